Context: an optimization exercise on an open-source flow, tuned for small area, a short achievable clock period and few clock cycles per item. The choices shown serve that exercise and are no tape-out recipe. RTL that was checked went through simulation tests only; none was proved equivalent to the original. The runs stand in the order in which they began. Some may have run side by side, so a run need not build on the results above it, and the first need not be the original design. Some runs may be left out. An edit can pass the tests and still lose a function that they never use. Function not checked in runs 2 to 7, 9 to 15, 17, 20, 26, 27, 32 and 33: the RTL went through the layout flow alone. In runs 26 and 28 to 34 the design's own scripts or RTL, not TritonCTS, make the clock network. The clock port is modelled as an ideal driver, which makes a skipped or thinned clock tree look cheaper than it is; a real chip needs a root buffer or a tree. Power figures rest on the tool's default switching activity, not on a simulated workload.

<file path="flow/config.mk">
export PLATFORM = sky130hd
export DESIGN_NAME = bnn_layer0
export DESIGN_NICKNAME = bnn_layer0
export VERILOG_FILES = /design/flow/design.v
export SDC_FILE = /design/flow/constraint.sdc
export NUM_CORES = 4
export LEC_CHECK = 0
export CAP_MARGIN = 20
export CORE_MARGIN = 2
export CORE_UTILIZATION = 40
export PLACE_DENSITY = 0.6
export SLEW_MARGIN = 20
</file>
<file path="flow/constraint.sdc">
create_clock -name core_clock -period 6.0 [get_ports {clk}]
set_input_delay 1.2000 -clock core_clock [delete_from_list [all_inputs] [get_ports {clk}]]
set_output_delay 1.2000 -clock core_clock [all_outputs]
set_load 0.01 [all_outputs]
</file>
<file path="flow/design.v">
`timescale 1ns / 1ps
module bnn_core #(
    parameter  STRIDE = 1,
    parameter  IN_CHANNEL = 3,
    parameter  OUT_CHANNEL = 3,
    parameter  WEGT_WIDTH = 3,
    parameter  IN_DATA_WIDTH = 28,
    parameter  IN_DATA_1CH = IN_DATA_WIDTH ** 2,
    parameter  IN_DATA_SIZE = IN_DATA_1CH * IN_CHANNEL,
    parameter  WEGT_1CH = WEGT_WIDTH ** 2,
    parameter  WEGT_SIZE = WEGT_1CH * IN_CHANNEL,
    parameter  WEGTS_SIZE = OUT_CHANNEL * WEGT_SIZE,
    parameter  OUT_DATA_WIDTH = (IN_DATA_WIDTH - WEGT_WIDTH) / STRIDE +1,
    parameter  OUT_DATA_1CH = OUT_DATA_WIDTH ** 2,
    parameter  OUT_DATA_SIZE = OUT_CHANNEL * OUT_DATA_1CH,
    parameter  NUM_BUF = WEGT_WIDTH * IN_CHANNEL,
    parameter CORE_DELAY = 5
)(
	input	wire	                    clk,
	input	wire	                    reset_n,
    input   wire [WEGT_SIZE -1: 0]      i_weight,       
    input   wire [IN_DATA_WIDTH -1:0]   i_data,         
    input   wire                        i_valid,
    input   wire [CORE_DELAY - 1 : 0]   i_calc_valid,
	output  reg                         o_valid,
	output  reg  [OUT_DATA_WIDTH -1: 0] o_result        
    );
reg [1 : 0] core_channel_cnt;
always @(posedge clk or negedge reset_n) begin
    if(!reset_n) begin
        core_channel_cnt <= 0;
    end
    else if(i_valid) begin
        if(core_channel_cnt == 2) begin
            core_channel_cnt <= 0;
        end
        else begin
            core_channel_cnt <= core_channel_cnt + 1;
        end
    end
    else begin
        core_channel_cnt <= 0;
    end
end
integer i, j;
reg [IN_DATA_WIDTH - 1 : 0] r_input_mem_data [NUM_BUF - 1 : 0];
always @(posedge clk or negedge reset_n) begin
	if(!reset_n) begin
		for(i = 0; i < NUM_BUF; i = i + 1) begin
			r_input_mem_data[i] <= {IN_DATA_WIDTH{1'b0}};
		end
	end
	else if(i_valid && core_channel_cnt == 0) begin		 
		for(i = 0; i < IN_CHANNEL; i = i + 1) begin
			r_input_mem_data[i * WEGT_WIDTH] 	    <= r_input_mem_data[i * WEGT_WIDTH + 1];
			r_input_mem_data[i * WEGT_WIDTH + 1] 	<= r_input_mem_data[i * WEGT_WIDTH + 2];
		end
		r_input_mem_data[2] <= i_data;
		r_input_mem_data[5] <= 0;
		r_input_mem_data[8] <= 0;
	end
	else if(i_valid) begin
		r_input_mem_data[core_channel_cnt * WEGT_WIDTH + 2] <= i_data;
	end
end
reg [WEGT_SIZE - 1 : 0] r_weight;
always @(posedge clk or negedge reset_n) begin
    if(!reset_n) begin
        r_weight <= {WEGT_SIZE{1'b0}};
    end
    else if(i_valid) begin
        r_weight <= i_weight;
    end
end
wire [WEGT_SIZE - 1 : 0] sliced_input [OUT_DATA_WIDTH - 1 : 0];
genvar a,b,c;
generate
	for(a = 0; a < OUT_DATA_WIDTH; a = a + 1) begin
		for(b = 0; b < IN_CHANNEL; b = b + 1) begin
			for(c = 0; c < WEGT_WIDTH; c = c + 1) begin
				assign sliced_input[a][(WEGT_SIZE - 1) - b * WEGT_1CH - c * WEGT_WIDTH -: WEGT_WIDTH] 
				= r_input_mem_data[b * WEGT_WIDTH + c][(IN_DATA_WIDTH - 1) - a -: WEGT_WIDTH];
			end
		end
	end
endgenerate
reg [WEGT_SIZE - 1 : 0 ] r_sliced_input [OUT_DATA_WIDTH - 1 : 0];
always @(posedge clk or negedge reset_n) begin
	if(!reset_n) begin
		for(i = 0; i < OUT_DATA_WIDTH; i = i + 1) begin
			r_sliced_input[i] <= {WEGT_SIZE{1'b0}};
		end
	end
	else if(i_calc_valid[1]) begin
		for(i = 0; i < OUT_DATA_WIDTH; i = i + 1) begin
			r_sliced_input[i] <= sliced_input[i];
		end
	end
end
wire [WEGT_SIZE - 1 : 0] xnor_result [OUT_DATA_WIDTH - 1 : 0];
genvar d;
generate
	for(d = 0; d < OUT_DATA_WIDTH; d = d + 1) begin
		assign xnor_result[d] = ~ (r_sliced_input[d] ^ r_weight);
	end
endgenerate
reg [WEGT_SIZE - 1 : 0] r_xnor_result [OUT_DATA_WIDTH - 1 : 0];
always @(posedge clk or negedge reset_n) begin
	if(!reset_n) begin
		for(i = 0; i < OUT_DATA_WIDTH; i = i + 1) begin
			r_xnor_result[i] <= {WEGT_SIZE{1'b0}};
		end
	end
	else if(i_calc_valid[2]) begin
		for(i = 0; i < OUT_DATA_WIDTH; i = i + 1) begin
			r_xnor_result[i] <= xnor_result[i];
		end
	end
end
reg [4 : 0] popcnt_result [OUT_DATA_WIDTH - 1 : 0];
always @(*) begin
	for(i = 0; i < OUT_DATA_WIDTH; i = i + 1) begin
		popcnt_result[i] = 0;
		for(j = 0; j < WEGT_SIZE; j = j + 1) begin
			popcnt_result[i] = popcnt_result[i] + r_xnor_result[i][j];
		end
	end
end
reg [4 : 0] r_popcnt_result [OUT_DATA_WIDTH - 1 : 0];
always @(posedge clk or negedge reset_n) begin
	if(!reset_n) begin
		for(i = 0; i < OUT_DATA_WIDTH; i = i + 1) begin
			r_popcnt_result[i] <= {WEGT_SIZE{1'b0}};
		end
	end
	else if(i_calc_valid[3]) begin
		for(i = 0; i < OUT_DATA_WIDTH; i = i + 1) begin
			r_popcnt_result[i] <= popcnt_result[i];
		end
	end
end
wire [OUT_DATA_WIDTH - 1 : 0] result;
genvar e;
generate
	for(e = 0; e < OUT_DATA_WIDTH; e = e + 1) begin
		assign result[(OUT_DATA_WIDTH - 1) - e] = (r_popcnt_result[e] << 1) > WEGT_SIZE ? 1 : 0;
	end
endgenerate
always @(posedge clk or negedge reset_n) begin
	if(!reset_n) begin
		o_result <= {WEGT_SIZE{1'b0}};
	end
	else if(i_calc_valid[4]) begin
		o_result <= result;
	end
end
always @(posedge clk or negedge reset_n) begin
    if(!reset_n) begin
        o_valid <= 0;
    end
    else begin
        o_valid <= i_calc_valid[4];
    end
end
endmodule
`timescale 1ns / 1ps
module bnn_layer
#(
	parameter CNT_BIT = 31,
	parameter IN_MEM_DWIDTH = 28,
	parameter IN_MEM_AWIDTH = 7,
	parameter IN_MEM_DEPTH  = 84,
	parameter WEGT_MEM_DWIDTH = 27,
	parameter WEGT_MEM_AWIDTH = 2,
	parameter WEGT_MEM_DEPTH  = 3,
	parameter OUT_MEM_DWIDTH = 26,
	parameter OUT_MEM_AWIDTH = 5,
	parameter OUT_MEM_DEPTH  = 78,
    parameter  STRIDE = 1,
    parameter  IN_CHANNEL = 3,
    parameter  OUT_CHANNEL = 3,
    parameter  WEGT_WIDTH = 3,
    parameter  IN_DATA_WIDTH = 28,
    parameter  IN_DATA_1CH = IN_DATA_WIDTH ** 2,
    parameter  IN_DATA_SIZE = IN_DATA_1CH * IN_CHANNEL,  
    parameter  WEGT_1CH = WEGT_WIDTH ** 2,
    parameter  WEGT_SIZE = WEGT_1CH * IN_CHANNEL,
    parameter  WEGTS_SIZE = OUT_CHANNEL * WEGT_SIZE,
    parameter  OUT_DATA_WIDTH = (IN_DATA_WIDTH - WEGT_WIDTH) / STRIDE +1,
    parameter  OUT_DATA_1CH = OUT_DATA_WIDTH ** 2,
    parameter  OUT_DATA_SIZE = OUT_CHANNEL * OUT_DATA_1CH,
    parameter  NUM_BUF = WEGT_WIDTH * IN_CHANNEL,
    parameter  STATE_WIDTH = 3,
    parameter  CORE_DELAY = 5
)
(
    input 				        clk,
    input 				        reset_n,
	input 				        i_run,
	input  [CNT_BIT-1:0]	    i_num_cnt,
	output   			        o_idle,
	output   			        o_read,
	output                      o_write,
	output  			        o_done,
	output[IN_MEM_AWIDTH-1:0] 	addr_input,
	output 				        ce_input,
	output 				        we_input,
	input [IN_MEM_DWIDTH-1:0]   q_input,
	output[IN_MEM_DWIDTH-1:0] 	d_input,
	output[WEGT_MEM_AWIDTH-1:0] addr_weight,
	output 				        ce_weight,
	output 				        we_weight,
	input [WEGT_MEM_DWIDTH-1:0] q_weight,
	output[WEGT_MEM_DWIDTH-1:0] d_weight,
    output[OUT_MEM_AWIDTH-1:0] 	addr_output,
	output 				        ce_output,
	output 				        we_output,
	input [OUT_MEM_DWIDTH-1:0]  q_output,
	output[OUT_MEM_DWIDTH-1:0] 	d_output
    );
localparam S_IDLE	= 2'b00;
localparam S_RUN	= 2'b01;
localparam S_DONE  	= 2'b10;
reg [1:0] c_state_read;  
reg [1:0] n_state_read;  
reg [1:0] c_state_write;  
reg [1:0] n_state_write;  
wire      is_write_start;
wire      calc_valid;
wire      out_channel_end;
wire      wegt_read;
wire      result_valid;
wire	  is_write_done;
wire	  is_read_done;
always @(posedge clk or negedge reset_n) begin
    if(!reset_n) begin
		c_state_read <= S_IDLE;
    end else begin
		c_state_read <= n_state_read;
    end
end
always @(posedge clk or negedge reset_n) begin
    if(!reset_n) begin
		c_state_write <= S_IDLE;
    end else begin
		c_state_write <= n_state_write;
    end
end
always @(*) 
begin
	n_state_read = c_state_read;  
	case(c_state_read)
	S_IDLE	: if(i_run)
				n_state_read = S_RUN;
	S_RUN   : if(is_read_done)
				n_state_read = S_DONE;
	S_DONE	: n_state_read 	 = S_IDLE;
	endcase
end 
always @(*) 
begin
	n_state_write = c_state_write;  
	case(c_state_write)
	S_IDLE	: if(is_write_start)
				n_state_write = S_RUN;
	S_RUN   : if(is_write_done)
				n_state_write = S_DONE;
	S_DONE	: n_state_write   = S_IDLE;
	endcase
end 
assign o_idle 		= (c_state_read == S_IDLE) && (c_state_write == S_IDLE);
assign o_read 		= (c_state_read == S_RUN);
assign o_write 		= (c_state_write == S_RUN);
assign o_done 		= (c_state_write == S_DONE);  
reg [CNT_BIT-1:0] num_cnt;
reg [3:0] o_write_cnt;
always @(posedge clk or negedge reset_n) begin
    if(!reset_n) begin
        num_cnt <= 0;  
    end else if (i_run) begin
        num_cnt <= i_num_cnt;
	end else if (o_done) begin
		num_cnt <= 0;
	end
end
reg [1:0] in_channel_cnt;
always @(posedge clk or negedge reset_n) begin	 
	if(!reset_n) begin
		in_channel_cnt <= 1;
	end
	else if(in_channel_cnt >= 2) begin
		in_channel_cnt <= 0;
	end
	else if(o_read) begin
		in_channel_cnt <= in_channel_cnt + 1;
	end
end
reg [2 : 0] out_channel_cnt;
always @(posedge clk or negedge reset_n) begin
	if(!reset_n) begin
		out_channel_cnt <= 0;
	end
	else if(out_channel_end) begin
		out_channel_cnt <= out_channel_cnt + 1;
	end
	else if(out_channel_cnt == OUT_CHANNEL) begin
		out_channel_cnt <= 0;
	end
end
reg [IN_DATA_WIDTH - 1 : 0] row_cnt;
always @(posedge clk or negedge reset_n) begin	
	if(!reset_n) begin
		row_cnt <= 0;
	end
	else if(row_cnt >= IN_DATA_WIDTH) begin
		row_cnt <= 0;
	end
	else if(o_read && in_channel_cnt == 2) begin
		row_cnt <= row_cnt + 1;
	end
end
reg [CORE_DELAY - 1 : 0] r_calc_valid;
always @(posedge clk or negedge reset_n) begin
	if(!reset_n) begin
		r_calc_valid <= {CORE_DELAY{1'b0}};
	end
	else begin
		r_calc_valid <= {r_calc_valid[CORE_DELAY - 2 : 0],{calc_valid}};
	end
end
reg [CNT_BIT-1:0] addr_cnt_read_input;
reg [CNT_BIT-1:0] addr_cnt_read_weight; 
reg [CNT_BIT-1:0] addr_cnt_write;
assign is_read_done  = o_read  && (out_channel_cnt == OUT_CHANNEL - 1) && out_channel_end ;
assign is_write_done = o_write && (addr_cnt_write == OUT_MEM_DEPTH - 1) && (|r_calc_valid == 0);
assign calc_valid	= o_read && (in_channel_cnt == 0) && (row_cnt > 2);
assign out_channel_end = (addr_cnt_read_input == IN_MEM_DEPTH - 1); 
assign wegt_read    = o_read && (out_channel_cnt > 0) && (in_channel_cnt == 0) &&(row_cnt == 2);
always @(posedge clk or negedge reset_n) begin
    if(!reset_n) begin
        addr_cnt_read_input <= 0;  
    end else if (is_read_done | out_channel_end) begin
        addr_cnt_read_input <= 0; 
    end else if (o_read) begin
        addr_cnt_read_input <= IN_DATA_WIDTH * in_channel_cnt + row_cnt;
	end
end
always @(posedge clk or negedge reset_n) begin
    if(!reset_n) begin
        addr_cnt_read_weight <= 0;  
    end else if (is_read_done) begin
        addr_cnt_read_weight <= 0; 
    end else if (wegt_read) begin
        addr_cnt_read_weight <= addr_cnt_read_weight + 1;
	end
end
always @(posedge clk or negedge reset_n) begin
    if(!reset_n) begin
        addr_cnt_write <= 0;  
    end else if (is_write_done) begin
        addr_cnt_write <= 0; 
    end else if (o_write && result_valid ) begin
        addr_cnt_write <= addr_cnt_write + 1;
	end
end
reg  r_valid;
always @(posedge clk or negedge reset_n) begin
    if(!reset_n) begin
        r_valid <= {IN_MEM_DWIDTH{1'b0}};  
    end else begin
	    r_valid <= o_read;  
    end
end
assign addr_input 	= addr_cnt_read_input;
assign ce_input 	= o_read;
assign we_input 	= 1'b0;  
assign d_input		= {IN_MEM_DWIDTH{1'b0}};  
wire [IN_MEM_DWIDTH - 1 : 0]    input_mem_data;
assign input_mem_data = q_input;
assign addr_weight 	= addr_cnt_read_weight;
assign ce_weight 	= o_read;    
assign we_weight 	= 1'b0;  
assign d_weight		= {IN_MEM_DWIDTH{1'b0}};  
wire [WEGT_MEM_DWIDTH - 1:0] 	weight_mem_data;
assign weight_mem_data = q_weight; 
wire [OUT_MEM_DWIDTH-1:0] w_result;
bnn_core #(
.WEGT_WIDTH     (WEGT_WIDTH),
.IN_DATA_WIDTH  (IN_DATA_WIDTH),
.STRIDE         (STRIDE),
.IN_CHANNEL     (IN_CHANNEL),
.OUT_CHANNEL    (OUT_CHANNEL)
) u_bnn_core (
.clk            (clk),
.reset_n        (reset_n),
.i_weight       (weight_mem_data),
.i_data         (input_mem_data),
.i_valid	    (r_valid),
.i_calc_valid   (r_calc_valid),
.o_valid        (result_valid),
.o_result       (w_result)
);
assign is_write_start = r_calc_valid[4];
assign addr_output 	= addr_cnt_write;
assign ce_output 	= o_write && result_valid;
assign we_output 	= o_write;
assign d_output		= w_result;
endmodule
module bnn_layer0 (
    input  wire        clk,
    input  wire        reset_n,
    input  wire        i_run,
    output wire        o_idle,
    output wire        o_done,
    output wire [6:0]  addr_input,
    output wire        ce_input,
    input  wire [27:0] q_input,
    output wire [1:0]  addr_weight,
    output wire        ce_weight,
    input  wire [26:0] q_weight,
    output wire [6:0]  addr_output,
    output wire        we_output,
    output wire [25:0] d_output
);
wire        w_read, w_write;
wire        w_we_input, w_we_weight, w_ce_output, w_we_output;
wire [27:0] w_d_input;
wire [26:0] w_d_weight;
bnn_layer #(
    .CNT_BIT         (31),
    .IN_MEM_DWIDTH   (28),
    .IN_MEM_AWIDTH   (7),
    .IN_MEM_DEPTH    (84),
    .WEGT_MEM_DWIDTH (27),
    .WEGT_MEM_AWIDTH (2),
    .WEGT_MEM_DEPTH  (3),
    .OUT_MEM_DWIDTH  (26),
    .OUT_MEM_AWIDTH  (7),
    .OUT_MEM_DEPTH   (78),
    .WEGT_WIDTH      (3),
    .IN_DATA_WIDTH   (28),
    .STRIDE          (1),
    .IN_CHANNEL      (3),
    .OUT_CHANNEL     (3)
) u_bnn_layer (
    .clk         (clk),
    .reset_n     (reset_n),
    .i_run       (i_run),
    .i_num_cnt   (31'd84),
    .o_idle      (o_idle),
    .o_read      (w_read),
    .o_write     (w_write),
    .o_done      (o_done),
    .addr_input  (addr_input),
    .ce_input    (ce_input),
    .we_input    (w_we_input),
    .q_input     (q_input),
    .d_input     (w_d_input),
    .addr_weight (addr_weight),
    .ce_weight   (ce_weight),
    .we_weight   (w_we_weight),
    .q_weight    (q_weight),
    .d_weight    (w_d_weight),
    .addr_output (addr_output),
    .ce_output   (w_ce_output),
    .we_output   (w_we_output),
    .q_output    (26'd0),
    .d_output    (d_output)
);
assign we_output = w_ce_output & w_we_output;
endmodule
</file>
<file path="flow/run.sh">
#!/bin/bash
# synth_recipe.tcl (not shown) runs the flow's synth.tcl, then flattens the netlist and writes it again
# the make line also repeats each setting of config.mk as NAME=value (left out here)
make -C /OpenROAD-flow-scripts/flow DESIGN_CONFIG=/design/flow/config.mk WORK_HOME=/design/flow/orfs CLKGATE_MAP_FILE= SYNTH_SCRIPT=/design/flow/synth_recipe.tcl finish
</file>
==> results of run 1 <==
critical path, cell delays in order, from the launching register on:
cell     delay [ps]
dfrtp_1         400
fa_1            540
inv_1            50
fa_1            520
inv_1            60
fa_1            530
inv_1            50
fa_1            480
fa_1            510
fa_1            550
inv_1            40
ha_1            280
a21oi_1         260
fa_1            270
inv_1            60
a21o_1          160
a21oi_1         170
xnor2_1          90
mux2_2          260
synthesized netlist by cell type (all sizes together), types with 13 or more instances:
cell	number	area share
clkbuf	109	0.0052
nor2	76	0.0036
o21bai	16	0.0015
nand2	566	0.027
a21o	47	0.0045
xnor2	816	0.091
nand3	15	0.0010
o21ai	493	0.031
buf	222	0.014
dfrtp	1470	0.47
mux2	830	0.12
mux2i	22	0.0028
a31oi	28	0.0022
ha	261	0.041
fa	469	0.12
xor2	19	0.0021
nor4	23	0.0024
inv	990	0.047
o22ai	20	0.0016
nand4	26	0.0022
a21oi	130	0.0082
nor3	13	0.00089
through the flow:
step | util | hold slack [ps] | cell area (sq um) | setup WS [ps] | instances
4_1_cts | 0.449 | 385 | 88200 | 544 | 9533
2_1_floorplan | - | 352 | 79000 | 852 | 6745
6_report | 0.449 | 389 | 88200 | 572 | 9536
3_5_place_dp | 0.420 | 488 | 82600 | 560 | 9232
5_1_grt | 0.449 | 402 | 88200 | 329 | 9533
3_3_place_gp | 0.420 | 479 | 82600 | 524 | 9232
layer usage:
metal	GRT usage	wire length, microns	up-vias
met4	0.0506	4390	6
li1	-	-	21401
met2	0.326	93200	899
met1	0.281	89400	24217
met3	0.0324	8890	241
met5	0	46	-
final cells by class:
class / count / share of cell area
antenna: 3 / 0.0000851
tap: 2640 / 0.0374
clock buffer: 247 / 0.0545
inverter: 990 / 0.0421
clock inverter: 54 / 0.00883
sequential: 1471 / 0.418
multi-input combinational: 3953 / 0.419
timing repair buffer: 178 / 0.0203
kinds of logic after synthesis:
kind of cell | synth area share
compound gates | 0.0515
xor+xnor | 0.0927
fa+ha+maj | 0.160
buf+inv | 0.0664
flops | 0.466
mux | 0.121
other cells | 0.0000475
simple gates | 0.0412
final timing paths:
path                                                               start                                            end  slack (ps)
hold reg to reg            u_bnn_layer.u_bnn_core.r_input_mem_data[0][3]  u_bnn_layer.u_bnn_core.r_sliced_input[22][24]         470
hold / removal                                                   reset_n    u_bnn_layer.u_bnn_core.r_sliced_input[4][8]         390
setup / recovery             u_bnn_layer.u_bnn_core.r_xnor_result[7][17]   u_bnn_layer.u_bnn_core.r_popcnt_result[7][4]         570
setup reg to reg             u_bnn_layer.u_bnn_core.r_xnor_result[7][17]   u_bnn_layer.u_bnn_core.r_popcnt_result[7][4]         570
min in group core_clock    u_bnn_layer.u_bnn_core.r_input_mem_data[0][3]  u_bnn_layer.u_bnn_core.r_sliced_input[22][24]         470
max in group asynchronous                                        reset_n   u_bnn_layer.u_bnn_core.r_xnor_result[23][24]        4170
power by group:
part           switching, uW  internal [uW]  leakage, uW
Sequential               742          11500       0.0174
Combinational          12300          13600       0.0188
Clock                   4290           6070      0.00273
==> results by group, run 1 <==
Global route
  • GRT overflow: 0
  • GRT Overall Usage: 0.201
  • Initial antenna violation count: 6
  • First-pass GRT wire length: 305,000 microns
  • Vias in the first global route: ~49,000
  • Largest net degree at the start of global routing: 210

CTS
  • Root Buffer: clkbuf_16
  • Worst skew pair latency: between 800 and 900 ps
  • Clock-pin transition on the worst setup and hold timing paths: roughly 60 ps
  • Clock buffer depth: 3
  • Cts bufs inserted: approximately 170
  • CTS Hold Bufs: 0
  • CTS tree: built
  • Gates resized, CTS repair: 0
  • CTS sink cnt: between 1,000 and 1,500
  • H-tree level count: 4
  • Setup Fix Bufs, Post-CTS: 0

Floorplanning
  • I/O pins: 105
  • Initial Util: 0.401
  • Die area: around 200,000 sq um
  • DIE WIDTH: 448 microns
  • Placeable Area: a little under 200,000 sq um
  • Num rows: 163
  • Die height: 448 microns

Critical path
  • Worst Path Max Fanout: 2
  • CP Class: flip-flop to flip-flop
  • CP required: 6670 ps
  • CP Data Arrival Time: 6100 ps
  • Reg2Reg Depth: 18
  • Worst setup SP type: flip-flop
  • Critical Path End Type: flip-flop

Route
  • Residual DRC: 0
  • Average wire per standard cell: ~21 microns
  • Vias/cell: 4.90
  • DR vias: 46,764
  • Initial DRC count: roughly 3,100
  • Final ANT Viol Nets: 0
  • Drt first pass iters: 7
  • Routed WL: approximately 200,000 microns

Final layout
  • Most common cell after layout, fill and taps aside: dfrtp_1
  • Share of layout cells above drive strength 1: 0.176
  • Multi-input gate area: between 30,000 and 40,000 sq um
  • Biggest regs: u_bnn_layer.u_bnn_core.r_xnor_result: 702 flops, u_bnn_layer.u_bnn_core.r_input_mem_data: 252 flops, u_bnn_layer.u_bnn_core.r_sliced_input: 252 flops
  • Largest register FFs: 702
  • FILL cells: 18,128
  • Reg area: 36,900 sq um
  • Area growth, synth to finish: 11.8%
  • Biggest register: u_bnn_layer.u_bnn_core.r_xnor_result
  • Most frequent cells in the layout: dfrtp_1, inv_1, mux2_2
  • Nets: 7,548

Timing
  • Pins over their slew limit: 0
  • Worst-Margin Slew: 1120 ps
  • Setup Skew: 44.5 ps
  • Period utilization: 0.905
  • RSZ-0062 raised after global routing: no
  • Slew margin rel.: 0.256
  • Final min period: 5430 ps
  • Setup_tns: 0 ps
  • Setup violations, final: 0
  • Final Hold Viols: 0
  • Fmax: 184 MHz

Yosys
  • Cells after Synth: 6,723
  • Synthesized cell area: a little under 80,000 sq um
  • Yosys reg bits: 1,471
  • Syn Area/Cell: 11.7 sq um
  • Post-synthesis sequential area ratio: 0.466
  • Post-synth EDFFs: 0
  • Top FF cell, synth: dfrtp_1
  • Synth warn: 7
  • FFs w/ async S/R, synth: 1.00
  • Yosys cell types: 57

Outcome
  • Status: timing/DRC/antenna clean

Pwr
  • Worst vdd ir: around 0.00042 V
  • Cell area power density: 550 nW/um^2
  • Total power draw: just under 50,000 uW
  • Leak pwr: 0.0389 uW

Place
  • Post-DP HPWL: 124,000 microns
  • Routability cong.: slightly above 0.8
  • Buffers on Ports: 104

Min path
  • HP Class: input pin to async pin

Job
  • Max cap viols: 0
Testbench counts, summed over its fixed seeds: cycles 24,960, runs 96.
==> run 2, diff against run 1 <==
==> flow/design.v (replaced) <==
module bnn_layer0 (
    input  wire        clk,
    input  wire        reset_n,
    input  wire        i_run,
    output wire        o_idle,
    output wire        o_done,
    output wire [6:0]  addr_input,
    output wire        ce_input,
    input  wire [27:0] q_input,
    output wire [1:0]  addr_weight,
    output wire        ce_weight,
    input  wire [26:0] q_weight,
    output wire [6:0]  addr_output,
    output wire        we_output,
    output wire [25:0] d_output
);
localparam LAT = 2;             
localparam END = 88 + LAT;        
reg        busy;
reg  [6:0] cnt;                   
reg  [1:0] m3;                    
reg        ce_in;
reg  [6:0] a_in;
reg  [1:0] rch;
reg        we;
reg  [6:0] a_out;
reg  [1:0] och;
reg        done;
wire start = i_run & ~busy;
always @(posedge clk or negedge reset_n) begin
    if (!reset_n) begin
        busy  <= 1'b0;
        cnt   <= 7'd0;
        m3    <= 2'd0;
        ce_in <= 1'b0;
        a_in  <= 7'd0;
        rch   <= 2'd0;
        we    <= 1'b0;
        a_out <= 7'd0;
        och   <= 2'd0;
        done  <= 1'b0;
    end else begin
        done <= busy && (cnt == END);
        if (start) begin
            busy <= 1'b1;
            cnt  <= 7'd1;
            m3   <= 2'd1;
        end else if (busy) begin
            cnt <= cnt + 7'd1;
            m3  <= (m3 == 2'd2) ? 2'd0 : m3 + 2'd1;
            if (cnt == END) busy <= 1'b0;
        end
        ce_in <= start | (busy && (cnt <= 7'd83));
        if (start) begin
            a_in <= 7'd0;
            rch  <= 2'd0;
        end else if (ce_in) begin
            if (rch == 2'd2) begin
                rch  <= 2'd0;
                a_in <= a_in - 7'd55;
            end else begin
                rch  <= rch + 2'd1;
                a_in <= a_in + 7'd28;
            end
        end
        we <= busy && (cnt >= 10 + LAT) && (cnt <= 87 + LAT);
        if (start) begin
            a_out <= 7'd0;
            och   <= 2'd0;
        end else if (we) begin
            if (och == 2'd2) begin
                och   <= 2'd0;
                a_out <= a_out - 7'd51;
            end else begin
                och   <= och + 2'd1;
                a_out <= a_out + 7'd26;
            end
        end
    end
end
assign o_idle      = ~busy;
assign o_done      = done;
assign addr_input  = a_in;
assign ce_input    = ce_in;
assign addr_weight = m3;
assign ce_weight   = busy;
assign addr_output = a_out;
assign we_output   = we;
reg [27:0] qd1, qd2;              
reg [26:0] w_reg;                 
always @(posedge clk) begin
    qd1   <= q_input;
    qd2   <= qd1;
    w_reg <= q_weight;
end
reg [27:0] win [0:8];
wire ld = busy && (m3 == 2'd1);   
always @(posedge clk) begin
    if (ld) begin
        win[0] <= win[1]; win[1] <= win[2]; win[2] <= qd2;
        win[3] <= win[4]; win[4] <= win[5]; win[5] <= qd1;
        win[6] <= win[7]; win[7] <= win[8]; win[8] <= q_input;
    end
end
wire [25:0] res;
genvar c, s, k;
generate
    for (c = 0; c < 26; c = c + 1) begin : g_col
        wire [26:0] mt;
        for (s = 0; s < 9; s = s + 1) begin : g_slot
            for (k = 0; k < 3; k = k + 1) begin : g_k
                assign mt[s*3 + k] = ~(win[s][27 - c - k] ^ w_reg[26 - (s*3 + k)]);
            end
        end
        bnn_col u_col (.clk(clk), .m(mt), .o(res[25 - c]));
    end
endgenerate
reg [25:0] d_out;
always @(posedge clk) d_out <= res;
assign d_output = d_out;
endmodule
module bnn_col (
    input  wire        clk,
    input  wire [26:0] m,
    output wire        o
);
wire s1;
wire c2;
wire s3;
wire c4;
wire s5;
wire c6;
wire s7;
wire c8;
wire s9;
wire c10;
wire s11;
wire c12;
wire s13;
wire c14;
wire s15;
wire c16;
wire s17;
wire c18;
wire s19;
wire c20;
wire s21;
wire c22;
wire s23;
wire c24;
wire s25;
wire c26;
wire s27;
wire c28;
wire s29;
wire c30;
wire s31;
wire c32;
wire s33;
wire c34;
wire s35;
wire c36;
wire s37;
wire c38;
wire s39;
wire c40;
wire s41;
wire c42;
wire s43;
wire c44;
wire s45;
wire c46;
assign s1 = m[0] ^ m[1] ^ m[2];
assign c2 = (m[0] & m[1]) | (m[0] & m[2]) | (m[1] & m[2]);
assign s3 = m[3] ^ m[4] ^ m[5];
assign c4 = (m[3] & m[4]) | (m[3] & m[5]) | (m[4] & m[5]);
assign s5 = m[6] ^ m[7] ^ m[8];
assign c6 = (m[6] & m[7]) | (m[6] & m[8]) | (m[7] & m[8]);
assign s7 = m[9] ^ m[10] ^ m[11];
assign c8 = (m[9] & m[10]) | (m[9] & m[11]) | (m[10] & m[11]);
assign s9 = m[12] ^ m[13] ^ m[14];
assign c10 = (m[12] & m[13]) | (m[12] & m[14]) | (m[13] & m[14]);
assign s11 = m[15] ^ m[16] ^ m[17];
assign c12 = (m[15] & m[16]) | (m[15] & m[17]) | (m[16] & m[17]);
assign s13 = m[18] ^ m[19] ^ m[20];
assign c14 = (m[18] & m[19]) | (m[18] & m[20]) | (m[19] & m[20]);
assign s15 = m[21] ^ m[22] ^ m[23];
assign c16 = (m[21] & m[22]) | (m[21] & m[23]) | (m[22] & m[23]);
assign s17 = m[24] ^ m[25] ^ m[26];
assign c18 = (m[24] & m[25]) | (m[24] & m[26]) | (m[25] & m[26]);
assign s19 = s1 ^ s3 ^ s5;
assign c20 = (s1 & s3) | (s1 & s5) | (s3 & s5);
assign s21 = s7 ^ s9 ^ s11;
assign c22 = (s7 & s9) | (s7 & s11) | (s9 & s11);
assign s23 = s13 ^ s15 ^ s17;
assign c24 = (s13 & s15) | (s13 & s17) | (s15 & s17);
assign s25 = s19 ^ s21 ^ s23;
assign c26 = (s19 & s21) | (s19 & s23) | (s21 & s23);
assign s27 = c2 ^ c4 ^ c6;
assign c28 = (c2 & c4) | (c2 & c6) | (c4 & c6);
assign s29 = c8 ^ c10 ^ c12;
assign c30 = (c8 & c10) | (c8 & c12) | (c10 & c12);
assign s31 = c14 ^ c16 ^ c18;
assign c32 = (c14 & c16) | (c14 & c18) | (c16 & c18);
assign s33 = c20 ^ c22 ^ c24;
assign c34 = (c20 & c22) | (c20 & c24) | (c22 & c24);
assign s35 = s27 ^ s29 ^ s31;
assign c36 = (s27 & s29) | (s27 & s31) | (s29 & s31);
assign s37 = r_c26 ^ r_s33 ^ r_s35;
assign c38 = (r_c26 & r_s33) | (r_c26 & r_s35) | (r_s33 & r_s35);
assign s39 = c28 ^ c30 ^ c32;
assign c40 = (c28 & c30) | (c28 & c32) | (c30 & c32);
assign s41 = r_c34 ^ r_c36 ^ r_s39;
assign c42 = (r_c34 & r_c36) | (r_c34 & r_s39) | (r_c36 & r_s39);
assign s43 = c38 ^ s41;
assign c44 = c38 & s41;
assign s45 = r_c40 ^ c42 ^ c44;
assign c46 = (r_c40 & c42) | (r_c40 & c44) | (c42 & c44);
reg r_c26;
reg r_c34;
reg r_c36;
reg r_c40;
reg r_s33;
reg r_s35;
reg r_s39;
always @(posedge clk) begin
    r_c26 <= c26;
    r_c34 <= c34;
    r_c36 <= c36;
    r_c40 <= c40;
    r_s33 <= s33;
    r_s35 <= s35;
    r_s39 <= s39;
end
assign o = c46 | 1'b0 | (s45 & s43 & s37);
endmodule
==> results by group, run 2 <==
Yosys
  • Post-synth EDFFs: 252 (+252)
  • Post-synthesis sequential area ratio: 0.401 (-0.0650)
  • Yosys reg bits: 574 (-61%)
  • Synth warn: 3 (-4)
  • Syn Area/Cell: 13.4 sq um (+14%)
  • Synth top area cells: fa_1, edfxtp_1, dfxtp_1
  • Leading area contributor after synthesis: fa_1
  • Top FF cell, synth: dfxtp_1
  • Synth cell count leaders: fa_1, inv_1, xnor2_1
  • Yosys cell types: 45 (-21%)
  • Most frequent cell after synthesis: fa_1
  • Synthesized cell area: 35,300 sq um (-55%)
  • FFs w/ async S/R, synth: 0.0540 (-0.946)
  • Cells after Synth: 2,636 (-61%)
  • Top-area cell type share of the netlist area: 0.310 (-0.156)

CTS
  • H-tree level count: 3 (-1)
  • Setup Fix Bufs, Post-CTS: 0 (unchanged)
  • Worst skew pair latency: 620 ps (-190 ps)
  • Clock-pin transition on the worst setup and hold timing paths: 60 ps (about the same)
  • Gates resized, CTS repair: 0 (unchanged)
  • CTS Hold Bufs: 0 (unchanged)
  • Root Buffer: clkbuf_16
  • Clock buffer depth: 3 (unchanged)
  • CTS sink cnt: 574 (-61%)
  • Cts bufs inserted: 72 (-57%)
  • CTS tree: built

Final layout
  • Largest register FFs: 252 (-64%)
  • Most frequent cells in the layout: fa_1, inv_1, xnor2_1
  • Area growth, synth to finish: 13.2%
  • Biggest register: win
  • Biggest regs: win: 252 flops, qd1: 28 flops, qd2: 28 flops
  • Share of layout cells above drive strength 1: 0.0649 (-0.111)
  • Most common cell after layout, fill and taps aside: fa_1
  • Post-layout util: 0.458 (+0.00953)
  • Nets: 3,386 (-55%)

Floorplanning
  • Placeable Area: 87,200 sq um (-56%)
  • Num rows: 108 (-34%)
  • Initial Util: 0.405 (+0.00356)
  • Die height: 301 microns (-33%)
  • Die area: 90,600 sq um (-55%)
  • DIE WIDTH: 301 microns (-33%)
  • I/O pins: 105 (unchanged)

Route
  • M1 WL: 34,000 microns (-62%)
  • Final ANT Viol Nets: 0 (unchanged)
  • Residual DRC: 0 (unchanged)
  • Vias/cell: 4.60 (-6.1%)
  • Routed wl met2: 39,900 microns (-57%)
  • Routed wl met3: 3260 microns (-63%)
  • Average wire per standard cell: 20.0 microns (-2.5%)
  • Initial DRC count: 849 (-73%)
  • Routed WL: 79,400 microns (-59%)
  • Drt first pass iters: 6 (-1)
  • DR vias: 18,233 (-61%)
  • Uppermost layer routed: met4

Global route
  • Vias in the first global route: 21,320 (-57%)
  • First-pass GRT wire length: 124,000 microns (-59%)
  • GRT Overall Usage: 0.183 (-0.0178)
  • GRT overflow: 0 (unchanged)
  • Initial antenna violation count: 0 (-6)
  • Largest net degree at the start of global routing: 164 (-22%)

Min path
  • Hold path cells: 0
  • Hold endpoint: qd2[2]
  • HP Class: flip-flop to flip-flop
  • Min-delay src: qd1[2]

Critical path
  • Worst path cell trace: inv_2 -> clkdlybuf4s50_1
  • Slowest CP cell: clkdlybuf4s50_1
  • CP Class: flip-flop to primary output
  • Critical Path End Type: primary output
  • Worst setup SP type: flip-flop
  • CP required: 4800 ps (-1870 ps)
  • CP Data Arrival Time: 1900 ps (-4200 ps)
  • Kind of cell adding the most delay to the critical path: buffers and inverters
  • Reg2Reg Depth: 5 (-13)
  • Reg2reg start: w_reg[2]
  • Reg-to-Reg End: g_col[16].u_col.r_s35
  • Max stage delay on crit path: 560 ps (about the same)
  • Buf/Inv on CP: 2 (-3)
  • R2R Setup Slk: 2930 ps (+2360 ps)
  • Worst Path Max Fanout: 14 (+12)

Timing
  • Fmax: 323 MHz (+75%)
  • Final Hold Viols: 0 (unchanged)
  • RSZ-0062 raised after global routing: no
  • Period utilization: 0.517 (-0.388)
  • Final min period: 3100 ps (-2330 ps)
  • Setup violations, final: 0 (unchanged)
  • Setup Skew: 31.2 ps (-13.3 ps)
  • Slew margin rel.: 0.205 (-0.0518)
  • Worst-Margin Slew: 1190 ps (+77.7 ps)
  • Pins over their slew limit: 0 (unchanged)

Place
  • Post-DP HPWL: 54,700 microns (-56%)
  • Buffers on Ports: 104 (unchanged)
  • Routability cong.: 0.822 (+1.3%)

Outcome
  • Status: timing/DRC/antenna clean

Job
  • Max cap viols: 0 (unchanged)
==> run 2: cell count changes after synthesis, moves of 115 or more <==
cell / change
a21oi_1: -115
dfrtp_1: -1439
edfxtp_1: +252
xnor2_1: -423
inv_1: -501
ha_1: -225
xor2_1: +297
mux2_2: -829
dfxtp_1: +291
nand2_1: -533
o21ai_0: -480
==> run 2: cells by family after synthesis <==
group / after synthesis / synth area share
xor+xnor: 709 / 0.176
fa+ha+maj: 608 / 0.330
buf+inv: 580 / 0.0649
flops: 574 / 0.401
simple gates: 83 / 0.0113
compound gates: 77 / 0.0151
mux: 5 / 0.00142
==> run 2: worst max-delay path by stage <==
stage	cells after the start	startpoint	to
global placement	5	w_reg[1]	g_col[18].u_col.r_s35
detailed placement	5	w_reg[0]	g_col[12].u_col.r_s35
finish	2	busy	o_idle
floorplan	2	busy	win[0][0]
CTS	2	busy	o_idle
global route	2	busy	o_idle
==> run 2: final cells by class <==
cell class / instances / area [sq um]
antenna: 1 / 2.50
tap: 1155 / 1450
fill: 7784 / 47200
sequential: 574 / 14200
multi-input combinational: 1482 / 18800
clock inverter: 30 / 327
inverter: 489 / 1840
timing repair buffer: 127 / 1230
clock buffer: 103 / 2060
==> run 2: metrics by stage <==
step	area (sq um)	worst slack [ps]	hold WS [ps]	setup TNS, ps	instances
after detailed placement	37600	2950	332	0	3827
after global placement	37600	3030	330	0	3827
after floorplan	35300	-1340	327	-337720	2636
final	39900	2900	338	0	3961
after CTS	39900	2860	335	0	3960
after global routing	39900	2780	341	0	3960
==> run 2: metal layers <==
metal | GRT usage | vias up
li1 | - | 8094
met1 | 0.237 | 9594
met2 | 0.318 | 400
met3 | 0.0271 | 145
met4 | 0.0556 | 0
met5 | 0 | -
Power of run 2 is not shown: the default activity estimate is doubtful for this run.
==> run 3, diff against run 2 <==
--- a/flow/design.v
+++ b/flow/design.v
@@ -109,10 +109,10 @@
         wire [26:0] mt;
         for (s = 0; s < 9; s = s + 1) begin : g_slot
             for (k = 0; k < 3; k = k + 1) begin : g_k
-                assign mt[s*3 + k] = ~(win[s][27 - c - k] ^ w_reg[26 - (s*3 + k)]);
+                assign mt[s*3 + k] = win[s][27 - c - k] ^ w_reg[26 - (s*3 + k)];
             end
         end
-        bnn_col u_col (.clk(clk), .m(mt), .o(res[25 - c]));
+        bnn_col u_col (.clk(clk), .m(mt), .o(res[25 - c]));   
     end
 endgenerate
 reg [25:0] d_out;
@@ -170,52 +170,30 @@
 wire c44;
 wire s45;
 wire c46;
-assign s1 = m[0] ^ m[1] ^ m[2];
-assign c2 = (m[0] & m[1]) | (m[0] & m[2]) | (m[1] & m[2]);
-assign s3 = m[3] ^ m[4] ^ m[5];
-assign c4 = (m[3] & m[4]) | (m[3] & m[5]) | (m[4] & m[5]);
-assign s5 = m[6] ^ m[7] ^ m[8];
-assign c6 = (m[6] & m[7]) | (m[6] & m[8]) | (m[7] & m[8]);
-assign s7 = m[9] ^ m[10] ^ m[11];
-assign c8 = (m[9] & m[10]) | (m[9] & m[11]) | (m[10] & m[11]);
-assign s9 = m[12] ^ m[13] ^ m[14];
-assign c10 = (m[12] & m[13]) | (m[12] & m[14]) | (m[13] & m[14]);
-assign s11 = m[15] ^ m[16] ^ m[17];
-assign c12 = (m[15] & m[16]) | (m[15] & m[17]) | (m[16] & m[17]);
-assign s13 = m[18] ^ m[19] ^ m[20];
-assign c14 = (m[18] & m[19]) | (m[18] & m[20]) | (m[19] & m[20]);
-assign s15 = m[21] ^ m[22] ^ m[23];
-assign c16 = (m[21] & m[22]) | (m[21] & m[23]) | (m[22] & m[23]);
-assign s17 = m[24] ^ m[25] ^ m[26];
-assign c18 = (m[24] & m[25]) | (m[24] & m[26]) | (m[25] & m[26]);
-assign s19 = s1 ^ s3 ^ s5;
-assign c20 = (s1 & s3) | (s1 & s5) | (s3 & s5);
-assign s21 = s7 ^ s9 ^ s11;
-assign c22 = (s7 & s9) | (s7 & s11) | (s9 & s11);
-assign s23 = s13 ^ s15 ^ s17;
-assign c24 = (s13 & s15) | (s13 & s17) | (s15 & s17);
-assign s25 = s19 ^ s21 ^ s23;
+bnn_fa u_s1 (.a(m[0]), .b(m[1]), .c(m[2]), .s(s1), .co(c2));
+bnn_fa u_s3 (.a(m[3]), .b(m[4]), .c(m[5]), .s(s3), .co(c4));
+bnn_fa u_s5 (.a(m[6]), .b(m[7]), .c(m[8]), .s(s5), .co(c6));
+bnn_fa u_s7 (.a(m[9]), .b(m[10]), .c(m[11]), .s(s7), .co(c8));
+bnn_fa u_s9 (.a(m[12]), .b(m[13]), .c(m[14]), .s(s9), .co(c10));
+bnn_fa u_s11 (.a(m[15]), .b(m[16]), .c(m[17]), .s(s11), .co(c12));
+bnn_fa u_s13 (.a(m[18]), .b(m[19]), .c(m[20]), .s(s13), .co(c14));
+bnn_fa u_s15 (.a(m[21]), .b(m[22]), .c(m[23]), .s(s15), .co(c16));
+bnn_fa u_s17 (.a(m[24]), .b(m[25]), .c(m[26]), .s(s17), .co(c18));
+bnn_fa u_s19 (.a(s1), .b(s3), .c(s5), .s(s19), .co(c20));
+bnn_fa u_s21 (.a(s7), .b(s9), .c(s11), .s(s21), .co(c22));
+bnn_fa u_s23 (.a(s13), .b(s15), .c(s17), .s(s23), .co(c24));
 assign c26 = (s19 & s21) | (s19 & s23) | (s21 & s23);
-assign s27 = c2 ^ c4 ^ c6;
-assign c28 = (c2 & c4) | (c2 & c6) | (c4 & c6);
-assign s29 = c8 ^ c10 ^ c12;
-assign c30 = (c8 & c10) | (c8 & c12) | (c10 & c12);
-assign s31 = c14 ^ c16 ^ c18;
-assign c32 = (c14 & c16) | (c14 & c18) | (c16 & c18);
-assign s33 = c20 ^ c22 ^ c24;
-assign c34 = (c20 & c22) | (c20 & c24) | (c22 & c24);
-assign s35 = s27 ^ s29 ^ s31;
-assign c36 = (s27 & s29) | (s27 & s31) | (s29 & s31);
-assign s37 = r_c26 ^ r_s33 ^ r_s35;
-assign c38 = (r_c26 & r_s33) | (r_c26 & r_s35) | (r_s33 & r_s35);
-assign s39 = c28 ^ c30 ^ c32;
-assign c40 = (c28 & c30) | (c28 & c32) | (c30 & c32);
-assign s41 = r_c34 ^ r_c36 ^ r_s39;
-assign c42 = (r_c34 & r_c36) | (r_c34 & r_s39) | (r_c36 & r_s39);
+bnn_fa u_s27 (.a(c2), .b(c4), .c(c6), .s(s27), .co(c28));
+bnn_fa u_s29 (.a(c8), .b(c10), .c(c12), .s(s29), .co(c30));
+bnn_fa u_s31 (.a(c14), .b(c16), .c(c18), .s(s31), .co(c32));
+bnn_fa u_s33 (.a(c20), .b(c22), .c(c24), .s(s33), .co(c34));
+bnn_fa u_s35 (.a(s27), .b(s29), .c(s31), .s(s35), .co(c36));
+bnn_fa u_s37 (.a(r_c26), .b(r_s33), .c(r_s35), .s(s37), .co(c38));
+bnn_fa u_s39 (.a(c28), .b(c30), .c(c32), .s(s39), .co(c40));
+bnn_fa u_s41 (.a(r_c34), .b(r_c36), .c(r_s39), .s(s41), .co(c42));
 assign s43 = c38 ^ s41;
 assign c44 = c38 & s41;
-assign s45 = r_c40 ^ c42 ^ c44;
-assign c46 = (r_c40 & c42) | (r_c40 & c44) | (c42 & c44);
+bnn_fa u_s45 (.a(r_c40), .b(c42), .c(c44), .s(s45), .co(c46));
 reg r_c26;
 reg r_c34;
 reg r_c36;
@@ -232,5 +210,9 @@
     r_s35 <= s35;
     r_s39 <= s39;
 end
-assign o = c46 | 1'b0 | (s45 & s43 & s37);
+assign o = ~(c46 | 1'b0 | (s45 & s43 & s37));
 endmodule
+module bnn_fa (input wire a, input wire b, input wire c, output wire s, output wire co);
+assign s  = a ^ b ^ c;
+assign co = (a & b) | (a & c) | (b & c);
+endmodule
--- a/flow/config.mk
+++ b/flow/config.mk
@@ -10,3 +10,5 @@
 export CORE_UTILIZATION = 40
 export PLACE_DENSITY = 0.6
 export SLEW_MARGIN = 20
+export SYNTH_HIERARCHICAL = 1
+export SYNTH_MINIMUM_KEEP_SIZE = 0
==> results by group, run 3 <==
Final layout
  • Biggest regs: win: 252 flops, qd1: 28 flops, qd2: 28 flops
  • Nets: 2,885 (-15%)
  • Largest register FFs: 252 (unchanged)
  • Share of layout cells above drive strength 1: 0.0804 (+0.0155)
  • Area growth, synth to finish: 13.3% (about the same)
  • FILL cells: 7,095 (-8.9%)
  • Multi-input gate area: 18,800 sq um (-0.49%)
  • Reg area: 14,200 sq um (about the same)
  • Biggest register: win
  • Final Cell Area: 37,800 sq um (-5.3%)
  • Ant. Diodes: 0 (-1)
  • Post-Layout Cell Count: 3,371 (-15%)
  • Most frequent cells in the layout: xor2_1, fa_1, dfxtp_1
  • Most common cell after layout, fill and taps aside: xor2_1

CTS
  • Gates resized, CTS repair: 0 (unchanged)
  • CTS Hold Bufs: 0 (unchanged)
  • Cts bufs inserted: 69 (-4.2%)
  • CTS sink cnt: 574 (unchanged)
  • H-tree level count: 3 (unchanged)
  • Root Buffer: clkbuf_16
  • Worst skew pair latency: 610 ps (about the same)
  • Clock buffer depth: 3 (unchanged)
  • CTS tree: built
  • Clock-pin transition on the worst setup and hold timing paths: 60 ps (about the same)
  • Setup Fix Bufs, Post-CTS: 0 (unchanged)

Yosys
  • Synth warn: 9 (+6)
  • Top-area cell type share of the netlist area: 0.327 (+0.0177)
  • Yosys cell types: 47 (+4.4%)
  • Cells after Synth: 2,135 (-19%)
  • Post-synthesis sequential area ratio: 0.424 (+0.0229)
  • Top FF cell, synth: dfxtp_1
  • Yosys reg bits: 574 (unchanged)
  • Syn Area/Cell: 15.6 sq um (+17%)
  • FFs w/ async S/R, synth: 0.0540 (unchanged)
  • Leading area contributor after synthesis: fa_1
  • Synth cell count leaders: xor2_1, fa_1, dfxtp_1
  • Synth top area cells: fa_1, edfxtp_1, xor2_1
  • Most frequent cell after synthesis: xor2_1
  • Post-synth EDFFs: 252 (unchanged)
  • Synthesized cell area: 33,400 sq um (-5.4%)

Timing
  • Worst-Margin Slew: 1130 ps (-58.6 ps)
  • Setup Skew: 26.4 ps (-4.85 ps)
  • Period utilization: 0.526 (+0.00894)
  • Final Hold Viols: 0 (unchanged)
  • Setup_tns: 0 ps (unchanged)
  • Pins over their slew limit: 0 (unchanged)
  • Fmax: 317 MHz (-1.7%)
  • Worst hold slack: 349 ps (+11.1 ps)
  • Setup violations, final: 0 (unchanged)
  • Final min period: 3150 ps (+53.6 ps)
  • Slew margin rel.: 0.244 (+0.0390)
  • RSZ-0062 raised after global routing: no

Critical path
  • CP Class: flip-flop to primary output
  • Max stage delay on crit path: 700 ps (+140 ps)
  • Buf/Inv on CP: 1 (-1)
  • Worst setup SP type: flip-flop
  • Kind of cell adding the most delay to the critical path: flip-flops
  • Worst Path Max Fanout: 15 (+1)
  • Reg-to-Reg End: g_col[6].u_col.r_s35
  • Slowest CP cell: dfrtp_1
  • Reg2reg start: w_reg[22]
  • CP Data Arrival Time: 1950 ps (+50 ps)
  • CP required: 4800 ps (about the same)
  • R2R Setup Slk: 3040 ps (+110 ps)
  • Reg2Reg Depth: 4 (-1)
  • Critical path depth: 1 (-1)
  • Worst path cell trace: clkdlybuf4s50_1
  • Critical Path End Type: primary output

Floorplanning
  • Die height: 293 microns (-2.7%)
  • Num rows: 105 (-2.8%)
  • Placeable Area: 82,400 sq um (-5.5%)
  • I/O pins: 105 (unchanged)
  • DIE WIDTH: 293 microns (-2.7%)
  • Die area: 85,800 sq um (-5.3%)
  • Initial Util: 0.405 (+0.000424)

Global route
  • GRT Overall Usage: 0.184 (+0.00104)
  • GRT overflow: 0 (unchanged)
  • Vias in the first global route: 18,991 (-11%)
  • First-pass GRT wire length: 117,000 microns (-5.5%)
  • Initial antenna violation count: 2 (+2)
  • Largest net degree at the start of global routing: 167 (+1.8%)

Route
  • Vias/cell: 4.84 (+5.2%)
  • DR vias: 16,331 (-10%)
  • Initial DRC count: 837 (-1.4%)
  • Average wire per standard cell: 22.5 microns (+12%)
  • Drt first pass iters: 6 (unchanged)
  • Residual DRC: 0 (unchanged)
  • Routed WL: 75,900 microns (-4.4%)
  • Final ANT Viol Nets: 0 (unchanged)

Place
  • Inst Count DP: 3,243 (-15%)
  • Buffers on Ports: 104 (unchanged)
  • Post-DP HPWL: 53,100 microns (-3.0%)
  • Post-DP Area: 35,600 sq um (-5.3%)
  • Routability cong.: 0.805 (-2.1%)

Min path
  • Hold endpoint: qd2[6]
  • HP Class: flip-flop to flip-flop
  • Hold path cells: 0 (unchanged)
  • Min-delay src: qd1[6]

Job
  • Max cap viols: 0 (unchanged)

Outcome
  • Status: timing/DRC/antenna clean
==> run 3: cell count changes in the layout (fill, tap and decap cells not counted), moves of 24 or more <==
cell,delta
maj3_2,+26
inv_1,-481
a31oi_1,+24
xnor2_1,-389
maj3_1,-26
xor2_1,+388
==> run 3: cells by family (layout without fill, tap and decap cells) <==
logic type | Yosys count | count (layout) | share of synthesized area
buf+inv | 97 | 263 | 0.0143
mux | 4 | 4 | 0.00124
flops | 574 | 574 | 0.424
fa+ha+maj | 608 | 608 | 0.350
compound gates | 77 | 77 | 0.0146
simple gates | 67 | 67 | 0.0102
xor+xnor | 708 | 708 | 0.186
==> run 3: Yosys stat by module, one instance, submodules excluded <==
module      flip-flops and latches  copies in the design  cell area [sq um]
bnn_fa                           0                   546               20.0
bnn_col                          7                    26                170
bnn_layer0                     392                     1              18000
==> run 3: per-layer routing <==
| metal | vias to the layer above | track usage | routed length [microns] |
|---|---|---|---|
| met3 | 85 | 0.0381 | 4130 |
| met2 | 377 | 0.302 | 36700 |
| li1 | 7085 | - | - |
| met4 | 0 | 0.0450 | 1350 |
| met1 | 8784 | 0.252 | 33700 |
| met5 | - | 0 | 0 |
==> run 3: final cells by class <==
cell class,count,area share
sequential,574,0.376
timing repair buffer,128,0.0329
tap,1070,0.0354
multi-input combinational,1464,0.496
inverter,8,0.000794
clock inverter,29,0.00645
clock buffer,98,0.0530
==> run 3: worst max-delay path by stage <==
stage	slack [ps]	end	from
after floorplan	1090	win[0][0]	busy
after global placement	3000	g_col[9].u_col.r_s35	w_reg[17]
after detailed placement	3010	g_col[10].u_col.r_s35	w_reg[20]
after CTS	2810	we_output	we
after global routing	2760	we_output	we
final	2850	we_output	we
==> run 3: per-stage QoR <==
stage | worst slack, ps | util
2_1_floorplan | 1090 | -
3_3_place_gp | 3000 | 0.432
3_5_place_dp | 3010 | 0.432
4_1_cts | 2810 | 0.459
5_1_grt | 2760 | 0.459
6_report | 2850 | 0.459
Power of run 3 is not shown: the default activity estimate is doubtful for this run.
==> run 4, diff against run 3 <==
--- a/flow/design.v
+++ b/flow/design.v
@@ -26,6 +26,7 @@
 reg  [6:0] a_out;
 reg  [1:0] och;
 reg        done;
+reg        idle;                    
 wire start = i_run & ~busy;
 always @(posedge clk or negedge reset_n) begin
     if (!reset_n) begin
@@ -39,8 +40,10 @@
         a_out <= 7'd0;
         och   <= 2'd0;
         done  <= 1'b0;
+        idle  <= 1'b1;
     end else begin
         done <= busy && (cnt == END);
+        idle <= busy ? (cnt == END) : ~i_run;
         if (start) begin
             busy <= 1'b1;
             cnt  <= 7'd1;
@@ -78,7 +81,7 @@
         end
     end
 end
-assign o_idle      = ~busy;
+assign o_idle      = idle;
 assign o_done      = done;
 assign addr_input  = a_in;
 assign ce_input    = ce_in;
--- a/flow/config.mk
+++ b/flow/config.mk
@@ -9,6 +9,7 @@
 export CORE_MARGIN = 2
 export CORE_UTILIZATION = 40
 export PLACE_DENSITY = 0.6
+export SETUP_SLACK_MARGIN = 3.5
 export SLEW_MARGIN = 20
 export SYNTH_HIERARCHICAL = 1
 export SYNTH_MINIMUM_KEEP_SIZE = 0
==> results by group, run 4 <==
Yosys
  • Synth Area in Simple Gates: 0.0106 (+0.000358)
  • Synthesized cell area: 33,400 sq um (+0.16%)
  • Post-synthesis sequential area ratio: 0.424 (about the same)
  • Top FF cell, synth: dfxtp_1
  • Synth warn: 9 (unchanged)
  • Leading area contributor after synthesis: fa_1
  • Syn Area/Cell: 15.6 sq um (about the same)
  • Largest family of logic cells by synthesized area: adder cells
  • Synth Area in Compound Gates: 0.0142 (-0.000397)
  • Yosys cell types: 45 (-4.3%)
  • Synth cell count leaders: xor2_1, fa_1, dfxtp_1
  • Post-synth EDFFs: 252 (unchanged)
  • Yosys reg bits: 575 (+0.17%)
  • Top-area cell type share of the netlist area: 0.327 (-0.000514)
  • Synth top area cells: fa_1, edfxtp_1, xor2_1
  • Synth Area in XOR/XNOR: 0.186 (+0.000232)
  • Most frequent cell after synthesis: xor2_1
  • Cells after Synth: 2,140 (+0.23%)
  • FFs w/ async S/R, synth: 0.0557 (+0.00165)
  • Adder-cell share of the synthesized area: 0.349 (-0.000549)
  • Multiplexer area fraction after synthesis: 0.00153 (+0.000297)

CTS
  • Worst skew pair latency: 610 ps (about the same)
  • Clock buffer depth: 3 (unchanged)
  • CTS Hold Bufs: 0 (unchanged)
  • H-tree level count: 3 (unchanged)
  • Clock-pin transition on the worst setup and hold timing paths: 60 ps (about the same)
  • Root Buffer: clkbuf_16
  • CTS tree: built
  • CTS sink cnt: 575 (+0.17%)
  • Cts bufs inserted: 68 (-1.4%)

Timing
  • RSZ-0062 raised after global routing: yes
  • Final min period: 2510 ps (-646 ps)
  • Final Hold Viols: 0 (unchanged)
  • Setup_tns: 0 ps (unchanged)
  • Period utilization: 0.418 (-0.108)
  • Slew margin rel.: 0.209 (-0.0347)
  • Fmax: 399 MHz (+26%)
  • Pins over their slew limit: 0 (unchanged)
  • Setup violations, final: 0 (unchanged)
  • Worst hold slack: 349 ps (-0.112 ps)
  • Worst-Margin Slew: 1190 ps (+52.1 ps)
  • Setup Skew: 28.8 ps (+2.46 ps)

Floorplanning
  • Initial Util: 0.402 (-0.00319)
  • Placeable Area: 83,200 sq um (+0.95%)
  • Num rows: 106 (+0.95%)
  • DIE WIDTH: 293 microns (about the same)
  • Die area: 85,900 sq um (+0.15%)
  • I/O pins: 105 (unchanged)
  • Die height: 293 microns (about the same)

Critical path
  • Worst path cell trace: buf_16 -> xor2_1 -> fa_1 -> fa_1 -> fa_1
  • CP Class: flip-flop to flip-flop
  • Kind of cell adding the most delay to the critical path: adder cells
  • Reg2reg start: w_reg[24]
  • Buf/Inv on CP: 1 (unchanged)
  • CP Data Arrival Time: 2980 ps (+1030 ps)
  • Slowest CP cell: fa_1
  • R2R Setup Slk: 3490 ps (+450 ps)
  • Critical Path End Type: flip-flop
  • Max stage delay on crit path: 490 ps (-210 ps)
  • CP Capture Point: g_col[22].u_col.r_s33
  • Worst setup SP type: flip-flop
  • Crit-path most repeated cell: fa_1
  • Critical path depth: 5 (+4)
  • Reg2Reg Depth: 5 (+1)
  • Crit path from: w_reg[24]
  • CP required: 6470 ps (+1670 ps)
  • Reg-to-Reg End: g_col[22].u_col.r_s33
  • Worst Path Max Fanout: 13 (-2)

Route
  • Residual DRC: 0 (unchanged)
  • Initial DRC count: 1,207 (+44%)
  • Vias/cell: 4.93 (+1.9%)
  • DR vias: 16,951 (+3.8%)
  • Final ANT Viol Nets: 0 (unchanged)
  • Average wire per standard cell: 24.8 microns (+10%)
  • Routed WL: 85,300 microns (+12%)
  • Drt first pass iters: 5 (-1)

Outcome
  • Status: timing/DRC/antenna clean

Min path
  • HP Class: flip-flop to flip-flop

Global route
  • Largest net degree at the start of global routing: 172 (+3.0%)
  • Initial antenna violation count: 1 (-1)
  • Vias in the first global route: 19,319 (+1.7%)
  • GRT Overall Usage: 0.199 (+0.0147)
  • GRT overflow: 0 (unchanged)
  • First-pass GRT wire length: 124,000 microns (+5.7%)

Job
  • Max cap viols: 0 (unchanged)

Final layout
  • Largest register FFs: 252 (unchanged)
  • Most common cell after layout, fill and taps aside: xor2_1
  • Most frequent cells in the layout: xor2_1, fa_1, dfxtp_1
  • Biggest regs: win: 252 flops, qd1: 28 flops, qd2: 28 flops
  • Nets: 2,942 (+2.0%)
  • Biggest register: win
  • Final Cell Area: 39,300 sq um (+3.8%)
  • Area growth, synth to finish: 17.4%
  • FILL cells: 7,026 (-0.97%)
  • Ant. Diodes: 0 (unchanged)
  • Share of layout cells above drive strength 1: 0.132 (+0.0512)

Place
  • Buffers on Ports: 104 (unchanged)
  • Post-DP HPWL: 52,900 microns (-0.40%)
  • Routability cong.: 0.790 (-1.9%)
  • Post-DP Area: 35,600 sq um (+0.16%)
run 4: worst min path at each step:
stage / from / end / slack (ps) / cells after the start
2_1_floorplan: qd1[0] / qd2[0] / 330 / 0
3_3_place_gp: qd1[18] / qd2[18] / 340 / 0
3_5_place_dp: qd1[17] / qd2[17] / 350 / 0
4_1_cts: qd1[0] / qd2[0] / 360 / 0
5_1_grt: qd1[0] / qd2[0] / 360 / 0
6_report: qd1[0] / qd2[0] / 350 / 0
run 4: kinds of logic (layout without fill, tap and decap cells):
kind of cell	after synthesis	after routing
AO/OA/AOI/OAI	72	72
XOR/XNOR	710	710
adder cells (fa/ha/maj)	608	608
AND/OR/NAND/NOR	71	71
buffers and inverters	99	314
flip-flops	575	575
multiplexers	5	5
run 4: final cells by class:
cell class | count | area, sq um | area share
inverters | 8 | 30.0 | 0.000765
clock buffers | 100 | 2020 | 0.0513
clock inverters | 23 | 223 | 0.00567
flip-flops and latches | 575 | 14300 | 0.363
well taps | 1080 | 1350 | 0.0344
multi-input cells | 1466 | 19100 | 0.486
repair buffers | 183 | 2280 | 0.0582
run 4: metal layers:
metal | track usage | wire length, microns
met5 | 0 | 0
met4 | 0.0582 | 2330
met3 | 0.0358 | 5720
met2 | 0.318 | 40400
met1 | 0.278 | 36900
run 4: what timing repair did:
item                       in CTS  in global routing
setup buffers                  44                  1
gates resized for setup       164                 46
cloned                          6                  7
setup endpoints to repair     230                 61
pin swaps                       3                  2
run 4: modules after synthesis, one instance, submodules excluded:
module      cells  area, sq um
bnn_fa          1         20.0
bnn_col        10          170
bnn_layer0   1334        18100
run 4: per-stage QoR:
step | std cells | setup WS, ps | utilization
finish | 3435 | 3490 | 0.472
detailed placement | 3254 | 2800 | 0.428
global route | 3435 | 3430 | 0.472
CTS | 3427 | 3440 | 0.468
floorplan | 2140 | 1210 | -
global placement | 3254 | 2860 | 0.428
Power of run 4 is not shown: the default activity estimate is doubtful for this run.
==> run 5, diff against run 4 <==
--- a/flow/config.mk
+++ b/flow/config.mk
@@ -9,7 +9,7 @@
 export CORE_MARGIN = 2
 export CORE_UTILIZATION = 40
 export PLACE_DENSITY = 0.6
-export SETUP_SLACK_MARGIN = 3.5
+export SETUP_SLACK_MARGIN = 3.9
 export SLEW_MARGIN = 20
 export SYNTH_HIERARCHICAL = 1
 export SYNTH_MINIMUM_KEEP_SIZE = 0
==> results by group, run 5 <==
CTS
  • H-tree level count: 3 (unchanged)
  • CTS sink cnt: 575 (unchanged)
  • Clock buffer depth: 3 (unchanged)
  • Root Buffer: clkbuf_16
  • Clock-pin transition on the worst setup and hold timing paths: 60 ps (about the same)
  • Cts bufs inserted: 68 (unchanged)
  • CTS tree: built
  • Worst skew pair latency: 620 ps (about the same)

Yosys
  • Adder-cell share of the synthesized area: 0.349 (unchanged)
  • Leading area contributor after synthesis: fa_1
  • Synth Area in XOR/XNOR: 0.186 (unchanged)
  • Largest family of logic cells by synthesized area: adder cells
  • Multiplexer area fraction after synthesis: 0.00153 (unchanged)
  • Synth cell count leaders: xor2_1, fa_1, dfxtp_1
  • Post-synth EDFFs: 252 (unchanged)
  • Top-area cell type share of the netlist area: 0.327 (unchanged)
  • Synth Area in Compound Gates: 0.0142 (unchanged)
  • Yosys cell types: 45 (unchanged)
  • Top FF cell, synth: dfxtp_1
  • FFs w/ async S/R, synth: 0.0557 (unchanged)
  • Synth warn: 9 (unchanged)
  • Most frequent cell after synthesis: xor2_1
  • Post-synthesis sequential area ratio: 0.424 (unchanged)
  • Synthesized cell area: 33,400 sq um (unchanged)
  • Synth Area in Simple Gates: 0.0106 (unchanged)
  • Synth top area cells: fa_1, edfxtp_1, xor2_1
  • Yosys reg bits: 575 (unchanged)
  • Cells after Synth: 2,140 (unchanged)
  • Syn Area/Cell: 15.6 sq um (unchanged)

Timing
  • Period utilization: 0.413 (-0.00519)
  • RSZ-0062 raised after global routing: yes
  • Setup_tns: 0 ps (unchanged)
  • Fmax: 404 MHz (+1.3%)
  • Slew margin rel.: 0.429 (+0.221)
  • Final Hold Viols: 0 (unchanged)
  • Final min period: 2480 ps (-31.1 ps)
  • Setup Skew: 18.8 ps (-10.1 ps)
  • Worst-Margin Slew: 856 ps (-331 ps)
  • Setup violations, final: 0 (unchanged)
  • Pins over their slew limit: 0 (unchanged)

Final layout
  • FILL cells: 6,488 (-7.7%)
  • Area growth, synth to finish: 33.5%
  • Biggest regs: win: 252 flops, qd1: 28 flops, qd2: 28 flops
  • Largest register FFs: 252 (unchanged)
  • Ant. Diodes: 0 (unchanged)
  • Most common cell after layout, fill and taps aside: xor2_1
  • Biggest register: win
  • Nets: 3,036 (+3.2%)
  • Share of layout cells above drive strength 1: 0.454 (+0.322)
  • Most frequent cells in the layout: xor2_1, fa_2, xor2_2

Route
  • Routed WL: 99,700 microns (+17%)
  • Final ANT Viol Nets: 0 (unchanged)
  • Average wire per standard cell: 28.2 microns (+14%)
  • Residual DRC: 0 (unchanged)
  • Vias/cell: 5.00 (+1.2%)
  • DR vias: 17,642 (+4.1%)
  • Drt first pass iters: 5 (unchanged)
  • Initial DRC count: 1,293 (+7.1%)

Global route
  • First-pass GRT wire length: 134,000 microns (+7.7%)
  • GRT overflow: 0 (unchanged)
  • Vias in the first global route: 19,886 (+2.9%)
  • Initial antenna violation count: 1 (unchanged)
  • Largest net degree at the start of global routing: 126 (-27%)
  • GRT Overall Usage: 0.218 (+0.0194)

Outcome
  • Status: timing/DRC/antenna clean

Critical path
  • Worst Path Max Fanout: 6 (-7)
  • Worst path cell trace: buf_12 -> buf_12 -> xor2_2 -> fa_2 -> fa_1 -> fa_1
  • CP required: 6480 ps (about the same)
  • Reg2Reg Depth: 6 (+1)
  • Max stage delay on crit path: 490 ps (about the same)
  • R2R Setup Slk: 3520 ps (+30 ps)
  • Worst setup SP type: flip-flop
  • Critical Path End Type: flip-flop
  • CP Class: flip-flop to flip-flop
  • Reg2reg start: w_reg[26]
  • Reg-to-Reg End: g_col[21].u_col.r_s33
  • Slowest CP cell: fa_2
  • CP Data Arrival Time: 2960 ps (-20 ps)

Place
  • Buffers on Ports: 104 (unchanged)
  • Post-DP HPWL: 54,900 microns (+3.8%)
  • Routability cong.: 0.860 (+8.9%)

Min path
  • Hold endpoint: qd2[0]
  • Hold path cells: 0 (unchanged)
  • HP Class: flip-flop to flip-flop
  • Min-delay src: qd1[0]

Floorplanning
  • Die height: 293 microns (unchanged)
  • Placeable Area: 83,200 sq um (unchanged)
  • I/O pins: 105 (unchanged)
  • Die area: 85,900 sq um (unchanged)
  • DIE WIDTH: 293 microns (unchanged)
  • Num rows: 106 (unchanged)
  • Initial Util: 0.402 (unchanged)

Job
  • Max cap viols: 0 (unchanged)
-- run 5: how the worst max path moves through the flow --
stage / from / to / slack (ps)
6_report: w_reg[26] / g_col[21].u_col.r_s33 / 3520
5_1_grt: w_reg[26] / g_col[21].u_col.r_s33 / 3470
4_1_cts: idle / o_idle / 3510
3_5_place_dp: w_reg[19] / g_col[25].u_col.r_s33 / 2680
3_3_place_gp: w_reg[19] / g_col[23].u_col.r_s33 / 2780
2_1_floorplan: busy / win[0][0] / 1210
-- run 5: logic make-up (layout without fill, tap and decap cells) --
kind of cell	after synthesis	count (layout)
and+or+nand+nor	71	71
xor gates and xnor gates	710	710
adders and majority gates	608	608
DFF	575	575
buffers and inverters	99	410
muxes	5	5
AOI/OAI and AO/OA	72	72
-- run 5: cell type report --
class / instances / area (sq um) / share of cell area
multi-input cells: 1466 / 22600 / 0.506
inverters: 8 / 30.0 / 0.000673
well taps: 1080 / 1350 / 0.0303
clock inverters: 29 / 332 / 0.00743
repair buffers: 277 / 4020 / 0.0901
flip-flops and latches: 575 / 14300 / 0.321
clock buffers: 96 / 2000 / 0.0448
-- run 5: routing by layer --
layer | up-vias | GRT usage | part of all wire
met5 | - | 0 | 0.00010
met4 | 2 | 0.0659 | 0.033
met3 | 157 | 0.0475 | 0.086
met2 | 681 | 0.350 | 0.47
met1 | 9668 | 0.299 | 0.41
li1 | 7134 | - | -
-- run 5: stage by stage --
stage          utilization  hold slack, ps  instances  worst slack, ps  instance area (sq um)
4_1_cts              0.505             346       3483             3510                  42000
2_1_floorplan            -             327       2140             1210                  35400
6_report             0.537             345       3531             3520                  44600
3_5_place_dp         0.444             332       3261             2680                  36900
5_1_grt              0.537             352       3531             3470                  44600
3_3_place_gp         0.444             329       3261             2780                  36900
-- run 5: worst max-delay path, delay by kind of cell, from the launching register on --
kind | cells | cell delay, ps
xor gates and xnor gates | 1 | 250
adders and majority gates | 3 | 1440
buffers and inverters | 2 | 280
DFF | 1 | 360
-- run 5: what timing repair did --
item | 4_1_cts | 5_1_grt
gates resized for setup | 518 | 326
setup buffers | 68 | 28
gates cloned | 29 | 20
hold buffers | 0 | 0
pin swaps | 53 | 127
setup endpoints to repair | 229 | 330
-- run 5: modules after synthesis, one instance, submodules excluded --
module      flops+latches  cell area (sq um)  copies in the design  cells inside
bnn_layer0            393              18100                     1          1334
bnn_col                 7                170                    26            10
bnn_fa                  0               20.0                   546             1
Power of run 5 is not shown: the default activity estimate is doubtful for this run.
==> run 6, diff against run 5 <==
--- a/flow/design.v
+++ b/flow/design.v
@@ -14,7 +14,7 @@
     output wire        we_output,
     output wire [25:0] d_output
 );
-localparam LAT = 2;             
+localparam LAT = 3;             
 localparam END = 88 + LAT;        
 reg        busy;
 reg  [6:0] cnt;                   
@@ -34,11 +34,7 @@
         cnt   <= 7'd0;
         m3    <= 2'd0;
         ce_in <= 1'b0;
-        a_in  <= 7'd0;
-        rch   <= 2'd0;
         we    <= 1'b0;
-        a_out <= 7'd0;
-        och   <= 2'd0;
         done  <= 1'b0;
         idle  <= 1'b1;
     end else begin
@@ -54,30 +50,32 @@
             if (cnt == END) busy <= 1'b0;
         end
         ce_in <= start | (busy && (cnt <= 7'd83));
-        if (start) begin
-            a_in <= 7'd0;
+        we <= busy && (cnt >= 10 + LAT) && (cnt <= 87 + LAT);
+    end
+end
+always @(posedge clk) begin
+    if (start) begin
+        a_in <= 7'd0;
+        rch  <= 2'd0;
+    end else if (ce_in) begin
+        if (rch == 2'd2) begin
             rch  <= 2'd0;
-        end else if (ce_in) begin
-            if (rch == 2'd2) begin
-                rch  <= 2'd0;
-                a_in <= a_in - 7'd55;
-            end else begin
-                rch  <= rch + 2'd1;
-                a_in <= a_in + 7'd28;
-            end
-        end
-        we <= busy && (cnt >= 10 + LAT) && (cnt <= 87 + LAT);
-        if (start) begin
-            a_out <= 7'd0;
+            a_in <= a_in - 7'd55;
+        end else begin
+            rch  <= rch + 2'd1;
+            a_in <= a_in + 7'd28;
+        end
+    end
+    if (start) begin
+        a_out <= 7'd0;
+        och   <= 2'd0;
+    end else if (we) begin
+        if (och == 2'd2) begin
             och   <= 2'd0;
-        end else if (we) begin
-            if (och == 2'd2) begin
-                och   <= 2'd0;
-                a_out <= a_out - 7'd51;
-            end else begin
-                och   <= och + 2'd1;
-                a_out <= a_out + 7'd26;
-            end
+            a_out <= a_out - 7'd51;
+        end else begin
+            och   <= och + 2'd1;
+            a_out <= a_out + 7'd26;
         end
     end
 end
@@ -185,35 +183,55 @@
 bnn_fa u_s19 (.a(s1), .b(s3), .c(s5), .s(s19), .co(c20));
 bnn_fa u_s21 (.a(s7), .b(s9), .c(s11), .s(s21), .co(c22));
 bnn_fa u_s23 (.a(s13), .b(s15), .c(s17), .s(s23), .co(c24));
-assign c26 = (s19 & s21) | (s19 & s23) | (s21 & s23);
+assign c26 = (r1_s19 & r1_s21) | (r1_s19 & r1_s23) | (r1_s21 & r1_s23);
 bnn_fa u_s27 (.a(c2), .b(c4), .c(c6), .s(s27), .co(c28));
 bnn_fa u_s29 (.a(c8), .b(c10), .c(c12), .s(s29), .co(c30));
 bnn_fa u_s31 (.a(c14), .b(c16), .c(c18), .s(s31), .co(c32));
-bnn_fa u_s33 (.a(c20), .b(c22), .c(c24), .s(s33), .co(c34));
-bnn_fa u_s35 (.a(s27), .b(s29), .c(s31), .s(s35), .co(c36));
-bnn_fa u_s37 (.a(r_c26), .b(r_s33), .c(r_s35), .s(s37), .co(c38));
-bnn_fa u_s39 (.a(c28), .b(c30), .c(c32), .s(s39), .co(c40));
-bnn_fa u_s41 (.a(r_c34), .b(r_c36), .c(r_s39), .s(s41), .co(c42));
-assign s43 = c38 ^ s41;
-assign c44 = c38 & s41;
-bnn_fa u_s45 (.a(r_c40), .b(c42), .c(c44), .s(s45), .co(c46));
-reg r_c26;
-reg r_c34;
-reg r_c36;
-reg r_c40;
-reg r_s33;
-reg r_s35;
-reg r_s39;
-always @(posedge clk) begin
-    r_c26 <= c26;
-    r_c34 <= c34;
-    r_c36 <= c36;
-    r_c40 <= c40;
-    r_s33 <= s33;
-    r_s35 <= s35;
-    r_s39 <= s39;
-end
-assign o = ~(c46 | 1'b0 | (s45 & s43 & s37));
+bnn_fa u_s33 (.a(r1_c20), .b(r1_c22), .c(r1_c24), .s(s33), .co(c34));
+bnn_fa u_s35 (.a(r1_s27), .b(r1_s29), .c(r1_s31), .s(s35), .co(c36));
+bnn_fa u_s37 (.a(c26), .b(s33), .c(s35), .s(s37), .co(c38));
+bnn_fa u_s39 (.a(r1_c28), .b(r1_c30), .c(r1_c32), .s(s39), .co(c40));
+bnn_fa u_s41 (.a(c34), .b(c36), .c(s39), .s(s41), .co(c42));
+assign s43 = r1_c38 ^ r1_s41;
+assign c44 = r1_c38 & r1_s41;
+bnn_fa u_s45 (.a(r1_c40), .b(r1_c42), .c(c44), .s(s45), .co(c46));
+reg r1_c20;
+reg r1_c22;
+reg r1_c24;
+reg r1_c28;
+reg r1_c30;
+reg r1_c32;
+reg r1_c38;
+reg r1_c40;
+reg r1_c42;
+reg r1_s19;
+reg r1_s21;
+reg r1_s23;
+reg r1_s27;
+reg r1_s29;
+reg r1_s31;
+reg r1_s37;
+reg r1_s41;
+always @(posedge clk) begin
+    r1_c20 <= c20;
+    r1_c22 <= c22;
+    r1_c24 <= c24;
+    r1_c28 <= c28;
+    r1_c30 <= c30;
+    r1_c32 <= c32;
+    r1_c38 <= c38;
+    r1_c40 <= c40;
+    r1_c42 <= c42;
+    r1_s19 <= s19;
+    r1_s21 <= s21;
+    r1_s23 <= s23;
+    r1_s27 <= s27;
+    r1_s29 <= s29;
+    r1_s31 <= s31;
+    r1_s37 <= s37;
+    r1_s41 <= s41;
+end
+assign o = ~(c46 | 1'b0 | (s45 & s43 & r1_s37));
 endmodule
 module bnn_fa (input wire a, input wire b, input wire c, output wire s, output wire co);
 assign s  = a ^ b ^ c;
--- a/flow/config.mk
+++ b/flow/config.mk
@@ -9,7 +9,7 @@
 export CORE_MARGIN = 2
 export CORE_UTILIZATION = 40
 export PLACE_DENSITY = 0.6
-export SETUP_SLACK_MARGIN = 3.9
+export SETUP_SLACK_MARGIN = 3.7
 export SLEW_MARGIN = 20
 export SYNTH_HIERARCHICAL = 1
 export SYNTH_MINIMUM_KEEP_SIZE = 0
==> results by group, run 6 <==
Route
  • Initial DRC count: 971 (-25%)
  • Final ANT Viol Nets: 0 (unchanged)
  • Vias/cell: 4.68 (-6.4%)
  • DR vias: 18,211 (+3.2%)
  • Drt first pass iters: 5 (unchanged)
  • Routed WL: 83,800 microns (-16%)
  • Residual DRC: 0 (unchanged)
  • Average wire per standard cell: 21.5 microns (-24%)

Place
  • Post-DP Area: 40,900 sq um (+11%)
  • Post-DP HPWL: 56,200 microns (+2.3%)
  • Buffers on Ports: 104 (unchanged)
  • Routability cong.: 0.772 (-10%)

Yosys
  • Synth warn: 9 (unchanged)
  • Most frequent cell after synthesis: xor2_1
  • Yosys reg bits: 835 (+45%)
  • Synth top area cells: dfxtp_1, fa_1, edfxtp_1
  • Yosys cell types: 47 (+4.4%)
  • Synth cell count leaders: xor2_1, dfxtp_1, fa_1
  • Synthesized cell area: 38,500 sq um (+15%)
  • Post-synthesis sequential area ratio: 0.502 (+0.0772)
  • Cells after Synth: 2,392 (+12%)
  • Top-area cell type share of the netlist area: 0.296 (-0.0309)
  • Syn Area/Cell: 16.1 sq um (+3.0%)
  • FFs w/ async S/R, synth: 0.0168 (-0.0389)
  • Top FF cell, synth: dfxtp_1
  • Leading area contributor after synthesis: dfxtp_1
  • Post-synth EDFFs: 252 (unchanged)

CTS
  • H-tree level count: 3 (unchanged)
  • Cts bufs inserted: 93 (+37%)
  • Clock buffer depth: 3 (unchanged)
  • CTS sink cnt: 835 (+45%)
  • CTS tree: built
  • Clock-pin transition on the worst setup and hold timing paths: 60 ps (about the same)
  • Worst skew pair latency: 650 ps (+30 ps)
  • Root Buffer: clkbuf_16

Timing
  • Period utilization: 0.412 (-0.000715)
  • Setup_tns: 0 ps (unchanged)
  • Fmax: 404 MHz (+0.17%)
  • Setup Skew: 27.4 ps (+8.59 ps)
  • RSZ-0062 raised after global routing: yes
  • Setup violations, final: 0 (unchanged)
  • Final Hold Viols: 0 (unchanged)
  • Slew margin rel.: 0.536 (+0.106)
  • Worst-Margin Slew: 696 ps (-160 ps)
  • Pins over their slew limit: 0 (unchanged)
  • Final min period: 2470 ps (-4.29 ps)

Floorplanning
  • Placeable Area: 95,200 sq um (+14%)
  • Num rows: 113 (+6.6%)
  • I/O pins: 105 (unchanged)
  • Die height: 314 microns (+7.2%)
  • DIE WIDTH: 314 microns (+7.2%)
  • Initial Util: 0.405 (+0.00237)
  • Die area: 98,700 sq um (+15%)

Critical path
  • Critical Path End Type: primary output
  • R2R Setup Slk: 3770 ps (+250 ps)
  • Worst setup SP type: flip-flop
  • Worst Path Max Fanout: 1 (-5)
  • Slowest CP cell: dfstp_2
  • CP Class: flip-flop to primary output
  • CP required: 4800 ps (-1680 ps)
  • Max stage delay on crit path: 530 ps (+40 ps)
  • Worst path cell trace: buf_6
  • Buf/Inv on CP: 1 (-1)
  • CP Data Arrival Time: 1270 ps (-1690 ps)
  • Kind of cell adding the most delay to the critical path: flip-flops

Min path
  • HP Class: flip-flop to flip-flop

Final layout
  • Most common cell after layout, fill and taps aside: xor2_1
  • Ant. Diodes: 0 (unchanged)
  • Biggest regs: win: 252 flops, qd1: 28 flops, qd2: 28 flops
  • Nets: 3,189 (+5.0%)
  • Area growth, synth to finish: 15.3%
  • Biggest register: win
  • Largest register FFs: 252 (unchanged)
  • Most frequent cells in the layout: xor2_1, fa_1, dfxtp_1
  • Post-layout util: 0.467 (-0.0702)
  • Final Cell Area: 44,400 sq um (-0.55%)
  • Share of layout cells above drive strength 1: 0.126 (-0.328)

Global route
  • GRT Overall Usage: 0.179 (-0.0390)
  • Initial antenna violation count: 2 (+1)
  • First-pass GRT wire length: 133,000 microns (-0.82%)
  • Largest net degree at the start of global routing: 83 (-34%)
  • Vias in the first global route: 21,559 (+8.4%)
  • GRT overflow: 0 (unchanged)

Job
  • Max cap viols: 0 (unchanged)

Outcome
  • Status: timing/DRC/antenna clean
run 6: cell count changes in the layout (fill, tap and decap cells not counted), moves of 59 or more:
| cell | previous run | this run |
|---|---|---|
| xor2_2 | 288 | 0 |
| buf_12 | 59 | 0 |
| xor2_1 | 381 | 705 |
| fa_2 | 371 | 0 |
| dfxtp_1 | 246 | 513 |
| fa_1 | 175 | 546 |
run 6: metrics by stage:
stage               hold slack (ps)  setup WS, ps  instances
finish                          345          3530       3895
global placement                329          2780       3700
global route                    355          3490       3895
floorplan                       327          2930       2392
CTS                             337          3480       3895
detailed placement              333          2760       3700
run 6: timing repair:
action / in CTS / in global routing
resized for setup: 277 / 20
cloned: 1 / 0
setup buffers: 19 / 0
hold buffers: 0 / 0
setup endpoints to repair: 415 / 96
run 6: worst paths after layout:
check                      startpoint                endpoint  cells past startpoint
max                              idle                  o_idle                      1
min                            qd1[6]                  qd2[6]                      0
max reg2reg                  w_reg[6]  g_col[17].u_col.r1_s23                      4
min reg2reg                    qd1[6]                  qd2[6]                      0
max in group asynchronous     reset_n                      we                      1
min in group asynchronous     reset_n                   m3[1]                      1
run 6: per-module statistics from Yosys, one instance, submodules excluded:
module | flops+latches | cells inside | area, sq um
bnn_col | 17 | 20 | 370
bnn_layer0 | 393 | 1326 | 17900
bnn_fa | 0 | 1 | 20.0
run 6: kinds of logic (layout without fill, tap and decap cells):
logic type,count (synthesis),in the layout,share of synthesized area
AND/OR/NAND/NOR,66,66,0.00904
flip-flops,835,835,0.502
XOR/XNOR,706,706,0.161
buffers and inverters,94,332,0.0118
AO/OA/AOI/OAI,80,80,0.0128
adder cells (fa/ha/maj),607,607,0.303
multiplexers,4,4,0.00107
run 6: final cells by class:
cell class              instances  area (sq um)
inverters                       8          30.0
clock buffers                 146          2900
multi-input cells            1463         18700
well taps                    1265          1580
clock inverters                29           250
flip-flops and latches        835         19400
repair buffers                149          1480
fillers                      8232         50800
run 6: metal layers:
layer  vias to the layer above  part of all wire  GRT usage
li1                       8004                 -          -
met3                       108             0.049     0.0293
met2                       418              0.48      0.290
met5                         -                 0          0
met4                         0             0.020     0.0475
met1                      9681              0.45      0.251
Power of run 6 is not shown: the default activity estimate is doubtful for this run.
==> run 7, diff against run 6 <==
==> flow/design.v (replaced) <==
module bnn_layer0 (
    input  wire        clk,
    input  wire        reset_n,
    input  wire        i_run,
    output wire        o_idle,
    output wire        o_done,
    output wire [6:0]  addr_input,
    output wire        ce_input,
    input  wire [27:0] q_input,
    output wire [1:0]  addr_weight,
    output wire        ce_weight,
    input  wire [26:0] q_weight,
    output wire [6:0]  addr_output,
    output wire        we_output,
    output wire [25:0] d_output
);
localparam LAT = 2;               
localparam END = 88 + LAT;        
reg        busy;
reg  [6:0] cnt;                   
reg  [1:0] m3;                    
reg        ce_in;
reg  [6:0] a_in;
reg  [1:0] rch;
reg        we;
reg  [6:0] a_out;
reg  [1:0] och;
reg        done;
wire start = i_run & ~busy;
always @(posedge clk or negedge reset_n) begin
    if (!reset_n) begin
        busy  <= 1'b0;
        cnt   <= 7'd0;
        m3    <= 2'd0;
        ce_in <= 1'b0;
        we    <= 1'b0;
        done  <= 1'b0;
    end else begin
        done <= busy && (cnt == END);
        if (start) begin
            busy <= 1'b1;
            cnt  <= 7'd1;
            m3   <= 2'd1;
        end else if (busy) begin
            cnt <= cnt + 7'd1;
            m3  <= (m3 == 2'd2) ? 2'd0 : m3 + 2'd1;
            if (cnt == END) busy <= 1'b0;
        end
        ce_in <= start | (busy && (cnt <= 7'd83));
        we <= busy && (cnt >= 10 + LAT) && (cnt <= 87 + LAT);
    end
end
wire nidle;
bnn_idle u_idle (
    .clk     (clk),
    .reset_n (reset_n),
    .d       (busy ? (cnt != END) : i_run),
    .q       (nidle)
);
always @(posedge clk) begin
    if (start) begin
        a_in <= 7'd0;
        rch  <= 2'd0;
    end else if (ce_in) begin
        if (rch == 2'd2) begin
            rch  <= 2'd0;
            a_in <= a_in - 7'd55;
        end else begin
            rch  <= rch + 2'd1;
            a_in <= a_in + 7'd28;
        end
    end
    if (start) begin
        a_out <= 7'd0;
        och   <= 2'd0;
    end else if (we) begin
        if (och == 2'd2) begin
            och   <= 2'd0;
            a_out <= a_out - 7'd51;
        end else begin
            och   <= och + 2'd1;
            a_out <= a_out + 7'd26;
        end
    end
end
assign o_idle      = ~nidle;
assign o_done      = done;
assign addr_input  = a_in;
assign ce_input    = ce_in;
assign addr_weight = m3;
assign ce_weight   = busy;
assign addr_output = a_out;
assign we_output   = we;
reg [27:0] qd1, qd2;              
always @(posedge clk) begin
    qd1 <= q_input;
    qd2 <= qd1;
end
reg [27:0] win [0:8];
wire ld = busy && (m3 == 2'd1);   
always @(posedge clk) begin
    if (ld) begin
        win[0] <= win[1]; win[1] <= win[2]; win[2] <= qd2;
        win[3] <= win[4]; win[4] <= win[5]; win[5] <= qd1;
        win[6] <= win[7]; win[7] <= win[8]; win[8] <= q_input;
    end
end
wire [25:0] res;
genvar h, s;
generate
    for (h = 0; h < 2; h = h + 1) begin : g_half
        wire [134:0] ws;
        for (s = 0; s < 9; s = s + 1) begin : g_s
            assign ws[s*15 +: 15] = win[s][27 - 13*h -: 15];
        end
        bnn_half u_half (
            .clk      (clk),
            .ws       (ws),
            .q_weight (q_weight),
            .res      (res[25 - 13*h -: 13])
        );
    end
endgenerate
reg [25:0] d_out;
always @(posedge clk) d_out <= res;
assign d_output = d_out;
endmodule
module bnn_idle (
    input  wire clk,
    input  wire reset_n,
    input  wire d,
    output reg  q
);
always @(posedge clk or negedge reset_n) begin
    if (!reset_n) q <= 1'b0;
    else          q <= d;
end
endmodule
module bnn_half (
    input  wire         clk,
    input  wire [134:0] ws,
    input  wire [26:0]  q_weight,
    output wire [12:0]  res
);
reg [26:0] w_reg;                 
always @(posedge clk) w_reg <= q_weight;
genvar j, s, k;
generate
    for (j = 0; j < 13; j = j + 1) begin : g_col
        wire [26:0] d, w;
        for (s = 0; s < 9; s = s + 1) begin : g_s
            for (k = 0; k < 3; k = k + 1) begin : g_k
                assign d[s*3 + k] = ws[s*15 + 14 - j - k];
                assign w[s*3 + k] = w_reg[26 - (s*3 + k)];
            end
        end
        bnn_col u_col (.clk(clk), .d(d), .w(w), .o(res[12 - j]));
    end
endgenerate
endmodule
module bnn_col (
    input  wire        clk,
    input  wire [26:0] d,
    input  wire [26:0] w,
    output wire        o
);
wire [26:0] m = d ^ w;
wire [8:0] s1, c1;                
wire [2:0] as_, ac, bs, bc;       
genvar i;
generate
    for (i = 0; i < 9; i = i + 1) begin : g_l1
        bnn_fa u_fa (.a(m[3*i]), .b(m[3*i+1]), .c(m[3*i+2]), .s(s1[i]), .co(c1[i]));
    end
    for (i = 0; i < 3; i = i + 1) begin : g_l2
        bnn_fa u_fa1 (.a(s1[3*i]), .b(s1[3*i+1]), .c(s1[3*i+2]), .s(as_[i]), .co(ac[i]));
        bnn_fa u_fa2 (.a(c1[3*i]), .b(c1[3*i+1]), .c(c1[3*i+2]), .s(bs[i]), .co(bc[i]));
    end
endgenerate
reg [2:0] r_as, r_ac, r_bs, r_bc;
always @(posedge clk) begin
    r_as <= as_;
    r_ac <= ac;
    r_bs <= bs;
    r_bc <= bc;
end
wire x0 = (r_as[0] & r_as[1]) | (r_as[0] & r_as[2]) | (r_as[1] & r_as[2]);
wire y_s, y_c, z_s, z_c, u_s, u_c;
bnn_fa u_y (.a(r_ac[0]), .b(r_ac[1]), .c(r_ac[2]), .s(y_s), .co(y_c));
bnn_fa u_z (.a(r_bs[0]), .b(r_bs[1]), .c(r_bs[2]), .s(z_s), .co(z_c));
bnn_fa u_u (.a(r_bc[0]), .b(r_bc[1]), .c(r_bc[2]), .s(u_s), .co(u_c));
wire a_ge1 = x0 | y_s | z_s;
wire a_eq3 = x0 & y_s & z_s;
wire b_ge1 = y_c | z_c | u_s;
wire b_ge2 = (y_c & z_c) | (y_c & u_s) | (z_c & u_s);
wire b_eq3 = y_c & z_c & u_s;
wire ge = (u_c & (b_ge2 | (b_ge1 & a_ge1) | a_eq3))
        | (b_eq3 & a_ge1)
        | (b_ge2 & a_eq3);
assign o = ~ge;
endmodule
module bnn_fa (
    input  wire a,
    input  wire b,
    input  wire c,
    output wire s,
    output wire co
);
assign s  = a ^ b ^ c;
assign co = (a & b) | (a & c) | (b & c);
endmodule
--- a/flow/config.mk
+++ b/flow/config.mk
@@ -9,7 +9,7 @@
 export CORE_MARGIN = 2
 export CORE_UTILIZATION = 40
 export PLACE_DENSITY = 0.6
-export SETUP_SLACK_MARGIN = 3.7
+export SETUP_SLACK_MARGIN = 3.8
 export SLEW_MARGIN = 20
 export SYNTH_HIERARCHICAL = 1
 export SYNTH_MINIMUM_KEEP_SIZE = 0
==> results by group, run 7 <==
Outcome
  • Status: timing/DRC/antenna clean

Final layout
  • Nets: 3,153 (-1.1%)
  • Final Cell Area: 42,200 sq um (-4.9%)
  • Share of layout cells above drive strength 1: 0.140 (+0.0139)
  • Largest register FFs: 252 (unchanged)
  • Area growth, synth to finish: 15.4% (about the same)
  • Post-Layout Cell Count: 3,859 (-0.92%)
  • FILL cells: 7,883 (-4.2%)
  • Multi-input gate area: 19,300 sq um (+2.9%)
  • Most common cell after layout, fill and taps aside: xor2_1
  • Reg area: 17,400 sq um (-11%)
  • Ant. Diodes: 0 (unchanged)
  • Most frequent cells in the layout: xor2_1, fa_1, dfxtp_1
  • Biggest register: win

Floorplanning
  • Placeable Area: 90,300 sq um (-5.1%)
  • Die area: 93,900 sq um (-4.9%)
  • Num rows: 110 (-2.7%)
  • I/O pins: 105 (unchanged)
  • Initial Util: 0.405 (+0.000600)
  • DIE WIDTH: 306 microns (-2.5%)
  • Die height: 306 microns (-2.5%)

Global route
  • Met2 GRT Util: 0.307 (+0.0167)
  • Largest net degree at the start of global routing: 137 (+65%)
  • First-pass GRT wire length: 137,000 microns (+3.3%)
  • GRT busiest layer: met2
  • GRT Overall Usage: 0.193 (+0.0140)
  • Grt met1 use: 0.277 (+0.0263)
  • Initial antenna violation count: 1 (-1)
  • Met3 GRT Util: 0.0326 (+0.00324)
  • GRT overflow: 0 (unchanged)
  • Vias in the first global route: 22,474 (+4.2%)

Place
  • Routability cong.: 0.839 (+8.7%)
  • Post-DP HPWL: 61,700 microns (+9.9%)
  • Post-DP Area: 39,300 sq um (-4.1%)
  • Buffers on Ports: 104 (unchanged)
  • Inst Count DP: 3,687 (-0.35%)

Route
  • Final ANT Viol Nets: 0 (unchanged)
  • Drt first pass iters: 7 (+2)
  • Residual DRC: 0 (unchanged)
  • DR vias: 19,958 (+9.6%)
  • Routed WL: 88,100 microns (+5.2%)
  • Average wire per standard cell: 22.8 microns (+6.1%)
  • Vias/cell: 5.17 (+11%)
  • Initial DRC count: 1,258 (+30%)

Min path
  • Min-delay src: qd1[8]
  • HP Class: flip-flop to flip-flop

Critical path
  • Worst path cell trace: buf_6
  • Reg2reg start: g_half[1].u_half.w_reg[23]
  • CP required: 4800 ps (about the same)
  • CP Class: flip-flop to primary output
  • Kind of cell adding the most delay to the critical path: flip-flops
  • Buf/Inv on CP: 1 (unchanged)
  • Worst setup SP type: flip-flop
  • Worst Path Max Fanout: 2 (+1)
  • CP Data Arrival Time: 1190 ps (-80 ps)
  • Crit path from: we
  • Max stage delay on crit path: 440 ps (-90 ps)
  • Slowest CP cell: dfrtp_2
  • Critical Path End Type: primary output

Job
  • Max cap viols: 0 (unchanged)

CTS
  • H-tree level count: 3 (unchanged)
  • Worst skew pair latency: 620 ps (-30 ps)
  • CTS tree: built
  • Clock-pin transition on the worst setup and hold timing paths: 60 ps (about the same)
  • CTS sink cnt: 732 (-12%)
  • Root Buffer: clkbuf_16
  • Clock buffer depth: 3 (unchanged)
  • Cts bufs inserted: 82 (-12%)

Timing
  • Slew margin rel.: 0.368 (-0.167)
  • Setup Skew: 13.3 ps (-14.1 ps)
  • Final min period: 2390 ps (-87.6 ps)
  • Pins over their slew limit: 0 (unchanged)
  • Setup violations, final: 0 (unchanged)
  • Period utilization: 0.398 (-0.0146)
  • RSZ-0062 raised after global routing: yes
  • Final Hold Viols: 0 (unchanged)
  • Setup_tns: 0 ps (unchanged)
  • Fmax: 419 MHz (+3.7%)
  • Worst-Margin Slew: 947 ps (+251 ps)

Yosys
  • Synthesized cell area: 36,600 sq um (-5.0%)
  • Cells after Synth: 2,393 (+0.042%)
  • Synth top area cells: fa_1, dfxtp_1, edfxtp_1
  • Leading area contributor after synthesis: fa_1
  • Top FF cell, synth: dfxtp_1
  • Top-area cell type share of the netlist area: 0.256 (-0.0398)
  • Yosys reg bits: 732 (-12%)
  • FFs w/ async S/R, synth: 0.0191 (+0.00236)
  • Syn Area/Cell: 15.3 sq um (-5.0%)
  • Most frequent cell after synthesis: xor2_1
  • Synth warn: 11 (+2)
  • Synth cell count leaders: xor2_1, fa_1, dfxtp_1
  • Yosys cell types: 54 (+15%)
  • Post-synth EDFFs: 252 (unchanged)
  • Post-synthesis sequential area ratio: 0.471 (-0.0302)
-- run 7: what timing repair did --
item	in CTS	in global routing
buffers inserted	16	6
resized for setup	272	26
pin swaps	0	0
hold buffers	0	0
setup endpoints to repair	255	49
-- run 7: per-module statistics from Yosys (local to each module, per instance) --
module | copies in the design | cell area [sq um] | flops+latches
bnn_layer0 | 1 | 10800 | 365
bnn_col | 26 | 587 | 12
bnn_half | 2 | 541 | 27
bnn_idle | 1 | 25.0 | 1
bnn_fa | 468 | 20.0 | 0
-- run 7: final timing paths --
| path | end | slack, ps | cells after the start |
|---|---|---|---|
| worst max register to register | g_half[1].u_half.g_col[11].u_col.r_as[0] | 3860 | 3 |
| worst min register to register | qd2[8] | 350 | 0 |
| worst max-delay path | we_output | 3610 | 1 |
| max in group asynchronous | ce_in | 4550 | 1 |
| worst min-delay path | qd2[8] | 350 | 0 |
| min in group asynchronous | cnt[6] | 990 | 1 |
-- run 7: final cells by class --
type,count,share of cell area
timing repair buffer,148,0.0318
sequential,732,0.411
multi-input combinational,1644,0.457
clock buffer,113,0.0588
tap,1176,0.0349
clock inverter,37,0.00531
inverter,9,0.000801
-- run 7: through the flow --
step | util | worst slack [ps] | hold WS [ps]
after CTS | 0.466 | 3560 | 348
final | 0.467 | 3610 | 347
after floorplan | - | 1230 | 327
after global routing | 0.467 | 3580 | 353
after detailed placement | 0.435 | 3350 | 335
after global placement | 0.435 | 3350 | 329
-- run 7: cells by family after synthesis --
logic type	count (synthesis)	synth area share
buffers and inverters	17	0.00198
AO/OA/AOI/OAI	310	0.0655
multiplexers	4	0.00113
flip-flops	732	0.471
adder cells (fa/ha/maj)	504	0.268
XOR/XNOR	709	0.170
AND/OR/NAND/NOR	117	0.0225
-- run 7: routing by layer --
metal	vias to the layer above	wire (microns)
met5	-	0
met4	0	1390
met3	98	4820
met2	582	41300
met1	10586	40600
li1	8692	-
Power of run 7 is not shown: the default activity estimate is doubtful for this run.
==> run 8, diff against run 7 <==
==> flow/design.v (replaced) <==
module bnn_layer0 (
    input  wire        clk,
    input  wire        reset_n,
    input  wire        i_run,
    output wire        o_idle,
    output wire        o_done,
    output wire [6:0]  addr_input,
    output wire        ce_input,
    input  wire [27:0] q_input,
    output wire [1:0]  addr_weight,
    output wire        ce_weight,
    input  wire [26:0] q_weight,
    output wire [6:0]  addr_output,
    output wire        we_output,
    output wire [25:0] d_output
);
localparam LAT = 2;             
localparam END = 88 + LAT;        
reg        busy;
reg  [6:0] cnt;                   
reg  [1:0] m3;                    
reg        ce_in;
reg  [6:0] a_in;
reg  [1:0] rch;
reg        we;
reg  [6:0] a_out;
reg  [1:0] och;
reg        done;
reg        idle;                    
wire start = i_run & ~busy;
always @(posedge clk or negedge reset_n) begin
    if (!reset_n) begin
        busy  <= 1'b0;
        cnt   <= 7'd0;
        m3    <= 2'd0;
        ce_in <= 1'b0;
        we    <= 1'b0;
        done  <= 1'b0;
        idle  <= 1'b1;
    end else begin
        done <= busy && (cnt == END);
        idle <= busy ? (cnt == END) : ~i_run;
        if (start) begin
            busy <= 1'b1;
            cnt  <= 7'd1;
            m3   <= 2'd1;
        end else if (busy) begin
            cnt <= cnt + 7'd1;
            m3  <= (m3 == 2'd2) ? 2'd0 : m3 + 2'd1;
            if (cnt == END) busy <= 1'b0;
        end
        ce_in <= start | (busy && (cnt <= 7'd83));
        we <= busy && (cnt >= 10 + LAT) && (cnt <= 87 + LAT);
    end
end
always @(posedge clk) begin
    if (start) begin
        a_in <= 7'd0;
        rch  <= 2'd0;
    end else if (ce_in) begin
        if (rch == 2'd2) begin
            rch  <= 2'd0;
            a_in <= a_in - 7'd55;
        end else begin
            rch  <= rch + 2'd1;
            a_in <= a_in + 7'd28;
        end
    end
    if (start) begin
        a_out <= 7'd0;
        och   <= 2'd0;
    end else if (we) begin
        if (och == 2'd2) begin
            och   <= 2'd0;
            a_out <= a_out - 7'd51;
        end else begin
            och   <= och + 2'd1;
            a_out <= a_out + 7'd26;
        end
    end
end
assign o_idle      = idle;
assign o_done      = done;
assign addr_input  = a_in;
assign ce_input    = ce_in;
assign addr_weight = m3;
assign ce_weight   = busy;
assign addr_output = a_out;
assign we_output   = we;
reg [27:0] qd1, qd2;              
reg [26:0] w_reg;                 
always @(posedge clk) begin
    qd1   <= q_input;
    qd2   <= qd1;
    w_reg <= q_weight;
end
reg [27:0] win [0:8];
wire ld = busy && (m3 == 2'd1);   
always @(posedge clk) begin
    if (ld) begin
        win[0] <= win[1]; win[1] <= win[2]; win[2] <= qd2;
        win[3] <= win[4]; win[4] <= win[5]; win[5] <= qd1;
        win[6] <= win[7]; win[7] <= win[8]; win[8] <= q_input;
    end
end
wire [25:0] res;
genvar c, s, k;
generate
    for (c = 0; c < 26; c = c + 1) begin : g_col
        wire [26:0] mt;
        for (s = 0; s < 9; s = s + 1) begin : g_slot
            for (k = 0; k < 3; k = k + 1) begin : g_k
                assign mt[s*3 + k] = win[s][27 - c - k] ^ w_reg[26 - (s*3 + k)];
            end
        end
        bnn_col u_col (.clk(clk), .m(mt), .o(res[25 - c]));   
    end
endgenerate
reg [25:0] d_out;
always @(posedge clk) d_out <= res;
assign d_output = d_out;
endmodule
module bnn_col (
    input  wire        clk,
    input  wire [26:0] m,
    output wire        o
);
wire s1;
wire c2;
wire s3;
wire c4;
wire s5;
wire c6;
wire s7;
wire c8;
wire s9;
wire c10;
wire s11;
wire c12;
wire s13;
wire c14;
wire s15;
wire c16;
wire s17;
wire c18;
wire s19;
wire c20;
wire s21;
wire c22;
wire s23;
wire c24;
wire s25;
wire c26;
wire s27;
wire c28;
wire s29;
wire c30;
wire s31;
wire c32;
wire s33;
wire c34;
wire s35;
wire c36;
wire s37;
wire c38;
wire s39;
wire c40;
wire s41;
wire c42;
wire s43;
wire c44;
wire s45;
wire c46;
bnn_fa u_s1 (.a(m[0]), .b(m[1]), .c(m[2]), .s(s1), .co(c2));
bnn_fa u_s3 (.a(m[3]), .b(m[4]), .c(m[5]), .s(s3), .co(c4));
bnn_fa u_s5 (.a(m[6]), .b(m[7]), .c(m[8]), .s(s5), .co(c6));
bnn_fa u_s7 (.a(m[9]), .b(m[10]), .c(m[11]), .s(s7), .co(c8));
bnn_fa u_s9 (.a(m[12]), .b(m[13]), .c(m[14]), .s(s9), .co(c10));
bnn_fa u_s11 (.a(m[15]), .b(m[16]), .c(m[17]), .s(s11), .co(c12));
bnn_fa u_s13 (.a(m[18]), .b(m[19]), .c(m[20]), .s(s13), .co(c14));
bnn_fa u_s15 (.a(m[21]), .b(m[22]), .c(m[23]), .s(s15), .co(c16));
bnn_fa u_s17 (.a(m[24]), .b(m[25]), .c(m[26]), .s(s17), .co(c18));
bnn_fa u_s19 (.a(s1), .b(s3), .c(s5), .s(s19), .co(c20));
bnn_fa u_s21 (.a(s7), .b(s9), .c(s11), .s(s21), .co(c22));
bnn_fa u_s23 (.a(s13), .b(s15), .c(s17), .s(s23), .co(c24));
assign c26 = (s19 & s21) | (s19 & s23) | (s21 & s23);
bnn_fa u_s27 (.a(c2), .b(c4), .c(c6), .s(s27), .co(c28));
bnn_fa u_s29 (.a(c8), .b(c10), .c(c12), .s(s29), .co(c30));
bnn_fa u_s31 (.a(c14), .b(c16), .c(c18), .s(s31), .co(c32));
bnn_fa u_s33 (.a(c20), .b(c22), .c(c24), .s(s33), .co(c34));
bnn_fa u_s35 (.a(s27), .b(s29), .c(s31), .s(s35), .co(c36));
bnn_fa u_s37 (.a(r1_c26), .b(r1_s33), .c(r1_s35), .s(s37), .co(c38));
bnn_fa u_s39 (.a(c28), .b(c30), .c(c32), .s(s39), .co(c40));
bnn_fa u_s41 (.a(r1_c34), .b(r1_c36), .c(r1_s39), .s(s41), .co(c42));
assign s43 = c38 ^ s41;
assign c44 = c38 & s41;
bnn_fa u_s45 (.a(r1_c40), .b(c42), .c(c44), .s(s45), .co(c46));
reg r1_c26;
reg r1_c34;
reg r1_c36;
reg r1_c40;
reg r1_s33;
reg r1_s35;
reg r1_s39;
always @(posedge clk) begin
    r1_c26 <= c26;
    r1_c34 <= c34;
    r1_c36 <= c36;
    r1_c40 <= c40;
    r1_s33 <= s33;
    r1_s35 <= s35;
    r1_s39 <= s39;
end
assign o = ~(c46 | 1'b0 | (s45 & s43 & s37));
endmodule
module bnn_fa (input wire a, input wire b, input wire c, output wire s, output wire co);
assign s  = a ^ b ^ c;
assign co = (a & b) | (a & c) | (b & c);
endmodule
--- a/flow/config.mk
+++ b/flow/config.mk
@@ -8,8 +8,10 @@
 export CAP_MARGIN = 20
 export CORE_MARGIN = 2
 export CORE_UTILIZATION = 40
+export CTS_BUF_LIST = sky130_fd_sc_hd__clkbuf_4 sky130_fd_sc_hd__clkbuf_8
+export CTS_CLUSTER_SIZE = 30
 export PLACE_DENSITY = 0.6
-export SETUP_SLACK_MARGIN = 3.8
+export SETUP_SLACK_MARGIN = 3.5
 export SLEW_MARGIN = 20
 export SYNTH_HIERARCHICAL = 1
 export SYNTH_MINIMUM_KEEP_SIZE = 0
==> results by group, run 8 <==
Outcome
  • Status: timing/DRC/antenna clean

Timing
  • Setup ws final: 3490 ps (-126 ps)
  • Worst-Margin Slew: 849 ps (-98.0 ps)
  • Final min period: 2510 ps (+126 ps)
  • Slew margin rel.: 0.434 (+0.0653)
  • Period utilization: 0.419 (+0.0211)
  • Setup_tns: 0 ps (unchanged)
  • Final Hold Viols: 0 (unchanged)
  • Worst hold slack: 344 ps (-3.37 ps)
  • Setup Skew: 38.3 ps (+25.0 ps)
  • Pins over their slew limit: 0 (unchanged)
  • Fmax: 398 MHz (-5.0%)
  • RSZ-0062 raised after global routing: yes
  • Setup violations, final: 0 (unchanged)

Route
  • Residual DRC: 0 (unchanged)
  • Initial DRC count: 1,096 (-13%)
  • DR vias: 17,272 (-13%)
  • Final ANT Viol Nets: 0 (unchanged)
  • Drt first pass iters: 5 (-2)
  • Average wire per standard cell: 25.3 microns (+11%)
  • Vias/cell: 4.93 (-4.6%)
  • Routed WL: 88,400 microns (+0.34%)

Min path
  • HP Class: flip-flop to flip-flop
  • Min-delay src: qd1[6]

Yosys
  • Cells after Synth: 2,139 (-11%)
  • Synth Area in Compound Gates: 0.0150 (-0.0506)
  • Synth top area cells: fa_1, edfxtp_1, dfxtp_1
  • Most frequent cell after synthesis: xor2_1
  • Yosys cell types: 47 (-13%)
  • Synth Area in Simple Gates: 0.0106 (-0.0119)
  • Post-synthesis sequential area ratio: 0.424 (-0.0478)
  • Synth Area in XOR/XNOR: 0.186 (+0.0160)
  • Top FF cell, synth: dfxtp_1
  • Multiplexer area fraction after synthesis: 0.00124 (+0.000111)
  • Synthesized cell area: 33,300 sq um (-9.0%)
  • Post-synth EDFFs: 252 (unchanged)
  • Synth cell count leaders: xor2_1, fa_1, dfxtp_1
  • Yosys reg bits: 575 (-21%)
  • Synth warn: 9 (-2)
  • Adder-cell share of the synthesized area: 0.351 (+0.0831)
  • Syn Area/Cell: 15.6 sq um (+1.8%)
  • Top-area cell type share of the netlist area: 0.328 (+0.0722)
  • FFs w/ async S/R, synth: 0.0243 (+0.00522)
  • Largest family of logic cells by synthesized area: adder cells
  • Leading area contributor after synthesis: fa_1

Global route
  • Largest net degree at the start of global routing: 136 (-0.73%)
  • Initial antenna violation count: 2 (+1)
  • GRT overflow: 0 (unchanged)
  • Met3 GRT Util: 0.0413 (+0.00872)
  • Vias in the first global route: 19,847 (-12%)
  • GRT Overall Usage: 0.202 (+0.00878)
  • GRT busiest layer: met2
  • First-pass GRT wire length: 127,000 microns (-7.5%)
  • Met2 GRT Util: 0.323 (+0.0163)
  • Grt met1 use: 0.282 (+0.00439)

Floorplanning
  • Placeable Area: 82,200 sq um (-8.9%)
  • I/O pins: 105 (unchanged)
  • Die area: 85,600 sq um (-8.9%)
  • Initial Util: 0.405 (about the same)
  • DIE WIDTH: 292 microns (-4.5%)
  • Die height: 292 microns (-4.5%)
  • Num rows: 105 (-4.5%)

CTS
  • Worst skew pair latency: 700 ps (+80 ps)
  • CTS sink cnt: 575 (-21%)
  • CTS tree: built
  • Clock-pin transition on the worst setup and hold timing paths: 60 ps (about the same)
  • Cts bufs inserted: 102 (+24%)
  • Clock buffer depth: 3 (unchanged)
  • Root Buffer: clkbuf_8
  • H-tree level count: 3 (unchanged)

Critical path
  • CP Data Arrival Time: 1310 ps (+120 ps)
  • Slowest CP cell: dfstp_2
  • CP required: 4800 ps (about the same)
  • Max stage delay on crit path: 520 ps (+80 ps)
  • Worst setup SP type: flip-flop
  • Buf/Inv on CP: 1 (unchanged)
  • Reg2reg start: w_reg[6]
  • Reg-to-Reg End: g_col[13].u_col.r1_s33
  • Worst Path Max Fanout: 1 (-1)
  • Crit path from: idle
  • Critical path depth: 1 (unchanged)
  • Reg2Reg Depth: 5 (+2)
  • CP Class: flip-flop to primary output
  • R2R Setup Slk: 3530 ps (-330 ps)
  • Kind of cell adding the most delay to the critical path: flip-flops
  • CP Capture Point: o_idle
  • Worst path cell trace: buf_6
  • Critical Path End Type: primary output

Final layout
  • Largest register FFs: 252 (unchanged)
  • Area growth, synth to finish: 17.8%
  • Nets: 2,982 (-5.4%)
  • Post-layout util: 0.477 (+0.00959)
  • Biggest register: win
  • Most frequent cells in the layout: xor2_1, fa_1, dfxtp_1
  • Share of layout cells above drive strength 1: 0.178 (+0.0381)
  • FILL cells: 7,059 (-10%)
  • Biggest regs: win: 252 flops, qd1: 28 flops, qd2: 28 flops
  • Most common cell after layout, fill and taps aside: xor2_1

Job
  • Max cap viols: 0 (unchanged)

Place
  • Post-DP HPWL: 53,400 microns (-13%)
  • Buffers on Ports: 104 (unchanged)
  • Routability cong.: 0.827 (-1.5%)
  • DP Worst Slack: 2970 ps (-374 ps)
## run 8: worst min path at each step
| stage | to | slack [ps] | cells past startpoint |
|---|---|---|---|
| after floorplan | qd2[0] | 330 | 0 |
| after global placement | qd2[18] | 330 | 0 |
| after detailed placement | qd2[6] | 340 | 0 |
| after CTS | qd2[17] | 350 | 0 |
| after global routing | qd2[17] | 360 | 0 |
| final | qd2[6] | 340 | 0 |
## run 8: cell type report
type	instances	area, sq um	area share
Multi-Input combinational cell	1468	19100	0.487
Timing Repair Buffer	188	2320	0.0592
Clock inverter	29	211	0.00539
Antenna cell	1	2.50	0.0000638
Sequential cell	575	14200	0.363
Tap cell	1070	1340	0.0341
Clock buffer	162	1990	0.0508
Inverter	7	26.3	0.000670
## run 8: per-layer routing
layer | share of wire | routed length, microns
met5 | 0 | 0
met2 | 0.48 | 42500
met1 | 0.44 | 38600
met4 | 0.015 | 1350
met3 | 0.068 | 6030
## run 8: metrics by stage
| stage | cells | area (sq um) |
|---|---|---|
| after global placement | 3241 | 35400 |
| after floorplan | 2139 | 33400 |
| final | 3500 | 39200 |
| after detailed placement | 3241 | 35500 |
| after CTS | 3485 | 38600 |
| after global routing | 3500 | 39200 |
## run 8: modules after synthesis (local to each module, per instance)
module / cells / area [sq um]
bnn_col: 10 / 170
bnn_fa: 1 / 20.0
bnn_layer0: 1333 / 17900
## run 8: cell families after synthesis
logic type | after synthesis
xor+xnor | 706
buf+inv | 97
compound gates | 81
flops | 575
fa+ha+maj | 608
simple gates | 68
mux | 4
## run 8: what timing repair did
| item | in CTS | in global routing |
|---|---|---|
| pin swaps | 1 | 1 |
| gates cloned | 1 | 13 |
| gates resized for setup | 243 | 64 |
| setup endpoints to repair | 441 | 42 |
| buffers inserted | 52 | 1 |
| hold buffers | 0 | 0 |
Testbench counts for the RTL of run 8, summed over its fixed seeds: cycles 8,744, runs 96.
Power of run 8 is not shown: the default activity estimate is doubtful for this run.
==> run 9, diff against run 8 <==
==> flow/design.v: back to that of run 7 <==
==> flow/config.mk (replaced) <==
export PLATFORM = sky130hd
export DESIGN_NAME = bnn_layer0
export DESIGN_NICKNAME = bnn_layer0
export VERILOG_FILES = /design/flow/design.v
export SDC_FILE = /design/flow/constraint.sdc
export NUM_CORES = 4
export LEC_CHECK = 0
export CAP_MARGIN = 20
export CORE_MARGIN = 2
export CORE_UTILIZATION = 65
export PLACE_DENSITY = 0.75
export SETUP_SLACK_MARGIN = 3.8
export SLEW_MARGIN = 20
export SYNTH_HIERARCHICAL = 1
export SYNTH_MINIMUM_KEEP_SIZE = 0
==> results by group, run 9 <==
Critical path
  • R2R Setup Slk: 3820 ps (+290 ps)
  • Reg2Reg Depth: 3 (-2)
  • Critical Path End Type: primary output
  • Worst Path Max Fanout: 2 (+1)
  • Max stage delay on crit path: 440 ps (-80 ps)
  • CP required: 4800 ps (about the same)
  • Slowest CP cell: dfrtp_2
  • Kind of cell adding the most delay to the critical path: flip-flops
  • CP Class: flip-flop to primary output
  • Worst path cell trace: buf_6
  • CP Data Arrival Time: 1190 ps (-120 ps)
  • Worst setup SP type: flip-flop
  • Reg-to-Reg End: g_half[1].u_half.g_col[10].u_col.r_as[1]
  • Reg2reg start: g_half[1].u_half.w_reg[11]
  • Buf/Inv on CP: 1 (unchanged)

Job
  • Max cap viols: 0 (unchanged)

Yosys
  • Largest family of logic cells by synthesized area: adder cells
  • Leading area contributor after synthesis: fa_1
  • Synth warn: 11 (+2)
  • Synth Area in Compound Gates: 0.0655 (+0.0506)
  • Syn Area/Cell: 15.3 sq um (-1.8%)
  • Multiplexer area fraction after synthesis: 0.00113 (-0.000111)
  • Cells after Synth: 2,393 (+12%)
  • Synth cell count leaders: xor2_1, fa_1, dfxtp_1
  • Most frequent cell after synthesis: xor2_1
  • Post-synthesis sequential area ratio: 0.471 (+0.0478)
  • Synth Area in Simple Gates: 0.0225 (+0.0119)
  • Adder-cell share of the synthesized area: 0.268 (-0.0831)
  • Top-area cell type share of the netlist area: 0.256 (-0.0722)
  • Top FF cell, synth: dfxtp_1
  • Post-synth EDFFs: 252 (unchanged)
  • Synth Area in XOR/XNOR: 0.170 (-0.0160)
  • Synth top area cells: fa_1, dfxtp_1, edfxtp_1
  • Yosys cell types: 54 (+15%)
  • Synthesized cell area: 36,600 sq um (+9.9%)
  • FFs w/ async S/R, synth: 0.0191 (-0.00522)
  • Yosys reg bits: 732 (+27%)

Outcome
  • Status: timing/DRC/antenna clean

Timing
  • Pins over their slew limit: 0 (unchanged)
  • Setup Skew: 23.7 ps (-14.6 ps)
  • Setup_tns: 0 ps (unchanged)
  • Worst-Margin Slew: 831 ps (-18.0 ps)
  • Final min period: 2390 ps (-120 ps)
  • Period utilization: 0.399 (-0.0200)
  • Slew margin rel.: 0.446 (+0.0120)
  • RSZ-0062 raised after global routing: yes
  • Setup violations, final: 0 (unchanged)
  • Worst hold slack: 351 ps (+7.39 ps)
  • Fmax: 418 MHz (+5.0%)
  • Final Hold Viols: 0 (unchanged)

Floorplanning
  • I/O pins: 105 (unchanged)
  • Initial Util: 0.660 (+0.255)
  • Num rows: 86 (-18%)
  • DIE WIDTH: 241 microns (-18%)
  • Die area: 58,200 sq um (-32%)
  • Placeable Area: 55,400 sq um (-33%)
  • Die height: 241 microns (-18%)

Route
  • Vias/cell: 5.85 (+19%)
  • Routed WL: 81,300 microns (-8.0%)
  • Residual DRC: 0 (unchanged)
  • DR vias: 19,935 (+15%)
  • Drt first pass iters: 5 (unchanged)
  • Initial DRC count: 1,413 (+29%)
  • Final ANT Viol Nets: 0 (unchanged)
  • Average wire per standard cell: 23.9 microns (-5.5%)

Min path
  • Hold endpoint: qd2[23]
  • Min-delay src: qd1[23]
  • HP Class: flip-flop to flip-flop
  • Hold path cells: 0 (unchanged)

CTS
  • H-tree level count: 3 (unchanged)
  • Cts bufs inserted: 77 (-25%)
  • Clock buffer depth: 3 (unchanged)
  • CTS Hold Bufs: 0 (unchanged)
  • Root Buffer: clkbuf_16
  • CTS tree: built
  • CTS sink cnt: 732 (+27%)
  • Worst skew pair latency: 620 ps (-80 ps)
  • Clock-pin transition on the worst setup and hold timing paths: 60 ps (about the same)

Global route
  • Vias in the first global route: 22,096 (+11%)
  • First-pass GRT wire length: 128,000 microns (+1.2%)
  • GRT overflow: 0 (unchanged)
  • Initial antenna violation count: 0 (-2)
  • GRT Overall Usage: 0.298 (+0.0957)
  • Largest net degree at the start of global routing: 139 (+2.2%)

Final layout
  • Post-layout util: 0.749 (+0.272)
  • Biggest register: win
  • Area growth, synth to finish: 13.5%
  • Ant. Diodes: 0 (-1)
  • Largest register FFs: 252 (unchanged)
  • Most frequent cells in the layout: xor2_1, fa_1, dfxtp_1
  • Nets: 3,131 (+5.0%)
  • Most common cell after layout, fill and taps aside: xor2_1
  • Share of layout cells above drive strength 1: 0.136 (-0.0421)

Place
  • Post-DP HPWL: 57,700 microns (+7.9%)
  • Buffers on Ports: 104 (unchanged)
  • Routability cong.: 0.837 (+1.2%)
## run 9: cell count changes after synthesis, sizes merged, moves of 27 or more
cell	before	now
a21o	4	55
buf	55	3
clkbuf	35	5
dfxtp	309	466
fa	546	468
nor4	0	27
o21ai	13	40
## run 9: worst max path at each step
stage / from / to / slack (ps) / cells after the start
global route: we / we_output / 3560 / 1
detailed placement: busy / win[0][13] / 3390 / 3
CTS: we / we_output / 3560 / 1
floorplan: busy / win[0][0] / 1230 / 3
global placement: i_run / a_out[3] / 3420 / 5
finish: we / we_output / 3610 / 1
## run 9: cells by family after synthesis
family                   count (synthesis)
AND/OR/NAND/NOR                        117
AO/OA/AOI/OAI                          310
flip-flops                             732
multiplexers                             4
adder cells (fa/ha/maj)                504
XOR/XNOR                               709
buffers and inverters                   17
## run 9: through the flow
step	cell area, sq um	instances	worst slack (ps)
detailed placement	38600	3243	3390
CTS	41400	3404	3560
global route	41500	3406	3560
finish	41500	3406	3610
global placement	38600	3243	3420
floorplan	36600	2393	1230
## run 9: Yosys stat by module (local to each module, per instance)
module / flip-flops and latches / cells inside / times used / area [sq um]
bnn_fa: 0 / 1 / 468 / 20.0
bnn_col: 12 / 52 / 26 / 587
bnn_half: 27 / 27 / 2 / 541
bnn_idle: 1 / 1 / 1 / 25.0
bnn_layer0: 365 / 518 / 1 / 10800
## run 9: cell type report
cell class / count / area (sq um)
clock buffers: 105 / 2240
clock inverters: 37 / 432
fillers: 3411 / 13900
inverters: 9 / 33.8
multi-input cells: 1645 / 19300
flip-flops and latches: 732 / 17400
well taps: 748 / 936
repair buffers: 130 / 1190
## run 9: metal layers
metal | global-route usage | share of wire | vias up
li1 | - | - | 8656
met1 | 0.419 | 0.43 | 10524
met2 | 0.483 | 0.49 | 636
met3 | 0.0612 | 0.065 | 119
met4 | 0.0692 | 0.020 | 0
met5 | 0 | 0 | -
## run 9: what timing repair did
item	4_1_cts	5_1_grt
resized for setup	295	18
gates cloned	1	0
setup endpoints to repair	576	53
buffers inserted	18	2
pin swaps	1	0
Power of run 9 is not shown: the default activity estimate is doubtful for this run.
==> run 10, diff against run 9 <==
--- a/flow/config.mk
+++ b/flow/config.mk
@@ -7,8 +7,10 @@
 export LEC_CHECK = 0
 export CAP_MARGIN = 20
 export CORE_MARGIN = 2
-export CORE_UTILIZATION = 65
-export PLACE_DENSITY = 0.75
+export CORE_UTILIZATION = 40
+export CTS_CLUSTER_DIAMETER = 80
+export CTS_CLUSTER_SIZE = 20
+export PLACE_DENSITY = 0.6
 export SETUP_SLACK_MARGIN = 3.8
 export SLEW_MARGIN = 20
 export SYNTH_HIERARCHICAL = 1
==> results by group, run 10 <==
CTS
  • CTS sink cnt: 732 (unchanged)
  • H-tree level count: 2 (-1)
  • Clock-pin transition on the worst setup and hold timing paths: 90 ps (+30 ps)
  • CTS tree: built
  • Worst skew pair latency: 620 ps (about the same)
  • Clock buffer depth: 3 (unchanged)
  • CTS Hold Bufs: 0 (unchanged)
  • Cts bufs inserted: 47 (-39%)
  • Root Buffer: clkbuf_16

Min path
  • HP Class: flip-flop to flip-flop
  • Hold endpoint: qd2[8]
  • Min-delay src: qd1[8]
  • Hold path cells: 0 (unchanged)

Yosys
  • Synth top area cells: fa_1, dfxtp_1, edfxtp_1
  • Synth warn: 11 (unchanged)
  • Leading area contributor after synthesis: fa_1
  • Top-area cell type share of the netlist area: 0.256 (unchanged)
  • Most frequent cell after synthesis: xor2_1
  • Top FF cell, synth: dfxtp_1
  • Yosys cell types: 54 (unchanged)
  • Syn Area/Cell: 15.3 sq um (unchanged)
  • Synthesized cell area: 36,600 sq um (unchanged)
  • Post-synthesis sequential area ratio: 0.471 (unchanged)
  • FFs w/ async S/R, synth: 0.0191 (unchanged)
  • Yosys reg bits: 732 (unchanged)
  • Synth cell count leaders: xor2_1, fa_1, dfxtp_1
  • Post-synth EDFFs: 252 (unchanged)
  • Cells after Synth: 2,393 (unchanged)

Route
  • Initial DRC count: 1,263 (-11%)
  • Routed WL: 87,200 microns (+7.2%)
  • Average wire per standard cell: 23.0 microns (-3.7%)
  • Vias/cell: 5.21 (-11%)
  • Drt first pass iters: 5 (unchanged)
  • DR vias: 19,747 (-0.94%)
  • Residual DRC: 0 (unchanged)
  • Final ANT Viol Nets: 0 (unchanged)

Critical path
  • CP Class: flip-flop to primary output
  • Worst Path Max Fanout: 2 (unchanged)
  • Critical Path End Type: primary output
  • Worst path cell trace: buf_6
  • Reg-to-Reg End: g_half[1].u_half.g_col[5].u_col.r_as[2]
  • Max stage delay on crit path: 450 ps (about the same)
  • Buf/Inv on CP: 1 (unchanged)
  • Reg2reg start: g_half[1].u_half.w_reg[3]
  • R2R Setup Slk: 3860 ps (+40 ps)
  • CP required: 4800 ps (about the same)
  • Kind of cell adding the most delay to the critical path: flip-flops
  • Worst setup SP type: flip-flop
  • CP Data Arrival Time: 1200 ps (about the same)
  • Reg2Reg Depth: 4 (+1)
  • Slowest CP cell: dfrtp_2

Global route
  • Initial antenna violation count: 1 (+1)
  • Vias in the first global route: 22,067 (-0.13%)
  • First-pass GRT wire length: 136,000 microns (+5.7%)
  • Largest net degree at the start of global routing: 137 (-1.4%)
  • GRT Overall Usage: 0.190 (-0.107)
  • GRT overflow: 0 (unchanged)

Timing
  • Fmax: 417 MHz (-0.30%)
  • Period utilization: 0.400 (+0.00118)
  • RSZ-0062 raised after global routing: yes
  • Final min period: 2400 ps (+7.08 ps)
  • Slew margin rel.: 0.392 (-0.0535)
  • Setup_tns: 0 ps (unchanged)
  • Setup Skew: 26.0 ps (+2.29 ps)
  • Pins over their slew limit: 0 (unchanged)
  • Worst-Margin Slew: 911 ps (+80.2 ps)
  • Setup violations, final: 0 (unchanged)
  • Final Hold Viols: 0 (unchanged)

Place
  • Post-DP Area: 39,300 sq um (+1.7%)
  • Buffers on Ports: 104 (unchanged)
  • Routability cong.: 0.839 (+0.30%)
  • Post-DP HPWL: 61,700 microns (+7.0%)

Final layout
  • Nets: 3,116 (-0.48%)
  • Post-layout util: 0.454 (-0.295)
  • Share of layout cells above drive strength 1: 0.116 (-0.0203)
  • Biggest register: win
  • Most frequent cells in the layout: xor2_1, fa_1, dfxtp_1
  • Largest register FFs: 252 (unchanged)
  • Area growth, synth to finish: 12.0%
  • Most common cell after layout, fill and taps aside: xor2_1
  • Final Cell Area: 41,000 sq um (-1.3%)

Floorplanning
  • Placeable Area: 90,300 sq um (+63%)
  • Die area: 93,900 sq um (+61%)
  • I/O pins: 105 (unchanged)
  • Initial Util: 0.405 (-0.255)
  • DIE WIDTH: 306 microns (+27%)
  • Num rows: 110 (+28%)
  • Die height: 306 microns (+27%)

Outcome
  • Status: timing/DRC/antenna clean

Job
  • Max cap viols: 0 (unchanged)
## run 10: cell count changes in the layout (fill, tap and decap cells not counted), moves of 6 or more
cell / before / now
clkbuf_8: 10 / 2
clkinv_2: 9 / 2
bufinv_16: 8 / 0
dfxtp_2: 58 / 49
clkbuf_1: 13 / 21
buf_4: 23 / 39
clkinv_1: 6 / 0
dfxtp_1: 391 / 405
clkbuf_16: 82 / 50
## run 10: area by class of cell
cell class / instances / area [sq um]
multi-input cells: 1644 / 19300
clock buffers: 73 / 1360
well taps: 1176 / 1470
repair buffers: 146 / 1330
diodes: 1 / 2.50
flip-flops and latches: 732 / 17400
clock inverters: 11 / 126
fillers: 7959 / 49300
inverters: 9 / 33.8
## run 10: per-layer routing
metal / vias to the layer above / global-route usage / wire length [microns]
li1: 8593 / - / -
met1: 10523 / 0.277 / 40400
met2: 550 / 0.306 / 40900
met3: 81 / 0.0284 / 4730
met4: 0 / 0.0317 / 1160
met5: - / 0 / 0
## run 10: cell families (layout without fill, tap and decap cells)
family | after synthesis | after routing | synth area share
xor gates and xnor gates | 709 | 709 | 0.170
buffers and inverters | 17 | 239 | 0.00198
and+or+nand+nor | 117 | 117 | 0.0225
muxes | 4 | 4 | 0.00113
adders and majority gates | 504 | 504 | 0.268
DFF | 732 | 732 | 0.471
AOI/OAI and AO/OA | 310 | 310 | 0.0655
other | 0 | 1 | 0
## run 10: stage by stage
step / cells / hold slack, ps / setup slack (ps)
floorplan: 2393 / 327 / 1230
global placement: 3687 / 329 / 3350
global route: 3791 / 356 / 3550
detailed placement: 3687 / 335 / 3350
finish: 3792 / 351 / 3600
CTS: 3787 / 350 / 3540
## run 10: repair_timing
action | 4_1_cts | 5_1_grt
cloned | 0 | 0
endpoints found under the setup margin | 255 | 49
setup buffers | 16 | 4
resized for setup | 272 | 26
## run 10: worst max path at each step
| stage | from | to | depth (start not counted) |
|---|---|---|---|
| after floorplan | busy | win[0][0] | 3 |
| after global placement | i_run | a_out[3] | 5 |
| after detailed placement | i_run | a_out[3] | 5 |
| after CTS | we | we_output | 1 |
| after global routing | we | we_output | 1 |
| final | we | we_output | 1 |
## run 10: Yosys stat by module (local to each module, per instance)
module / cells inside / times used / cell area, sq um / flip-flops and latches
bnn_layer0: 518 / 1 / 10800 / 365
bnn_fa: 1 / 468 / 20.0 / 0
bnn_idle: 1 / 1 / 25.0 / 1
bnn_half: 27 / 2 / 541 / 27
bnn_col: 52 / 26 / 587 / 12
Power of run 10 is not shown: the default activity estimate is doubtful for this run.
==> run 11, diff against run 10 <==
--- a/flow/config.mk
+++ b/flow/config.mk
@@ -8,8 +8,8 @@
 export CAP_MARGIN = 20
 export CORE_MARGIN = 2
 export CORE_UTILIZATION = 40
-export CTS_CLUSTER_DIAMETER = 80
-export CTS_CLUSTER_SIZE = 20
+export CTS_CLUSTER_DIAMETER = 50
+export CTS_CLUSTER_SIZE = 16
 export PLACE_DENSITY = 0.6
 export SETUP_SLACK_MARGIN = 3.8
 export SLEW_MARGIN = 20
==> results by group, run 11 <==
CTS
  • Cts bufs inserted: 89 (+89%)
  • Root Buffer: clkbuf_16
  • H-tree level count: 3 (+1)
  • CTS sink cnt: 732 (unchanged)
  • Worst skew pair latency: 650 ps (+30 ps)
  • CTS tree: built
  • Clock-pin transition on the worst setup and hold timing paths: 60 ps (-30 ps)
  • Clock buffer depth: 3 (unchanged)

Timing
  • Slew margin rel.: 0.384 (-0.00815)
  • Fmax: 417 MHz (about the same)
  • RSZ-0062 raised after global routing: yes
  • Setup violations, final: 0 (unchanged)
  • Pins over their slew limit: 0 (unchanged)
  • Period utilization: 0.400 (about the same)
  • Final min period: 2400 ps (+0.370 ps)
  • Worst-Margin Slew: 924 ps (+12.2 ps)
  • Final Hold Viols: 0 (unchanged)
  • Setup_tns: 0 ps (unchanged)
  • Setup Skew: 23.8 ps (-2.19 ps)

Route
  • Average wire per standard cell: 22.7 microns (-1.4%)
  • Vias/cell: 5.17 (-0.72%)
  • DR vias: 20,033 (+1.4%)
  • Initial DRC count: 1,193 (-5.5%)
  • Final ANT Viol Nets: 0 (unchanged)
  • Drt first pass iters: 5 (unchanged)
  • Residual DRC: 0 (unchanged)
  • Routed WL: 87,900 microns (+0.79%)

Critical path
  • Max stage delay on crit path: 440 ps (about the same)
  • Worst path cell trace: buf_6
  • Buf/Inv on CP: 1 (unchanged)
  • Critical Path End Type: primary output
  • Worst Path Max Fanout: 2 (unchanged)
  • CP Data Arrival Time: 1200 ps (about the same)
  • Kind of cell adding the most delay to the critical path: flip-flops
  • Slowest CP cell: dfrtp_2
  • CP Class: flip-flop to primary output
  • Worst setup SP type: flip-flop
  • CP required: 4800 ps (about the same)

Final layout
  • Most common cell after layout, fill and taps aside: xor2_1
  • Area growth, synth to finish: 16.6%
  • FILL cells: 7,829 (-1.6%)
  • Share of layout cells above drive strength 1: 0.148 (+0.0323)
  • Biggest register: win
  • Most frequent cells in the layout: xor2_1, fa_1, dfxtp_1
  • Largest register FFs: 252 (unchanged)
  • Nets: 3,158 (+1.3%)
  • Ant. Diodes: 0 (-1)

Floorplanning
  • DIE WIDTH: 306 microns (unchanged)
  • I/O pins: 105 (unchanged)
  • Initial Util: 0.405 (unchanged)
  • Die area: 93,900 sq um (unchanged)
  • Placeable Area: 90,300 sq um (unchanged)
  • Die height: 306 microns (unchanged)
  • Num rows: 110 (unchanged)

Global route
  • GRT Overall Usage: 0.193 (+0.00266)
  • Vias in the first global route: 22,609 (+2.5%)
  • GRT overflow: 0 (unchanged)
  • Initial antenna violation count: 1 (unchanged)
  • Largest net degree at the start of global routing: 137 (unchanged)
  • First-pass GRT wire length: 137,000 microns (+0.98%)

Yosys
  • Top FF cell, synth: dfxtp_1
  • Yosys reg bits: 732 (unchanged)
  • Most frequent cell after synthesis: xor2_1
  • Synth cell count leaders: xor2_1, fa_1, dfxtp_1
  • Synth warn: 11 (unchanged)
  • Synthesized cell area: 36,600 sq um (unchanged)
  • Top-area cell type share of the netlist area: 0.256 (unchanged)
  • Post-synth EDFFs: 252 (unchanged)
  • Synth top area cells: fa_1, dfxtp_1, edfxtp_1
  • Syn Area/Cell: 15.3 sq um (unchanged)
  • Cells after Synth: 2,393 (unchanged)
  • Post-synthesis sequential area ratio: 0.471 (unchanged)
  • Leading area contributor after synthesis: fa_1
  • Yosys cell types: 54 (unchanged)
  • FFs w/ async S/R, synth: 0.0191 (unchanged)

Min path
  • HP Class: flip-flop to flip-flop

Place
  • Routability cong.: 0.839 (unchanged)
  • Buffers on Ports: 104 (unchanged)
  • Post-DP HPWL: 61,700 microns (unchanged)

Job
  • Max cap viols: 0 (unchanged)

Outcome
  • Status: timing/DRC/antenna clean
[run 11: routing by layer]
metal	track usage	vias up	routed length [microns]
met5	0	-	0
met4	0.0453	0	1410
met3	0.0360	99	5060
met2	0.305	575	41000
met1	0.276	10621	40500
li1	-	8738	-
[run 11: cell families (layout without fill, tap and decap cells)]
logic type / count (synthesis) / count (layout) / share of synthesized area
flops: 732 / 732 / 0.471
xor+xnor: 709 / 709 / 0.170
compound gates: 310 / 310 / 0.0655
simple gates: 117 / 117 / 0.0225
buf+inv: 17 / 323 / 0.00198
fa+ha+maj: 504 / 504 / 0.268
mux: 4 / 4 / 0.00113
[run 11: final timing paths]
kind	cells after the start	slack, ps	from	end
min in group asynchronous	1	980	reset_n	cnt[6]
max in group asynchronous	1	4550	reset_n	busy
hold reg to reg	0	350	qd1[8]	qd2[8]
setup reg to reg	4	3840	g_half[1].u_half.w_reg[3]	g_half[1].u_half.g_col[5].u_col.r_as[2]
setup / recovery	1	3600	we	we_output
hold / removal	0	350	qd1[8]	qd2[8]
[run 11: per-stage QoR]
step	worst slack [ps]	instances	instance area, sq um	util	hold WS [ps]
2_1_floorplan	1230	2393	36600	-	327
3_3_place_gp	3350	3687	39300	0.435	329
3_5_place_dp	3350	3687	39300	0.435	335
4_1_cts	3550	3871	42500	0.471	351
5_1_grt	3560	3875	42700	0.472	353
6_report	3600	3875	42700	0.472	352
[run 11: Yosys stat by module, one instance, submodules excluded]
| module | times used | flops+latches |
|---|---|---|
| bnn_layer0 | 1 | 365 |
| bnn_col | 26 | 12 |
| bnn_half | 2 | 27 |
| bnn_fa | 468 | 0 |
| bnn_idle | 1 | 1 |
[run 11: final cells by class]
cell class,instances,area (sq um),share of cell area
Multi-Input combinational cell,1644,19300,0.452
Clock inverter,64,790,0.0185
Clock buffer,104,2390,0.0560
Sequential cell,732,17400,0.407
Tap cell,1176,1470,0.0345
Timing Repair Buffer,146,1330,0.0311
Inverter,9,33.8,0.000792
[run 11: repair_timing]
action / CTS / global route
gates resized for setup: 272 / 26
setup buffers: 16 / 4
hold buffers: 0 / 0
endpoints found under the setup margin: 255 / 49
gates cloned: 0 / 0
Power of run 11 is not shown: the default activity estimate is doubtful for this run.
==> run 12, diff against run 11 <==
--- a/flow/config.mk
+++ b/flow/config.mk
@@ -8,10 +8,10 @@
 export CAP_MARGIN = 20
 export CORE_MARGIN = 2
 export CORE_UTILIZATION = 40
-export CTS_CLUSTER_DIAMETER = 50
-export CTS_CLUSTER_SIZE = 16
+export CTS_CLUSTER_DIAMETER = 80
+export CTS_CLUSTER_SIZE = 20
 export PLACE_DENSITY = 0.6
-export SETUP_SLACK_MARGIN = 3.8
+export SETUP_SLACK_MARGIN = 3.6
 export SLEW_MARGIN = 20
 export SYNTH_HIERARCHICAL = 1
 export SYNTH_MINIMUM_KEEP_SIZE = 0
==> results by group, run 12 <==
Yosys
  • Synthesized cell area: 36,600 sq um (unchanged)
  • FFs w/ async S/R, synth: 0.0191 (unchanged)
  • Synth top area cells: fa_1, dfxtp_1, edfxtp_1
  • Post-synthesis sequential area ratio: 0.471 (unchanged)
  • Top-area cell type share of the netlist area: 0.256 (unchanged)
  • Cells after Synth: 2,393 (unchanged)
  • Most frequent cell after synthesis: xor2_1
  • Yosys reg bits: 732 (unchanged)
  • Leading area contributor after synthesis: fa_1
  • Syn Area/Cell: 15.3 sq um (unchanged)
  • Synth cell count leaders: xor2_1, fa_1, dfxtp_1
  • Post-synth EDFFs: 252 (unchanged)
  • Yosys cell types: 54 (unchanged)
  • Top FF cell, synth: dfxtp_1
  • Synth warn: 11 (unchanged)

Timing
  • Setup_tns: 0 ps (unchanged)
  • Period utilization: 0.400 (about the same)
  • Pins over their slew limit: 0 (unchanged)
  • Final Hold Viols: 0 (unchanged)
  • RSZ-0062 raised after global routing: yes
  • Fmax: 416 MHz (about the same)
  • Final min period: 2400 ps (+2.27 ps)
  • Worst-Margin Slew: 1030 ps (+103 ps)
  • Setup Skew: 25.8 ps (+2.01 ps)
  • Slew margin rel.: 0.315 (-0.0693)
  • Setup violations, final: 0 (unchanged)

Route
  • Final ANT Viol Nets: 0 (unchanged)
  • Average wire per standard cell: 23.0 microns (+1.5%)
  • Vias/cell: 5.21 (+0.76%)
  • Routed WL: 87,100 microns (-0.84%)
  • Drt first pass iters: 5 (unchanged)
  • Residual DRC: 0 (unchanged)
  • DR vias: 19,716 (-1.6%)
  • Initial DRC count: 1,298 (+8.8%)

Job
  • Max cap viols: 0 (unchanged)

Global route
  • Initial antenna violation count: 1 (unchanged)
  • GRT Overall Usage: 0.190 (-0.00280)
  • Largest net degree at the start of global routing: 137 (unchanged)
  • GRT overflow: 0 (unchanged)
  • First-pass GRT wire length: 135,000 microns (-1.0%)
  • Vias in the first global route: 22,066 (-2.4%)

Final layout
  • Nets: 3,110 (-1.5%)
  • Multi-input gate area: 19,300 sq um (about the same)
  • Biggest register: win
  • Reg area: 17,300 sq um (-0.13%)
  • FILL cells: 7,985 (+2.0%)
  • Share of layout cells above drive strength 1: 0.107 (-0.0413)
  • Largest register FFs: 252 (unchanged)
  • Most frequent cells in the layout: xor2_1, fa_1, dfxtp_1
  • Area growth, synth to finish: 11.6%
  • Ant. Diodes: 0 (unchanged)
  • Final Cell Area: 40,800 sq um (-4.3%)
  • Most common cell after layout, fill and taps aside: xor2_1

Outcome
  • Status: timing/DRC/antenna clean

Place
  • Buffers on Ports: 104 (unchanged)
  • Post-DP HPWL: 61,700 microns (unchanged)
  • Routability cong.: 0.839 (unchanged)
  • Post-DP Area: 39,300 sq um (unchanged)

Critical path
  • Kind of cell adding the most delay to the critical path: flip-flops
  • Buf/Inv on CP: 1 (unchanged)
  • Worst Path Max Fanout: 2 (unchanged)
  • Max stage delay on crit path: 450 ps (about the same)
  • Critical Path End Type: primary output
  • CP required: 4800 ps (about the same)
  • Worst setup SP type: flip-flop
  • CP Class: flip-flop to primary output
  • CP Data Arrival Time: 1200 ps (about the same)
  • Worst path cell trace: buf_6
  • Slowest CP cell: dfrtp_2

Floorplanning
  • I/O pins: 105 (unchanged)
  • Placeable Area: 90,300 sq um (unchanged)
  • Num rows: 110 (unchanged)
  • Die area: 93,900 sq um (unchanged)
  • DIE WIDTH: 306 microns (unchanged)
  • Initial Util: 0.405 (unchanged)
  • Die height: 306 microns (unchanged)

CTS
  • CTS tree: built
  • CTS sink cnt: 732 (unchanged)
  • Clock buffer depth: 3 (unchanged)
  • Root Buffer: clkbuf_16
  • H-tree level count: 2 (-1)
  • Worst skew pair latency: 620 ps (-30 ps)
  • Clock-pin transition on the worst setup and hold timing paths: 90 ps (+30 ps)
  • Cts bufs inserted: 47 (-47%)

Min path
  • HP Class: flip-flop to flip-flop
[run 12: cell count changes in the layout (fill, tap and decap cells not counted), sizes merged, moves of 7 or more]
cell | before | now
clkinv | 25 | 6
buf | 89 | 62
inv | 38 | 14
bufinv | 7 | 0
clkbuf | 104 | 77
clkdlybuf4s15 | 0 | 17
[run 12: path summary, 6_finish.rpt]
check                                           start                                 endpoint  slack [ps]  cells past startpoint
setup / recovery                                   we                                we_output        3600                      1
hold / removal                                 qd1[8]                                   qd2[8]         350                      0
setup reg to reg           g_half[0].u_half.w_reg[18]  g_half[0].u_half.g_col[3].u_col.r_as[0]        3650                      3
hold reg to reg                                qd1[8]                                   qd2[8]         350                      0
max in group asynchronous                     reset_n                                     busy        4550                      1
min in group asynchronous                     reset_n                                   cnt[5]         970                      1
[run 12: per-layer routing]
| metal | vias up | wire length (microns) | global-route usage |
|---|---|---|---|
| li1 | 8580 | - | - |
| met1 | 10502 | 40300 | 0.277 |
| met2 | 552 | 40900 | 0.306 |
| met3 | 82 | 4720 | 0.0281 |
| met4 | 0 | 1170 | 0.0317 |
| met5 | - | 0 | 0 |
[run 12: logic make-up (layout without fill, tap and decap cells)]
group	count (synthesis)	after routing	share of synthesized area
flops	732	732	0.471
xor+xnor	709	709	0.170
fa+ha+maj	504	504	0.268
compound gates	310	310	0.0655
simple gates	117	117	0.0225
buf+inv	17	233	0.00198
mux	4	4	0.00113
[run 12: Yosys stat by module (local to each module, per instance)]
module	times used	area (sq um)
bnn_col	26	587
bnn_fa	468	20.0
bnn_half	2	541
bnn_idle	1	25.0
bnn_layer0	1	10800
[run 12: per-stage QoR]
step | utilization | worst slack [ps] | hold slack, ps | cells
after global placement | 0.435 | 3350 | 329 | 3687
after detailed placement | 0.435 | 3350 | 335 | 3687
after CTS | 0.452 | 3540 | 350 | 3784
after global routing | 0.452 | 3550 | 356 | 3785
after floorplan | - | 1230 | 327 | 2393
final | 0.452 | 3600 | 351 | 3785
[run 12: final cells by class]
class | count | area share
clock buffer | 73 | 0.0333
multi-input combinational | 1644 | 0.472
sequential | 732 | 0.425
clock inverter | 11 | 0.00310
timing repair buffer | 140 | 0.0299
tap | 1176 | 0.0360
inverter | 9 | 0.000828
[run 12: repair_timing]
| item | 4_1_cts | 5_1_grt |
|---|---|---|
| hold buffers | 0 | 0 |
| pin swaps | 0 | 0 |
| setup buffers | 13 | 1 |
| setup endpoints to repair | 152 | 132 |
| gates resized for setup | 208 | 19 |
Power of run 12 is not shown: the default activity estimate is doubtful for this run.
==> run 13, diff against run 12 <==
--- a/flow/design.v
+++ b/flow/design.v
@@ -105,6 +105,8 @@
         win[6] <= win[7]; win[7] <= win[8]; win[8] <= q_input;
     end
 end
+reg [26:0] w_reg;                 
+always @(posedge clk) w_reg <= q_weight;
 wire [25:0] res;
 genvar h, s;
 generate
@@ -116,7 +118,7 @@
         bnn_half u_half (
             .clk      (clk),
             .ws       (ws),
-            .q_weight (q_weight),
+            .w_reg    (w_reg),
             .res      (res[25 - 13*h -: 13])
         );
     end
@@ -139,11 +141,9 @@
 module bnn_half (
     input  wire         clk,
     input  wire [134:0] ws,
-    input  wire [26:0]  q_weight,
+    input  wire [26:0]  w_reg,
     output wire [12:0]  res
 );
-reg [26:0] w_reg;                 
-always @(posedge clk) w_reg <= q_weight;
 genvar j, s, k;
 generate
     for (j = 0; j < 13; j = j + 1) begin : g_col
==> results by group, run 13 <==
Place
  • Routability cong.: 0.832 (-0.80%)
  • Buffers on Ports: 104 (unchanged)
  • Post-DP HPWL: 57,700 microns (-6.5%)

Timing
  • Slew margin rel.: 0.429 (+0.114)
  • Pins over their slew limit: 0 (unchanged)
  • Setup violations, final: 0 (unchanged)
  • Worst-Margin Slew: 856 ps (-170 ps)
  • Fmax: 416 MHz (-0.16%)
  • Setup_tns: 0 ps (unchanged)
  • Period utilization: 0.401 (+0.000662)
  • Final min period: 2410 ps (+3.97 ps)
  • RSZ-0062 raised after global routing: yes
  • Final Hold Viols: 0 (unchanged)
  • Setup Skew: 45.3 ps (+19.5 ps)

Route
  • Initial DRC count: 1,173 (-9.6%)
  • Routed WL: 84,000 microns (-3.6%)
  • Average wire per standard cell: 22.3 microns (-3.1%)
  • Drt first pass iters: 5 (unchanged)
  • Final ANT Viol Nets: 0 (unchanged)
  • Residual DRC: 0 (unchanged)
  • DR vias: 19,375 (-1.7%)
  • Vias/cell: 5.14 (-1.2%)

Global route
  • Vias in the first global route: 21,523 (-2.5%)
  • GRT Overall Usage: 0.184 (-0.00567)
  • Largest net degree at the start of global routing: 131 (-4.4%)
  • GRT overflow: 0 (unchanged)
  • First-pass GRT wire length: 131,000 microns (-3.3%)
  • Initial antenna violation count: 0 (-1)

Yosys
  • Syn Area/Cell: 15.2 sq um (-0.56%)
  • Cells after Synth: 2,372 (-0.88%)
  • Top-area cell type share of the netlist area: 0.260 (+0.00373)
  • Leading area contributor after synthesis: fa_1
  • Synth warn: 10 (-1)
  • Yosys reg bits: 705 (-3.7%)
  • Post-synth EDFFs: 252 (unchanged)
  • FFs w/ async S/R, synth: 0.0199 (+0.000732)
  • Synth top area cells: fa_1, dfxtp_1, edfxtp_1
  • Synthesized cell area: 36,100 sq um (-1.4%)
  • Yosys cell types: 52 (-3.7%)
  • Synth cell count leaders: xor2_1, fa_1, dfxtp_1
  • Top FF cell, synth: dfxtp_1
  • Post-synthesis sequential area ratio: 0.463 (-0.00812)
  • Most frequent cell after synthesis: xor2_1

Floorplanning
  • Die height: 304 microns (-0.71%)
  • I/O pins: 105 (unchanged)
  • Initial Util: 0.402 (-0.00337)
  • Placeable Area: 89,700 sq um (-0.61%)
  • DIE WIDTH: 304 microns (-0.71%)
  • Num rows: 110 (unchanged)
  • Die area: 92,500 sq um (-1.4%)

Final layout
  • Share of layout cells above drive strength 1: 0.110 (+0.00349)
  • Area growth, synth to finish: 12.0%
  • Most common cell after layout, fill and taps aside: xor2_1
  • Nets: 3,089 (-0.68%)
  • Biggest register: win
  • Largest register FFs: 252 (unchanged)
  • Ant. Diodes: 0 (unchanged)
  • Most frequent cells in the layout: xor2_1, fa_1, dfxtp_1

Critical path
  • Worst path cell trace: buf_6
  • Worst Path Max Fanout: 5 (+3)
  • CP Data Arrival Time: 1210 ps (about the same)
  • Max stage delay on crit path: 460 ps (about the same)
  • Critical path depth: 1 (unchanged)
  • Reg2Reg Depth: 4 (+1)
  • Worst setup SP type: flip-flop
  • CP required: 4800 ps (about the same)
  • Buf/Inv on CP: 1 (unchanged)
  • CP Class: flip-flop to primary output
  • Kind of cell adding the most delay to the critical path: flip-flops
  • Critical Path End Type: primary output
  • Slowest CP cell: dfrtp_2

Job
  • Max cap viols: 0 (unchanged)

CTS
  • Cts bufs inserted: 47 (unchanged)
  • CTS sink cnt: 705 (-3.7%)
  • Root Buffer: clkbuf_16
  • Clock-pin transition on the worst setup and hold timing paths: 90 ps (about the same)
  • Clock buffer depth: 3 (unchanged)
  • H-tree level count: 2 (unchanged)
  • Worst skew pair latency: 640 ps (+20 ps)
  • CTS tree: built

Outcome
  • Status: timing/DRC/antenna clean

Min path
  • HP Class: flip-flop to flip-flop
  • Hold path cells: 0 (unchanged)
-- run 13: kinds of logic after synthesis --
| logic type | Yosys count | share of synthesized area |
|---|---|---|
| XOR/XNOR | 708 | 0.172 |
| flip-flops | 705 | 0.463 |
| adder cells (fa/ha/maj) | 504 | 0.271 |
| AO/OA/AOI/OAI | 316 | 0.0673 |
| AND/OR/NAND/NOR | 117 | 0.0226 |
| buffers and inverters | 18 | 0.00212 |
| multiplexers | 4 | 0.00115 |
-- run 13: routing by layer --
| metal | GRT usage | up-vias | wire (microns) |
|---|---|---|---|
| met5 | 0 | - | 0 |
| met4 | 0.0444 | 0 | 1830 |
| met3 | 0.0284 | 120 | 3780 |
| met2 | 0.304 | 456 | 40700 |
| met1 | 0.256 | 10285 | 37700 |
| li1 | - | 8514 | - |
-- run 13: worst reg2reg max path: stages (launching register included) --
cell	delay, ps
dfxtp_2	320
buf_4	580
xor2_1	300
fa_1	480
fa_1	470
-- run 13: final cells by class --
type | count | area, sq um
Sequential cell | 705 | 16800
Multi-Input combinational cell | 1650 | 19300
Tap cell | 1176 | 1470
Clock buffer | 68 | 1350
Fill cell | 7997 | 49400
Clock inverter | 18 | 228
Timing Repair Buffer | 139 | 1180
Inverter | 10 | 37.5
-- run 13: path summary, 6_finish.rpt --
| kind | start | to | slack, ps |
|---|---|---|---|
| min reg2reg | qd1[12] | qd2[12] | 350 |
| min in group asynchronous | reset_n | cnt[2] | 970 |
| min | qd1[12] | qd2[12] | 350 |
| max reg2reg | w_reg[4] | g_half[0].u_half.g_col[9].u_col.r_as[2] | 3700 |
| max in group asynchronous | reset_n | busy | 4570 |
| max | m3[1] | addr_weight[1] | 3590 |
-- run 13: per-module statistics from Yosys (local to each module, per instance), excerpt --
module	times used	cells	area [sq um]
bnn_col	26	52	587
bnn_fa	468	1	20.0
bnn_idle	1	1	25.0
bnn_layer0	1	551	11400
-- run 13: per-stage QoR --
stage	std cells	instance area, sq um	utilization	setup slack, ps	hold WS (ps)
after floorplan	2372	36100	-	1230	327
after global placement	3665	38700	0.432	2860	333
after detailed placement	3665	38700	0.432	2830	334
after CTS	3764	40400	0.450	3500	347
after global routing	3766	40400	0.450	3550	353
final	3766	40400	0.450	3590	349
-- run 13: timing repair --
item / CTS / global route
endpoints found under the setup margin: 433 / 144
gates resized for setup: 210 / 10
pin swaps: 1 / 1
hold buffers: 0 / 0
cloned: 0 / 1
buffers inserted: 13 / 1
Power of run 13 is not shown: the default activity estimate is doubtful for this run.
==> run 14, diff against run 13 <==
--- a/flow/design.v
+++ b/flow/design.v
@@ -177,24 +177,24 @@
         bnn_fa u_fa2 (.a(c1[3*i]), .b(c1[3*i+1]), .c(c1[3*i+2]), .s(bs[i]), .co(bc[i]));
     end
 endgenerate
-reg [2:0] r_as, r_ac, r_bs, r_bc;
-always @(posedge clk) begin
-    r_as <= as_;
-    r_ac <= ac;
-    r_bs <= bs;
-    r_bc <= bc;
-end
-wire x0 = (r_as[0] & r_as[1]) | (r_as[0] & r_as[2]) | (r_as[1] & r_as[2]);
+wire x0 = (as_[0] & as_[1]) | (as_[0] & as_[2]) | (as_[1] & as_[2]);
 wire y_s, y_c, z_s, z_c, u_s, u_c;
-bnn_fa u_y (.a(r_ac[0]), .b(r_ac[1]), .c(r_ac[2]), .s(y_s), .co(y_c));
-bnn_fa u_z (.a(r_bs[0]), .b(r_bs[1]), .c(r_bs[2]), .s(z_s), .co(z_c));
-bnn_fa u_u (.a(r_bc[0]), .b(r_bc[1]), .c(r_bc[2]), .s(u_s), .co(u_c));
-wire a_ge1 = x0 | y_s | z_s;
-wire a_eq3 = x0 & y_s & z_s;
-wire b_ge1 = y_c | z_c | u_s;
-wire b_ge2 = (y_c & z_c) | (y_c & u_s) | (z_c & u_s);
-wire b_eq3 = y_c & z_c & u_s;
-wire ge = (u_c & (b_ge2 | (b_ge1 & a_ge1) | a_eq3))
+bnn_fa u_y (.a(ac[0]), .b(ac[1]), .c(ac[2]), .s(y_s), .co(y_c));
+bnn_fa u_z (.a(bs[0]), .b(bs[1]), .c(bs[2]), .s(z_s), .co(z_c));
+bnn_fa u_u (.a(bc[0]), .b(bc[1]), .c(bc[2]), .s(u_s), .co(u_c));
+reg [2:0] ra, rb;                 
+reg       rc;                     
+always @(posedge clk) begin
+    ra <= {x0, y_s, z_s};
+    rb <= {y_c, z_c, u_s};
+    rc <= u_c;
+end
+wire a_ge1 = |ra;
+wire a_eq3 = &ra;
+wire b_ge1 = |rb;
+wire b_ge2 = (rb[0] & rb[1]) | (rb[0] & rb[2]) | (rb[1] & rb[2]);
+wire b_eq3 = &rb;
+wire ge = (rc & (b_ge2 | (b_ge1 & a_ge1) | a_eq3))
         | (b_eq3 & a_ge1)
         | (b_ge2 & a_eq3);
 assign o = ~ge;
==> results by group, run 14 <==
Timing
  • Period utilization: 0.412 (+0.0109)
  • Pins over their slew limit: 0 (unchanged)
  • Final Hold Viols: 0 (unchanged)
  • Setup Skew: 44.3 ps (-0.924 ps)
  • Setup violations, final: 0 (unchanged)
  • Final min period: 2470 ps (+65.4 ps)
  • Slew margin rel.: 0.433 (+0.00363)
  • Worst-Margin Slew: 851 ps (-5.44 ps)
  • Worst hold slack: 335 ps (-14.3 ps)
  • Setup ws final: 3530 ps (-65.4 ps)
  • Setup_tns: 0 ps (unchanged)
  • Fmax: 405 MHz (-2.6%)
  • RSZ-0062 raised after global routing: yes

Yosys
  • Top FF cell, synth: dfxtp_1
  • Synthesized cell area: 32,600 sq um (-9.7%)
  • Synth top area cells: fa_1, edfxtp_1, dfxtp_1
  • Yosys reg bits: 575 (-18%)
  • Most frequent cell after synthesis: xor2_1
  • Synth cell count leaders: xor2_1, fa_1, dfxtp_1
  • Leading area contributor after synthesis: fa_1
  • Cells after Synth: 2,216 (-6.6%)
  • Top-area cell type share of the netlist area: 0.288 (+0.0278)
  • Synth warn: 10 (unchanged)
  • Syn Area/Cell: 14.7 sq um (-3.3%)
  • Yosys cell types: 46 (-12%)
  • FFs w/ async S/R, synth: 0.0243 (+0.00449)
  • Post-synthesis sequential area ratio: 0.433 (-0.0304)
  • Post-synth EDFFs: 252 (unchanged)

Place
  • DP Worst Slack: 2830 ps (-3.29 ps)
  • Post-DP HPWL: 54,000 microns (-6.4%)
  • Routability cong.: 0.859 (+3.2%)
  • Buffers on Ports: 104 (unchanged)

Global route
  • First-pass GRT wire length: 142,000 microns (+8.5%)
  • Largest net degree at the start of global routing: 122 (-6.9%)
  • GRT overflow: 0 (unchanged)
  • GRT Overall Usage: 0.238 (+0.0538)
  • Vias in the first global route: 20,888 (-3.0%)
  • Initial antenna violation count: 2 (+2)

Final layout
  • Biggest register: win
  • Area growth, synth to finish: 29.1%
  • Biggest regs: win: 252 flops, g_half.u_half.g_col.u_col.ra: 78 flops, g_half.u_half.g_col.u_col.rb: 78 flops
  • Reg area: 14,200 sq um (-15%)
  • Ant. Diodes: 0 (unchanged)
  • Most common cell after layout, fill and taps aside: xor2_1
  • FILL cells: 6,426 (-20%)
  • Share of layout cells above drive strength 1: 0.332 (+0.222)
  • Multi-input gate area: 21,400 sq um (+11%)
  • Largest register FFs: 252 (unchanged)
  • Most frequent cells in the layout: xor2_1, dfxtp_1, edfxtp_1
  • Nets: 3,045 (-1.4%)

Route
  • Drt first pass iters: 7 (+2)
  • Residual DRC: 0 (unchanged)
  • Routed WL: 98,000 microns (+17%)
  • Vias/cell: 5.24 (+1.8%)
  • Initial DRC count: 1,497 (+28%)
  • M1 WL: 39,900 microns (+5.9%)
  • DR vias: 18,852 (-2.7%)
  • Uppermost layer routed: met5
  • Routed wl met3: 7260 microns (+92%)
  • Routed wl met2: 46,600 microns (+14%)
  • Average wire per standard cell: 27.2 microns (+22%)
  • Final ANT Viol Nets: 0 (unchanged)

Critical path
  • Critical Path End Type: flip-flop
  • CP Class: flip-flop to flip-flop
  • Reg-to-Reg End: g_half[0].u_half.g_col[10].u_col.ra[0]
  • Worst Path Max Fanout: 6 (+1)
  • CP required: 6560 ps (+1760 ps)
  • R2R Setup Slk: 3530 ps (-170 ps)
  • Slowest CP cell: fa_2
  • Reg2reg start: w_reg[7]
  • Buf/Inv on CP: 2 (+1)
  • Worst setup SP type: flip-flop
  • Reg2Reg Depth: 6 (+2)
  • Kind of cell adding the most delay to the critical path: adder cells
  • Max stage delay on crit path: 570 ps (+110 ps)
  • CP Data Arrival Time: 3030 ps (+1820 ps)
  • Crit-path most repeated cell: fa_2
  • Worst path cell trace: buf_12 -> buf_16 -> xor2_2 -> fa_2 -> fa_1 -> fa_2

Floorplanning
  • Num rows: 104 (-5.5%)
  • Placeable Area: 80,500 sq um (-10%)
  • Die height: 289 microns (-4.9%)
  • Die area: 83,700 sq um (-9.5%)
  • Initial Util: 0.404 (+0.00262)
  • I/O pins: 105 (unchanged)
  • DIE WIDTH: 289 microns (-4.9%)

Min path
  • Hold endpoint: qd2[12]
  • Min-delay src: qd1[12]
  • Hold path cells: 0 (unchanged)
  • HP Class: flip-flop to flip-flop

CTS
  • CTS tree: built
  • H-tree level count: 2 (unchanged)
  • Root Buffer: clkbuf_16
  • Clock buffer depth: 3 (unchanged)
  • Clock-pin transition on the worst setup and hold timing paths: 100 ps (about the same)
  • CTS sink cnt: 575 (-18%)
  • Worst skew pair latency: 620 ps (-20 ps)
  • Cts bufs inserted: 40 (-15%)

Job
  • Max cap viols: 0 (unchanged)

Outcome
  • Status: timing/DRC/antenna clean
run 14: changes by cell type in the layout (fill, tap and decap cells not counted), sizes merged, moves of 27 or more:
cell   before  now
a21o       56    4
buf        68  174
dfxtp     439  309
inv        17   44
o21ai      40   92
run 14: through the flow:
stage                     area, sq um  cells   util
final                           42100   3599  0.522
after floorplan                 32700   2216      -
after global placement          35100   3388  0.436
after detailed placement        35100   3389  0.436
after global routing            42100   3599  0.522
after CTS                       40700   3586  0.505
run 14: worst max-delay path by stage:
stage                     startpoint                                endpoint  slack (ps)  depth (start not counted)
after floorplan                 busy                               win[0][0]        1230                          3
after global placement         i_run                                a_out[3]        2870                          4
after detailed placement       i_run                                a_out[3]        2830                          4
after CTS                       busy                               ce_weight        3500                          1
after global routing       w_reg[25]   g_half[0].u_half.g_col[4].u_col.ra[1]        3500                          5
final                       w_reg[7]  g_half[0].u_half.g_col[10].u_col.ra[0]        3530                          6
run 14: final cells by class:
cell class | instances | area share
clock inverters | 15 | 0.00420
well taps | 1060 | 0.0315
multi-input cells | 1597 | 0.509
repair buffers | 259 | 0.0873
inverters | 36 | 0.00321
clock buffers | 57 | 0.0261
flip-flops and latches | 575 | 0.339
run 14: Yosys stat by module, one instance, submodules excluded, excerpt:
module	flip-flops and latches	cells
bnn_col	7	46
bnn_idle	1	1
bnn_layer0	392	551
bnn_fa	0	1
run 14: worst register-to-register path: cells and delay by family (launching register included):
| family | cells | cell delay [ps] |
|---|---|---|
| xor gates and xnor gates | 1 | 200 |
| DFF | 1 | 400 |
| adders and majority gates | 3 | 1490 |
| buffers and inverters | 2 | 330 |
run 14: routing by layer:
layer  up-vias  global-route usage
met5         -                   0
met4         2              0.0751
met3       183              0.0456
met2       726               0.385
met1     10190               0.327
li1       7751                   -
run 14: cell families (layout without fill, tap and decap cells):
kind of cell	count (synthesis)	count (layout)	share of synthesized area
muxes	4	4	0.00127
DFF	575	575	0.433
xor gates and xnor gates	708	708	0.190
and+or+nand+nor	143	143	0.0230
adders and majority gates	504	504	0.299
buffers and inverters	44	367	0.00534
AOI/OAI and AO/OA	238	238	0.0475
run 14: timing repair:
item / in CTS / in global routing
setup buffers: 92 / 9
endpoints found under the setup margin: 230 / 160
gates resized for setup: 602 / 242
pin swaps: 128 / 110
cloned: 33 / 4
hold buffers: 0 / 0
Power of run 14 is not shown: the default activity estimate is doubtful for this run.
==> run 15, diff against run 14 <==
--- a/flow/config.mk
+++ b/flow/config.mk
@@ -11,7 +11,7 @@
 export CTS_CLUSTER_DIAMETER = 80
 export CTS_CLUSTER_SIZE = 20
 export PLACE_DENSITY = 0.6
-export SETUP_SLACK_MARGIN = 3.6
+export SETUP_SLACK_MARGIN = 3.45
 export SLEW_MARGIN = 20
 export SYNTH_HIERARCHICAL = 1
 export SYNTH_MINIMUM_KEEP_SIZE = 0
==> results by group, run 15 <==
Job
  • Max cap viols: 0 (unchanged)

Critical path
  • R2R Setup Slk: 3450 ps (-80 ps)
  • Crit-path most repeated cell: fa_1
  • Reg-to-Reg End: g_half[0].u_half.g_col[11].u_col.ra[1]
  • Worst path cell trace: clkbuf_16 -> xor2_1 -> fa_1 -> fa_1 -> fa_1
  • Worst Path Max Fanout: 13 (+7)
  • Max stage delay on crit path: 490 ps (-80 ps)
  • Reg2Reg Depth: 5 (-1)
  • Critical Path End Type: flip-flop
  • Worst setup SP type: flip-flop
  • Slowest CP cell: fa_1
  • CP Class: flip-flop to flip-flop
  • Reg2reg start: w_reg[8]
  • CP required: 6490 ps (-70 ps)
  • CP Data Arrival Time: 3040 ps (about the same)

Timing
  • Final Hold Viols: 0 (unchanged)
  • Setup Skew: 39.0 ps (-5.37 ps)
  • Setup_tns: 0 ps (unchanged)
  • Pins over their slew limit: 0 (unchanged)
  • Setup violations, final: 0 (unchanged)
  • Fmax: 392 MHz (-3.3%)
  • Worst-Margin Slew: 903 ps (+52.0 ps)
  • Slew margin rel.: 0.398 (-0.0347)
  • RSZ-0062 raised after global routing: yes
  • Final min period: 2550 ps (+83.3 ps)
  • Period utilization: 0.426 (+0.0139)

Min path
  • Hold path cells: 0 (unchanged)
  • HP Class: flip-flop to flip-flop
  • Hold endpoint: qd2[2]
  • Min-delay src: qd1[2]

Global route
  • GRT Overall Usage: 0.198 (-0.0405)
  • Largest net degree at the start of global routing: 143 (+17%)
  • GRT overflow: 0 (unchanged)
  • Vias in the first global route: 20,066 (-3.9%)
  • First-pass GRT wire length: 123,000 microns (-14%)
  • Initial antenna violation count: 1 (-1)

Route
  • Vias/cell: 5.12 (-2.3%)
  • Final ANT Viol Nets: 0 (unchanged)
  • Routed WL: 82,600 microns (-16%)
  • Residual DRC: 0 (unchanged)
  • Initial DRC count: 1,183 (-21%)
  • DR vias: 17,888 (-5.1%)
  • Average wire per standard cell: 23.6 microns (-13%)
  • Drt first pass iters: 5 (-2)

Final layout
  • Most frequent cells in the layout: xor2_1, fa_1, dfxtp_1
  • Multi-input gate area: 18,300 sq um (-14%)
  • Final Cell Area: 37,300 sq um (-11%)
  • Biggest register: win
  • Biggest regs: win: 252 flops, g_half.u_half.g_col.u_col.ra: 78 flops, g_half.u_half.g_col.u_col.rb: 78 flops
  • Most common cell after layout, fill and taps aside: xor2_1
  • Reg area: 14,200 sq um (-0.38%)
  • Largest register FFs: 252 (unchanged)
  • Ant. Diodes: 0 (unchanged)
  • Area growth, synth to finish: 14.4%
  • Share of layout cells above drive strength 1: 0.0800 (-0.252)
  • FILL cells: 7,004 (+9.0%)
  • Nets: 2,944 (-3.3%)

Floorplanning
  • DIE WIDTH: 289 microns (unchanged)
  • I/O pins: 105 (unchanged)
  • Num rows: 104 (unchanged)
  • Die height: 289 microns (unchanged)
  • Initial Util: 0.404 (unchanged)
  • Placeable Area: 80,500 sq um (unchanged)
  • Die area: 83,700 sq um (unchanged)

CTS
  • Clock-pin transition on the worst setup and hold timing paths: 80 ps (-20 ps)
  • Cts bufs inserted: 39 (-2.5%)
  • CTS tree: built
  • H-tree level count: 2 (unchanged)
  • Root Buffer: clkbuf_16
  • Clock buffer depth: 3 (unchanged)
  • CTS Hold Bufs: 0 (unchanged)
  • CTS sink cnt: 575 (unchanged)
  • Worst skew pair latency: 610 ps (about the same)

Place
  • Post-DP Area: 35,100 sq um (about the same)
  • Routability cong.: 0.835 (-2.8%)
  • Post-DP HPWL: 53,900 microns (-0.22%)
  • Buffers on Ports: 104 (unchanged)

Yosys
  • Leading area contributor after synthesis: fa_1
  • Top FF cell, synth: dfxtp_1
  • Post-synthesis sequential area ratio: 0.433 (unchanged)
  • Most frequent cell after synthesis: xor2_1
  • Synth warn: 10 (unchanged)
  • Synth top area cells: fa_1, edfxtp_1, dfxtp_1
  • Syn Area/Cell: 14.7 sq um (unchanged)
  • Synthesized cell area: 32,600 sq um (unchanged)
  • Yosys reg bits: 575 (unchanged)
  • FFs w/ async S/R, synth: 0.0243 (unchanged)
  • Top-area cell type share of the netlist area: 0.288 (unchanged)
  • Post-synth EDFFs: 252 (unchanged)
  • Cells after Synth: 2,216 (unchanged)
  • Yosys cell types: 46 (unchanged)
  • Synth cell count leaders: xor2_1, fa_1, dfxtp_1

Outcome
  • Status: timing/DRC/antenna clean
==> run 15: Yosys stat by module (local to each module, per instance), a selection <==
module / times used / cells inside / area [sq um]
bnn_fa: 468 / 1 / 20.0
bnn_layer0: 1 / 551 / 11400
bnn_col: 26 / 46 / 453
bnn_idle: 1 / 1 / 25.0
==> run 15: area by class of cell <==
type	instances	share of cell area
multi-input cells	1597	0.492
repair buffers	159	0.0538
flip-flops and latches	575	0.381
well taps	1060	0.0356
inverters	36	0.00363
clock buffers	52	0.0289
clock inverters	18	0.00500
==> run 15: logic make-up (layout without fill, tap and decap cells) <==
family                     Yosys count  after routing  share of synthesized area
xor gates and xnor gates           708            708                      0.190
DFF                                575            575                      0.433
adders and majority gates          504            504                      0.299
AOI/OAI and AO/OA                  238            238                     0.0475
and+or+nand+nor                    143            143                     0.0230
buffers and inverters               44            265                    0.00534
muxes                                4              4                    0.00127
==> run 15: repair_timing <==
| item | CTS | global route |
|---|---|---|
| endpoints found under the setup margin | 229 | 42 |
| buffers inserted | 30 | 0 |
| pin swaps | 0 | 0 |
| gates cloned | 0 | 4 |
| resized for setup | 106 | 29 |
| endpoints found under the hold margin | 0 | 0 |
==> run 15: per-stage QoR <==
stage | instances | utilization | hold WS [ps] | worst slack (ps)
detailed placement | 3393 | 0.436 | 333 | 2850
finish | 3497 | 0.462 | 350 | 3450
CTS | 3493 | 0.460 | 351 | 3250
global placement | 3393 | 0.436 | 330 | 2880
floorplan | 2216 | - | 327 | 1230
global route | 3497 | 0.462 | 354 | 3420
==> run 15: worst max-delay path, delay by kind of cell, from the launching register on <==
kind	cells	cell delay, ps
adder cells (fa/ha/maj)	3	1380
flip-flops	1	460
XOR/XNOR	1	290
buffers and inverters	1	280
==> run 15: routing by layer <==
metal  vias up  GRT usage  wire length, microns
met5         -          0                     0
met1      9501      0.274                 35900
met4         0     0.0445                  1740
met2       523      0.326                 39500
li1       7769          -                     -
met3        95     0.0347                  5470
==> run 15: worst max-delay path by stage <==
stage / from / to / slack, ps
floorplan: busy / win[0][0] / 1230
global placement: i_run / a_out[3] / 2880
detailed placement: i_run / a_out[3] / 2850
CTS: busy / ce_weight / 3250
global route: w_reg[8] / g_half[0].u_half.g_col[11].u_col.ra[1] / 3420
finish: w_reg[8] / g_half[0].u_half.g_col[11].u_col.ra[1] / 3450
Power of run 15 is not shown: the default activity estimate is doubtful for this run.
==> run 16, diff against run 15 <==
--- a/flow/design.v
+++ b/flow/design.v
@@ -15,11 +15,10 @@
     output wire [25:0] d_output
 );
 localparam LAT = 2;               
-localparam END = 88 + LAT;        
+localparam END = 87 + LAT;        
 reg        busy;
 reg  [6:0] cnt;                   
 reg  [1:0] m3;                    
-reg        ce_in;
 reg  [6:0] a_in;
 reg  [1:0] rch;
 reg        we;
@@ -32,7 +31,6 @@
         busy  <= 1'b0;
         cnt   <= 7'd0;
         m3    <= 2'd0;
-        ce_in <= 1'b0;
         we    <= 1'b0;
         done  <= 1'b0;
     end else begin
@@ -40,14 +38,13 @@
         if (start) begin
             busy <= 1'b1;
             cnt  <= 7'd1;
-            m3   <= 2'd1;
+            m3   <= 2'd2;
         end else if (busy) begin
             cnt <= cnt + 7'd1;
             m3  <= (m3 == 2'd2) ? 2'd0 : m3 + 2'd1;
             if (cnt == END) busy <= 1'b0;
         end
-        ce_in <= start | (busy && (cnt <= 7'd83));
-        we <= busy && (cnt >= 10 + LAT) && (cnt <= 87 + LAT);
+        we <= busy && (cnt >= 9 + LAT) && (cnt <= 86 + LAT);
     end
 end
 wire nidle;
@@ -57,11 +54,19 @@
     .d       (busy ? (cnt != END) : i_run),
     .q       (nidle)
 );
-always @(posedge clk) begin
-    if (start) begin
+wire nce;
+bnn_idle u_nce (
+    .clk     (clk),
+    .reset_n (reset_n),
+    .d       (busy & (cnt > 7'd82) & (cnt != END)),
+    .q       (nce)
+);
+wire ce_in = ~nce;
+always @(posedge clk or negedge reset_n) begin
+    if (!reset_n) begin
         a_in <= 7'd0;
         rch  <= 2'd0;
-    end else if (ce_in) begin
+    end else if (ce_in && (busy || i_run)) begin
         if (rch == 2'd2) begin
             rch  <= 2'd0;
             a_in <= a_in - 7'd55;
@@ -69,7 +74,12 @@
             rch  <= rch + 2'd1;
             a_in <= a_in + 7'd28;
         end
-    end
+    end else begin
+        a_in <= 7'd0;
+        rch  <= 2'd0;
+    end
+end
+always @(posedge clk) begin
     if (start) begin
         a_out <= 7'd0;
         och   <= 2'd0;
--- a/flow/config.mk
+++ b/flow/config.mk
@@ -11,7 +11,7 @@
 export CTS_CLUSTER_DIAMETER = 80
 export CTS_CLUSTER_SIZE = 20
 export PLACE_DENSITY = 0.6
-export SETUP_SLACK_MARGIN = 3.45
+export SETUP_SLACK_MARGIN = 3.5
 export SLEW_MARGIN = 20
 export SYNTH_HIERARCHICAL = 1
 export SYNTH_MINIMUM_KEEP_SIZE = 0
==> results by group, run 16 <==
Final layout
  • Final Cell Area: 37,800 sq um (+1.4%)
  • Biggest register: win
  • Largest register FFs: 252 (unchanged)
  • Nets: 2,951 (+0.24%)
  • Most common cell after layout, fill and taps aside: xor2_1
  • Biggest regs: win: 252 flops, g_half.u_half.g_col.u_col.ra: 78 flops, g_half.u_half.g_col.u_col.rb: 78 flops
  • FILL cells: 6,949 (-0.79%)
  • Area growth, synth to finish: 15.9%
  • Share of layout cells above drive strength 1: 0.108 (+0.0278)
  • Most frequent cells in the layout: xor2_1, fa_1, dfxtp_1

CTS
  • H-tree level count: 2 (unchanged)
  • Root Buffer: clkbuf_16
  • CTS Hold Bufs: 0 (unchanged)
  • Cts bufs inserted: 40 (+2.6%)
  • Clock-pin transition on the worst setup and hold timing paths: 80 ps (about the same)
  • CTS sink cnt: 575 (unchanged)
  • Worst skew pair latency: 600 ps (about the same)
  • CTS tree: built
  • Clock buffer depth: 3 (unchanged)

Timing
  • Fmax: 399 MHz (+1.9%)
  • Setup_tns: 0 ps (unchanged)
  • Period utilization: 0.418 (-0.00777)
  • Setup Skew: 23.8 ps (-15.2 ps)
  • Setup violations, final: 0 (unchanged)
  • Worst-Margin Slew: 710 ps (-193 ps)
  • Pins over their slew limit: 0 (unchanged)
  • Final min period: 2510 ps (-46.6 ps)
  • Slew margin rel.: 0.524 (+0.126)
  • Final Hold Viols: 0 (unchanged)
  • RSZ-0062 raised after global routing: yes

Floorplanning
  • Die area: 83,800 sq um (about the same)
  • Num rows: 104 (unchanged)
  • Die height: 289 microns (about the same)
  • Initial Util: 0.405 (about the same)
  • Placeable Area: 80,500 sq um (unchanged)
  • I/O pins: 105 (unchanged)
  • DIE WIDTH: 289 microns (about the same)

Outcome
  • Status: timing/DRC/antenna clean

Route
  • DR vias: 18,001 (+0.63%)
  • Routed WL: 86,200 microns (+4.4%)
  • Vias/cell: 5.13 (+0.29%)
  • Final ANT Viol Nets: 0 (unchanged)
  • Initial DRC count: 1,182 (-0.085%)
  • Drt first pass iters: 5 (unchanged)
  • Residual DRC: 0 (unchanged)
  • Average wire per standard cell: 24.6 microns (+4.1%)

Critical path
  • Critical Path End Type: flip-flop
  • CP required: 6460 ps (-30 ps)
  • CP Data Arrival Time: 2970 ps (-70 ps)
  • CP Class: flip-flop to flip-flop
  • Worst Path Max Fanout: 7 (-6)
  • R2R Setup Slk: 3490 ps (+50 ps)
  • Worst setup SP type: flip-flop

Yosys
  • Syn Area/Cell: 14.7 sq um (+0.21%)
  • Synth cell count leaders: xor2_1, fa_1, dfxtp_1
  • Most frequent cell after synthesis: xor2_1
  • FFs w/ async S/R, synth: 0.0400 (+0.0157)
  • Top FF cell, synth: dfxtp_1
  • Synth warn: 10 (unchanged)
  • Synthesized cell area: 32,600 sq um (about the same)
  • Synth top area cells: fa_1, edfxtp_1, xor2_1
  • Post-synth EDFFs: 252 (unchanged)
  • Leading area contributor after synthesis: fa_1
  • Yosys reg bits: 575 (unchanged)
  • Cells after Synth: 2,212 (-0.18%)
  • Top-area cell type share of the netlist area: 0.288 (about the same)
  • Post-synthesis sequential area ratio: 0.434 (+0.00125)
  • Yosys cell types: 46 (unchanged)

Global route
  • Vias in the first global route: 20,201 (+0.67%)
  • GRT busiest layer: met2
  • GRT overflow: 0 (unchanged)
  • Largest net degree at the start of global routing: 122 (-15%)
  • First-pass GRT wire length: 124,000 microns (+1.2%)
  • Met2 GRT Util: 0.330 (+0.00376)
  • Grt met1 use: 0.277 (+0.00360)
  • GRT Overall Usage: 0.201 (+0.00314)
  • Met3 GRT Util: 0.0297 (-0.00504)
  • Initial antenna violation count: 0 (-1)

Job
  • Max cap viols: 0 (unchanged)

Place
  • Buffers on Ports: 104 (unchanged)
  • Post-DP Area: 35,100 sq um (about the same)
  • Post-DP HPWL: 54,600 microns (+1.2%)
  • Routability cong.: 0.840 (+0.50%)

Min path
  • HP Class: flip-flop to flip-flop
==> run 16: final timing paths <==
check                                                          to      from  depth (start not counted)
max                        g_half[0].u_half.g_col[11].u_col.ra[1]  w_reg[7]                          5
min                                                       qd2[22]   qd1[22]                          0
max reg2reg                g_half[0].u_half.g_col[11].u_col.ra[1]  w_reg[7]                          5
min reg2reg                                               qd2[22]   qd1[22]                          0
max in group asynchronous                                      we   reset_n                          1
min in group asynchronous                                 a_in[5]   reset_n                          1
==> run 16: cell type report <==
class                           instances  area, sq um  share of cell area
Clock buffer                           54         1090              0.0290
Tap cell                             1060         1330              0.0351
Antenna cell                            1         2.50           0.0000663
Clock inverter                         20          171             0.00454
Timing Repair Buffer                  169         2160              0.0571
Sequential cell                       575        14200               0.377
Multi-Input combinational cell       1591        18600               0.493
Inverter                               39          146             0.00388
==> run 16: Yosys stat by module (local to each module, per instance), excerpt <==
module / cells inside / times used
bnn_col: 46 / 26
bnn_layer0: 546 / 1
bnn_fa: 1 / 468
bnn_idle: 1 / 2
==> run 16: per-stage QoR <==
| step | hold WS (ps) | cells | setup slack (ps) | util |
|---|---|---|---|---|
| detailed placement | 333 | 3391 | 2990 | 0.436 |
| global placement | 331 | 3391 | 3050 | 0.436 |
| floorplan | 327 | 2212 | 1270 | - |
| global route | 342 | 3508 | 3440 | 0.469 |
| finish | 339 | 3509 | 3490 | 0.469 |
| CTS | 335 | 3495 | 3240 | 0.460 |
==> run 16: what timing repair did <==
action	4_1_cts	5_1_grt
endpoints found under the setup margin	361	117
endpoints found under the hold margin	0	0
gates resized for setup	144	77
setup buffers	29	1
cloned	1	12
==> run 16: per-layer routing <==
| metal | wire length, microns | up-vias |
|---|---|---|
| met5 | 0 | - |
| met4 | 2580 | 0 |
| met3 | 4770 | 115 |
| met2 | 41200 | 495 |
| met1 | 37700 | 9653 |
| li1 | - | 7738 |
==> run 16: critical path: stages, from the launching register on <==
cell and delay [ps]:
dfxtp_4 480, clkbuf_16 260, xor2_2 180, fa_1 470
fa_1 500, fa_1 460
==> run 16: kinds of logic after synthesis <==
group | count (synthesis) | share of synthesized area
simple gates | 146 | 0.0233
buf+inv | 46 | 0.00584
flops | 575 | 0.434
xor+xnor | 708 | 0.190
fa+ha+maj | 503 | 0.299
mux | 4 | 0.00127
compound gates | 230 | 0.0460
Testbench counts for the RTL of run 16, summed over its fixed seeds: cycles 8,648, runs 96.
Power of run 16 is not shown: the default activity estimate is doubtful for this run.
==> run 17, diff against run 16 <==
--- a/flow/design.v
+++ b/flow/design.v
@@ -187,24 +187,24 @@
         bnn_fa u_fa2 (.a(c1[3*i]), .b(c1[3*i+1]), .c(c1[3*i+2]), .s(bs[i]), .co(bc[i]));
     end
 endgenerate
-wire x0 = (as_[0] & as_[1]) | (as_[0] & as_[2]) | (as_[1] & as_[2]);
+reg [2:0] r_as, r_ac, r_bs, r_bc;
+always @(posedge clk) begin
+    r_as <= as_;
+    r_ac <= ac;
+    r_bs <= bs;
+    r_bc <= bc;
+end
+wire x0 = (r_as[0] & r_as[1]) | (r_as[0] & r_as[2]) | (r_as[1] & r_as[2]);
 wire y_s, y_c, z_s, z_c, u_s, u_c;
-bnn_fa u_y (.a(ac[0]), .b(ac[1]), .c(ac[2]), .s(y_s), .co(y_c));
-bnn_fa u_z (.a(bs[0]), .b(bs[1]), .c(bs[2]), .s(z_s), .co(z_c));
-bnn_fa u_u (.a(bc[0]), .b(bc[1]), .c(bc[2]), .s(u_s), .co(u_c));
-reg [2:0] ra, rb;                 
-reg       rc;                     
-always @(posedge clk) begin
-    ra <= {x0, y_s, z_s};
-    rb <= {y_c, z_c, u_s};
-    rc <= u_c;
-end
-wire a_ge1 = |ra;
-wire a_eq3 = &ra;
-wire b_ge1 = |rb;
-wire b_ge2 = (rb[0] & rb[1]) | (rb[0] & rb[2]) | (rb[1] & rb[2]);
-wire b_eq3 = &rb;
-wire ge = (rc & (b_ge2 | (b_ge1 & a_ge1) | a_eq3))
+bnn_fa u_y (.a(r_ac[0]), .b(r_ac[1]), .c(r_ac[2]), .s(y_s), .co(y_c));
+bnn_fa u_z (.a(r_bs[0]), .b(r_bs[1]), .c(r_bs[2]), .s(z_s), .co(z_c));
+bnn_fa u_u (.a(r_bc[0]), .b(r_bc[1]), .c(r_bc[2]), .s(u_s), .co(u_c));
+wire a_ge1 = x0 | y_s | z_s;
+wire a_eq3 = x0 & y_s & z_s;
+wire b_ge1 = y_c | z_c | u_s;
+wire b_ge2 = (y_c & z_c) | (y_c & u_s) | (z_c & u_s);
+wire b_eq3 = y_c & z_c & u_s;
+wire ge = (u_c & (b_ge2 | (b_ge1 & a_ge1) | a_eq3))
         | (b_eq3 & a_ge1)
         | (b_ge2 & a_eq3);
 assign o = ~ge;
--- a/flow/config.mk
+++ b/flow/config.mk
@@ -11,7 +11,7 @@
 export CTS_CLUSTER_DIAMETER = 80
 export CTS_CLUSTER_SIZE = 20
 export PLACE_DENSITY = 0.6
-export SETUP_SLACK_MARGIN = 3.5
+export SETUP_SLACK_MARGIN = 3.6
 export SLEW_MARGIN = 20
 export SYNTH_HIERARCHICAL = 1
 export SYNTH_MINIMUM_KEEP_SIZE = 0
==> results by group, run 17 <==
Route
  • Initial DRC count: 1,243 (+5.2%)
  • Final ANT Viol Nets: 0 (unchanged)
  • DR vias: 19,518 (+8.4%)
  • Vias/cell: 5.18 (+1.0%)
  • Routed WL: 85,200 microns (-1.1%)
  • Residual DRC: 0 (unchanged)
  • Drt first pass iters: 7 (+2)
  • Average wire per standard cell: 22.6 microns (-7.9%)

Yosys
  • Synth warn: 10 (unchanged)
  • Multiplexer area fraction after synthesis: 0.00114 (-0.000122)
  • Cells after Synth: 2,368 (+7.1%)
  • Top FF cell, synth: dfxtp_1
  • Synthesized cell area: 36,100 sq um (+11%)
  • Synth top area cells: fa_1, dfxtp_1, edfxtp_1
  • FFs w/ async S/R, synth: 0.0326 (-0.00738)
  • Post-synthesis sequential area ratio: 0.464 (+0.0303)
  • Most frequent cell after synthesis: xor2_1
  • Leading area contributor after synthesis: fa_1
  • Yosys reg bits: 705 (+23%)
  • Top-area cell type share of the netlist area: 0.260 (-0.0278)
  • Largest family of logic cells by synthesized area: adder cells
  • Adder-cell share of the synthesized area: 0.271 (-0.0280)
  • Synth Area in Simple Gates: 0.0229 (-0.000449)
  • Syn Area/Cell: 15.2 sq um (+3.4%)
  • Post-synth EDFFs: 252 (unchanged)
  • Synth Area in XOR/XNOR: 0.172 (-0.0184)
  • Synth cell count leaders: xor2_1, fa_1, dfxtp_1
  • Yosys cell types: 52 (+13%)
  • Synth Area in Compound Gates: 0.0659 (+0.0199)

Critical path
  • Max stage delay on crit path: 420 ps (-80 ps)
  • Slowest CP cell: dfrtp_1
  • Worst Path Max Fanout: 3 (-4)
  • Worst setup SP type: flip-flop
  • Critical Path End Type: primary output
  • Worst path cell trace: buf_6
  • CP required: 4800 ps (-1660 ps)
  • CP Class: flip-flop to primary output
  • Kind of cell adding the most delay to the critical path: flip-flops
  • Reg-to-Reg End: g_half[0].u_half.g_col[11].u_col.r_as[2]
  • Reg2Reg Depth: 4 (-1)
  • Reg2reg start: w_reg[8]
  • CP Data Arrival Time: 1170 ps (-1800 ps)
  • R2R Setup Slk: 3640 ps (+150 ps)
  • Buf/Inv on CP: 1 (unchanged)

Min path
  • Min-delay src: qd1[2]
  • Hold endpoint: qd2[2]
  • Hold path cells: 0 (unchanged)
  • HP Class: flip-flop to flip-flop

Job
  • Max cap viols: 0 (unchanged)

Timing
  • Setup Skew: 28.2 ps (+4.37 ps)
  • Pins over their slew limit: 0 (unchanged)
  • Fmax: 422 MHz (+5.9%)
  • Setup_tns: 0 ps (unchanged)
  • Worst-Margin Slew: 737 ps (+27.5 ps)
  • Final Hold Viols: 0 (unchanged)
  • Slew margin rel.: 0.509 (-0.0151)
  • RSZ-0062 raised after global routing: yes
  • Final min period: 2370 ps (-139 ps)
  • Period utilization: 0.395 (-0.0232)
  • Setup violations, final: 0 (unchanged)

Global route
  • Initial antenna violation count: 0 (unchanged)
  • GRT Overall Usage: 0.187 (-0.0138)
  • Vias in the first global route: 21,899 (+8.4%)
  • First-pass GRT wire length: 133,000 microns (+6.8%)
  • GRT overflow: 0 (unchanged)
  • Largest net degree at the start of global routing: 124 (+1.6%)

Floorplanning
  • Placeable Area: 89,700 sq um (+11%)
  • Die height: 304 microns (+5.1%)
  • Num rows: 110 (+5.8%)
  • Die area: 92,600 sq um (+11%)
  • Initial Util: 0.402 (-0.00263)
  • I/O pins: 105 (unchanged)
  • DIE WIDTH: 304 microns (+5.1%)

Final layout
  • Most frequent cells in the layout: xor2_1, fa_1, dfxtp_1
  • Biggest register: win
  • Largest register FFs: 252 (unchanged)
  • Multi-input gate area: 19,200 sq um (+3.3%)
  • FILL cells: 7,891 (+14%)
  • Nets: 3,088 (+4.6%)
  • Most common cell after layout, fill and taps aside: xor2_1
  • Reg area: 16,800 sq um (+18%)
  • Share of layout cells above drive strength 1: 0.108 (+0.000651)
  • Area growth, synth to finish: 12.0%

Place
  • Routability cong.: 0.798 (-5.0%)
  • Post-DP HPWL: 59,600 microns (+9.1%)
  • Buffers on Ports: 104 (unchanged)

Outcome
  • Status: timing/DRC/antenna clean

CTS
  • CTS sink cnt: 705 (+23%)
  • H-tree level count: 2 (unchanged)
  • Root Buffer: clkbuf_16
  • Worst skew pair latency: 610 ps (about the same)
  • Clock buffer depth: 3 (unchanged)
  • Clock-pin transition on the worst setup and hold timing paths: 90 ps (about the same)
  • CTS tree: built
  • CTS Hold Bufs: 0 (unchanged)
  • Cts bufs inserted: 46 (+15%)
-- run 17: repair_timing --
item	CTS	global route
resized for setup	184	18
endpoints found under the setup margin	438	88
cloned	1	0
setup buffers	17	0
pin swaps	1	0
-- run 17: area by class of cell --
type                       instances  area share
tap                             1176      0.0364
multi-input combinational       1644       0.476
clock buffer                      71      0.0339
timing repair buffer             143      0.0308
antenna                            1   0.0000619
inverter                          13     0.00121
clock inverter                    14     0.00434
sequential                       705       0.417
-- run 17: worst max path at each step --
stage	slack (ps)	cells past startpoint	start	to
2_1_floorplan	1270	3	busy	win[0][0]
3_3_place_gp	3420	3	i_run	rch[1]
3_5_place_dp	3350	3	i_run	rch[1]
4_1_cts	3510	1	busy	ce_weight
5_1_grt	3580	2	u_idle.q	o_idle
6_report	3630	1	a_in[6]	addr_input[6]
-- run 17: logic make-up (layout without fill, tap and decap cells) --
group,after synthesis,after routing
AO/OA/AOI/OAI,308,308
XOR/XNOR,708,708
flip-flops,705,705
AND/OR/NAND/NOR,120,121
other,0,1
multiplexers,4,4
adder cells (fa/ha/maj),503,503
buffers and inverters,20,241
-- run 17: routing by layer --
layer  wire, microns  part of all wire  up-vias  GRT usage
li1                -                 -     8513          -
met1           38800              0.46    10405      0.264
met2           40800              0.48      494      0.307
met3            3820             0.045      106     0.0254
met4            1830             0.021        0     0.0447
met5               0                 0        -          0
-- run 17: through the flow --
step	hold slack [ps]	utilization	worst slack [ps]	instances	area (sq um)
final	351	0.450	3630	3767	40400
after detailed placement	337	0.432	3350	3663	38800
after global routing	361	0.450	3580	3766	40400
after global placement	331	0.432	3420	3663	38800
after CTS	353	0.451	3510	3766	40400
after floorplan	327	-	1270	2368	36100
-- run 17: per-module statistics from Yosys, one instance, submodules excluded, excerpt --
| module | cells | flip-flops and latches | cell area (sq um) |
|---|---|---|---|
| bnn_layer0 | 546 | 391 | 11400 |
| bnn_col | 52 | 12 | 587 |
| bnn_idle | 1 | 1 | 25.0 |
| bnn_fa | 1 | 0 | 20.0 |
Power of run 17 is not shown: the default activity estimate is doubtful for this run.
==> run 18, diff against run 17 <==
--- a/flow/design.v
+++ b/flow/design.v
@@ -187,24 +187,24 @@
         bnn_fa u_fa2 (.a(c1[3*i]), .b(c1[3*i+1]), .c(c1[3*i+2]), .s(bs[i]), .co(bc[i]));
     end
 endgenerate
-reg [2:0] r_as, r_ac, r_bs, r_bc;
-always @(posedge clk) begin
-    r_as <= as_;
-    r_ac <= ac;
-    r_bs <= bs;
-    r_bc <= bc;
-end
-wire x0 = (r_as[0] & r_as[1]) | (r_as[0] & r_as[2]) | (r_as[1] & r_as[2]);
+wire x0 = (as_[0] & as_[1]) | (as_[0] & as_[2]) | (as_[1] & as_[2]);
 wire y_s, y_c, z_s, z_c, u_s, u_c;
-bnn_fa u_y (.a(r_ac[0]), .b(r_ac[1]), .c(r_ac[2]), .s(y_s), .co(y_c));
-bnn_fa u_z (.a(r_bs[0]), .b(r_bs[1]), .c(r_bs[2]), .s(z_s), .co(z_c));
-bnn_fa u_u (.a(r_bc[0]), .b(r_bc[1]), .c(r_bc[2]), .s(u_s), .co(u_c));
-wire a_ge1 = x0 | y_s | z_s;
-wire a_eq3 = x0 & y_s & z_s;
-wire b_ge1 = y_c | z_c | u_s;
-wire b_ge2 = (y_c & z_c) | (y_c & u_s) | (z_c & u_s);
-wire b_eq3 = y_c & z_c & u_s;
-wire ge = (u_c & (b_ge2 | (b_ge1 & a_ge1) | a_eq3))
+bnn_fa u_y (.a(ac[0]), .b(ac[1]), .c(ac[2]), .s(y_s), .co(y_c));
+bnn_fa u_z (.a(bs[0]), .b(bs[1]), .c(bs[2]), .s(z_s), .co(z_c));
+bnn_fa u_u (.a(bc[0]), .b(bc[1]), .c(bc[2]), .s(u_s), .co(u_c));
+reg [2:0] ra, rb;                 
+reg       rc;                     
+always @(posedge clk) begin
+    ra <= {x0, y_s, z_s};
+    rb <= {y_c, z_c, u_s};
+    rc <= u_c;
+end
+wire a_ge1 = |ra;
+wire a_eq3 = &ra;
+wire b_ge1 = |rb;
+wire b_ge2 = (rb[0] & rb[1]) | (rb[0] & rb[2]) | (rb[1] & rb[2]);
+wire b_eq3 = &rb;
+wire ge = (rc & (b_ge2 | (b_ge1 & a_ge1) | a_eq3))
         | (b_eq3 & a_ge1)
         | (b_ge2 & a_eq3);
 assign o = ~ge;
--- a/flow/config.mk
+++ b/flow/config.mk
@@ -11,7 +11,7 @@
 export CTS_CLUSTER_DIAMETER = 80
 export CTS_CLUSTER_SIZE = 20
 export PLACE_DENSITY = 0.6
-export SETUP_SLACK_MARGIN = 3.6
+export SETUP_SLACK_MARGIN = 3.4
 export SLEW_MARGIN = 20
 export SYNTH_HIERARCHICAL = 1
 export SYNTH_MINIMUM_KEEP_SIZE = 0
==> results by group, run 18 <==
Floorplanning
  • Num rows: 104 (-5.5%)
  • Die area: 83,800 sq um (-9.5%)
  • Placeable Area: 80,500 sq um (-10%)
  • I/O pins: 105 (unchanged)
  • Initial Util: 0.405 (+0.00263)
  • DIE WIDTH: 289 microns (-4.9%)
  • Die height: 289 microns (-4.9%)

Global route
  • Largest net degree at the start of global routing: 133 (+7.3%)
  • GRT Overall Usage: 0.197 (+0.0101)
  • Vias in the first global route: 20,063 (-8.4%)
  • GRT overflow: 0 (unchanged)
  • First-pass GRT wire length: 122,000 microns (-7.7%)
  • Initial antenna violation count: 0 (unchanged)

Yosys
  • Yosys reg bits: 575 (-18%)
  • Synth top area cells: fa_1, edfxtp_1, xor2_1
  • Synth warn: 10 (unchanged)
  • Yosys cell types: 46 (-12%)
  • Synth cell count leaders: xor2_1, fa_1, dfxtp_1
  • Cells after Synth: 2,212 (-6.6%)
  • Top-area cell type share of the netlist area: 0.288 (+0.0278)
  • Synthesized cell area: 32,600 sq um (-9.7%)
  • Top FF cell, synth: dfxtp_1
  • FFs w/ async S/R, synth: 0.0400 (+0.00738)
  • Syn Area/Cell: 14.7 sq um (-3.3%)
  • Leading area contributor after synthesis: fa_1
  • Most frequent cell after synthesis: xor2_1
  • Post-synth EDFFs: 252 (unchanged)
  • Post-synthesis sequential area ratio: 0.434 (-0.0303)

CTS
  • Root Buffer: clkbuf_16
  • CTS Hold Bufs: 0 (unchanged)
  • CTS sink cnt: 575 (-18%)
  • Worst skew pair latency: 600 ps (about the same)
  • Cts bufs inserted: 40 (-13%)
  • Clock buffer depth: 3 (unchanged)
  • CTS tree: built
  • H-tree level count: 2 (unchanged)
  • Clock-pin transition on the worst setup and hold timing paths: 80 ps (about the same)

Timing
  • Setup Skew: 23.9 ps (-4.29 ps)
  • Final min period: 2560 ps (+193 ps)
  • Setup violations, final: 0 (unchanged)
  • Final Hold Viols: 0 (unchanged)
  • Pins over their slew limit: 0 (unchanged)
  • Setup_tns: 0 ps (unchanged)
  • RSZ-0062 raised after global routing: yes
  • Slew margin rel.: 0.421 (-0.0882)
  • Period utilization: 0.427 (+0.0321)
  • Fmax: 391 MHz (-7.5%)
  • Worst-Margin Slew: 869 ps (+132 ps)

Final layout
  • FILL cells: 7,039 (-11%)
  • Biggest regs: win: 252 flops, g_half.u_half.g_col.u_col.ra: 78 flops, g_half.u_half.g_col.u_col.rb: 78 flops
  • Ant. Diodes: 0 (-1)
  • Share of layout cells above drive strength 1: 0.0745 (-0.0340)
  • Largest register FFs: 252 (unchanged)
  • Final Cell Area: 36,900 sq um (-8.6%)
  • Area growth, synth to finish: 13.4%
  • Nets: 2,932 (-5.1%)
  • Most common cell after layout, fill and taps aside: xor2_1
  • Biggest register: win
  • Most frequent cells in the layout: xor2_1, fa_1, dfxtp_1

Critical path
  • CP required: 6470 ps (+1670 ps)
  • Worst Path Max Fanout: 26 (+23)
  • R2R Setup Slk: 3440 ps (-200 ps)
  • Worst setup SP type: flip-flop
  • Critical Path End Type: flip-flop
  • CP Data Arrival Time: 3040 ps (+1870 ps)
  • CP Class: flip-flop to flip-flop

Outcome
  • Status: timing/DRC/antenna clean

Route
  • Average wire per standard cell: 23.0 microns (+1.9%)
  • Routed wl met3: 4030 microns (+5.6%)
  • Vias/cell: 5.09 (-1.8%)
  • Drt first pass iters: 5 (-2)
  • Final ANT Viol Nets: 0 (unchanged)
  • Uppermost layer routed: met4
  • Residual DRC: 0 (unchanged)
  • Initial DRC count: 1,179 (-5.1%)
  • M1 WL: 35,500 microns (-8.5%)
  • DR vias: 17,744 (-9.1%)
  • Routed WL: 80,400 microns (-5.7%)
  • Routed wl met2: 38,700 microns (-5.1%)

Place
  • Post-DP Area: 35,100 sq um (-9.4%)
  • Routability cong.: 0.840 (+5.3%)
  • Post-DP HPWL: 54,600 microns (-8.4%)
  • Buffers on Ports: 104 (unchanged)

Min path
  • HP Class: flip-flop to flip-flop

Job
  • Max cap viols: 0 (unchanged)
-- run 18: cell type report --
class | count | area [sq um] | share of cell area
Timing Repair Buffer | 150 | 1720 | 0.0467
Clock inverter | 20 | 171 | 0.00464
Tap cell | 1060 | 1330 | 0.0359
Sequential cell | 575 | 14200 | 0.385
Multi-Input combinational cell | 1591 | 18300 | 0.494
Clock buffer | 54 | 1090 | 0.0296
Inverter | 39 | 146 | 0.00396
-- run 18: cell families (layout without fill, tap and decap cells) --
group / after synthesis / count (layout) / share of synthesized area
xor gates and xnor gates: 708 / 708 / 0.190
DFF: 575 / 575 / 0.434
adders and majority gates: 503 / 503 / 0.299
AOI/OAI and AO/OA: 230 / 230 / 0.0460
and+or+nand+nor: 146 / 146 / 0.0233
buffers and inverters: 46 / 263 / 0.00584
muxes: 4 / 4 / 0.00127
-- run 18: routing by layer --
layer | vias to the layer above | track usage
li1 | 7739 | -
met1 | 9420 | 0.275
met2 | 470 | 0.323
met3 | 115 | 0.0271
met4 | 0 | 0.0568
met5 | - | 0
-- run 18: final timing paths --
path,from,to,depth (start not counted)
min in group asynchronous,reset_n,a_in[5],1
worst max register to register,w_reg[3],g_half[1].u_half.g_col[12].u_col.ra[1],5
worst min-delay path,qd1[22],qd2[22],0
worst min register to register,qd1[22],qd2[22],0
max in group asynchronous,reset_n,we,1
worst max-delay path,w_reg[3],g_half[1].u_half.g_col[12].u_col.ra[1],5
-- run 18: worst max-delay path, stage by stage (launching register included) --
cell,delay [ps]
dfxtp_2,340
buf_8,370
xor2_1,240
fa_1,470
fa_1,520
fa_1,470
-- run 18: per-module statistics from Yosys (local to each module, per instance), a selection --
module / flops+latches / area, sq um
bnn_idle: 1 / 25.0
bnn_layer0: 391 / 11400
bnn_fa: 0 / 20.0
bnn_col: 7 / 453
-- run 18: repair_timing --
action                     in CTS  in global routing
buffers inserted               16                  7
resized for setup              84                 31
cloned                          0                  1
setup endpoints to repair     361                162
-- run 18: stage by stage --
step	setup slack [ps]	util	std cells	hold WS, ps
after detailed placement	2990	0.436	3391	333
final	3440	0.459	3489	336
after global routing	3400	0.459	3489	342
after CTS	3240	0.456	3481	335
after global placement	3050	0.436	3391	331
after floorplan	1270	-	2212	327
Testbench counts for the RTL of run 18, summed over its fixed seeds: cycles 8,648, runs 96.
Power of run 18 is not shown: the default activity estimate is doubtful for this run.
==> run 19, diff against run 18 <==
--- a/flow/config.mk
+++ b/flow/config.mk
@@ -5,6 +5,7 @@
 export SDC_FILE = /design/flow/constraint.sdc
 export NUM_CORES = 4
 export LEC_CHECK = 0
+export ABC_AREA = 1
 export CAP_MARGIN = 20
 export CORE_MARGIN = 2
 export CORE_UTILIZATION = 40
==> results by group, run 19 <==
Outcome
  • Status: timing/DRC/antenna clean

CTS
  • H-tree level count: 2 (unchanged)
  • CTS Hold Bufs: 0 (unchanged)
  • Worst skew pair latency: 600 ps (about the same)
  • Root Buffer: clkbuf_16
  • Clock buffer depth: 3 (unchanged)
  • Clock-pin transition on the worst setup and hold timing paths: 90 ps (about the same)
  • CTS sink cnt: 575 (unchanged)
  • CTS tree: built
  • Cts bufs inserted: 40 (unchanged)

Route
  • Initial DRC count: 1,001 (-15%)
  • M1 WL: 36,600 microns (+3.1%)
  • Average wire per standard cell: 22.2 microns (-3.7%)
  • Routed WL: 82,200 microns (+2.3%)
  • Uppermost layer routed: met5
  • Vias/cell: 4.90 (-3.7%)
  • Routed wl met2: 39,200 microns (+1.3%)
  • Residual DRC: 0 (unchanged)
  • Drt first pass iters: 5 (unchanged)
  • Routed wl met3: 4360 microns (+8.2%)
  • Final ANT Viol Nets: 0 (unchanged)
  • DR vias: 18,152 (+2.3%)

Final layout
  • Final Cell Area: 37,400 sq um (+1.1%)
  • Most frequent cells in the layout: xor2_1, fa_1, dfxtp_1
  • Ant. Diodes: 0 (unchanged)
  • Largest register FFs: 252 (unchanged)
  • Post-layout util: 0.457 (-0.00144)
  • Area growth, synth to finish: 13.7%
  • Biggest register: win
  • Most common cell after layout, fill and taps aside: xor2_1
  • Biggest regs: win: 252 flops, g_half.u_half.g_col.u_col.ra: 78 flops, g_half.u_half.g_col.u_col.rb: 78 flops
  • Share of layout cells above drive strength 1: 0.0884 (+0.0138)
  • Nets: 3,142 (+7.2%)

Global route
  • First-pass GRT wire length: 124,000 microns (+1.6%)
  • GRT Overall Usage: 0.198 (+0.000286)
  • GRT overflow: 0 (unchanged)
  • Initial antenna violation count: 1 (+1)
  • Largest net degree at the start of global routing: 101 (-24%)
  • Vias in the first global route: 20,374 (+1.6%)

Yosys
  • Synth warn: 10 (unchanged)
  • Syn Area/Cell: 13.6 sq um (-7.4%)
  • Synthesized cell area: 32,900 sq um (+0.83%)
  • Yosys reg bits: 575 (unchanged)
  • Top-area cell type share of the netlist area: 0.285 (-0.00238)
  • Synth cell count leaders: xor2_1, fa_1, dfxtp_1
  • Leading area contributor after synthesis: fa_1
  • Most frequent cell after synthesis: xor2_1
  • Yosys cell types: 32 (-30%)
  • Post-synthesis sequential area ratio: 0.431 (-0.00359)
  • Top FF cell, synth: dfxtp_1
  • Post-synth EDFFs: 252 (unchanged)
  • Synth top area cells: fa_1, edfxtp_1, xor2_1
  • FFs w/ async S/R, synth: 0.0400 (unchanged)
  • Cells after Synth: 2,408 (+8.9%)

Place
  • Post-DP HPWL: 54,700 microns (+0.23%)
  • Routability cong.: 0.831 (-1.0%)
  • DP Worst Slack: 3000 ps (+10.0 ps)
  • Post-DP Area: 35,400 sq um (+0.83%)
  • Buffers on Ports: 104 (unchanged)

Timing
  • Setup violations, final: 0 (unchanged)
  • Period utilization: 0.424 (-0.00259)
  • Pins over their slew limit: 0 (unchanged)
  • Fmax: 393 MHz (+0.61%)
  • Final Hold Viols: 0 (unchanged)
  • Final min period: 2550 ps (-15.6 ps)
  • Setup Skew: 28.7 ps (+4.81 ps)
  • Worst-Margin Slew: 711 ps (-159 ps)
  • Setup ws final: 3450 ps (+15.6 ps)
  • Setup_tns: 0 ps (unchanged)
  • RSZ-0062 raised after global routing: no
  • Slew margin rel.: 0.526 (+0.105)

Critical path
  • CP required: 4800 ps (-1670 ps)
  • Max stage delay on crit path: 450 ps (-70 ps)
  • Worst Path Max Fanout: 6 (-77%)
  • Worst setup SP type: flip-flop
  • CP Class: flip-flop to primary output
  • Buf/Inv on CP: 1 (unchanged)
  • Kind of cell adding the most delay to the critical path: flip-flops
  • Slowest CP cell: dfrtp_2
  • Worst path cell trace: dlygate4sd2_1
  • CP Data Arrival Time: 1350 ps (-1690 ps)
  • Critical Path End Type: primary output

Floorplanning
  • I/O pins: 105 (unchanged)
  • Die area: 84,400 sq um (+0.82%)
  • Initial Util: 0.402 (-0.00246)
  • Placeable Area: 81,700 sq um (+1.5%)
  • Die height: 291 microns (+0.41%)
  • Num rows: 105 (+0.96%)
  • DIE WIDTH: 291 microns (+0.41%)

Job
  • Max cap viols: 0 (unchanged)

Min path
  • HP Class: flip-flop to flip-flop
-- run 19: changes by cell type after synthesis, moves of 45 or more --
cell	delta
nor2_1	+51
nand3_1	+65
nand2_1	+165
o21ai_1	-45
inv_1	+64
-- run 19: stage by stage --
stage,hold WS [ps],std cells
after floorplan,327,2408
after global placement,330,3602
after detailed placement,333,3602
after CTS,348,3702
after global routing,348,3707
final,340,3707
-- run 19: what timing repair did --
action / in CTS / in global routing
gates resized for setup: 91 / 30
pin swaps: 1 / 1
setup endpoints to repair: 457 / 266
setup buffers: 28 / 4
gates cloned: 0 / 1
-- run 19: path summary, 6_finish.rpt --
check	start	endpoint	slack, ps	cells past startpoint
min in group asynchronous	reset_n	rch[0]	560	1
setup / recovery	a_in[2]	addr_input[2]	3450	1
hold reg to reg	qd1[25]	qd2[25]	340	0
hold / removal	qd1[25]	qd2[25]	340	0
max in group asynchronous	reset_n	u_nce.q	5040	1
setup reg to reg	w_reg[15]	g_half[0].u_half.g_col[3].u_col.ra[1]	3450	5
-- run 19: logic make-up (layout without fill, tap and decap cells) --
family | count (synthesis) | count (layout) | share of synthesized area
AOI/OAI and AO/OA | 95 | 95 | 0.0150
buffers and inverters | 114 | 342 | 0.0136
adders and majority gates | 503 | 503 | 0.297
and+or+nand+nor | 418 | 419 | 0.0567
xor gates and xnor gates | 703 | 703 | 0.187
DFF | 575 | 575 | 0.431
-- run 19: Yosys stat by module (local to each module, per instance), excerpt --
module	times used	flip-flops and latches	cell area, sq um	cells inside
bnn_layer0	1	391	11500	586
bnn_col	26	7	460	52
bnn_idle	2	1	25.0	1
bnn_fa	468	0	20.0	1
-- run 19: metal layers --
metal | GRT usage | vias up
met4 | 0.0536 | 2
met3 | 0.0321 | 106
met5 | 0 | -
li1 | - | 8045
met1 | 0.272 | 9519
met2 | 0.326 | 480
-- run 19: worst reg2reg max path, delay by kind of cell (launching register included) --
kind | cells | cell delay (ps)
fa+ha+maj | 3 | 1430
flops | 1 | 340
buf+inv | 1 | 330
xor+xnor | 1 | 330
-- run 19: area by class of cell --
cell class / instances / area (sq um)
clock buffers: 52 / 1080
clock inverters: 20 / 200
multi-input cells: 1720 / 18300
repair buffers: 158 / 1810
well taps: 1070 / 1340
flip-flops and latches: 575 / 14200
inverters: 112 / 428
fillers: 7297 / 44400
Power of run 19 is not shown: the default activity estimate is doubtful for this run.
==> run 20, diff against run 19 <==
--- a/flow/design.v
+++ b/flow/design.v
@@ -187,24 +187,24 @@
         bnn_fa u_fa2 (.a(c1[3*i]), .b(c1[3*i+1]), .c(c1[3*i+2]), .s(bs[i]), .co(bc[i]));
     end
 endgenerate
-wire x0 = (as_[0] & as_[1]) | (as_[0] & as_[2]) | (as_[1] & as_[2]);
+reg [2:0] r_as, r_ac, r_bs, r_bc;
+always @(posedge clk) begin
+    r_as <= as_;
+    r_ac <= ac;
+    r_bs <= bs;
+    r_bc <= bc;
+end
+wire x0 = (r_as[0] & r_as[1]) | (r_as[0] & r_as[2]) | (r_as[1] & r_as[2]);
 wire y_s, y_c, z_s, z_c, u_s, u_c;
-bnn_fa u_y (.a(ac[0]), .b(ac[1]), .c(ac[2]), .s(y_s), .co(y_c));
-bnn_fa u_z (.a(bs[0]), .b(bs[1]), .c(bs[2]), .s(z_s), .co(z_c));
-bnn_fa u_u (.a(bc[0]), .b(bc[1]), .c(bc[2]), .s(u_s), .co(u_c));
-reg [2:0] ra, rb;                 
-reg       rc;                     
-always @(posedge clk) begin
-    ra <= {x0, y_s, z_s};
-    rb <= {y_c, z_c, u_s};
-    rc <= u_c;
-end
-wire a_ge1 = |ra;
-wire a_eq3 = &ra;
-wire b_ge1 = |rb;
-wire b_ge2 = (rb[0] & rb[1]) | (rb[0] & rb[2]) | (rb[1] & rb[2]);
-wire b_eq3 = &rb;
-wire ge = (rc & (b_ge2 | (b_ge1 & a_ge1) | a_eq3))
+bnn_fa u_y (.a(r_ac[0]), .b(r_ac[1]), .c(r_ac[2]), .s(y_s), .co(y_c));
+bnn_fa u_z (.a(r_bs[0]), .b(r_bs[1]), .c(r_bs[2]), .s(z_s), .co(z_c));
+bnn_fa u_u (.a(r_bc[0]), .b(r_bc[1]), .c(r_bc[2]), .s(u_s), .co(u_c));
+wire a_ge1 = x0 | y_s | z_s;
+wire a_eq3 = x0 & y_s & z_s;
+wire b_ge1 = y_c | z_c | u_s;
+wire b_ge2 = (y_c & z_c) | (y_c & u_s) | (z_c & u_s);
+wire b_eq3 = y_c & z_c & u_s;
+wire ge = (u_c & (b_ge2 | (b_ge1 & a_ge1) | a_eq3))
         | (b_eq3 & a_ge1)
         | (b_ge2 & a_eq3);
 assign o = ~ge;
==> flow/flow/run.sh (new file) <==
#!/bin/bash
# The standard layout (standard.sh), with plain buffers instead of delay cells
# on the ports: buffer_ports otherwise picks a delay-cell buffer, whose
# footprint the later resizing then keeps.
set -o pipefail
cp standard.sh standard_copy.txt 2>/dev/null
export BUFFER_PORTS_ARGS="-buffer_cell sky130_fd_sc_hd__buf_2"
bash standard.sh > standard.log 2>&1
==> flow/standard.sh (new file) <==
#!/bin/bash
# synth_recipe.tcl (not shown) runs the flow's synth.tcl, then flattens the netlist and writes it again
# the make line also repeats each setting of config.mk as NAME=value (left out here)
make -C /OpenROAD-flow-scripts/flow DESIGN_CONFIG=/design/flow/config.mk WORK_HOME=/design/flow/orfs CLKGATE_MAP_FILE= SYNTH_SCRIPT=/design/flow/synth_recipe.tcl "${@:-finish}"
--- a/flow/config.mk
+++ b/flow/config.mk
@@ -5,14 +5,13 @@
 export SDC_FILE = /design/flow/constraint.sdc
 export NUM_CORES = 4
 export LEC_CHECK = 0
-export ABC_AREA = 1
 export CAP_MARGIN = 20
 export CORE_MARGIN = 2
 export CORE_UTILIZATION = 40
 export CTS_CLUSTER_DIAMETER = 80
 export CTS_CLUSTER_SIZE = 20
 export PLACE_DENSITY = 0.6
-export SETUP_SLACK_MARGIN = 3.4
+export SETUP_SLACK_MARGIN = 3.6
 export SLEW_MARGIN = 20
 export SYNTH_HIERARCHICAL = 1
 export SYNTH_MINIMUM_KEEP_SIZE = 0
removed: flow/run.sh
==> results by group, run 20 <==
Outcome
  • Status: timing/DRC/antenna clean

Timing
  • Worst-Margin Slew: 818 ps (+107 ps)
  • Slew margin rel.: 0.454 (-0.0716)
  • Final Hold Viols: 0 (unchanged)
  • RSZ-0062 raised after global routing: yes
  • Worst hold slack: 349 ps (+8.72 ps)
  • Pins over their slew limit: 0 (unchanged)
  • Setup Skew: 26.2 ps (-2.44 ps)
  • Setup violations, final: 0 (unchanged)
  • Final min period: 2410 ps (-139 ps)
  • Setup_tns: 0 ps (unchanged)
  • Period utilization: 0.401 (-0.0232)
  • Fmax: 416 MHz (+5.8%)
  • Setup ws final: 3590 ps (+139 ps)

Floorplanning
  • Placeable Area: 89,700 sq um (+9.8%)
  • I/O pins: 105 (unchanged)
  • Initial Util: 0.402 (about the same)
  • Die area: 92,600 sq um (+9.6%)
  • Num rows: 110 (+4.8%)
  • Die height: 304 microns (+4.7%)
  • DIE WIDTH: 304 microns (+4.7%)

Critical path
  • Worst Path Max Fanout: 4 (-2)
  • Worst setup SP type: flip-flop
  • CP required: 4800 ps (about the same)
  • Critical Path End Type: primary output
  • CP Data Arrival Time: 1210 ps (-140 ps)
  • CP Class: flip-flop to primary output
  • Kind of cell adding the most delay to the critical path: flip-flops
  • Buf/Inv on CP: 1 (unchanged)
  • Slowest CP cell: dfrtp_1
  • Max stage delay on crit path: 430 ps (-20 ps)
  • Worst path cell trace: buf_2

CTS
  • Root Buffer: clkbuf_16
  • H-tree level count: 2 (unchanged)
  • CTS tree: built
  • Clock-pin transition on the worst setup and hold timing paths: 80 ps (about the same)
  • Worst skew pair latency: 620 ps (+20 ps)
  • Cts bufs inserted: 48 (+20%)
  • Clock buffer depth: 3 (unchanged)
  • CTS sink cnt: 705 (+23%)

Global route
  • Met3 GRT Util: 0.0283 (-0.00378)
  • Grt met1 use: 0.266 (-0.00577)
  • First-pass GRT wire length: 133,000 microns (+7.2%)
  • Initial antenna violation count: 4 (+3)
  • GRT Overall Usage: 0.188 (-0.00999)
  • GRT busiest layer: met2
  • GRT overflow: 0 (unchanged)
  • Largest net degree at the start of global routing: 134 (+33%)
  • Met2 GRT Util: 0.304 (-0.0217)
  • Vias in the first global route: 21,936 (+7.7%)

Route
  • Vias/cell: 5.14 (+5.0%)
  • DR vias: 19,350 (+6.6%)
  • Final ANT Viol Nets: 0 (unchanged)
  • Drt first pass iters: 5 (unchanged)
  • Initial DRC count: 1,165 (+16%)
  • Average wire per standard cell: 22.6 microns (+2.0%)
  • Routed WL: 85,200 microns (+3.6%)
  • Residual DRC: 0 (unchanged)

Yosys
  • Yosys cell types: 52 (+63%)
  • Syn Area/Cell: 15.2 sq um (+12%)
  • Post-synth EDFFs: 252 (unchanged)
  • Top FF cell, synth: dfxtp_1
  • Synth cell count leaders: xor2_1, fa_1, dfxtp_1
  • FFs w/ async S/R, synth: 0.0326 (-0.00738)
  • Top-area cell type share of the netlist area: 0.260 (-0.0254)
  • Synth top area cells: fa_1, dfxtp_1, edfxtp_1
  • Synthesized cell area: 36,100 sq um (+9.8%)
  • Leading area contributor after synthesis: fa_1
  • Most frequent cell after synthesis: xor2_1
  • Synth warn: 10 (unchanged)
  • Cells after Synth: 2,368 (-1.7%)
  • Yosys reg bits: 705 (+23%)
  • Post-synthesis sequential area ratio: 0.464 (+0.0338)

Min path
  • HP Class: flip-flop to flip-flop

Final layout
  • Final Cell Area: 40,000 sq um (+7.0%)
  • Biggest register: win
  • Nets: 3,083 (-1.9%)
  • Area growth, synth to finish: 10.8%
  • Largest register FFs: 252 (unchanged)
  • Most frequent cells in the layout: xor2_1, fa_1, dfxtp_1
  • FILL cells: 8,052 (+10%)
  • Share of layout cells above drive strength 1: 0.128 (+0.0400)
  • Most common cell after layout, fill and taps aside: xor2_1

Place
  • Post-DP Area: 38,200 sq um (+7.8%)
  • Buffers on Ports: 104 (unchanged)
  • Post-DP HPWL: 58,700 microns (+7.3%)
  • Routability cong.: 0.832 (+0.18%)
  • DP Worst Slack: 3370 ps (+370 ps)

Job
  • Max cap viols: 0 (unchanged)
[run 20: path summary, 6_finish.rpt]
path                            startpoint             end  slack, ps  cells after the start
worst max-delay path                 m3[0]  addr_weight[0]       3590                      1
worst min-delay path                qd1[0]          qd2[0]        350                      0
worst max register to register       m3[1]      win[1][11]       3640                      4
worst min register to register      qd1[0]          qd2[0]        350                      0
max in group asynchronous          reset_n              we       5060                      1
min in group asynchronous          reset_n            done        550                      1
[run 20: cell type report]
class	instances	area, sq um	share of cell area
clock inverters	20	199	0.00498
clock buffers	68	1300	0.0325
flip-flops and latches	705	16800	0.421
inverters	13	48.8	0.00122
diodes	1	2.50	0.0000626
multi-input cells	1644	19200	0.481
well taps	1176	1470	0.0368
repair buffers	136	862	0.0216
[run 20: what timing repair did]
item,in CTS,in global routing
setup endpoints to repair,376,148
hold buffers,0,0
setup buffers,11,3
gates cloned,1,1
hold endpoints to repair,0,0
resized for setup,29,11
pin swaps,1,0
[run 20: per-layer routing]
| layer | up-vias | part of all wire |
|---|---|---|
| li1 | 8491 | - |
| met5 | - | 0 |
| met4 | 0 | 0.021 |
| met3 | 107 | 0.051 |
| met1 | 10278 | 0.45 |
| met2 | 474 | 0.47 |
[run 20: Yosys stat by module, one instance, submodules excluded, a selection]
| module | area (sq um) | flip-flops and latches | times used | cells |
|---|---|---|---|---|
| bnn_col | 587 | 12 | 26 | 52 |
| bnn_layer0 | 11400 | 391 | 1 | 546 |
| bnn_idle | 25.0 | 1 | 2 | 1 |
| bnn_fa | 20.0 | 0 | 468 | 1 |
[run 20: cell families (layout without fill, tap and decap cells)]
kind of cell	Yosys count	after routing	share of synthesized area
other cells	0	1	0
flops	705	705	0.464
simple gates	120	121	0.0229
compound gates	308	308	0.0659
xor+xnor	708	708	0.172
mux	4	4	0.00114
buf+inv	20	237	0.00257
fa+ha+maj	503	503	0.271
[run 20: through the flow]
step / cells / util
floorplan: 2368 / -
detailed placement: 3658 / 0.426
global route: 3763 / 0.445
CTS: 3758 / 0.444
finish: 3763 / 0.445
global placement: 3658 / 0.426
Power of run 20 is not shown: the default activity estimate is doubtful for this run.
==> run 21, diff against run 20 <==
--- a/flow/design.v
+++ b/flow/design.v
@@ -107,7 +107,11 @@
     qd2 <= qd1;
 end
 reg [27:0] win [0:8];
-wire ld = busy && (m3 == 2'd1);   
+reg ld;
+always @(posedge clk or negedge reset_n) begin
+    if (!reset_n) ld <= 1'b0;
+    else          ld <= busy && (cnt != END) && (m3 == 2'd0);
+end
 always @(posedge clk) begin
     if (ld) begin
         win[0] <= win[1]; win[1] <= win[2]; win[2] <= qd2;
@@ -115,24 +119,25 @@
         win[6] <= win[7]; win[7] <= win[8]; win[8] <= q_input;
     end
 end
-reg [26:0] w_reg;                 
-always @(posedge clk) w_reg <= q_weight;
 wire [25:0] res;
-genvar h, s;
+genvar s;
 generate
-    for (h = 0; h < 2; h = h + 1) begin : g_half
-        wire [134:0] ws;
-        for (s = 0; s < 9; s = s + 1) begin : g_s
-            assign ws[s*15 +: 15] = win[s][27 - 13*h -: 15];
-        end
-        bnn_half u_half (
-            .clk      (clk),
-            .ws       (ws),
-            .w_reg    (w_reg),
-            .res      (res[25 - 13*h -: 13])
-        );
+    for (s = 0; s < 9; s = s + 1) begin : g_s
+        wire [27:0] ww = win[s];
     end
 endgenerate
+bnn_group #(.NC(7)) u_g0 (.clk(clk), .q_weight(q_weight), .res(res[25:19]),
+    .ws({g_s[0].ww[27:19], g_s[1].ww[27:19], g_s[2].ww[27:19], g_s[3].ww[27:19], g_s[4].ww[27:19],
+         g_s[5].ww[27:19], g_s[6].ww[27:19], g_s[7].ww[27:19], g_s[8].ww[27:19]}));
+bnn_group #(.NC(6)) u_g1 (.clk(clk), .q_weight(q_weight), .res(res[18:13]),
+    .ws({g_s[0].ww[20:13], g_s[1].ww[20:13], g_s[2].ww[20:13], g_s[3].ww[20:13], g_s[4].ww[20:13],
+         g_s[5].ww[20:13], g_s[6].ww[20:13], g_s[7].ww[20:13], g_s[8].ww[20:13]}));
+bnn_group #(.NC(7)) u_g2 (.clk(clk), .q_weight(q_weight), .res(res[12:6]),
+    .ws({g_s[0].ww[14:6], g_s[1].ww[14:6], g_s[2].ww[14:6], g_s[3].ww[14:6], g_s[4].ww[14:6],
+         g_s[5].ww[14:6], g_s[6].ww[14:6], g_s[7].ww[14:6], g_s[8].ww[14:6]}));
+bnn_group #(.NC(6)) u_g3 (.clk(clk), .q_weight(q_weight), .res(res[5:0]),
+    .ws({g_s[0].ww[7:0], g_s[1].ww[7:0], g_s[2].ww[7:0], g_s[3].ww[7:0], g_s[4].ww[7:0],
+         g_s[5].ww[7:0], g_s[6].ww[7:0], g_s[7].ww[7:0], g_s[8].ww[7:0]}));
 reg [25:0] d_out;
 always @(posedge clk) d_out <= res;
 assign d_output = d_out;
@@ -148,23 +153,28 @@
     else          q <= d;
 end
 endmodule
-module bnn_half (
-    input  wire         clk,
-    input  wire [134:0] ws,
-    input  wire [26:0]  w_reg,
-    output wire [12:0]  res
-);
+module bnn_group #(
+    parameter NC = 7
+) (
+    input  wire              clk,
+    input  wire [9*(NC+2)-1:0] ws,
+    input  wire [26:0]       q_weight,
+    output wire [NC-1:0]     res
+);
+localparam NB = NC + 2;
+reg [26:0] w_reg;                 
+always @(posedge clk) w_reg <= q_weight;
 genvar j, s, k;
 generate
-    for (j = 0; j < 13; j = j + 1) begin : g_col
+    for (j = 0; j < NC; j = j + 1) begin : g_col
         wire [26:0] d, w;
         for (s = 0; s < 9; s = s + 1) begin : g_s
             for (k = 0; k < 3; k = k + 1) begin : g_k
-                assign d[s*3 + k] = ws[s*15 + 14 - j - k];
+                assign d[s*3 + k] = ws[(8 - s)*NB + NB - 1 - j - k];
                 assign w[s*3 + k] = w_reg[26 - (s*3 + k)];
             end
         end
-        bnn_col u_col (.clk(clk), .d(d), .w(w), .o(res[12 - j]));
+        bnn_col u_col (.clk(clk), .d(d), .w(w), .o(res[NC - 1 - j]));
     end
 endgenerate
 endmodule
@@ -187,24 +197,24 @@
         bnn_fa u_fa2 (.a(c1[3*i]), .b(c1[3*i+1]), .c(c1[3*i+2]), .s(bs[i]), .co(bc[i]));
     end
 endgenerate
-reg [2:0] r_as, r_ac, r_bs, r_bc;
-always @(posedge clk) begin
-    r_as <= as_;
-    r_ac <= ac;
-    r_bs <= bs;
-    r_bc <= bc;
-end
-wire x0 = (r_as[0] & r_as[1]) | (r_as[0] & r_as[2]) | (r_as[1] & r_as[2]);
+wire x0 = (as_[0] & as_[1]) | (as_[0] & as_[2]) | (as_[1] & as_[2]);
 wire y_s, y_c, z_s, z_c, u_s, u_c;
-bnn_fa u_y (.a(r_ac[0]), .b(r_ac[1]), .c(r_ac[2]), .s(y_s), .co(y_c));
-bnn_fa u_z (.a(r_bs[0]), .b(r_bs[1]), .c(r_bs[2]), .s(z_s), .co(z_c));
-bnn_fa u_u (.a(r_bc[0]), .b(r_bc[1]), .c(r_bc[2]), .s(u_s), .co(u_c));
-wire a_ge1 = x0 | y_s | z_s;
-wire a_eq3 = x0 & y_s & z_s;
-wire b_ge1 = y_c | z_c | u_s;
-wire b_ge2 = (y_c & z_c) | (y_c & u_s) | (z_c & u_s);
-wire b_eq3 = y_c & z_c & u_s;
-wire ge = (u_c & (b_ge2 | (b_ge1 & a_ge1) | a_eq3))
+bnn_fa u_y (.a(ac[0]), .b(ac[1]), .c(ac[2]), .s(y_s), .co(y_c));
+bnn_fa u_z (.a(bs[0]), .b(bs[1]), .c(bs[2]), .s(z_s), .co(z_c));
+bnn_fa u_u (.a(bc[0]), .b(bc[1]), .c(bc[2]), .s(u_s), .co(u_c));
+reg [2:0] ra, rb;                 
+reg       rc;                     
+always @(posedge clk) begin
+    ra <= {x0, y_s, z_s};
+    rb <= {y_c, z_c, u_s};
+    rc <= u_c;
+end
+wire a_ge1 = |ra;
+wire a_eq3 = &ra;
+wire b_ge1 = |rb;
+wire b_ge2 = (rb[0] & rb[1]) | (rb[0] & rb[2]) | (rb[1] & rb[2]);
+wire b_eq3 = &rb;
+wire ge = (rc & (b_ge2 | (b_ge1 & a_ge1) | a_eq3))
         | (b_eq3 & a_ge1)
         | (b_ge2 & a_eq3);
 assign o = ~ge;
==> results by group, run 21 <==
Critical path
  • Crit-path most repeated cell: fa_1
  • Worst Path Max Fanout: 4 (unchanged)
  • CP Class: flip-flop to flip-flop
  • Kind of cell adding the most delay to the critical path: adder cells
  • Critical Path End Type: flip-flop
  • CP Data Arrival Time: 2860 ps (+1650 ps)
  • Max stage delay on crit path: 580 ps (+150 ps)
  • Worst path cell trace: xor2_2 -> fa_1 -> fa_1 -> fa_1
  • Slowest CP cell: fa_1
  • Buf/Inv on CP: 0 (-1)
  • Worst setup SP type: flip-flop
  • CP required: 6480 ps (+1680 ps)
  • R2R Setup Slk: 3620 ps (-20 ps)

CTS
  • CTS Hold Bufs: 0 (unchanged)
  • Root Buffer: clkbuf_16
  • Clock buffer depth: 3 (unchanged)
  • CTS sink cnt: 657 (-6.8%)
  • Cts bufs inserted: 43 (-10%)
  • Clock-pin transition on the worst setup and hold timing paths: 80 ps (about the same)
  • H-tree level count: 2 (unchanged)
  • Worst skew pair latency: 610 ps (about the same)
  • CTS tree: built

Yosys
  • Synth warn: 12 (+2)
  • Synth top area cells: fa_1, dfxtp_1, edfxtp_1
  • Post-synthesis sequential area ratio: 0.462 (-0.00273)
  • FFs w/ async S/R, synth: 0.0365 (+0.00391)
  • Yosys reg bits: 657 (-6.8%)
  • Most frequent cell after synthesis: xor2_1
  • Yosys cell types: 49 (-5.8%)
  • Post-synth EDFFs: 252 (unchanged)
  • Leading area contributor after synthesis: fa_1
  • Cells after Synth: 2,287 (-3.4%)
  • Top FF cell, synth: dfxtp_1
  • Syn Area/Cell: 15.0 sq um (-1.8%)
  • Synthesized cell area: 34,200 sq um (-5.1%)
  • Synth cell count leaders: xor2_1, fa_1, dfxtp_1
  • Top-area cell type share of the netlist area: 0.274 (+0.0141)

Final layout
  • Most frequent cells in the layout: xor2_1, fa_1, dfxtp_1
  • Share of layout cells above drive strength 1: 0.164 (+0.0354)
  • Nets: 2,999 (-2.7%)
  • Post-Layout Cell Count: 3,644 (-3.2%)
  • Area growth, synth to finish: 11.9%
  • Most common cell after layout, fill and taps aside: xor2_1
  • Biggest register: win
  • Largest register FFs: 252 (unchanged)
  • Biggest regs: win: 252 flops, qd1: 28 flops, qd2: 28 flops

Timing
  • RSZ-0062 raised after global routing: yes
  • Period utilization: 0.397 (-0.00448)
  • Final Hold Viols: 0 (unchanged)
  • Setup violations, final: 0 (unchanged)
  • Setup_tns: 0 ps (unchanged)
  • Slew margin rel.: 0.263 (-0.191)
  • Final min period: 2380 ps (-26.9 ps)
  • Fmax: 420 MHz (+1.1%)
  • Setup Skew: 30.2 ps (+3.93 ps)
  • Pins over their slew limit: 0 (unchanged)
  • Worst-Margin Slew: 1110 ps (+288 ps)

Floorplanning
  • DIE WIDTH: 296 microns (-2.6%)
  • Num rows: 107 (-2.7%)
  • Initial Util: 0.402 (+0.000487)
  • Placeable Area: 85,000 sq um (-5.3%)
  • Die area: 87,900 sq um (-5.1%)
  • Die height: 296 microns (-2.6%)
  • I/O pins: 105 (unchanged)

Route
  • DR vias: 17,884 (-7.6%)
  • Initial DRC count: 1,143 (-1.9%)
  • Vias/cell: 4.91 (-4.6%)
  • Average wire per standard cell: 22.0 microns (-3.0%)
  • Final ANT Viol Nets: 0 (unchanged)
  • Routed WL: 80,000 microns (-6.0%)
  • Residual DRC: 0 (unchanged)
  • Drt first pass iters: 6 (+1)

Global route
  • GRT Overall Usage: 0.188 (+0.000518)
  • First-pass GRT wire length: 123,000 microns (-8.1%)
  • Vias in the first global route: 20,141 (-8.2%)
  • Initial antenna violation count: 8 (+4)
  • Largest net degree at the start of global routing: 178 (+33%)
  • GRT overflow: 0 (unchanged)

Outcome
  • Status: timing/DRC/antenna clean

Place
  • Buffers on Ports: 104 (unchanged)
  • Inst Count DP: 3,530 (-3.5%)
  • Post-DP HPWL: 62,300 microns (+6.2%)
  • Routability cong.: 0.879 (+5.5%)

Min path
  • HP Class: flip-flop to flip-flop

Job
  • Max cap viols: 0 (unchanged)
==> run 21: repair_timing <==
| action | CTS | global route |
|---|---|---|
| hold endpoints to repair | 0 | 0 |
| resized for setup | 87 | 115 |
| pin swaps | 4 | 19 |
| setup buffers | 8 | 25 |
| endpoints found under the setup margin | 105 | 101 |
==> run 21: layer usage <==
metal,share of wire,vias up,GRT usage
li1,-,7921,-
met1,0.44,9455,0.260
met2,0.48,410,0.303
met3,0.065,90,0.0448
met4,0.017,8,0.0382
met5,0.00052,-,0
==> run 21: final cells by class <==
| class | count | area (sq um) |
|---|---|---|
| multi-input cells | 1585 | 18500 |
| fillers | 7437 | 46700 |
| repair buffers | 139 | 832 |
| diodes | 3 | 7.51 |
| well taps | 1144 | 1430 |
| flip-flops and latches | 657 | 16000 |
| clock inverters | 12 | 125 |
| inverters | 38 | 143 |
| clock buffers | 66 | 1230 |
==> run 21: worst paths after layout <==
| kind | startpoint | end | cells past startpoint |
|---|---|---|---|
| setup / recovery | win[7][11] | u_g2.g_col[2].u_col.ra[0] | 4 |
| hold / removal | qd1[19] | qd2[19] | 0 |
| setup reg to reg | win[7][11] | u_g2.g_col[2].u_col.ra[0] | 4 |
| hold reg to reg | qd1[19] | qd2[19] | 0 |
| max in group asynchronous | reset_n | ld | 1 |
| min in group asynchronous | reset_n | we | 1 |
==> run 21: through the flow <==
| stage | instance area, sq um | utilization | hold WS (ps) | setup slack (ps) |
|---|---|---|---|---|
| after global placement | 36200 | 0.425 | 330 | 3490 |
| final | 38300 | 0.450 | 343 | 3620 |
| after detailed placement | 36200 | 0.425 | 333 | 3480 |
| after global routing | 38300 | 0.450 | 349 | 3580 |
| after CTS | 37700 | 0.443 | 344 | 3520 |
| after floorplan | 34200 | - | 327 | 3550 |
==> run 21: Yosys stat by module, one instance, submodules excluded, a selection <==
module      cells inside  cell area (sq um)  copies in the design  flops+latches
bnn_layer0           513              10800                     1            365
bnn_col               46                453                    26              7
bnn_idle               1               25.0                     2              1
bnn_fa                 1               20.0                   468              0
==> run 21: cell families (layout without fill, tap and decap cells) <==
| kind of cell | Yosys count | in the layout | share of synthesized area |
|---|---|---|---|
| fa+ha+maj | 503 | 503 | 0.285 |
| compound gates | 224 | 224 | 0.0440 |
| buf+inv | 45 | 255 | 0.00497 |
| simple gates | 146 | 146 | 0.0221 |
| flops | 657 | 657 | 0.462 |
| xor+xnor | 710 | 710 | 0.182 |
| other cells | 0 | 3 | 0 |
| mux | 2 | 2 | 0.000585 |
Testbench counts for the RTL of run 21, summed over its fixed seeds: cycles 8,648, runs 96.
Power of run 21 is not shown: the default activity estimate is doubtful for this run.
==> run 22, diff against run 21 <==
==> flow/run.sh (new file) <==
#!/bin/bash
# synth_recipe.tcl (not shown) runs the flow's synth.tcl, then flattens the netlist and writes it again
# the make line also repeats each setting of config.mk as NAME=value (left out here)
make -C /OpenROAD-flow-scripts/flow DESIGN_CONFIG=/design/flow/config.mk WORK_HOME=/design/flow/orfs CLKGATE_MAP_FILE= SYNTH_SCRIPT=/design/flow/synth_recipe.tcl finish
removed: flow/flow/run.sh
removed: flow/standard.sh
==> results by group, run 22 <==
Final layout
  • Most common cell after layout, fill and taps aside: xor2_1
  • Final Cell Area: 38,500 sq um (+0.63%)
  • Share of layout cells above drive strength 1: 0.123 (-0.0408)
  • Biggest regs: win: 252 flops, qd1: 28 flops, qd2: 28 flops
  • Multi-input gate area: 18,400 sq um (-0.97%)
  • Nets: 2,999 (unchanged)
  • Biggest register: win
  • FILL cells: 7,441 (+0.054%)
  • Largest register FFs: 252 (unchanged)
  • Reg area: 16,000 sq um (about the same)
  • Area growth, synth to finish: 12.6%
  • Most frequent cells in the layout: xor2_1, fa_1, dfxtp_1

CTS
  • CTS sink cnt: 657 (unchanged)
  • Root Buffer: clkbuf_16
  • Cts bufs inserted: 43 (unchanged)
  • CTS tree: built
  • Clock-pin transition on the worst setup and hold timing paths: 90 ps (about the same)
  • Clock buffer depth: 3 (unchanged)
  • H-tree level count: 2 (unchanged)
  • Worst skew pair latency: 600 ps (about the same)

Timing
  • Setup_tns: 0 ps (unchanged)
  • Worst-Margin Slew: 1010 ps (-98.8 ps)
  • Setup Skew: 17.8 ps (-12.3 ps)
  • Period utilization: 0.397 (about the same)
  • Final min period: 2380 ps (+1.65 ps)
  • Fmax: 420 MHz (about the same)
  • Slew margin rel.: 0.329 (+0.0659)
  • Pins over their slew limit: 0 (unchanged)
  • RSZ-0062 raised after global routing: yes
  • Setup violations, final: 0 (unchanged)
  • Final Hold Viols: 0 (unchanged)
  • Worst hold slack: 351 ps (+7.91 ps)

Route
  • M1 WL: 35,300 microns (-0.33%)
  • Vias/cell: 4.87 (-0.72%)
  • Initial DRC count: 1,004 (-12%)
  • DR vias: 17,751 (-0.74%)
  • Residual DRC: 0 (unchanged)
  • Routed WL: 78,000 microns (-2.5%)
  • Drt first pass iters: 6 (unchanged)
  • Uppermost layer routed: met5
  • Average wire per standard cell: 21.4 microns (-2.5%)
  • Final ANT Viol Nets: 0 (unchanged)
  • Routed wl met3: 4160 microns (-20%)
  • Routed wl met2: 37,400 microns (-1.6%)

Place
  • Post-DP HPWL: 61,200 microns (-1.9%)
  • Post-DP Area: 36,700 sq um (+1.4%)
  • Buffers on Ports: 104 (unchanged)
  • Routability cong.: 0.894 (+1.8%)

Floorplanning
  • Die area: 87,900 sq um (unchanged)
  • Initial Util: 0.402 (unchanged)
  • Placeable Area: 85,000 sq um (unchanged)
  • Num rows: 107 (unchanged)
  • Die height: 296 microns (unchanged)
  • I/O pins: 105 (unchanged)
  • DIE WIDTH: 296 microns (unchanged)

Min path
  • HP Class: flip-flop to flip-flop
  • Min-delay src: qd1[2]

Yosys
  • Top-area cell type share of the netlist area: 0.274 (unchanged)
  • Most frequent cell after synthesis: xor2_1
  • Synth warn: 12 (unchanged)
  • Post-synth EDFFs: 252 (unchanged)
  • Yosys cell types: 49 (unchanged)
  • Synthesized cell area: 34,200 sq um (unchanged)
  • Top FF cell, synth: dfxtp_1
  • Synth cell count leaders: xor2_1, fa_1, dfxtp_1
  • Syn Area/Cell: 15.0 sq um (unchanged)
  • Cells after Synth: 2,287 (unchanged)
  • Yosys reg bits: 657 (unchanged)
  • Synth top area cells: fa_1, dfxtp_1, edfxtp_1
  • Post-synthesis sequential area ratio: 0.462 (unchanged)
  • Leading area contributor after synthesis: fa_1
  • FFs w/ async S/R, synth: 0.0365 (unchanged)

Critical path
  • Max stage delay on crit path: 600 ps (+20 ps)
  • Worst path cell trace: xor2_1 -> fa_1 -> fa_2 -> fa_1
  • CP Data Arrival Time: 2860 ps (about the same)
  • Kind of cell adding the most delay to the critical path: adder cells
  • Crit path from: win[5][25]
  • Worst setup SP type: flip-flop
  • Slowest CP cell: fa_2
  • CP required: 6470 ps (about the same)
  • Reg2reg start: win[5][25]
  • Worst Path Max Fanout: 4 (unchanged)
  • Buf/Inv on CP: 0 (unchanged)
  • Critical Path End Type: flip-flop
  • CP Class: flip-flop to flip-flop
  • Crit-path most repeated cell: fa_1

Job
  • Max cap viols: 0 (unchanged)

Global route
  • GRT overflow: 0 (unchanged)
  • Vias in the first global route: 20,323 (+0.90%)
  • Initial antenna violation count: 12 (+4)
  • First-pass GRT wire length: 121,000 microns (-1.5%)
  • Largest net degree at the start of global routing: 135 (-24%)
  • GRT Overall Usage: 0.184 (-0.00414)

Outcome
  • Status: timing/DRC/antenna clean
-- run 22: cell types whose count changed in the layout (fill, tap and decap cells not counted), sizes merged, moves of 3 or more --
cell and change:
clkdlybuf4s50 +56, buf -79, clkinv -3, clkdlybuf4s15 +19, clkbuf +4
-- run 22: per-stage QoR --
step	setup WS, ps	instances	util
after floorplan	3550	2287	-
after global placement	3300	3530	0.431
after detailed placement	3310	3530	0.431
after CTS	3460	3627	0.450
after global routing	3580	3641	0.453
final	3620	3643	0.453
-- run 22: logic make-up after synthesis --
group / share of synthesized area
xor gates and xnor gates: 0.182
DFF: 0.462
adders and majority gates: 0.285
AOI/OAI and AO/OA: 0.0440
and+or+nand+nor: 0.0221
buffers and inverters: 0.00497
muxes: 0.000585
-- run 22: final timing paths --
path	end	cells after the start	slack, ps
max reg2reg	u_g0.g_col[2].u_col.ra[0]	4	3620
max in group asynchronous	ld	1	5000
max	u_g0.g_col[2].u_col.ra[0]	4	3620
min in group asynchronous	m3[1]	1	590
min reg2reg	qd2[2]	0	350
min	qd2[2]	0	350
-- run 22: area by class of cell --
type,count,share of cell area
multi-input combinational,1585,0.477
clock buffer,67,0.0335
antenna,2,0.000130
sequential,657,0.415
inverter,38,0.00370
timing repair buffer,139,0.0307
tap,1144,0.0371
clock inverter,11,0.00360
-- run 22: layer usage --
metal / track usage / vias up
li1: - / 7936
met1: 0.257 / 9375
met2: 0.303 / 360
met3: 0.0347 / 74
met4: 0.0318 / 6
met5: 0 / -
-- run 22: repair_timing --
| item | CTS | global route |
|---|---|---|
| resized for setup | 220 | 88 |
| gates cloned | 0 | 0 |
| buffers inserted | 19 | 14 |
| endpoints found under the setup margin | 139 | 88 |
| endpoints found under the hold margin | 0 | 0 |
| pin swaps | 0 | 10 |
| hold buffers | 0 | 0 |
-- run 22: per-module statistics from Yosys, one instance, submodules excluded, a selection --
module,flip-flops and latches,copies in the design,area [sq um],cells inside
bnn_col,7,26,453,46
bnn_fa,0,468,20.0,1
bnn_idle,1,2,25.0,1
bnn_layer0,365,1,10800,513
Power of run 22 is not shown: the default activity estimate is doubtful for this run.
==> run 23, diff against run 22 <==
==> flow/flow/run.sh (new file) <==
#!/bin/bash
# The standard layout (standard.sh), with plain buffers instead of delay cells
# on the ports, and cell resizing not held to the cells' footprints.
set -o pipefail
cp standard.sh standard_copy.txt 2>/dev/null
export BUFFER_PORTS_ARGS="-buffer_cell sky130_fd_sc_hd__buf_2"
bash standard.sh MATCH_CELL_FOOTPRINT=0 finish > standard.log 2>&1
==> flow/standard.sh (new file) <==
#!/bin/bash
# synth_recipe.tcl (not shown) runs the flow's synth.tcl, then flattens the netlist and writes it again
# the make line also repeats each setting of config.mk as NAME=value (left out here)
make -C /OpenROAD-flow-scripts/flow DESIGN_CONFIG=/design/flow/config.mk WORK_HOME=/design/flow/orfs CLKGATE_MAP_FILE= SYNTH_SCRIPT=/design/flow/synth_recipe.tcl "${@:-finish}"
removed: flow/run.sh
==> results by group, run 23 <==
Final layout
  • Area growth, synth to finish: 11.9%
  • Biggest regs: win: 252 flops, qd1: 28 flops, qd2: 28 flops
  • Nets: 2,999 (unchanged)
  • Most frequent cells in the layout: xor2_1, fa_1, dfxtp_1
  • Most common cell after layout, fill and taps aside: xor2_1
  • Biggest register: win
  • Largest register FFs: 252 (unchanged)
  • FILL cells: 7,437 (-0.054%)
  • Share of layout cells above drive strength 1: 0.164 (+0.0408)

CTS
  • Cts bufs inserted: 43 (unchanged)
  • Worst skew pair latency: 610 ps (about the same)
  • CTS tree: built
  • Clock-pin transition on the worst setup and hold timing paths: 90 ps (about the same)
  • Root Buffer: clkbuf_16
  • H-tree level count: 2 (unchanged)
  • CTS Hold Bufs: 0 (unchanged)
  • CTS sink cnt: 657 (unchanged)
  • Clock buffer depth: 3 (unchanged)

Global route
  • GRT Overall Usage: 0.188 (+0.00419)
  • Largest net degree at the start of global routing: 178 (+32%)
  • Vias in the first global route: 20,151 (-0.85%)
  • Initial antenna violation count: 8 (-4)
  • First-pass GRT wire length: 123,000 microns (+1.6%)
  • GRT overflow: 0 (unchanged)

Timing
  • Worst-Margin Slew: 1110 ps (+105 ps)
  • Slew margin rel.: 0.258 (-0.0703)
  • Fmax: 419 MHz (-0.15%)
  • Final Hold Viols: 0 (unchanged)
  • Setup_tns: 0 ps (unchanged)
  • Period utilization: 0.397 (+0.000608)
  • Final min period: 2380 ps (+3.65 ps)
  • Pins over their slew limit: 0 (unchanged)
  • Setup Skew: 29.3 ps (+11.5 ps)
  • RSZ-0062 raised after global routing: yes
  • Setup violations, final: 0 (unchanged)

Critical path
  • Crit-path most repeated cell: fa_1
  • CP required: 6490 ps (+20 ps)
  • Reg2Reg Depth: 5 (+1)
  • Kind of cell adding the most delay to the critical path: adder cells
  • Max stage delay on crit path: 510 ps (-90 ps)
  • Worst path cell trace: buf_4 -> xor2_1 -> fa_2 -> fa_1 -> fa_1
  • CP Class: flip-flop to flip-flop
  • R2R Setup Slk: 3620 ps (about the same)
  • Critical Path End Type: flip-flop
  • Buf/Inv on CP: 1 (+1)
  • Worst Path Max Fanout: 3 (-1)
  • CP Data Arrival Time: 2880 ps (+20 ps)
  • Reg2reg start: win[7][7]
  • Slowest CP cell: edfxtp_1
  • Reg-to-Reg End: u_g2.g_col[6].u_col.ra[1]
  • Worst setup SP type: flip-flop

Yosys
  • Post-synth EDFFs: 252 (unchanged)
  • Post-synthesis sequential area ratio: 0.462 (unchanged)
  • Synth warn: 12 (unchanged)
  • Cells after Synth: 2,287 (unchanged)
  • Top-area cell type share of the netlist area: 0.274 (unchanged)
  • Leading area contributor after synthesis: fa_1
  • Synthesized cell area: 34,200 sq um (unchanged)
  • Yosys reg bits: 657 (unchanged)
  • FFs w/ async S/R, synth: 0.0365 (unchanged)
  • Yosys cell types: 49 (unchanged)
  • Synth cell count leaders: xor2_1, fa_1, dfxtp_1
  • Top FF cell, synth: dfxtp_1
  • Synth top area cells: fa_1, dfxtp_1, edfxtp_1
  • Most frequent cell after synthesis: xor2_1
  • Syn Area/Cell: 15.0 sq um (unchanged)

Route
  • Drt first pass iters: 5 (-1)
  • DR vias: 17,931 (+1.0%)
  • Initial DRC count: 1,125 (+12%)
  • Routed WL: 80,200 microns (+2.8%)
  • Final ANT Viol Nets: 0 (unchanged)
  • Average wire per standard cell: 22.0 microns (+2.7%)
  • Vias/cell: 4.92 (+0.99%)
  • Residual DRC: 0 (unchanged)

Min path
  • Hold endpoint: qd2[19]
  • Hold path cells: 0 (unchanged)
  • Min-delay src: qd1[19]
  • HP Class: flip-flop to flip-flop

Floorplanning
  • Initial Util: 0.402 (unchanged)
  • Die height: 296 microns (unchanged)
  • DIE WIDTH: 296 microns (unchanged)
  • Num rows: 107 (unchanged)
  • Die area: 87,900 sq um (unchanged)
  • I/O pins: 105 (unchanged)
  • Placeable Area: 85,000 sq um (unchanged)

Outcome
  • Status: timing/DRC/antenna clean

Place
  • Routability cong.: 0.879 (-1.7%)
  • Buffers on Ports: 104 (unchanged)
  • Post-DP HPWL: 62,300 microns (+1.9%)

Job
  • Max cap viols: 0 (unchanged)
## run 23: cell counts after synthesis
No cell type changed its count.
## run 23: layout make-up
cell class	instances	area, sq um	area share
Multi-Input combinational cell	1585	18500	0.484
Sequential cell	657	16000	0.417
Tap cell	1144	1430	0.0374
Clock buffer	66	1230	0.0320
Timing Repair Buffer	139	835	0.0218
Inverter	38	143	0.00372
Clock inverter	12	125	0.00327
Antenna cell	3	7.51	0.000196
## run 23: per-stage QoR
step | hold slack [ps] | setup slack [ps] | instance area, sq um | util | std cells
after detailed placement | 333 | 3480 | 36200 | 0.425 | 3530
final | 343 | 3620 | 38300 | 0.450 | 3644
after floorplan | 327 | 3550 | 34200 | - | 2287
after global placement | 330 | 3490 | 36200 | 0.425 | 3530
after CTS | 344 | 3520 | 37700 | 0.443 | 3616
after global routing | 349 | 3580 | 38300 | 0.450 | 3642
## run 23: logic make-up after synthesis
| family | share of synthesized area |
|---|---|
| and+or+nand+nor | 0.0221 |
| muxes | 0.000585 |
| adders and majority gates | 0.285 |
| buffers and inverters | 0.00497 |
| DFF | 0.462 |
| xor gates and xnor gates | 0.182 |
| AOI/OAI and AO/OA | 0.0440 |
## run 23: Yosys stat by module, one instance, submodules excluded, excerpt
module / times used / flip-flops and latches / cells inside / cell area [sq um]
bnn_col: 26 / 7 / 46 / 453
bnn_layer0: 1 / 365 / 513 / 10800
bnn_fa: 468 / 0 / 1 / 20.0
bnn_idle: 2 / 1 / 1 / 25.0
## run 23: per-layer routing
layer,routed length [microns],track usage,share of wire
met1,35700,0.260,0.45
met2,38000,0.303,0.47
met3,5010,0.0448,0.062
met4,1400,0.0382,0.017
met5,42,0,0.00052
## run 23: what timing repair did
| action | in CTS | in global routing |
|---|---|---|
| resized for setup | 87 | 115 |
| buffers inserted | 8 | 25 |
| setup endpoints to repair | 105 | 101 |
| pin swaps | 4 | 19 |
## run 23: worst max-delay path by stage
stage                       start                        end  slack (ps)  cells after the start
floorplan                      ld                  win[0][0]        3550                      0
global placement    u_g2.w_reg[8]  u_g2.g_col[3].u_col.ra[1]        3490                      4
detailed placement  u_g2.w_reg[8]  u_g2.g_col[3].u_col.ra[1]        3480                      4
CTS                          busy                  ce_weight        3520                      1
global route           win[0][19]  u_g1.g_col[1].u_col.ra[1]        3580                      4
finish                  win[7][7]  u_g2.g_col[6].u_col.ra[1]        3620                      5
Power of run 23 is not shown: the default activity estimate is doubtful for this run.
==> run 24, diff against run 23 <==
==> flow/run.sh (new file) <==
#!/bin/bash
# synth_recipe.tcl (not shown) runs the flow's synth.tcl, then flattens the netlist and writes it again
# the make line also repeats each setting of config.mk as NAME=value (left out here)
make -C /OpenROAD-flow-scripts/flow DESIGN_CONFIG=/design/flow/config.mk WORK_HOME=/design/flow/orfs CLKGATE_MAP_FILE= SYNTH_SCRIPT=/design/flow/synth_recipe.tcl finish
--- a/flow/config.mk
+++ b/flow/config.mk
@@ -11,7 +11,7 @@
 export CTS_CLUSTER_DIAMETER = 80
 export CTS_CLUSTER_SIZE = 20
 export PLACE_DENSITY = 0.6
-export SETUP_SLACK_MARGIN = 3.6
+export SETUP_SLACK_MARGIN = 3.7
 export SLEW_MARGIN = 20
 export SYNTH_HIERARCHICAL = 1
 export SYNTH_MINIMUM_KEEP_SIZE = 0
removed: flow/flow/run.sh
removed: flow/standard.sh
==> results by group, run 24 <==
Outcome
  • Status: timing/DRC/antenna clean

Critical path
  • Reg2Reg Depth: 4 (-1)
  • R2R Setup Slk: 3640 ps (+30 ps)
  • CP Data Arrival Time: 1160 ps (-1720 ps)
  • Worst path cell trace: buf_2
  • Worst setup SP type: flip-flop
  • Kind of cell adding the most delay to the critical path: flip-flops
  • Critical Path End Type: primary output
  • Worst Path Max Fanout: 2 (-1)
  • Slowest CP cell: dfrtp_1
  • Reg-to-Reg End: u_g0.g_col[4].u_col.ra[0]
  • CP Class: flip-flop to primary output
  • CP required: 4800 ps (-1690 ps)
  • Max stage delay on crit path: 410 ps (-100 ps)
  • Reg2reg start: win[5][21]
  • Buf/Inv on CP: 1 (unchanged)

Yosys
  • Synth cell count leaders: xor2_1, fa_1, dfxtp_1
  • Top-area cell type share of the netlist area: 0.274 (unchanged)
  • FFs w/ async S/R, synth: 0.0365 (unchanged)
  • Cells after Synth: 2,287 (unchanged)
  • Most frequent cell after synthesis: xor2_1
  • Post-synthesis sequential area ratio: 0.462 (unchanged)
  • Synthesized cell area: 34,200 sq um (unchanged)
  • Top FF cell, synth: dfxtp_1
  • Leading area contributor after synthesis: fa_1
  • Synth top area cells: fa_1, dfxtp_1, edfxtp_1
  • Yosys reg bits: 657 (unchanged)
  • Synth warn: 12 (unchanged)
  • Yosys cell types: 49 (unchanged)
  • Syn Area/Cell: 15.0 sq um (unchanged)
  • Post-synth EDFFs: 252 (unchanged)

Min path
  • HP Class: flip-flop to flip-flop
  • Hold path cells: 0 (unchanged)
  • Min-delay src: qd1[2]
  • Hold endpoint: qd2[2]

Timing
  • Final Hold Viols: 0 (unchanged)
  • Pins over their slew limit: 0 (unchanged)
  • Slew margin rel.: 0.457 (+0.199)
  • Fmax: 424 MHz (+1.2%)
  • RSZ-0062 raised after global routing: yes
  • Period utilization: 0.393 (-0.00472)
  • Worst-Margin Slew: 815 ps (-298 ps)
  • Setup violations, final: 0 (unchanged)
  • Setup_tns: 0 ps (unchanged)
  • Final min period: 2360 ps (-28.3 ps)
  • Setup Skew: 19.1 ps (-10.2 ps)

Route
  • Average wire per standard cell: 21.4 microns (-2.6%)
  • Final ANT Viol Nets: 0 (unchanged)
  • Routed WL: 79,300 microns (-1.1%)
  • DR vias: 17,921 (-0.056%)
  • Drt first pass iters: 5 (unchanged)
  • Vias/cell: 4.84 (-1.6%)
  • Initial DRC count: 915 (-19%)
  • Residual DRC: 0 (unchanged)

Job
  • Max cap viols: 0 (unchanged)

CTS
  • H-tree level count: 2 (unchanged)
  • Root Buffer: clkbuf_16
  • Clock buffer depth: 3 (unchanged)
  • Worst skew pair latency: 600 ps (about the same)
  • Cts bufs inserted: 43 (unchanged)
  • Clock-pin transition on the worst setup and hold timing paths: 80 ps (about the same)
  • CTS sink cnt: 657 (unchanged)
  • CTS Hold Bufs: 0 (unchanged)
  • CTS tree: built

Final layout
  • FILL cells: 7,169 (-3.6%)
  • Post-layout util: 0.481 (+0.0306)
  • Area growth, synth to finish: 19.6%
  • Nets: 3,053 (+1.8%)
  • Final Cell Area: 40,900 sq um (+6.8%)
  • Largest register FFs: 252 (unchanged)
  • Most frequent cells in the layout: xor2_1, dfxtp_1, edfxtp_1
  • Biggest regs: win: 252 flops, qd1: 28 flops, qd2: 28 flops
  • Share of layout cells above drive strength 1: 0.296 (+0.132)
  • Biggest register: win
  • Most common cell after layout, fill and taps aside: xor2_1

Floorplanning
  • Die height: 296 microns (unchanged)
  • Die area: 87,900 sq um (unchanged)
  • I/O pins: 105 (unchanged)
  • DIE WIDTH: 296 microns (unchanged)
  • Initial Util: 0.402 (unchanged)
  • Placeable Area: 85,000 sq um (unchanged)
  • Num rows: 107 (unchanged)

Global route
  • GRT overflow: 0 (unchanged)
  • Initial antenna violation count: 9 (+1)
  • First-pass GRT wire length: 121,000 microns (-0.96%)
  • GRT Overall Usage: 0.185 (-0.00308)
  • Largest net degree at the start of global routing: 135 (-24%)
  • Vias in the first global route: 20,406 (+1.3%)

Place
  • Post-DP HPWL: 61,200 microns (-1.9%)
  • Routability cong.: 0.894 (+1.8%)
  • Post-DP Area: 36,700 sq um (+1.4%)
  • Buffers on Ports: 104 (unchanged)
## run 24: cell type report
type / instances / area, sq um / area share
Clock inverter: 11 / 139 / 0.00340
Inverter: 38 / 143 / 0.00349
Timing Repair Buffer: 193 / 1650 / 0.0403
Clock buffer: 67 / 1290 / 0.0316
Tap cell: 1144 / 1430 / 0.0350
Antenna cell: 5 / 12.5 / 0.000306
Sequential cell: 657 / 16100 / 0.394
Multi-Input combinational cell: 1585 / 20100 / 0.492
## run 24: per-layer routing
| metal | part of all wire | track usage | vias to the layer above |
|---|---|---|---|
| met4 | 0.015 | 0.0331 | 6 |
| li1 | - | - | 7898 |
| met3 | 0.058 | 0.0338 | 83 |
| met5 | 0.00053 | 0 | - |
| met2 | 0.49 | 0.306 | 383 |
| met1 | 0.44 | 0.258 | 9551 |
## run 24: worst max path at each step
stage	start	end	slack, ps	depth (start not counted)
CTS	busy	ce_weight	3610	1
finish	a_in[0]	addr_input[0]	3640	1
floorplan	ld	win[0][0]	3550	0
global placement	i_run	a_out[3]	3300	4
detailed placement	reset_n	ld	3310	1
global route	win[2][2]	u_g3.g_col[4].u_col.ra[1]	3580	5
## run 24: timing repair
item                       4_1_cts  5_1_grt
pin swaps                       48      143
gates resized for setup        436      381
buffers inserted                48       39
setup endpoints to repair      218      210
## run 24: cells by family (layout without fill, tap and decap cells)
kind of cell	after synthesis	after routing	share of synthesized area
AO/OA/AOI/OAI	224	224	0.0440
XOR/XNOR	710	710	0.182
adder cells (fa/ha/maj)	503	503	0.285
buffers and inverters	45	309	0.00497
flip-flops	657	657	0.462
multiplexers	2	2	0.000585
other	0	5	0
AND/OR/NAND/NOR	146	146	0.0221
## run 24: per-stage QoR
stage / hold WS, ps / setup slack, ps / instances
after floorplan: 327 / 3550 / 2287
after global placement: 329 / 3300 / 3530
after detailed placement: 335 / 3310 / 3530
after CTS: 352 / 3610 / 3656
after global routing: 356 / 3580 / 3695
final: 350 / 3640 / 3700
## run 24: modules after synthesis (local to each module, per instance), excerpt
module | area (sq um) | cells | copies in the design
bnn_layer0 | 10800 | 513 | 1
bnn_fa | 20.0 | 1 | 468
bnn_col | 453 | 46 | 26
bnn_idle | 25.0 | 1 | 2
Power of run 24 is not shown: the default activity estimate is doubtful for this run.
==> run 25, diff against run 24 <==
--- a/flow/config.mk
+++ b/flow/config.mk
@@ -11,7 +11,8 @@
 export CTS_CLUSTER_DIAMETER = 80
 export CTS_CLUSTER_SIZE = 20
 export PLACE_DENSITY = 0.6
-export SETUP_SLACK_MARGIN = 3.7
+export SETUP_SLACK_MARGIN = 3.6
 export SLEW_MARGIN = 20
 export SYNTH_HIERARCHICAL = 1
 export SYNTH_MINIMUM_KEEP_SIZE = 0
+export TNS_END_PERCENT = 10
==> results by group, run 25 <==
Outcome
  • Status: timing/DRC/antenna clean

Floorplanning
  • Placeable Area: 85,000 sq um (unchanged)
  • Die height: 296 microns (unchanged)
  • Num rows: 107 (unchanged)
  • DIE WIDTH: 296 microns (unchanged)
  • I/O pins: 105 (unchanged)
  • Initial Util: 0.402 (unchanged)
  • Die area: 87,900 sq um (unchanged)

Timing
  • Pins over their slew limit: 0 (unchanged)
  • RSZ-0062 raised after global routing: yes
  • Slew margin rel.: 0.324 (-0.133)
  • Final Hold Viols: 0 (unchanged)
  • Setup Skew: 17.1 ps (-1.96 ps)
  • Final min period: 2510 ps (+152 ps)
  • Setup_tns: 0 ps (unchanged)
  • Fmax: 399 MHz (-6.0%)
  • Setup violations, final: 0 (unchanged)
  • Worst-Margin Slew: 1010 ps (+200 ps)
  • Period utilization: 0.418 (+0.0253)

Yosys
  • Multiplexer area fraction after synthesis: 0.000585 (unchanged)
  • Post-synth EDFFs: 252 (unchanged)
  • Adder-cell share of the synthesized area: 0.285 (unchanged)
  • Synth top area cells: fa_1, dfxtp_1, edfxtp_1
  • Post-synthesis sequential area ratio: 0.462 (unchanged)
  • Synth Area in XOR/XNOR: 0.182 (unchanged)
  • Yosys cell types: 49 (unchanged)
  • Top-area cell type share of the netlist area: 0.274 (unchanged)
  • Cells after Synth: 2,287 (unchanged)
  • FFs w/ async S/R, synth: 0.0365 (unchanged)
  • Most frequent cell after synthesis: xor2_1
  • Yosys reg bits: 657 (unchanged)
  • Top FF cell, synth: dfxtp_1
  • Synth warn: 12 (unchanged)
  • Leading area contributor after synthesis: fa_1
  • Syn Area/Cell: 15.0 sq um (unchanged)
  • Synth cell count leaders: xor2_1, fa_1, dfxtp_1
  • Synthesized cell area: 34,200 sq um (unchanged)
  • Synth Area in Simple Gates: 0.0221 (unchanged)
  • Synth Area in Compound Gates: 0.0440 (unchanged)
  • Largest family of logic cells by synthesized area: adder cells

CTS
  • Root Buffer: clkbuf_16
  • Clock buffer depth: 3 (unchanged)
  • CTS tree: built
  • CTS Hold Bufs: 0 (unchanged)
  • Cts bufs inserted: 43 (unchanged)
  • H-tree level count: 2 (unchanged)
  • CTS sink cnt: 657 (unchanged)
  • Worst skew pair latency: 600 ps (about the same)
  • Clock-pin transition on the worst setup and hold timing paths: 80 ps (about the same)

Global route
  • GRT Overall Usage: 0.184 (-0.00120)
  • Vias in the first global route: 20,312 (-0.46%)
  • Initial antenna violation count: 11 (+2)
  • Largest net degree at the start of global routing: 135 (unchanged)
  • First-pass GRT wire length: 121,000 microns (-0.63%)
  • GRT overflow: 0 (unchanged)

Route
  • DR vias: 17,729 (-1.1%)
  • Residual DRC: 0 (unchanged)
  • Initial DRC count: 983 (+7.4%)
  • Average wire per standard cell: 21.5 microns (+0.21%)
  • Routed WL: 77,900 microns (-1.8%)
  • Final ANT Viol Nets: 0 (unchanged)
  • Vias/cell: 4.89 (+0.92%)
  • Drt first pass iters: 5 (unchanged)

Critical path
  • CP Data Arrival Time: 1310 ps (+150 ps)
  • Slowest CP cell: dfrtp_1
  • Kind of cell adding the most delay to the critical path: flip-flops
  • Reg-to-Reg End: u_g3.g_col[4].u_col.ra[1]
  • Critical Path End Type: primary output
  • CP required: 4800 ps (about the same)
  • Buf/Inv on CP: 1 (unchanged)
  • Max stage delay on crit path: 420 ps (about the same)
  • Reg2Reg Depth: 4 (unchanged)
  • R2R Setup Slk: 3540 ps (-100 ps)
  • CP Class: flip-flop to primary output
  • Worst path cell trace: dlygate4sd2_1
  • Worst setup SP type: flip-flop
  • Reg2reg start: u_g3.w_reg[14]
  • Worst Path Max Fanout: 4 (+2)

Final layout
  • Most common cell after layout, fill and taps aside: xor2_1
  • Most frequent cells in the layout: xor2_1, fa_1, dfxtp_1
  • Area growth, synth to finish: 12.0%
  • Share of layout cells above drive strength 1: 0.0810 (-0.215)
  • Final Cell Area: 38,300 sq um (-6.3%)
  • Post-layout util: 0.451 (-0.0303)
  • Multi-input gate area: 18,300 sq um (-9.0%)
  • Reg area: 15,900 sq um (-1.3%)
  • Nets: 2,983 (-2.3%)
  • Largest register FFs: 252 (unchanged)
  • FILL cells: 7,466 (+4.1%)
  • Biggest regs: win: 252 flops, qd1: 28 flops, qd2: 28 flops
  • Biggest register: win

Place
  • Post-DP Area: 36,700 sq um (unchanged)
  • Routability cong.: 0.894 (unchanged)
  • Post-DP HPWL: 61,200 microns (unchanged)
  • Buffers on Ports: 104 (unchanged)

Min path
  • Hold path cells: 0 (unchanged)
  • Min-delay src: qd1[2]
  • HP Class: flip-flop to flip-flop
  • Hold endpoint: qd2[2]

Job
  • Max cap viols: 0 (unchanged)
[run 25: cell counts after synthesis]
No cell type changed its count.
[run 25: logic make-up (layout without fill, tap and decap cells)]
group | after synthesis | in the layout
other | 0 | 2
AOI/OAI and AO/OA | 224 | 224
xor gates and xnor gates | 710 | 710
buffers and inverters | 45 | 239
DFF | 657 | 657
and+or+nand+nor | 146 | 146
muxes | 2 | 2
adders and majority gates | 503 | 503
[run 25: how the worst max path moves through the flow]
| stage | start | end | slack (ps) | cells past startpoint |
|---|---|---|---|---|
| 2_1_floorplan | ld | win[0][0] | 3550 | 0 |
| 3_3_place_gp | i_run | a_out[3] | 3300 | 4 |
| 3_5_place_dp | reset_n | ld | 3310 | 1 |
| 4_1_cts | d_out[11] | d_output[11] | 3330 | 1 |
| 5_1_grt | m3[1] | addr_weight[1] | 3440 | 1 |
| 6_report | m3[1] | addr_weight[1] | 3490 | 1 |
[run 25: routing by layer]
layer | wire length [microns] | vias to the layer above | part of all wire | GRT usage
li1 | - | 7901 | - | -
met1 | 35000 | 9372 | 0.45 | 0.257
met2 | 37300 | 378 | 0.48 | 0.302
met3 | 4370 | 72 | 0.056 | 0.0359
met4 | 1130 | 6 | 0.015 | 0.0317
met5 | 42 | - | 0.00054 | 0
[run 25: metrics by stage]
step / setup WS [ps] / hold WS, ps / instances
after floorplan: 3550 / 327 / 2287
after global placement: 3300 / 329 / 3530
after detailed placement: 3310 / 335 / 3530
after CTS: 3330 / 352 / 3624
after global routing: 3440 / 356 / 3625
final: 3490 / 351 / 3627
[run 25: worst register-to-register path, stage by stage, from the launching register on]
cell     delay (ps)
dfxtp_1         660
xor2_1          290
fa_1            460
fa_1            450
fa_1            480
[run 25: layout make-up]
class	instances	share of cell area
multi-input combinational	1585	0.478
sequential	657	0.415
tap	1144	0.0374
clock buffer	67	0.0337
timing repair buffer	123	0.0287
inverter	38	0.00372
clock inverter	11	0.00362
antenna	2	0.000131
[run 25: what timing repair did]
item	4_1_cts	5_1_grt
setup buffers	16	1
gates cloned	0	0
pin swaps	0	0
gates resized for setup	97	73
setup endpoints to repair	139	192
hold endpoints to repair	0	0
[run 25: modules after synthesis (local to each module, per instance), excerpt]
module	cells inside	flops+latches
bnn_fa	1	0
bnn_col	46	7
bnn_layer0	513	365
bnn_idle	1	1
Power of run 25 is not shown: the default activity estimate is doubtful for this run.
==> run 26, diff against run 25 <==
--- a/flow/design.v
+++ b/flow/design.v
@@ -198,17 +198,21 @@
     end
 endgenerate
 wire x0 = (as_[0] & as_[1]) | (as_[0] & as_[2]) | (as_[1] & as_[2]);
+reg       rx0;
+reg [2:0] r_ac, r_bs, r_bc;
+always @(posedge clk) begin
+    rx0  <= x0;
+    r_ac <= ac;
+    r_bs <= bs;
+    r_bc <= bc;
+end
 wire y_s, y_c, z_s, z_c, u_s, u_c;
-bnn_fa u_y (.a(ac[0]), .b(ac[1]), .c(ac[2]), .s(y_s), .co(y_c));
-bnn_fa u_z (.a(bs[0]), .b(bs[1]), .c(bs[2]), .s(z_s), .co(z_c));
-bnn_fa u_u (.a(bc[0]), .b(bc[1]), .c(bc[2]), .s(u_s), .co(u_c));
-reg [2:0] ra, rb;                 
-reg       rc;                     
-always @(posedge clk) begin
-    ra <= {x0, y_s, z_s};
-    rb <= {y_c, z_c, u_s};
-    rc <= u_c;
-end
+bnn_fa u_y (.a(r_ac[0]), .b(r_ac[1]), .c(r_ac[2]), .s(y_s), .co(y_c));
+bnn_fa u_z (.a(r_bs[0]), .b(r_bs[1]), .c(r_bs[2]), .s(z_s), .co(z_c));
+bnn_fa u_u (.a(r_bc[0]), .b(r_bc[1]), .c(r_bc[2]), .s(u_s), .co(u_c));
+wire [2:0] ra = {rx0, y_s, z_s};
+wire [2:0] rb = {y_c, z_c, u_s};
+wire       rc = u_c;
 wire a_ge1 = |ra;
 wire a_eq3 = &ra;
 wire b_ge1 = |rb;
==> flow/flow/run.sh (new file) <==
#!/bin/bash
# The standard layout (standard.sh) with two changes:
#  * plain buffers (buf_2) on the ports, instead of the delay cells that
#    buffer_ports picks and that the later resizing keeps (same footprint);
#  * the clock tree: after clock_tree_synthesis, manual_cts.tcl (the POST_CTS
#    hook) rebuilds it as a two-level balanced tree, clk port -> 4 root
#    buffers -> leaf buffers -> flip-flops (see manual_cts.tcl). The CTS step's
#    own timing repair is skipped, since it would size for the tree that is
#    replaced; the hook repairs hold, and global routing repairs setup.
# Each tool's full output is in standard.log and in ORFS's logs.
set -o pipefail
here=$(cd "$(dirname "$0")" && pwd)
cp standard.sh standard_copy.txt 2>/dev/null
export BUFFER_PORTS_ARGS="-buffer_cell sky130_fd_sc_hd__buf_2"
export POST_CTS_TCL="$here/manual_cts.tcl"
bash standard.sh SKIP_CTS_REPAIR_TIMING=1 finish > standard.log 2>&1
==> flow/flow/manual_cts.tcl (new file) <==
# POST_CTS hook: replaces the clock tree that clock_tree_synthesis built with a
# two-level balanced tree: the clk port drives NR root buffers, each root
# drives the leaf buffers of its part of the die, and each leaf buffer drives
# a cluster of nearby flip-flops. Every register gets the same number of
# buffers (2) between the clock port and its clock pin; the tree only has
# fewer levels than the H-tree clock_tree_synthesis builds for this design.
set mcts_K  30
set mcts_NR 4
set block [ord::get_db_block]
set db [ord::get_db]
set clknet [$block findNet clk]

# 1. collect the tree built by CTS: buffers reached from clk, and the sinks
set tree_insts {}
set tree_nets {}
set sinks {}
set todo [list $clknet]
while {[llength $todo]} {
  set net [lindex $todo 0]
  set todo [lrange $todo 1 end]
  foreach it [$net getITerms] {
    if {[$it isOutputSignal]} continue
    set inst [$it getInst]
    set m [[$inst getMaster] getName]
    if {[string match "sky130_fd_sc_hd__clkbuf_*" $m] || [string match "sky130_fd_sc_hd__buf_*" $m] || [string match "sky130_fd_sc_hd__clkinv*" $m] || [string match "sky130_fd_sc_hd__inv_*" $m]} {
      if {[lsearch -exact $tree_insts $inst] >= 0} continue
      set out [$inst findITerm X]
      if {$out eq "NULL" || $out eq ""} { set out [$inst findITerm Y] }
      set onet [$out getNet]
      if {[string match "*inv*" $m] && $onet ne "NULL" && $onet ne ""} { error "manual_cts: inverter $m in the clock tree" }
      lappend tree_insts $inst
      if {$onet ne "NULL" && $onet ne ""} { lappend tree_nets $onet; lappend todo $onet }
    } else {
      lappend sinks $it
    }
  }
}
puts "manual_cts: [llength $tree_insts] CTS buffers, [llength $sinks] sinks"

# 2. remove that tree; every sink back on clk
foreach it $sinks { $it disconnect; $it connect $clknet }
foreach inst $tree_insts { odb::dbInst_destroy $inst }
foreach net $tree_nets { if {[llength [$net getITerms]] == 0 && [llength [$net getBTerms]] == 0} { odb::dbNet_destroy $net } }

# 3. clusters of sinks (capacity-limited k-means)
set pts {}
foreach it $sinks {
  set inst [$it getInst]
  lassign [$inst getLocation] x y
  set m [$inst getMaster]
  lappend pts [list $it [expr {$x + [$m getWidth]/2}] [expr {$y + [$m getHeight]/2}]]
}
set n [llength $pts]
set sorted [lsort -real -index 1 $pts]
set cents {}
set cols [expr {int(ceil(sqrt($mcts_K)))}]
set rows [expr {int(ceil(double($mcts_K)/$cols))}]
set per [expr {int(ceil(double($n)/$cols))}]
for {set c 0} {$c < $cols} {incr c} {
  set band [lsort -real -index 2 [lrange $sorted [expr {$c*$per}] [expr {($c+1)*$per-1}]]]
  set bp [expr {int(ceil(double([llength $band])/$rows))}]
  for {set r 0} {$r < $rows} {incr r} {
    set grp [lrange $band [expr {$r*$bp}] [expr {($r+1)*$bp-1}]]
    if {[llength $grp] == 0} continue
    set sx 0; set sy 0
    foreach g $grp { set sx [expr {$sx + [lindex $g 1]}]; set sy [expr {$sy + [lindex $g 2]}] }
    lappend cents [list [expr {$sx/[llength $grp]}] [expr {$sy/[llength $grp]}]]
  }
}
set K [llength $cents]
set cap [expr {int(ceil(double($n)/$K)) + 3}]
for {set iter 0} {$iter < 15} {incr iter} {
  set pairs {}
  set i 0
  foreach s $pts {
    set k 0
    foreach c $cents {
      lappend pairs [list [expr {abs([lindex $s 1]-[lindex $c 0]) + abs([lindex $s 2]-[lindex $c 1])}] $i $k]
      incr k
    }
    incr i
  }
  set pairs [lsort -real -index 0 $pairs]
  array unset asg
  array unset cnt
  for {set k 0} {$k < $K} {incr k} { set cnt($k) 0; set ax($k) 0; set ay($k) 0 }
  set done 0
  foreach p $pairs {
    lassign $p d i k
    if {[info exists asg($i)] || $cnt($k) >= $cap} continue
    set asg($i) $k
    incr cnt($k)
    incr done
    if {$done == $n} break
  }
  for {set i 0} {$i < $n} {incr i} {
    set k $asg($i)
    set s [lindex $pts $i]
    set ax($k) [expr {$ax($k) + [lindex $s 1]}]
    set ay($k) [expr {$ay($k) + [lindex $s 2]}]
  }
  set newc {}
  for {set k 0} {$k < $K} {incr k} {
    if {$cnt($k) > 0} { lappend newc [list [expr {$ax($k)/$cnt($k)}] [expr {$ay($k)/$cnt($k)}]] } else { lappend newc [lindex $cents $k] }
  }
  set cents $newc
}

# 4. leaf buffers at the cluster centres
set bufm [$db findMaster sky130_fd_sc_hd__clkbuf_16]
set leaves {}
for {set k 0} {$k < $K} {incr k} {
  if {$cnt($k) == 0} continue
  set inst [odb::dbInst_create $block $bufm "mcts_leaf_$k"]
  lassign [lindex $cents $k] cx cy
  $inst setLocation [expr {int($cx)}] [expr {int($cy)}]
  $inst setPlacementStatus PLACED
  set net [odb::dbNet_create $block "mcts_net_leaf_$k"]
  $net setSigType CLOCK
  [$inst findITerm X] connect $net
  set leafnet($k) $net
  lappend leaves [list [$inst findITerm A] $cx $cy]
}
for {set i 0} {$i < $n} {incr i} {
  set it [lindex [lindex $pts $i] 0]
  $it disconnect
  $it connect $leafnet($asg($i))
}

# 5. root buffers, one per sector of leaves, driven by the clk port
set mx 0; set my 0
foreach l $leaves { set mx [expr {$mx + [lindex $l 1]}]; set my [expr {$my + [lindex $l 2]}] }
set mx [expr {$mx / [llength $leaves]}]
set my [expr {$my / [llength $leaves]}]
set ang {}
foreach l $leaves { lappend ang [list [expr {atan2([lindex $l 2]-$my, [lindex $l 1]-$mx)}] $l] }
set ang [lsort -real -index 0 $ang]
set per [expr {int(ceil(double([llength $ang])/$mcts_NR))}]
for {set r 0} {$r < $mcts_NR} {incr r} {
  set grp [lrange $ang [expr {$r*$per}] [expr {($r+1)*$per-1}]]
  if {[llength $grp] == 0} continue
  set sx 0; set sy 0
  foreach g $grp { set sx [expr {$sx + [lindex [lindex $g 1] 1]}]; set sy [expr {$sy + [lindex [lindex $g 1] 2]}] }
  set inst [odb::dbInst_create $block $bufm "mcts_root_$r"]
  $inst setLocation [expr {int($sx/[llength $grp])}] [expr {int($sy/[llength $grp])}]
  $inst setPlacementStatus PLACED
  set net [odb::dbNet_create $block "mcts_net_root_$r"]
  $net setSigType CLOCK
  [$inst findITerm X] connect $net
  [$inst findITerm A] connect $clknet
  foreach g $grp { [lindex [lindex $g 1] 0] connect $net }
}
puts "manual_cts: [llength $leaves] leaf buffers, $mcts_NR root buffers"

# 6. legalize, then hold repair for the new clock arrival times
detailed_placement
estimate_parasitics -placement
report_clock_latency
repair_timing -hold -hold_margin 0
detailed_placement
check_placement -verbose
estimate_parasitics -placement
puts "manual_cts: worst setup slack [worst_slack -max], hold [worst_slack -min]"
==> flow/standard.sh (new file) <==
#!/bin/bash
# synth_recipe.tcl (not shown) runs the flow's synth.tcl, then flattens the netlist and writes it again
# the make line also repeats each setting of config.mk as NAME=value (left out here)
make -C /OpenROAD-flow-scripts/flow DESIGN_CONFIG=/design/flow/config.mk WORK_HOME=/design/flow/orfs CLKGATE_MAP_FILE= SYNTH_SCRIPT=/design/flow/synth_recipe.tcl "${@:-finish}"
--- a/flow/config.mk
+++ b/flow/config.mk
@@ -11,8 +11,7 @@
 export CTS_CLUSTER_DIAMETER = 80
 export CTS_CLUSTER_SIZE = 20
 export PLACE_DENSITY = 0.6
-export SETUP_SLACK_MARGIN = 3.6
+export SETUP_SLACK_MARGIN = 3.8
 export SLEW_MARGIN = 20
 export SYNTH_HIERARCHICAL = 1
 export SYNTH_MINIMUM_KEEP_SIZE = 0
-export TNS_END_PERCENT = 10
removed: flow/run.sh
==> results by group, run 26 <==
Route
  • Vias/cell: 4.93 (+0.86%)
  • DR vias: 18,216 (+2.7%)
  • Drt first pass iters: 7 (+2)
  • Routed WL: 82,900 microns (+6.5%)
  • Average wire per standard cell: 22.4 microns (+4.5%)
  • Residual DRC: 0 (unchanged)
  • Final ANT Viol Nets: 0 (unchanged)
  • Initial DRC count: 1,103 (+12%)

Critical path
  • Critical Path End Type: flip-flop
  • R2R Setup Slk: 3690 ps (+150 ps)
  • CP required: 6280 ps (+1480 ps)
  • Crit path from: win[6][20]
  • Worst Path Max Fanout: 2 (-2)
  • Worst setup SP type: flip-flop
  • CP Capture Point: u_g0.g_col[5].u_col.rx0
  • CP Data Arrival Time: 2580 ps (+1270 ps)
  • Reg2Reg Depth: 5 (+1)
  • Reg2reg start: win[6][20]
  • Reg-to-Reg End: u_g0.g_col[5].u_col.rx0
  • CP Class: flip-flop to flip-flop

Yosys
  • Most frequent cell after synthesis: xor2_1
  • Top FF cell, synth: dfxtp_1
  • Leading area contributor after synthesis: fa_1
  • Synth cell count leaders: xor2_1, fa_1, dfxtp_1
  • Synth warn: 12 (unchanged)
  • Synth Area in XOR/XNOR: 0.174 (-0.00794)
  • Yosys cell types: 49 (unchanged)
  • Yosys reg bits: 735 (+12%)
  • Post-synthesis sequential area ratio: 0.485 (+0.0235)
  • Syn Area/Cell: 15.1 sq um (+1.1%)
  • Adder-cell share of the synthesized area: 0.272 (-0.0124)
  • Post-synth EDFFs: 252 (unchanged)
  • Synth Area in Simple Gates: 0.0211 (-0.000963)
  • Top-area cell type share of the netlist area: 0.262 (-0.0120)
  • Multiplexer area fraction after synthesis: 0.000560 (-0.0000255)
  • Cells after Synth: 2,365 (+3.4%)
  • Synth top area cells: fa_1, dfxtp_1, edfxtp_1
  • FFs w/ async S/R, synth: 0.0327 (-0.00388)
  • Synthesized cell area: 35,800 sq um (+4.6%)
  • Synth Area in Compound Gates: 0.0421 (-0.00192)
  • Largest family of logic cells by synthesized area: adder cells

Job
  • Max cap viols: 0 (unchanged)

Min path
  • HP Class: flip-flop to flip-flop

Floorplanning
  • Initial Util: 0.404 (+0.00174)
  • Die area: 91,800 sq um (+4.5%)
  • I/O pins: 105 (unchanged)
  • DIE WIDTH: 303 microns (+2.2%)
  • Num rows: 109 (+1.9%)
  • Placeable Area: 88,500 sq um (+4.1%)
  • Die height: 303 microns (+2.2%)

Final layout
  • Most common cell after layout, fill and taps aside: xor2_1
  • Multi-input gate area: 18,700 sq um (+2.4%)
  • FILL cells: 7,787 (+4.3%)
  • Biggest register: win
  • Reg area: 17,600 sq um (+11%)
  • Share of layout cells above drive strength 1: 0.159 (+0.0775)
  • Largest register FFs: 252 (unchanged)
  • Most frequent cells in the layout: xor2_1, fa_1, dfxtp_1
  • Nets: 3,066 (+2.8%)
  • Area growth, synth to finish: 10.7%
  • Biggest regs: win: 252 flops, qd1: 28 flops, qd2: 28 flops

Global route
  • Vias in the first global route: 20,205 (-0.53%)
  • Largest net degree at the start of global routing: 112 (-17%)
  • First-pass GRT wire length: 125,000 microns (+4.0%)
  • GRT Overall Usage: 0.184 (+0.000548)
  • GRT overflow: 0 (unchanged)
  • Initial antenna violation count: 15 (+4)

Timing
  • Setup_tns: 0 ps (unchanged)
  • Period utilization: 0.384 (-0.0337)
  • Setup Skew: 55.7 ps (+38.6 ps)
  • Fmax: 434 MHz (+8.8%)
  • Final min period: 2310 ps (-202 ps)
  • Worst-Margin Slew: 911 ps (-104 ps)
  • RSZ-0062 raised after global routing: yes
  • Setup ws final: 3690 ps (+202 ps)
  • Pins over their slew limit: 0 (unchanged)
  • Final Hold Viols: 0 (unchanged)
  • Setup violations, final: 0 (unchanged)
  • Slew margin rel.: 0.393 (+0.0691)

Place
  • Buffers on Ports: 104 (unchanged)
  • Post-DP HPWL: 63,900 microns (+4.5%)
  • DP Worst Slack: 3500 ps (+197 ps)
  • Routability cong.: 0.849 (-5.1%)

CTS
  • CTS sink cnt: 735 (+12%)
  • Worst skew pair latency: 410 ps (-190 ps)
  • Clock-pin transition on the worst setup and hold timing paths: 100 ps (+20 ps)

Outcome
  • Status: timing/DRC/antenna clean
-- run 26: cell count changes in the layout (fill, tap and decap cells not counted), sizes merged, moves of 2 or more --
| cell | before | now |
|---|---|---|
| buf | 31 | 136 |
| clkbuf | 67 | 35 |
| clkdlybuf4s50 | 56 | 0 |
| clkinv | 5 | 0 |
| dfxtp | 381 | 459 |
| dlygate4sd2 | 33 | 0 |
| dlymetal6s2s | 2 | 0 |
| inv | 43 | 38 |
-- run 26: worst min path at each step --
stage / start / endpoint / slack [ps] / cells past startpoint
after floorplan: qd1[0] / qd2[0] / 330 / 0
after global placement: qd1[23] / qd2[23] / 330 / 0
after detailed placement: qd1[6] / qd2[6] / 340 / 0
after global routing: qd1[0] / qd2[0] / 350 / 0
final: qd1[0] / qd2[0] / 350 / 0
-- run 26: kinds of logic after synthesis --
logic type | Yosys count
buf+inv | 45
xor+xnor | 710
compound gates | 224
fa+ha+maj | 503
flops | 735
mux | 2
simple gates | 146
-- run 26: layout make-up --
class	instances	area share
Inverter	38	0.00360
Multi-Input combinational cell	1585	0.474
Tap cell	1165	0.0368
Buffer	34	0.0215
Sequential cell	735	0.445
Timing Repair Buffer	137	0.0197
Antenna cell	1	0.0000632
-- run 26: per-stage QoR --
stage / instance area (sq um) / instances / hold WS (ps) / util
6_report: 39600 / 3695 / 348 / 0.447
2_1_floorplan: 35800 / 2365 / 327 / -
5_1_grt: 39600 / 3694 / 348 / 0.447
3_3_place_gp: 37800 / 3630 / 331 / 0.427
3_5_place_dp: 37800 / 3630 / 337 / 0.427
-- run 26: modules after synthesis (local to each module, per instance), a selection --
module	area (sq um)	times used	cells	flip-flops and latches
bnn_idle	25.0	2	1	1
bnn_col	513	26	49	10
bnn_layer0	10800	1	513	365
bnn_fa	20.0	468	1	0
-- run 26: metal layers --
| metal | vias up | global-route usage | wire [microns] | part of all wire |
|---|---|---|---|---|
| li1 | 8045 | - | - | - |
| met1 | 9569 | 0.250 | 35900 | 0.43 |
| met2 | 459 | 0.303 | 39800 | 0.48 |
| met3 | 131 | 0.0324 | 4440 | 0.054 |
| met4 | 12 | 0.0554 | 2600 | 0.031 |
| met5 | - | 0 | 69 | 0.00083 |
-- run 26: worst max-delay path: stages (launching register included) --
cell	delay, ps
edfxtp_1	470
buf_4	190
xor2_2	160
fa_1	570
fa_1	440
maj3_1	360
Power of run 26 is not shown: the default activity estimate is doubtful for this run.
==> run 27, diff against run 26 <==
==> flow/run.sh (new file) <==
#!/bin/bash
# synth_recipe.tcl (not shown) runs the flow's synth.tcl, then flattens the netlist and writes it again
# the make line also repeats each setting of config.mk as NAME=value (left out here)
make -C /OpenROAD-flow-scripts/flow DESIGN_CONFIG=/design/flow/config.mk WORK_HOME=/design/flow/orfs CLKGATE_MAP_FILE= SYNTH_SCRIPT=/design/flow/synth_recipe.tcl finish
--- a/flow/config.mk
+++ b/flow/config.mk
@@ -11,7 +11,7 @@
 export CTS_CLUSTER_DIAMETER = 80
 export CTS_CLUSTER_SIZE = 20
 export PLACE_DENSITY = 0.6
-export SETUP_SLACK_MARGIN = 3.8
+export SETUP_SLACK_MARGIN = 3.65
 export SLEW_MARGIN = 20
 export SYNTH_HIERARCHICAL = 1
 export SYNTH_MINIMUM_KEEP_SIZE = 0
removed: flow/flow/run.sh
removed: flow/flow/manual_cts.tcl
removed: flow/standard.sh
==> results by group, run 27 <==
CTS
  • Clock-pin transition on the worst setup and hold timing paths: 90 ps (about the same)
  • Worst skew pair latency: 640 ps (+230 ps)
  • H-tree level count: 2
  • CTS Hold Bufs: 0
  • CTS tree: built
  • Clock buffer depth: 3
  • Cts bufs inserted: 47
  • Root Buffer: clkbuf_16
  • CTS sink cnt: 735 (unchanged)

Yosys
  • Post-synth EDFFs: 252 (unchanged)
  • FFs w/ async S/R, synth: 0.0327 (unchanged)
  • Yosys cell types: 49 (unchanged)
  • Synth cell count leaders: xor2_1, fa_1, dfxtp_1
  • Largest family of logic cells by synthesized area: adder cells
  • Synth Area in XOR/XNOR: 0.174 (unchanged)
  • Synth top area cells: fa_1, dfxtp_1, edfxtp_1
  • Synth Area in Compound Gates: 0.0421 (unchanged)
  • Post-synthesis sequential area ratio: 0.485 (unchanged)
  • Most frequent cell after synthesis: xor2_1
  • Synthesized cell area: 35,800 sq um (unchanged)
  • Top FF cell, synth: dfxtp_1
  • Synth warn: 12 (unchanged)
  • Yosys reg bits: 735 (unchanged)
  • Multiplexer area fraction after synthesis: 0.000560 (unchanged)
  • Syn Area/Cell: 15.1 sq um (unchanged)
  • Top-area cell type share of the netlist area: 0.262 (unchanged)
  • Leading area contributor after synthesis: fa_1
  • Cells after Synth: 2,365 (unchanged)
  • Adder-cell share of the synthesized area: 0.272 (unchanged)
  • Synth Area in Simple Gates: 0.0211 (unchanged)

Critical path
  • Worst setup SP type: flip-flop
  • CP Data Arrival Time: 1180 ps (-1400 ps)
  • Max stage delay on crit path: 430 ps (-140 ps)
  • Slowest CP cell: dfrtp_2
  • Worst path cell trace: buf_6
  • Kind of cell adding the most delay to the critical path: flip-flops
  • Crit path from: a_in[2]
  • Worst Path Max Fanout: 2 (unchanged)
  • Buf/Inv on CP: 1 (unchanged)
  • CP required: 4800 ps (-1480 ps)
  • CP Class: flip-flop to primary output
  • Reg2reg start: win[7][19]
  • Critical Path End Type: primary output

Timing
  • Setup violations, final: 0 (unchanged)
  • Worst hold slack: 350 ps (+2.09 ps)
  • Setup_tns: 0 ps (unchanged)
  • Fmax: 420 MHz (-3.2%)
  • RSZ-0062 raised after global routing: yes
  • Pins over their slew limit: 0 (unchanged)
  • Worst-Margin Slew: 791 ps (-120 ps)
  • Final min period: 2380 ps (+77.4 ps)
  • Slew margin rel.: 0.472 (+0.0797)
  • Setup ws final: 3620 ps (-77.4 ps)
  • Period utilization: 0.397 (+0.0129)
  • Final Hold Viols: 0 (unchanged)
  • Setup Skew: 42.2 ps (-13.5 ps)

Floorplanning
  • Initial Util: 0.404 (unchanged)
  • DIE WIDTH: 303 microns (unchanged)
  • I/O pins: 105 (unchanged)
  • Die height: 303 microns (unchanged)
  • Die area: 91,800 sq um (unchanged)
  • Num rows: 109 (unchanged)
  • Placeable Area: 88,500 sq um (unchanged)

Final layout
  • Post-layout util: 0.453 (+0.00626)
  • Largest register FFs: 252 (unchanged)
  • Share of layout cells above drive strength 1: 0.120 (-0.0386)
  • Biggest regs: win: 252 flops, qd1: 28 flops, qd2: 28 flops
  • FILL cells: 7,738 (-0.63%)
  • Most common cell after layout, fill and taps aside: xor2_1
  • Area growth, synth to finish: 12.2%
  • Most frequent cells in the layout: xor2_1, fa_1, dfxtp_1
  • Biggest register: win
  • Nets: 3,089 (+0.75%)

Route
  • DR vias: 18,335 (+0.65%)
  • Residual DRC: 0 (unchanged)
  • Final ANT Viol Nets: 0 (unchanged)
  • Drt first pass iters: 5 (-2)
  • Average wire per standard cell: 21.9 microns (-2.6%)
  • Initial DRC count: 988 (-10%)
  • Vias/cell: 4.88 (-1.1%)
  • Routed WL: 82,200 microns (-0.85%)

Outcome
  • Status: timing/DRC/antenna clean

Place
  • Buffers on Ports: 104 (unchanged)
  • Routability cong.: 0.819 (-3.5%)
  • Post-DP HPWL: 62,000 microns (-3.0%)
  • DP Worst Slack: 3230 ps (-273 ps)

Global route
  • GRT overflow: 0 (unchanged)
  • GRT Overall Usage: 0.184 (about the same)
  • Initial antenna violation count: 8 (-7)
  • First-pass GRT wire length: 127,000 microns (+1.3%)
  • Vias in the first global route: 20,818 (+3.0%)
  • Largest net degree at the start of global routing: 108 (-3.6%)

Min path
  • Min-delay src: qd1[23]
  • HP Class: flip-flop to flip-flop

Job
  • Max cap viols: 0 (unchanged)
[run 27: logic make-up after synthesis]
kind of cell / count (synthesis)
flops: 735
xor+xnor: 710
fa+ha+maj: 503
compound gates: 224
simple gates: 146
buf+inv: 45
mux: 2
[run 27: path summary, 6_finish.rpt]
kind,endpoint,slack [ps],cells after the start
max,addr_input[2],3620,1
min,qd2[23],350,0
max reg2reg,u_g1.g_col[0].u_col.rx0,3710,5
min reg2reg,qd2[23],350,0
max in group asynchronous,ld,5040,1
min in group asynchronous,cnt[3],550,1
[run 27: stage by stage]
step	area [sq um]	cells
3_5_place_dp	38300	3629
3_3_place_gp	38300	3629
2_1_floorplan	35800	2365
4_1_cts	39900	3745
6_report	40100	3760
5_1_grt	40100	3758
[run 27: final cells by class]
cell class	count	area (sq um)	share of cell area
multi-input cells	1585	18300	0.456
flip-flops and latches	735	17500	0.437
well taps	1165	1460	0.0363
clock buffers	74	1310	0.0326
repair buffers	147	1240	0.0308
clock inverters	14	163	0.00405
inverters	38	143	0.00355
diodes	2	5.00	0.000125
[run 27: per-module statistics from Yosys (local to each module, per instance), a selection]
module	times used	cell area, sq um	cells	flops+latches
bnn_idle	2	25.0	1	1
bnn_layer0	1	10800	513	365
bnn_col	26	513	49	10
bnn_fa	468	20.0	1	0
[run 27: layer usage]
layer	share of wire	track usage	wire length [microns]
met3	0.048	0.0280	3980
met5	0.00016	0	13
met4	0.020	0.0441	1660
met2	0.49	0.310	40400
met1	0.44	0.252	36100
[run 27: repair_timing]
action | in CTS | in global routing
pin swaps | 2 | 7
endpoints found under the setup margin | 71 | 47
resized for setup | 288 | 49
setup buffers | 28 | 13
Power of run 27 is not shown: the default activity estimate is doubtful for this run.
==> run 28, diff against run 27 <==
--- a/flow/design.v
+++ b/flow/design.v
@@ -98,7 +98,7 @@
 assign addr_input  = a_in;
 assign ce_input    = ce_in;
 assign addr_weight = m3;
-assign ce_weight   = busy;
+assign ce_weight   = nidle;          
 assign addr_output = a_out;
 assign we_output   = we;
 reg [27:0] qd1, qd2;              
@@ -197,20 +197,19 @@
         bnn_fa u_fa2 (.a(c1[3*i]), .b(c1[3*i+1]), .c(c1[3*i+2]), .s(bs[i]), .co(bc[i]));
     end
 endgenerate
-wire x0 = (as_[0] & as_[1]) | (as_[0] & as_[2]) | (as_[1] & as_[2]);
-reg       rx0;
-reg [2:0] r_ac, r_bs, r_bc;
-always @(posedge clk) begin
-    rx0  <= x0;
+reg [2:0] r_as, r_ac, r_bs, r_bc;
+always @(posedge clk) begin
+    r_as <= as_;
     r_ac <= ac;
     r_bs <= bs;
     r_bc <= bc;
 end
+wire x0 = (r_as[0] & r_as[1]) | (r_as[0] & r_as[2]) | (r_as[1] & r_as[2]);
 wire y_s, y_c, z_s, z_c, u_s, u_c;
 bnn_fa u_y (.a(r_ac[0]), .b(r_ac[1]), .c(r_ac[2]), .s(y_s), .co(y_c));
 bnn_fa u_z (.a(r_bs[0]), .b(r_bs[1]), .c(r_bs[2]), .s(z_s), .co(z_c));
 bnn_fa u_u (.a(r_bc[0]), .b(r_bc[1]), .c(r_bc[2]), .s(u_s), .co(u_c));
-wire [2:0] ra = {rx0, y_s, z_s};
+wire [2:0] ra = {x0, y_s, z_s};
 wire [2:0] rb = {y_c, z_c, u_s};
 wire       rc = u_c;
 wire a_ge1 = |ra;
==> flow/flow/run.sh (new file) <==
#!/bin/bash
# The standard layout (standard.sh) with two changes:
#  * plain buffers (buf_2) on the ports, instead of the delay cells that
#    buffer_ports picks and that the later resizing keeps (same footprint);
#  * the clock tree: after clock_tree_synthesis, manual_cts.tcl (the POST_CTS
#    hook) rebuilds it as a two-level balanced tree, clk port -> 4 root
#    buffers -> leaf buffers -> flip-flops (see manual_cts.tcl). The CTS step's
#    own timing repair is skipped, since it would size for the tree that is
#    replaced; the hook repairs hold, and global routing repairs setup.
# Each tool's full output is in standard.log and in ORFS's logs.
set -o pipefail
here=$(cd "$(dirname "$0")" && pwd)
cp standard.sh standard_copy.txt 2>/dev/null
export BUFFER_PORTS_ARGS="-buffer_cell sky130_fd_sc_hd__buf_2"
export POST_CTS_TCL="$here/manual_cts.tcl"
bash standard.sh SKIP_CTS_REPAIR_TIMING=1 finish > standard.log 2>&1
==> flow/flow/manual_cts.tcl: back to that of run 26 <==
==> flow/standard.sh (new file) <==
#!/bin/bash
# synth_recipe.tcl (not shown) runs the flow's synth.tcl, then flattens the netlist and writes it again
# the make line also repeats each setting of config.mk as NAME=value (left out here)
make -C /OpenROAD-flow-scripts/flow DESIGN_CONFIG=/design/flow/config.mk WORK_HOME=/design/flow/orfs CLKGATE_MAP_FILE= SYNTH_SCRIPT=/design/flow/synth_recipe.tcl "${@:-finish}"
--- a/flow/config.mk
+++ b/flow/config.mk
@@ -11,7 +11,7 @@
 export CTS_CLUSTER_DIAMETER = 80
 export CTS_CLUSTER_SIZE = 20
 export PLACE_DENSITY = 0.6
-export SETUP_SLACK_MARGIN = 3.65
+export SETUP_SLACK_MARGIN = 3.95
 export SLEW_MARGIN = 20
 export SYNTH_HIERARCHICAL = 1
 export SYNTH_MINIMUM_KEEP_SIZE = 0
removed: flow/run.sh
==> results by group, run 28 <==
Critical path
  • CP Class: flip-flop to primary output
  • Worst setup SP type: flip-flop
  • Critical Path End Type: primary output
  • CP required: 4800 ps (about the same)
  • CP Data Arrival Time: 990 ps (-190 ps)
  • Worst Path Max Fanout: 6 (+4)
  • Buf/Inv on CP: 1 (unchanged)
  • Max stage delay on crit path: 480 ps (+50 ps)
  • Kind of cell adding the most delay to the critical path: flip-flops
  • Slowest CP cell: dfrtp_2
  • Worst path cell trace: buf_6

Yosys
  • Leading area contributor after synthesis: dfxtp_1
  • Top-area cell type share of the netlist area: 0.271 (+0.00950)
  • Synth warn: 12 (unchanged)
  • Top FF cell, synth: dfxtp_1
  • Most frequent cell after synthesis: xor2_1
  • Synth top area cells: dfxtp_1, fa_1, edfxtp_1
  • Yosys cell types: 52 (+6.1%)
  • Post-synthesis sequential area ratio: 0.488 (+0.00291)
  • Synthesized cell area: 37,700 sq um (+5.4%)
  • Syn Area/Cell: 15.4 sq um (+2.0%)
  • Yosys reg bits: 787 (+7.1%)
  • Synth cell count leaders: xor2_1, dfxtp_1, fa_1
  • Cells after Synth: 2,443 (+3.3%)
  • FFs w/ async S/R, synth: 0.0305 (-0.00216)
  • Post-synth EDFFs: 252 (unchanged)

Global route
  • GRT Overall Usage: 0.178 (-0.00637)
  • Initial antenna violation count: 11 (+3)
  • GRT overflow: 0 (unchanged)
  • Largest net degree at the start of global routing: 160 (+48%)
  • First-pass GRT wire length: 132,000 microns (+3.8%)
  • Vias in the first global route: 21,833 (+4.9%)

Final layout
  • Area growth, synth to finish: 9.17%
  • Share of layout cells above drive strength 1: 0.118 (-0.00200)
  • Biggest register: win
  • Largest register FFs: 252 (unchanged)
  • Post-layout util: 0.441 (-0.0126)
  • Reg area: 18,500 sq um (+5.5%)
  • Most common cell after layout, fill and taps aside: xor2_1
  • Biggest regs: win: 252 flops, qd1: 28 flops, qd2: 28 flops
  • Multi-input gate area: 19,200 sq um (+5.0%)
  • FILL cells: 8,294 (+7.2%)
  • Nets: 3,138 (+1.6%)
  • Most frequent cells in the layout: xor2_1, fa_1, dfxtp_1

Timing
  • Period utilization: 0.365 (-0.0323)
  • RSZ-0062 raised after global routing: yes
  • Fmax: 457 MHz (+8.9%)
  • Setup Skew: 49.7 ps (+7.53 ps)
  • Final min period: 2190 ps (-194 ps)
  • Setup_tns: 0 ps (unchanged)
  • Final Hold Viols: 0 (unchanged)
  • Pins over their slew limit: 0 (unchanged)
  • Worst-Margin Slew: 716 ps (-75.2 ps)
  • Setup violations, final: 0 (unchanged)
  • Slew margin rel.: 0.523 (+0.0502)

Floorplanning
  • I/O pins: 105 (unchanged)
  • Num rows: 112 (+2.8%)
  • Die height: 311 microns (+2.6%)
  • Placeable Area: 93,300 sq um (+5.4%)
  • DIE WIDTH: 311 microns (+2.6%)
  • Die area: 96,700 sq um (+5.3%)
  • Initial Util: 0.404 (about the same)

Job
  • Max cap viols: 0 (unchanged)

Route
  • Drt first pass iters: 5 (unchanged)
  • Residual DRC: 0 (unchanged)
  • Vias/cell: 5.00 (+2.6%)
  • DR vias: 19,311 (+5.3%)
  • Initial DRC count: 1,074 (+8.7%)
  • Final ANT Viol Nets: 0 (unchanged)
  • Routed WL: 85,700 microns (+4.3%)
  • Average wire per standard cell: 22.2 microns (+1.6%)

Outcome
  • Status: timing/DRC/antenna clean

Min path
  • HP Class: flip-flop to flip-flop

Place
  • Buffers on Ports: 104 (unchanged)
  • Routability cong.: 0.840 (+2.6%)
  • Post-DP HPWL: 66,300 microns (+6.9%)

CTS
  • Clock-pin transition on the worst setup and hold timing paths: 100 ps (about the same)
  • Worst skew pair latency: 400 ps (-240 ps)
  • CTS sink cnt: 787 (+7.1%)
==> run 28: metrics by stage <==
stage / cell area (sq um) / setup slack (ps) / cells / hold WS [ps]
after global placement: 39800 / 3750 / 3796 / 334
after global routing: 41100 / 3770 / 3857 / 361
final: 41100 / 3810 / 3860 / 355
after floorplan: 37700 / 3550 / 2443 / 327
after detailed placement: 39800 / 3760 / 3796 / 335
==> run 28: cells by family after synthesis <==
family	Yosys count	share of synthesized area
adders and majority gates	503	0.259
buffers and inverters	19	0.00193
DFF	787	0.488
muxes	2	0.000531
xor gates and xnor gates	710	0.165
and+or+nand+nor	120	0.0217
AOI/OAI and AO/OA	302	0.0633
==> run 28: worst paths after layout <==
| check | slack [ps] | startpoint | cells after the start | to |
|---|---|---|---|---|
| min | 360 | qd1[5] | 0 | qd2[5] |
| max | 3810 | we | 1 | we_output |
| max in group asynchronous | 4780 | reset_n | 1 | a_in[4] |
| min in group asynchronous | 810 | reset_n | 1 | cnt[4] |
| min reg2reg | 360 | qd1[5] | 0 | qd2[5] |
| max reg2reg | 3980 | u_g2.w_reg[20] | 3 | u_g2.g_col[2].u_col.r_ac[0] |
==> run 28: routing by layer <==
layer | global-route usage | up-vias | wire length [microns]
met5 | 0 | - | 38
li1 | - | 8644 | -
met2 | 0.306 | 395 | 42700
met1 | 0.241 | 10177 | 37800
met3 | 0.0265 | 89 | 3610
met4 | 0.0346 | 6 | 1570
==> run 28: layout make-up <==
| type | instances | area share |
|---|---|---|
| Tap cell | 1254 | 0.0381 |
| Clock inverter | 2 | 0.00146 |
| Multi-Input combinational cell | 1637 | 0.467 |
| Antenna cell | 3 | 0.000182 |
| Timing Repair Buffer | 131 | 0.0221 |
| Buffer | 34 | 0.0207 |
| Sequential cell | 787 | 0.449 |
| Inverter | 12 | 0.00109 |
==> run 28: Yosys stat by module, one instance, submodules excluded, a selection <==
module	cells inside	flip-flops and latches	area [sq um]	times used
bnn_col	52	12	587	26
bnn_fa	1	0	20.0	468
bnn_idle	1	1	25.0	2
bnn_layer0	513	365	10800	1
Testbench counts for the RTL of run 28, summed over its fixed seeds: cycles 8,648, runs 96.
Power of run 28 is not shown: the default activity estimate is doubtful for this run.
==> run 29, diff against run 28 <==
--- a/flow/config.mk
+++ b/flow/config.mk
@@ -11,7 +11,7 @@
 export CTS_CLUSTER_DIAMETER = 80
 export CTS_CLUSTER_SIZE = 20
 export PLACE_DENSITY = 0.6
-export SETUP_SLACK_MARGIN = 3.95
+export SETUP_SLACK_MARGIN = 3.85
 export SLEW_MARGIN = 20
 export SYNTH_HIERARCHICAL = 1
 export SYNTH_MINIMUM_KEEP_SIZE = 0
==> results by group, run 29 <==
Outcome
  • Status: timing/DRC/antenna clean

Yosys
  • Synth Area in Compound Gates: 0.0633 (unchanged)
  • Cells after Synth: 2,443 (unchanged)
  • Post-synthesis sequential area ratio: 0.488 (unchanged)
  • Synth Area in XOR/XNOR: 0.165 (unchanged)
  • Synth top area cells: dfxtp_1, fa_1, edfxtp_1
  • Top-area cell type share of the netlist area: 0.271 (unchanged)
  • Synth cell count leaders: xor2_1, dfxtp_1, fa_1
  • Largest family of logic cells by synthesized area: adder cells
  • Yosys cell types: 52 (unchanged)
  • Most frequent cell after synthesis: xor2_1
  • Multiplexer area fraction after synthesis: 0.000531 (unchanged)
  • Synth Area in Simple Gates: 0.0217 (unchanged)
  • Adder-cell share of the synthesized area: 0.259 (unchanged)
  • Yosys reg bits: 787 (unchanged)
  • Top FF cell, synth: dfxtp_1
  • Post-synth EDFFs: 252 (unchanged)
  • FFs w/ async S/R, synth: 0.0305 (unchanged)
  • Synth warn: 12 (unchanged)
  • Synthesized cell area: 37,700 sq um (unchanged)
  • Leading area contributor after synthesis: dfxtp_1
  • Syn Area/Cell: 15.4 sq um (unchanged)

Global route
  • Grt met1 use: 0.252 (+0.0107)
  • Met3 GRT Util: 0.0211 (-0.00533)
  • GRT busiest layer: met2
  • Largest net degree at the start of global routing: 162 (+1.3%)
  • GRT Overall Usage: 0.179 (+0.000397)
  • GRT overflow: 0 (unchanged)
  • Vias in the first global route: 21,493 (-1.6%)
  • First-pass GRT wire length: 132,000 microns (unchanged)
  • Initial antenna violation count: 6 (-5)
  • Met2 GRT Util: 0.297 (-0.00888)

Critical path
  • Slowest CP cell: dfrtp_2
  • Kind of cell adding the most delay to the critical path: flip-flops
  • CP required: 4800 ps (about the same)
  • Critical Path End Type: primary output
  • CP Class: flip-flop to primary output
  • Worst path cell trace: buf_6
  • Worst Path Max Fanout: 4 (-2)
  • Max stage delay on crit path: 450 ps (-30 ps)
  • CP Data Arrival Time: 940 ps (-50 ps)
  • Worst setup SP type: flip-flop
  • Buf/Inv on CP: 1 (unchanged)

Place
  • Post-DP HPWL: 66,300 microns (about the same)
  • Inst Count DP: 3,796 (unchanged)
  • Buffers on Ports: 104 (unchanged)
  • Routability cong.: 0.835 (-0.68%)
  • Post-DP Area: 39,800 sq um (unchanged)

Timing
  • Setup Skew: 50.6 ps (+0.912 ps)
  • Fmax: 466 MHz (+2.1%)
  • Slew margin rel.: 0.325 (-0.197)
  • Setup violations, final: 0 (unchanged)
  • Pins over their slew limit: 0 (unchanged)
  • RSZ-0062 raised after global routing: yes
  • Setup_tns: 0 ps (unchanged)
  • Final min period: 2140 ps (-44.9 ps)
  • Period utilization: 0.357 (-0.00749)
  • Final Hold Viols: 0 (unchanged)
  • Worst-Margin Slew: 1010 ps (+296 ps)

Route
  • Routed WL: 85,400 microns (-0.35%)
  • DR vias: 19,339 (+0.14%)
  • Average wire per standard cell: 22.2 microns (about the same)
  • Vias/cell: 5.02 (+0.43%)
  • Initial DRC count: 1,263 (+18%)
  • Residual DRC: 0 (unchanged)
  • Final ANT Viol Nets: 0 (unchanged)
  • Drt first pass iters: 7 (+2)

Floorplanning
  • DIE WIDTH: 311 microns (unchanged)
  • Placeable Area: 93,300 sq um (unchanged)
  • Num rows: 112 (unchanged)
  • Initial Util: 0.404 (unchanged)
  • Die height: 311 microns (unchanged)
  • Die area: 96,700 sq um (unchanged)
  • I/O pins: 105 (unchanged)

Final layout
  • Share of layout cells above drive strength 1: 0.0962 (-0.0218)
  • Post-Layout Cell Count: 3,849 (-0.28%)
  • Biggest register: win
  • Final Cell Area: 40,800 sq um (-0.84%)
  • Biggest regs: win: 252 flops, qd1: 28 flops, qd2: 28 flops
  • Nets: 3,126 (-0.38%)
  • Most frequent cells in the layout: xor2_1, dfxtp_1, fa_1
  • Area growth, synth to finish: 8.25%
  • Most common cell after layout, fill and taps aside: xor2_1
  • Largest register FFs: 252 (unchanged)

CTS
  • CTS sink cnt: 787 (unchanged)
  • Worst skew pair latency: 410 ps (about the same)
  • Clock-pin transition on the worst setup and hold timing paths: 110 ps (about the same)

Job
  • Max cap viols: 0 (unchanged)

Min path
  • HP Class: flip-flop to flip-flop
run 29: cells by family (layout without fill, tap and decap cells):
| group | Yosys count | count (layout) |
|---|---|---|
| DFF | 787 | 787 |
| xor gates and xnor gates | 710 | 710 |
| adders and majority gates | 503 | 503 |
| AOI/OAI and AO/OA | 302 | 302 |
| and+or+nand+nor | 120 | 120 |
| buffers and inverters | 19 | 165 |
| muxes | 2 | 2 |
| other | 0 | 6 |
run 29: Yosys stat by module, one instance, submodules excluded, a selection:
module      flip-flops and latches  area, sq um  times used
bnn_col                         12          587          26
bnn_fa                           0         20.0         468
bnn_idle                         1         25.0           2
bnn_layer0                     365        10800           1
run 29: final timing paths:
path | cells after the start | slack [ps] | startpoint | to
worst max-delay path | 1 | 3860 | a_in[1] | addr_input[1]
max in group asynchronous | 1 | 4780 | reset_n | ld
worst min register to register | 0 | 340 | qd1[26] | qd2[26]
worst max register to register | 3 | 3920 | u_g2.w_reg[6] | u_g2.g_col[3].u_col.r_as[2]
min in group asynchronous | 1 | 810 | reset_n | a_in[3]
worst min-delay path | 0 | 340 | qd1[26] | qd2[26]
run 29: layer usage:
layer	up-vias	wire [microns]
met2	390	41900
met5	-	33
met3	90	3690
met1	10241	38100
met4	6	1730
li1	8612	-
run 29: worst register-to-register path: stages (launching register included):
cell and delay (ps):
dfxtp_1 750, xor2_1 250, fa_1 480, fa_1 490
run 29: stage by stage:
stage / hold WS, ps / setup WS [ps] / utilization
3_5_place_dp: 337 / 3780 / 0.426
3_3_place_gp: 333 / 3760 / 0.426
5_1_grt: 355 / 3820 / 0.437
2_1_floorplan: 327 / 3550 / -
6_report: 339 / 3860 / 0.437
run 29: cell type report:
cell class,count,area (sq um)
fill,8384,52500
sequential,787,18400
antenna,6,15.0
tap,1254,1570
inverter,12,45.0
buffer,34,851
timing repair buffer,119,677
multi-input combinational,1637,19200
Power of run 29 is not shown: the default activity estimate is doubtful for this run.
==> run 30, diff against run 29 <==
--- a/flow/flow/manual_cts.tcl
+++ b/flow/flow/manual_cts.tcl
@@ -4,7 +4,7 @@
 # a cluster of nearby flip-flops. Every register gets the same number of
 # buffers (2) between the clock port and its clock pin; the tree only has
 # fewer levels than the H-tree clock_tree_synthesis builds for this design.
-set mcts_K  30
+set mcts_K  40
 set mcts_NR 4
 set block [ord::get_db_block]
 set db [ord::get_db]
==> results by group, run 30 <==
Global route
  • Largest net degree at the start of global routing: 162 (unchanged)
  • Initial antenna violation count: 9 (+3)
  • Vias in the first global route: 21,595 (+0.47%)
  • First-pass GRT wire length: 132,000 microns (+0.32%)
  • GRT Overall Usage: 0.179 (+0.000577)
  • GRT overflow: 0 (unchanged)

Final layout
  • Share of layout cells above drive strength 1: 0.106 (+0.00949)
  • Most frequent cells in the layout: xor2_1, dfxtp_1, fa_1
  • Largest register FFs: 252 (unchanged)
  • Biggest regs: win: 252 flops, qd1: 28 flops, qd2: 28 flops
  • Biggest register: win
  • Most common cell after layout, fill and taps aside: xor2_1
  • Post-Layout Cell Count: 3,872 (+0.60%)
  • Nets: 3,149 (+0.74%)
  • Area growth, synth to finish: 9.30%

Outcome
  • Status: timing/DRC/antenna clean

Route
  • Final ANT Viol Nets: 0 (unchanged)
  • Vias/cell: 5.03 (about the same)
  • Routed WL: 85,900 microns (+0.54%)
  • Drt first pass iters: 5 (-2)
  • DR vias: 19,473 (+0.69%)
  • Average wire per standard cell: 22.2 microns (about the same)
  • Initial DRC count: 1,221 (-3.3%)
  • Residual DRC: 0 (unchanged)

CTS
  • Clock-pin transition on the worst setup and hold timing paths: 80 ps (-30 ps)
  • CTS sink cnt: 787 (unchanged)
  • Worst skew pair latency: 430 ps (+20 ps)

Yosys
  • Post-synth EDFFs: 252 (unchanged)
  • FFs w/ async S/R, synth: 0.0305 (unchanged)
  • Synthesized cell area: 37,700 sq um (unchanged)
  • Cells after Synth: 2,443 (unchanged)
  • Synth warn: 12 (unchanged)
  • Top-area cell type share of the netlist area: 0.271 (unchanged)
  • Synth top area cells: dfxtp_1, fa_1, edfxtp_1
  • Synth cell count leaders: xor2_1, dfxtp_1, fa_1
  • Post-synthesis sequential area ratio: 0.488 (unchanged)
  • Yosys cell types: 52 (unchanged)
  • Yosys reg bits: 787 (unchanged)
  • Syn Area/Cell: 15.4 sq um (unchanged)
  • Most frequent cell after synthesis: xor2_1
  • Leading area contributor after synthesis: dfxtp_1
  • Top FF cell, synth: dfxtp_1

Critical path
  • Worst setup SP type: flip-flop
  • Max stage delay on crit path: 430 ps (-20 ps)
  • CP Class: flip-flop to primary output
  • Critical path depth: 1 (unchanged)
  • Reg2Reg Depth: 3 (unchanged)
  • Worst Path Max Fanout: 3 (-1)
  • Slowest CP cell: dfrtp_2
  • CP required: 4800 ps (about the same)
  • CP Data Arrival Time: 970 ps (+30 ps)
  • Kind of cell adding the most delay to the critical path: flip-flops
  • Worst path cell trace: buf_2
  • Buf/Inv on CP: 1 (unchanged)
  • Critical Path End Type: primary output

Min path
  • Hold path cells: 0 (unchanged)
  • HP Class: flip-flop to flip-flop

Floorplanning
  • Die height: 311 microns (unchanged)
  • Num rows: 112 (unchanged)
  • I/O pins: 105 (unchanged)
  • Initial Util: 0.404 (unchanged)
  • Placeable Area: 93,300 sq um (unchanged)
  • DIE WIDTH: 311 microns (unchanged)
  • Die area: 96,700 sq um (unchanged)

Timing
  • Setup violations, final: 0 (unchanged)
  • Setup Skew: 43.2 ps (-7.49 ps)
  • Worst-Margin Slew: 1010 ps (+0.626 ps)
  • Worst hold slack: 346 ps (+7.49 ps)
  • Final min period: 2170 ps (+27.1 ps)
  • Pins over their slew limit: 0 (unchanged)
  • Fmax: 461 MHz (-1.3%)
  • RSZ-0062 raised after global routing: yes
  • Final Hold Viols: 0 (unchanged)
  • Period utilization: 0.362 (+0.00452)
  • Slew margin rel.: 0.325 (-0.000417)
  • Setup_tns: 0 ps (unchanged)

Place
  • Post-DP HPWL: 66,300 microns (unchanged)
  • Routability cong.: 0.835 (unchanged)
  • Buffers on Ports: 104 (unchanged)
  • Inst Count DP: 3,796 (unchanged)

Job
  • Max cap viols: 0 (unchanged)
run 30: cell types whose count changed in the layout (fill, tap and decap cells not counted), sizes merged:
cell | previous run | this run
clkbuf | 34 | 46
buf | 119 | 130
run 30: kinds of logic (layout without fill, tap and decap cells):
| logic type | count (synthesis) | count (layout) | synth area share |
|---|---|---|---|
| compound gates | 302 | 302 | 0.0633 |
| xor+xnor | 710 | 710 | 0.165 |
| fa+ha+maj | 503 | 503 | 0.259 |
| buf+inv | 19 | 188 | 0.00193 |
| flops | 787 | 787 | 0.488 |
| mux | 2 | 2 | 0.000531 |
| other cells | 0 | 6 | 0 |
| simple gates | 120 | 120 | 0.0217 |
run 30: final timing paths:
path | start | endpoint | slack, ps
worst max register to register | u_g2.w_reg[3] | u_g2.g_col[5].u_col.r_as[2] | 3930
max in group asynchronous | reset_n | ld | 4820
min in group asynchronous | reset_n | done | 770
worst min register to register | qd1[22] | qd2[22] | 350
worst min-delay path | qd1[22] | qd2[22] | 350
worst max-delay path | we | we_output | 3830
run 30: routing by layer:
metal | share of wire | wire length, microns | vias up | track usage
met5 | 0.00065 | 56 | - | 0
met4 | 0.021 | 1780 | 10 | 0.0369
met3 | 0.044 | 3780 | 115 | 0.0260
met2 | 0.49 | 42000 | 412 | 0.297
met1 | 0.45 | 38300 | 10262 | 0.251
li1 | - | - | 8674 | -
run 30: Yosys stat by module (local to each module, per instance), excerpt:
module	area, sq um	flops+latches
bnn_layer0	10800	365
bnn_col	587	12
bnn_idle	25.0	1
bnn_fa	20.0	0
run 30: layout make-up:
| cell class | count | area [sq um] |
|---|---|---|
| antenna | 6 | 15.0 |
| buffer | 46 | 1150 |
| fill | 8370 | 52100 |
| inverter | 12 | 45.0 |
| multi-input combinational | 1637 | 19200 |
| sequential | 787 | 18400 |
| tap | 1254 | 1570 |
| timing repair buffer | 130 | 759 |
run 30: per-stage QoR:
stage	util	worst slack [ps]	area [sq um]
after floorplan	-	3550	37700
after global placement	0.426	3760	39800
after detailed placement	0.426	3780	39800
after global routing	0.441	3790	41200
final	0.441	3830	41200
Power of run 30 is not shown: the default activity estimate is doubtful for this run.
==> run 31, diff against run 30 <==
--- a/flow/flow/manual_cts.tcl
+++ b/flow/flow/manual_cts.tcl
@@ -4,7 +4,7 @@
 # a cluster of nearby flip-flops. Every register gets the same number of
 # buffers (2) between the clock port and its clock pin; the tree only has
 # fewer levels than the H-tree clock_tree_synthesis builds for this design.
-set mcts_K  40
+set mcts_K  30
 set mcts_NR 4
 set block [ord::get_db_block]
 set db [ord::get_db]
--- a/flow/config.mk
+++ b/flow/config.mk
@@ -5,6 +5,7 @@
 export SDC_FILE = /design/flow/constraint.sdc
 export NUM_CORES = 4
 export LEC_CHECK = 0
+export ABC_AREA = 1
 export CAP_MARGIN = 20
 export CORE_MARGIN = 2
 export CORE_UTILIZATION = 40
==> results by group, run 31 <==
Global route
  • Vias in the first global route: 20,279 (-6.1%)
  • GRT overflow: 0 (unchanged)
  • Initial antenna violation count: 16 (+7)
  • Largest net degree at the start of global routing: 134 (-17%)
  • GRT Overall Usage: 0.169 (-0.0102)
  • First-pass GRT wire length: 123,000 microns (-6.9%)

Timing
  • RSZ-0062 raised after global routing: yes
  • Setup violations, final: 0 (unchanged)
  • Final Hold Viols: 0 (unchanged)
  • Fmax: 445 MHz (-3.4%)
  • Pins over their slew limit: 0 (unchanged)
  • Setup Skew: 64.0 ps (+20.8 ps)
  • Final min period: 2250 ps (+75.9 ps)
  • Slew margin rel.: 0.437 (+0.112)
  • Period utilization: 0.375 (+0.0127)
  • Setup_tns: 0 ps (unchanged)
  • Worst-Margin Slew: 845 ps (-168 ps)

Place
  • Post-DP HPWL: 62,900 microns (-5.1%)
  • Buffers on Ports: 104 (unchanged)
  • Routability cong.: 0.797 (-4.5%)

Floorplanning
  • Placeable Area: 93,500 sq um (+0.15%)
  • DIE WIDTH: 311 microns (about the same)
  • Die area: 96,900 sq um (+0.17%)
  • Num rows: 112 (unchanged)
  • Initial Util: 0.404 (about the same)
  • Die height: 311 microns (about the same)
  • I/O pins: 105 (unchanged)

Final layout
  • Biggest register: win
  • Biggest regs: win: 252 flops, qd1: 28 flops, qd2: 28 flops
  • Most common cell after layout, fill and taps aside: xor2_1
  • Area growth, synth to finish: 8.26%
  • Share of layout cells above drive strength 1: 0.0703 (-0.0354)
  • Nets: 3,551 (+13%)
  • Ant. Diodes: 0 (-6)
  • Largest register FFs: 252 (unchanged)
  • Most frequent cells in the layout: xor2_1, dfxtp_1, fa_1
  • Post-layout util: 0.437 (-0.00411)

Route
  • Residual DRC: 0 (unchanged)
  • Initial DRC count: 1,123 (-8.0%)
  • Drt first pass iters: 7 (+2)
  • Average wire per standard cell: 18.9 microns (-15%)
  • DR vias: 19,148 (-1.7%)
  • Final ANT Viol Nets: 0 (unchanged)
  • Vias/cell: 4.49 (-11%)
  • Routed WL: 80,500 microns (-6.3%)

Outcome
  • Status: timing/DRC/antenna clean

Critical path
  • Worst setup SP type: flip-flop
  • Buf/Inv on CP: 1 (unchanged)
  • Worst Path Max Fanout: 9 (+6)
  • CP Class: flip-flop to primary output
  • Reg2Reg Depth: 3 (unchanged)
  • Critical Path End Type: primary output
  • CP required: 4800 ps (about the same)
  • CP Data Arrival Time: 1050 ps (+80 ps)
  • Slowest CP cell: dfrtp_2
  • Kind of cell adding the most delay to the critical path: flip-flops
  • Max stage delay on crit path: 490 ps (+60 ps)
  • Critical path depth: 1 (unchanged)
  • Worst path cell trace: buf_2

CTS
  • Clock-pin transition on the worst setup and hold timing paths: 100 ps (+20 ps)
  • Worst skew pair latency: 410 ps (-20 ps)
  • CTS sink cnt: 787 (unchanged)

Yosys
  • Synth Area in Compound Gates: 0.0129 (-0.0504)
  • Synth Area in XOR/XNOR: 0.163 (-0.00214)
  • Cells after Synth: 2,865 (+17%)
  • Most frequent cell after synthesis: xor2_1
  • Syn Area/Cell: 13.2 sq um (-15%)
  • Yosys cell types: 29 (-44%)
  • Adder-cell share of the synthesized area: 0.251 (-0.00820)
  • Post-synth EDFFs: 252 (unchanged)
  • Top FF cell, synth: dfxtp_1
  • Synth cell count leaders: xor2_1, dfxtp_1, fa_1
  • Synthesized cell area: 37,800 sq um (+0.17%)
  • Top-area cell type share of the netlist area: 0.271 (-0.000468)
  • Post-synthesis sequential area ratio: 0.487 (-0.000841)
  • Leading area contributor after synthesis: dfxtp_1
  • Synth Area in Simple Gates: 0.0629 (+0.0412)
  • Largest family of logic cells by synthesized area: adder cells
  • Multiplexer area fraction after synthesis: 0 (-0.000531)
  • Synth top area cells: dfxtp_1, fa_1, edfxtp_1
  • FFs w/ async S/R, synth: 0.0305 (unchanged)
  • Yosys reg bits: 787 (unchanged)
  • Synth warn: 12 (unchanged)

Min path
  • HP Class: flip-flop to flip-flop
  • Hold path cells: 0 (unchanged)

Job
  • Max cap viols: 0 (unchanged)
## run 31: cell types whose count changed after synthesis, moves of 28 or more
cell     previous run  this run
nand3_1             3        43
nand2_1            16       415
nor2_1             21        76
nor2_2              0        28
a21o_1             53         0
inv_1              12       189
## run 31: logic make-up (layout without fill, tap and decap cells)
kind of cell / Yosys count / count (layout)
adders and majority gates: 477 / 477
xor gates and xnor gates: 702 / 702
buffers and inverters: 226 / 376
DFF: 787 / 787
and+or+nand+nor: 579 / 579
AOI/OAI and AO/OA: 94 / 94
## run 31: through the flow
step | hold WS (ps) | worst slack, ps | cells | area (sq um)
final | 349 | 3750 | 4269 | 40900
after global routing | 362 | 3690 | 4269 | 40900
after detailed placement | 341 | 3740 | 4222 | 39800
after global placement | 336 | 3780 | 4222 | 39800
after floorplan | 327 | 3550 | 2865 | 37800
## run 31: path summary, 6_finish.rpt
check                               start                     endpoint  slack (ps)
max                                    we                    we_output        3750
min in group asynchronous         reset_n                     u_idle.q         800
max in group asynchronous         reset_n                           ld        4760
max reg2reg                u_g2.w_reg[16]  u_g2.g_col[5].u_col.r_as[1]        3970
min reg2reg                       qd1[15]                      qd2[15]         350
min                               qd1[15]                      qd2[15]         350
## run 31: per-module statistics from Yosys, one instance, submodules excluded, excerpt
| module | cells | flops+latches | cell area [sq um] |
|---|---|---|---|
| bnn_layer0 | 571 | 365 | 11000 |
| bnn_idle | 1 | 1 | 25.0 |
| bnn_fa | 1 | 0 | 20.0 |
| bnn_col | 66 | 12 | 584 |
## run 31: metal layers
metal	GRT usage	vias to the layer above	part of all wire
li1	-	9123	-
met1	0.241	9645	0.46
met2	0.285	319	0.49
met3	0.0169	59	0.037
met4	0.0277	2	0.016
met5	0	-	0.00012
## run 31: layout make-up
type,instances,area [sq um]
Buffer,34,851
Inverter,223,837
Fill cell,8570,52600
Multi-Input combinational cell,1852,18500
Clock inverter,1,30.0
Timing Repair Buffer,118,667
Tap cell,1254,1570
Sequential cell,787,18400
Power of run 31 is not shown: the default activity estimate is doubtful for this run.
==> run 32, diff against run 31 <==
--- a/flow/design.v
+++ b/flow/design.v
@@ -26,6 +26,8 @@
 reg  [1:0] och;
 reg        done;
 wire start = i_run & ~busy;
+wire [1:0] m3_d  = start ? 2'd2 : busy ? ((m3 == 2'd2) ? 2'd0 : m3 + 2'd1) : m3;
+wire       we_d  = busy && (cnt >= 9 + LAT) && (cnt <= 86 + LAT);
 always @(posedge clk or negedge reset_n) begin
     if (!reset_n) begin
         busy  <= 1'b0;
@@ -35,72 +37,59 @@
         done  <= 1'b0;
     end else begin
         done <= busy && (cnt == END);
+        m3   <= m3_d;
+        we   <= we_d;
         if (start) begin
             busy <= 1'b1;
             cnt  <= 7'd1;
-            m3   <= 2'd2;
         end else if (busy) begin
             cnt <= cnt + 7'd1;
-            m3  <= (m3 == 2'd2) ? 2'd0 : m3 + 2'd1;
             if (cnt == END) busy <= 1'b0;
         end
-        we <= busy && (cnt >= 9 + LAT) && (cnt <= 86 + LAT);
     end
 end
 wire nidle;
-bnn_idle u_idle (
-    .clk     (clk),
-    .reset_n (reset_n),
-    .d       (busy ? (cnt != END) : i_run),
-    .q       (nidle)
-);
-wire nce;
-bnn_idle u_nce (
-    .clk     (clk),
-    .reset_n (reset_n),
-    .d       (busy & (cnt > 7'd82) & (cnt != END)),
-    .q       (nce)
-);
+bnn_oreg #(.W(1)) u_idle (.clk(clk), .reset_n(reset_n), .d(busy ? (cnt != END) : i_run), .q(nidle));
+wire nce_d = busy & (cnt > 7'd82) & (cnt != END);
+wire nce, nce_o;
+bnn_oreg #(.W(1)) u_nce   (.clk(clk), .reset_n(reset_n), .d(nce_d), .q(nce));
+bnn_oreg #(.W(1)) u_nce_o (.clk(clk), .reset_n(reset_n), .d(nce_d), .q(nce_o));
 wire ce_in = ~nce;
+wire       rd    = ce_in && (busy || i_run);
+wire [6:0] a_in_d = rd ? ((rch == 2'd2) ? a_in - 7'd55 : a_in + 7'd28) : 7'd0;
+wire [1:0] rch_d  = (rd && rch != 2'd2) ? rch + 2'd1 : 2'd0;
 always @(posedge clk or negedge reset_n) begin
     if (!reset_n) begin
         a_in <= 7'd0;
         rch  <= 2'd0;
-    end else if (ce_in && (busy || i_run)) begin
-        if (rch == 2'd2) begin
-            rch  <= 2'd0;
-            a_in <= a_in - 7'd55;
-        end else begin
-            rch  <= rch + 2'd1;
-            a_in <= a_in + 7'd28;
-        end
     end else begin
-        a_in <= 7'd0;
-        rch  <= 2'd0;
-    end
-end
-always @(posedge clk) begin
-    if (start) begin
-        a_out <= 7'd0;
-        och   <= 2'd0;
-    end else if (we) begin
-        if (och == 2'd2) begin
-            och   <= 2'd0;
-            a_out <= a_out - 7'd51;
-        end else begin
-            och   <= och + 2'd1;
-            a_out <= a_out + 7'd26;
-        end
-    end
-end
+        a_in <= a_in_d;
+        rch  <= rch_d;
+    end
+end
+wire [6:0] a_out_d = start ? 7'd0 : we ? ((och == 2'd2) ? a_out - 7'd51 : a_out + 7'd26) : a_out;
+always @(posedge clk) begin
+    a_out <= a_out_d;
+    if (start)
+        och <= 2'd0;
+    else if (we)
+        och <= (och == 2'd2) ? 2'd0 : och + 2'd1;
+end
+wire [6:0] a_in_o, a_out_o;
+wire [1:0] m3_o;
+wire       we_o;
+bnn_oreg #(.W(7)) u_ain  (.clk(clk), .reset_n(reset_n), .d(a_in_d),  .q(a_in_o));
+bnn_oreg #(.W(7)) u_aout (.clk(clk), .reset_n(reset_n), .d(a_out_d), .q(a_out_o));
+bnn_oreg #(.W(2)) u_m3   (.clk(clk), .reset_n(reset_n), .d(m3_d),    .q(m3_o));
+bnn_oreg #(.W(1)) u_we   (.clk(clk), .reset_n(reset_n), .d(we_d),    .q(we_o));
 assign o_idle      = ~nidle;
 assign o_done      = done;
-assign addr_input  = a_in;
-assign ce_input    = ce_in;
-assign addr_weight = m3;
+assign addr_input  = a_in_o;
+assign ce_input    = ~nce_o;
+assign addr_weight = m3_o;
 assign ce_weight   = nidle;          
-assign addr_output = a_out;
-assign we_output   = we;
+assign addr_output = a_out_o;
+assign we_output   = we_o;
 reg [27:0] qd1, qd2;              
 always @(posedge clk) begin
     qd1 <= q_input;
@@ -142,14 +131,16 @@
 always @(posedge clk) d_out <= res;
 assign d_output = d_out;
 endmodule
-module bnn_idle (
-    input  wire clk,
-    input  wire reset_n,
-    input  wire d,
-    output reg  q
-);
-always @(posedge clk or negedge reset_n) begin
-    if (!reset_n) q <= 1'b0;
+module bnn_oreg #(
+    parameter W = 1
+) (
+    input  wire         clk,
+    input  wire         reset_n,
+    input  wire [W-1:0] d,
+    output reg  [W-1:0] q
+);
+always @(posedge clk or negedge reset_n) begin
+    if (!reset_n) q <= {W{1'b0}};
     else          q <= d;
 end
 endmodule
--- a/flow/config.mk
+++ b/flow/config.mk
@@ -5,7 +5,6 @@
 export SDC_FILE = /design/flow/constraint.sdc
 export NUM_CORES = 4
 export LEC_CHECK = 0
-export ABC_AREA = 1
 export CAP_MARGIN = 20
 export CORE_MARGIN = 2
 export CORE_UTILIZATION = 40
==> results by group, run 32 <==
Yosys
  • Top-area cell type share of the netlist area: 0.268 (-0.00311)
  • FFs w/ async S/R, synth: 0.0522 (+0.0217)
  • Top FF cell, synth: dfxtp_1
  • Synth top area cells: dfxtp_1, fa_1, edfxtp_1
  • Cells after Synth: 2,474 (-14%)
  • Syn Area/Cell: 15.4 sq um (+17%)
  • Synth warn: 14 (+2)
  • Synth cell count leaders: xor2_1, dfxtp_1, fa_1
  • Most frequent cell after synthesis: xor2_1
  • Yosys reg bits: 805 (+2.3%)
  • Post-synth EDFFs: 252 (unchanged)
  • Synthesized cell area: 38,200 sq um (+1.2%)
  • Post-synthesis sequential area ratio: 0.494 (+0.00621)
  • Yosys cell types: 56 (+93%)
  • Leading area contributor after synthesis: dfxtp_1

Final layout
  • Largest register FFs: 252 (unchanged)
  • Area growth, synth to finish: 7.79%
  • Most frequent cells in the layout: xor2_1, dfxtp_1, fa_1
  • Nets: 3,145 (-11%)
  • Share of layout cells above drive strength 1: 0.0878 (+0.0175)
  • Biggest regs: win: 252 flops, qd1: 28 flops, qd2: 28 flops
  • Most common cell after layout, fill and taps aside: xor2_1
  • Biggest register: win

Job
  • Max cap viols: 0 (unchanged)

Timing
  • Setup violations, final: 0 (unchanged)
  • Worst-Margin Slew: 917 ps (+72.0 ps)
  • Pins over their slew limit: 0 (unchanged)
  • RSZ-0062 raised after global routing: yes
  • Period utilization: 0.357 (-0.0178)
  • Final min period: 2140 ps (-107 ps)
  • Slew margin rel.: 0.389 (-0.0480)
  • Setup_tns: 0 ps (unchanged)
  • Final Hold Viols: 0 (unchanged)
  • Fmax: 467 MHz (+5.0%)
  • Setup Skew: 43.6 ps (-20.4 ps)

Global route
  • GRT overflow: 0 (unchanged)
  • Largest net degree at the start of global routing: 83 (-38%)
  • Vias in the first global route: 21,984 (+8.4%)
  • First-pass GRT wire length: 133,000 microns (+8.1%)
  • GRT Overall Usage: 0.178 (+0.00914)
  • Initial antenna violation count: 12 (-4)

Route
  • Final ANT Viol Nets: 0 (unchanged)
  • Initial DRC count: 1,197 (+6.6%)
  • DR vias: 19,397 (+1.3%)
  • Drt first pass iters: 6 (-1)
  • Routed WL: 85,200 microns (+5.8%)
  • Average wire per standard cell: 22.0 microns (+17%)
  • Residual DRC: 0 (unchanged)
  • Vias/cell: 5.01 (+12%)

Floorplanning
  • Placeable Area: 94,900 sq um (+1.5%)
  • Initial Util: 0.403 (-0.00134)
  • Num rows: 113 (+0.89%)
  • Die height: 313 microns (+0.57%)
  • I/O pins: 105 (unchanged)
  • DIE WIDTH: 313 microns (+0.57%)
  • Die area: 98,000 sq um (+1.1%)

Min path
  • HP Class: flip-flop to flip-flop

Critical path
  • Worst setup SP type: flip-flop
  • Worst Path Max Fanout: 2 (-7)
  • Max stage delay on crit path: 400 ps (-90 ps)
  • CP Class: flip-flop to primary output
  • Slowest CP cell: dfrtp_1
  • CP required: 4800 ps (about the same)
  • Worst path cell trace: inv_1 -> buf_2
  • Critical Path End Type: primary output
  • CP Data Arrival Time: 940 ps (-110 ps)

CTS
  • CTS sink cnt: 805 (+2.3%)
  • Clock-pin transition on the worst setup and hold timing paths: 110 ps (about the same)
  • Worst skew pair latency: 420 ps (about the same)

Place
  • Buffers on Ports: 104 (unchanged)
  • Routability cong.: 0.839 (+5.2%)
  • Post-DP HPWL: 66,800 microns (+6.2%)

Outcome
  • Status: timing/DRC/antenna clean
-- run 32: routing by layer --
layer / GRT usage / share of wire / vias up
met5: 0 / 0.0013 / -
met4: 0.0457 / 0.027 / 16
met3: 0.0248 / 0.037 / 101
met2: 0.300 / 0.49 / 340
met1: 0.243 / 0.44 / 10264
li1: - / - / 8676
-- run 32: worst paths after layout --
check                               from                     endpoint  slack (ps)  depth (start not counted)
min in group asynchronous        reset_n                      a_in[6]         940                          1
max in group asynchronous        reset_n                           ld        4390                          1
max                             u_idle.q                       o_idle        3860                          2
max reg2reg                u_g2.w_reg[5]  u_g2.g_col[3].u_col.r_as[2]        3940                          3
min reg2reg                      qd1[25]                      qd2[25]         340                          0
min                              qd1[25]                      qd2[25]         340                          0
-- run 32: cell families (layout without fill, tap and decap cells) --
kind of cell / after synthesis / after routing / share of synthesized area
flops: 805 / 805 / 0.494
other cells: 0 / 3 / 0
compound gates: 308 / 308 / 0.0623
buf+inv: 21 / 154 / 0.00229
xor+xnor: 707 / 707 / 0.162
mux: 5 / 5 / 0.00134
fa+ha+maj: 504 / 504 / 0.256
simple gates: 124 / 124 / 0.0221
-- run 32: Yosys stat by module (local to each module, per instance), a selection --
module,cells,copies in the design
bnn_layer0,526,1
bnn_fa,1,468
bnn_col,52,26
-- run 32: critical path, delay by kind of cell (launching register included) --
kind | cells | cell delay, ps
buffers and inverters | 2 | 160
flip-flops | 1 | 400
-- run 32: stage by stage --
stage | utilization | std cells | hold slack [ps] | setup WS, ps | area [sq um]
5_1_grt | 0.434 | 3872 | 342 | 3820 | 41200
3_5_place_dp | 0.425 | 3838 | 335 | 3630 | 40300
6_report | 0.434 | 3875 | 337 | 3860 | 41200
3_3_place_gp | 0.425 | 3838 | 332 | 3690 | 40300
2_1_floorplan | - | 2474 | 327 | 3550 | 38200
-- run 32: final cells by class --
class / count / area [sq um]
tap: 1265 / 1580
inverter: 13 / 48.8
antenna: 3 / 7.51
buffer: 34 / 851
fill: 8447 / 53700
multi-input combinational: 1648 / 19300
timing repair buffer: 107 / 566
sequential: 805 / 18900
Power of run 32 is not shown: the default activity estimate is doubtful for this run.
==> run 33, diff against run 32 <==
--- a/flow/design.v
+++ b/flow/design.v
@@ -26,8 +26,6 @@
 reg  [1:0] och;
 reg        done;
 wire start = i_run & ~busy;
-wire [1:0] m3_d  = start ? 2'd2 : busy ? ((m3 == 2'd2) ? 2'd0 : m3 + 2'd1) : m3;
-wire       we_d  = busy && (cnt >= 9 + LAT) && (cnt <= 86 + LAT);
 always @(posedge clk or negedge reset_n) begin
     if (!reset_n) begin
         busy  <= 1'b0;
@@ -37,59 +35,72 @@
         done  <= 1'b0;
     end else begin
         done <= busy && (cnt == END);
-        m3   <= m3_d;
-        we   <= we_d;
         if (start) begin
             busy <= 1'b1;
             cnt  <= 7'd1;
+            m3   <= 2'd2;
         end else if (busy) begin
             cnt <= cnt + 7'd1;
+            m3  <= (m3 == 2'd2) ? 2'd0 : m3 + 2'd1;
             if (cnt == END) busy <= 1'b0;
         end
+        we <= busy && (cnt >= 9 + LAT) && (cnt <= 86 + LAT);
     end
 end
 wire nidle;
-bnn_oreg #(.W(1)) u_idle (.clk(clk), .reset_n(reset_n), .d(busy ? (cnt != END) : i_run), .q(nidle));
-wire nce_d = busy & (cnt > 7'd82) & (cnt != END);
-wire nce, nce_o;
-bnn_oreg #(.W(1)) u_nce   (.clk(clk), .reset_n(reset_n), .d(nce_d), .q(nce));
-bnn_oreg #(.W(1)) u_nce_o (.clk(clk), .reset_n(reset_n), .d(nce_d), .q(nce_o));
+bnn_idle u_idle (
+    .clk     (clk),
+    .reset_n (reset_n),
+    .d       (busy ? (cnt != END) : i_run),
+    .q       (nidle)
+);
+wire nce;
+bnn_idle u_nce (
+    .clk     (clk),
+    .reset_n (reset_n),
+    .d       (busy & (cnt > 7'd82) & (cnt != END)),
+    .q       (nce)
+);
 wire ce_in = ~nce;
-wire       rd    = ce_in && (busy || i_run);
-wire [6:0] a_in_d = rd ? ((rch == 2'd2) ? a_in - 7'd55 : a_in + 7'd28) : 7'd0;
-wire [1:0] rch_d  = (rd && rch != 2'd2) ? rch + 2'd1 : 2'd0;
 always @(posedge clk or negedge reset_n) begin
     if (!reset_n) begin
         a_in <= 7'd0;
         rch  <= 2'd0;
+    end else if (ce_in && (busy || i_run)) begin
+        if (rch == 2'd2) begin
+            rch  <= 2'd0;
+            a_in <= a_in - 7'd55;
+        end else begin
+            rch  <= rch + 2'd1;
+            a_in <= a_in + 7'd28;
+        end
     end else begin
-        a_in <= a_in_d;
-        rch  <= rch_d;
-    end
-end
-wire [6:0] a_out_d = start ? 7'd0 : we ? ((och == 2'd2) ? a_out - 7'd51 : a_out + 7'd26) : a_out;
-always @(posedge clk) begin
-    a_out <= a_out_d;
-    if (start)
-        och <= 2'd0;
-    else if (we)
-        och <= (och == 2'd2) ? 2'd0 : och + 2'd1;
-end
-wire [6:0] a_in_o, a_out_o;
-wire [1:0] m3_o;
-wire       we_o;
-bnn_oreg #(.W(7)) u_ain  (.clk(clk), .reset_n(reset_n), .d(a_in_d),  .q(a_in_o));
-bnn_oreg #(.W(7)) u_aout (.clk(clk), .reset_n(reset_n), .d(a_out_d), .q(a_out_o));
-bnn_oreg #(.W(2)) u_m3   (.clk(clk), .reset_n(reset_n), .d(m3_d),    .q(m3_o));
-bnn_oreg #(.W(1)) u_we   (.clk(clk), .reset_n(reset_n), .d(we_d),    .q(we_o));
+        a_in <= 7'd0;
+        rch  <= 2'd0;
+    end
+end
+always @(posedge clk) begin
+    if (start) begin
+        a_out <= 7'd0;
+        och   <= 2'd0;
+    end else if (we) begin
+        if (och == 2'd2) begin
+            och   <= 2'd0;
+            a_out <= a_out - 7'd51;
+        end else begin
+            och   <= och + 2'd1;
+            a_out <= a_out + 7'd26;
+        end
+    end
+end
 assign o_idle      = ~nidle;
 assign o_done      = done;
-assign addr_input  = a_in_o;
-assign ce_input    = ~nce_o;
-assign addr_weight = m3_o;
+assign addr_input  = a_in;
+assign ce_input    = ce_in;
+assign addr_weight = m3;
 assign ce_weight   = nidle;          
-assign addr_output = a_out_o;
-assign we_output   = we_o;
+assign addr_output = a_out;
+assign we_output   = we;
 reg [27:0] qd1, qd2;              
 always @(posedge clk) begin
     qd1 <= q_input;
@@ -115,32 +126,24 @@
         wire [27:0] ww = win[s];
     end
 endgenerate
-bnn_group #(.NC(7)) u_g0 (.clk(clk), .q_weight(q_weight), .res(res[25:19]),
-    .ws({g_s[0].ww[27:19], g_s[1].ww[27:19], g_s[2].ww[27:19], g_s[3].ww[27:19], g_s[4].ww[27:19],
-         g_s[5].ww[27:19], g_s[6].ww[27:19], g_s[7].ww[27:19], g_s[8].ww[27:19]}));
-bnn_group #(.NC(6)) u_g1 (.clk(clk), .q_weight(q_weight), .res(res[18:13]),
-    .ws({g_s[0].ww[20:13], g_s[1].ww[20:13], g_s[2].ww[20:13], g_s[3].ww[20:13], g_s[4].ww[20:13],
-         g_s[5].ww[20:13], g_s[6].ww[20:13], g_s[7].ww[20:13], g_s[8].ww[20:13]}));
-bnn_group #(.NC(7)) u_g2 (.clk(clk), .q_weight(q_weight), .res(res[12:6]),
-    .ws({g_s[0].ww[14:6], g_s[1].ww[14:6], g_s[2].ww[14:6], g_s[3].ww[14:6], g_s[4].ww[14:6],
-         g_s[5].ww[14:6], g_s[6].ww[14:6], g_s[7].ww[14:6], g_s[8].ww[14:6]}));
-bnn_group #(.NC(6)) u_g3 (.clk(clk), .q_weight(q_weight), .res(res[5:0]),
-    .ws({g_s[0].ww[7:0], g_s[1].ww[7:0], g_s[2].ww[7:0], g_s[3].ww[7:0], g_s[4].ww[7:0],
-         g_s[5].ww[7:0], g_s[6].ww[7:0], g_s[7].ww[7:0], g_s[8].ww[7:0]}));
+bnn_group #(.NC(13)) u_g0 (.clk(clk), .q_weight(q_weight), .res(res[25:13]),
+    .ws({g_s[0].ww[27:13], g_s[1].ww[27:13], g_s[2].ww[27:13], g_s[3].ww[27:13], g_s[4].ww[27:13],
+         g_s[5].ww[27:13], g_s[6].ww[27:13], g_s[7].ww[27:13], g_s[8].ww[27:13]}));
+bnn_group #(.NC(13)) u_g1 (.clk(clk), .q_weight(q_weight), .res(res[12:0]),
+    .ws({g_s[0].ww[14:0], g_s[1].ww[14:0], g_s[2].ww[14:0], g_s[3].ww[14:0], g_s[4].ww[14:0],
+         g_s[5].ww[14:0], g_s[6].ww[14:0], g_s[7].ww[14:0], g_s[8].ww[14:0]}));
 reg [25:0] d_out;
 always @(posedge clk) d_out <= res;
 assign d_output = d_out;
 endmodule
-module bnn_oreg #(
-    parameter W = 1
-) (
-    input  wire         clk,
-    input  wire         reset_n,
-    input  wire [W-1:0] d,
-    output reg  [W-1:0] q
-);
-always @(posedge clk or negedge reset_n) begin
-    if (!reset_n) q <= {W{1'b0}};
+module bnn_idle (
+    input  wire clk,
+    input  wire reset_n,
+    input  wire d,
+    output reg  q
+);
+always @(posedge clk or negedge reset_n) begin
+    if (!reset_n) q <= 1'b0;
     else          q <= d;
 end
 endmodule
==> results by group, run 33 <==
Route
  • Final ANT Viol Nets: 0 (unchanged)
  • Vias/cell: 5.19 (+3.6%)
  • Average wire per standard cell: 22.9 microns (+4.0%)
  • Residual DRC: 0 (unchanged)
  • Routed WL: 85,500 microns (+0.39%)
  • DR vias: 19,408 (+0.057%)
  • Drt first pass iters: 5 (-1)
  • Initial DRC count: 1,182 (-1.3%)

Outcome
  • Status: timing/DRC/antenna clean

Yosys
  • Most frequent cell after synthesis: xor2_1
  • Yosys cell types: 52 (-7.1%)
  • Leading area contributor after synthesis: fa_1
  • Yosys reg bits: 733 (-8.9%)
  • Cells after Synth: 2,389 (-3.4%)
  • Synthesized cell area: 36,600 sq um (-4.1%)
  • Syn Area/Cell: 15.3 sq um (-0.74%)
  • Top FF cell, synth: dfxtp_1
  • Post-synth EDFFs: 252 (unchanged)
  • Synth warn: 11 (-3)
  • FFs w/ async S/R, synth: 0.0327 (-0.0194)
  • Top-area cell type share of the netlist area: 0.256 (-0.0119)
  • Synth cell count leaders: xor2_1, fa_1, dfxtp_1
  • Post-synthesis sequential area ratio: 0.473 (-0.0205)
  • Synth top area cells: fa_1, dfxtp_1, edfxtp_1

Critical path
  • Kind of cell adding the most delay to the critical path: flip-flops
  • CP Capture Point: we_output
  • Buf/Inv on CP: 1 (-1)
  • CP Class: flip-flop to primary output
  • Max stage delay on crit path: 480 ps (+80 ps)
  • CP required: 4800 ps (about the same)
  • Reg2reg start: u_g1.w_reg[9]
  • Critical Path End Type: primary output
  • Worst Path Max Fanout: 7 (+5)
  • CP Data Arrival Time: 1020 ps (+80 ps)
  • R2R Setup Slk: 3880 ps (-60 ps)
  • Reg-to-Reg End: u_g1.g_col[7].u_col.r_as[1]
  • Worst setup SP type: flip-flop
  • Worst path cell trace: buf_6
  • Reg2Reg Depth: 3 (unchanged)
  • Slowest CP cell: dfrtp_2
  • Critical path depth: 1 (-1)
  • Crit path from: we

Global route
  • First-pass GRT wire length: 132,000 microns (-0.97%)
  • Met2 GRT Util: 0.302 (+0.00202)
  • Grt met1 use: 0.259 (+0.0154)
  • Largest net degree at the start of global routing: 133 (+60%)
  • Vias in the first global route: 21,800 (-0.84%)
  • Met3 GRT Util: 0.0296 (+0.00475)
  • GRT busiest layer: met2
  • GRT overflow: 0 (unchanged)
  • Initial antenna violation count: 3 (-9)
  • GRT Overall Usage: 0.184 (+0.00627)

Final layout
  • Most frequent cells in the layout: xor2_1, fa_1, dfxtp_1
  • Area growth, synth to finish: 9.25%
  • FILL cells: 8,046 (-4.7%)
  • Reg area: 17,400 sq um (-7.6%)
  • Largest register FFs: 252 (unchanged)
  • Multi-input gate area: 19,200 sq um (-0.21%)
  • Final Cell Area: 40,000 sq um (-2.9%)
  • Share of layout cells above drive strength 1: 0.122 (+0.0346)
  • Biggest register: win
  • Most common cell after layout, fill and taps aside: xor2_1
  • Nets: 3,100 (-1.4%)
  • Post-layout util: 0.443 (+0.00901)

CTS
  • Worst skew pair latency: 420 ps (about the same)
  • Clock-pin transition on the worst setup and hold timing paths: 90 ps (-20 ps)
  • CTS sink cnt: 733 (-8.9%)

Place
  • Routability cong.: 0.836 (-0.33%)
  • Buffers on Ports: 104 (unchanged)
  • Post-DP Area: 38,700 sq um (-3.9%)
  • Post-DP HPWL: 62,700 microns (-6.2%)

Timing
  • RSZ-0062 raised after global routing: yes
  • Worst-Margin Slew: 834 ps (-82.7 ps)
  • Final Hold Viols: 0 (unchanged)
  • Period utilization: 0.369 (+0.0126)
  • Setup_tns: 0 ps (unchanged)
  • Final min period: 2220 ps (+75.3 ps)
  • Setup violations, final: 0 (unchanged)
  • Fmax: 451 MHz (-3.4%)
  • Slew margin rel.: 0.444 (+0.0551)
  • Pins over their slew limit: 0 (unchanged)
  • Setup Skew: 68.7 ps (+25.2 ps)

Floorplanning
  • Die area: 94,000 sq um (-4.1%)
  • Initial Util: 0.405 (+0.00289)
  • I/O pins: 105 (unchanged)
  • Num rows: 110 (-2.7%)
  • DIE WIDTH: 307 microns (-2.1%)
  • Placeable Area: 90,300 sq um (-4.8%)
  • Die height: 307 microns (-2.1%)

Min path
  • HP Class: flip-flop to flip-flop

Job
  • Max cap viols: 0 (unchanged)
## run 33: metal layers
metal | share of wire | routed length (microns)
met5 | 0.00033 | 28
met4 | 0.022 | 1840
met3 | 0.053 | 4570
met2 | 0.47 | 40500
met1 | 0.45 | 38500
## run 33: area by class of cell
| cell class | count | area share |
|---|---|---|
| Sequential cell | 733 | 0.436 |
| Clock inverter | 1 | 0.000751 |
| Tap cell | 1176 | 0.0368 |
| Inverter | 12 | 0.00113 |
| Multi-Input combinational cell | 1637 | 0.481 |
| Buffer | 34 | 0.0213 |
| Timing Repair Buffer | 147 | 0.0236 |
| Antenna cell | 1 | 0.0000626 |
## run 33: cell families after synthesis
group	Yosys count	share of synthesized area
xor gates and xnor gates	710	0.170
and+or+nand+nor	120	0.0224
buffers and inverters	19	0.00198
muxes	2	0.000547
DFF	733	0.473
AOI/OAI and AO/OA	302	0.0651
adders and majority gates	503	0.267
## run 33: Yosys stat by module (local to each module, per instance), excerpt
module      times used  cell area (sq um)  flip-flops and latches
bnn_idle             2               25.0                       1
bnn_col             26                587                      12
bnn_layer0           1              10800                     365
bnn_fa             468               20.0                       0
## run 33: per-stage QoR
step / std cells / hold WS (ps) / setup WS, ps
2_1_floorplan: 2389 / 327 / 3550
3_3_place_gp: 3681 / 328 / 3370
3_5_place_dp: 3681 / 335 / 3390
5_1_grt: 3740 / 339 / 3750
6_report: 3741 / 336 / 3780
## run 33: how the worst min path moves through the flow
stage,from,end,slack (ps),cells after the start
floorplan,qd1[0],qd2[0],330,0
global placement,qd1[22],qd2[22],330,0
detailed placement,qd1[3],qd2[3],340,0
global route,qd1[12],qd2[12],340,0
finish,qd1[12],qd2[12],340,0
Power of run 33 is not shown: the default activity estimate is doubtful for this run.
==> run 34, diff against run 33 <==
--- a/flow/design.v
+++ b/flow/design.v
@@ -126,12 +126,18 @@
         wire [27:0] ww = win[s];
     end
 endgenerate
-bnn_group #(.NC(13)) u_g0 (.clk(clk), .q_weight(q_weight), .res(res[25:13]),
-    .ws({g_s[0].ww[27:13], g_s[1].ww[27:13], g_s[2].ww[27:13], g_s[3].ww[27:13], g_s[4].ww[27:13],
-         g_s[5].ww[27:13], g_s[6].ww[27:13], g_s[7].ww[27:13], g_s[8].ww[27:13]}));
-bnn_group #(.NC(13)) u_g1 (.clk(clk), .q_weight(q_weight), .res(res[12:0]),
-    .ws({g_s[0].ww[14:0], g_s[1].ww[14:0], g_s[2].ww[14:0], g_s[3].ww[14:0], g_s[4].ww[14:0],
-         g_s[5].ww[14:0], g_s[6].ww[14:0], g_s[7].ww[14:0], g_s[8].ww[14:0]}));
+bnn_group #(.NC(7)) u_g0 (.clk(clk), .q_weight(q_weight), .res(res[25:19]),
+    .ws({g_s[0].ww[27:19], g_s[1].ww[27:19], g_s[2].ww[27:19], g_s[3].ww[27:19], g_s[4].ww[27:19],
+         g_s[5].ww[27:19], g_s[6].ww[27:19], g_s[7].ww[27:19], g_s[8].ww[27:19]}));
+bnn_group #(.NC(6)) u_g1 (.clk(clk), .q_weight(q_weight), .res(res[18:13]),
+    .ws({g_s[0].ww[20:13], g_s[1].ww[20:13], g_s[2].ww[20:13], g_s[3].ww[20:13], g_s[4].ww[20:13],
+         g_s[5].ww[20:13], g_s[6].ww[20:13], g_s[7].ww[20:13], g_s[8].ww[20:13]}));
+bnn_group #(.NC(7)) u_g2 (.clk(clk), .q_weight(q_weight), .res(res[12:6]),
+    .ws({g_s[0].ww[14:6], g_s[1].ww[14:6], g_s[2].ww[14:6], g_s[3].ww[14:6], g_s[4].ww[14:6],
+         g_s[5].ww[14:6], g_s[6].ww[14:6], g_s[7].ww[14:6], g_s[8].ww[14:6]}));
+bnn_group #(.NC(6)) u_g3 (.clk(clk), .q_weight(q_weight), .res(res[5:0]),
+    .ws({g_s[0].ww[7:0], g_s[1].ww[7:0], g_s[2].ww[7:0], g_s[3].ww[7:0], g_s[4].ww[7:0],
+         g_s[5].ww[7:0], g_s[6].ww[7:0], g_s[7].ww[7:0], g_s[8].ww[7:0]}));
 reg [25:0] d_out;
 always @(posedge clk) d_out <= res;
 assign d_output = d_out;
--- a/flow/config.mk
+++ b/flow/config.mk
@@ -7,10 +7,10 @@
 export LEC_CHECK = 0
 export CAP_MARGIN = 20
 export CORE_MARGIN = 2
-export CORE_UTILIZATION = 40
+export CORE_UTILIZATION = 55
 export CTS_CLUSTER_DIAMETER = 80
 export CTS_CLUSTER_SIZE = 20
-export PLACE_DENSITY = 0.6
+export PLACE_DENSITY = 0.7
 export SETUP_SLACK_MARGIN = 3.85
 export SLEW_MARGIN = 20
 export SYNTH_HIERARCHICAL = 1
==> results by group, run 34 <==
Critical path
  • Slowest CP cell: dfrtp_2
  • Worst path cell trace: buf_2
  • Worst setup SP type: flip-flop
  • Kind of cell adding the most delay to the critical path: flip-flops
  • Critical Path End Type: primary output
  • Worst Path Max Fanout: 12 (+5)
  • CP required: 4800 ps (about the same)
  • CP Data Arrival Time: 1100 ps (+80 ps)
  • Max stage delay on crit path: 510 ps (+30 ps)
  • Buf/Inv on CP: 1 (unchanged)
  • CP Class: flip-flop to primary output

Yosys
  • Syn Area/Cell: 15.4 sq um (+0.68%)
  • Cells after Synth: 2,443 (+2.3%)
  • Leading area contributor after synthesis: dfxtp_1
  • Synthesized cell area: 37,700 sq um (+3.0%)
  • Top FF cell, synth: dfxtp_1
  • FFs w/ async S/R, synth: 0.0305 (-0.00225)
  • Synth warn: 12 (+1)
  • Top-area cell type share of the netlist area: 0.271 (+0.0155)
  • Most frequent cell after synthesis: xor2_1
  • Synth cell count leaders: xor2_1, dfxtp_1, fa_1
  • Synth top area cells: dfxtp_1, fa_1, edfxtp_1
  • Yosys cell types: 52 (unchanged)
  • Post-synthesis sequential area ratio: 0.488 (+0.0151)
  • Post-synth EDFFs: 252 (unchanged)
  • Yosys reg bits: 787 (+7.4%)

Route
  • Initial DRC count: 1,284 (+8.6%)
  • Final ANT Viol Nets: 0 (unchanged)
  • Vias/cell: 5.63 (+8.5%)
  • Drt first pass iters: 5 (unchanged)
  • Routed WL: 82,600 microns (-3.4%)
  • Average wire per standard cell: 23.8 microns (+4.0%)
  • Residual DRC: 0 (unchanged)
  • DR vias: 19,555 (+0.76%)

Final layout
  • Most frequent cells in the layout: xor2_1, dfxtp_1, fa_1
  • Reg area: 18,400 sq um (+5.8%)
  • Area growth, synth to finish: 7.23%
  • Biggest register: win
  • FILL cells: 5,135 (-36%)
  • Biggest regs: win: 252 flops, qd1: 28 flops, qd2: 28 flops
  • Post-Layout Cell Count: 3,473 (-7.2%)
  • Most common cell after layout, fill and taps aside: xor2_1
  • Largest register FFs: 252 (unchanged)
  • Nets: 3,135 (+1.1%)
  • Multi-input gate area: 19,200 sq um (unchanged)
  • Share of layout cells above drive strength 1: 0.101 (-0.0212)

Timing
  • RSZ-0062 raised after global routing: yes
  • Worst hold slack: 340 ps (+4.37 ps)
  • Setup_tns: 0 ps (unchanged)
  • Slew margin rel.: 0.458 (+0.0143)
  • Worst-Margin Slew: 813 ps (-21.5 ps)
  • Final min period: 2300 ps (+84.6 ps)
  • Final Hold Viols: 0 (unchanged)
  • Period utilization: 0.383 (+0.0141)
  • Fmax: 435 MHz (-3.7%)
  • Setup Skew: 53.6 ps (-15.1 ps)
  • Pins over their slew limit: 0 (unchanged)
  • Setup violations, final: 0 (unchanged)

Floorplanning
  • Initial Util: 0.558 (+0.153)
  • DIE WIDTH: 266 microns (-13%)
  • Num rows: 95 (-14%)
  • I/O pins: 105 (unchanged)
  • Placeable Area: 67,500 sq um (-25%)
  • Die area: 70,600 sq um (-25%)
  • Die height: 266 microns (-13%)

Global route
  • Grt met1 use: 0.317 (+0.0585)
  • Initial antenna violation count: 2 (-1)
  • Met3 GRT Util: 0.0336 (+0.00408)
  • Largest net degree at the start of global routing: 135 (+1.5%)
  • First-pass GRT wire length: 127,000 microns (-3.4%)
  • GRT busiest layer: met2
  • GRT Overall Usage: 0.240 (+0.0554)
  • Vias in the first global route: 21,712 (-0.40%)
  • Met2 GRT Util: 0.413 (+0.111)
  • GRT overflow: 0 (unchanged)

CTS
  • Worst skew pair latency: 410 ps (about the same)
  • CTS sink cnt: 787 (+7.4%)
  • Clock-pin transition on the worst setup and hold timing paths: 110 ps (+20 ps)

Place
  • Post-DP HPWL: 62,500 microns (-0.17%)
  • Buffers on Ports: 104 (unchanged)
  • Inst Count DP: 3,415 (-7.2%)
  • Routability cong.: 0.846 (+1.2%)

Job
  • Max cap viols: 0 (unchanged)

Outcome
  • Status: timing/DRC/antenna clean

Min path
  • HP Class: flip-flop to flip-flop
## run 34: changes by cell type after synthesis
cell,before,now
dfxtp_1,457,511
## run 34: per-stage QoR
step | setup WS (ps) | util | cell area [sq um]
after global placement | 3780 | 0.582 | 39300
final | 3700 | 0.599 | 40400
after global routing | 3660 | 0.599 | 40400
after detailed placement | 3760 | 0.582 | 39300
after floorplan | 3550 | - | 37700
## run 34: logic make-up after synthesis
group                    synth area share
AO/OA/AOI/OAI                      0.0633
flip-flops                          0.488
AND/OR/NAND/NOR                    0.0217
multiplexers                     0.000531
adder cells (fa/ha/maj)             0.259
XOR/XNOR                            0.165
buffers and inverters             0.00193
## run 34: final timing paths
path	start	end	slack, ps	depth (start not counted)
worst min-delay path	qd1[21]	qd2[21]	340	0
max in group asynchronous	reset_n	ld	4780	1
min in group asynchronous	reset_n	cnt[5]	770	1
worst min register to register	qd1[21]	qd2[21]	340	0
worst max register to register	u_g2.w_reg[14]	u_g2.g_col[3].u_col.r_ac[1]	3870	3
worst max-delay path	we	we_output	3700	1
## run 34: area by class of cell
type	instances	area share
Sequential cell	787	0.456
Timing Repair Buffer	128	0.0190
Multi-Input combinational cell	1637	0.476
Buffer	34	0.0211
Antenna cell	2	0.000124
Tap cell	873	0.0270
Inverter	12	0.00111
## run 34: modules after synthesis (local to each module, per instance), a selection
| module | times used | flip-flops and latches | cells | area [sq um] |
|---|---|---|---|---|
| bnn_idle | 2 | 1 | 1 | 25.0 |
| bnn_layer0 | 1 | 365 | 513 | 10800 |
| bnn_fa | 468 | 0 | 1 | 20.0 |
| bnn_col | 26 | 12 | 52 | 587 |
## run 34: metal layers
metal / vias up / part of all wire
met1: 10286 / 0.42
met2: 527 / 0.50
met3: 123 / 0.048
met5: - / 0
li1: 8619 / -
met4: 0 / 0.033
Testbench counts for the RTL of run 34, summed over its fixed seeds: cycles 8,648, runs 96.
Power of run 34 is not shown: the default activity estimate is doubtful for this run.

[separate check: timing with driven ports]
The flow's constraints put no driver on any port. The routed layouts listed below were extracted and timed again, unchanged, in two steps. Step 1: set_driving_cell puts a clkbuf_16 on clk and a buf_2 on each other input, an assumption about the parent block. Step 2 adds t to the input delays and takes it off the output delays; t is the mean of the earliest and latest rising clock arrival at the registers after step 1. Input paths then give back, and output paths get back, about the clock's delay inside the block. Slacks: ideal ports / drivers / drivers and shift; pairs: ideal ports / drivers.
run	shift t [ns]	setup slack, ns	pins driven straight from the clock port
run 1	0.873	0.572 / 0.572 / 0.572	1
run 2	0.671	2.899 / 2.837 / 2.930	1
run 3	0.666	2.846 / 2.779 / 3.036	1
run 4	0.655	3.492 / 3.482 / 3.152	1
run 5	0.674	3.523 / 3.488 / 3.464	1
run 6	0.708	3.527 / 3.459 / 3.344	1
run 7	0.679	3.615 / 3.548 / 3.375	1
run 8	0.747	3.489 / 3.426 / 3.388	1
run 9	0.669	3.608 / 3.550 / 3.387	1
run 10	0.663	3.601 / 3.539 / 3.399	1
run 11	0.703	3.601 / 3.535 / 3.363	1
run 12	0.665	3.599 / 3.536 / 3.403	1
run 13	0.678	3.595 / 3.528 / 3.143	1
run 14	0.665	3.529 / 3.529 / 3.171	1
run 15	0.656	3.446 / 3.432 / 3.164	1
run 16	0.650	3.493 / 3.487 / 3.289	1
run 17	0.662	3.632 / 3.571 / 3.354	1
run 18	0.645	3.439 / 3.408 / 3.316	1
run 19	0.649	3.455 / 3.393 / 3.460	1
run 20	0.673	3.594 / 3.530 / 3.641	1
run 21	0.658	3.621 / 3.583 / 3.621	1
run 22	0.657	3.619 / 3.576 / 3.287	1
run 23	0.657	3.616 / 3.580 / 3.616	1
run 24	0.657	3.644 / 3.579 / 3.287	1
run 25	0.657	3.492 / 3.426 / 3.294	1
run 26	0.520	3.695 / 3.599 / 3.679	4
run 27	0.690	3.617 / 3.554 / 3.218	1
run 28	0.518	3.811 / 3.670 / 3.756	4
run 29	0.524	3.856 / 3.716 / 3.748	4
run 30	0.547	3.829 / 3.690 / 3.756	4
run 31	0.510	3.753 / 3.624 / 3.973	4
run 32	0.528	3.860 / 3.722 / 3.626	4
run 33	0.516	3.784 / 3.650 / 3.617	4
run 34	0.510	3.700 / 3.568 / 3.818	4
After both steps every run listed still meets setup and hold. The setup slack of run 13, which loses most, moves by -0.067 ns with the drivers and by -0.452 ns with both steps.
